Source: an optimization exercise on an open RTL-to-GDS flow (aim: small area, a short achievable clock period and few clock cycles). Production flows keep margins and buffers that such runs may drop.
RTL that was checked went through simulation tests only; none was proved equivalent to the original.
Runs are listed by start time; runs that overlapped did not see each other's results, and the first one shown may already differ from the original design.
Not every run is shown, and edits may drop behaviour that the tests do not exercise.
Function not checked in runs 2 to 14 and 17: the RTL went through the layout flow alone.

File: flow/run.sh
#!/bin/bash
# synth_recipe.tcl (not shown) runs the flow's synth.tcl, then flattens the netlist and writes it again
# the make line also repeats each setting of config.mk as NAME=value (left out here)
make -C /OpenROAD-flow-scripts/flow DESIGN_CONFIG=/design/flow/config.mk WORK_HOME=/design/flow/orfs CLKGATE_MAP_FILE= SYNTH_SCRIPT=/design/flow/synth_recipe.tcl finish
File: flow/config.mk
export PLATFORM = sky130hd
export DESIGN_NAME = mod_mult_m_23
export DESIGN_NICKNAME = mod_mult_m_23
export VERILOG_FILES = /design/flow/design.v
export SDC_FILE = /design/flow/constraint.sdc
export NUM_CORES = 4
export LEC_CHECK = 0
export CAP_MARGIN = 20
export CORE_MARGIN = 2
export CORE_UTILIZATION = 40
export SLEW_MARGIN = 20
File: flow/constraint.sdc
create_clock -name core_clock -period 7.5 [get_ports {clk}]
set_input_delay 1.5000 -clock core_clock [delete_from_list [all_inputs] [get_ports {clk}]]
set_output_delay 1.5000 -clock core_clock [all_outputs]
set_load 0.01 [all_outputs]
File: flow/design.v
module mod_mult_m_23 (
  input  wire        clk,
  input  wire        rst,
  input  wire        in_valid,
  input  wire [22:0] input_data0,
  input  wire [22:0] input_data1,
  output wire        out_valid,
  output reg  [22:0] output_data
);
  localparam [22:0] modulus = 23'd8380417;
  reg [45:0] x_stage_00, x_stage_01, x_stage_10;
  reg [22:0] q_est;
  reg [47:0] r_partial0, r_partial1, r_partial2, r_est;
  reg [46:0] y_partial0, y_partial1, y_partial2, y_term;
  reg [24:0] diff;
  reg [22:0] q_d1, q_d2, q_d3;
  reg [23:0] h_d1, h_d2;
  reg [24:0] x_low [0:8];
  reg [12:0] valid_pipe;
  integer k;
  always @(posedge clk or negedge rst) begin
    if (!rst) begin
      x_stage_00 <= 0;
      x_stage_01 <= 0;
    end else begin
      x_stage_00 <= input_data0 * input_data1[16:0];
      x_stage_01 <= input_data0 * input_data1[22:17];
    end
  end
  always @(posedge clk or negedge rst) begin
    if (!rst)
      x_stage_10 <= 0;
    else
      x_stage_10 <= x_stage_00 + (x_stage_01 << 17);
  end
  always @(posedge clk or negedge rst) begin
    if (!rst)
      q_est <= 0;
    else
      q_est <= x_stage_10[45:23];
  end
  always @(posedge clk or negedge rst) begin
    if (!rst) begin
      for (k = 0; k < 9; k = k + 1)
        x_low[k] <= 0;
    end else begin
      x_low[0] <= x_stage_10[24:0];
      for (k = 1; k < 9; k = k + 1)
        x_low[k] <= x_low[k-1];
    end
  end
  always @(posedge clk or negedge rst) begin
    if (!rst) begin
      r_partial0 <= 0;
      r_partial1 <= 0;
      r_partial2 <= 0;
      r_est <= 0;
      q_d1 <= 0;
      q_d2 <= 0;
      q_d3 <= 0;
    end else begin
      r_partial0 <= (q_est << 23);
      r_partial1 <= r_partial0 + (q_d1 << 13);
      r_partial2 <= r_partial1 + (q_d2 << 3);
      r_est <= r_partial2 - q_d3;
      q_d1 <= q_est;
      q_d2 <= q_d1;
      q_d3 <= q_d2;
    end
  end
  always @(posedge clk or negedge rst) begin
    if (!rst) begin
      y_partial0 <= 0;
      y_partial1 <= 0;
      y_partial2 <= 0;
      y_term <= 0;
      h_d1 <= 0;
      h_d2 <= 0;
    end else begin
      y_partial0 <= (r_est[46:23] << 23);
      y_partial1 <= y_partial0 - (h_d1 << 13);
      y_partial2 <= y_partial1 + h_d2;
      y_term <= y_partial2;
      h_d1 <= r_est[46:23];
      h_d2 <= h_d1;
    end
  end
  always @(posedge clk or negedge rst) begin
    if (!rst) begin
      diff <= 0;
      output_data <= 0;
    end else begin
      diff <= x_low[8] - y_term[24:0];
      if (diff >= (modulus << 1))
        output_data <= diff - (modulus << 1);
      else if (diff >= modulus)
        output_data <= diff - modulus;
      else
        output_data <= diff;
    end
  end
  always @(posedge clk or negedge rst) begin
    if (!rst)
      valid_pipe <= 0;
    else
      valid_pipe <= {valid_pipe[11:0], in_valid};
  end
  assign out_valid = valid_pipe[12];
endmodule
==> results of run 1 <==
==> metrics by stage <==
step	cells	hold slack [ps]
after floorplan	3607	331.2
after global placement	5069	331.1
after detailed placement	5069	334.7
after CTS	5192	320.5
after global routing	5192	334.0
final	5193	327.6
==> cells in the mapped netlist (4+ instances only) <==
master	instances
sky130_fd_sc_hd__nand2_1	453
sky130_fd_sc_hd__and2_1	183
sky130_fd_sc_hd__nand4_1	24
sky130_fd_sc_hd__a21boi_0	5
sky130_fd_sc_hd__o21ai_0	61
sky130_fd_sc_hd__nor4_1	11
sky130_fd_sc_hd__o31a_1	4
sky130_fd_sc_hd__a21o_1	57
sky130_fd_sc_hd__nor3_1	38
sky130_fd_sc_hd__o21bai_1	15
sky130_fd_sc_hd__xnor2_1	158
sky130_fd_sc_hd__a211oi_1	18
sky130_fd_sc_hd__nand3b_1	7
sky130_fd_sc_hd__a21oi_1	118
sky130_fd_sc_hd__o21a_1	19
sky130_fd_sc_hd__a31oi_1	19
sky130_fd_sc_hd__or3_1	6
sky130_fd_sc_hd__nor3b_1	8
sky130_fd_sc_hd__a221oi_1	5
sky130_fd_sc_hd__o2111ai_1	6
sky130_fd_sc_hd__dfrtp_1	676
sky130_fd_sc_hd__o31ai_1	7
sky130_fd_sc_hd__o21ai_1	6
sky130_fd_sc_hd__xor2_1	58
sky130_fd_sc_hd__nor2b_1	25
sky130_fd_sc_hd__nand3_1	55
sky130_fd_sc_hd__and4_1	6
sky130_fd_sc_hd__or2_2	5
sky130_fd_sc_hd__fa_1	404
sky130_fd_sc_hd__nand2b_1	18
sky130_fd_sc_hd__inv_1	576
sky130_fd_sc_hd__and3_1	23
sky130_fd_sc_hd__ha_1	262
sky130_fd_sc_hd__nor2_1	109
sky130_fd_sc_hd__clkbuf_1	103
sky130_fd_sc_hd__o211ai_1	9
==> final cells by class <==
class,instances,area share
Clock buffer,91,0.04175
Clock inverter,32,0.009864
Tap cell,1287,0.03507
Inverter,576,0.04709
Multi-Input combinational cell,2248,0.4452
Timing Repair Buffer,282,0.05259
Sequential cell,676,0.3684
Antenna cell,1,0.00005450
==> worst max-delay path: stages <==
cell and delay [ps]:
sky130_fd_sc_hd__clkdlybuf4s50_1 570, sky130_fd_sc_hd__buf_4 240, sky130_fd_sc_hd__and2_1 150, sky130_fd_sc_hd__fa_1 490, sky130_fd_sc_hd__inv_1 50, sky130_fd_sc_hd__fa_1 550
sky130_fd_sc_hd__fa_1 440, sky130_fd_sc_hd__fa_1 490, sky130_fd_sc_hd__inv_1 60, sky130_fd_sc_hd__fa_1 530, sky130_fd_sc_hd__inv_1 60, sky130_fd_sc_hd__fa_1 520
sky130_fd_sc_hd__inv_1 40, sky130_fd_sc_hd__ha_1 190, sky130_fd_sc_hd__a21o_1 180, sky130_fd_sc_hd__a221oi_1 250, sky130_fd_sc_hd__buf_4 170, sky130_fd_sc_hd__nand3_1 90
sky130_fd_sc_hd__o211ai_1 170, sky130_fd_sc_hd__buf_4 170, sky130_fd_sc_hd__a21oi_1 70, sky130_fd_sc_hd__or4_1 500, sky130_fd_sc_hd__a21oi_1 180, sky130_fd_sc_hd__xnor2_1 130
==> logic make-up (layout without fill, tap and decap cells) <==
| kind of cell | Yosys count | after routing |
|---|---|---|
| and+or+nand+nor | 982 | 982 |
| buffers and inverters | 683 | 981 |
| DFF | 676 | 676 |
| adders and majority gates | 666 | 666 |
| AOI/OAI and AO/OA | 380 | 380 |
| xor gates and xnor gates | 216 | 216 |
| muxes | 4 | 4 |
| other | 0 | 1 |
==> registers in the layout, summed over array words and instances, names as in the netlist, 25 cells and up <==
signal,cells
y_partial2,25
x_stage_00,40
x_stage_10,46
x_stage_01,29
y_term,25
diff,25
r_partial2,34
x_low,220
==> per-layer routing <==
layer	GRT usage	vias up	wire length, µm
met5	0	-	31
met4	0.04434	6	1630
met3	0.02508	111	3232
met2	0.2709	431	37620
met1	0.2132	12280	35950
li1	-	11760	-
==> final timing paths <==
path,startpoint,endpoint,depth (start not counted)
worst min-delay path,x_low[2][15],x_low[3][15],0
worst min register to register,x_low[2][15],x_low[3][15],0
max in group asynchronous,rst,x_stage_00[25],2
worst max-delay path,input_data0[6],x_stage_00[38],24
worst max register to register,q_d2[10],r_partial2[29],11
min in group asynchronous,rst,q_d3[6],1
==> implementation parameters, run 1 <==
Parameter                              Value

Outcome
  Outcome ... finished clean

GRT
  Total congestion overflow ... 0
  Number of antenna violations at the first check in global routing ... 5
  Largest net degree at the start of global routing ... roughly 170
  Vias in the first global route ... between 20000 and 30000
  Wire length of the first global-routing pass ... 133100 µm
  Overall Global Routing Usage ... 0.1598

Routing
  Final wirelength ... between 70000 and 80000 µm
  Post-DR vias/cell ... ~4.7
  Average routed wire per standard cell ... 15.11 µm
  Final routed DRC violation total ... 0
  Pre-antenna DRT Iters ... 5
  Number of antenna-violating nets in the routed design ... 0
  DRC violation total after the first TritonRoute iteration ... about 1300
  Vias after detailed routing ... about 25000

Logic synthesis
  Share of synthesized cell area in and, or, nand and nor gates ... 0.1174
  Number of enable-type register cells in the synthesized netlist ... 0
  Net count of the mapped netlist ... 4322
  Largest cells by area after synthesis ... sky130_fd_sc_hd__dfrtp_1 42%, sky130_fd_sc_hd__fa_1 20%, sky130_fd_sc_hd__ha_1 8.2%
  Seq cells post-synth ... between 600 and 700
  Share of cell area taken by muxes after synthesis ... 0.001034
  Mapped cell area ... ~40000 µm²
  Post-synthesis async set-or-reset flop share ... 1.000
  Post-Synth Adder-Cell Area ... 0.2847
  Combinational family with the most area after synthesis ... adder cells
  Area share of the largest cell type after synthesis ... 0.4238
  Library cells used by synthesis ... 69
  Biggest area consumer among synthesized cells ... sky130_fd_sc_hd__dfrtp_1
  Average footprint of a synthesized cell ... 11.07 µm²
  Post-synthesis compound-gate area fraction ... 0.06134
  Synth Warn # ... 2
  Top_reg_cell synth ... sky130_fd_sc_hd__dfrtp_1
  Gate count after technology mapping ... 3607
  Part of the Yosys area used for sequential elements ... 0.4238
  Share of the synthesized netlist area taken by xor and xnor gates ... 0.04739

Placed design
  Placed cell area ... between 40000 and 50000 µm²
  Post-place setup slack ... -459.9 ps
  Final weighted congestion in routability-driven placement ... 0.8610
  Total of buffers placed on input and output ports ... 72
  Dpl hpwl ... just over 60000 µm

Clock tree
  Clk buf depth ... 3
  Hold buffer count at CTS ... 0
  Clk slew on worst S/H paths ... approximately 60 ps
  Post-cts gate resize count ... 0
  Num Clock Sinks ... slightly below 700
  Clk Latency, worst-skew pair ... between 600 and 700 ps
  Number of levels in the clock H-tree ... 3
  Root Buffer Master ... sky130_fd_sc_hd__clkbuf_16
  Number of buffers inserted during clock tree synthesis ... 67
  TritonCTS clock tree ... done
  Post-CTS Setup Bufs ... 0

Die
  Number of rows in the core area ... 115
  Core area ... approximately 100000 µm²
  Initial core utilization ... 0.4044
  I/O pin total ... 73
  Area enclosed by the die boundary ... 102300 µm²
  Die outline width ... 319.9 µm
  Die outline height ... roughly 320 µm

Worst setup path
  Flop2flop setup slack ... 4180 ps
  Crit path capture type ... register
  Critical path launch point type ... primary input
  Largest fanout on the critical path ... 7
  Critical path required time ... between 8000 and 9000 ps
  Worst endpoint data arrival time ... between 7000 and 8000 ps
  Crit Path Class ... primary input to register

STA
  Number of max-slew violations in the final report ... 0
  Max Clock Freq ... about 0.14 GHz
  Unrepaired setup endpoints after global routing ... no
  Setup violations, final ... 0
  Rel. slew slack ... 0.3082
  Post-route minimum period ... roughly 7300 ps
  Worst Tran Pin Value ... 1033 ps
  Max Clock Skew ... approximately 22 ps
  Post-route fraction of the period consumed by the critical path ... 0.9693
  TNS Setup ... 0 ps
  Worst Slack Setup Final ... between 200 and 250 ps
  Number of endpoints with negative hold slack in the final report ... 0

Finish
  Count of nets after finishing ... roughly 4600
  Storage cell area ... approximately 17000 µm²
  Highest-count cells in the layout ignoring fill and taps ... 676 x sky130_fd_sc_hd__dfrtp_1, 576 x sky130_fd_sc_hd__inv_1, 453 x sky130_fd_sc_hd__nand2_1, 404 x sky130_fd_sc_hd__fa_1, 262 x sky130_fd_sc_hd__ha_1
  Most common cell after layout, fill and taps aside ... sky130_fd_sc_hd__dfrtp_1
  Final Cell Area ... between 40000 and 50000 µm²
  Share of final-layout standard cells stronger than drive strength 1 ... 0.08809
  Share of the core filled with cells in the final layout ... 0.4652
  Syn-to-layout area delta ... 15.03%
  Area of combinational cells with multiple inputs ... 20440 µm²
  Number of inserted filler cells in the final layout ... slightly above 9000

Flow run
  Number of maximum-capacitance constraint violations ... 0

Worst hold path
  Worst min path class ... register to register
Testbench counts, summed over its fixed seeds: cycles 24,104.
Power of run 1 is not shown: the default activity estimate is doubtful for this run.
==> run 2, diff against run 1 <==
==> flow/design.v (replaced) <==
module mod_mult_m_23 (
  input  wire        clk,
  input  wire        rst,
  input  wire        in_valid,
  input  wire [22:0] input_data0,
  input  wire [22:0] input_data1,
  output wire        out_valid,
  output reg  [22:0] output_data
);
  localparam [22:0] modulus = 23'd8380417;
  reg [22:0] a_r, b_r;
  reg [45:0] prod;
  reg [26:0] y_r;
  reg [3:0]  valid_pipe;
  wire [12:0] pa = prod[45:33];
  wire [9:0]  pb = prod[32:23];
  wire [22:0] pl = prod[22:0];
  wire [26:0] y  = {4'd0, pl} + {1'b0, pa, 13'd0} + {4'd0, pb, 13'd0} + {4'd0, modulus}
                   - {4'd0, pa, 10'd0} - {14'd0, pa} - {17'd0, pb};
  wire [3:0]  t  = y_r[26:23];
  wire [23:0] w  = {1'b0, y_r[22:0]} + {7'd0, t, 13'd0} - {20'd0, t};
  wire [24:0] wq = {1'b0, w} - {2'd0, modulus};
  always @(posedge clk) begin
    a_r <= input_data0;
    b_r <= input_data1;
    prod <= a_r * b_r;
    y_r <= y;
    output_data <= wq[24] ? w[22:0] : wq[22:0];
  end
  always @(posedge clk or negedge rst) begin
    if (!rst)
      valid_pipe <= 0;
    else
      valid_pipe <= {valid_pipe[2:0], in_valid};
  end
  assign out_valid = valid_pipe[3];
endmodule
==> implementation parameters, run 2 <==
Parameter                              Value

Die
  Initial core utilization ... 0.4052 (+0.0008187)
  I/O pin total ... 73 (unchanged)
  Number of rows in the core area ... 91 (-21%)
  Core area ... 61830 µm² (-37%)
  Die outline height ... 254.3 µm (-21%)
  Area enclosed by the die boundary ... 64650 µm² (-37%)
  Die outline width ... 254.3 µm (-21%)

Worst hold path
  Worst min path class ... register to register

STA
  Post-route minimum period ... 7241 ps (-28.55 ps)
  TNS Setup ... 0 ps (unchanged)
  Worst Tran Pin Value ... 918.1 ps (-114.8 ps)
  Max Clock Freq ... 0.1381 GHz (+0.39%)
  Number of endpoints with negative hold slack in the final report ... 0 (unchanged)
  Unrepaired setup endpoints after global routing ... no
  Post-route fraction of the period consumed by the critical path ... 0.9655 (-0.003807)
  Max Clock Skew ... 21.77 ps (+0.2645 ps)
  Setup violations, final ... 0 (unchanged)
  Number of max-slew violations in the final report ... 0 (unchanged)
  Post-Route Hold Slack ... 354.2 ps (+26.61 ps)
  Rel. slew slack ... 0.3871 (+0.07893)

Logic synthesis
  Synth Warn # ... 1 (-1)
  Part of the Yosys area used for sequential elements ... 0.1175 (-0.3063)
  List of most frequent post-synthesis cells ... 635 x sky130_fd_sc_hd__inv_1, 473 x sky130_fd_sc_hd__fa_1, 324 x sky130_fd_sc_hd__nand2_1
  Area share of the largest cell type after synthesis ... 0.3780 (-0.04582)
  Average footprint of a synthesized cell ... 9.200 µm² (-17%)
  Biggest area consumer among synthesized cells ... sky130_fd_sc_hd__fa_1
  Largest cells by area after synthesis ... sky130_fd_sc_hd__fa_1 38%, sky130_fd_sc_hd__ha_1 14%, sky130_fd_sc_hd__dfxtp_1 11%
  Number of enable-type register cells in the synthesized netlist ... 0 (unchanged)
  Seq cells post-synth ... 146 (-78%)
  Library cells used by synthesis ... 76 (+10%)
  Mapped cell area ... 25050 µm² (-37%)
  Dominant cell by count in the synthesized netlist ... sky130_fd_sc_hd__inv_1
  Top_reg_cell synth ... sky130_fd_sc_hd__dfxtp_1
  Gate count after technology mapping ... 2723 (-25%)
  Post-synthesis async set-or-reset flop share ... 0.02740 (-0.9726)
  Net count of the mapped netlist ... 3531 (-18%)

GRT
  Fraction of met3 tracks used by global routing ... 0.02307 (-0.002010)
  Global-route track usage on met2 ... 0.3374 (+0.06649)
  Wire length of the first global-routing pass ... 97780 µm (-27%)
  Peak-usage layer in the global routing report ... met2
  Met1 capacity usage during global routing ... 0.2412 (+0.02793)
  Number of antenna violations at the first check in global routing ... 1 (-4)
  Overall Global Routing Usage ... 0.1920 (+0.03215)
  Total congestion overflow ... 0 (unchanged)
  Largest net degree at the start of global routing ... 24 (-86%)
  Vias in the first global route ... 19640 (-25%)

Worst setup path
  CP cell instances ... buf_6, and2_1, fa_1, fa_1, inv_1, fa_1, fa_1, inv_1, fa_1, fa_1, inv_1, fa_1, inv_1, ha_1, a21oi_1, or3b_1, or4_1, a21o_1, a31o_2, a221oi_4, o211ai_2, a221o_1, a21oi_2, xnor2_1
  Crit-path slowest cell ... sky130_fd_sc_hd__fa_1
  Crit path capture type ... register
  CP most frequent cell ... sky130_fd_sc_hd__fa_1
  Critical path launch point type ... register
  Worst endpoint data arrival time ... 7650 ps (-150 ps)
  Critical path required time ... 7910 ps (-120 ps)
  Flop2flop setup slack ... 260 ps (-3920 ps)
  Critical Path Max Stage Delay ... 530 ps (-40 ps)
  Largest fanout on the critical path ... 11 (+4)
  Crit Path Class ... register to register

Clock tree
  Root Buffer Master ... sky130_fd_sc_hd__clkbuf_16
  Number of buffers inserted during clock tree synthesis ... 17 (-75%)
  Hold buffer count at CTS ... 0 (unchanged)
  Number of levels in the clock H-tree ... 4 (+1)
  Num Clock Sinks ... 146 (-78%)
  Clk Latency, worst-skew pair ... 490 ps (-120 ps)
  Clk slew on worst S/H paths ... 80 ps (+20 ps)
  Clk buf depth ... 2 (-1)
  TritonCTS clock tree ... done
  Post-CTS Setup Bufs ... 0 (unchanged)

Placed design
  Final weighted congestion in routability-driven placement ... 0.8897 (+3.3%)
  Number of placed cells counting well taps ... 3629 (-28%)
  Total of buffers placed on input and output ports ... 72 (unchanged)
  Dpl hpwl ... 51120 µm (-17%)

Finish
  Most common cell after layout, fill and taps aside ... sky130_fd_sc_hd__inv_1
  Number of standard cells in the final layout excluding fillers ... 3662 (-29%)
  Number of flip-flops in the largest register ... 46 (-79%)
  Top flop regs ... prod (46), y_r (27)
  Share of final-layout standard cells stronger than drive strength 1 ... 0.06655 (-0.02154)
  Syn-to-layout area delta ... 11.64%
  Highest-count cells in the layout ignoring fill and taps ... 635 x sky130_fd_sc_hd__inv_1, 472 x sky130_fd_sc_hd__fa_1, 324 x sky130_fd_sc_hd__nand2_1, 286 x sky130_fd_sc_hd__ha_1, 252 x sky130_fd_sc_hd__and2_1
  Diodes inserted ... 0 (-1)
  Share of the core filled with cells in the final layout ... 0.4524 (-0.01281)
  Number of inserted filler cells in the final layout ... 5933 (-35%)
  Reg with most FFs ... prod
  Count of nets after finishing ... 3620 (-21%)

Outcome
  Outcome ... finished clean

Routing
  Final routed DRC violation total ... 0 (unchanged)
  DRC violation total after the first TritonRoute iteration ... 842 (-36%)
  Vias after detailed routing ... 17970 (-27%)
  Final wirelength ... 58610 µm (-25%)
  Post-DR vias/cell ... 4.907 (+3.7%)
  Pre-antenna DRT Iters ... 4 (-1)
  Number of antenna-violating nets in the routed design ... 0 (unchanged)
  Average routed wire per standard cell ... 16.01 µm (+5.9%)

Flow run
  Number of maximum-capacitance constraint violations ... 0 (unchanged)
## run 2: cell types whose count changed after synthesis, sizes merged, moves of 69 or more
cell   before  now
and2      183  253
dfrtp     676    4
dfxtp       0  142
fa        404  473
nand2     453  325
xnor2     158   60
## run 2: kinds of logic (layout without fill, tap and decap cells)
group,count (synthesis),after routing,synth area share
compound gates,262,262,0.07147
xor+xnor,96,96,0.03356
fa+ha+maj,759,759,0.5208
buf+inv,735,837,0.1107
flops,146,146,0.1175
mux,3,3,0.001199
simple gates,722,722,0.1448
## run 2: worst paths after layout
kind / start / end / cells after the start
setup reg to reg: a_r[15] / prod[43] / 24
max in group asynchronous: rst / valid_pipe[2] / 1
hold / removal: valid_pipe[2] / valid_pipe[3] / 0
hold reg to reg: valid_pipe[2] / valid_pipe[3] / 0
min in group asynchronous: rst / valid_pipe[1] / 1
setup / recovery: a_r[15] / prod[43] / 24
## run 2: routing by layer
metal  part of all wire  vias to the layer above
li1                   -                     8397
met1               0.43                     9147
met2               0.51                      334
met3              0.031                       91
met4              0.029                        0
met5                  0                        -
## run 2: area by class of cell
cell class | instances | area [µm²] | area share
clock buffer | 17 | 425.4 | 0.01521
clock inverter | 15 | 188.9 | 0.006755
inverter | 635 | 2384 | 0.08522
multi-input combinational | 1842 | 19360 | 0.6924
sequential | 146 | 2994 | 0.1071
tap | 837 | 1047 | 0.03744
timing repair buffer | 170 | 1564 | 0.05592
## run 2: critical path, delay by kind of cell (launching register included)
| family | cells | cell delay [ps] |
|---|---|---|
| compound gates | 7 | 1600 |
| xor+xnor | 1 | 110 |
| fa+ha+maj | 8 | 3760 |
| buf+inv | 5 | 370 |
| flops | 1 | 360 |
| simple gates | 3 | 940 |
## run 2: repair_timing
item	CTS	global route
resized for setup	1	43
gates cloned	0	1
pin swaps	0	1
setup endpoints to repair	2	12
endpoints found under the hold margin	0	0
## run 2: per-stage QoR
stage	worst slack, ps	cell area (µm²)
final	258.9	27970
after global routing	1.184	27970
after CTS	0.6581	27860
after detailed placement	20.36	27240
after global placement	102.0	27240
after floorplan	247.0	25050
Power of run 2 is left out: the tool's default activity adds up to more than one toggle a clock period on the data nets, which glitch-free logic cannot reach.
==> run 3, diff against run 2 <==
==> flow/design.v (replaced) <==
module mod_mult_m_23 (
  input  wire        clk,
  input  wire        rst,
  input  wire        in_valid,
  input  wire [22:0] input_data0,
  input  wire [22:0] input_data1,
  output wire        out_valid,
  output reg  [22:0] output_data
);
  reg [22:0] a_r, b_r;
  reg [3:0] valid_pipe;
  wire e1;
  wire p2;
  wire p3;
  wire p5;
  wire p7;
  wire p9;
  wire p11;
  wire p13;
  wire p15;
  wire p17;
  wire p19;
  wire p21;
  wire p23;
  wire p25;
  wire p27;
  wire p29;
  wire p31;
  wire p33;
  wire p35;
  wire p37;
  wire p39;
  wire p41;
  wire p43;
  wire p45;
  wire p47;
  wire e48;
  wire e49;
  wire p50;
  wire p51;
  wire p53;
  wire p55;
  wire p57;
  wire p59;
  wire p61;
  wire p63;
  wire p65;
  wire p67;
  wire p69;
  wire p71;
  wire p73;
  wire p75;
  wire p77;
  wire p79;
  wire p81;
  wire p83;
  wire p85;
  wire p87;
  wire p89;
  wire p91;
  wire p93;
  wire p95;
  wire e96;
  wire e97;
  wire p98;
  wire p99;
  wire p101;
  wire p103;
  wire p105;
  wire p107;
  wire p109;
  wire p111;
  wire p113;
  wire p115;
  wire p117;
  wire p119;
  wire p121;
  wire p123;
  wire p125;
  wire p127;
  wire p129;
  wire p131;
  wire p133;
  wire p135;
  wire p137;
  wire p139;
  wire p141;
  wire p143;
  wire e144;
  wire e145;
  wire p146;
  wire p147;
  wire p149;
  wire p151;
  wire p153;
  wire p155;
  wire p157;
  wire p159;
  wire p161;
  wire p163;
  wire p165;
  wire p167;
  wire p169;
  wire p171;
  wire p173;
  wire p175;
  wire p177;
  wire p179;
  wire p181;
  wire p183;
  wire p185;
  wire p187;
  wire p189;
  wire p191;
  wire e192;
  wire e193;
  wire p194;
  wire p195;
  wire p197;
  wire p199;
  wire p201;
  wire p203;
  wire p205;
  wire p207;
  wire p209;
  wire p211;
  wire p213;
  wire p215;
  wire p217;
  wire p219;
  wire p221;
  wire p223;
  wire p225;
  wire p227;
  wire p229;
  wire p231;
  wire p233;
  wire p235;
  wire p237;
  wire p239;
  wire e240;
  wire e241;
  wire p242;
  wire p243;
  wire p245;
  wire p247;
  wire p249;
  wire p251;
  wire p253;
  wire p255;
  wire p257;
  wire p259;
  wire p261;
  wire p263;
  wire p265;
  wire p267;
  wire p269;
  wire p271;
  wire p273;
  wire p275;
  wire p277;
  wire p279;
  wire p281;
  wire p283;
  wire p285;
  wire p287;
  wire e288;
  wire e289;
  wire p290;
  wire p291;
  wire p293;
  wire p295;
  wire p297;
  wire p299;
  wire p301;
  wire p303;
  wire p305;
  wire p307;
  wire p309;
  wire p311;
  wire p313;
  wire p315;
  wire p317;
  wire p319;
  wire p321;
  wire p323;
  wire p325;
  wire p327;
  wire p329;
  wire p331;
  wire p333;
  wire p335;
  wire e336;
  wire e337;
  wire p338;
  wire p339;
  wire p341;
  wire p343;
  wire p345;
  wire p347;
  wire p349;
  wire p351;
  wire p353;
  wire p355;
  wire p357;
  wire p359;
  wire p361;
  wire p363;
  wire p365;
  wire p367;
  wire p369;
  wire p371;
  wire p373;
  wire p375;
  wire p377;
  wire p379;
  wire p381;
  wire p383;
  wire e384;
  wire e385;
  wire p386;
  wire p387;
  wire p389;
  wire p391;
  wire p393;
  wire p395;
  wire p397;
  wire p399;
  wire p401;
  wire p403;
  wire p405;
  wire p407;
  wire p409;
  wire p411;
  wire p413;
  wire p415;
  wire p417;
  wire p419;
  wire p421;
  wire p423;
  wire p425;
  wire p427;
  wire p429;
  wire p431;
  wire e432;
  wire e433;
  wire p434;
  wire p435;
  wire p437;
  wire p439;
  wire p441;
  wire p443;
  wire p445;
  wire p447;
  wire p449;
  wire p451;
  wire p453;
  wire p455;
  wire p457;
  wire p459;
  wire p461;
  wire p463;
  wire p465;
  wire p467;
  wire p469;
  wire p471;
  wire p473;
  wire p475;
  wire p477;
  wire p479;
  wire e480;
  wire e481;
  wire p482;
  wire p483;
  wire p485;
  wire p487;
  wire p489;
  wire p491;
  wire p493;
  wire p495;
  wire p497;
  wire p499;
  wire p501;
  wire p503;
  wire p505;
  wire p507;
  wire p509;
  wire p511;
  wire p513;
  wire p515;
  wire p517;
  wire p519;
  wire p521;
  wire p523;
  wire p525;
  wire p527;
  wire e528;
  wire e529;
  wire p530;
  wire p531;
  wire p532;
  wire p533;
  wire p534;
  wire p535;
  wire p536;
  wire p537;
  wire p538;
  wire p539;
  wire p540;
  wire p541;
  wire p542;
  wire p543;
  wire p544;
  wire p545;
  wire p546;
  wire p547;
  wire p548;
  wire p549;
  wire p550;
  wire p551;
  wire p552;
  wire p553;
  wire s554;
  wire c555;
  wire s557;
  wire c558;
  wire s560;
  wire c561;
  wire s563;
  wire c564;
  wire s566;
  wire c567;
  wire s569;
  wire c570;
  wire s572;
  wire c573;
  wire s575;
  wire c576;
  wire s578;
  wire c579;
  wire s581;
  wire c582;
  wire s584;
  wire c585;
  wire s587;
  wire c588;
  wire s590;
  wire c591;
  wire s593;
  wire c594;
  wire s596;
  wire c597;
  wire s599;
  wire c600;
  wire s602;
  wire c603;
  wire s605;
  wire c606;
  wire s608;
  wire c609;
  wire s611;
  wire c612;
  wire s614;
  wire c615;
  wire s617;
  wire c618;
  wire s620;
  wire c621;
  wire s623;
  wire c624;
  wire s626;
  wire c627;
  wire s629;
  wire c630;
  wire s632;
  wire c633;
  wire s635;
  wire c636;
  wire s638;
  wire c639;
  wire s641;
  wire c642;
  wire s644;
  wire c645;
  wire s647;
  wire c648;
  wire s650;
  wire c651;
  wire s653;
  wire c654;
  wire s656;
  wire c657;
  wire s659;
  wire c660;
  wire s662;
  wire c663;
  wire s665;
  wire c666;
  wire s668;
  wire c669;
  wire s671;
  wire c672;
  wire s674;
  wire c675;
  wire s677;
  wire c678;
  wire s680;
  wire c681;
  wire s683;
  wire c684;
  wire s686;
  wire c687;
  wire s689;
  wire c690;
  wire s692;
  wire c693;
  wire s695;
  wire c696;
  wire s698;
  wire c699;
  wire s701;
  wire c702;
  wire s704;
  wire c705;
  wire s707;
  wire c708;
  wire s710;
  wire c711;
  wire s713;
  wire c714;
  wire s716;
  wire c717;
  wire s719;
  wire c720;
  wire s722;
  wire c723;
  wire s725;
  wire c726;
  wire s728;
  wire c729;
  wire s731;
  wire c732;
  wire s734;
  wire c735;
  wire s737;
  wire c738;
  wire s740;
  wire c741;
  wire s743;
  wire c744;
  wire s746;
  wire c747;
  wire s749;
  wire c750;
  wire s752;
  wire c753;
  wire s755;
  wire c756;
  wire s758;
  wire c759;
  wire s761;
  wire c762;
  wire s764;
  wire c765;
  wire s767;
  wire c768;
  wire s770;
  wire c771;
  wire s773;
  wire c774;
  wire s776;
  wire c777;
  wire s779;
  wire c780;
  wire s782;
  wire c783;
  wire s784;
  wire c785;
  wire s787;
  wire c788;
  wire s790;
  wire c791;
  wire s792;
  wire c793;
  wire s795;
  wire c796;
  wire s798;
  wire c799;
  wire s801;
  wire c802;
  wire s804;
  wire c805;
  wire s807;
  wire c808;
  wire s809;
  wire c810;
  wire s812;
  wire c813;
  wire s815;
  wire c816;
  wire s818;
  wire c819;
  wire s821;
  wire c822;
  wire s824;
  wire c825;
  wire s826;
  wire c827;
  wire s829;
  wire c830;
  wire s832;
  wire c833;
  wire s835;
  wire c836;
  wire s838;
  wire c839;
  wire s841;
  wire c842;
  wire s843;
  wire c844;
  wire s846;
  wire c847;
  wire s849;
  wire c850;
  wire s852;
  wire c853;
  wire s855;
  wire c856;
  wire s858;
  wire c859;
  wire s861;
  wire c862;
  wire s864;
  wire c865;
  wire s867;
  wire c868;
  wire s870;
  wire c871;
  wire s873;
  wire c874;
  wire s876;
  wire c877;
  wire s879;
  wire c880;
  wire s882;
  wire c883;
  wire s885;
  wire c886;
  wire s888;
  wire c889;
  wire s891;
  wire c892;
  wire s894;
  wire c895;
  wire s897;
  wire c898;
  wire s900;
  wire c901;
  wire s903;
  wire c904;
  wire s906;
  wire c907;
  wire s909;
  wire c910;
  wire s912;
  wire c913;
  wire s915;
  wire c916;
  wire s918;
  wire c919;
  wire s921;
  wire c922;
  wire s924;
  wire c925;
  wire s927;
  wire c928;
  wire s930;
  wire c931;
  wire s933;
  wire c934;
  wire s936;
  wire c937;
  wire s939;
  wire c940;
  wire s942;
  wire c943;
  wire s945;
  wire c946;
  wire s948;
  wire c949;
  wire s951;
  wire c952;
  wire s954;
  wire c955;
  wire s957;
  wire c958;
  wire s960;
  wire c961;
  wire s963;
  wire c964;
  wire s966;
  wire c967;
  wire s969;
  wire c970;
  wire s972;
  wire c973;
  wire s975;
  wire c976;
  wire s978;
  wire c979;
  wire s981;
  wire c982;
  wire s984;
  wire c985;
  wire s987;
  wire c988;
  wire s990;
  wire c991;
  wire s993;
  wire c994;
  wire s996;
  wire c997;
  wire s999;
  wire c1000;
  wire s1002;
  wire c1003;
  wire s1005;
  wire c1006;
  wire s1008;
  wire c1009;
  wire s1011;
  wire c1012;
  wire s1014;
  wire c1015;
  wire s1017;
  wire c1018;
  wire s1020;
  wire c1021;
  wire s1023;
  wire c1024;
  wire s1026;
  wire c1027;
  wire s1029;
  wire c1030;
  wire s1032;
  wire c1033;
  wire s1035;
  wire c1036;
  wire s1038;
  wire c1039;
  wire s1041;
  wire c1042;
  wire s1044;
  wire c1045;
  wire s1047;
  wire c1048;
  wire s1049;
  wire c1050;
  wire s1052;
  wire c1053;
  wire s1055;
  wire c1056;
  wire s1058;
  wire c1059;
  wire s1060;
  wire c1061;
  wire s1063;
  wire c1064;
  wire s1066;
  wire c1067;
  wire s1069;
  wire c1070;
  wire s1072;
  wire c1073;
  wire s1075;
  wire c1076;
  wire s1078;
  wire c1079;
  wire s1081;
  wire c1082;
  wire s1084;
  wire c1085;
  wire s1087;
  wire c1088;
  wire s1090;
  wire c1091;
  wire s1093;
  wire c1094;
  wire s1096;
  wire c1097;
  wire s1099;
  wire c1100;
  wire s1102;
  wire c1103;
  wire s1105;
  wire c1106;
  wire s1108;
  wire c1109;
  wire s1111;
  wire c1112;
  wire s1114;
  wire c1115;
  wire s1117;
  wire c1118;
  wire s1120;
  wire c1121;
  wire s1123;
  wire c1124;
  wire s1126;
  wire c1127;
  wire s1129;
  wire c1130;
  wire s1132;
  wire c1133;
  wire s1135;
  wire c1136;
  wire s1138;
  wire c1139;
  wire s1141;
  wire c1142;
  wire s1144;
  wire c1145;
  wire s1147;
  wire c1148;
  wire s1150;
  wire c1151;
  wire s1153;
  wire c1154;
  wire s1156;
  wire c1157;
  wire s1159;
  wire c1160;
  wire s1162;
  wire c1163;
  wire s1165;
  wire c1166;
  wire s1168;
  wire c1169;
  wire s1171;
  wire c1172;
  wire s1174;
  wire c1175;
  wire s1177;
  wire c1178;
  wire s1180;
  wire c1181;
  wire s1183;
  wire c1184;
  wire s1186;
  wire c1187;
  wire s1189;
  wire c1190;
  wire s1192;
  wire c1193;
  wire s1195;
  wire c1196;
  wire s1198;
  wire c1199;
  wire s1201;
  wire c1202;
  wire s1204;
  wire c1205;
  wire s1207;
  wire c1208;
  wire s1210;
  wire c1211;
  wire s1213;
  wire c1214;
  wire s1216;
  wire c1217;
  wire s1219;
  wire c1220;
  wire s1222;
  wire c1223;
  wire s1225;
  wire c1226;
  wire s1228;
  wire c1229;
  wire s1231;
  wire c1232;
  wire s1234;
  wire c1235;
  wire s1237;
  wire c1238;
  wire s1240;
  wire c1241;
  wire s1243;
  wire c1244;
  wire s1246;
  wire c1247;
  wire s1249;
  wire c1250;
  wire s1252;
  wire c1253;
  wire s1255;
  wire c1256;
  wire s1258;
  wire c1259;
  wire s1261;
  wire c1262;
  wire s1264;
  wire c1265;
  wire s1267;
  wire c1268;
  wire s1270;
  wire c1271;
  wire s1273;
  wire c1274;
  wire s1276;
  wire c1277;
  wire s1279;
  wire c1280;
  wire s1282;
  wire c1283;
  wire s1285;
  wire c1286;
  wire s1288;
  wire c1289;
  wire s1291;
  wire c1292;
  wire s1294;
  wire c1295;
  wire s1297;
  wire c1298;
  wire s1300;
  wire c1301;
  wire s1303;
  wire c1304;
  wire s1306;
  wire c1307;
  wire s1309;
  wire c1310;
  wire s1312;
  wire c1313;
  wire s1314;
  wire c1315;
  wire s1317;
  wire c1318;
  wire s1319;
  wire c1320;
  wire [45:0] sum1322;
  reg x1323;
  reg x1324;
  reg x1325;
  reg x1326;
  reg x1327;
  reg x1328;
  reg x1329;
  reg x1330;
  reg x1331;
  reg x1332;
  reg x1333;
  reg x1334;
  reg x1335;
  reg x1336;
  reg x1337;
  reg x1338;
  reg x1339;
  reg x1340;
  reg x1341;
  reg x1342;
  reg x1343;
  reg x1344;
  reg x1345;
  reg x1346;
  reg x1347;
  reg x1348;
  reg x1349;
  reg x1350;
  reg x1351;
  reg x1352;
  reg x1353;
  reg x1354;
  reg x1355;
  reg x1356;
  reg x1357;
  reg x1358;
  reg x1359;
  reg x1360;
  reg x1361;
  reg x1362;
  reg x1363;
  reg x1364;
  reg x1365;
  reg x1366;
  reg x1367;
  reg x1368;
  wire s1369;
  wire c1370;
  wire s1372;
  wire c1373;
  wire s1375;
  wire c1376;
  wire s1378;
  wire c1379;
  wire s1381;
  wire c1382;
  wire s1384;
  wire c1385;
  wire s1387;
  wire c1388;
  wire s1390;
  wire c1391;
  wire s1393;
  wire c1394;
  wire s1396;
  wire c1397;
  wire s1399;
  wire c1400;
  wire s1402;
  wire c1403;
  wire s1405;
  wire c1406;
  wire s1408;
  wire c1409;
  wire s1411;
  wire c1412;
  wire s1414;
  wire c1415;
  wire s1417;
  wire c1418;
  wire s1420;
  wire c1421;
  wire s1423;
  wire c1424;
  wire s1426;
  wire c1427;
  wire s1429;
  wire c1430;
  wire s1432;
  wire c1433;
  wire s1435;
  wire c1436;
  wire s1438;
  wire c1439;
  wire s1441;
  wire c1442;
  wire s1444;
  wire c1445;
  wire s1447;
  wire c1448;
  wire s1450;
  wire c1451;
  wire s1453;
  wire c1454;
  wire s1456;
  wire c1457;
  wire s1459;
  wire c1460;
  wire s1462;
  wire c1463;
  wire s1465;
  wire c1466;
  wire s1468;
  wire c1469;
  wire s1470;
  wire c1471;
  wire s1473;
  wire c1474;
  wire s1476;
  wire c1477;
  wire s1479;
  wire c1480;
  wire s1482;
  wire c1483;
  wire s1485;
  wire c1486;
  wire s1488;
  wire c1489;
  wire s1491;
  wire c1492;
  wire s1494;
  wire c1495;
  wire s1497;
  wire c1498;
  wire s1500;
  wire c1501;
  wire s1503;
  wire c1504;
  wire s1505;
  wire c1506;
  wire s1507;
  wire c1508;
  wire s1509;
  wire c1510;
  wire s1511;
  wire c1512;
  wire s1513;
  wire c1514;
  wire s1515;
  wire c1516;
  wire s1517;
  wire c1518;
  wire s1519;
  wire c1520;
  wire s1521;
  wire c1522;
  wire s1523;
  wire c1524;
  wire [26:0] sum1526;
  reg y1527;
  reg y1528;
  reg y1529;
  reg y1530;
  reg y1531;
  reg y1532;
  reg y1533;
  reg y1534;
  reg y1535;
  reg y1536;
  reg y1537;
  reg y1538;
  reg y1539;
  reg y1540;
  reg y1541;
  reg y1542;
  reg y1543;
  reg y1544;
  reg y1545;
  reg y1546;
  reg y1547;
  reg y1548;
  reg y1549;
  reg y1550;
  reg y1551;
  reg y1552;
  reg y1553;
  wire [23:0] w;
  wire [24:0] wq;
  assign e1 = b_r[1] & ~b_r[0];
  assign p2 = ((b_r[0] & a_r[0])) ^ b_r[1];
  mm_bpp u4 (.one(b_r[0]), .two(e1), .neg(b_r[1]), .a0(a_r[1]), .a1(a_r[0]), .p(p3));
  mm_bpp u6 (.one(b_r[0]), .two(e1), .neg(b_r[1]), .a0(a_r[2]), .a1(a_r[1]), .p(p5));
  mm_bpp u8 (.one(b_r[0]), .two(e1), .neg(b_r[1]), .a0(a_r[3]), .a1(a_r[2]), .p(p7));
  mm_bpp u10 (.one(b_r[0]), .two(e1), .neg(b_r[1]), .a0(a_r[4]), .a1(a_r[3]), .p(p9));
  mm_bpp u12 (.one(b_r[0]), .two(e1), .neg(b_r[1]), .a0(a_r[5]), .a1(a_r[4]), .p(p11));
  mm_bpp u14 (.one(b_r[0]), .two(e1), .neg(b_r[1]), .a0(a_r[6]), .a1(a_r[5]), .p(p13));
  mm_bpp u16 (.one(b_r[0]), .two(e1), .neg(b_r[1]), .a0(a_r[7]), .a1(a_r[6]), .p(p15));
  mm_bpp u18 (.one(b_r[0]), .two(e1), .neg(b_r[1]), .a0(a_r[8]), .a1(a_r[7]), .p(p17));
  mm_bpp u20 (.one(b_r[0]), .two(e1), .neg(b_r[1]), .a0(a_r[9]), .a1(a_r[8]), .p(p19));
  mm_bpp u22 (.one(b_r[0]), .two(e1), .neg(b_r[1]), .a0(a_r[10]), .a1(a_r[9]), .p(p21));
  mm_bpp u24 (.one(b_r[0]), .two(e1), .neg(b_r[1]), .a0(a_r[11]), .a1(a_r[10]), .p(p23));
  mm_bpp u26 (.one(b_r[0]), .two(e1), .neg(b_r[1]), .a0(a_r[12]), .a1(a_r[11]), .p(p25));
  mm_bpp u28 (.one(b_r[0]), .two(e1), .neg(b_r[1]), .a0(a_r[13]), .a1(a_r[12]), .p(p27));
  mm_bpp u30 (.one(b_r[0]), .two(e1), .neg(b_r[1]), .a0(a_r[14]), .a1(a_r[13]), .p(p29));
  mm_bpp u32 (.one(b_r[0]), .two(e1), .neg(b_r[1]), .a0(a_r[15]), .a1(a_r[14]), .p(p31));
  mm_bpp u34 (.one(b_r[0]), .two(e1), .neg(b_r[1]), .a0(a_r[16]), .a1(a_r[15]), .p(p33));
  mm_bpp u36 (.one(b_r[0]), .two(e1), .neg(b_r[1]), .a0(a_r[17]), .a1(a_r[16]), .p(p35));
  mm_bpp u38 (.one(b_r[0]), .two(e1), .neg(b_r[1]), .a0(a_r[18]), .a1(a_r[17]), .p(p37));
  mm_bpp u40 (.one(b_r[0]), .two(e1), .neg(b_r[1]), .a0(a_r[19]), .a1(a_r[18]), .p(p39));
  mm_bpp u42 (.one(b_r[0]), .two(e1), .neg(b_r[1]), .a0(a_r[20]), .a1(a_r[19]), .p(p41));
  mm_bpp u44 (.one(b_r[0]), .two(e1), .neg(b_r[1]), .a0(a_r[21]), .a1(a_r[20]), .p(p43));
  mm_bpp u46 (.one(b_r[0]), .two(e1), .neg(b_r[1]), .a0(a_r[22]), .a1(a_r[21]), .p(p45));
  assign p47 = ((e1 & a_r[22])) ^ b_r[1];
  assign e48 = b_r[2] ^ b_r[1];
  assign e49 = (b_r[3] & ~b_r[2] & ~b_r[1]) | (~b_r[3] & b_r[2] & b_r[1]);
  assign p50 = ((e48 & a_r[0])) ^ b_r[3];
  mm_bpp u52 (.one(e48), .two(e49), .neg(b_r[3]), .a0(a_r[1]), .a1(a_r[0]), .p(p51));
  mm_bpp u54 (.one(e48), .two(e49), .neg(b_r[3]), .a0(a_r[2]), .a1(a_r[1]), .p(p53));
  mm_bpp u56 (.one(e48), .two(e49), .neg(b_r[3]), .a0(a_r[3]), .a1(a_r[2]), .p(p55));
  mm_bpp u58 (.one(e48), .two(e49), .neg(b_r[3]), .a0(a_r[4]), .a1(a_r[3]), .p(p57));
  mm_bpp u60 (.one(e48), .two(e49), .neg(b_r[3]), .a0(a_r[5]), .a1(a_r[4]), .p(p59));
  mm_bpp u62 (.one(e48), .two(e49), .neg(b_r[3]), .a0(a_r[6]), .a1(a_r[5]), .p(p61));
  mm_bpp u64 (.one(e48), .two(e49), .neg(b_r[3]), .a0(a_r[7]), .a1(a_r[6]), .p(p63));
  mm_bpp u66 (.one(e48), .two(e49), .neg(b_r[3]), .a0(a_r[8]), .a1(a_r[7]), .p(p65));
  mm_bpp u68 (.one(e48), .two(e49), .neg(b_r[3]), .a0(a_r[9]), .a1(a_r[8]), .p(p67));
  mm_bpp u70 (.one(e48), .two(e49), .neg(b_r[3]), .a0(a_r[10]), .a1(a_r[9]), .p(p69));
  mm_bpp u72 (.one(e48), .two(e49), .neg(b_r[3]), .a0(a_r[11]), .a1(a_r[10]), .p(p71));
  mm_bpp u74 (.one(e48), .two(e49), .neg(b_r[3]), .a0(a_r[12]), .a1(a_r[11]), .p(p73));
  mm_bpp u76 (.one(e48), .two(e49), .neg(b_r[3]), .a0(a_r[13]), .a1(a_r[12]), .p(p75));
  mm_bpp u78 (.one(e48), .two(e49), .neg(b_r[3]), .a0(a_r[14]), .a1(a_r[13]), .p(p77));
  mm_bpp u80 (.one(e48), .two(e49), .neg(b_r[3]), .a0(a_r[15]), .a1(a_r[14]), .p(p79));
  mm_bpp u82 (.one(e48), .two(e49), .neg(b_r[3]), .a0(a_r[16]), .a1(a_r[15]), .p(p81));
  mm_bpp u84 (.one(e48), .two(e49), .neg(b_r[3]), .a0(a_r[17]), .a1(a_r[16]), .p(p83));
  mm_bpp u86 (.one(e48), .two(e49), .neg(b_r[3]), .a0(a_r[18]), .a1(a_r[17]), .p(p85));
  mm_bpp u88 (.one(e48), .two(e49), .neg(b_r[3]), .a0(a_r[19]), .a1(a_r[18]), .p(p87));
  mm_bpp u90 (.one(e48), .two(e49), .neg(b_r[3]), .a0(a_r[20]), .a1(a_r[19]), .p(p89));
  mm_bpp u92 (.one(e48), .two(e49), .neg(b_r[3]), .a0(a_r[21]), .a1(a_r[20]), .p(p91));
  mm_bpp u94 (.one(e48), .two(e49), .neg(b_r[3]), .a0(a_r[22]), .a1(a_r[21]), .p(p93));
  assign p95 = ((e49 & a_r[22])) ^ b_r[3];
  assign e96 = b_r[4] ^ b_r[3];
  assign e97 = (b_r[5] & ~b_r[4] & ~b_r[3]) | (~b_r[5] & b_r[4] & b_r[3]);
  assign p98 = ((e96 & a_r[0])) ^ b_r[5];
  mm_bpp u100 (.one(e96), .two(e97), .neg(b_r[5]), .a0(a_r[1]), .a1(a_r[0]), .p(p99));
  mm_bpp u102 (.one(e96), .two(e97), .neg(b_r[5]), .a0(a_r[2]), .a1(a_r[1]), .p(p101));
  mm_bpp u104 (.one(e96), .two(e97), .neg(b_r[5]), .a0(a_r[3]), .a1(a_r[2]), .p(p103));
  mm_bpp u106 (.one(e96), .two(e97), .neg(b_r[5]), .a0(a_r[4]), .a1(a_r[3]), .p(p105));
  mm_bpp u108 (.one(e96), .two(e97), .neg(b_r[5]), .a0(a_r[5]), .a1(a_r[4]), .p(p107));
  mm_bpp u110 (.one(e96), .two(e97), .neg(b_r[5]), .a0(a_r[6]), .a1(a_r[5]), .p(p109));
  mm_bpp u112 (.one(e96), .two(e97), .neg(b_r[5]), .a0(a_r[7]), .a1(a_r[6]), .p(p111));
  mm_bpp u114 (.one(e96), .two(e97), .neg(b_r[5]), .a0(a_r[8]), .a1(a_r[7]), .p(p113));
  mm_bpp u116 (.one(e96), .two(e97), .neg(b_r[5]), .a0(a_r[9]), .a1(a_r[8]), .p(p115));
  mm_bpp u118 (.one(e96), .two(e97), .neg(b_r[5]), .a0(a_r[10]), .a1(a_r[9]), .p(p117));
  mm_bpp u120 (.one(e96), .two(e97), .neg(b_r[5]), .a0(a_r[11]), .a1(a_r[10]), .p(p119));
  mm_bpp u122 (.one(e96), .two(e97), .neg(b_r[5]), .a0(a_r[12]), .a1(a_r[11]), .p(p121));
  mm_bpp u124 (.one(e96), .two(e97), .neg(b_r[5]), .a0(a_r[13]), .a1(a_r[12]), .p(p123));
  mm_bpp u126 (.one(e96), .two(e97), .neg(b_r[5]), .a0(a_r[14]), .a1(a_r[13]), .p(p125));
  mm_bpp u128 (.one(e96), .two(e97), .neg(b_r[5]), .a0(a_r[15]), .a1(a_r[14]), .p(p127));
  mm_bpp u130 (.one(e96), .two(e97), .neg(b_r[5]), .a0(a_r[16]), .a1(a_r[15]), .p(p129));
  mm_bpp u132 (.one(e96), .two(e97), .neg(b_r[5]), .a0(a_r[17]), .a1(a_r[16]), .p(p131));
  mm_bpp u134 (.one(e96), .two(e97), .neg(b_r[5]), .a0(a_r[18]), .a1(a_r[17]), .p(p133));
  mm_bpp u136 (.one(e96), .two(e97), .neg(b_r[5]), .a0(a_r[19]), .a1(a_r[18]), .p(p135));
  mm_bpp u138 (.one(e96), .two(e97), .neg(b_r[5]), .a0(a_r[20]), .a1(a_r[19]), .p(p137));
  mm_bpp u140 (.one(e96), .two(e97), .neg(b_r[5]), .a0(a_r[21]), .a1(a_r[20]), .p(p139));
  mm_bpp u142 (.one(e96), .two(e97), .neg(b_r[5]), .a0(a_r[22]), .a1(a_r[21]), .p(p141));
  assign p143 = ((e97 & a_r[22])) ^ b_r[5];
  assign e144 = b_r[6] ^ b_r[5];
  assign e145 = (b_r[7] & ~b_r[6] & ~b_r[5]) | (~b_r[7] & b_r[6] & b_r[5]);
  assign p146 = ((e144 & a_r[0])) ^ b_r[7];
  mm_bpp u148 (.one(e144), .two(e145), .neg(b_r[7]), .a0(a_r[1]), .a1(a_r[0]), .p(p147));
  mm_bpp u150 (.one(e144), .two(e145), .neg(b_r[7]), .a0(a_r[2]), .a1(a_r[1]), .p(p149));
  mm_bpp u152 (.one(e144), .two(e145), .neg(b_r[7]), .a0(a_r[3]), .a1(a_r[2]), .p(p151));
  mm_bpp u154 (.one(e144), .two(e145), .neg(b_r[7]), .a0(a_r[4]), .a1(a_r[3]), .p(p153));
  mm_bpp u156 (.one(e144), .two(e145), .neg(b_r[7]), .a0(a_r[5]), .a1(a_r[4]), .p(p155));
  mm_bpp u158 (.one(e144), .two(e145), .neg(b_r[7]), .a0(a_r[6]), .a1(a_r[5]), .p(p157));
  mm_bpp u160 (.one(e144), .two(e145), .neg(b_r[7]), .a0(a_r[7]), .a1(a_r[6]), .p(p159));
  mm_bpp u162 (.one(e144), .two(e145), .neg(b_r[7]), .a0(a_r[8]), .a1(a_r[7]), .p(p161));
  mm_bpp u164 (.one(e144), .two(e145), .neg(b_r[7]), .a0(a_r[9]), .a1(a_r[8]), .p(p163));
  mm_bpp u166 (.one(e144), .two(e145), .neg(b_r[7]), .a0(a_r[10]), .a1(a_r[9]), .p(p165));
  mm_bpp u168 (.one(e144), .two(e145), .neg(b_r[7]), .a0(a_r[11]), .a1(a_r[10]), .p(p167));
  mm_bpp u170 (.one(e144), .two(e145), .neg(b_r[7]), .a0(a_r[12]), .a1(a_r[11]), .p(p169));
  mm_bpp u172 (.one(e144), .two(e145), .neg(b_r[7]), .a0(a_r[13]), .a1(a_r[12]), .p(p171));
  mm_bpp u174 (.one(e144), .two(e145), .neg(b_r[7]), .a0(a_r[14]), .a1(a_r[13]), .p(p173));
  mm_bpp u176 (.one(e144), .two(e145), .neg(b_r[7]), .a0(a_r[15]), .a1(a_r[14]), .p(p175));
  mm_bpp u178 (.one(e144), .two(e145), .neg(b_r[7]), .a0(a_r[16]), .a1(a_r[15]), .p(p177));
  mm_bpp u180 (.one(e144), .two(e145), .neg(b_r[7]), .a0(a_r[17]), .a1(a_r[16]), .p(p179));
  mm_bpp u182 (.one(e144), .two(e145), .neg(b_r[7]), .a0(a_r[18]), .a1(a_r[17]), .p(p181));
  mm_bpp u184 (.one(e144), .two(e145), .neg(b_r[7]), .a0(a_r[19]), .a1(a_r[18]), .p(p183));
  mm_bpp u186 (.one(e144), .two(e145), .neg(b_r[7]), .a0(a_r[20]), .a1(a_r[19]), .p(p185));
  mm_bpp u188 (.one(e144), .two(e145), .neg(b_r[7]), .a0(a_r[21]), .a1(a_r[20]), .p(p187));
  mm_bpp u190 (.one(e144), .two(e145), .neg(b_r[7]), .a0(a_r[22]), .a1(a_r[21]), .p(p189));
  assign p191 = ((e145 & a_r[22])) ^ b_r[7];
  assign e192 = b_r[8] ^ b_r[7];
  assign e193 = (b_r[9] & ~b_r[8] & ~b_r[7]) | (~b_r[9] & b_r[8] & b_r[7]);
  assign p194 = ((e192 & a_r[0])) ^ b_r[9];
  mm_bpp u196 (.one(e192), .two(e193), .neg(b_r[9]), .a0(a_r[1]), .a1(a_r[0]), .p(p195));
  mm_bpp u198 (.one(e192), .two(e193), .neg(b_r[9]), .a0(a_r[2]), .a1(a_r[1]), .p(p197));
  mm_bpp u200 (.one(e192), .two(e193), .neg(b_r[9]), .a0(a_r[3]), .a1(a_r[2]), .p(p199));
  mm_bpp u202 (.one(e192), .two(e193), .neg(b_r[9]), .a0(a_r[4]), .a1(a_r[3]), .p(p201));
  mm_bpp u204 (.one(e192), .two(e193), .neg(b_r[9]), .a0(a_r[5]), .a1(a_r[4]), .p(p203));
  mm_bpp u206 (.one(e192), .two(e193), .neg(b_r[9]), .a0(a_r[6]), .a1(a_r[5]), .p(p205));
  mm_bpp u208 (.one(e192), .two(e193), .neg(b_r[9]), .a0(a_r[7]), .a1(a_r[6]), .p(p207));
  mm_bpp u210 (.one(e192), .two(e193), .neg(b_r[9]), .a0(a_r[8]), .a1(a_r[7]), .p(p209));
  mm_bpp u212 (.one(e192), .two(e193), .neg(b_r[9]), .a0(a_r[9]), .a1(a_r[8]), .p(p211));
  mm_bpp u214 (.one(e192), .two(e193), .neg(b_r[9]), .a0(a_r[10]), .a1(a_r[9]), .p(p213));
  mm_bpp u216 (.one(e192), .two(e193), .neg(b_r[9]), .a0(a_r[11]), .a1(a_r[10]), .p(p215));
  mm_bpp u218 (.one(e192), .two(e193), .neg(b_r[9]), .a0(a_r[12]), .a1(a_r[11]), .p(p217));
  mm_bpp u220 (.one(e192), .two(e193), .neg(b_r[9]), .a0(a_r[13]), .a1(a_r[12]), .p(p219));
  mm_bpp u222 (.one(e192), .two(e193), .neg(b_r[9]), .a0(a_r[14]), .a1(a_r[13]), .p(p221));
  mm_bpp u224 (.one(e192), .two(e193), .neg(b_r[9]), .a0(a_r[15]), .a1(a_r[14]), .p(p223));
  mm_bpp u226 (.one(e192), .two(e193), .neg(b_r[9]), .a0(a_r[16]), .a1(a_r[15]), .p(p225));
  mm_bpp u228 (.one(e192), .two(e193), .neg(b_r[9]), .a0(a_r[17]), .a1(a_r[16]), .p(p227));
  mm_bpp u230 (.one(e192), .two(e193), .neg(b_r[9]), .a0(a_r[18]), .a1(a_r[17]), .p(p229));
  mm_bpp u232 (.one(e192), .two(e193), .neg(b_r[9]), .a0(a_r[19]), .a1(a_r[18]), .p(p231));
  mm_bpp u234 (.one(e192), .two(e193), .neg(b_r[9]), .a0(a_r[20]), .a1(a_r[19]), .p(p233));
  mm_bpp u236 (.one(e192), .two(e193), .neg(b_r[9]), .a0(a_r[21]), .a1(a_r[20]), .p(p235));
  mm_bpp u238 (.one(e192), .two(e193), .neg(b_r[9]), .a0(a_r[22]), .a1(a_r[21]), .p(p237));
  assign p239 = ((e193 & a_r[22])) ^ b_r[9];
  assign e240 = b_r[10] ^ b_r[9];
  assign e241 = (b_r[11] & ~b_r[10] & ~b_r[9]) | (~b_r[11] & b_r[10] & b_r[9]);
  assign p242 = ((e240 & a_r[0])) ^ b_r[11];
  mm_bpp u244 (.one(e240), .two(e241), .neg(b_r[11]), .a0(a_r[1]), .a1(a_r[0]), .p(p243));
  mm_bpp u246 (.one(e240), .two(e241), .neg(b_r[11]), .a0(a_r[2]), .a1(a_r[1]), .p(p245));
  mm_bpp u248 (.one(e240), .two(e241), .neg(b_r[11]), .a0(a_r[3]), .a1(a_r[2]), .p(p247));
  mm_bpp u250 (.one(e240), .two(e241), .neg(b_r[11]), .a0(a_r[4]), .a1(a_r[3]), .p(p249));
  mm_bpp u252 (.one(e240), .two(e241), .neg(b_r[11]), .a0(a_r[5]), .a1(a_r[4]), .p(p251));
  mm_bpp u254 (.one(e240), .two(e241), .neg(b_r[11]), .a0(a_r[6]), .a1(a_r[5]), .p(p253));
  mm_bpp u256 (.one(e240), .two(e241), .neg(b_r[11]), .a0(a_r[7]), .a1(a_r[6]), .p(p255));
  mm_bpp u258 (.one(e240), .two(e241), .neg(b_r[11]), .a0(a_r[8]), .a1(a_r[7]), .p(p257));
  mm_bpp u260 (.one(e240), .two(e241), .neg(b_r[11]), .a0(a_r[9]), .a1(a_r[8]), .p(p259));
  mm_bpp u262 (.one(e240), .two(e241), .neg(b_r[11]), .a0(a_r[10]), .a1(a_r[9]), .p(p261));
  mm_bpp u264 (.one(e240), .two(e241), .neg(b_r[11]), .a0(a_r[11]), .a1(a_r[10]), .p(p263));
  mm_bpp u266 (.one(e240), .two(e241), .neg(b_r[11]), .a0(a_r[12]), .a1(a_r[11]), .p(p265));
  mm_bpp u268 (.one(e240), .two(e241), .neg(b_r[11]), .a0(a_r[13]), .a1(a_r[12]), .p(p267));
  mm_bpp u270 (.one(e240), .two(e241), .neg(b_r[11]), .a0(a_r[14]), .a1(a_r[13]), .p(p269));
  mm_bpp u272 (.one(e240), .two(e241), .neg(b_r[11]), .a0(a_r[15]), .a1(a_r[14]), .p(p271));
  mm_bpp u274 (.one(e240), .two(e241), .neg(b_r[11]), .a0(a_r[16]), .a1(a_r[15]), .p(p273));
  mm_bpp u276 (.one(e240), .two(e241), .neg(b_r[11]), .a0(a_r[17]), .a1(a_r[16]), .p(p275));
  mm_bpp u278 (.one(e240), .two(e241), .neg(b_r[11]), .a0(a_r[18]), .a1(a_r[17]), .p(p277));
  mm_bpp u280 (.one(e240), .two(e241), .neg(b_r[11]), .a0(a_r[19]), .a1(a_r[18]), .p(p279));
  mm_bpp u282 (.one(e240), .two(e241), .neg(b_r[11]), .a0(a_r[20]), .a1(a_r[19]), .p(p281));
  mm_bpp u284 (.one(e240), .two(e241), .neg(b_r[11]), .a0(a_r[21]), .a1(a_r[20]), .p(p283));
  mm_bpp u286 (.one(e240), .two(e241), .neg(b_r[11]), .a0(a_r[22]), .a1(a_r[21]), .p(p285));
  assign p287 = ((e241 & a_r[22])) ^ b_r[11];
  assign e288 = b_r[12] ^ b_r[11];
  assign e289 = (b_r[13] & ~b_r[12] & ~b_r[11]) | (~b_r[13] & b_r[12] & b_r[11]);
  assign p290 = ((e288 & a_r[0])) ^ b_r[13];
  mm_bpp u292 (.one(e288), .two(e289), .neg(b_r[13]), .a0(a_r[1]), .a1(a_r[0]), .p(p291));
  mm_bpp u294 (.one(e288), .two(e289), .neg(b_r[13]), .a0(a_r[2]), .a1(a_r[1]), .p(p293));
  mm_bpp u296 (.one(e288), .two(e289), .neg(b_r[13]), .a0(a_r[3]), .a1(a_r[2]), .p(p295));
  mm_bpp u298 (.one(e288), .two(e289), .neg(b_r[13]), .a0(a_r[4]), .a1(a_r[3]), .p(p297));
  mm_bpp u300 (.one(e288), .two(e289), .neg(b_r[13]), .a0(a_r[5]), .a1(a_r[4]), .p(p299));
  mm_bpp u302 (.one(e288), .two(e289), .neg(b_r[13]), .a0(a_r[6]), .a1(a_r[5]), .p(p301));
  mm_bpp u304 (.one(e288), .two(e289), .neg(b_r[13]), .a0(a_r[7]), .a1(a_r[6]), .p(p303));
  mm_bpp u306 (.one(e288), .two(e289), .neg(b_r[13]), .a0(a_r[8]), .a1(a_r[7]), .p(p305));
  mm_bpp u308 (.one(e288), .two(e289), .neg(b_r[13]), .a0(a_r[9]), .a1(a_r[8]), .p(p307));
  mm_bpp u310 (.one(e288), .two(e289), .neg(b_r[13]), .a0(a_r[10]), .a1(a_r[9]), .p(p309));
  mm_bpp u312 (.one(e288), .two(e289), .neg(b_r[13]), .a0(a_r[11]), .a1(a_r[10]), .p(p311));
  mm_bpp u314 (.one(e288), .two(e289), .neg(b_r[13]), .a0(a_r[12]), .a1(a_r[11]), .p(p313));
  mm_bpp u316 (.one(e288), .two(e289), .neg(b_r[13]), .a0(a_r[13]), .a1(a_r[12]), .p(p315));
  mm_bpp u318 (.one(e288), .two(e289), .neg(b_r[13]), .a0(a_r[14]), .a1(a_r[13]), .p(p317));
  mm_bpp u320 (.one(e288), .two(e289), .neg(b_r[13]), .a0(a_r[15]), .a1(a_r[14]), .p(p319));
  mm_bpp u322 (.one(e288), .two(e289), .neg(b_r[13]), .a0(a_r[16]), .a1(a_r[15]), .p(p321));
  mm_bpp u324 (.one(e288), .two(e289), .neg(b_r[13]), .a0(a_r[17]), .a1(a_r[16]), .p(p323));
  mm_bpp u326 (.one(e288), .two(e289), .neg(b_r[13]), .a0(a_r[18]), .a1(a_r[17]), .p(p325));
  mm_bpp u328 (.one(e288), .two(e289), .neg(b_r[13]), .a0(a_r[19]), .a1(a_r[18]), .p(p327));
  mm_bpp u330 (.one(e288), .two(e289), .neg(b_r[13]), .a0(a_r[20]), .a1(a_r[19]), .p(p329));
  mm_bpp u332 (.one(e288), .two(e289), .neg(b_r[13]), .a0(a_r[21]), .a1(a_r[20]), .p(p331));
  mm_bpp u334 (.one(e288), .two(e289), .neg(b_r[13]), .a0(a_r[22]), .a1(a_r[21]), .p(p333));
  assign p335 = ((e289 & a_r[22])) ^ b_r[13];
  assign e336 = b_r[14] ^ b_r[13];
  assign e337 = (b_r[15] & ~b_r[14] & ~b_r[13]) | (~b_r[15] & b_r[14] & b_r[13]);
  assign p338 = ((e336 & a_r[0])) ^ b_r[15];
  mm_bpp u340 (.one(e336), .two(e337), .neg(b_r[15]), .a0(a_r[1]), .a1(a_r[0]), .p(p339));
  mm_bpp u342 (.one(e336), .two(e337), .neg(b_r[15]), .a0(a_r[2]), .a1(a_r[1]), .p(p341));
  mm_bpp u344 (.one(e336), .two(e337), .neg(b_r[15]), .a0(a_r[3]), .a1(a_r[2]), .p(p343));
  mm_bpp u346 (.one(e336), .two(e337), .neg(b_r[15]), .a0(a_r[4]), .a1(a_r[3]), .p(p345));
  mm_bpp u348 (.one(e336), .two(e337), .neg(b_r[15]), .a0(a_r[5]), .a1(a_r[4]), .p(p347));
  mm_bpp u350 (.one(e336), .two(e337), .neg(b_r[15]), .a0(a_r[6]), .a1(a_r[5]), .p(p349));
  mm_bpp u352 (.one(e336), .two(e337), .neg(b_r[15]), .a0(a_r[7]), .a1(a_r[6]), .p(p351));
  mm_bpp u354 (.one(e336), .two(e337), .neg(b_r[15]), .a0(a_r[8]), .a1(a_r[7]), .p(p353));
  mm_bpp u356 (.one(e336), .two(e337), .neg(b_r[15]), .a0(a_r[9]), .a1(a_r[8]), .p(p355));
  mm_bpp u358 (.one(e336), .two(e337), .neg(b_r[15]), .a0(a_r[10]), .a1(a_r[9]), .p(p357));
  mm_bpp u360 (.one(e336), .two(e337), .neg(b_r[15]), .a0(a_r[11]), .a1(a_r[10]), .p(p359));
  mm_bpp u362 (.one(e336), .two(e337), .neg(b_r[15]), .a0(a_r[12]), .a1(a_r[11]), .p(p361));
  mm_bpp u364 (.one(e336), .two(e337), .neg(b_r[15]), .a0(a_r[13]), .a1(a_r[12]), .p(p363));
  mm_bpp u366 (.one(e336), .two(e337), .neg(b_r[15]), .a0(a_r[14]), .a1(a_r[13]), .p(p365));
  mm_bpp u368 (.one(e336), .two(e337), .neg(b_r[15]), .a0(a_r[15]), .a1(a_r[14]), .p(p367));
  mm_bpp u370 (.one(e336), .two(e337), .neg(b_r[15]), .a0(a_r[16]), .a1(a_r[15]), .p(p369));
  mm_bpp u372 (.one(e336), .two(e337), .neg(b_r[15]), .a0(a_r[17]), .a1(a_r[16]), .p(p371));
  mm_bpp u374 (.one(e336), .two(e337), .neg(b_r[15]), .a0(a_r[18]), .a1(a_r[17]), .p(p373));
  mm_bpp u376 (.one(e336), .two(e337), .neg(b_r[15]), .a0(a_r[19]), .a1(a_r[18]), .p(p375));
  mm_bpp u378 (.one(e336), .two(e337), .neg(b_r[15]), .a0(a_r[20]), .a1(a_r[19]), .p(p377));
  mm_bpp u380 (.one(e336), .two(e337), .neg(b_r[15]), .a0(a_r[21]), .a1(a_r[20]), .p(p379));
  mm_bpp u382 (.one(e336), .two(e337), .neg(b_r[15]), .a0(a_r[22]), .a1(a_r[21]), .p(p381));
  assign p383 = ((e337 & a_r[22])) ^ b_r[15];
  assign e384 = b_r[16] ^ b_r[15];
  assign e385 = (b_r[17] & ~b_r[16] & ~b_r[15]) | (~b_r[17] & b_r[16] & b_r[15]);
  assign p386 = ((e384 & a_r[0])) ^ b_r[17];
  mm_bpp u388 (.one(e384), .two(e385), .neg(b_r[17]), .a0(a_r[1]), .a1(a_r[0]), .p(p387));
  mm_bpp u390 (.one(e384), .two(e385), .neg(b_r[17]), .a0(a_r[2]), .a1(a_r[1]), .p(p389));
  mm_bpp u392 (.one(e384), .two(e385), .neg(b_r[17]), .a0(a_r[3]), .a1(a_r[2]), .p(p391));
  mm_bpp u394 (.one(e384), .two(e385), .neg(b_r[17]), .a0(a_r[4]), .a1(a_r[3]), .p(p393));
  mm_bpp u396 (.one(e384), .two(e385), .neg(b_r[17]), .a0(a_r[5]), .a1(a_r[4]), .p(p395));
  mm_bpp u398 (.one(e384), .two(e385), .neg(b_r[17]), .a0(a_r[6]), .a1(a_r[5]), .p(p397));
  mm_bpp u400 (.one(e384), .two(e385), .neg(b_r[17]), .a0(a_r[7]), .a1(a_r[6]), .p(p399));
  mm_bpp u402 (.one(e384), .two(e385), .neg(b_r[17]), .a0(a_r[8]), .a1(a_r[7]), .p(p401));
  mm_bpp u404 (.one(e384), .two(e385), .neg(b_r[17]), .a0(a_r[9]), .a1(a_r[8]), .p(p403));
  mm_bpp u406 (.one(e384), .two(e385), .neg(b_r[17]), .a0(a_r[10]), .a1(a_r[9]), .p(p405));
  mm_bpp u408 (.one(e384), .two(e385), .neg(b_r[17]), .a0(a_r[11]), .a1(a_r[10]), .p(p407));
  mm_bpp u410 (.one(e384), .two(e385), .neg(b_r[17]), .a0(a_r[12]), .a1(a_r[11]), .p(p409));
  mm_bpp u412 (.one(e384), .two(e385), .neg(b_r[17]), .a0(a_r[13]), .a1(a_r[12]), .p(p411));
  mm_bpp u414 (.one(e384), .two(e385), .neg(b_r[17]), .a0(a_r[14]), .a1(a_r[13]), .p(p413));
  mm_bpp u416 (.one(e384), .two(e385), .neg(b_r[17]), .a0(a_r[15]), .a1(a_r[14]), .p(p415));
  mm_bpp u418 (.one(e384), .two(e385), .neg(b_r[17]), .a0(a_r[16]), .a1(a_r[15]), .p(p417));
  mm_bpp u420 (.one(e384), .two(e385), .neg(b_r[17]), .a0(a_r[17]), .a1(a_r[16]), .p(p419));
  mm_bpp u422 (.one(e384), .two(e385), .neg(b_r[17]), .a0(a_r[18]), .a1(a_r[17]), .p(p421));
  mm_bpp u424 (.one(e384), .two(e385), .neg(b_r[17]), .a0(a_r[19]), .a1(a_r[18]), .p(p423));
  mm_bpp u426 (.one(e384), .two(e385), .neg(b_r[17]), .a0(a_r[20]), .a1(a_r[19]), .p(p425));
  mm_bpp u428 (.one(e384), .two(e385), .neg(b_r[17]), .a0(a_r[21]), .a1(a_r[20]), .p(p427));
  mm_bpp u430 (.one(e384), .two(e385), .neg(b_r[17]), .a0(a_r[22]), .a1(a_r[21]), .p(p429));
  assign p431 = ((e385 & a_r[22])) ^ b_r[17];
  assign e432 = b_r[18] ^ b_r[17];
  assign e433 = (b_r[19] & ~b_r[18] & ~b_r[17]) | (~b_r[19] & b_r[18] & b_r[17]);
  assign p434 = ((e432 & a_r[0])) ^ b_r[19];
  mm_bpp u436 (.one(e432), .two(e433), .neg(b_r[19]), .a0(a_r[1]), .a1(a_r[0]), .p(p435));
  mm_bpp u438 (.one(e432), .two(e433), .neg(b_r[19]), .a0(a_r[2]), .a1(a_r[1]), .p(p437));
  mm_bpp u440 (.one(e432), .two(e433), .neg(b_r[19]), .a0(a_r[3]), .a1(a_r[2]), .p(p439));
  mm_bpp u442 (.one(e432), .two(e433), .neg(b_r[19]), .a0(a_r[4]), .a1(a_r[3]), .p(p441));
  mm_bpp u444 (.one(e432), .two(e433), .neg(b_r[19]), .a0(a_r[5]), .a1(a_r[4]), .p(p443));
  mm_bpp u446 (.one(e432), .two(e433), .neg(b_r[19]), .a0(a_r[6]), .a1(a_r[5]), .p(p445));
  mm_bpp u448 (.one(e432), .two(e433), .neg(b_r[19]), .a0(a_r[7]), .a1(a_r[6]), .p(p447));
  mm_bpp u450 (.one(e432), .two(e433), .neg(b_r[19]), .a0(a_r[8]), .a1(a_r[7]), .p(p449));
  mm_bpp u452 (.one(e432), .two(e433), .neg(b_r[19]), .a0(a_r[9]), .a1(a_r[8]), .p(p451));
  mm_bpp u454 (.one(e432), .two(e433), .neg(b_r[19]), .a0(a_r[10]), .a1(a_r[9]), .p(p453));
  mm_bpp u456 (.one(e432), .two(e433), .neg(b_r[19]), .a0(a_r[11]), .a1(a_r[10]), .p(p455));
  mm_bpp u458 (.one(e432), .two(e433), .neg(b_r[19]), .a0(a_r[12]), .a1(a_r[11]), .p(p457));
  mm_bpp u460 (.one(e432), .two(e433), .neg(b_r[19]), .a0(a_r[13]), .a1(a_r[12]), .p(p459));
  mm_bpp u462 (.one(e432), .two(e433), .neg(b_r[19]), .a0(a_r[14]), .a1(a_r[13]), .p(p461));
  mm_bpp u464 (.one(e432), .two(e433), .neg(b_r[19]), .a0(a_r[15]), .a1(a_r[14]), .p(p463));
  mm_bpp u466 (.one(e432), .two(e433), .neg(b_r[19]), .a0(a_r[16]), .a1(a_r[15]), .p(p465));
  mm_bpp u468 (.one(e432), .two(e433), .neg(b_r[19]), .a0(a_r[17]), .a1(a_r[16]), .p(p467));
  mm_bpp u470 (.one(e432), .two(e433), .neg(b_r[19]), .a0(a_r[18]), .a1(a_r[17]), .p(p469));
  mm_bpp u472 (.one(e432), .two(e433), .neg(b_r[19]), .a0(a_r[19]), .a1(a_r[18]), .p(p471));
  mm_bpp u474 (.one(e432), .two(e433), .neg(b_r[19]), .a0(a_r[20]), .a1(a_r[19]), .p(p473));
  mm_bpp u476 (.one(e432), .two(e433), .neg(b_r[19]), .a0(a_r[21]), .a1(a_r[20]), .p(p475));
  mm_bpp u478 (.one(e432), .two(e433), .neg(b_r[19]), .a0(a_r[22]), .a1(a_r[21]), .p(p477));
  assign p479 = ((e433 & a_r[22])) ^ b_r[19];
  assign e480 = b_r[20] ^ b_r[19];
  assign e481 = (b_r[21] & ~b_r[20] & ~b_r[19]) | (~b_r[21] & b_r[20] & b_r[19]);
  assign p482 = ((e480 & a_r[0])) ^ b_r[21];
  mm_bpp u484 (.one(e480), .two(e481), .neg(b_r[21]), .a0(a_r[1]), .a1(a_r[0]), .p(p483));
  mm_bpp u486 (.one(e480), .two(e481), .neg(b_r[21]), .a0(a_r[2]), .a1(a_r[1]), .p(p485));
  mm_bpp u488 (.one(e480), .two(e481), .neg(b_r[21]), .a0(a_r[3]), .a1(a_r[2]), .p(p487));
  mm_bpp u490 (.one(e480), .two(e481), .neg(b_r[21]), .a0(a_r[4]), .a1(a_r[3]), .p(p489));
  mm_bpp u492 (.one(e480), .two(e481), .neg(b_r[21]), .a0(a_r[5]), .a1(a_r[4]), .p(p491));
  mm_bpp u494 (.one(e480), .two(e481), .neg(b_r[21]), .a0(a_r[6]), .a1(a_r[5]), .p(p493));
  mm_bpp u496 (.one(e480), .two(e481), .neg(b_r[21]), .a0(a_r[7]), .a1(a_r[6]), .p(p495));
  mm_bpp u498 (.one(e480), .two(e481), .neg(b_r[21]), .a0(a_r[8]), .a1(a_r[7]), .p(p497));
  mm_bpp u500 (.one(e480), .two(e481), .neg(b_r[21]), .a0(a_r[9]), .a1(a_r[8]), .p(p499));
  mm_bpp u502 (.one(e480), .two(e481), .neg(b_r[21]), .a0(a_r[10]), .a1(a_r[9]), .p(p501));
  mm_bpp u504 (.one(e480), .two(e481), .neg(b_r[21]), .a0(a_r[11]), .a1(a_r[10]), .p(p503));
  mm_bpp u506 (.one(e480), .two(e481), .neg(b_r[21]), .a0(a_r[12]), .a1(a_r[11]), .p(p505));
  mm_bpp u508 (.one(e480), .two(e481), .neg(b_r[21]), .a0(a_r[13]), .a1(a_r[12]), .p(p507));
  mm_bpp u510 (.one(e480), .two(e481), .neg(b_r[21]), .a0(a_r[14]), .a1(a_r[13]), .p(p509));
  mm_bpp u512 (.one(e480), .two(e481), .neg(b_r[21]), .a0(a_r[15]), .a1(a_r[14]), .p(p511));
  mm_bpp u514 (.one(e480), .two(e481), .neg(b_r[21]), .a0(a_r[16]), .a1(a_r[15]), .p(p513));
  mm_bpp u516 (.one(e480), .two(e481), .neg(b_r[21]), .a0(a_r[17]), .a1(a_r[16]), .p(p515));
  mm_bpp u518 (.one(e480), .two(e481), .neg(b_r[21]), .a0(a_r[18]), .a1(a_r[17]), .p(p517));
  mm_bpp u520 (.one(e480), .two(e481), .neg(b_r[21]), .a0(a_r[19]), .a1(a_r[18]), .p(p519));
  mm_bpp u522 (.one(e480), .two(e481), .neg(b_r[21]), .a0(a_r[20]), .a1(a_r[19]), .p(p521));
  mm_bpp u524 (.one(e480), .two(e481), .neg(b_r[21]), .a0(a_r[21]), .a1(a_r[20]), .p(p523));
  mm_bpp u526 (.one(e480), .two(e481), .neg(b_r[21]), .a0(a_r[22]), .a1(a_r[21]), .p(p525));
  assign p527 = ((e481 & a_r[22])) ^ b_r[21];
  assign e528 = b_r[22] ^ b_r[21];
  assign e529 = b_r[22] & b_r[21];
  assign p530 = (e528 & a_r[0]);
  assign p531 = (e528 & a_r[1]) | (e529 & a_r[0]);
  assign p532 = (e528 & a_r[2]) | (e529 & a_r[1]);
  assign p533 = (e528 & a_r[3]) | (e529 & a_r[2]);
  assign p534 = (e528 & a_r[4]) | (e529 & a_r[3]);
  assign p535 = (e528 & a_r[5]) | (e529 & a_r[4]);
  assign p536 = (e528 & a_r[6]) | (e529 & a_r[5]);
  assign p537 = (e528 & a_r[7]) | (e529 & a_r[6]);
  assign p538 = (e528 & a_r[8]) | (e529 & a_r[7]);
  assign p539 = (e528 & a_r[9]) | (e529 & a_r[8]);
  assign p540 = (e528 & a_r[10]) | (e529 & a_r[9]);
  assign p541 = (e528 & a_r[11]) | (e529 & a_r[10]);
  assign p542 = (e528 & a_r[12]) | (e529 & a_r[11]);
  assign p543 = (e528 & a_r[13]) | (e529 & a_r[12]);
  assign p544 = (e528 & a_r[14]) | (e529 & a_r[13]);
  assign p545 = (e528 & a_r[15]) | (e529 & a_r[14]);
  assign p546 = (e528 & a_r[16]) | (e529 & a_r[15]);
  assign p547 = (e528 & a_r[17]) | (e529 & a_r[16]);
  assign p548 = (e528 & a_r[18]) | (e529 & a_r[17]);
  assign p549 = (e528 & a_r[19]) | (e529 & a_r[18]);
  assign p550 = (e528 & a_r[20]) | (e529 & a_r[19]);
  assign p551 = (e528 & a_r[21]) | (e529 & a_r[20]);
  assign p552 = (e528 & a_r[22]) | (e529 & a_r[21]);
  assign p553 = (e529 & a_r[22]);
  mm_ha u556 (.a(p33), .b(p77), .s(s554), .co(c555));
  mm_ha u559 (.a(p35), .b(p79), .s(s557), .co(c558));
  mm_fa u562 (.a(p37), .b(p81), .ci(p125), .s(s560), .co(c561));
  mm_ha u565 (.a(p169), .b(p213), .s(s563), .co(c564));
  mm_fa u568 (.a(p39), .b(p83), .ci(p127), .s(s566), .co(c567));
  mm_ha u571 (.a(p171), .b(p215), .s(s569), .co(c570));
  mm_fa u574 (.a(p41), .b(p85), .ci(p129), .s(s572), .co(c573));
  mm_fa u577 (.a(p173), .b(p217), .ci(p261), .s(s575), .co(c576));
  mm_ha u580 (.a(p305), .b(p349), .s(s578), .co(c579));
  mm_fa u583 (.a(p43), .b(p87), .ci(p131), .s(s581), .co(c582));
  mm_fa u586 (.a(p175), .b(p219), .ci(p263), .s(s584), .co(c585));
  mm_ha u589 (.a(p307), .b(p351), .s(s587), .co(c588));
  mm_fa u592 (.a(p45), .b(p89), .ci(p133), .s(s590), .co(c591));
  mm_fa u595 (.a(p177), .b(p221), .ci(p265), .s(s593), .co(c594));
  mm_fa u598 (.a(p309), .b(p353), .ci(p397), .s(s596), .co(c597));
  mm_fa u601 (.a(p47), .b(p91), .ci(p135), .s(s599), .co(c600));
  mm_fa u604 (.a(p179), .b(p223), .ci(p267), .s(s602), .co(c603));
  mm_fa u607 (.a(p311), .b(p355), .ci(p399), .s(s605), .co(c606));
  mm_fa u610 (.a(~b_r[1]), .b(p93), .ci(p137), .s(s608), .co(c609));
  mm_fa u613 (.a(p181), .b(p225), .ci(p269), .s(s611), .co(c612));
  mm_fa u616 (.a(p313), .b(p357), .ci(p401), .s(s614), .co(c615));
  mm_ha u619 (.a(p445), .b(p489), .s(s617), .co(c618));
  mm_fa u622 (.a(p95), .b(p139), .ci(p183), .s(s620), .co(c621));
  mm_fa u625 (.a(p227), .b(p271), .ci(p315), .s(s623), .co(c624));
  mm_fa u628 (.a(p359), .b(p403), .ci(p447), .s(s626), .co(c627));
  mm_ha u631 (.a(p491), .b(p533), .s(s629), .co(c630));
  mm_fa u634 (.a(~b_r[3]), .b(p141), .ci(p185), .s(s632), .co(c633));
  mm_fa u637 (.a(p229), .b(p273), .ci(p317), .s(s635), .co(c636));
  mm_fa u640 (.a(p361), .b(p405), .ci(p449), .s(s638), .co(c639));
  mm_fa u643 (.a(p143), .b(p187), .ci(p231), .s(s641), .co(c642));
  mm_fa u646 (.a(p275), .b(p319), .ci(p363), .s(s644), .co(c645));
  mm_ha u649 (.a(p407), .b(p451), .s(s647), .co(c648));
  mm_fa u652 (.a(~b_r[5]), .b(p189), .ci(p233), .s(s650), .co(c651));
  mm_fa u655 (.a(p277), .b(p321), .ci(p365), .s(s653), .co(c654));
  mm_fa u658 (.a(p191), .b(p235), .ci(p279), .s(s656), .co(c657));
  mm_ha u661 (.a(p323), .b(p367), .s(s659), .co(c660));
  mm_fa u664 (.a(~b_r[7]), .b(p237), .ci(p281), .s(s662), .co(c663));
  mm_ha u667 (.a(p239), .b(p283), .s(s665), .co(c666));
  mm_ha u670 (.a(p21), .b(p65), .s(s668), .co(c669));
  mm_ha u673 (.a(p23), .b(p67), .s(s671), .co(c672));
  mm_fa u676 (.a(p25), .b(p69), .ci(p113), .s(s674), .co(c675));
  mm_ha u679 (.a(p157), .b(p201), .s(s677), .co(c678));
  mm_fa u682 (.a(p27), .b(p71), .ci(p115), .s(s680), .co(c681));
  mm_ha u685 (.a(p159), .b(p203), .s(s683), .co(c684));
  mm_fa u688 (.a(p29), .b(p73), .ci(p117), .s(s686), .co(c687));
  mm_fa u691 (.a(p161), .b(p205), .ci(p249), .s(s689), .co(c690));
  mm_ha u694 (.a(p293), .b(p338), .s(s692), .co(c693));
  mm_fa u697 (.a(p31), .b(p75), .ci(p119), .s(s695), .co(c696));
  mm_fa u700 (.a(p163), .b(p207), .ci(p251), .s(s698), .co(c699));
  mm_ha u703 (.a(p295), .b(p339), .s(s701), .co(c702));
  mm_fa u706 (.a(s554), .b(p121), .ci(p165), .s(s704), .co(c705));
  mm_fa u709 (.a(p209), .b(p253), .ci(p297), .s(s707), .co(c708));
  mm_fa u712 (.a(p341), .b(p386), .ci(b_r[17]), .s(s710), .co(c711));
  mm_fa u715 (.a(s557), .b(p123), .ci(p167), .s(s713), .co(c714));
  mm_fa u718 (.a(p211), .b(p255), .ci(p299), .s(s716), .co(c717));
  mm_fa u721 (.a(p343), .b(p387), .ci(c555), .s(s719), .co(c720));
  mm_fa u724 (.a(s560), .b(s563), .ci(p257), .s(s722), .co(c723));
  mm_fa u727 (.a(p301), .b(p345), .ci(p389), .s(s725), .co(c726));
  mm_fa u730 (.a(p434), .b(b_r[19]), .ci(c558), .s(s728), .co(c729));
  mm_fa u733 (.a(s566), .b(s569), .ci(p259), .s(s731), .co(c732));
  mm_fa u736 (.a(p303), .b(p347), .ci(p391), .s(s734), .co(c735));
  mm_fa u739 (.a(p435), .b(c561), .ci(c564), .s(s737), .co(c738));
  mm_fa u742 (.a(s572), .b(s575), .ci(s578), .s(s740), .co(c741));
  mm_fa u745 (.a(p393), .b(p437), .ci(p482), .s(s743), .co(c744));
  mm_fa u748 (.a(b_r[21]), .b(c567), .ci(c570), .s(s746), .co(c747));
  mm_fa u751 (.a(s581), .b(s584), .ci(s587), .s(s749), .co(c750));
  mm_fa u754 (.a(p395), .b(p439), .ci(p483), .s(s752), .co(c753));
  mm_fa u757 (.a(c573), .b(c576), .ci(c579), .s(s755), .co(c756));
  mm_fa u760 (.a(s590), .b(s593), .ci(s596), .s(s758), .co(c759));
  mm_fa u763 (.a(p441), .b(p485), .ci(p530), .s(s761), .co(c762));
  mm_fa u766 (.a(c582), .b(c585), .ci(c588), .s(s764), .co(c765));
  mm_fa u769 (.a(s599), .b(s602), .ci(s605), .s(s767), .co(c768));
  mm_fa u772 (.a(p443), .b(p487), .ci(p531), .s(s770), .co(c771));
  mm_fa u775 (.a(c591), .b(c594), .ci(c597), .s(s773), .co(c774));
  mm_fa u778 (.a(s608), .b(s611), .ci(s614), .s(s776), .co(c777));
  mm_fa u781 (.a(s617), .b(p532), .ci(c600), .s(s779), .co(c780));
  assign s782 = ~(c603 ^ c606);
  assign c783 = c603 | c606;
  mm_fa u786 (.a(s620), .b(s623), .ci(s626), .s(s784), .co(c785));
  mm_fa u789 (.a(s629), .b(c609), .ci(c612), .s(s787), .co(c788));
  assign s790 = ~(c615 ^ c618);
  assign c791 = c615 | c618;
  mm_fa u794 (.a(s632), .b(s635), .ci(s638), .s(s792), .co(c793));
  mm_fa u797 (.a(p493), .b(p534), .ci(c621), .s(s795), .co(c796));
  mm_fa u800 (.a(c624), .b(c627), .ci(c630), .s(s798), .co(c799));
  mm_fa u803 (.a(s641), .b(s644), .ci(s647), .s(s801), .co(c802));
  mm_fa u806 (.a(p495), .b(p535), .ci(c633), .s(s804), .co(c805));
  assign s807 = ~(c636 ^ c639);
  assign c808 = c636 | c639;
  mm_fa u811 (.a(s650), .b(s653), .ci(p409), .s(s809), .co(c810));
  mm_fa u814 (.a(p453), .b(p497), .ci(p536), .s(s812), .co(c813));
  mm_fa u817 (.a(c642), .b(c645), .ci(c648), .s(s815), .co(c816));
  mm_fa u820 (.a(s656), .b(s659), .ci(p411), .s(s818), .co(c819));
  mm_fa u823 (.a(p455), .b(p499), .ci(p537), .s(s821), .co(c822));
  assign s824 = ~(c651 ^ c654);
  assign c825 = c651 | c654;
  mm_fa u828 (.a(s662), .b(p325), .ci(p369), .s(s826), .co(c827));
  mm_fa u831 (.a(p413), .b(p457), .ci(p501), .s(s829), .co(c830));
  mm_fa u834 (.a(p538), .b(c657), .ci(c660), .s(s832), .co(c833));
  mm_fa u837 (.a(s665), .b(p327), .ci(p371), .s(s835), .co(c836));
  mm_fa u840 (.a(p415), .b(p459), .ci(p503), .s(s838), .co(c839));
  assign s841 = ~(p539 ^ c663);
  assign c842 = p539 | c663;
  mm_fa u845 (.a(~b_r[9]), .b(p285), .ci(p329), .s(s843), .co(c844));
  mm_fa u848 (.a(p373), .b(p417), .ci(p461), .s(s846), .co(c847));
  mm_fa u851 (.a(p505), .b(p540), .ci(c666), .s(s849), .co(c850));
  mm_fa u854 (.a(p287), .b(p331), .ci(p375), .s(s852), .co(c853));
  mm_fa u857 (.a(p419), .b(p463), .ci(p507), .s(s855), .co(c856));
  mm_fa u860 (.a(~b_r[11]), .b(p333), .ci(p377), .s(s858), .co(c859));
  mm_fa u863 (.a(p421), .b(p465), .ci(p509), .s(s861), .co(c862));
  mm_fa u866 (.a(p335), .b(p379), .ci(p423), .s(s864), .co(c865));
  mm_ha u869 (.a(p467), .b(p511), .s(s867), .co(c868));
  mm_fa u872 (.a(~b_r[13]), .b(p381), .ci(p425), .s(s870), .co(c871));
  mm_ha u875 (.a(p383), .b(p427), .s(s873), .co(c874));
  mm_ha u878 (.a(p13), .b(p57), .s(s876), .co(c877));
  mm_ha u881 (.a(p15), .b(p59), .s(s879), .co(c880));
  mm_fa u884 (.a(p17), .b(p61), .ci(p105), .s(s882), .co(c883));
  mm_ha u887 (.a(p149), .b(p194), .s(s885), .co(c886));
  mm_fa u890 (.a(p19), .b(p63), .ci(p107), .s(s888), .co(c889));
  mm_ha u893 (.a(p151), .b(p195), .s(s891), .co(c892));
  mm_fa u896 (.a(s668), .b(p109), .ci(p153), .s(s894), .co(c895));
  mm_fa u899 (.a(p197), .b(p242), .ci(b_r[11]), .s(s897), .co(c898));
  mm_fa u902 (.a(s671), .b(p111), .ci(p155), .s(s900), .co(c901));
  mm_fa u905 (.a(p199), .b(p243), .ci(c669), .s(s903), .co(c904));
  mm_fa u908 (.a(s674), .b(s677), .ci(p245), .s(s906), .co(c907));
  mm_fa u911 (.a(p290), .b(b_r[13]), .ci(c672), .s(s909), .co(c910));
  mm_fa u914 (.a(s680), .b(s683), .ci(p247), .s(s912), .co(c913));
  mm_fa u917 (.a(p291), .b(c675), .ci(c678), .s(s915), .co(c916));
  mm_fa u920 (.a(s686), .b(s689), .ci(s692), .s(s918), .co(c919));
  mm_fa u923 (.a(b_r[15]), .b(c681), .ci(c684), .s(s921), .co(c922));
  mm_fa u926 (.a(s695), .b(s698), .ci(s701), .s(s924), .co(c925));
  mm_fa u929 (.a(c687), .b(c690), .ci(c693), .s(s927), .co(c928));
  mm_fa u932 (.a(s704), .b(s707), .ci(s710), .s(s930), .co(c931));
  mm_fa u935 (.a(c696), .b(c699), .ci(c702), .s(s933), .co(c934));
  mm_fa u938 (.a(s713), .b(s716), .ci(s719), .s(s936), .co(c937));
  mm_fa u941 (.a(c705), .b(c708), .ci(c711), .s(s939), .co(c940));
  mm_fa u944 (.a(s722), .b(s725), .ci(s728), .s(s942), .co(c943));
  mm_fa u947 (.a(c714), .b(c717), .ci(c720), .s(s945), .co(c946));
  mm_fa u950 (.a(s731), .b(s734), .ci(s737), .s(s948), .co(c949));
  mm_fa u953 (.a(c723), .b(c726), .ci(c729), .s(s951), .co(c952));
  mm_fa u956 (.a(s740), .b(s743), .ci(s746), .s(s954), .co(c955));
  mm_fa u959 (.a(c732), .b(c735), .ci(c738), .s(s957), .co(c958));
  mm_fa u962 (.a(s749), .b(s752), .ci(s755), .s(s960), .co(c961));
  mm_fa u965 (.a(c741), .b(c744), .ci(c747), .s(s963), .co(c964));
  mm_fa u968 (.a(s758), .b(s761), .ci(s764), .s(s966), .co(c967));
  mm_fa u971 (.a(c750), .b(c753), .ci(c756), .s(s969), .co(c970));
  mm_fa u974 (.a(s767), .b(s770), .ci(s773), .s(s972), .co(c973));
  mm_fa u977 (.a(c759), .b(c762), .ci(c765), .s(s975), .co(c976));
  mm_fa u980 (.a(s776), .b(s779), .ci(s782), .s(s978), .co(c979));
  mm_fa u983 (.a(c768), .b(c771), .ci(c774), .s(s981), .co(c982));
  mm_fa u986 (.a(s784), .b(s787), .ci(s790), .s(s984), .co(c985));
  mm_fa u989 (.a(c777), .b(c780), .ci(c783), .s(s987), .co(c988));
  mm_fa u992 (.a(s792), .b(s795), .ci(s798), .s(s990), .co(c991));
  mm_fa u995 (.a(c785), .b(c788), .ci(c791), .s(s993), .co(c994));
  mm_fa u998 (.a(s801), .b(s804), .ci(s807), .s(s996), .co(c997));
  mm_fa u1001 (.a(c793), .b(c796), .ci(c799), .s(s999), .co(c1000));
  mm_fa u1004 (.a(s809), .b(s812), .ci(s815), .s(s1002), .co(c1003));
  mm_fa u1007 (.a(c802), .b(c805), .ci(c808), .s(s1005), .co(c1006));
  mm_fa u1010 (.a(s818), .b(s821), .ci(s824), .s(s1008), .co(c1009));
  mm_fa u1013 (.a(c810), .b(c813), .ci(c816), .s(s1011), .co(c1012));
  mm_fa u1016 (.a(s826), .b(s829), .ci(s832), .s(s1014), .co(c1015));
  mm_fa u1019 (.a(c819), .b(c822), .ci(c825), .s(s1017), .co(c1018));
  mm_fa u1022 (.a(s835), .b(s838), .ci(s841), .s(s1020), .co(c1021));
  mm_fa u1025 (.a(c827), .b(c830), .ci(c833), .s(s1023), .co(c1024));
  mm_fa u1028 (.a(s843), .b(s846), .ci(s849), .s(s1026), .co(c1027));
  mm_fa u1031 (.a(c836), .b(c839), .ci(c842), .s(s1029), .co(c1030));
  mm_fa u1034 (.a(s852), .b(s855), .ci(~p541), .s(s1032), .co(c1033));
  mm_fa u1037 (.a(c844), .b(c847), .ci(c850), .s(s1035), .co(c1036));
  mm_fa u1040 (.a(s858), .b(s861), .ci(p542), .s(s1038), .co(c1039));
  mm_fa u1043 (.a(c853), .b(c856), .ci(p541), .s(s1041), .co(c1042));
  mm_fa u1046 (.a(s864), .b(s867), .ci(p543), .s(s1044), .co(c1045));
  assign s1047 = ~(c859 ^ c862);
  assign c1048 = c859 | c862;
  mm_fa u1051 (.a(s870), .b(p469), .ci(p513), .s(s1049), .co(c1050));
  mm_fa u1054 (.a(p544), .b(c865), .ci(c868), .s(s1052), .co(c1053));
  mm_fa u1057 (.a(s873), .b(p471), .ci(p515), .s(s1055), .co(c1056));
  assign s1058 = ~(p545 ^ c871);
  assign c1059 = p545 | c871;
  mm_fa u1062 (.a(~b_r[15]), .b(p429), .ci(p473), .s(s1060), .co(c1061));
  mm_fa u1065 (.a(p517), .b(p546), .ci(c874), .s(s1063), .co(c1064));
  mm_fa u1068 (.a(p431), .b(p475), .ci(p519), .s(s1066), .co(c1067));
  mm_fa u1071 (.a(~b_r[17]), .b(p477), .ci(p521), .s(s1069), .co(c1070));
  mm_ha u1074 (.a(p479), .b(p523), .s(s1072), .co(c1073));
  mm_ha u1077 (.a(p9), .b(p53), .s(s1075), .co(c1076));
  mm_ha u1080 (.a(p11), .b(p55), .s(s1078), .co(c1079));
  mm_fa u1083 (.a(s876), .b(p101), .ci(p146), .s(s1081), .co(c1082));
  mm_fa u1086 (.a(s879), .b(p103), .ci(p147), .s(s1084), .co(c1085));
  mm_fa u1089 (.a(s882), .b(s885), .ci(b_r[9]), .s(s1087), .co(c1088));
  mm_fa u1092 (.a(s888), .b(s891), .ci(c883), .s(s1090), .co(c1091));
  mm_fa u1095 (.a(s894), .b(s897), .ci(c889), .s(s1093), .co(c1094));
  mm_fa u1098 (.a(s900), .b(s903), .ci(c895), .s(s1096), .co(c1097));
  mm_fa u1101 (.a(s906), .b(s909), .ci(c901), .s(s1099), .co(c1100));
  mm_fa u1104 (.a(s912), .b(s915), .ci(c907), .s(s1102), .co(c1103));
  mm_fa u1107 (.a(s918), .b(s921), .ci(c913), .s(s1105), .co(c1106));
  mm_fa u1110 (.a(s924), .b(s927), .ci(c919), .s(s1108), .co(c1109));
  mm_fa u1113 (.a(s930), .b(s933), .ci(c925), .s(s1111), .co(c1112));
  mm_fa u1116 (.a(s936), .b(s939), .ci(c931), .s(s1114), .co(c1115));
  mm_fa u1119 (.a(s942), .b(s945), .ci(c937), .s(s1117), .co(c1118));
  mm_fa u1122 (.a(s948), .b(s951), .ci(c943), .s(s1120), .co(c1121));
  mm_fa u1125 (.a(s954), .b(s957), .ci(c949), .s(s1123), .co(c1124));
  mm_fa u1128 (.a(s960), .b(s963), .ci(c955), .s(s1126), .co(c1127));
  mm_fa u1131 (.a(s966), .b(s969), .ci(c961), .s(s1129), .co(c1130));
  mm_fa u1134 (.a(s972), .b(s975), .ci(c967), .s(s1132), .co(c1133));
  mm_fa u1137 (.a(s978), .b(s981), .ci(c973), .s(s1135), .co(c1136));
  mm_fa u1140 (.a(s984), .b(s987), .ci(c979), .s(s1138), .co(c1139));
  mm_fa u1143 (.a(s990), .b(s993), .ci(c985), .s(s1141), .co(c1142));
  mm_fa u1146 (.a(s996), .b(s999), .ci(c991), .s(s1144), .co(c1145));
  mm_fa u1149 (.a(s1002), .b(s1005), .ci(c997), .s(s1147), .co(c1148));
  mm_fa u1152 (.a(s1008), .b(s1011), .ci(c1003), .s(s1150), .co(c1151));
  mm_fa u1155 (.a(s1014), .b(s1017), .ci(c1009), .s(s1153), .co(c1154));
  mm_fa u1158 (.a(s1020), .b(s1023), .ci(c1015), .s(s1156), .co(c1157));
  mm_fa u1161 (.a(s1026), .b(s1029), .ci(c1021), .s(s1159), .co(c1160));
  mm_fa u1164 (.a(s1032), .b(s1035), .ci(c1027), .s(s1162), .co(c1163));
  mm_fa u1167 (.a(s1038), .b(s1041), .ci(c1033), .s(s1165), .co(c1166));
  mm_fa u1170 (.a(s1044), .b(s1047), .ci(c1039), .s(s1168), .co(c1169));
  mm_fa u1173 (.a(s1049), .b(s1052), .ci(c1045), .s(s1171), .co(c1172));
  mm_fa u1176 (.a(s1055), .b(s1058), .ci(c1050), .s(s1174), .co(c1175));
  mm_fa u1179 (.a(s1060), .b(s1063), .ci(c1056), .s(s1177), .co(c1178));
  mm_fa u1182 (.a(s1066), .b(~p547), .ci(c1061), .s(s1180), .co(c1181));
  mm_fa u1185 (.a(s1069), .b(p548), .ci(c1067), .s(s1183), .co(c1184));
  mm_fa u1188 (.a(s1072), .b(p549), .ci(c1070), .s(s1186), .co(c1187));
  mm_fa u1191 (.a(~b_r[19]), .b(p525), .ci(p550), .s(s1189), .co(c1190));
  mm_ha u1194 (.a(p527), .b(p551), .s(s1192), .co(c1193));
  mm_ha u1197 (.a(p5), .b(p50), .s(s1195), .co(c1196));
  mm_ha u1200 (.a(p7), .b(p51), .s(s1198), .co(c1199));
  mm_fa u1203 (.a(s1075), .b(p98), .ci(b_r[5]), .s(s1201), .co(c1202));
  mm_fa u1206 (.a(s1078), .b(p99), .ci(c1076), .s(s1204), .co(c1205));
  mm_fa u1209 (.a(s1081), .b(b_r[7]), .ci(c1079), .s(s1207), .co(c1208));
  mm_fa u1212 (.a(s1084), .b(c877), .ci(c1082), .s(s1210), .co(c1211));
  mm_fa u1215 (.a(s1087), .b(c880), .ci(c1085), .s(s1213), .co(c1214));
  mm_fa u1218 (.a(s1090), .b(c886), .ci(c1088), .s(s1216), .co(c1217));
  mm_fa u1221 (.a(s1093), .b(c892), .ci(c1091), .s(s1219), .co(c1220));
  mm_fa u1224 (.a(s1096), .b(c898), .ci(c1094), .s(s1222), .co(c1223));
  mm_fa u1227 (.a(s1099), .b(c904), .ci(c1097), .s(s1225), .co(c1226));
  mm_fa u1230 (.a(s1102), .b(c910), .ci(c1100), .s(s1228), .co(c1229));
  mm_fa u1233 (.a(s1105), .b(c916), .ci(c1103), .s(s1231), .co(c1232));
  mm_fa u1236 (.a(s1108), .b(c922), .ci(c1106), .s(s1234), .co(c1235));
  mm_fa u1239 (.a(s1111), .b(c928), .ci(c1109), .s(s1237), .co(c1238));
  mm_fa u1242 (.a(s1114), .b(c934), .ci(c1112), .s(s1240), .co(c1241));
  mm_fa u1245 (.a(s1117), .b(c940), .ci(c1115), .s(s1243), .co(c1244));
  mm_fa u1248 (.a(s1120), .b(c946), .ci(c1118), .s(s1246), .co(c1247));
  mm_fa u1251 (.a(s1123), .b(c952), .ci(c1121), .s(s1249), .co(c1250));
  mm_fa u1254 (.a(s1126), .b(c958), .ci(c1124), .s(s1252), .co(c1253));
  mm_fa u1257 (.a(s1129), .b(c964), .ci(c1127), .s(s1255), .co(c1256));
  mm_fa u1260 (.a(s1132), .b(c970), .ci(c1130), .s(s1258), .co(c1259));
  mm_fa u1263 (.a(s1135), .b(c976), .ci(c1133), .s(s1261), .co(c1262));
  mm_fa u1266 (.a(s1138), .b(c982), .ci(c1136), .s(s1264), .co(c1265));
  mm_fa u1269 (.a(s1141), .b(c988), .ci(c1139), .s(s1267), .co(c1268));
  mm_fa u1272 (.a(s1144), .b(c994), .ci(c1142), .s(s1270), .co(c1271));
  mm_fa u1275 (.a(s1147), .b(c1000), .ci(c1145), .s(s1273), .co(c1274));
  mm_fa u1278 (.a(s1150), .b(c1006), .ci(c1148), .s(s1276), .co(c1277));
  mm_fa u1281 (.a(s1153), .b(c1012), .ci(c1151), .s(s1279), .co(c1280));
  mm_fa u1284 (.a(s1156), .b(c1018), .ci(c1154), .s(s1282), .co(c1283));
  mm_fa u1287 (.a(s1159), .b(c1024), .ci(c1157), .s(s1285), .co(c1286));
  mm_fa u1290 (.a(s1162), .b(c1030), .ci(c1160), .s(s1288), .co(c1289));
  mm_fa u1293 (.a(s1165), .b(c1036), .ci(c1163), .s(s1291), .co(c1292));
  mm_fa u1296 (.a(s1168), .b(c1042), .ci(c1166), .s(s1294), .co(c1295));
  mm_fa u1299 (.a(s1171), .b(c1048), .ci(c1169), .s(s1297), .co(c1298));
  mm_fa u1302 (.a(s1174), .b(c1053), .ci(c1172), .s(s1300), .co(c1301));
  mm_fa u1305 (.a(s1177), .b(c1059), .ci(c1175), .s(s1303), .co(c1304));
  mm_fa u1308 (.a(s1180), .b(c1064), .ci(c1178), .s(s1306), .co(c1307));
  mm_fa u1311 (.a(s1183), .b(p547), .ci(c1181), .s(s1309), .co(c1310));
  assign s1312 = ~(s1186 ^ c1184);
  assign c1313 = s1186 | c1184;
  mm_fa u1316 (.a(s1189), .b(c1073), .ci(c1187), .s(s1314), .co(c1315));
  assign s1317 = ~(s1192 ^ c1190);
  assign c1318 = s1192 | c1190;
  mm_fa u1321 (.a(~b_r[21]), .b(p552), .ci(c1193), .s(s1319), .co(c1320));
  assign sum1322 = {~p553, s1319, s1317, s1314, s1312, s1309, s1306, s1303, s1300, s1297, s1294, s1291, s1288, s1285, s1282, s1279, s1276, s1273, s1270, s1267, s1264, s1261, s1258, s1255, s1252, s1249, s1246, s1243, s1240, s1237, s1234, s1231, s1228, s1225, s1222, s1219, s1216, s1213, s1210, s1207, s1204, s1201, s1198, s1195, p3, p2} + {c1320, c1318, c1315, c1313, c1310, c1307, c1304, c1301, c1298, c1295, c1292, c1289, c1286, c1283, c1280, c1277, c1274, c1271, c1268, c1265, c1262, c1259, c1256, c1253, c1250, c1247, c1244, c1241, c1238, c1235, c1232, c1229, c1226, c1223, c1220, c1217, c1214, c1211, c1208, c1205, c1202, c1199, c1196, b_r[3], 1'b0, b_r[1]};
  mm_ha u1371 (.a(x1336), .b(x1346), .s(s1369), .co(c1370));
  mm_fa u1374 (.a(x1337), .b(x1347), .ci(x1357), .s(s1372), .co(c1373));
  mm_fa u1377 (.a(x1338), .b(x1348), .ci(x1358), .s(s1375), .co(c1376));
  mm_fa u1380 (.a(x1339), .b(x1349), .ci(x1359), .s(s1378), .co(c1379));
  mm_fa u1383 (.a(x1340), .b(x1350), .ci(x1360), .s(s1381), .co(c1382));
  mm_fa u1386 (.a(x1341), .b(x1351), .ci(x1361), .s(s1384), .co(c1385));
  mm_fa u1389 (.a(x1342), .b(x1352), .ci(x1362), .s(s1387), .co(c1388));
  mm_fa u1392 (.a(x1343), .b(x1353), .ci(x1363), .s(s1390), .co(c1391));
  mm_fa u1395 (.a(x1344), .b(x1354), .ci(x1364), .s(s1393), .co(c1394));
  mm_fa u1398 (.a(x1345), .b(x1355), .ci(x1365), .s(s1396), .co(c1397));
  mm_ha u1401 (.a(x1324), .b(~x1357), .s(s1399), .co(c1400));
  mm_ha u1404 (.a(x1325), .b(~x1358), .s(s1402), .co(c1403));
  mm_ha u1407 (.a(x1326), .b(~x1359), .s(s1405), .co(c1406));
  mm_ha u1410 (.a(x1327), .b(~x1360), .s(s1408), .co(c1409));
  mm_ha u1413 (.a(x1328), .b(~x1361), .s(s1411), .co(c1412));
  mm_ha u1416 (.a(x1329), .b(~x1362), .s(s1414), .co(c1415));
  mm_ha u1419 (.a(x1330), .b(~x1363), .s(s1417), .co(c1418));
  mm_ha u1422 (.a(x1331), .b(~x1364), .s(s1420), .co(c1421));
  mm_ha u1425 (.a(x1332), .b(~x1365), .s(s1423), .co(c1424));
  mm_ha u1428 (.a(x1333), .b(~x1366), .s(s1426), .co(c1427));
  mm_ha u1431 (.a(x1334), .b(~x1367), .s(s1429), .co(c1430));
  mm_ha u1434 (.a(x1335), .b(~x1368), .s(s1432), .co(c1433));
  mm_fa u1437 (.a(s1369), .b(x1356), .ci(~x1359), .s(s1435), .co(c1436));
  mm_fa u1440 (.a(s1372), .b(~x1360), .ci(c1370), .s(s1438), .co(c1439));
  mm_fa u1443 (.a(s1375), .b(~x1361), .ci(c1373), .s(s1441), .co(c1442));
  mm_fa u1446 (.a(s1378), .b(~x1362), .ci(c1376), .s(s1444), .co(c1445));
  mm_fa u1449 (.a(s1381), .b(~x1363), .ci(c1379), .s(s1447), .co(c1448));
  mm_fa u1452 (.a(s1384), .b(~x1364), .ci(c1382), .s(s1450), .co(c1451));
  mm_fa u1455 (.a(s1387), .b(~x1365), .ci(c1385), .s(s1453), .co(c1454));
  mm_fa u1458 (.a(s1390), .b(~x1366), .ci(c1388), .s(s1456), .co(c1457));
  mm_fa u1461 (.a(s1393), .b(~x1367), .ci(c1391), .s(s1459), .co(c1460));
  mm_fa u1464 (.a(s1396), .b(~x1368), .ci(c1394), .s(s1462), .co(c1463));
  mm_ha u1467 (.a(x1323), .b(~x1356), .s(s1465), .co(c1466));
  assign s1468 = ~(s1399 ^ ~x1347);
  assign c1469 = s1399 | ~x1347;
  mm_fa u1472 (.a(s1402), .b(~x1348), .ci(c1400), .s(s1470), .co(c1471));
  mm_fa u1475 (.a(s1405), .b(~x1349), .ci(c1403), .s(s1473), .co(c1474));
  mm_fa u1478 (.a(s1408), .b(~x1350), .ci(c1406), .s(s1476), .co(c1477));
  mm_fa u1481 (.a(s1411), .b(~x1351), .ci(c1409), .s(s1479), .co(c1480));
  mm_fa u1484 (.a(s1414), .b(~x1352), .ci(c1412), .s(s1482), .co(c1483));
  mm_fa u1487 (.a(s1417), .b(~x1353), .ci(c1415), .s(s1485), .co(c1486));
  mm_fa u1490 (.a(s1420), .b(~x1354), .ci(c1418), .s(s1488), .co(c1489));
  mm_fa u1493 (.a(s1423), .b(~x1355), .ci(c1421), .s(s1491), .co(c1492));
  mm_fa u1496 (.a(s1426), .b(~x1356), .ci(c1424), .s(s1494), .co(c1495));
  mm_fa u1499 (.a(s1429), .b(~x1357), .ci(c1427), .s(s1497), .co(c1498));
  mm_fa u1502 (.a(s1432), .b(~x1358), .ci(c1430), .s(s1500), .co(c1501));
  assign s1503 = ~(s1435 ^ c1433);
  assign c1504 = s1435 | c1433;
  assign s1505 = ~(s1438 ^ c1436);
  assign c1506 = s1438 | c1436;
  assign s1507 = ~(s1441 ^ c1439);
  assign c1508 = s1441 | c1439;
  assign s1509 = ~(s1444 ^ c1442);
  assign c1510 = s1444 | c1442;
  assign s1511 = ~(s1447 ^ c1445);
  assign c1512 = s1447 | c1445;
  assign s1513 = ~(s1450 ^ c1448);
  assign c1514 = s1450 | c1448;
  assign s1515 = ~(s1453 ^ c1451);
  assign c1516 = s1453 | c1451;
  assign s1517 = ~(s1456 ^ c1454);
  assign c1518 = s1456 | c1454;
  assign s1519 = ~(s1459 ^ c1457);
  assign c1520 = s1459 | c1457;
  assign s1521 = ~(s1462 ^ c1460);
  assign c1522 = s1462 | c1460;
  mm_fa u1525 (.a(x1366), .b(c1397), .ci(c1463), .s(s1523), .co(c1524));
  assign sum1526 = {1'b1, ~x1368, ~x1367, s1523, s1521, s1519, s1517, s1515, s1513, s1511, s1509, s1507, s1505, s1503, s1500, s1497, s1494, s1491, s1488, s1485, s1482, s1479, s1476, s1473, s1470, s1468, s1465} + {x1368, x1367, c1524, c1522, c1520, c1518, c1516, c1514, c1512, c1510, c1508, c1506, c1504, c1501, c1498, c1495, c1492, c1489, c1486, c1483, c1480, c1477, c1474, c1471, c1469, c1466, ~x1346};
  assign w = {1'b0, {y1549, y1548, y1547, y1546, y1545, y1544, y1543, y1542, y1541, y1540, y1539, y1538, y1537, y1536, y1535, y1534, y1533, y1532, y1531, y1530, y1529, y1528, y1527}} + {7'd0, {y1553, y1552, y1551, y1550}, 13'd0} - {20'd0, {y1553, y1552, y1551, y1550}};
  assign wq = {1'b0, w} - 25'd8380417;
  wire [22:0] res = wq[24] ? w[22:0] : wq[22:0];
  always @(posedge clk) begin
    a_r <= input_data0;
    b_r <= input_data1;
    x1323 <= sum1322[0];
    x1324 <= sum1322[1];
    x1325 <= sum1322[2];
    x1326 <= sum1322[3];
    x1327 <= sum1322[4];
    x1328 <= sum1322[5];
    x1329 <= sum1322[6];
    x1330 <= sum1322[7];
    x1331 <= sum1322[8];
    x1332 <= sum1322[9];
    x1333 <= sum1322[10];
    x1334 <= sum1322[11];
    x1335 <= sum1322[12];
    x1336 <= sum1322[13];
    x1337 <= sum1322[14];
    x1338 <= sum1322[15];
    x1339 <= sum1322[16];
    x1340 <= sum1322[17];
    x1341 <= sum1322[18];
    x1342 <= sum1322[19];
    x1343 <= sum1322[20];
    x1344 <= sum1322[21];
    x1345 <= sum1322[22];
    x1346 <= sum1322[23];
    x1347 <= sum1322[24];
    x1348 <= sum1322[25];
    x1349 <= sum1322[26];
    x1350 <= sum1322[27];
    x1351 <= sum1322[28];
    x1352 <= sum1322[29];
    x1353 <= sum1322[30];
    x1354 <= sum1322[31];
    x1355 <= sum1322[32];
    x1356 <= sum1322[33];
    x1357 <= sum1322[34];
    x1358 <= sum1322[35];
    x1359 <= sum1322[36];
    x1360 <= sum1322[37];
    x1361 <= sum1322[38];
    x1362 <= sum1322[39];
    x1363 <= sum1322[40];
    x1364 <= sum1322[41];
    x1365 <= sum1322[42];
    x1366 <= sum1322[43];
    x1367 <= sum1322[44];
    x1368 <= sum1322[45];
    y1527 <= sum1526[0];
    y1528 <= sum1526[1];
    y1529 <= sum1526[2];
    y1530 <= sum1526[3];
    y1531 <= sum1526[4];
    y1532 <= sum1526[5];
    y1533 <= sum1526[6];
    y1534 <= sum1526[7];
    y1535 <= sum1526[8];
    y1536 <= sum1526[9];
    y1537 <= sum1526[10];
    y1538 <= sum1526[11];
    y1539 <= sum1526[12];
    y1540 <= sum1526[13];
    y1541 <= sum1526[14];
    y1542 <= sum1526[15];
    y1543 <= sum1526[16];
    y1544 <= sum1526[17];
    y1545 <= sum1526[18];
    y1546 <= sum1526[19];
    y1547 <= sum1526[20];
    y1548 <= sum1526[21];
    y1549 <= sum1526[22];
    y1550 <= sum1526[23];
    y1551 <= sum1526[24];
    y1552 <= sum1526[25];
    y1553 <= sum1526[26];
    output_data <= res;
  end
  always @(posedge clk or negedge rst) begin
    if (!rst)
      valid_pipe <= 0;
    else
      valid_pipe <= {valid_pipe, in_valid};
  end
  assign out_valid = valid_pipe[3];
endmodule
module mm_fa (input wire a, input wire b, input wire ci, output wire s, output wire co);
  assign s = a ^ b ^ ci;
  assign co = (a & b) | (a & ci) | (b & ci);
endmodule
module mm_bpp (input wire one, input wire two, input wire neg, input wire a0, input wire a1, output wire p);
  assign p = ((one & a0) | (two & a1)) ^ neg;
endmodule
module mm_ha (input wire a, input wire b, output wire s, output wire co);
  assign s = a ^ b;
  assign co = a & b;
endmodule
--- a/flow/config.mk
+++ b/flow/config.mk
@@ -9,3 +9,5 @@
 export CORE_MARGIN = 2
 export CORE_UTILIZATION = 40
+export SETUP_SLACK_MARGIN = 4
 export SLEW_MARGIN = 20
+export SYNTH_HIERARCHICAL = 1
==> implementation parameters, run 3 <==
Parameter                              Value

Die
  Area enclosed by the die boundary ... 53450 µm² (-17%)
  Die outline width ... 231.2 µm (-9.1%)
  Core area ... 51200 µm² (-17%)
  Die outline height ... 231.2 µm (-9.1%)
  I/O pin total ... 73 (unchanged)
  Initial core utilization ... 0.4033 (-0.001933)
  Number of rows in the core area ... 83 (-8.8%)

Flow run
  Number of maximum-capacitance constraint violations ... 0 (unchanged)

Finish
  Number of standard cells in the final layout excluding fillers ... 3012 (-18%)
  Count of nets after finishing ... 2789 (-23%)
  Storage cell area ... 3043 µm² (+1.6%)
  Syn-to-layout area delta ... 36.31%
  Diodes inserted ... 0 (unchanged)
  Highest-count cells in the layout ignoring fill and taps ... 250 x sky130_fd_sc_hd__xnor2_1, 242 x sky130_fd_sc_hd__a22oi_2, 227 x sky130_fd_sc_hd__fa_1, 201 x sky130_fd_sc_hd__buf_4, 166 x sky130_fd_sc_hd__inv_1
  Area of combinational cells with multiple inputs ... 19270 µm² (-0.50%)
  Top flop regs ... a_r (23), b_r (23), output_data (23)
  Number of inserted filler cells in the final layout ... 4275 (-28%)
  Share of final-layout standard cells stronger than drive strength 1 ... 0.4207 (+0.3541)
  Most common cell after layout, fill and taps aside ... sky130_fd_sc_hd__xnor2_1

Logic synthesis
  Number of enable-type register cells in the synthesized netlist ... 0 (unchanged)
  Gate count after technology mapping ... 1954 (-28%)
  Average footprint of a synthesized cell ... 10.57 µm² (+15%)
  Area share of the largest cell type after synthesis ... 0.2463 (-0.1317)
  Dominant cell by count in the synthesized netlist ... sky130_fd_sc_hd__xnor2_1
  Library cells used by synthesis ... 83 (+9.2%)
  Post-synthesis async set-or-reset flop share ... 0.02740 (unchanged)
  Top_reg_cell synth ... sky130_fd_sc_hd__dfxtp_1
  Net count of the mapped netlist ... 2424 (-31%)
  Biggest area consumer among synthesized cells ... sky130_fd_sc_hd__fa_1
  Seq cells post-synth ... 146 (unchanged)
  Largest cells by area after synthesis ... sky130_fd_sc_hd__fa_1 25%, sky130_fd_sc_hd__a22oi_2 15%, sky130_fd_sc_hd__dfxtp_1 14%
  Part of the Yosys area used for sequential elements ... 0.1425 (+0.02506)
  Mapped cell area ... 20650 µm² (-18%)
  List of most frequent post-synthesis cells ... 317 x sky130_fd_sc_hd__xnor2_1, 254 x sky130_fd_sc_hd__fa_1, 242 x sky130_fd_sc_hd__a22oi_2
  Synth Warn # ... 7 (+6)

STA
  Post-route fraction of the period consumed by the critical path ... 0.7803 (-0.1852)
  Max Clock Freq ... 0.1709 GHz (+24%)
  Number of max-slew violations in the final report ... 0 (unchanged)
  Unrepaired setup endpoints after global routing ... yes
  Post-route minimum period ... 5852 ps (-1389 ps)
  Rel. slew slack ... 0.3643 (-0.02286)
  Max Clock Skew ... 30.76 ps (+8.993 ps)
  Worst Tran Pin Value ... 952.3 ps (+34.24 ps)
  Number of endpoints with negative hold slack in the final report ... 0 (unchanged)
  TNS Setup ... 0 ps (unchanged)
  Setup violations, final ... 0 (unchanged)

Worst hold path
  Launch point of the worst hold path ... valid_pipe[2]
  Worst min path class ... register to register
  Count of cells along the worst hold path ... 0 (unchanged)
  Terminating pin of the worst hold path ... valid_pipe[3]

Routing
  Final wirelength ... 64760 µm (+10%)
  DRC violation total after the first TritonRoute iteration ... 943 (+12%)
  Vias after detailed routing ... 16710 (-7.0%)
  Pre-antenna DRT Iters ... 5 (+1)
  Final routed DRC violation total ... 0 (unchanged)
  Post-DR vias/cell ... 5.549 (+13%)
  Number of antenna-violating nets in the routed design ... 0 (unchanged)
  Average routed wire per standard cell ... 21.50 µm (+34%)

Worst setup path
  Critical path required time ... 7860 ps (-50 ps)
  R2R Path Start ... b_r[3]
  Depth of the worst register-to-register path ... 21 (-13%)
  CP cell instances ... buf_4, xor2_4, buf_6, a22oi_2, xnor2_2, fa_1, fa_2, fa_2, fa_2, fa_2, ha_4, buf_4, nand2_4, nor2_4, o211a_1, o21ai_2, a311oi_2, and2_4, a41oi_2, buf_4, xnor2_1
  R2R Path End ... x1363
  Worst endpoint data arrival time ... 6210 ps (-1440 ps)
  Crit-path slowest cell ... sky130_fd_sc_hd__fa_2
  Crit Path Class ... register to register
  Flop2flop setup slack ... 1650 ps (+1390 ps)
  Crit path capture type ... register
  Critical path launch point type ... register
  Largest fanout on the critical path ... 6 (-5)
  Critical Path Max Stage Delay ... 600 ps (+70 ps)
  CP most frequent cell ... sky130_fd_sc_hd__fa_2

Placed design
  Final weighted congestion in routability-driven placement ... 0.9101 (+2.3%)
  Number of placed cells counting well taps ... 2740 (-24%)
  Dpl hpwl ... 45610 µm (-11%)
  Total of buffers placed on input and output ports ... 72 (unchanged)

Clock tree
  Clk Latency, worst-skew pair ... 510 ps (+20 ps)
  Num Clock Sinks ... 146 (unchanged)
  Root Buffer Master ... sky130_fd_sc_hd__clkbuf_16
  Number of buffers inserted during clock tree synthesis ... 17 (unchanged)
  Hold buffer count at CTS ... 0 (unchanged)
  Clk slew on worst S/H paths ... 60 ps (-20 ps)
  Clk buf depth ... 2 (unchanged)
  TritonCTS clock tree ... done
  Number of levels in the clock H-tree ... 4 (unchanged)

GRT
  Total congestion overflow ... 0 (unchanged)
  Overall Global Routing Usage ... 0.2429 (+0.05095)
  Number of antenna violations at the first check in global routing ... 0 (-1)
  Vias in the first global route ... 17250 (-12%)
  Largest net degree at the start of global routing ... 25 (+4.2%)
  Wire length of the first global-routing pass ... 99850 µm (+2.1%)

Outcome
  Outcome ... finished clean
[run 3: cell types whose count changed after synthesis, sizes merged, moves of 16 or more]
cell	previous run	this run
a22oi	0	244
fa	473	254
and2	253	8
nand2	325	59
nand2b	7	23
a22o	1	20
xnor2	60	317
inv	635	185
ha	286	167
clkbuf	94	28
[run 3: worst max path at each step]
stage | slack (ps) | cells after the start | endpoint | from
after floorplan | 1400 | 20 | x1367 | b_r[3]
after global placement | 910 | 19 | x1367 | b_r[5]
after detailed placement | 840 | 19 | x1367 | b_r[5]
after CTS | 1740 | 22 | x1367 | b_r[13]
after global routing | 1510 | 23 | x1359 | b_r[9]
final | 1650 | 21 | x1363 | b_r[3]
[run 3: layer usage]
layer	up-vias	track usage	part of all wire
met5	-	0	0
met4	0	0.09355	0.043
met3	156	0.04552	0.058
met2	597	0.4095	0.49
met1	8338	0.3079	0.41
li1	7622	-	-
[run 3: layout make-up]
class / count / share of cell area
clock buffers: 21 / 0.01716
repair buffers: 371 / 0.1309
flip-flops and latches: 146 / 0.1081
clock inverters: 11 / 0.003290
well taps: 680 / 0.03023
inverters: 185 / 0.02565
multi-input cells: 1598 / 0.6846
[run 3: logic make-up (layout without fill, tap and decap cells)]
kind of cell,Yosys count,count (layout),share of synthesized area
fa+ha+maj,421,421,0.3475
mux,3,3,0.001576
buf+inv,214,588,0.03927
xor+xnor,362,362,0.1536
simple gates,260,260,0.06587
flops,146,146,0.1425
compound gates,548,552,0.2497
[run 3: metrics by stage]
step           worst slack (ps)  cell area [µm²]  utilization  hold slack [ps]
4_1_cts                    1738            26990       0.5272            357.2
6_report                   1648            28140       0.5497            352.8
3_3_place_gp              905.1            23430       0.4576            337.6
5_1_grt                    1508            28140       0.5497            365.9
2_1_floorplan              1398            21670            -            331.2
3_5_place_dp              842.8            23430       0.4576            341.3
[run 3: worst max-delay path: cells and delay by family, from the launching register on]
| kind | cells | cell delay [ps] |
|---|---|---|
| simple gates | 3 | 430 |
| xor+xnor | 3 | 530 |
| buf+inv | 4 | 620 |
| flops | 1 | 400 |
| compound gates | 5 | 830 |
| fa+ha+maj | 6 | 2900 |
[run 3: modules after synthesis (local to each module, per instance)]
module | area (µm²) | copies in the design | cells
mm_bpp | 21.27 | 242 | 2
mm_fa | 20.02 | 252 | 1
mm_ha | 12.51 | 43 | 1
mod_mult_m_23 | 9917 | 1 | 1175
[run 3: repair_timing]
| item | 4_1_cts | 5_1_grt |
|---|---|---|
| setup buffers | 189 | 44 |
| cloned | 6 | 1 |
| resized for setup | 264 | 161 |
| endpoints found under the setup margin | 70 | 68 |
| pin swaps | 182 | 126 |
Power of run 3 is left out for the same reason.
==> run 4, diff against run 3 <==
--- a/flow/config.mk
+++ b/flow/config.mk
@@ -9,5 +9,4 @@
 export CORE_MARGIN = 2
 export CORE_UTILIZATION = 40
-export SETUP_SLACK_MARGIN = 4
 export SLEW_MARGIN = 20
 export SYNTH_HIERARCHICAL = 1
==> implementation parameters, run 4 <==
Parameter                              Value

Die
  Core area ... 51200 µm² (unchanged)
  Die outline height ... 231.2 µm (unchanged)
  Area enclosed by the die boundary ... 53450 µm² (unchanged)
  Number of rows in the core area ... 83 (unchanged)
  Initial core utilization ... 0.4033 (unchanged)
  Die outline width ... 231.2 µm (unchanged)
  I/O pin total ... 73 (unchanged)

STA
  Number of max-slew violations in the final report ... 0 (unchanged)
  Post-route minimum period ... 6940 ps (+1088 ps)
  Post-Route Hold Slack ... 357.1 ps (+4.319 ps)
  TNS Setup ... 0 ps (unchanged)
  Max Clock Skew ... 21.73 ps (-9.032 ps)
  Worst Tran Pin Value ... 960.4 ps (+8.047 ps)
  Setup violations, final ... 0 (unchanged)
  Number of endpoints with negative hold slack in the final report ... 0 (unchanged)
  Unrepaired setup endpoints after global routing ... no
  Max Clock Freq ... 0.1441 GHz (-16%)
  Post-route fraction of the period consumed by the critical path ... 0.9254 (+0.1451)
  Rel. slew slack ... 0.3589 (-0.005371)

Worst setup path
  Worst endpoint data arrival time ... 7290 ps (+1080 ps)
  Crit path capture type ... register
  CP most frequent cell ... sky130_fd_sc_hd__fa_1
  R2R Path End ... x1367
  Crit-path slowest cell ... sky130_fd_sc_hd__o21ai_2
  Depth of the worst register-to-register path ... 21 (unchanged)
  Critical path launch point type ... register
  CP cell instances ... nand2b_1, o21ai_2, buf_4, a22oi_2, xnor2_1, fa_1, fa_1, fa_1, fa_1, fa_1, ha_1, a21o_1, a21o_1, a21oi_1, o21ai_0, o21ai_0, a311oi_1, and2_1, a41oi_1, o21ai_0, xor2_1
  Crit Path Class ... register to register
  Critical path required time ... 7850 ps (about the same)
  R2R Path Start ... b_r[14]
  Flop2flop setup slack ... 560 ps (-1090 ps)
  Critical Path Max Stage Delay ... 720 ps (+120 ps)
  Timing startpoint of the critical path ... b_r[14]
  Largest fanout on the critical path ... 14 (+8)

Logic synthesis
  Number of enable-type register cells in the synthesized netlist ... 0 (unchanged)
  Gate count after technology mapping ... 1954 (unchanged)
  Post-synthesis async set-or-reset flop share ... 0.02740 (unchanged)
  Area share of the largest cell type after synthesis ... 0.2463 (unchanged)
  Dominant cell by count in the synthesized netlist ... sky130_fd_sc_hd__xnor2_1
  Net count of the mapped netlist ... 2424 (unchanged)
  Biggest area consumer among synthesized cells ... sky130_fd_sc_hd__fa_1
  Average footprint of a synthesized cell ... 10.57 µm² (unchanged)
  Mapped cell area ... 20650 µm² (unchanged)
  List of most frequent post-synthesis cells ... 317 x sky130_fd_sc_hd__xnor2_1, 254 x sky130_fd_sc_hd__fa_1, 242 x sky130_fd_sc_hd__a22oi_2
  Synth Warn # ... 7 (unchanged)
  Largest cells by area after synthesis ... sky130_fd_sc_hd__fa_1 25%, sky130_fd_sc_hd__a22oi_2 15%, sky130_fd_sc_hd__dfxtp_1 14%
  Top_reg_cell synth ... sky130_fd_sc_hd__dfxtp_1
  Part of the Yosys area used for sequential elements ... 0.1425 (unchanged)
  Library cells used by synthesis ... 83 (unchanged)
  Seq cells post-synth ... 146 (unchanged)

Clock tree
  Clk Latency, worst-skew pair ... 490 ps (-20 ps)
  Post-CTS Setup Bufs ... 0 (-100%)
  Number of buffers inserted during clock tree synthesis ... 17 (unchanged)
  Post-cts gate resize count ... 0 (-100%)
  Number of levels in the clock H-tree ... 4 (unchanged)
  Root Buffer Master ... sky130_fd_sc_hd__clkbuf_16
  TritonCTS clock tree ... done
  Num Clock Sinks ... 146 (unchanged)
  Clk buf depth ... 2 (unchanged)
  Clk slew on worst S/H paths ... 60 ps (about the same)
  Hold buffer count at CTS ... 0 (unchanged)

Routing
  Post-DR vias/cell ... 5.437 (-2.0%)
  Final wirelength ... 55930 µm (-14%)
  Pre-antenna DRT Iters ... 5 (unchanged)
  Vias after detailed routing ... 15150 (-9.3%)
  Number of antenna-violating nets in the routed design ... 0 (unchanged)
  Final routed DRC violation total ... 0 (unchanged)
  Average routed wire per standard cell ... 20.07 µm (-6.7%)
  DRC violation total after the first TritonRoute iteration ... 746 (-21%)

Finish
  Diodes inserted ... 0 (unchanged)
  Count of nets after finishing ... 2564 (-8.1%)
  Top flop regs ... a_r (23), b_r (23), output_data (23)
  Syn-to-layout area delta ... 13.59%
  Highest-count cells in the layout ignoring fill and taps ... 317 x sky130_fd_sc_hd__xnor2_1, 254 x sky130_fd_sc_hd__fa_1, 242 x sky130_fd_sc_hd__a22oi_2, 185 x sky130_fd_sc_hd__inv_1, 167 x sky130_fd_sc_hd__ha_1
  Share of final-layout standard cells stronger than drive strength 1 ... 0.1984 (-0.2223)
  Most common cell after layout, fill and taps aside ... sky130_fd_sc_hd__xnor2_1

GRT
  Overall Global Routing Usage ... 0.2161 (-0.02683)
  Fraction of met3 tracks used by global routing ... 0.03469 (-0.01083)
  Total congestion overflow ... 0 (unchanged)
  Global-route track usage on met2 ... 0.3812 (-0.02834)
  Largest net degree at the start of global routing ... 29 (+16%)
  Met1 capacity usage during global routing ... 0.2623 (-0.04557)
  Vias in the first global route ... 15970 (-7.4%)
  Wire length of the first global-routing pass ... 89310 µm (-11%)
  Number of antenna violations at the first check in global routing ... 0 (unchanged)
  Peak-usage layer in the global routing report ... met2

Worst hold path
  Launch point of the worst hold path ... valid_pipe[1]
  Count of cells along the worst hold path ... 0 (unchanged)
  Worst min path class ... register to register
  Terminating pin of the worst hold path ... valid_pipe[2]

Placed design
  Dpl hpwl ... 45470 µm (-0.31%)
  Final weighted congestion in routability-driven placement ... 0.9094 (about the same)
  Total of buffers placed on input and output ports ... 72 (unchanged)

Flow run
  Number of maximum-capacitance constraint violations ... 0 (unchanged)

Outcome
  Outcome ... finished clean
[run 4: cells by family (layout without fill, tap and decap cells)]
kind of cell,count (synthesis),after routing,synth area share
multiplexers,3,3,0.001576
AO/OA/AOI/OAI,548,548,0.2497
buffers and inverters,214,367,0.03927
flip-flops,146,146,0.1425
adder cells (fa/ha/maj),421,421,0.3475
XOR/XNOR,362,362,0.1536
AND/OR/NAND/NOR,260,260,0.06587
[run 4: how the worst max path moves through the flow]
stage / to / slack, ps
final: x1367 / 560
after global routing: x1367 / 210
after CTS: x1367 / 600
after detailed placement: x1367 / 600
after global placement: x1367 / 680
after floorplan: x1367 / 130
[run 4: modules after synthesis (local to each module, per instance)]
module	cells inside	cell area, µm²	flops+latches
mod_mult_m_23	1175	9917	146
mm_bpp	2	21.27	0
mm_fa	1	20.02	0
mm_ha	1	12.51	0
[run 4: routing by layer]
metal,share of wire,up-vias
met5,0,-
met4,0.031,0
met1,0.42,7542
met2,0.50,376
li1,-,7152
met3,0.046,82
[run 4: stage by stage]
step | util | cells | area [µm²] | setup WS, ps
2_1_floorplan | - | 1954 | 20760 | 128.5
3_3_place_gp | 0.4456 | 2755 | 22820 | 684.6
3_5_place_dp | 0.4456 | 2755 | 22820 | 603.4
4_1_cts | 0.4581 | 2787 | 23450 | 604.6
5_1_grt | 0.4581 | 2787 | 23450 | 208.7
6_report | 0.4581 | 2787 | 23450 | 559.5
[run 4: layout make-up]
type | count | area [µm²]
clock buffers | 20 | 467.9
clock inverters | 12 | 168.9
fillers | 4806 | 27750
inverters | 185 | 694.4
multi-input cells | 1594 | 17010
flip-flops and latches | 146 | 2955
well taps | 680 | 850.8
repair buffers | 150 | 1306
[run 4: critical path, delay by kind of cell (launching register included)]
kind                     cells  cell delay (ps)
AO/OA/AOI/OAI               10             2540
XOR/XNOR                     2              430
adder cells (fa/ha/maj)      6             2710
buffers and inverters        1              350
flip-flops                   1              360
AND/OR/NAND/NOR              2              410
Power of run 4 is left out for the same reason.
## Run 5: large edit since run 4, in outline
flow/design.v: 1777 -> 1942 lines; modules unchanged: 3
  mod_mult_m_23: edited, 1766 -> 1931 lines, shown in part
==> module mod_mult_m_23, changes in run 5, first 131 of 3357 lines <==
@@ -10,35 +10,35 @@
   reg [22:0] a_r, b_r;
   reg [3:0] valid_pipe;
-  wire e1;
-  wire p2;
-  wire p3;
+  reg be2;
+  reg be3;
+  reg be4;
   wire p5;
-  wire p7;
-  wire p9;
-  wire p11;
-  wire p13;
-  wire p15;
-  wire p17;
-  wire p19;
-  wire p21;
-  wire p23;
-  wire p25;
-  wire p27;
-  wire p29;
-  wire p31;
-  wire p33;
-  wire p35;
-  wire p37;
-  wire p39;
-  wire p41;
-  wire p43;
-  wire p45;
-  wire p47;
-  wire e48;
-  wire e49;
+  wire p6;
+  wire p8;
+  wire p10;
+  wire p12;
+  wire p14;
+  wire p16;
+  wire p18;
+  wire p20;
+  wire p22;
+  wire p24;
+  wire p26;
+  wire p28;
+  wire p30;
+  wire p32;
+  wire p34;
+  wire p36;
+  wire p38;
+  wire p40;
+  wire p42;
+  wire p44;
+  wire p46;
+  wire p48;
   wire p50;
-  wire p51;
-  wire p53;
-  wire p55;
+  reg be53;
+  reg be54;
+  reg be55;
+  wire p56;
   wire p57;
   wire p59;
@@ -61,39 +61,38 @@
   wire p93;
   wire p95;
-  wire e96;
-  wire e97;
-  wire p98;
+  wire p97;
   wire p99;
   wire p101;
-  wire p103;
-  wire p105;
+  reg be104;
+  reg be105;
+  reg be106;
   wire p107;
-  wire p109;
-  wire p111;
-  wire p113;
-  wire p115;
-  wire p117;
-  wire p119;
-  wire p121;
-  wire p123;
-  wire p125;
-  wire p127;
-  wire p129;
-  wire p131;
-  wire p133;
-  wire p135;
-  wire p137;
-  wire p139;
-  wire p141;
-  wire p143;
-  wire e144;
-  wire e145;
+  wire p108;
+  wire p110;
+  wire p112;
+  wire p114;
+  wire p116;
+  wire p118;
+  wire p120;
+  wire p122;
+  wire p124;
+  wire p126;
+  wire p128;
+  wire p130;
+  wire p132;
+  wire p134;
+  wire p136;
+  wire p138;
+  wire p140;
+  wire p142;
+  wire p144;
   wire p146;
-  wire p147;
-  wire p149;
-  wire p151;
-  wire p153;
-  wire p155;
-  wire p157;
+  wire p148;
+  wire p150;
+  wire p152;
+  reg be155;
+  reg be156;
--- a/flow/config.mk
+++ b/flow/config.mk
@@ -9,4 +9,5 @@
 export CORE_MARGIN = 2
 export CORE_UTILIZATION = 40
+export SETUP_SLACK_MARGIN = 4.2
 export SLEW_MARGIN = 20
 export SYNTH_HIERARCHICAL = 1
==> implementation parameters, run 5 <==
Parameter                              Value

STA
  Worst Tran Pin Value ... 735.1 ps (-225.2 ps)
  Post-route fraction of the period consumed by the critical path ... 0.7239 (-0.2015)
  TNS Setup ... 0 ps (unchanged)
  Number of max-slew violations in the final report ... 0 (unchanged)
  Rel. slew slack ... 0.5070 (+0.1481)
  Number of endpoints with negative hold slack in the final report ... 0 (unchanged)
  Setup violations, final ... 0 (unchanged)
  Unrepaired setup endpoints after global routing ... yes
  Post-Route Hold Slack ... 351.2 ps (-5.931 ps)
  Max Clock Freq ... 0.1842 GHz (+28%)
  Max Clock Skew ... 44.09 ps (+22.37 ps)
  Post-route minimum period ... 5429 ps (-1512 ps)

Clock tree
  Num Clock Sinks ... 229 (+57%)
  Clk slew on worst S/H paths ... 60 ps (about the same)
  Root Buffer Master ... sky130_fd_sc_hd__clkbuf_16
  Number of buffers inserted during clock tree synthesis ... 28 (+11)
  TritonCTS clock tree ... done
  Clk Latency, worst-skew pair ... 600 ps (+110 ps)
  Number of levels in the clock H-tree ... 1 (-3)
  Clk buf depth ... 3 (+1)

Logic synthesis
  Gate count after technology mapping ... 2032 (+4.0%)
  Top_reg_cell synth ... sky130_fd_sc_hd__dfxtp_1
  List of most frequent post-synthesis cells ... 336 x sky130_fd_sc_hd__xnor2_1, 254 x sky130_fd_sc_hd__fa_1, 242 x sky130_fd_sc_hd__a22oi_2
  Mapped cell area ... 22410 µm² (+8.6%)
  Largest cells by area after synthesis ... sky130_fd_sc_hd__fa_1 23%, sky130_fd_sc_hd__dfxtp_1 20%, sky130_fd_sc_hd__a22oi_2 14%
  Area share of the largest cell type after synthesis ... 0.2269 (-0.01940)
  Number of enable-type register cells in the synthesized netlist ... 0 (unchanged)
  Seq cells post-synth ... 229 (+57%)
  Average footprint of a synthesized cell ... 11.03 µm² (+4.4%)
  Net count of the mapped netlist ... 2493 (+2.8%)
  Synth Warn # ... 7 (unchanged)
  Biggest area consumer among synthesized cells ... sky130_fd_sc_hd__fa_1
  Post-synthesis async set-or-reset flop share ... 0.01747 (-0.009930)
  Part of the Yosys area used for sequential elements ... 0.2054 (+0.06291)
  Library cells used by synthesis ... 75 (-9.6%)
  Dominant cell by count in the synthesized netlist ... sky130_fd_sc_hd__xnor2_1

Routing
  DRC violation total after the first TritonRoute iteration ... 1396 (+87%)
  Pre-antenna DRT Iters ... 5 (unchanged)
  Final routed DRC violation total ... 0 (unchanged)
  Number of antenna-violating nets in the routed design ... 0 (unchanged)
  Final wirelength ... 77880 µm (+39%)
  Average routed wire per standard cell ... 24.16 µm (+20%)
  Post-DR vias/cell ... 5.649 (+3.9%)
  Vias after detailed routing ... 18210 (+20%)

Worst setup path
  Critical path launch point type ... register
  Flop2flop setup slack ... 2070 ps (+1510 ps)
  Crit path capture type ... register
  Crit Path Class ... register to register
  Worst endpoint data arrival time ... 5850 ps (-1440 ps)
  Critical path required time ... 7920 ps (+70 ps)
  Largest fanout on the critical path ... 7 (-7)

GRT
  Total congestion overflow ... 0 (unchanged)
  Number of antenna violations at the first check in global routing ... 0 (unchanged)
  Vias in the first global route ... 19130 (+20%)
  Largest net degree at the start of global routing ... 27 (-6.9%)
  Wire length of the first global-routing pass ... 114800 µm (+29%)
  Overall Global Routing Usage ... 0.2632 (+0.04710)

Placed design
  Dpl hpwl ... 43560 µm (-4.2%)
  Total of buffers placed on input and output ports ... 72 (unchanged)
  Final weighted congestion in routability-driven placement ... 0.9059 (-0.38%)

Die
  Area enclosed by the die boundary ... 57940 µm² (+8.4%)
  Die outline height ... 240.7 µm (+4.1%)
  Core area ... 55200 µm² (+7.8%)
  Initial core utilization ... 0.4060 (+0.002740)
  Number of rows in the core area ... 86 (+3.6%)
  Die outline width ... 240.7 µm (+4.1%)
  I/O pin total ... 73 (unchanged)

Flow run
  Number of maximum-capacitance constraint violations ... 0 (unchanged)

Finish
  Syn-to-layout area delta ... 38.42%
  Count of nets after finishing ... 2914 (+14%)
  Most common cell after layout, fill and taps aside ... sky130_fd_sc_hd__xnor2_1
  Highest-count cells in the layout ignoring fill and taps ... 267 x sky130_fd_sc_hd__xnor2_1, 242 x sky130_fd_sc_hd__a22oi_2, 197 x sky130_fd_sc_hd__buf_4, 157 x sky130_fd_sc_hd__fa_1, 150 x sky130_fd_sc_hd__dfxtp_1
  Diodes inserted ... 0 (unchanged)
  Top flop regs ... a_r (23), output_data (23), valid_pipe (4)
  Number of inserted filler cells in the final layout ... 4513 (-6.1%)
  Share of final-layout standard cells stronger than drive strength 1 ... 0.4279 (+0.2295)

Worst hold path
  Worst min path class ... register to register

Outcome
  Outcome ... finished clean
-- run 5: cell count changes after synthesis, moves of 8 or more --
cell / before / now
sky130_fd_sc_hd__xor2_1: 45 / 54
sky130_fd_sc_hd__o21ai_1: 3 / 11
sky130_fd_sc_hd__inv_1: 185 / 137
sky130_fd_sc_hd__a21oi_1: 85 / 71
sky130_fd_sc_hd__a211oi_1: 4 / 14
sky130_fd_sc_hd__nand2_1: 59 / 85
sky130_fd_sc_hd__ha_1: 167 / 158
sky130_fd_sc_hd__xnor2_1: 317 / 336
sky130_fd_sc_hd__clkbuf_1: 28 / 15
sky130_fd_sc_hd__nand3b_1: 3 / 12
sky130_fd_sc_hd__nand3_1: 35 / 23
sky130_fd_sc_hd__dfxtp_1: 142 / 225
sky130_fd_sc_hd__o22ai_1: 12 / 1
-- run 5: path summary, 6_finish.rpt --
check                                   to          start  depth (start not counted)
setup / recovery           output_data[10]          y1606                         24
hold / removal               valid_pipe[2]  valid_pipe[1]                          0
setup reg to reg           output_data[10]          y1606                         24
hold reg to reg              valid_pipe[2]  valid_pipe[1]                          0
max in group asynchronous    valid_pipe[1]            rst                          1
min in group asynchronous    valid_pipe[2]            rst                          1
-- run 5: critical path, cell delays in order, from the launching register on --
cell and delay, ps:
sky130_fd_sc_hd__dfxtp_2 330, sky130_fd_sc_hd__ha_4 160, sky130_fd_sc_hd__fa_2 350, sky130_fd_sc_hd__a211oi_2 180, sky130_fd_sc_hd__o21bai_1 110, sky130_fd_sc_hd__o21ai_2 220
sky130_fd_sc_hd__a21oi_4 90, sky130_fd_sc_hd__a211oi_2 280, sky130_fd_sc_hd__o31ai_2 110, sky130_fd_sc_hd__a21o_1 180, sky130_fd_sc_hd__a21oi_2 160, sky130_fd_sc_hd__xnor2_2 170
sky130_fd_sc_hd__xor2_1 180, sky130_fd_sc_hd__ha_2 310, sky130_fd_sc_hd__nor2b_4 130, sky130_fd_sc_hd__o31a_1 350, sky130_fd_sc_hd__o2111a_2 310, sky130_fd_sc_hd__o311a_4 340
sky130_fd_sc_hd__o21a_1 210, sky130_fd_sc_hd__o311ai_4 270, sky130_fd_sc_hd__o211ai_4 150, sky130_fd_sc_hd__o21bai_4 270, sky130_fd_sc_hd__buf_4 160, sky130_fd_sc_hd__nand3_1 100
sky130_fd_sc_hd__xnor2_1 160
-- run 5: area by class of cell --
| cell class | instances | area, µm² | area share |
|---|---|---|---|
| inverters | 137 | 521.8 | 0.01682 |
| clock buffers | 39 | 803.3 | 0.02589 |
| repair buffers | 410 | 4467 | 0.1440 |
| clock inverters | 13 | 96.34 | 0.003105 |
| multi-input cells | 1647 | 19370 | 0.6242 |
| flip-flops and latches | 229 | 4833 | 0.1558 |
| well taps | 748 | 935.9 | 0.03017 |
-- run 5: per-module statistics from Yosys, one instance, submodules excluded --
| module | times used | cells |
|---|---|---|
| mod_mult_m_23 | 1 | 1253 |
| mm_bpp | 242 | 2 |
| mm_fa | 252 | 1 |
| mm_ha | 43 | 1 |
-- run 5: repair_timing --
item | CTS | global route
cloned | 2 | 0
gates resized for setup | 269 | 148
hold buffers | 0 | 0
setup buffers | 258 | 74
endpoints found under the setup margin | 114 | 121
pin swaps | 178 | 155
-- run 5: kinds of logic (layout without fill, tap and decap cells) --
family	Yosys count	count (layout)	share of synthesized area
AOI/OAI and AO/OA	550	550	0.2301
muxes	8	8	0.003629
and+or+nand+nor	287	287	0.06682
xor gates and xnor gates	390	390	0.1524
DFF	229	229	0.2054
buffers and inverters	156	599	0.02657
adders and majority gates	412	412	0.3151
-- run 5: routing by layer --
layer	vias to the layer above	part of all wire	track usage
li1	8089	-	-
met2	837	0.49	0.4556
met5	-	0	0
met1	8983	0.37	0.3014
met3	299	0.072	0.04644
met4	0	0.075	0.1651
-- run 5: per-stage QoR --
stage	cells	setup WS (ps)	utilization	instance area, µm²
after detailed placement	2837	1510	0.4463	24640
after CTS	3149	2122	0.5369	29640
after global routing	3223	1768	0.5620	31020
after floorplan	2032	2282	-	23050
after global placement	2837	1698	0.4463	24640
final	3223	2071	0.5620	31020
Power of run 5 is left out for the same reason.
## Run 6: large edit since run 5, in outline
flow/design.v: 1942 -> 3306 lines; modules unchanged: 3
  mod_mult_m_23: edited, 1931 -> 3295 lines, shown in part
==> module mod_mult_m_23, changes in run 6, first 124 of 3506 lines <==
@@ -8,6 +8,6 @@
   output reg  [22:0] output_data
 );
-  reg [22:0] a_r, b_r;
-  reg [3:0] valid_pipe;
+  reg [22:0] a_r;
+  reg [4:0] valid_pipe;
   reg be2;
   reg be3;
@@ -487,22 +487,20 @@
   wire s817;
   wire c818;
-  wire s819;
-  wire c820;
-  wire s822;
-  wire c823;
-  wire s825;
-  wire c826;
-  wire s827;
-  wire c828;
-  wire s830;
-  wire c831;
-  wire s833;
-  wire c834;
-  wire s836;
-  wire c837;
-  wire s839;
-  wire c840;
-  wire s842;
-  wire c843;
+  wire s820;
+  wire c821;
+  wire s823;
+  wire c824;
+  wire s826;
+  wire c827;
+  wire s829;
+  wire c830;
+  wire s832;
+  wire c833;
+  wire s835;
+  wire c836;
+  wire s838;
+  wire c839;
+  wire s841;
+  wire c842;
   wire s844;
   wire c845;
@@ -517,154 +515,152 @@
   wire s859;
   wire c860;
-  wire s861;
-  wire c862;
-  wire s864;
-  wire c865;
-  wire s867;
-  wire c868;
-  wire s870;
-  wire c871;
-  wire s873;
-  wire c874;
-  wire s876;
-  wire c877;
-  wire s878;
-  wire c879;
-  wire s881;
-  wire c882;
-  wire s884;
-  wire c885;
-  wire s887;
-  wire c888;
-  wire s890;
-  wire c891;
-  wire s893;
-  wire c894;
-  wire s896;
-  wire c897;
-  wire s899;
-  wire c900;
-  wire s902;
-  wire c903;
-  wire s905;
-  wire c906;
-  wire s908;
-  wire c909;
-  wire s911;
-  wire c912;
-  wire s914;
-  wire c915;
-  wire s917;
-  wire c918;
-  wire s920;
-  wire c921;
-  wire s923;
-  wire c924;
-  wire s926;
-  wire c927;
-  wire s929;
-  wire c930;
-  wire s932;
-  wire c933;
-  wire s935;
-  wire c936;
-  wire s938;
-  wire c939;
-  wire s941;
-  wire c942;
-  wire s944;
-  wire c945;
-  wire s947;
-  wire c948;
-  wire s950;
-  wire c951;
-  wire s953;
-  wire c954;
-  wire s956;
-  wire c957;
-  wire s959;
-  wire c960;
-  wire s962;
-  wire c963;
-  wire s965;
-  wire c966;
-  wire s968;
==> implementation parameters, run 6 <==
Parameter                              Value

Die
  I/O pin total ... 73 (unchanged)
  Die outline height ... 237.3 µm (-1.4%)
  Initial core utilization ... 0.4047 (-0.001305)
  Core area ... 53810 µm² (-2.5%)
  Number of rows in the core area ... 85 (-1.2%)
  Area enclosed by the die boundary ... 56330 µm² (-2.8%)
  Die outline width ... 237.3 µm (-1.4%)

Finish
  Most common cell after layout, fill and taps aside ... sky130_fd_sc_hd__fa_1
  Diodes inserted ... 0 (unchanged)
  Highest-count cells in the layout ignoring fill and taps ... 300 x sky130_fd_sc_hd__fa_1, 261 x sky130_fd_sc_hd__xnor2_1, 242 x sky130_fd_sc_hd__a22oi_2, 206 x sky130_fd_sc_hd__dfxtp_1, 125 x sky130_fd_sc_hd__inv_1
  Share of the core filled with cells in the final layout ... 0.5075 (-0.05453)
  Syn-to-layout area delta ... 25.39%
  Number of inserted filler cells in the final layout ... 4628 (+2.5%)
  Share of final-layout standard cells stronger than drive strength 1 ... 0.3172 (-0.1107)
  Final Cell Area ... 27310 µm² (-12%)
  Top flop regs ... a_r (23), output_data (23)
  Count of nets after finishing ... 2466 (-15%)

Placed design
  Dpl hpwl ... 42690 µm (-2.0%)
  Total of buffers placed on input and output ports ... 72 (unchanged)
  Final weighted congestion in routability-driven placement ... 0.9231 (+1.9%)
  Placed cell area ... 23570 µm² (-4.3%)

Worst setup path
  Critical path required time ... 7930 ps (about the same)
  CP most frequent cell ... sky130_fd_sc_hd__fa_2
  Critical Path Max Stage Delay ... 590 ps (+240 ps)
  R2R Path Start ... a_r[11]
  Crit-path slowest cell ... sky130_fd_sc_hd__fa_2
  Largest fanout on the critical path ... 4 (-3)
  Flop2flop setup slack ... 3970 ps (+1900 ps)
  Crit Path Class ... register to register
  R2R Path End ... m1388
  Depth of the worst register-to-register path ... 9 (-63%)
  CP cell instances ... buf_4, buf_4, a22oi_2, xnor2_1, ha_1, fa_2, fa_2, fa_2, fa_2
  Crit path capture type ... register
  Worst endpoint data arrival time ... 3960 ps (-1890 ps)
  Critical path launch point type ... register
  Timing startpoint of the critical path ... a_r[11]

GRT
  Number of antenna violations at the first check in global routing ... 0 (unchanged)
  Largest net degree at the start of global routing ... 27 (unchanged)
  Overall Global Routing Usage ... 0.2487 (-0.01448)
  Wire length of the first global-routing pass ... 102600 µm (-11%)
  Total congestion overflow ... 0 (unchanged)
  Vias in the first global route ... 16110 (-16%)

Routing
  Final wirelength ... 69140 µm (-11%)
  Post-DR vias/cell ... 5.512 (-2.4%)
  Vias after detailed routing ... 14750 (-19%)
  DRC violation total after the first TritonRoute iteration ... 1159 (-17%)
  Final routed DRC violation total ... 0 (unchanged)
  Pre-antenna DRT Iters ... 5 (unchanged)
  Average routed wire per standard cell ... 25.84 µm (+6.9%)
  Number of antenna-violating nets in the routed design ... 0 (unchanged)

Clock tree
  Clk Latency, worst-skew pair ... 560 ps (-40 ps)
  TritonCTS clock tree ... done
  Clk slew on worst S/H paths ... 60 ps (about the same)
  Clk buf depth ... 3 (unchanged)
  Num Clock Sinks ... 267 (+17%)
  Root Buffer Master ... sky130_fd_sc_hd__clkbuf_16
  Number of levels in the clock H-tree ... 2 (+1)
  Number of buffers inserted during clock tree synthesis ... 34 (+21%)
  Hold buffer count at CTS ... 0 (unchanged)

STA
  Post-route minimum period ... 3532 ps (-1897 ps)
  Setup violations, final ... 0 (unchanged)
  Max Clock Freq ... 0.2831 GHz (+54%)
  Worst Tran Pin Value ... 688.6 ps (-46.48 ps)
  Rel. slew slack ... 0.5394 (+0.03247)
  Post-route fraction of the period consumed by the critical path ... 0.4710 (-0.2529)
  TNS Setup ... 0 ps (unchanged)
  Unrepaired setup endpoints after global routing ... yes
  Number of endpoints with negative hold slack in the final report ... 0 (unchanged)
  Max Clock Skew ... 31.98 ps (-12.11 ps)
  Number of max-slew violations in the final report ... 0 (unchanged)

Flow run
  Number of maximum-capacitance constraint violations ... 0 (unchanged)

Logic synthesis
  Top_reg_cell synth ... sky130_fd_sc_hd__dfxtp_1
  Net count of the mapped netlist ... 2197 (-12%)
  List of most frequent post-synthesis cells ... 350 x sky130_fd_sc_hd__fa_1, 290 x sky130_fd_sc_hd__xnor2_1, 262 x sky130_fd_sc_hd__dfxtp_1
  Dominant cell by count in the synthesized netlist ... sky130_fd_sc_hd__fa_1
  Number of enable-type register cells in the synthesized netlist ... 0 (unchanged)
  Biggest area consumer among synthesized cells ... sky130_fd_sc_hd__fa_1
  Area share of the largest cell type after synthesis ... 0.3217 (+0.09484)
  Library cells used by synthesis ... 61 (-19%)
  Share of the synthesized netlist area taken by xor and xnor gates ... 0.1275 (-0.02493)
  Post-synthesis async set-or-reset flop share ... 0.01873 (+0.001259)
  Seq cells post-synth ... 267 (+17%)
  Mapped cell area ... 21780 µm² (-2.8%)
  Gate count after technology mapping ... 1685 (-17%)
  Synth Warn # ... 7 (unchanged)
  Share of cell area taken by muxes after synthesis ... 0.002355 (-0.001273)
  Part of the Yosys area used for sequential elements ... 0.2466 (+0.04113)
  Post-Synth Adder-Cell Area ... 0.3866 (+0.07155)
  Largest cells by area after synthesis ... sky130_fd_sc_hd__fa_1 32%, sky130_fd_sc_hd__dfxtp_1 24%, sky130_fd_sc_hd__a22oi_2 14%
  Combinational family with the most area after synthesis ... adder cells
  Average footprint of a synthesized cell ... 12.93 µm² (+17%)
  Post-synthesis compound-gate area fraction ... 0.1804 (-0.04967)
  Share of synthesized cell area in and, or, nand and nor gates ... 0.03275 (-0.03408)

Worst hold path
  Terminating pin of the worst hold path ... valid_pipe[2]
  Count of cells along the worst hold path ... 0 (unchanged)
  Worst min path class ... register to register
  Launch point of the worst hold path ... valid_pipe[1]

Outcome
  Outcome ... finished clean
[run 6: cell types whose count changed after synthesis, sizes merged, moves of 35 or more]
cell and change:
a21o -35, a21oi -40, dfxtp +37, fa +96, ha -45, nand2 -41, xnor2 -46
[run 6: layout make-up]
cell class	instances	area, µm²	area share
clock buffer	40	873.3	0.03198
tap	696	870.8	0.03189
timing repair buffer	243	2885	0.1056
inverter	125	469.2	0.01718
multi-input combinational	1283	16310	0.5974
sequential	267	5578	0.2042
clock inverter	22	319.1	0.01168
[run 6: worst max-delay path by stage]
stage                     cells after the start  slack (ps)     end
after floorplan                               7        4130   m1392
after global placement                       14        3780  k0[15]
after detailed placement                     14        3640  k0[15]
after CTS                                     8        4040   m1378
after global routing                          8        3920   m1388
final                                         9        3970   m1388
[run 6: repair_timing]
| action | CTS | global route |
|---|---|---|
| gates resized for setup | 52 | 60 |
| buffers inserted | 148 | 20 |
| pin swaps | 38 | 59 |
| hold endpoints to repair | 0 | 0 |
| endpoints found under the setup margin | 52 | 54 |
| cloned | 0 | 1 |
[run 6: critical path, delay by kind of cell (launching register included)]
| family | cells | cell delay (ps) |
|---|---|---|
| adders and majority gates | 5 | 2330 |
| buffers and inverters | 2 | 350 |
| xor gates and xnor gates | 1 | 170 |
| DFF | 1 | 380 |
| AOI/OAI and AO/OA | 1 | 160 |
[run 6: Yosys stat by module (local to each module, per instance)]
module	copies in the design	flops+latches
mm_fa	337	0
mod_mult_m_23	1	267
mm_ha	48	0
mm_bpp	242	0
[run 6: metal layers]
metal / share of wire / track usage
met5: 0 / 0
met4: 0.063 / 0.1414
met3: 0.068 / 0.04343
met2: 0.49 / 0.4308
met1: 0.38 / 0.2915
[run 6: cell families (layout without fill, tap and decap cells)]
family                     count (synthesis)  count (layout)
DFF                                      267             267
muxes                                      5               5
adders and majority gates                463             463
AOI/OAI and AO/OA                        362             362
and+or+nand+nor                          136             136
xor gates and xnor gates                 317             317
buffers and inverters                    135             430
[run 6: per-stage QoR]
| stage | hold slack, ps | setup slack [ps] | std cells |
|---|---|---|---|
| after floorplan | 331.2 | 4129 | 1685 |
| after global placement | 334.9 | 3784 | 2445 |
| after detailed placement | 336.5 | 3643 | 2445 |
| after CTS | 349.4 | 4040 | 2655 |
| after global routing | 358.5 | 3915 | 2676 |
| final | 345.2 | 3968 | 2676 |
Power of run 6 is not shown: the default activity estimate is doubtful for this run.
==> run 7, diff against run 6 <==
--- a/flow/config.mk
+++ b/flow/config.mk
@@ -8,5 +8,5 @@
 export CAP_MARGIN = 20
 export CORE_MARGIN = 2
-export CORE_UTILIZATION = 40
+export CORE_UTILIZATION = 55
 export SETUP_SLACK_MARGIN = 4.2
 export SLEW_MARGIN = 20
==> implementation parameters, run 7 <==
Parameter                              Value

GRT
  Wire length of the first global-routing pass ... 105600 µm (+2.9%)
  Largest net degree at the start of global routing ... 27 (unchanged)
  Number of antenna violations at the first check in global routing ... 1 (+1)
  Vias in the first global route ... 16480 (+2.3%)
  Total congestion overflow ... 0 (unchanged)
  Overall Global Routing Usage ... 0.3539 (+0.1052)

Worst setup path
  Largest fanout on the critical path ... 5 (+1)
  Crit path capture type ... register
  Flop2flop setup slack ... 3920 ps (-50 ps)
  Worst endpoint data arrival time ... 4070 ps (+110 ps)
  Critical path required time ... 7980 ps (+50 ps)
  Critical path launch point type ... register
  Crit Path Class ... register to register

Routing
  DRC violation total after the first TritonRoute iteration ... 1346 (+16%)
  Final wirelength ... 73310 µm (+6.0%)
  Average routed wire per standard cell ... 29.23 µm (+13%)
  Number of antenna-violating nets in the routed design ... 0 (unchanged)
  Vias after detailed routing ... 15410 (+4.5%)
  Pre-antenna DRT Iters ... 5 (unchanged)
  Final routed DRC violation total ... 0 (unchanged)
  Post-DR vias/cell ... 6.146 (+12%)

Die
  Area enclosed by the die boundary ... 41210 µm² (-27%)
  Die outline width ... 203.0 µm (-14%)
  Number of rows in the core area ... 72 (-15%)
  Die outline height ... 203.0 µm (-14%)
  Core area ... 38830 µm² (-28%)
  I/O pin total ... 73 (unchanged)
  Initial core utilization ... 0.5609 (+0.1562)

Placed design
  Final weighted congestion in routability-driven placement ... 0.9013 (-2.4%)
  Total of buffers placed on input and output ports ... 72 (unchanged)
  Number of placed cells counting well taps ... 2268 (-7.2%)
  Dpl hpwl ... 42850 µm (+0.38%)

Finish
  Share of final-layout standard cells stronger than drive strength 1 ... 0.3372 (+0.02001)
  Highest-count cells in the layout ignoring fill and taps ... 284 x sky130_fd_sc_hd__fa_1, 257 x sky130_fd_sc_hd__xnor2_1, 242 x sky130_fd_sc_hd__a22oi_2, 204 x sky130_fd_sc_hd__dfxtp_1, 125 x sky130_fd_sc_hd__inv_1
  Number of standard cells in the final layout excluding fillers ... 2508 (-6.3%)
  Syn-to-layout area delta ... 24.49%
  Most common cell after layout, fill and taps aside ... sky130_fd_sc_hd__fa_1
  Diodes inserted ... 0 (unchanged)
  Count of nets after finishing ... 2478 (+0.49%)
  Number of inserted filler cells in the final layout ... 2703 (-42%)
  Top flop regs ... a_r (23), output_data (23)

Logic synthesis
  Largest cells by area after synthesis ... sky130_fd_sc_hd__fa_1 32%, sky130_fd_sc_hd__dfxtp_1 24%, sky130_fd_sc_hd__a22oi_2 14%
  Share of the synthesized netlist area taken by xor and xnor gates ... 0.1275 (unchanged)
  Net count of the mapped netlist ... 2197 (unchanged)
  Area share of the largest cell type after synthesis ... 0.3217 (unchanged)
  Top_reg_cell synth ... sky130_fd_sc_hd__dfxtp_1
  Dominant cell by count in the synthesized netlist ... sky130_fd_sc_hd__fa_1
  Post-synthesis async set-or-reset flop share ... 0.01873 (unchanged)
  Share of cell area taken by muxes after synthesis ... 0.002355 (unchanged)
  Combinational family with the most area after synthesis ... adder cells
  Gate count after technology mapping ... 1685 (unchanged)
  Mapped cell area ... 21780 µm² (unchanged)
  Library cells used by synthesis ... 61 (unchanged)
  Post-synthesis compound-gate area fraction ... 0.1804 (unchanged)
  Synth Warn # ... 7 (unchanged)
  Share of synthesized cell area in and, or, nand and nor gates ... 0.03275 (unchanged)
  Biggest area consumer among synthesized cells ... sky130_fd_sc_hd__fa_1
  List of most frequent post-synthesis cells ... 350 x sky130_fd_sc_hd__fa_1, 290 x sky130_fd_sc_hd__xnor2_1, 262 x sky130_fd_sc_hd__dfxtp_1
  Average footprint of a synthesized cell ... 12.93 µm² (unchanged)
  Seq cells post-synth ... 267 (unchanged)
  Post-Synth Adder-Cell Area ... 0.3866 (unchanged)
  Part of the Yosys area used for sequential elements ... 0.2466 (unchanged)
  Number of enable-type register cells in the synthesized netlist ... 0 (unchanged)

STA
  Post-route fraction of the period consumed by the critical path ... 0.4779 (+0.006936)
  Unrepaired setup endpoints after global routing ... yes
  Number of endpoints with negative hold slack in the final report ... 0 (unchanged)
  Post-route minimum period ... 3584 ps (+52.02 ps)
  Max Clock Skew ... 18.75 ps (-13.24 ps)
  Setup violations, final ... 0 (unchanged)
  Max Clock Freq ... 0.2790 GHz (-1.5%)
  Worst Tran Pin Value ... 671.0 ps (-17.64 ps)
  Rel. slew slack ... 0.5485 (+0.009109)
  TNS Setup ... 0 ps (unchanged)
  Number of max-slew violations in the final report ... 0 (unchanged)

Clock tree
  Clk Latency, worst-skew pair ... 600 ps (+40 ps)
  Number of buffers inserted during clock tree synthesis ... 30 (-12%)
  Hold buffer count at CTS ... 0 (unchanged)
  Root Buffer Master ... sky130_fd_sc_hd__clkbuf_16
  Clk slew on worst S/H paths ... 70 ps (about the same)
  Num Clock Sinks ... 267 (unchanged)
  Number of levels in the clock H-tree ... 1 (-1)
  Clk buf depth ... 3 (unchanged)
  TritonCTS clock tree ... done

Worst hold path
  Worst min path class ... register to register

Outcome
  Outcome ... finished clean

Flow run
  Number of maximum-capacitance constraint violations ... 0 (unchanged)
## run 7: routing by layer
layer / wire length (µm) / GRT usage / vias to the layer above
li1: - / - / 6372
met4: 5022 / 0.1926 / 0
met1: 25680 / 0.4021 / 7798
met2: 35860 / 0.6085 / 929
met5: 0 / 0 / -
met3: 6747 / 0.09406 / 315
## run 7: repair_timing
action	CTS	global route
setup endpoints to repair	48	58
gates resized for setup	74	86
pin swaps	50	67
buffers inserted	139	45
## run 7: metrics by stage
stage | area, µm² | hold slack, ps | util | setup slack, ps
4_1_cts | 26310 | 356.9 | 0.6775 | 4029
5_1_grt | 27110 | 374.4 | 0.6983 | 3903
6_report | 27110 | 351.6 | 0.6983 | 3916
2_1_floorplan | 22020 | 331.2 | - | 4129
3_3_place_gp | 23350 | 335.0 | 0.6014 | 3756
3_5_place_dp | 23350 | 338.0 | 0.6014 | 3647
## run 7: worst max-delay path: stages, from the launching register on
cell	delay (ps)
sky130_fd_sc_hd__dfxtp_4	420
sky130_fd_sc_hd__buf_8	170
sky130_fd_sc_hd__a22oi_2	80
sky130_fd_sc_hd__xnor2_1	280
sky130_fd_sc_hd__fa_1	500
sky130_fd_sc_hd__fa_2	590
sky130_fd_sc_hd__fa_2	450
sky130_fd_sc_hd__fa_2	540
sky130_fd_sc_hd__fa_2	420
## run 7: logic make-up after synthesis
group                      after synthesis
AOI/OAI and AO/OA                      362
xor gates and xnor gates               317
adders and majority gates              463
buffers and inverters                  135
DFF                                    267
muxes                                    5
and+or+nand+nor                        136
## run 7: Yosys stat by module (local to each module, per instance)
module         flops+latches  cell area [µm²]  cells  times used
mod_mult_m_23            267             9285    816           1
mm_ha                      0            12.51      1          48
mm_fa                      0            20.02      1         337
mm_bpp                     0            21.27      2         242
## run 7: cell type report
class	instances	area, µm²	area share
multi-input cells	1283	16420	0.6057
flip-flops and latches	267	5580	0.2058
repair buffers	259	2952	0.1089
clock buffers	40	868.3	0.03203
well taps	518	648.1	0.02390
inverters	125	469.2	0.01731
clock inverters	16	173.9	0.006414
## run 7: path summary, 6_finish.rpt
check / endpoint / depth (start not counted) / startpoint
min in group asynchronous: valid_pipe[3] / 1 / rst
hold reg to reg: valid_pipe[3] / 0 / valid_pipe[2]
setup / recovery: m1382 / 8 / a_r[12]
setup reg to reg: m1382 / 8 / a_r[12]
max in group asynchronous: valid_pipe[4] / 1 / rst
hold / removal: valid_pipe[3] / 0 / valid_pipe[2]
Power of run 7 is not shown: the default activity estimate is doubtful for this run.
==> run 8, diff against run 7 <==
--- a/flow/config.mk
+++ b/flow/config.mk
@@ -8,6 +8,6 @@
 export CAP_MARGIN = 20
 export CORE_MARGIN = 2
-export CORE_UTILIZATION = 55
-export SETUP_SLACK_MARGIN = 4.2
+export CORE_UTILIZATION = 50
+export SETUP_SLACK_MARGIN = 4.6
 export SLEW_MARGIN = 20
 export SYNTH_HIERARCHICAL = 1
==> implementation parameters, run 8 <==
Parameter                              Value

Clock tree
  Root Buffer Master ... sky130_fd_sc_hd__clkbuf_16
  Number of buffers inserted during clock tree synthesis ... 31 (+3.3%)
  TritonCTS clock tree ... done
  Clk slew on worst S/H paths ... 60 ps (about the same)
  Clk Latency, worst-skew pair ... 630 ps (+30 ps)
  Clk buf depth ... 3 (unchanged)
  Num Clock Sinks ... 267 (unchanged)
  Number of levels in the clock H-tree ... 1 (unchanged)

Routing
  Pre-antenna DRT Iters ... 5 (unchanged)
  Average routed wire per standard cell ... 29.03 µm (-0.69%)
  Vias after detailed routing ... 15490 (+0.52%)
  Post-DR vias/cell ... 5.862 (-4.6%)
  Number of antenna-violating nets in the routed design ... 0 (unchanged)
  DRC violation total after the first TritonRoute iteration ... 1379 (+2.5%)
  Final routed DRC violation total ... 0 (unchanged)
  Final wirelength ... 76720 µm (+4.7%)

STA
  TNS Setup ... 0 ps (unchanged)
  Worst Tran Pin Value ... 604.1 ps (-66.91 ps)
  Post-route minimum period ... 3595 ps (+10.30 ps)
  Post-route fraction of the period consumed by the critical path ... 0.4793 (+0.001373)
  Setup violations, final ... 0 (unchanged)
  Unrepaired setup endpoints after global routing ... yes
  Max Clock Skew ... 46.39 ps (+27.65 ps)
  Number of max-slew violations in the final report ... 0 (unchanged)
  Number of endpoints with negative hold slack in the final report ... 0 (unchanged)
  Rel. slew slack ... 0.5936 (+0.04502)
  Max Clock Freq ... 0.2782 GHz (-0.29%)

Logic synthesis
  Net count of the mapped netlist ... 2197 (unchanged)
  Share of cell area taken by muxes after synthesis ... 0.002355 (unchanged)
  Biggest area consumer among synthesized cells ... sky130_fd_sc_hd__fa_1
  Dominant cell by count in the synthesized netlist ... sky130_fd_sc_hd__fa_1
  Mapped cell area ... 21780 µm² (unchanged)
  Library cells used by synthesis ... 61 (unchanged)
  Post-Synth Adder-Cell Area ... 0.3866 (unchanged)
  Seq cells post-synth ... 267 (unchanged)
  Share of the synthesized netlist area taken by xor and xnor gates ... 0.1275 (unchanged)
  List of most frequent post-synthesis cells ... 350 x sky130_fd_sc_hd__fa_1, 290 x sky130_fd_sc_hd__xnor2_1, 262 x sky130_fd_sc_hd__dfxtp_1
  Post-synthesis async set-or-reset flop share ... 0.01873 (unchanged)
  Largest cells by area after synthesis ... sky130_fd_sc_hd__fa_1 32%, sky130_fd_sc_hd__dfxtp_1 24%, sky130_fd_sc_hd__a22oi_2 14%
  Combinational family with the most area after synthesis ... adder cells
  Top_reg_cell synth ... sky130_fd_sc_hd__dfxtp_1
  Part of the Yosys area used for sequential elements ... 0.2466 (unchanged)
  Share of synthesized cell area in and, or, nand and nor gates ... 0.03275 (unchanged)
  Average footprint of a synthesized cell ... 12.93 µm² (unchanged)
  Gate count after technology mapping ... 1685 (unchanged)
  Area share of the largest cell type after synthesis ... 0.3217 (unchanged)
  Number of enable-type register cells in the synthesized netlist ... 0 (unchanged)
  Synth Warn # ... 7 (unchanged)
  Post-synthesis compound-gate area fraction ... 0.1804 (unchanged)

Worst setup path
  CP cell instances ... buf_12, a22oi_2, xnor2_1, fa_1, fa_2, fa_2, fa_2, fa_2
  Critical path launch point type ... register
  Crit Path Class ... register to register
  Worst endpoint data arrival time ... 4090 ps (+20 ps)
  CP most frequent cell ... sky130_fd_sc_hd__fa_2
  Crit-path slowest cell ... sky130_fd_sc_hd__fa_2
  Largest fanout on the critical path ... 4 (-1)
  Critical Path Max Stage Delay ... 590 ps (about the same)
  Critical path required time ... 7990 ps (about the same)
  Crit path capture type ... register

Finish
  Most common cell after layout, fill and taps aside ... sky130_fd_sc_hd__fa_1
  Share of the core filled with cells in the final layout ... 0.6593 (-0.03905)
  Count of nets after finishing ... 2545 (+2.7%)
  Number of inserted filler cells in the final layout ... 3197 (+18%)
  Diodes inserted ... 0 (unchanged)
  Syn-to-layout area delta ... 30.39%
  Share of final-layout standard cells stronger than drive strength 1 ... 0.3892 (+0.05203)
  Top flop regs ... a_r (23), output_data (23)
  Area of combinational cells with multiple inputs ... 16710 µm² (+1.7%)
  Storage cell area ... 5597 µm² (+0.29%)
  Highest-count cells in the layout ignoring fill and taps ... 247 x sky130_fd_sc_hd__fa_1, 246 x sky130_fd_sc_hd__xnor2_1, 242 x sky130_fd_sc_hd__a22oi_2, 199 x sky130_fd_sc_hd__dfxtp_1, 124 x sky130_fd_sc_hd__inv_1

GRT
  Largest net degree at the start of global routing ... 27 (unchanged)
  Vias in the first global route ... 16990 (+3.1%)
  Overall Global Routing Usage ... 0.3395 (-0.01448)
  Number of antenna violations at the first check in global routing ... 1 (unchanged)
  Wire length of the first global-routing pass ... 109700 µm (+3.9%)
  Total congestion overflow ... 0 (unchanged)

Flow run
  Number of maximum-capacitance constraint violations ... 0 (unchanged)

Die
  Core area ... 43080 µm² (+11%)
  Area enclosed by the die boundary ... 45250 µm² (+9.8%)
  Number of rows in the core area ... 76 (+5.6%)
  I/O pin total ... 73 (unchanged)
  Die outline height ... 212.7 µm (+4.8%)
  Initial core utilization ... 0.5056 (-0.05533)
  Die outline width ... 212.7 µm (+4.8%)

Outcome
  Outcome ... finished clean

Placed design
  Dpl hpwl ... 43610 µm (+1.8%)
  Final weighted congestion in routability-driven placement ... 0.8959 (-0.60%)
  Total of buffers placed on input and output ports ... 72 (unchanged)

Worst hold path
  Worst min path class ... register to register
## run 8: cell counts after synthesis
No cell type changed its count.
## run 8: final timing paths
kind                               start       endpoint  slack, ps  depth (start not counted)
max                                be308          m1382       3910                          8
min                        valid_pipe[0]  valid_pipe[1]        350                          0
max reg2reg                        be308          m1382       3910                          8
min reg2reg                valid_pipe[0]  valid_pipe[1]        350                          0
max in group asynchronous            rst  valid_pipe[1]       6190                          1
min in group asynchronous            rst  valid_pipe[3]       1130                          1
## run 8: per-stage QoR
stage | worst slack [ps] | instances | hold WS (ps) | area [µm²]
6_report | 3905 | 2643 | 349.5 | 28400
5_1_grt | 3883 | 2643 | 356.6 | 28400
4_1_cts | 4022 | 2579 | 353.9 | 27360
3_5_place_dp | 3765 | 2335 | 339.7 | 23510
3_3_place_gp | 3790 | 2335 | 337.9 | 23510
2_1_floorplan | 4157 | 1685 | 331.2 | 22100
## run 8: cells by family (layout without fill, tap and decap cells)
| family | Yosys count | count (layout) |
|---|---|---|
| muxes | 5 | 5 |
| adders and majority gates | 463 | 463 |
| buffers and inverters | 135 | 507 |
| xor gates and xnor gates | 317 | 317 |
| and+or+nand+nor | 136 | 136 |
| DFF | 267 | 267 |
| AOI/OAI and AO/OA | 362 | 363 |
## run 8: what timing repair did
action / CTS / global route
hold buffers: 0 / 0
buffers inserted: 184 / 62
resized for setup: 169 / 105
cloned: 2 / 2
pin swaps: 104 / 104
setup endpoints to repair: 116 / 93
## run 8: critical path: cells and delay by family, from the launching register on
family | cells | cell delay [ps]
AO/OA/AOI/OAI | 1 | 220
XOR/XNOR | 1 | 180
adder cells (fa/ha/maj) | 5 | 2550
buffers and inverters | 1 | 140
flip-flops | 1 | 370
## run 8: final cells by class
type,instances,share of cell area
multi-input combinational,1284,0.5883
sequential,267,0.1971
timing repair buffer,324,0.1348
clock buffer,40,0.02956
tap,585,0.02577
inverter,125,0.01652
clock inverter,18,0.007975
## run 8: per-module statistics from Yosys (local to each module, per instance)
module         area, µm²  cells inside
mm_fa              20.02             1
mm_bpp             21.27             2
mm_ha              12.51             1
mod_mult_m_23       9285           816
## run 8: per-layer routing
| layer | track usage | vias to the layer above | wire length, µm |
|---|---|---|---|
| met1 | 0.3928 | 7883 | 27030 |
| li1 | - | 6501 | - |
| met2 | 0.5911 | 807 | 37770 |
| met5 | 0 | - | 0 |
| met4 | 0.1982 | 0 | 6281 |
| met3 | 0.06119 | 303 | 5645 |
Power of run 8 is not shown: the default activity estimate is doubtful for this run.
==> run 9, diff against run 8 <==
--- a/flow/config.mk
+++ b/flow/config.mk
@@ -9,5 +9,5 @@
 export CORE_MARGIN = 2
 export CORE_UTILIZATION = 50
-export SETUP_SLACK_MARGIN = 4.6
+export SETUP_SLACK_MARGIN = 3.8
 export SLEW_MARGIN = 20
 export SYNTH_HIERARCHICAL = 1
==> implementation parameters, run 9 <==
Parameter                              Value

STA
  Post-route fraction of the period consumed by the critical path ... 0.4869 (+0.007636)
  Max Clock Skew ... 29.99 ps (-16.40 ps)
  Number of endpoints with negative hold slack in the final report ... 0 (unchanged)
  Number of max-slew violations in the final report ... 0 (unchanged)
  Rel. slew slack ... 0.2381 (-0.3554)
  Setup violations, final ... 0 (unchanged)
  Post-route minimum period ... 3652 ps (+57.27 ps)
  Unrepaired setup endpoints after global routing ... yes
  Max Clock Freq ... 0.2738 GHz (-1.6%)
  Worst Tran Pin Value ... 1141 ps (+537.2 ps)
  TNS Setup ... 0 ps (unchanged)

GRT
  Met1 capacity usage during global routing ... 0.3739 (-0.01890)
  Number of antenna violations at the first check in global routing ... 2 (+1)
  Wire length of the first global-routing pass ... 96460 µm (-12%)
  Overall Global Routing Usage ... 0.2920 (-0.04742)
  Global-route track usage on met2 ... 0.4936 (-0.09748)
  Total congestion overflow ... 0 (unchanged)
  Largest net degree at the start of global routing ... 27 (unchanged)
  Vias in the first global route ... 15320 (-9.9%)
  Fraction of met3 tracks used by global routing ... 0.04883 (-0.01235)
  Peak-usage layer in the global routing report ... met2

Worst setup path
  Critical path required time ... 8020 ps (+30 ps)
  Critical Path Max Stage Delay ... 640 ps (+50 ps)
  Critical path launch point type ... register
  Timing startpoint of the critical path ... be208
  R2R Path Start ... be208
  Largest fanout on the critical path ... 14 (+10)
  Cell depth of the worst setup path ... 6 (-2)
  Worst endpoint data arrival time ... 4180 ps (+90 ps)
  Top cell family by delay on the critical path ... adder cells
  R2R Path End ... m1396
  CP most frequent cell ... sky130_fd_sc_hd__fa_1
  Crit Path Class ... register to register
  End point of the critical path ... m1396
  Depth of the worst register-to-register path ... 6 (-2)
  Flop2flop setup slack ... 3850 ps (-60 ps)
  Sum of buffers and inverters on the critical path ... 0 (-1)
  Crit-path slowest cell ... sky130_fd_sc_hd__fa_1
  CP cell instances ... xnor2_1, fa_1, fa_1, fa_1, fa_1, fa_1
  Crit path capture type ... register

Logic synthesis
  Mapped cell area ... 21780 µm² (unchanged)
  Library cells used by synthesis ... 61 (unchanged)
  Net count of the mapped netlist ... 2197 (unchanged)
  Post-synthesis async set-or-reset flop share ... 0.01873 (unchanged)
  Top_reg_cell synth ... sky130_fd_sc_hd__dfxtp_1
  Seq cells post-synth ... 267 (unchanged)
  Dominant cell by count in the synthesized netlist ... sky130_fd_sc_hd__fa_1
  Average footprint of a synthesized cell ... 12.93 µm² (unchanged)
  Area share of the largest cell type after synthesis ... 0.3217 (unchanged)
  Biggest area consumer among synthesized cells ... sky130_fd_sc_hd__fa_1
  Number of enable-type register cells in the synthesized netlist ... 0 (unchanged)
  Largest cells by area after synthesis ... sky130_fd_sc_hd__fa_1 32%, sky130_fd_sc_hd__dfxtp_1 24%, sky130_fd_sc_hd__a22oi_2 14%
  Synth Warn # ... 7 (unchanged)
  List of most frequent post-synthesis cells ... 350 x sky130_fd_sc_hd__fa_1, 290 x sky130_fd_sc_hd__xnor2_1, 262 x sky130_fd_sc_hd__dfxtp_1
  Part of the Yosys area used for sequential elements ... 0.2466 (unchanged)
  Gate count after technology mapping ... 1685 (unchanged)

Clock tree
  Number of buffers inserted during clock tree synthesis ... 31 (unchanged)
  Clk slew on worst S/H paths ... 60 ps (about the same)
  Root Buffer Master ... sky130_fd_sc_hd__clkbuf_16
  TritonCTS clock tree ... done
  Num Clock Sinks ... 267 (unchanged)
  Number of levels in the clock H-tree ... 1 (unchanged)
  Clk buf depth ... 3 (unchanged)
  Hold buffer count at CTS ... 0 (unchanged)
  Clk Latency, worst-skew pair ... 610 ps (-20 ps)

Finish
  Top flop regs ... a_r (23), output_data (23)
  Syn-to-layout area delta ... 18.04%
  Number of inserted filler cells in the final layout ... 3552 (+11%)
  Share of final-layout standard cells stronger than drive strength 1 ... 0.2432 (-0.1460)
  Final Cell Area ... 25710 µm² (-9.5%)
  Most common cell after layout, fill and taps aside ... sky130_fd_sc_hd__fa_1
  Count of nets after finishing ... 2403 (-5.6%)
  Highest-count cells in the layout ignoring fill and taps ... 350 x sky130_fd_sc_hd__fa_1, 289 x sky130_fd_sc_hd__xnor2_1, 242 x sky130_fd_sc_hd__a22oi_2, 217 x sky130_fd_sc_hd__dfxtp_1, 125 x sky130_fd_sc_hd__inv_1

Die
  Initial core utilization ... 0.5056 (unchanged)
  Number of rows in the core area ... 76 (unchanged)
  Die outline width ... 212.7 µm (unchanged)
  Die outline height ... 212.7 µm (unchanged)
  Core area ... 43080 µm² (unchanged)
  Area enclosed by the die boundary ... 45250 µm² (unchanged)
  I/O pin total ... 73 (unchanged)

Routing
  Final wirelength ... 66340 µm (-14%)
  Post-DR vias/cell ... 5.813 (-0.85%)
  DRC violation total after the first TritonRoute iteration ... 1013 (-27%)
  Vias after detailed routing ... 14520 (-6.3%)
  Average routed wire per standard cell ... 26.56 µm (-8.5%)
  Number of antenna-violating nets in the routed design ... 0 (unchanged)
  Final routed DRC violation total ... 0 (unchanged)
  Pre-antenna DRT Iters ... 5 (unchanged)

Flow run
  Number of maximum-capacitance constraint violations ... 0 (unchanged)

Placed design
  Placed cell area ... 23340 µm² (-0.76%)
  Final weighted congestion in routability-driven placement ... 0.9066 (+1.2%)
  Total of buffers placed on input and output ports ... 72 (unchanged)
  Dpl hpwl ... 43760 µm (+0.34%)

Outcome
  Outcome ... finished clean

Worst hold path
  Worst min path class ... register to register
  Launch point of the worst hold path ... valid_pipe[2]
[run 9: what timing repair did]
| item | in CTS | in global routing |
|---|---|---|
| setup buffers | 25 | 73 |
| gates resized for setup | 47 | 5 |
| endpoints found under the hold margin | 0 | 0 |
| setup endpoints to repair | 36 | 25 |
| pin swaps | 1 | 2 |
[run 9: modules after synthesis (local to each module, per instance)]
module	flip-flops and latches	cell area, µm²	copies in the design	cells inside
mod_mult_m_23	267	9285	1	816
mm_fa	0	20.02	337	1
mm_bpp	0	21.27	242	2
mm_ha	0	12.51	48	1
[run 9: kinds of logic (layout without fill, tap and decap cells)]
| group | after synthesis | after routing | synth area share |
|---|---|---|---|
| compound gates | 362 | 362 | 0.1804 |
| mux | 5 | 5 | 0.002355 |
| other cells | 0 | 1 | 0 |
| buf+inv | 135 | 362 | 0.02384 |
| flops | 267 | 267 | 0.2466 |
| xor+xnor | 317 | 317 | 0.1275 |
| fa+ha+maj | 463 | 463 | 0.3866 |
| simple gates | 136 | 136 | 0.03275 |
[run 9: worst register-to-register path: stages (launching register included)]
cell	delay, ps
sky130_fd_sc_hd__dfxtp_4	590
sky130_fd_sc_hd__xnor2_1	230
sky130_fd_sc_hd__fa_1	510
sky130_fd_sc_hd__fa_1	520
sky130_fd_sc_hd__fa_1	540
sky130_fd_sc_hd__fa_1	540
sky130_fd_sc_hd__fa_1	640
[run 9: worst min path at each step]
stage | end | slack (ps) | depth (start not counted)
after floorplan | valid_pipe[1] | 330 | 0
after detailed placement | valid_pipe[2] | 340 | 0
after global placement | valid_pipe[3] | 340 | 0
after CTS | valid_pipe[2] | 350 | 0
final | valid_pipe[3] | 350 | 0
after global routing | valid_pipe[4] | 350 | 0
[run 9: area by class of cell]
type / instances / area (µm²) / area share
timing repair buffer: 183 / 1964 / 0.07641
multi-input combinational: 1283 / 15930 / 0.6196
inverter: 125 / 469.2 / 0.01825
sequential: 267 / 5534 / 0.2153
clock buffer: 44 / 884.6 / 0.03441
antenna: 1 / 2.502 / 0.00009733
tap: 585 / 732.0 / 0.02847
clock inverter: 10 / 192.7 / 0.007495
[run 9: through the flow]
stage,util,instances,hold slack (ps),worst slack [ps]
final,0.5968,2498,348.8,3848
after global routing,0.5968,2497,354.8,3762
after CTS,0.5776,2424,351.9,3787
after detailed placement,0.5417,2345,338.9,3349
after global placement,0.5417,2345,335.8,3343
after floorplan,-,1685,331.2,3810
[run 9: layer usage]
| metal | part of all wire | vias to the layer above | wire length [µm] |
|---|---|---|---|
| met5 | 0.00017 | - | 11 |
| met4 | 0.050 | 2 | 3330 |
| met3 | 0.067 | 177 | 4447 |
| met2 | 0.48 | 579 | 32100 |
| met1 | 0.40 | 7558 | 26440 |
| li1 | - | 6204 | - |
Power of run 9 is not shown: the default activity estimate is doubtful for this run.
==> run 10: too many edits to list; what changed since run 9 <==
flow/design.v: 3306 -> 3378 lines; modules unchanged: 3
  mod_mult_m_23: edited, 3295 -> 3367 lines, shown in part
==> module mod_mult_m_23, changes in run 10, first 131 of 6233 lines <==
@@ -10,38 +10,42 @@
   reg [22:0] a_r;
   reg [4:0] valid_pipe;
+  reg [22:0] a_r2;
   reg be2;
-  reg be3;
+  reg bf3;
   reg be4;
-  wire p5;
-  wire p6;
+  reg bf5;
+  reg be6;
+  reg bf7;
   wire p8;
-  wire p10;
-  wire p12;
-  wire p14;
-  wire p16;
-  wire p18;
-  wire p20;
-  wire p22;
-  wire p24;
-  wire p26;
-  wire p28;
-  wire p30;
-  wire p32;
-  wire p34;
-  wire p36;
-  wire p38;
-  wire p40;
-  wire p42;
-  wire p44;
-  wire p46;
-  wire p48;
-  wire p50;
-  reg be53;
-  reg be54;
-  reg be55;
-  wire p56;
-  wire p57;
-  wire p59;
-  wire p61;
+  wire p9;
+  wire p11;
+  wire p13;
+  wire p15;
+  wire p17;
+  wire p19;
+  wire p21;
+  wire p23;
+  wire p25;
+  wire p27;
+  wire p29;
+  wire p31;
+  wire p33;
+  wire p35;
+  wire p37;
+  wire p39;
+  wire p41;
+  wire p43;
+  wire p45;
+  wire p47;
+  wire p49;
+  wire p51;
+  wire p53;
+  reg be56;
+  reg bf57;
+  reg be58;
+  reg bf59;
+  reg be60;
+  reg bf61;
+  wire p62;
   wire p63;
   wire p65;
@@ -64,41 +68,44 @@
   wire p99;
   wire p101;
-  reg be104;
-  reg be105;
-  reg be106;
+  wire p103;
+  wire p105;
   wire p107;
-  wire p108;
-  wire p110;
-  wire p112;
-  wire p114;
+  reg be110;
+  reg bf111;
+  reg be112;
+  reg bf113;
+  reg be114;
+  reg bf115;
   wire p116;
-  wire p118;
-  wire p120;
-  wire p122;
-  wire p124;
-  wire p126;
-  wire p128;
-  wire p130;
-  wire p132;
-  wire p134;
-  wire p136;
-  wire p138;
-  wire p140;
-  wire p142;
-  wire p144;
-  wire p146;
-  wire p148;
-  wire p150;
-  wire p152;
-  reg be155;
-  reg be156;
-  reg be157;
-  wire p158;
+  wire p117;
+  wire p119;
+  wire p121;
+  wire p123;
+  wire p125;
+  wire p127;
+  wire p129;
+  wire p131;
+  wire p133;
+  wire p135;
+  wire p137;
+  wire p139;
+  wire p141;
+  wire p143;
+  wire p145;
--- a/flow/config.mk
+++ b/flow/config.mk
@@ -9,5 +9,5 @@
 export CORE_MARGIN = 2
 export CORE_UTILIZATION = 50
-export SETUP_SLACK_MARGIN = 3.8
+export SETUP_SLACK_MARGIN = 4.2
 export SLEW_MARGIN = 20
 export SYNTH_HIERARCHICAL = 1
==> implementation parameters, run 10 <==
Parameter                              Value

Finish
  Share of final-layout standard cells stronger than drive strength 1 ... 0.3414 (+0.09815)
  Count of nets after finishing ... 2525 (+5.1%)
  Highest-count cells in the layout ignoring fill and taps ... 283 x sky130_fd_sc_hd__fa_1, 256 x sky130_fd_sc_hd__xnor2_1, 242 x sky130_fd_sc_hd__a22oi_2, 207 x sky130_fd_sc_hd__dfxtp_1, 130 x sky130_fd_sc_hd__buf_4
  Top flop regs ... a_r2 (23), output_data (23)
  Most common cell after layout, fill and taps aside ... sky130_fd_sc_hd__fa_1
  Number of standard cells in the final layout excluding fillers ... 2622 (+5.0%)
  Final Cell Area ... 27550 µm² (+7.2%)
  Syn-to-layout area delta ... 26.45%

Worst setup path
  Crit Path Class ... register to register
  Worst endpoint data arrival time ... 4100 ps (-80 ps)
  Timing startpoint of the critical path ... a_r2[18]
  Largest fanout on the critical path ... 7 (-7)
  Flop2flop setup slack ... 3920 ps (+70 ps)
  Critical path launch point type ... register
  Crit path capture type ... register
  R2R Path Start ... a_r2[18]
  Critical path required time ... 8020 ps (about the same)
  Depth of the worst register-to-register path ... 8 (+2)
  R2R Path End ... m1421
  End point of the critical path ... m1421

STA
  Worst Tran Pin Value ... 630.6 ps (-510.7 ps)
  Setup violations, final ... 0 (unchanged)
  Number of endpoints with negative hold slack in the final report ... 0 (unchanged)
  Number of max-slew violations in the final report ... 0 (unchanged)
  Rel. slew slack ... 0.5741 (+0.3360)
  Post-route minimum period ... 3579 ps (-73.23 ps)
  Unrepaired setup endpoints after global routing ... yes
  Max Clock Freq ... 0.2794 GHz (+2.0%)
  Post-route fraction of the period consumed by the critical path ... 0.4771 (-0.009764)
  TNS Setup ... 0 ps (unchanged)
  Max Clock Skew ... 14.33 ps (-15.66 ps)

Placed design
  Placed cell area ... 23460 µm² (+0.51%)
  Dpl hpwl ... 44300 µm (+1.2%)
  Final weighted congestion in routability-driven placement ... 0.9361 (+3.3%)
  Number of placed cells counting well taps ... 2348 (+0.13%)
  Total of buffers placed on input and output ports ... 72 (unchanged)

Logic synthesis
  Post-synthesis compound-gate area fraction ... 0.1791 (-0.001268)
  Combinational family with the most area after synthesis ... adder cells
  Gate count after technology mapping ... 1696 (+0.65%)
  Seq cells post-synth ... 267 (unchanged)
  Dominant cell by count in the synthesized netlist ... sky130_fd_sc_hd__fa_1
  Biggest area consumer among synthesized cells ... sky130_fd_sc_hd__fa_1
  Library cells used by synthesis ... 55 (-9.8%)
  Post-synthesis async set-or-reset flop share ... 0.01873 (unchanged)
  List of most frequent post-synthesis cells ... 350 x sky130_fd_sc_hd__fa_1, 290 x sky130_fd_sc_hd__xnor2_1, 262 x sky130_fd_sc_hd__dfxtp_1
  Share of synthesized cell area in and, or, nand and nor gates ... 0.03262 (-0.0001261)
  Mapped cell area ... 21790 µm² (about the same)
  Average footprint of a synthesized cell ... 12.85 µm² (-0.61%)
  Share of cell area taken by muxes after synthesis ... 0.004709 (+0.002354)
  Synth Warn # ... 7 (unchanged)
  Area share of the largest cell type after synthesis ... 0.3216 (about the same)
  Post-Synth Adder-Cell Area ... 0.3865 (about the same)
  Share of the synthesized netlist area taken by xor and xnor gates ... 0.1274 (about the same)
  Largest cells by area after synthesis ... sky130_fd_sc_hd__fa_1 32%, sky130_fd_sc_hd__dfxtp_1 24%, sky130_fd_sc_hd__a22oi_2 14%
  Number of enable-type register cells in the synthesized netlist ... 0 (unchanged)
  Top_reg_cell synth ... sky130_fd_sc_hd__dfxtp_1
  Part of the Yosys area used for sequential elements ... 0.2465 (about the same)
  Net count of the mapped netlist ... 2208 (+0.50%)

Die
  I/O pin total ... 73 (unchanged)
  Die outline height ... 212.7 µm (about the same)
  Area enclosed by the die boundary ... 45260 µm² (about the same)
  Number of rows in the core area ... 76 (unchanged)
  Core area ... 43080 µm² (unchanged)
  Initial core utilization ... 0.5058 (about the same)
  Die outline width ... 212.7 µm (about the same)

Clock tree
  Root Buffer Master ... sky130_fd_sc_hd__clkbuf_16
  Clk slew on worst S/H paths ... 70 ps (about the same)
  Clk buf depth ... 3 (unchanged)
  Num Clock Sinks ... 267 (unchanged)
  TritonCTS clock tree ... done
  Clk Latency, worst-skew pair ... 580 ps (-30 ps)
  Number of levels in the clock H-tree ... 1 (unchanged)
  Number of buffers inserted during clock tree synthesis ... 31 (unchanged)

GRT
  Wire length of the first global-routing pass ... 105300 µm (+9.1%)
  Vias in the first global route ... 16040 (+4.7%)
  Total congestion overflow ... 0 (unchanged)
  Peak-usage layer in the global routing report ... met2
  Largest net degree at the start of global routing ... 29 (+7.4%)
  Number of antenna violations at the first check in global routing ... 1 (-1)
  Met1 capacity usage during global routing ... 0.3933 (+0.01938)
  Fraction of met3 tracks used by global routing ... 0.05207 (+0.003236)
  Global-route track usage on met2 ... 0.5613 (+0.06773)
  Overall Global Routing Usage ... 0.3269 (+0.03483)

Routing
  Final routed DRC violation total ... 0 (unchanged)
  Pre-antenna DRT Iters ... 5 (unchanged)
  Final wirelength ... 73480 µm (+11%)
  Vias after detailed routing ... 15180 (+4.6%)
  Average routed wire per standard cell ... 28.03 µm (+5.5%)
  DRC violation total after the first TritonRoute iteration ... 1306 (+29%)
  Number of antenna-violating nets in the routed design ... 0 (unchanged)
  Post-DR vias/cell ... 5.790 (-0.39%)

Worst hold path
  Worst min path class ... register to register

Flow run
  Number of maximum-capacitance constraint violations ... 0 (unchanged)

Outcome
  Outcome ... finished clean
## run 10: cell count changes in the layout (fill, tap and decap cells not counted), sizes merged, moves of 3 or more
cell and change:
a21o +7, a21oi -6, and3 +3, buf +113
clkbuf -8, clkinv +4, mux2i +4, nand2b -6
nand3 -3, nor2 +5, o21a -3, o21ai +9
or2 +5
## run 10: kinds of logic (layout without fill, tap and decap cells)
logic type	Yosys count	in the layout
xor gates and xnor gates	317	317
muxes	10	10
AOI/OAI and AO/OA	368	368
buffers and inverters	131	471
other	0	1
DFF	267	267
and+or+nand+nor	140	140
adders and majority gates	463	463
## run 10: how the worst min path moves through the flow
stage,from,end,cells after the start
final,valid_pipe[3],valid_pipe[4],0
after global routing,valid_pipe[3],valid_pipe[4],0
after CTS,valid_pipe[3],valid_pipe[4],0
after detailed placement,valid_pipe[3],valid_pipe[4],0
after global placement,valid_pipe[2],valid_pipe[3],0
after floorplan,valid_pipe[0],valid_pipe[1],0
## run 10: layer usage
layer	routed length, µm	vias to the layer above	part of all wire
met4	4963	0	0.068
met5	0	-	0
met2	35950	742	0.49
met1	26930	7699	0.37
li1	-	6500	-
met3	5635	241	0.077
## run 10: worst max-delay path: stages (launching register included)
cell and delay [ps]:
sky130_fd_sc_hd__dfxtp_4 430, sky130_fd_sc_hd__buf_8 170, sky130_fd_sc_hd__a22oi_2 100, sky130_fd_sc_hd__xnor2_2 160, sky130_fd_sc_hd__fa_2 660, sky130_fd_sc_hd__fa_2 470
sky130_fd_sc_hd__fa_2 560, sky130_fd_sc_hd__fa_2 450, sky130_fd_sc_hd__fa_2 520
## run 10: area by class of cell
cell class,count,area (µm²)
clock buffers,38,842.1
well taps,585,732.0
multi-input cells,1298,16400
inverters,121,454.2
fillers,3283,15530
clock inverters,18,231.5
repair buffers,294,3309
flip-flops and latches,267,5574
diodes,1,2.502
## run 10: per-stage QoR
| step | hold slack (ps) | utilization | setup slack (ps) |
|---|---|---|---|
| final | 349.5 | 0.6395 | 3921 |
| after global routing | 354.1 | 0.6395 | 3877 |
| after CTS | 350.1 | 0.6173 | 3967 |
| after detailed placement | 336.5 | 0.5445 | 3690 |
| after global placement | 337.5 | 0.5445 | 3702 |
| after floorplan | 331.2 | - | 4129 |
## run 10: timing repair
| action | in CTS | in global routing |
|---|---|---|
| hold buffers | 0 | 0 |
| gates resized for setup | 52 | 93 |
| setup endpoints to repair | 48 | 58 |
| gates cloned | 0 | 1 |
| hold endpoints to repair | 0 | 0 |
| pin swaps | 33 | 91 |
| setup buffers | 153 | 63 |
## run 10: modules after synthesis (local to each module, per instance)
module / flops+latches / cells inside / area, µm² / times used
mm_bpp: 0 / 2 / 21.27 / 242
mm_fa: 0 / 1 / 20.02 / 337
mm_ha: 0 / 1 / 12.51 / 48
mod_mult_m_23: 267 / 827 / 9293 / 1
Power of run 10 is not shown: the default activity estimate is doubtful for this run.
==> run 11, diff against run 10 <==
==> flow/design.v: back to that of run 6 <==
==> flow/flow/run.sh (new file) <==
#!/bin/bash
# Own flow: the standard layout, with its scripts kept for inspection.
cp standard.sh standard.sh.txt 2>/dev/null
cp config.mk config.mk.txt 2>/dev/null
bash standard.sh > standard.log 2>&1
==> flow/standard.sh (new file) <==
#!/bin/bash
# synth_recipe.tcl (not shown) runs the flow's synth.tcl, then flattens the netlist and writes it again
# the make line also repeats each setting of config.mk as NAME=value (left out here)
make -C /OpenROAD-flow-scripts/flow DESIGN_CONFIG=/design/flow/config.mk WORK_HOME=/design/flow/orfs CLKGATE_MAP_FILE= SYNTH_SCRIPT=/design/flow/synth_recipe.tcl "${@:-finish}"
--- a/flow/config.mk
+++ b/flow/config.mk
@@ -9,5 +9,5 @@
 export CORE_MARGIN = 2
 export CORE_UTILIZATION = 50
-export SETUP_SLACK_MARGIN = 4.2
+export SETUP_SLACK_MARGIN = 3.8
 export SLEW_MARGIN = 20
 export SYNTH_HIERARCHICAL = 1
removed: flow/run.sh
==> implementation parameters, run 11 <==
Parameter                              Value

Outcome
  Outcome ... finished clean

Worst setup path
  Critical path required time ... 8020 ps (about the same)
  Critical path launch point type ... register
  Crit Path Class ... register to register
  Depth of the worst register-to-register path ... 6 (-2)
  Flop2flop setup slack ... 3850 ps (-70 ps)
  Crit path capture type ... register
  R2R Path End ... m1396
  R2R Path Start ... be208
  Worst endpoint data arrival time ... 4180 ps (+80 ps)
  Largest fanout on the critical path ... 14 (+7)

Logic synthesis
  Top_reg_cell synth ... sky130_fd_sc_hd__dfxtp_1
  Gate count after technology mapping ... 1685 (-0.65%)
  Average footprint of a synthesized cell ... 12.93 µm² (+0.62%)
  List of most frequent post-synthesis cells ... 350 x sky130_fd_sc_hd__fa_1, 290 x sky130_fd_sc_hd__xnor2_1, 262 x sky130_fd_sc_hd__dfxtp_1
  Library cells used by synthesis ... 61 (+11%)
  Dominant cell by count in the synthesized netlist ... sky130_fd_sc_hd__fa_1
  Net count of the mapped netlist ... 2197 (-0.50%)
  Seq cells post-synth ... 267 (unchanged)
  Mapped cell area ... 21780 µm² (about the same)
  Biggest area consumer among synthesized cells ... sky130_fd_sc_hd__fa_1
  Synth Warn # ... 7 (unchanged)
  Part of the Yosys area used for sequential elements ... 0.2466 (about the same)
  Number of enable-type register cells in the synthesized netlist ... 0 (unchanged)
  Area share of the largest cell type after synthesis ... 0.3217 (about the same)
  Post-synthesis async set-or-reset flop share ... 0.01873 (unchanged)
  Largest cells by area after synthesis ... sky130_fd_sc_hd__fa_1 32%, sky130_fd_sc_hd__dfxtp_1 24%, sky130_fd_sc_hd__a22oi_2 14%

Finish
  Top flop regs ... a_r (23), output_data (23)
  Syn-to-layout area delta ... 18.04%
  Highest-count cells in the layout ignoring fill and taps ... 350 x sky130_fd_sc_hd__fa_1, 289 x sky130_fd_sc_hd__xnor2_1, 242 x sky130_fd_sc_hd__a22oi_2, 217 x sky130_fd_sc_hd__dfxtp_1, 125 x sky130_fd_sc_hd__inv_1
  Most common cell after layout, fill and taps aside ... sky130_fd_sc_hd__fa_1
  Number of inserted filler cells in the final layout ... 3552 (+8.2%)
  Count of nets after finishing ... 2403 (-4.8%)
  Number of standard cells in the final layout excluding fillers ... 2498 (-4.7%)
  Share of final-layout standard cells stronger than drive strength 1 ... 0.2432 (-0.09815)
  Share of the core filled with cells in the final layout ... 0.5968 (-0.04270)

Routing
  Total length of routed met2 wires ... 32100 µm (-11%)
  DRC violation total after the first TritonRoute iteration ... 1013 (-22%)
  Average routed wire per standard cell ... 26.56 µm (-5.2%)
  Number of antenna-violating nets in the routed design ... 0 (unchanged)
  Highest metal layer used by the detailed router ... met5
  Post-DR vias/cell ... 5.813 (+0.39%)
  Final wirelength ... 66340 µm (-9.7%)
  Pre-antenna DRT Iters ... 5 (unchanged)
  Final routed DRC violation total ... 0 (unchanged)
  Post-Route M1 WL ... 26440 µm (-1.8%)
  Vias after detailed routing ... 14520 (-4.4%)
  Routed wl met3 ... 4447 µm (-21%)

Die
  Die outline width ... 212.7 µm (about the same)
  I/O pin total ... 73 (unchanged)
  Initial core utilization ... 0.5056 (about the same)
  Core area ... 43080 µm² (unchanged)
  Number of rows in the core area ... 76 (unchanged)
  Area enclosed by the die boundary ... 45250 µm² (about the same)
  Die outline height ... 212.7 µm (about the same)

Worst hold path
  Launch point of the worst hold path ... valid_pipe[2]
  Terminating pin of the worst hold path ... valid_pipe[3]
  Count of cells along the worst hold path ... 0 (unchanged)
  Worst min path class ... register to register

STA
  Max Clock Freq ... 0.2738 GHz (-2.0%)
  Rel. slew slack ... 0.2381 (-0.3360)
  Number of endpoints with negative hold slack in the final report ... 0 (unchanged)
  Post-route fraction of the period consumed by the critical path ... 0.4869 (+0.009764)
  Worst Tran Pin Value ... 1141 ps (+510.7 ps)
  Setup violations, final ... 0 (unchanged)
  Unrepaired setup endpoints after global routing ... yes
  Post-route minimum period ... 3652 ps (+73.23 ps)
  Number of max-slew violations in the final report ... 0 (unchanged)
  TNS Setup ... 0 ps (unchanged)
  Max Clock Skew ... 29.99 ps (+15.66 ps)

Clock tree
  Num Clock Sinks ... 267 (unchanged)
  Hold buffer count at CTS ... 0 (unchanged)
  TritonCTS clock tree ... done
  Number of buffers inserted during clock tree synthesis ... 31 (unchanged)
  Clk buf depth ... 3 (unchanged)
  Clk slew on worst S/H paths ... 60 ps (about the same)
  Number of levels in the clock H-tree ... 1 (unchanged)
  Clk Latency, worst-skew pair ... 610 ps (+30 ps)
  Root Buffer Master ... sky130_fd_sc_hd__clkbuf_16

GRT
  Largest net degree at the start of global routing ... 27 (-6.9%)
  Overall Global Routing Usage ... 0.2920 (-0.03483)
  Vias in the first global route ... 15320 (-4.5%)
  Wire length of the first global-routing pass ... 96460 µm (-8.4%)
  Total congestion overflow ... 0 (unchanged)
  Number of antenna violations at the first check in global routing ... 2 (+1)

Placed design
  Final weighted congestion in routability-driven placement ... 0.9066 (-3.2%)
  Dpl hpwl ... 43760 µm (-1.2%)
  Total of buffers placed on input and output ports ... 72 (unchanged)
  Number of placed cells counting well taps ... 2345 (-0.13%)

Flow run
  Number of maximum-capacitance constraint violations ... 0 (unchanged)
## run 11: timing repair
action / CTS / global route
endpoints found under the hold margin: 0 / 0
pin swaps: 1 / 2
setup buffers: 25 / 73
gates cloned: 0 / 0
gates resized for setup: 47 / 5
endpoints found under the setup margin: 36 / 25
## run 11: cells by family (layout without fill, tap and decap cells)
family / count (synthesis) / count (layout) / synth area share
compound gates: 362 / 362 / 0.1804
simple gates: 136 / 136 / 0.03275
mux: 5 / 5 / 0.002355
buf+inv: 135 / 362 / 0.02384
fa+ha+maj: 463 / 463 / 0.3866
flops: 267 / 267 / 0.2466
other cells: 0 / 1 / 0
xor+xnor: 317 / 317 / 0.1275
## run 11: layout make-up
cell class	count	area, µm²	area share
clock inverter	10	192.7	0.007495
timing repair buffer	183	1964	0.07641
sequential	267	5534	0.2153
inverter	125	469.2	0.01825
multi-input combinational	1283	15930	0.6196
tap	585	732.0	0.02847
clock buffer	44	884.6	0.03441
antenna	1	2.502	0.00009733
## run 11: worst max-delay path, stage by stage, from the launching register on
cell and delay (ps):
sky130_fd_sc_hd__dfxtp_4 590, sky130_fd_sc_hd__xnor2_1 210, sky130_fd_sc_hd__fa_1 510, sky130_fd_sc_hd__fa_1 520, sky130_fd_sc_hd__fa_1 540, sky130_fd_sc_hd__fa_1 530
sky130_fd_sc_hd__fa_1 640
## run 11: per-layer routing
metal,GRT usage,up-vias
li1,-,6204
met1,0.3739,7558
met2,0.4936,579
met3,0.04883,177
met4,0.1194,2
met5,0,-
## run 11: how the worst max path moves through the flow
| stage | slack [ps] | to | depth (start not counted) | start |
|---|---|---|---|---|
| after floorplan | 3810 | m1396 | 8 | a_r[22] |
| after global placement | 3340 | m1396 | 7 | be206 |
| after detailed placement | 3350 | m1396 | 7 | be156 |
| after CTS | 3790 | m1396 | 7 | be206 |
| after global routing | 3760 | k0[15] | 14 | y1861 |
| final | 3850 | m1396 | 6 | be208 |
## run 11: per-stage QoR
| stage | area, µm² | hold WS (ps) | setup slack [ps] |
|---|---|---|---|
| floorplan | 21840 | 331.2 | 3810 |
| global placement | 23340 | 335.8 | 3343 |
| detailed placement | 23340 | 338.9 | 3349 |
| CTS | 24880 | 351.9 | 3787 |
| global route | 25710 | 354.8 | 3762 |
| finish | 25710 | 348.8 | 3848 |
## run 11: Yosys stat by module, one instance, submodules excluded
module,cells,flip-flops and latches,copies in the design
mm_ha,1,0,48
mod_mult_m_23,816,267,1
mm_bpp,2,0,242
mm_fa,1,0,337
Power of run 11 is not shown: the default activity estimate is doubtful for this run.
==> run 12, diff against run 11 <==
==> flow/run.sh (new file) <==
#!/bin/bash
# synth_recipe.tcl (not shown) runs the flow's synth.tcl, then flattens the netlist and writes it again
# the make line also repeats each setting of config.mk as NAME=value (left out here)
make -C /OpenROAD-flow-scripts/flow DESIGN_CONFIG=/design/flow/config.mk WORK_HOME=/design/flow/orfs CLKGATE_MAP_FILE= SYNTH_SCRIPT=/design/flow/synth_recipe.tcl finish
--- a/flow/config.mk
+++ b/flow/config.mk
@@ -9,5 +9,5 @@
 export CORE_MARGIN = 2
 export CORE_UTILIZATION = 50
-export SETUP_SLACK_MARGIN = 3.8
+export SETUP_SLACK_MARGIN = 3.4
 export SLEW_MARGIN = 20
 export SYNTH_HIERARCHICAL = 1
removed: flow/flow/run.sh
removed: flow/standard.sh
==> implementation parameters, run 12 <==
Parameter                              Value

Finish
  Most common cell after layout, fill and taps aside ... sky130_fd_sc_hd__fa_1
  Highest-count cells in the layout ignoring fill and taps ... 350 x sky130_fd_sc_hd__fa_1, 290 x sky130_fd_sc_hd__xnor2_1, 250 x sky130_fd_sc_hd__dfxtp_1, 242 x sky130_fd_sc_hd__a22oi_2, 125 x sky130_fd_sc_hd__inv_1
  Share of final-layout standard cells stronger than drive strength 1 ... 0.2023 (-0.04095)
  Diodes inserted ... 0 (-1)
  Count of nets after finishing ... 2351 (-2.2%)
  Top flop regs ... a_r (23), output_data (23)
  Syn-to-layout area delta ... 13.41%

Worst hold path
  Count of cells along the worst hold path ... 0 (unchanged)
  Worst min path class ... register to register
  Terminating pin of the worst hold path ... valid_pipe[4]
  Launch point of the worst hold path ... valid_pipe[3]

Logic synthesis
  Combinational family with the most area after synthesis ... adder cells
  Top_reg_cell synth ... sky130_fd_sc_hd__dfxtp_1
  Share of the synthesized netlist area taken by xor and xnor gates ... 0.1275 (unchanged)
  Share of synthesized cell area in and, or, nand and nor gates ... 0.03275 (unchanged)
  Net count of the mapped netlist ... 2197 (unchanged)
  Synth Warn # ... 7 (unchanged)
  Part of the Yosys area used for sequential elements ... 0.2466 (unchanged)
  Number of enable-type register cells in the synthesized netlist ... 0 (unchanged)
  Mapped cell area ... 21780 µm² (unchanged)
  Library cells used by synthesis ... 61 (unchanged)
  Share of cell area taken by muxes after synthesis ... 0.002355 (unchanged)
  Average footprint of a synthesized cell ... 12.93 µm² (unchanged)
  Post-Synth Adder-Cell Area ... 0.3866 (unchanged)
  Post-synthesis compound-gate area fraction ... 0.1804 (unchanged)
  Post-synthesis async set-or-reset flop share ... 0.01873 (unchanged)
  Biggest area consumer among synthesized cells ... sky130_fd_sc_hd__fa_1
  Gate count after technology mapping ... 1685 (unchanged)
  Largest cells by area after synthesis ... sky130_fd_sc_hd__fa_1 32%, sky130_fd_sc_hd__dfxtp_1 24%, sky130_fd_sc_hd__a22oi_2 14%
  List of most frequent post-synthesis cells ... 350 x sky130_fd_sc_hd__fa_1, 290 x sky130_fd_sc_hd__xnor2_1, 262 x sky130_fd_sc_hd__dfxtp_1
  Area share of the largest cell type after synthesis ... 0.3217 (unchanged)
  Seq cells post-synth ... 267 (unchanged)
  Dominant cell by count in the synthesized netlist ... sky130_fd_sc_hd__fa_1

Placed design
  Dpl hpwl ... 44140 µm (+0.88%)
  Final weighted congestion in routability-driven placement ... 0.8979 (-0.96%)
  Total of buffers placed on input and output ports ... 72 (unchanged)

Clock tree
  Clk Latency, worst-skew pair ... 590 ps (-20 ps)
  Num Clock Sinks ... 267 (unchanged)
  Clk buf depth ... 3 (unchanged)
  Clk slew on worst S/H paths ... 60 ps (about the same)
  TritonCTS clock tree ... done
  Root Buffer Master ... sky130_fd_sc_hd__clkbuf_16
  Number of levels in the clock H-tree ... 1 (unchanged)
  Number of buffers inserted during clock tree synthesis ... 31 (unchanged)

STA
  Worst Tran Pin Value ... 627.2 ps (-514.0 ps)
  Post-Route Hold Slack ... 350.6 ps (+1.869 ps)
  Max Clock Skew ... 9.036 ps (-20.96 ps)
  Unrepaired setup endpoints after global routing ... no
  Post-route minimum period ... 3969 ps (+317.3 ps)
  Post-route fraction of the period consumed by the critical path ... 0.5292 (+0.04230)
  Number of max-slew violations in the final report ... 0 (unchanged)
  Number of endpoints with negative hold slack in the final report ... 0 (unchanged)
  Setup violations, final ... 0 (unchanged)
  Max Clock Freq ... 0.2519 GHz (-8.0%)
  Rel. slew slack ... 0.5818 (+0.3437)
  TNS Setup ... 0 ps (unchanged)

GRT
  Largest net degree at the start of global routing ... 27 (unchanged)
  Number of antenna violations at the first check in global routing ... 1 (-1)
  Overall Global Routing Usage ... 0.2800 (-0.01205)
  Total congestion overflow ... 0 (unchanged)
  Vias in the first global route ... 15210 (-0.70%)
  Wire length of the first global-routing pass ... 92900 µm (-3.7%)

Routing
  Final routed DRC violation total ... 0 (unchanged)
  DRC violation total after the first TritonRoute iteration ... 901 (-11%)
  Post-DR vias/cell ... 5.671 (-2.4%)
  Average routed wire per standard cell ... 24.90 µm (-6.2%)
  Vias after detailed routing ... 13890 (-4.4%)
  Number of antenna-violating nets in the routed design ... 0 (unchanged)
  Pre-antenna DRT Iters ... 5 (unchanged)
  Final wirelength ... 60990 µm (-8.1%)

Die
  Number of rows in the core area ... 76 (unchanged)
  Initial core utilization ... 0.5056 (unchanged)
  Area enclosed by the die boundary ... 45250 µm² (unchanged)
  Core area ... 43080 µm² (unchanged)
  I/O pin total ... 73 (unchanged)
  Die outline width ... 212.7 µm (unchanged)
  Die outline height ... 212.7 µm (unchanged)

Worst setup path
  Worst endpoint data arrival time ... 4420 ps (+240 ps)
  Critical path launch point type ... register
  Crit Path Class ... register to register
  Depth of the worst register-to-register path ... 8 (+2)
  R2R Path End ... m1384
  R2R Path Start ... be360
  Critical path required time ... 7950 ps (-70 ps)
  Flop2flop setup slack ... 3530 ps (-320 ps)
  Crit path capture type ... register
  Largest fanout on the critical path ... 15 (+1)

Outcome
  Outcome ... finished clean

Flow run
  Number of maximum-capacitance constraint violations ... 0 (unchanged)
==> run 12: changes by cell type in the layout (fill, tap and decap cells not counted), moves of 6 or more <==
cell                      delta
sky130_fd_sc_hd__buf_4      -12
sky130_fd_sc_hd__buf_6       -6
sky130_fd_sc_hd__dfxtp_1    +33
sky130_fd_sc_hd__dfxtp_2     +8
sky130_fd_sc_hd__dfxtp_4    -41
sky130_fd_sc_hd__buf_8      -21
==> run 12: worst max path at each step <==
| stage | cells past startpoint | from | slack (ps) | endpoint |
|---|---|---|---|---|
| 2_1_floorplan | 7 | be2 | 3520 | m1378 |
| 3_3_place_gp | 8 | be359 | 3310 | m1384 |
| 3_5_place_dp | 8 | be105 | 3250 | m1392 |
| 4_1_cts | 14 | y1861 | 3410 | k0[15] |
| 5_1_grt | 8 | be3 | 3410 | m1376 |
| 6_report | 8 | be360 | 3530 | m1384 |
==> run 12: critical path: stages, from the launching register on <==
cell,delay (ps)
sky130_fd_sc_hd__dfxtp_2,500
sky130_fd_sc_hd__buf_4,420
sky130_fd_sc_hd__a22oi_2,100
sky130_fd_sc_hd__xnor2_1,180
sky130_fd_sc_hd__fa_1,620
sky130_fd_sc_hd__fa_1,470
sky130_fd_sc_hd__fa_1,520
sky130_fd_sc_hd__fa_1,520
sky130_fd_sc_hd__fa_1,490
==> run 12: cells by family (layout without fill, tap and decap cells) <==
group / count (synthesis) / after routing
AOI/OAI and AO/OA: 362 / 362
adders and majority gates: 463 / 463
buffers and inverters: 135 / 314
muxes: 5 / 5
DFF: 267 / 267
xor gates and xnor gates: 317 / 317
and+or+nand+nor: 136 / 136
==> run 12: timing repair <==
action / CTS / global route
gates cloned: 0 / 0
gates resized for setup: 9 / 11
buffers inserted: 0 / 0
setup endpoints to repair: 25 / 25
hold buffers: 0 / 0
==> run 12: routing by layer <==
layer | share of wire | wire length (µm) | GRT usage
met2 | 0.48 | 29240 | 0.4622
met4 | 0.030 | 1838 | 0.08536
met3 | 0.075 | 4582 | 0.06545
met1 | 0.42 | 25320 | 0.3673
met5 | 0.00015 | 9 | 0
==> run 12: Yosys stat by module, one instance, submodules excluded <==
module,cells,cell area (µm²),copies in the design,flops+latches
mod_mult_m_23,816,9285,1,267
mm_bpp,2,21.27,242,0
mm_fa,1,20.02,337,0
mm_ha,1,12.51,48,0
==> run 12: final cells by class <==
cell class	count	area, µm²
clock buffers	48	909.6
clock inverters	10	120.1
fillers	3598	18380
inverters	125	469.2
multi-input cells	1283	15900
flip-flops and latches	267	5390
well taps	585	732.0
repair buffers	131	1179
==> run 12: metrics by stage <==
step | cells | setup slack [ps] | instance area [µm²] | util
after floorplan | 1685 | 3517 | 21780 | -
after global placement | 2390 | 3312 | 23620 | 0.5483
after detailed placement | 2390 | 3251 | 23620 | 0.5483
after CTS | 2448 | 3410 | 24660 | 0.5725
after global routing | 2449 | 3410 | 24700 | 0.5734
final | 2449 | 3531 | 24700 | 0.5734
Power of run 12 is not shown: the default activity estimate is doubtful for this run.
==> run 13, diff against run 12 <==
==> flow/flow/run.sh (new file) <==
#!/bin/bash
# Own flow: the standard synthesis, then every combinational cell set to its
# smallest drive strength (timing repair upsizes where the margin needs it), then
# the standard layout with port buffers of the smallest buffer cell.
set -euo pipefail
bash standard.sh synth > synth.log 2>&1
R=orfs/results/sky130hd/mod_mult_m_23/base
cp $R/1_2_yosys.v 1_2_yosys.orig.v
python3 flow/downsize.py $R/1_2_yosys.v $FLOW_HOME/platforms/sky130hd/lib/sky130_fd_sc_hd__tt_025C_1v80.lib > downsize.log 2>&1
rm -f $R/1_synth.odb $R/1_synth.sdc
bash standard.sh "BUFFER_PORTS_ARGS=-buffer_cell sky130_fd_sc_hd__buf_1" finish > layout.log 2>&1
==> flow/flow/downsize.py (new file) <==
#!/usr/bin/env python3
"""Set every combinational cell of the synthesized netlist to its smallest drive
strength (same function and pins); timing repair later upsizes where needed.
Flip-flops and other sequential cells are left as synthesis made them.
usage: downsize.py NETLIST LIBERTY"""
import re, sys
net, lib = sys.argv[1], sys.argv[2]
lt = open(lib).read()
cells = set(re.findall(r'cell\s*\(\s*"?(sky130_fd_sc_hd__\w+?)"?\s*\)', lt))
seq = set(m for m in cells if re.search(r'__(df|dl|sdf|edf|sdl|lpflow|clk|probe|conb|tap|fill|decap|diode)', m))
txt = open(net).read()
count = {}
def repl(m):
    base, drv = m.group(1), m.group(2)
    full = base + '_' + drv
    if full in seq or base + '_1' in seq:
        return m.group(0)
    for small in ('0', '1'):
        cand = base + '_' + small
        if cand in cells and cand != full and int(small) < int(drv):
            count[full + '->' + cand] = count.get(full + '->' + cand, 0) + 1
            return cand + m.group(3)
    return m.group(0)
txt2 = re.sub(r'\b(sky130_fd_sc_hd__[a-z0-9]+?)_(\d+)(\s+[\\\w])', repl, txt)
open(net, 'w').write(txt2)
for k, v in sorted(count.items()):
    print(v, k)
==> flow/standard.sh (new file) <==
#!/bin/bash
# synth_recipe.tcl (not shown) runs the flow's synth.tcl, then flattens the netlist and writes it again
# the make line also repeats each setting of config.mk as NAME=value (left out here)
make -C /OpenROAD-flow-scripts/flow DESIGN_CONFIG=/design/flow/config.mk WORK_HOME=/design/flow/orfs CLKGATE_MAP_FILE= SYNTH_SCRIPT=/design/flow/synth_recipe.tcl "${@:-finish}"
--- a/flow/config.mk
+++ b/flow/config.mk
@@ -9,5 +9,5 @@
 export CORE_MARGIN = 2
 export CORE_UTILIZATION = 50
-export SETUP_SLACK_MARGIN = 3.4
+export SETUP_SLACK_MARGIN = 3.8
 export SLEW_MARGIN = 20
 export SYNTH_HIERARCHICAL = 1
removed: flow/run.sh
==> implementation parameters, run 13 <==
Parameter                              Value

GRT
  Largest net degree at the start of global routing ... 27 (unchanged)
  Vias in the first global route ... 14990 (-1.4%)
  Overall Global Routing Usage ... 0.2815 (+0.001461)
  Number of antenna violations at the first check in global routing ... 1 (unchanged)
  Total congestion overflow ... 0 (unchanged)
  Wire length of the first global-routing pass ... 88650 µm (-4.6%)

Routing
  Final wirelength ... 60340 µm (-1.1%)
  Average routed wire per standard cell ... 25.25 µm (+1.4%)
  Pre-antenna DRT Iters ... 6 (+1)
  Vias after detailed routing ... 14170 (+2.0%)
  DRC violation total after the first TritonRoute iteration ... 1172 (+30%)
  Number of antenna-violating nets in the routed design ... 0 (unchanged)
  Post-DR vias/cell ... 5.929 (+4.5%)
  Final routed DRC violation total ... 0 (unchanged)

STA
  Post-route fraction of the period consumed by the critical path ... 0.4823 (-0.04695)
  Worst Slack Setup Final ... 3883 ps (+352.1 ps)
  Number of max-slew violations in the final report ... 0 (unchanged)
  Worst Tran Pin Value ... 1111 ps (+484.2 ps)
  Number of endpoints with negative hold slack in the final report ... 0 (unchanged)
  Max Clock Skew ... 27.67 ps (+18.63 ps)
  Post-Route Hold Slack ... 351.9 ps (+1.261 ps)
  Setup violations, final ... 0 (unchanged)
  Max Clock Freq ... 0.2765 GHz (+9.7%)
  Post-route minimum period ... 3617 ps (-352.1 ps)
  TNS Setup ... 0 ps (unchanged)
  Unrepaired setup endpoints after global routing ... yes
  Rel. slew slack ... 0.2580 (-0.3238)

Worst setup path
  Crit Path Class ... register to register
  R2R Path Start ... be3
  Flop2flop setup slack ... 3880 ps (+350 ps)
  Worst endpoint data arrival time ... 4080 ps (-340 ps)
  R2R Path End ... m1378
  Critical path required time ... 7960 ps (about the same)
  Largest fanout on the critical path ... 23 (+8)
  Critical path launch point type ... register
  Crit path capture type ... register
  Crit-path slowest cell ... sky130_fd_sc_hd__fa_1
  CP most frequent cell ... sky130_fd_sc_hd__fa_1
  Depth of the worst register-to-register path ... 8 (unchanged)
  CP cell instances ... buf_8, a22oi_1, xnor2_1, fa_1, fa_1, fa_1, fa_1, fa_1
  Critical Path Max Stage Delay ... 580 ps (-40 ps)

Worst hold path
  Terminating pin of the worst hold path ... valid_pipe[4]
  Worst min path class ... register to register
  Count of cells along the worst hold path ... 0 (unchanged)
  Launch point of the worst hold path ... valid_pipe[3]

Finish
  Syn-to-layout area delta ... 14.75%
  Number of standard cells in the final layout excluding fillers ... 2390 (-2.4%)
  Highest-count cells in the layout ignoring fill and taps ... 350 x sky130_fd_sc_hd__fa_1, 288 x sky130_fd_sc_hd__xnor2_1, 236 x sky130_fd_sc_hd__a22oi_1, 230 x sky130_fd_sc_hd__dfxtp_1, 125 x sky130_fd_sc_hd__inv_1
  Count of nets after finishing ... 2346 (-0.21%)
  Share of final-layout standard cells stronger than drive strength 1 ... 0.08288 (-0.1194)
  Area of combinational cells with multiple inputs ... 14670 µm² (-7.7%)
  Storage cell area ... 5465 µm² (+1.4%)
  Top flop regs ... a_r (23), output_data (23)
  Most common cell after layout, fill and taps aside ... sky130_fd_sc_hd__fa_1
  Diodes inserted ... 0 (unchanged)
  Number of inserted filler cells in the final layout ... 3393 (-5.7%)

Placed design
  Total of buffers placed on input and output ports ... 72 (unchanged)
  Final weighted congestion in routability-driven placement ... 0.9690 (+7.9%)
  Post-place setup slack ... 3214 ps (-36.96 ps)
  Number of placed cells counting well taps ... 2314 (-3.2%)
  Dpl hpwl ... 41160 µm (-6.8%)

Clock tree
  Clk slew on worst S/H paths ... 60 ps (about the same)
  Hold buffer count at CTS ... 0 (unchanged)
  TritonCTS clock tree ... done
  Clk Latency, worst-skew pair ... 600 ps (about the same)
  Clk buf depth ... 3 (unchanged)
  Number of buffers inserted during clock tree synthesis ... 31 (unchanged)
  Num Clock Sinks ... 267 (unchanged)
  Number of levels in the clock H-tree ... 1 (unchanged)
  Root Buffer Master ... sky130_fd_sc_hd__clkbuf_16

Die
  Die outline height ... 206.2 µm (-3.1%)
  Number of rows in the core area ... 74 (-2.6%)
  I/O pin total ... 73 (unchanged)
  Initial core utilization ... 0.5039 (-0.001718)
  Core area ... 40550 µm² (-5.9%)
  Die outline width ... 206.2 µm (-3.1%)
  Area enclosed by the die boundary ... 42500 µm² (-6.1%)

Logic synthesis
  Mapped cell area ... 20430 µm² (-6.2%)
  Gate count after technology mapping ... 1685 (unchanged)
  Average footprint of a synthesized cell ... 12.13 µm² (-6.2%)
  Net count of the mapped netlist ... 2197 (unchanged)
  Synth Warn # ... 7 (unchanged)

Flow run
  Number of maximum-capacitance constraint violations ... 0 (unchanged)

Outcome
  Outcome ... finished clean
[run 13: metrics by stage]
| stage | utilization | cell area, µm² |
|---|---|---|
| finish | 0.5782 | 23450 |
| global route | 0.5782 | 23450 |
| CTS | 0.5624 | 22810 |
| detailed placement | 0.5329 | 21610 |
| global placement | 0.5329 | 21610 |
| floorplan | - | 20450 |
[run 13: layer usage]
layer / GRT usage / share of wire
met3: 0.05125 / 0.083
met1: 0.3475 / 0.38
met2: 0.4752 / 0.50
met5: 0 / 0.00023
met4: 0.1398 / 0.043
[run 13: final cells by class]
type	instances	area share
Multi-Input combinational cell	1283	0.6257
Sequential cell	267	0.2331
Timing Repair Buffer	126	0.04898
Clock buffer	41	0.03596
Tap cell	532	0.02839
Inverter	125	0.02001
Clock inverter	16	0.007897
[run 13: how the worst max path moves through the flow]
stage	to	slack (ps)	startpoint
floorplan	m1374	3820	a_r[18]
global placement	m1380	3300	a_r[19]
detailed placement	m1376	3210	a_r[19]
CTS	m1374	3800	be3
global route	m1384	3770	a_r[9]
finish	m1378	3880	be3
[run 13: what timing repair did]
item	4_1_cts	5_1_grt
gates resized for setup	60	70
endpoints found under the setup margin	64	29
pin swaps	1	33
hold endpoints to repair	0	0
buffers inserted	0	12
cloned	0	7
[run 13: worst max-delay path: cells and delay by family (launching register included)]
kind / cells / cell delay, ps
flops: 1 / 340
compound gates: 1 / 110
xor+xnor: 1 / 290
buf+inv: 1 / 220
fa+ha+maj: 5 / 2530
Power of run 13 is not shown: the default activity estimate is doubtful for this run.
==> run 14, diff against run 13 <==
==> flow/run.sh (new file) <==
#!/bin/bash
# synth_recipe.tcl (not shown) runs the flow's synth.tcl, then flattens the netlist and writes it again
# the make line also repeats each setting of config.mk as NAME=value (left out here)
make -C /OpenROAD-flow-scripts/flow DESIGN_CONFIG=/design/flow/config.mk WORK_HOME=/design/flow/orfs CLKGATE_MAP_FILE= SYNTH_SCRIPT=/design/flow/synth_recipe.tcl finish
--- a/flow/config.mk
+++ b/flow/config.mk
@@ -9,4 +9,6 @@
 export CORE_MARGIN = 2
 export CORE_UTILIZATION = 50
+export CTS_BUF_LIST = sky130_fd_sc_hd__clkbuf_8
+export CTS_CLUSTER_SIZE = 24
 export SETUP_SLACK_MARGIN = 3.8
 export SLEW_MARGIN = 20
removed: flow/flow/run.sh
removed: flow/flow/downsize.py
removed: flow/standard.sh
==> implementation parameters, run 14 <==
Parameter                              Value

Outcome
  Outcome ... finished clean

Routing
  Vias after detailed routing ... 14550 (+2.7%)
  Final routed DRC violation total ... 0 (unchanged)
  Average routed wire per standard cell ... 25.96 µm (+2.8%)
  Post-DR vias/cell ... 5.743 (-3.1%)
  DRC violation total after the first TritonRoute iteration ... 929 (-21%)
  Pre-antenna DRT Iters ... 5 (-1)
  Number of antenna-violating nets in the routed design ... 0 (unchanged)
  Final wirelength ... 65780 µm (+9.0%)

GRT
  Number of antenna violations at the first check in global routing ... 2 (+1)
  Overall Global Routing Usage ... 0.2938 (+0.01238)
  Total congestion overflow ... 0 (unchanged)
  Wire length of the first global-routing pass ... 96480 µm (+8.8%)
  Largest net degree at the start of global routing ... 27 (unchanged)
  Vias in the first global route ... 15430 (+2.9%)

Logic synthesis
  Net count of the mapped netlist ... 2197 (unchanged)
  Post-synthesis async set-or-reset flop share ... 0.01873
  Part of the Yosys area used for sequential elements ... 0.2466
  Seq cells post-synth ... 267
  Largest cells by area after synthesis ... sky130_fd_sc_hd__fa_1 32%, sky130_fd_sc_hd__dfxtp_1 24%, sky130_fd_sc_hd__a22oi_2 14%
  Dominant cell by count in the synthesized netlist ... sky130_fd_sc_hd__fa_1
  Biggest area consumer among synthesized cells ... sky130_fd_sc_hd__fa_1
  Library cells used by synthesis ... 61
  Number of enable-type register cells in the synthesized netlist ... 0
  Mapped cell area ... 21780 µm² (+6.6%)
  Average footprint of a synthesized cell ... 12.93 µm² (+6.6%)
  Synth Warn # ... 7 (unchanged)
  Area share of the largest cell type after synthesis ... 0.3217
  Top_reg_cell synth ... sky130_fd_sc_hd__dfxtp_1
  Gate count after technology mapping ... 1685 (unchanged)
  List of most frequent post-synthesis cells ... 350 x sky130_fd_sc_hd__fa_1, 290 x sky130_fd_sc_hd__xnor2_1, 262 x sky130_fd_sc_hd__dfxtp_1

Worst setup path
  Critical path launch point type ... register
  Largest fanout on the critical path ... 11 (-52%)
  Crit path capture type ... register
  Crit Path Class ... register to register
  Worst endpoint data arrival time ... 4130 ps (+50 ps)
  Critical path required time ... 7980 ps (+20 ps)
  Flop2flop setup slack ... 3850 ps (-30 ps)

STA
  Worst Tran Pin Value ... 1097 ps (-13.98 ps)
  Rel. slew slack ... 0.2674 (+0.009332)
  Unrepaired setup endpoints after global routing ... yes
  Max Clock Freq ... 0.2741 GHz (-0.85%)
  Max Clock Skew ... 27.51 ps (-0.1632 ps)
  Number of endpoints with negative hold slack in the final report ... 0 (unchanged)
  Setup violations, final ... 0 (unchanged)
  Number of max-slew violations in the final report ... 0 (unchanged)
  TNS Setup ... 0 ps (unchanged)
  Post-route fraction of the period consumed by the critical path ... 0.4864 (+0.004112)
  Post-route minimum period ... 3648 ps (+30.84 ps)

Finish
  Area of combinational cells with multiple inputs ... 15930 µm² (+8.6%)
  Count of nets after finishing ... 2422 (+3.2%)
  Most common cell after layout, fill and taps aside ... sky130_fd_sc_hd__fa_1
  Top flop regs ... a_r (23), output_data (23)
  Highest-count cells in the layout ignoring fill and taps ... 350 x sky130_fd_sc_hd__fa_1, 289 x sky130_fd_sc_hd__xnor2_1, 242 x sky130_fd_sc_hd__a22oi_2, 217 x sky130_fd_sc_hd__dfxtp_1, 136 x sky130_fd_sc_hd__inv_1
  Number of inserted filler cells in the final layout ... 3593 (+5.9%)
  Storage cell area ... 5534 µm² (+1.3%)
  Syn-to-layout area delta ... 18.03%
  Share of final-layout standard cells stronger than drive strength 1 ... 0.2556 (+0.1728)

Placed design
  Final weighted congestion in routability-driven placement ... 0.9066 (-6.4%)
  Total of buffers placed on input and output ports ... 72 (unchanged)
  Dpl hpwl ... 43760 µm (+6.3%)

Die
  I/O pin total ... 73 (unchanged)
  Area enclosed by the die boundary ... 45250 µm² (+6.5%)
  Die outline width ... 212.7 µm (+3.2%)
  Core area ... 43080 µm² (+6.2%)
  Initial core utilization ... 0.5056 (+0.001718)
  Die outline height ... 212.7 µm (+3.2%)
  Number of rows in the core area ... 76 (+2.7%)

Worst hold path
  Worst min path class ... register to register

Clock tree
  Number of buffers inserted during clock tree synthesis ... 49 (+58%)
  Root Buffer Master ... sky130_fd_sc_hd__clkbuf_8
  Clk buf depth ... 3 (unchanged)
  TritonCTS clock tree ... done
  Hold buffer count at CTS ... 0 (unchanged)
  Clk slew on worst S/H paths ... 60 ps (about the same)
  Clk Latency, worst-skew pair ... 650 ps (+50 ps)
  Num Clock Sinks ... 267 (unchanged)
  Number of levels in the clock H-tree ... 2 (+1)

Flow run
  Number of maximum-capacitance constraint violations ... 0 (unchanged)
-- run 14: Yosys stat by module, one instance, submodules excluded --
module	cells inside	area, µm²	copies in the design	flops+latches
mm_ha	1	12.51	48	0
mm_fa	1	20.02	337	0
mm_bpp	2	21.27	242	0
mod_mult_m_23	816	9285	1	267
-- run 14: layout make-up --
class                   count  area share
diodes                      1  0.00009734
clock buffers              61     0.03266
clock inverters            28    0.008858
inverters                 125     0.01825
multi-input cells        1283      0.6195
flip-flops and latches    267      0.2153
well taps                 585     0.02847
repair buffers            184     0.07685
-- run 14: critical path, stage by stage (launching register included) --
cell and delay [ps]:
sky130_fd_sc_hd__dfxtp_4 460, sky130_fd_sc_hd__buf_4 190, sky130_fd_sc_hd__a22oi_2 70, sky130_fd_sc_hd__xnor2_1 170, sky130_fd_sc_hd__fa_1 580, sky130_fd_sc_hd__fa_1 460
sky130_fd_sc_hd__fa_1 530, sky130_fd_sc_hd__fa_1 520, sky130_fd_sc_hd__fa_1 500
-- run 14: path summary, 6_finish.rpt --
check,end,from,depth (start not counted)
setup reg to reg,m1381,be156,8
setup / recovery,m1381,be156,8
max in group asynchronous,valid_pipe[1],rst,1
min in group asynchronous,valid_pipe[4],rst,1
hold reg to reg,valid_pipe[3],valid_pipe[2],0
hold / removal,valid_pipe[3],valid_pipe[2],0
-- run 14: routing by layer --
| layer | track usage | share of wire | up-vias |
|---|---|---|---|
| li1 | - | - | 6251 |
| met1 | 0.3719 | 0.40 | 7528 |
| met2 | 0.4952 | 0.48 | 592 |
| met3 | 0.05677 | 0.070 | 180 |
| met4 | 0.1213 | 0.047 | 2 |
| met5 | 0 | 0.00020 | - |
-- run 14: what timing repair did --
| action | CTS | global route |
|---|---|---|
| endpoints found under the hold margin | 0 | 0 |
| pin swaps | 1 | 3 |
| resized for setup | 47 | 6 |
| endpoints found under the setup margin | 36 | 25 |
| setup buffers | 24 | 73 |
-- run 14: per-stage QoR --
| stage | util | setup slack (ps) | hold slack [ps] | cell area [µm²] | std cells |
|---|---|---|---|---|---|
| after floorplan | - | 3810 | 331.2 | 21840 | 1685 |
| after global placement | 0.5417 | 3343 | 335.8 | 23340 | 2345 |
| after detailed placement | 0.5417 | 3349 | 338.9 | 23340 | 2345 |
| after CTS | 0.5771 | 3770 | 350.4 | 24860 | 2458 |
| after global routing | 0.5968 | 3773 | 353.5 | 25710 | 2534 |
| final | 0.5968 | 3852 | 348.9 | 25710 | 2534 |
-- run 14: logic make-up (layout without fill, tap and decap cells) --
family / Yosys count / in the layout / share of synthesized area
compound gates: 362 / 362 / 0.1804
xor+xnor: 317 / 317 / 0.1275
fa+ha+maj: 463 / 463 / 0.3866
buf+inv: 135 / 398 / 0.02384
flops: 267 / 267 / 0.2466
mux: 5 / 5 / 0.002355
other cells: 0 / 1 / 0
simple gates: 136 / 136 / 0.03275
Power of run 14 is not shown: the default activity estimate is doubtful for this run.
==> run 15: too many edits to list; what changed since run 14 <==
flow/design.v: 3306 -> 3278 lines; modules unchanged: 3
  mod_mult_m_23: edited, 3295 -> 3267 lines, shown in part
==> module mod_mult_m_23, changes in run 15, first 96 of 2755 lines <==
@@ -926,32 +926,36 @@
   wire s1430;
   wire c1431;
-  wire s1433;
-  wire c1434;
-  wire s1436;
-  wire c1437;
-  wire s1439;
-  wire c1440;
-  wire s1442;
-  wire c1443;
-  wire s1445;
-  wire c1446;
-  wire s1448;
-  wire c1449;
-  wire s1451;
-  wire c1452;
-  wire s1454;
-  wire c1455;
-  wire s1457;
-  wire c1458;
+  wire s1432;
+  wire c1433;
+  wire s1435;
+  wire c1436;
+  wire s1438;
+  wire c1439;
+  wire s1441;
+  wire c1442;
+  wire s1444;
+  wire c1445;
+  wire s1447;
+  wire c1448;
+  wire s1450;
+  wire c1451;
+  wire s1453;
+  wire c1454;
+  wire s1455;
+  wire c1456;
+  wire s1458;
+  wire c1459;
   wire s1460;
   wire c1461;
   wire s1463;
   wire c1464;
-  wire s1466;
-  wire c1467;
-  wire s1469;
-  wire c1470;
-  wire s1472;
-  wire c1473;
+  wire s1465;
+  wire c1466;
+  wire s1468;
+  wire c1469;
+  wire s1470;
+  wire c1471;
+  wire s1473;
+  wire c1474;
   wire s1475;
   wire c1476;
@@ -994,16 +998,14 @@
   wire s1532;
   wire c1533;
-  wire s1534;
-  wire c1535;
-  wire s1537;
-  wire c1538;
-  wire s1540;
-  wire c1541;
-  wire s1542;
-  wire c1543;
-  wire s1545;
-  wire c1546;
-  wire s1548;
-  wire c1549;
+  wire s1535;
+  wire c1536;
+  wire s1538;
+  wire c1539;
+  wire s1541;
+  wire c1542;
+  wire s1544;
+  wire c1545;
+  wire s1547;
+  wire c1548;
   wire s1550;
   wire c1551;
@@ -1012,16 +1014,14 @@
   wire s1556;
   wire c1557;
-  wire s1558;
-  wire c1559;
-  wire s1561;
-  wire c1562;
-  wire s1564;
removed: flow/run.sh
==> flow/flow/run.sh (new file) <==
#!/bin/bash
# Own flow: the standard synthesis, then every combinational cell set to its
# smallest drive strength (timing repair upsizes where the margin needs it), then
# the standard layout with port buffers of the smallest buffer cell.
set -euo pipefail
bash standard.sh synth > synth.log 2>&1
R=orfs/results/sky130hd/mod_mult_m_23/base
cp $R/1_2_yosys.v 1_2_yosys.orig.v
python3 flow/downsize.py $R/1_2_yosys.v $FLOW_HOME/platforms/sky130hd/lib/sky130_fd_sc_hd__tt_025C_1v80.lib > downsize.log 2>&1
rm -f $R/1_synth.odb $R/1_synth.sdc
bash standard.sh "BUFFER_PORTS_ARGS=-buffer_cell sky130_fd_sc_hd__buf_1" finish > layout.log 2>&1
==> flow/flow/downsize.py (new file) <==
#!/usr/bin/env python3
"""Set every combinational cell of the synthesized netlist to its smallest drive
strength (same function and pins); timing repair later upsizes where needed.
Flip-flops and other sequential cells are left as synthesis made them.
usage: downsize.py NETLIST LIBERTY"""
import re, sys
net, lib = sys.argv[1], sys.argv[2]
lt = open(lib).read()
cells = set(re.findall(r'cell\s*\(\s*"?(sky130_fd_sc_hd__\w+?)"?\s*\)', lt))
seq = set(m for m in cells if re.search(r'__(df|dl|sdf|edf|sdl|lpflow|clk|probe|conb|tap|fill|decap|diode)', m))
txt = open(net).read()
count = {}
def repl(m):
    base, drv = m.group(1), m.group(2)
    full = base + '_' + drv
    if full in seq or base + '_1' in seq:
        return m.group(0)
    for small in ('0', '1'):
        cand = base + '_' + small
        if cand in cells and cand != full and int(small) < int(drv):
            count[full + '->' + cand] = count.get(full + '->' + cand, 0) + 1
            return cand + m.group(3)
    return m.group(0)
txt2 = re.sub(r'\b(sky130_fd_sc_hd__[a-z0-9]+?)_(\d+)(\s+[\\\w])', repl, txt)
open(net, 'w').write(txt2)
for k, v in sorted(count.items()):
    print(v, k)
==> flow/standard.sh (new file) <==
#!/bin/bash
# synth_recipe.tcl (not shown) runs the flow's synth.tcl, then flattens the netlist and writes it again
# the make line also repeats each setting of config.mk as NAME=value (left out here)
make -C /OpenROAD-flow-scripts/flow DESIGN_CONFIG=/design/flow/config.mk WORK_HOME=/design/flow/orfs CLKGATE_MAP_FILE= SYNTH_SCRIPT=/design/flow/synth_recipe.tcl "${@:-finish}"
--- a/flow/config.mk
+++ b/flow/config.mk
@@ -8,7 +8,5 @@
 export CAP_MARGIN = 20
 export CORE_MARGIN = 2
-export CORE_UTILIZATION = 50
-export CTS_BUF_LIST = sky130_fd_sc_hd__clkbuf_8
-export CTS_CLUSTER_SIZE = 24
+export CORE_UTILIZATION = 65
 export SETUP_SLACK_MARGIN = 3.8
 export SLEW_MARGIN = 20
==> implementation parameters, run 15 <==
Parameter                              Value

Worst setup path
  Largest fanout on the critical path ... 24 (+13)
  Worst endpoint data arrival time ... 4110 ps (-20 ps)
  Crit Path Class ... register to register
  Critical path launch point type ... register
  R2R Path Start ... a_r[20]
  Flop2flop setup slack ... 3820 ps (-30 ps)
  Depth of the worst register-to-register path ... 7 (-1)
  R2R Path End ... m1386
  Crit path capture type ... register
  Critical path required time ... 7940 ps (-40 ps)

Placed design
  Final weighted congestion in routability-driven placement ... 0.9380 (+3.5%)
  Placed cell area ... 21470 µm² (-8.0%)
  Total of buffers placed on input and output ports ... 72 (unchanged)
  Dpl hpwl ... 39980 µm (-8.6%)
  Post-place setup slack ... 3480 ps (+131.1 ps)

STA
  Post-route minimum period ... 3675 ps (+27.25 ps)
  Number of endpoints with negative hold slack in the final report ... 0 (unchanged)
  Worst Slack Setup Final ... 3825 ps (-27.25 ps)
  Setup violations, final ... 0 (unchanged)
  Number of max-slew violations in the final report ... 0 (unchanged)
  Max Clock Skew ... 15.49 ps (-12.02 ps)
  Worst Tran Pin Value ... 670.0 ps (-427.5 ps)
  Max Clock Freq ... 0.2721 GHz (-0.74%)
  TNS Setup ... 0 ps (unchanged)
  Unrepaired setup endpoints after global routing ... yes
  Rel. slew slack ... 0.5534 (+0.2860)
  Post-route fraction of the period consumed by the critical path ... 0.4900 (+0.003633)

Worst hold path
  Launch point of the worst hold path ... valid_pipe[2]
  Terminating pin of the worst hold path ... valid_pipe[3]
  Worst min path class ... register to register
  Count of cells along the worst hold path ... 0 (unchanged)

Routing
  Final routed DRC violation total ... 0 (unchanged)
  Post-Route M1 WL ... 19550 µm (-25%)
  Total length of routed met2 wires ... 28420 µm (-11%)
  Routed wl met3 ... 5508 µm (+19%)
  Pre-antenna DRT Iters ... 6 (+1)
  Average routed wire per standard cell ... 25.26 µm (-2.7%)
  Highest metal layer used by the detailed router ... met4
  Final wirelength ... 56180 µm (-15%)
  DRC violation total after the first TritonRoute iteration ... 1216 (+31%)
  Post-DR vias/cell ... 6.367 (+11%)
  Vias after detailed routing ... 14160 (-2.7%)
  Number of antenna-violating nets in the routed design ... 0 (unchanged)

Clock tree
  Num Clock Sinks ... 267 (unchanged)
  Post-CTS Setup Bufs ... 0 (-100%)
  Hold buffer count at CTS ... 0 (unchanged)
  Clk Latency, worst-skew pair ... 570 ps (-80 ps)
  Number of buffers inserted during clock tree synthesis ... 28 (-43%)
  Number of levels in the clock H-tree ... 1 (-1)
  TritonCTS clock tree ... done
  Clk buf depth ... 3 (unchanged)
  Root Buffer Master ... sky130_fd_sc_hd__clkbuf_16
  Clk slew on worst S/H paths ... 70 ps (about the same)

Flow run
  Number of maximum-capacitance constraint violations ... 0 (unchanged)

Die
  I/O pin total ... 73 (unchanged)
  Die outline height ... 181 µm (-15%)
  Core area ... 30750 µm² (-29%)
  Die outline width ... 181 µm (-15%)
  Initial core utilization ... 0.6623 (+0.1567)
  Number of rows in the core area ... 64 (-16%)
  Area enclosed by the die boundary ... 32760 µm² (-28%)

Finish
  Final Cell Area ... 22460 µm² (-13%)
  Diodes inserted ... 0 (-1)
  Share of the core filled with cells in the final layout ... 0.7304 (+0.1336)
  Count of nets after finishing ... 2313 (-4.5%)
  Top flop regs ... a_r (23), output_data (23)
  Area of combinational cells with multiple inputs ... 14560 µm² (-8.6%)
  Highest-count cells in the layout ignoring fill and taps ... 357 x sky130_fd_sc_hd__fa_1, 287 x sky130_fd_sc_hd__xnor2_1, 249 x sky130_fd_sc_hd__dfxtp_1, 242 x sky130_fd_sc_hd__a22oi_1, 116 x sky130_fd_sc_hd__inv_1
  Share of final-layout standard cells stronger than drive strength 1 ... 0.06018 (-0.1955)
  Number of inserted filler cells in the final layout ... 2173 (-40%)
  Most common cell after layout, fill and taps aside ... sky130_fd_sc_hd__fa_1
  Storage cell area ... 5391 µm² (-2.6%)
  Syn-to-layout area delta ... 10.29%

Logic synthesis
  Average footprint of a synthesized cell ... 12.22 µm² (-5.4%)
  Net count of the mapped netlist ... 2171 (-1.2%)
  Gate count after technology mapping ... 1666 (-1.1%)
  Synth Warn # ... 7 (unchanged)
  Mapped cell area ... 20360 µm² (-6.5%)

GRT
  Largest net degree at the start of global routing ... 33 (+22%)
  Total congestion overflow ... 0 (unchanged)
  Wire length of the first global-routing pass ... 86720 µm (-10%)
  Overall Global Routing Usage ... 0.3506 (+0.05674)
  Vias in the first global route ... 15230 (-1.3%)
  Number of antenna violations at the first check in global routing ... 0 (-2)

Outcome
  Outcome ... finished clean
## run 15: per-stage QoR
step	std cells	hold slack (ps)
floorplan	1666	331.2
global route	2224	362.6
global placement	2174	332.3
detailed placement	2174	343.4
finish	2224	352.4
CTS	2224	354.8
## run 15: how the worst max path moves through the flow
stage             from     end  slack (ps)
4_1_cts          be563   m1386        3840
5_1_grt          y1847  k0[15]        3760
3_5_place_dp   a_r[18]   m1386        3480
6_report       a_r[20]   m1386        3820
2_1_floorplan      be4   m1388        3810
3_3_place_gp   a_r[18]   m1386        3540
## run 15: what timing repair did
action	4_1_cts	5_1_grt
resized for setup	8	8
hold endpoints to repair	0	0
endpoints found under the setup margin	26	13
## run 15: worst max-delay path: stages, from the launching register on
cell and delay, ps:
sky130_fd_sc_hd__dfxtp_2 700, sky130_fd_sc_hd__a22oi_1 200, sky130_fd_sc_hd__xnor2_1 250, sky130_fd_sc_hd__fa_1 500
sky130_fd_sc_hd__fa_1 530, sky130_fd_sc_hd__fa_1 390, sky130_fd_sc_hd__fa_1 530, sky130_fd_sc_hd__fa_1 430
## run 15: final cells by class
cell class / instances / share of cell area
Sequential cell: 267 / 0.2400
Clock buffer: 42 / 0.03666
Clock inverter: 8 / 0.005348
Tap cell: 396 / 0.02206
Inverter: 116 / 0.01939
Multi-Input combinational cell: 1274 / 0.6481
Timing Repair Buffer: 121 / 0.02841
## run 15: routing by layer
metal	global-route usage	vias up
met3	0.07821	188
met4	0.1620	0
met1	0.4176	7073
li1	-	6010
met2	0.6089	889
met5	0	-
Testbench counts for the RTL of run 15, summed over its fixed seeds: cycles 24,040.
Power of run 15 is not shown: the default activity estimate is doubtful for this run.
==> run 16, diff against run 15 <==
--- a/flow/config.mk
+++ b/flow/config.mk
@@ -8,5 +8,5 @@
 export CAP_MARGIN = 20
 export CORE_MARGIN = 2
-export CORE_UTILIZATION = 65
+export CORE_UTILIZATION = 50
 export SETUP_SLACK_MARGIN = 3.8
 export SLEW_MARGIN = 20
==> implementation parameters, run 16 <==
Parameter                              Value

Outcome
  Outcome ... finished clean

Finish
  Share of the core filled with cells in the final layout ... 0.5705 (-0.1599)
  Count of nets after finishing ... 2313 (unchanged)
  Number of inserted filler cells in the final layout ... 3349 (+54%)
  Share of final-layout standard cells stronger than drive strength 1 ... 0.06710 (+0.006928)
  Most common cell after layout, fill and taps aside ... sky130_fd_sc_hd__fa_1
  Syn-to-layout area delta ... 12.08%
  Diodes inserted ... 0 (unchanged)
  Final Cell Area ... 22820 µm² (+1.6%)
  Top flop regs ... a_r (23), output_data (23)
  Highest-count cells in the layout ignoring fill and taps ... 357 x sky130_fd_sc_hd__fa_1, 288 x sky130_fd_sc_hd__xnor2_1, 246 x sky130_fd_sc_hd__dfxtp_1, 242 x sky130_fd_sc_hd__a22oi_1, 116 x sky130_fd_sc_hd__inv_1

Clock tree
  Num Clock Sinks ... 267 (unchanged)
  TritonCTS clock tree ... done
  Clk slew on worst S/H paths ... 70 ps (about the same)
  Root Buffer Master ... sky130_fd_sc_hd__clkbuf_16
  Clk Latency, worst-skew pair ... 600 ps (+30 ps)
  Clk buf depth ... 3 (unchanged)
  Number of buffers inserted during clock tree synthesis ... 31 (+11%)
  Number of levels in the clock H-tree ... 1 (unchanged)
  Post-CTS Setup Bufs ... 0 (unchanged)

Worst setup path
  Largest fanout on the critical path ... 23 (-4.2%)
  Crit Path Class ... register to register
  Crit path capture type ... register
  Critical path launch point type ... register
  Critical path required time ... 7970 ps (+30 ps)
  Worst endpoint data arrival time ... 4000 ps (-110 ps)

Routing
  Vias after detailed routing ... 13830 (-2.4%)
  DRC violation total after the first TritonRoute iteration ... 1195 (-1.7%)
  Pre-antenna DRT Iters ... 5 (-1)
  Final wirelength ... 58730 µm (+4.5%)
  Average routed wire per standard cell ... 24.91 µm (-1.4%)
  Post-DR vias/cell ... 5.863 (-7.9%)
  Number of antenna-violating nets in the routed design ... 0 (unchanged)
  Final routed DRC violation total ... 0 (unchanged)

STA
  Worst Tran Pin Value ... 674.4 ps (+4.449 ps)
  Number of endpoints with negative hold slack in the final report ... 0 (unchanged)
  Max Clock Freq ... 0.2830 GHz (+4.0%)
  Setup violations, final ... 0 (unchanged)
  Rel. slew slack ... 0.5473 (-0.006013)
  TNS Setup ... 0 ps (unchanged)
  Post-route minimum period ... 3534 ps (-141.5 ps)
  Post-route fraction of the period consumed by the critical path ... 0.4711 (-0.01887)
  Max Clock Skew ... 18.75 ps (+3.260 ps)
  Number of max-slew violations in the final report ... 0 (unchanged)
  Unrepaired setup endpoints after global routing ... no

Placed design
  Total of buffers placed on input and output ports ... 72 (unchanged)
  Placed cell area ... 21620 µm² (+0.66%)
  Final weighted congestion in routability-driven placement ... 0.9081 (-3.2%)
  Dpl hpwl ... 41250 µm (+3.2%)

Die
  I/O pin total ... 73 (unchanged)
  Number of rows in the core area ... 73 (+14%)
  Die outline height ... 205.8 µm (+14%)
  Die outline width ... 205.8 µm (+14%)
  Initial core utilization ... 0.5090 (-0.1532)
  Area enclosed by the die boundary ... 42360 µm² (+29%)
  Core area ... 40010 µm² (+30%)

GRT
  Vias in the first global route ... 15320 (+0.56%)
  Overall Global Routing Usage ... 0.2893 (-0.06127)
  Total congestion overflow ... 0 (unchanged)
  Largest net degree at the start of global routing ... 33 (unchanged)
  Wire length of the first global-routing pass ... 91210 µm (+5.2%)
  Number of antenna violations at the first check in global routing ... 0 (unchanged)

Flow run
  Number of maximum-capacitance constraint violations ... 0 (unchanged)

Worst hold path
  Worst min path class ... register to register

Logic synthesis
  Mapped cell area ... 20360 µm² (unchanged)
  Synth Warn # ... 7 (unchanged)
  Net count of the mapped netlist ... 2171 (unchanged)
  Gate count after technology mapping ... 1666 (unchanged)
  Average footprint of a synthesized cell ... 12.22 µm² (unchanged)
## run 16: worst max-delay path: stages, from the launching register on
cell and delay [ps]:
sky130_fd_sc_hd__dfxtp_2 750, sky130_fd_sc_hd__a22oi_1 180, sky130_fd_sc_hd__xnor2_1 210, sky130_fd_sc_hd__fa_1 460, sky130_fd_sc_hd__fa_1 480, sky130_fd_sc_hd__fa_1 390
sky130_fd_sc_hd__fa_1 520, sky130_fd_sc_hd__fa_1 420
## run 16: area by class of cell
cell class              instances  area (µm²)  share of cell area
well taps                     525       656.9             0.02878
clock inverters                23       334.1             0.01464
clock buffers                  35       810.8             0.03552
flip-flops and latches        267        5418              0.2374
multi-input cells            1274       14550              0.6377
repair buffers                118       615.6             0.02697
inverters                     116       435.4             0.01908
## run 16: per-layer routing
metal / share of wire / vias to the layer above / global-route usage
li1: - / 6010 / -
met1: 0.39 / 7090 / 0.3593
met2: 0.50 / 602 / 0.5114
met3: 0.069 / 123 / 0.04561
met4: 0.036 / 0 / 0.1015
met5: 0 / - / 0
## run 16: worst paths after layout
check	startpoint	endpoint	slack, ps	cells after the start
setup / recovery	be360	m1388	3970	7
hold / removal	valid_pipe[0]	valid_pipe[1]	350	0
setup reg to reg	be360	m1388	3970	7
hold reg to reg	valid_pipe[0]	valid_pipe[1]	350	0
max in group asynchronous	rst	valid_pipe[2]	6540	1
min in group asynchronous	rst	valid_pipe[4]	750	1
## run 16: through the flow
step                instances  worst slack [ps]  hold WS, ps
detailed placement       2300              3425        339.5
global route             2358              3835        365.0
finish                   2358              3966        348.4
global placement         2300              3385        334.7
CTS                      2358              3840        353.4
floorplan                1666              3810        331.2
## run 16: repair_timing
action | CTS | global route
hold buffers | 0 | 0
gates resized for setup | 12 | 15
endpoints found under the hold margin | 0 | 0
setup endpoints to repair | 30 | 15
Power of run 16 is not shown: the default activity estimate is doubtful for this run.
==> run 17: too many edits to list; what changed since run 16 <==
flow/design.v: 3278 -> 3921 lines; modules unchanged: 3
  mod_mult_m_23: edited, 3267 -> 3910 lines, shown in part
==> module mod_mult_m_23, changes in run 17, first 124 of 4086 lines <==
@@ -801,36 +801,52 @@
   wire s1288;
   wire c1289;
-  wire s1291;
-  wire c1292;
-  wire s1294;
-  wire c1295;
-  wire s1297;
-  wire c1298;
-  wire s1300;
-  wire c1301;
-  wire s1303;
-  wire c1304;
-  wire s1306;
-  wire c1307;
-  wire s1309;
-  wire c1310;
-  wire s1312;
-  wire c1313;
-  wire s1315;
-  wire c1316;
-  wire s1318;
-  wire c1319;
-  wire s1321;
-  wire c1322;
-  wire s1324;
-  wire c1325;
-  wire s1327;
-  wire c1328;
-  wire s1330;
-  wire c1331;
-  wire s1333;
-  wire c1334;
-  wire s1336;
-  wire c1337;
+  reg m1291;
+  reg m1292;
+  reg m1293;
+  reg m1294;
+  reg m1295;
+  reg m1296;
+  reg m1297;
+  reg m1298;
+  reg m1299;
+  reg m1300;
+  reg m1301;
+  reg m1302;
+  reg m1303;
+  reg m1304;
+  reg m1305;
+  reg m1306;
+  reg m1307;
+  reg m1308;
+  reg m1309;
+  reg m1310;
+  reg m1311;
+  reg m1312;
+  reg m1313;
+  reg m1314;
+  reg m1315;
+  reg m1316;
+  reg m1317;
+  reg m1318;
+  reg m1319;
+  reg m1320;
+  reg m1321;
+  reg m1322;
+  reg m1323;
+  reg m1324;
+  reg m1325;
+  reg m1326;
+  reg m1327;
+  reg m1328;
+  reg m1329;
+  reg m1330;
+  reg m1331;
+  reg m1332;
+  reg m1333;
+  reg m1334;
+  reg m1335;
+  reg m1336;
+  reg m1337;
+  reg m1338;
   reg m1339;
   reg m1340;
@@ -893,69 +909,60 @@
   reg m1397;
   reg m1398;
-  reg m1399;
-  reg m1400;
-  reg m1401;
-  reg m1402;
-  reg m1403;
-  reg m1404;
-  reg m1405;
-  reg m1406;
-  reg m1407;
-  reg m1408;
-  reg m1409;
-  reg m1410;
-  reg m1411;
-  reg m1412;
-  reg m1413;
-  reg m1414;
-  reg m1415;
-  reg m1416;
-  reg m1417;
-  reg m1418;
-  reg m1419;
-  reg m1420;
-  reg m1421;
-  reg m1422;
-  reg m1423;
-  reg m1424;
-  reg m1425;
-  reg m1426;
-  reg m1427;
-  reg m1428;
-  reg m1429;
-  wire s1430;
-  wire c1431;
+  wire s1399;
+  wire c1400;
+  wire s1401;
--- a/flow/config.mk
+++ b/flow/config.mk
@@ -9,5 +9,5 @@
 export CORE_MARGIN = 2
 export CORE_UTILIZATION = 50
-export SETUP_SLACK_MARGIN = 3.8
+export SETUP_SLACK_MARGIN = 4.2
 export SLEW_MARGIN = 20
 export SYNTH_HIERARCHICAL = 1
==> implementation parameters, run 17 <==
Parameter                              Value

Outcome
  Outcome ... finished clean

STA
  Unrepaired setup endpoints after global routing ... yes
  Rel. slew slack ... 0.5397 (-0.007675)
  Max Clock Freq ... 0.3003 GHz (+6.1%)
  Post-route fraction of the period consumed by the critical path ... 0.4439 (-0.02720)
  TNS Setup ... 0 ps (unchanged)
  Post-route minimum period ... 3330 ps (-204.0 ps)
  Max Clock Skew ... 29.13 ps (+10.38 ps)
  Worst Tran Pin Value ... 690.5 ps (+16.08 ps)
  Number of max-slew violations in the final report ... 0 (unchanged)
  Number of endpoints with negative hold slack in the final report ... 0 (unchanged)
  Setup violations, final ... 0 (unchanged)

Die
  I/O pin total ... 73 (unchanged)
  Die outline width ... 208.7 µm (+1.4%)
  Area enclosed by the die boundary ... 43570 µm² (+2.9%)
  Core area ... 41670 µm² (+4.1%)
  Initial core utilization ... 0.5030 (-0.006006)
  Number of rows in the core area ... 75 (+2.7%)
  Die outline height ... 208.7 µm (+1.4%)

GRT
  Overall Global Routing Usage ... 0.2800 (-0.009281)
  Vias in the first global route ... 15510 (+1.3%)
  Wire length of the first global-routing pass ... 92200 µm (+1.1%)
  Number of antenna violations at the first check in global routing ... 0 (unchanged)
  Largest net degree at the start of global routing ... 27 (-18%)
  Total congestion overflow ... 0 (unchanged)

Placed design
  Dpl hpwl ... 43310 µm (+5.0%)
  Final weighted congestion in routability-driven placement ... 0.9233 (+1.7%)
  Total of buffers placed on input and output ports ... 72 (unchanged)

Finish
  Highest-count cells in the layout ignoring fill and taps ... 375 x sky130_fd_sc_hd__fa_1, 291 x sky130_fd_sc_hd__xnor2_1, 246 x sky130_fd_sc_hd__a22oi_1, 241 x sky130_fd_sc_hd__dfxtp_1, 173 x sky130_fd_sc_hd__inv_1
  Storage cell area ... 5468 µm² (+0.92%)
  Top flop regs ... a_r (23), output_data (23), valid_pipe (5)
  Number of inserted filler cells in the final layout ... 3560 (+6.3%)
  Most common cell after layout, fill and taps aside ... sky130_fd_sc_hd__fa_1
  Syn-to-layout area delta ... 12.29%
  Diodes inserted ... 0 (unchanged)
  Area of combinational cells with multiple inputs ... 14920 µm² (+2.5%)
  Count of nets after finishing ... 2408 (+4.1%)
  Share of final-layout standard cells stronger than drive strength 1 ... 0.07826 (+0.01115)

Clock tree
  Hold buffer count at CTS ... 0 (unchanged)
  Clk Latency, worst-skew pair ... 590 ps (about the same)
  TritonCTS clock tree ... done
  Clk buf depth ... 3 (unchanged)
  Num Clock Sinks ... 270 (+1.1%)
  Number of levels in the clock H-tree ... 1 (unchanged)
  Root Buffer Master ... sky130_fd_sc_hd__clkbuf_16
  Number of buffers inserted during clock tree synthesis ... 31 (unchanged)
  Clk slew on worst S/H paths ... 60 ps (about the same)

Worst setup path
  Worst endpoint data arrival time ... 3800 ps (-200 ps)
  Critical path launch point type ... register
  Crit path capture type ... register
  Crit Path Class ... register to register
  Critical path required time ... 7970 ps (about the same)
  Largest fanout on the critical path ... 3 (-87%)

Routing
  Pre-antenna DRT Iters ... 7 (+2)
  Final routed DRC violation total ... 0 (unchanged)
  Average routed wire per standard cell ... 24.56 µm (-1.4%)
  Post-DR vias/cell ... 5.872 (+0.16%)
  Vias after detailed routing ... 14350 (+3.8%)
  Final wirelength ... 59990 µm (+2.1%)
  Number of antenna-violating nets in the routed design ... 0 (unchanged)
  DRC violation total after the first TritonRoute iteration ... 1197 (+0.17%)

Logic synthesis
  Gate count after technology mapping ... 1734 (+4.1%)
  Net count of the mapped netlist ... 2263 (+4.2%)
  Mapped cell area ... 20960 µm² (+2.9%)
  Synth Warn # ... 7 (unchanged)
  Average footprint of a synthesized cell ... 12.09 µm² (-1.1%)

Flow run
  Number of maximum-capacitance constraint violations ... 0 (unchanged)

Worst hold path
  Worst min path class ... register to register
[run 17: metal layers]
layer,up-vias,GRT usage,wire length (µm)
met4,0,0.08571,1596
li1,6171,-,-
met1,7344,0.3736,24200
met5,-,0,0
met3,110,0.04779,4821
met2,721,0.4699,29380
[run 17: area by class of cell]
type / count / share of cell area
clock buffers: 38 / 0.03578
clock inverters: 20 / 0.01276
inverters: 174 / 0.02775
multi-input cells: 1276 / 0.6339
flip-flops and latches: 270 / 0.2323
well taps: 539 / 0.02865
repair buffers: 126 / 0.02887
[run 17: metrics by stage]
stage	util	area, µm²	hold slack (ps)	setup slack [ps]	std cells
after floorplan	-	21000	331.2	4158	1734
final	0.5649	23540	352.5	4170	2443
after global placement	0.5334	22220	336.2	3997	2375
after detailed placement	0.5334	22220	341.2	3939	2375
after global routing	0.5649	23540	362.8	4063	2443
after CTS	0.5637	23490	359.4	4181	2441
[run 17: worst max-delay path, stage by stage, from the launching register on]
cell	delay, ps
sky130_fd_sc_hd__dfxtp_2	320
sky130_fd_sc_hd__fa_2	390
sky130_fd_sc_hd__fa_1	550
sky130_fd_sc_hd__ha_4	210
sky130_fd_sc_hd__o211ai_1	230
sky130_fd_sc_hd__a21oi_2	60
sky130_fd_sc_hd__or4_4	530
sky130_fd_sc_hd__a21oi_4	210
sky130_fd_sc_hd__nor2b_4	60
sky130_fd_sc_hd__a21o_1	160
sky130_fd_sc_hd__fa_2	330
sky130_fd_sc_hd__xor2_1	160
[run 17: path summary, 6_finish.rpt]
path	from	to	slack, ps	cells after the start
max in group asynchronous	rst	valid_pipe[4]	6540	1
worst max-delay path	y1919	v2458	4170	11
min in group asynchronous	rst	valid_pipe[2]	760	1
worst max register to register	y1919	v2458	4170	11
worst min-delay path	valid_pipe[1]	valid_pipe[2]	350	0
worst min register to register	valid_pipe[1]	valid_pipe[2]	350	0
[run 17: what timing repair did]
item / 4_1_cts / 5_1_grt
buffers inserted: 8 / 2
pin swaps: 7 / 1
gates resized for setup: 27 / 9
setup endpoints to repair: 53 / 20
hold endpoints to repair: 0 / 0
Power of run 17 is not shown: the default activity estimate is doubtful for this run.
==> run 18, diff against run 17 <==
--- a/flow/design.v
+++ b/flow/design.v
@@ -1512,658 +1512,373 @@
   wire s2163;
   wire s2164;
-  wire s2165;
-  wire c2166;
-  wire s2167;
-  wire c2168;
-  wire s2170;
-  wire c2171;
-  wire s2173;
-  wire c2174;
-  wire s2176;
-  wire c2177;
-  wire s2179;
-  wire c2180;
-  wire s2182;
-  wire c2183;
-  wire s2185;
-  wire c2186;
-  wire s2188;
-  wire c2189;
-  wire s2190;
-  wire c2191;
-  wire s2193;
-  wire c2194;
-  wire s2196;
-  wire c2197;
-  wire s2199;
-  wire c2200;
-  wire s2202;
-  wire c2203;
-  wire s2205;
-  wire c2206;
-  wire s2208;
-  wire c2209;
-  wire s2211;
-  wire c2212;
-  wire s2214;
-  wire c2215;
-  wire s2217;
-  wire c2218;
-  wire s2220;
-  wire c2221;
-  wire s2223;
-  wire c2224;
-  wire s2226;
-  wire c2227;
-  wire s2229;
-  wire c2230;
-  wire s2232;
-  wire c2233;
-  wire s2235;
-  wire c2236;
-  wire s2238;
-  wire c2239;
-  wire s2241;
-  wire c2242;
-  wire s2244;
-  wire c2245;
-  wire s2247;
-  wire c2248;
-  wire s2250;
-  wire c2251;
-  wire s2253;
-  wire c2254;
-  wire s2256;
-  wire c2257;
-  wire g2259;
-  wire x2260;
-  wire g2261;
-  wire x2262;
-  wire g2263;
-  wire x2264;
-  wire g2265;
-  wire x2266;
-  wire g2267;
-  wire x2268;
-  wire g2269;
-  wire x2270;
-  wire g2271;
-  wire x2272;
-  wire g2273;
-  wire x2274;
-  wire g2275;
-  wire x2276;
-  wire g2277;
-  wire x2278;
-  wire g2279;
-  wire x2280;
-  wire g2281;
-  wire x2282;
-  wire g2283;
-  wire x2284;
-  wire g2285;
-  wire x2286;
-  wire g2287;
-  wire x2288;
-  wire g2289;
-  wire x2290;
-  wire g2291;
-  wire x2292;
-  wire g2293;
-  wire x2294;
-  wire g2295;
-  wire x2296;
-  wire g2297;
-  wire x2298;
-  wire g2299;
-  wire x2300;
-  wire g2301;
-  wire x2302;
-  wire g2303;
-  wire x2304;
-  wire g2305;
-  wire x2306;
-  wire g2307;
-  wire x2308;
-  wire g2309;
-  wire q2310;
-  wire g2311;
-  wire q2312;
-  wire g2313;
-  wire q2314;
-  wire g2315;
-  wire q2316;
-  wire g2317;
-  wire q2318;
-  wire g2319;
-  wire q2320;
-  wire g2321;
-  wire q2322;
-  wire g2323;
-  wire q2324;
-  wire g2325;
-  wire q2326;
-  wire g2327;
-  wire q2328;
-  wire g2329;
-  wire q2330;
-  wire g2331;
-  wire q2332;
-  wire g2333;
-  wire q2334;
-  wire g2335;
-  wire q2336;
-  wire g2337;
-  wire q2338;
-  wire g2339;
-  wire q2340;
-  wire g2341;
-  wire q2342;
-  wire g2343;
-  wire q2344;
-  wire g2345;
-  wire q2346;
-  wire g2347;
-  wire q2348;
-  wire g2349;
-  wire q2350;
-  wire g2351;
-  wire q2352;
-  wire g2353;
-  wire q2354;
-  wire g2355;
-  wire q2356;
-  wire g2357;
-  wire q2358;
-  wire g2359;
-  wire q2360;
-  wire g2361;
-  wire q2362;
-  wire g2363;
-  wire q2364;
-  wire g2365;
-  wire q2366;
-  wire g2367;
-  wire q2368;
-  wire g2369;
-  wire q2370;
-  wire g2371;
-  wire q2372;
-  wire g2373;
-  wire q2374;
-  wire g2375;
-  wire q2376;
-  wire g2377;
-  wire q2378;
-  wire g2379;
-  wire q2380;
-  wire g2381;
-  wire q2382;
-  wire g2383;
-  wire q2384;
-  wire g2385;
-  wire q2386;
-  wire g2387;
-  wire q2388;
-  wire g2389;
-  wire q2390;
-  wire g2391;
-  wire q2392;
-  wire g2393;
-  wire q2394;
-  wire g2395;
-  wire q2396;
-  wire g2397;
-  wire q2398;
-  wire g2399;
-  wire q2400;
-  wire g2401;
-  wire q2402;
-  wire g2403;
-  wire q2404;
-  wire g2405;
-  wire q2406;
-  wire g2407;
-  wire q2408;
-  wire g2409;
-  wire q2410;
-  wire g2411;
-  wire q2412;
-  wire g2413;
-  wire q2414;
-  wire g2415;
-  wire q2416;
-  wire s2417;
-  wire s2418;
-  wire s2419;
-  wire s2420;
-  wire s2421;
-  wire s2422;
-  wire s2423;
-  wire s2424;
-  wire s2425;
-  wire s2426;
-  wire s2427;
-  wire s2428;
-  wire s2429;
-  wire s2430;
-  wire s2431;
-  wire s2432;
-  wire s2433;
-  wire s2434;
-  wire s2435;
-  wire s2436;
-  wire s2437;
-  wire s2438;
-  wire s2439;
-  wire s2440;
-  reg v2441;
-  reg v2442;
-  reg v2443;
-  reg v2444;
-  reg v2445;
-  reg v2446;
-  reg v2447;
-  reg v2448;
-  reg v2449;
-  reg v2450;
-  reg v2451;
-  reg v2452;
-  reg v2453;
-  reg v2454;
-  reg v2455;
-  reg v2456;
-  reg v2457;
-  reg v2458;
-  reg v2459;
-  reg v2460;
-  reg v2461;
-  reg v2462;
-  reg v2463;
-  reg v2464;
-  reg v2465;
+  wire [3:0] tt;
+  reg k2165;
+  reg k2166;
+  reg k2167;
+  reg k2168;
+  reg k2169;
+  reg k2170;
+  reg k2171;
+  reg k2172;
+  reg k2173;
+  reg k2174;
+  reg k2175;
+  reg k2176;
+  reg k2177;
+  reg k2178;
+  reg k2179;
+  reg k2180;
+  reg z2181;
+  reg z2182;
+  reg z2183;
+  reg z2184;
+  reg z2185;
+  reg z2186;
+  reg z2187;
+  reg z2188;
+  reg z2189;
+  reg z2190;
+  reg z2191;
+  reg z2192;
+  reg z2193;
+  reg z2194;
+  reg z2195;
+  reg z2196;
+  reg z2197;
+  reg z2198;
+  reg z2199;
+  reg z2200;
+  reg z2201;
+  reg z2202;
+  reg z2203;
+  wire g2204;
+  wire x2205;
+  wire g2206;
+  wire x2207;
+  wire g2208;
+  wire x2209;
+  wire g2210;
+  wire x2211;
+  wire g2212;
+  wire x2213;
+  wire g2214;
+  wire x2215;
+  wire g2216;
+  wire x2217;
+  wire g2218;
+  wire x2219;
+  wire g2220;
+  wire x2221;
+  wire g2222;
+  wire x2223;
+  wire g2224;
+  wire x2225;
+  wire g2226;
+  wire x2227;
+  wire g2228;
+  wire x2229;
+  wire g2230;
+  wire x2231;
+  wire g2232;
+  wire x2233;
+  wire g2234;
+  wire x2235;
+  wire g2236;
+  wire x2237;
+  wire g2238;
+  wire x2239;
+  wire g2240;
+  wire x2241;
+  wire g2242;
+  wire x2243;
+  wire g2244;
+  wire x2245;
+  wire g2246;
+  wire x2247;
+  wire g2248;
+  wire x2249;
+  wire g2250;
+  wire q2251;
+  wire g2252;
+  wire q2253;
+  wire g2254;
+  wire q2255;
+  wire g2256;
+  wire q2257;
+  wire g2258;
+  wire q2259;
+  wire g2260;
+  wire q2261;
+  wire g2262;
+  wire q2263;
+  wire g2264;
+  wire q2265;
+  wire g2266;
+  wire q2267;
+  wire g2268;
+  wire q2269;
+  wire g2270;
+  wire q2271;
+  wire g2272;
+  wire q2273;
+  wire g2274;
+  wire q2275;
+  wire g2276;
+  wire q2277;
+  wire g2278;
+  wire q2279;
+  wire g2280;
+  wire q2281;
+  wire g2282;
+  wire q2283;
+  wire g2284;
+  wire q2285;
+  wire g2286;
+  wire q2287;
+  wire g2288;
+  wire q2289;
+  wire g2290;
+  wire q2291;
+  wire g2292;
+  wire q2293;
+  wire g2294;
+  wire q2295;
+  wire g2296;
+  wire q2297;
+  wire g2298;
+  wire q2299;
+  wire g2300;
+  wire q2301;
+  wire g2302;
+  wire q2303;
+  wire g2304;
+  wire q2305;
+  wire g2306;
+  wire q2307;
+  wire g2308;
+  wire q2309;
+  wire g2310;
+  wire q2311;
+  wire g2312;
+  wire q2313;
+  wire g2314;
+  wire q2315;
+  wire g2316;
+  wire q2317;
+  wire g2318;
+  wire q2319;
+  wire g2320;
+  wire q2321;
+  wire g2322;
+  wire q2323;
+  wire g2324;
+  wire q2325;
+  wire g2326;
+  wire q2327;
+  wire g2328;
+  wire q2329;
+  wire g2330;
+  wire q2331;
+  wire g2332;
+  wire q2333;
+  wire g2334;
+  wire q2335;
+  wire g2336;
+  wire q2337;
+  wire g2338;
+  wire q2339;
+  wire g2340;
+  wire q2341;
+  wire g2342;
+  wire q2343;
+  wire g2344;
+  wire q2345;
+  wire s2346;
+  wire s2347;
+  wire s2348;
+  wire s2349;
+  wire s2350;
+  wire s2351;
+  wire s2352;
+  wire s2353;
+  wire s2354;
+  wire s2355;
+  wire s2356;
+  wire s2357;
+  wire s2358;
+  wire s2359;
+  wire s2360;
+  wire s2361;
+  wire s2362;
+  wire s2363;
+  wire s2364;
+  wire s2365;
+  wire s2366;
+  wire s2367;
+  wire g2368;
+  wire x2369;
+  wire g2370;
+  wire x2371;
+  wire g2372;
+  wire x2373;
+  wire g2374;
+  wire x2375;
+  wire g2376;
+  wire x2377;
+  wire g2378;
+  wire x2379;
+  wire g2380;
+  wire x2381;
+  wire g2382;
+  wire x2383;
+  wire g2384;
+  wire x2385;
+  wire g2386;
+  wire x2387;
+  wire g2388;
+  wire x2389;
+  wire g2390;
+  wire x2391;
+  wire g2392;
+  wire x2393;
+  wire g2394;
+  wire x2395;
+  wire g2396;
+  wire x2397;
+  wire g2398;
+  wire x2399;
+  wire g2400;
+  wire x2401;
+  wire g2402;
+  wire x2403;
+  wire g2404;
+  wire x2405;
+  wire g2406;
+  wire x2407;
+  wire g2408;
+  wire x2409;
+  wire g2410;
+  wire x2411;
+  wire g2412;
+  wire x2413;
+  wire g2414;
+  wire q2415;
+  wire g2416;
+  wire q2417;
+  wire g2418;
+  wire q2419;
+  wire g2420;
+  wire q2421;
+  wire g2422;
+  wire q2423;
+  wire g2424;
+  wire q2425;
+  wire g2426;
+  wire q2427;
+  wire g2428;
+  wire q2429;
+  wire g2430;
+  wire q2431;
+  wire g2432;
+  wire q2433;
+  wire g2434;
+  wire q2435;
+  wire g2436;
+  wire q2437;
+  wire g2438;
+  wire q2439;
+  wire g2440;
+  wire q2441;
+  wire g2442;
+  wire q2443;
+  wire g2444;
+  wire q2445;
+  wire g2446;
+  wire q2447;
+  wire g2448;
+  wire q2449;
+  wire g2450;
+  wire q2451;
+  wire g2452;
+  wire q2453;
+  wire g2454;
+  wire q2455;
+  wire g2456;
+  wire q2457;
+  wire g2458;
+  wire q2459;
+  wire g2460;
+  wire q2461;
+  wire g2462;
+  wire q2463;
+  wire g2464;
+  wire q2465;
   wire g2466;
-  wire x2467;
+  wire q2467;
   wire g2468;
-  wire x2469;
+  wire q2469;
   wire g2470;
-  wire x2471;
+  wire q2471;
   wire g2472;
-  wire x2473;
+  wire q2473;
   wire g2474;
-  wire x2475;
+  wire q2475;
   wire g2476;
-  wire x2477;
+  wire q2477;
   wire g2478;
-  wire x2479;
+  wire q2479;
   wire g2480;
-  wire x2481;
+  wire q2481;
   wire g2482;
-  wire x2483;
+  wire q2483;
   wire g2484;
-  wire x2485;
+  wire q2485;
   wire g2486;
-  wire x2487;
+  wire q2487;
   wire g2488;
-  wire x2489;
+  wire q2489;
   wire g2490;
-  wire x2491;
+  wire q2491;
   wire g2492;
-  wire x2493;
+  wire q2493;
   wire g2494;
-  wire x2495;
+  wire q2495;
   wire g2496;
-  wire x2497;
+  wire q2497;
   wire g2498;
-  wire x2499;
+  wire q2499;
   wire g2500;
-  wire x2501;
+  wire q2501;
   wire g2502;
-  wire x2503;
+  wire q2503;
   wire g2504;
-  wire x2505;
+  wire q2505;
   wire g2506;
-  wire x2507;
+  wire q2507;
   wire g2508;
-  wire x2509;
-  wire g2510;
-  wire x2511;
-  wire g2512;
-  wire x2513;
-  wire g2514;
-  wire x2515;
-  wire g2516;
-  wire x2517;
-  wire g2518;
-  wire q2519;
-  wire g2520;
-  wire q2521;
-  wire g2522;
-  wire q2523;
-  wire g2524;
-  wire q2525;
-  wire g2526;
-  wire q2527;
-  wire g2528;
-  wire q2529;
-  wire g2530;
-  wire q2531;
-  wire g2532;
-  wire q2533;
-  wire g2534;
-  wire q2535;
-  wire g2536;
-  wire q2537;
-  wire g2538;
-  wire q2539;
-  wire g2540;
-  wire q2541;
-  wire g2542;
-  wire q2543;
-  wire g2544;
-  wire q2545;
-  wire g2546;
-  wire q2547;
-  wire g2548;
-  wire q2549;
-  wire g2550;
-  wire q2551;
-  wire g2552;
-  wire q2553;
-  wire g2554;
-  wire q2555;
-  wire g2556;
-  wire q2557;
-  wire g2558;
-  wire q2559;
-  wire g2560;
-  wire q2561;
-  wire g2562;
-  wire q2563;
-  wire g2564;
-  wire q2565;
-  wire g2566;
-  wire q2567;
-  wire g2568;
-  wire q2569;
-  wire g2570;
-  wire q2571;
-  wire g2572;
-  wire q2573;
-  wire g2574;
-  wire q2575;
-  wire g2576;
-  wire q2577;
-  wire g2578;
-  wire q2579;
-  wire g2580;
-  wire q2581;
-  wire g2582;
-  wire q2583;
-  wire g2584;
-  wire q2585;
-  wire g2586;
-  wire q2587;
-  wire g2588;
-  wire q2589;
-  wire g2590;
-  wire q2591;
-  wire g2592;
-  wire q2593;
-  wire g2594;
-  wire q2595;
-  wire g2596;
-  wire q2597;
-  wire g2598;
-  wire q2599;
-  wire g2600;
-  wire q2601;
-  wire g2602;
-  wire q2603;
-  wire g2604;
-  wire q2605;
-  wire g2606;
-  wire q2607;
-  wire g2608;
-  wire q2609;
-  wire g2610;
-  wire q2611;
-  wire g2612;
-  wire q2613;
-  wire g2614;
-  wire q2615;
-  wire g2616;
-  wire q2617;
-  wire g2618;
-  wire q2619;
-  wire g2620;
-  wire q2621;
-  wire g2622;
-  wire q2623;
-  wire g2624;
-  wire q2625;
-  wire g2626;
-  wire q2627;
-  wire g2628;
-  wire q2629;
-  wire g2630;
-  wire q2631;
-  wire s2632;
-  wire s2633;
-  wire s2634;
-  wire s2635;
-  wire s2636;
-  wire s2637;
-  wire s2638;
-  wire s2639;
-  wire s2640;
-  wire s2641;
-  wire s2642;
-  wire s2643;
-  wire s2644;
-  wire s2645;
-  wire s2646;
-  wire s2647;
-  wire s2648;
-  wire s2649;
-  wire s2650;
-  wire s2651;
-  wire s2652;
-  wire s2653;
-  wire s2654;
-  wire s2655;
-  wire s2656;
-  wire g2657;
-  wire x2658;
-  wire g2659;
-  wire x2660;
-  wire g2661;
-  wire x2662;
-  wire g2663;
-  wire x2664;
-  wire g2665;
-  wire x2666;
-  wire g2667;
-  wire x2668;
-  wire g2669;
-  wire x2670;
-  wire g2671;
-  wire x2672;
-  wire g2673;
-  wire x2674;
-  wire g2675;
-  wire x2676;
-  wire g2677;
-  wire x2678;
-  wire g2679;
-  wire x2680;
-  wire g2681;
-  wire x2682;
-  wire g2683;
-  wire x2684;
-  wire g2685;
-  wire x2686;
-  wire g2687;
-  wire x2688;
-  wire g2689;
-  wire x2690;
-  wire g2691;
-  wire x2692;
-  wire g2693;
-  wire x2694;
-  wire g2695;
-  wire x2696;
-  wire g2697;
-  wire x2698;
-  wire g2699;
-  wire x2700;
-  wire g2701;
-  wire x2702;
-  wire g2703;
-  wire x2704;
-  wire g2705;
-  wire x2706;
-  wire g2707;
-  wire x2708;
-  wire g2709;
-  wire q2710;
-  wire g2711;
-  wire q2712;
-  wire g2713;
-  wire q2714;
-  wire g2715;
-  wire q2716;
-  wire g2717;
-  wire q2718;
-  wire g2719;
-  wire q2720;
-  wire g2721;
-  wire q2722;
-  wire g2723;
-  wire q2724;
-  wire g2725;
-  wire q2726;
-  wire g2727;
-  wire q2728;
-  wire g2729;
-  wire q2730;
-  wire g2731;
-  wire q2732;
-  wire g2733;
-  wire q2734;
-  wire g2735;
-  wire q2736;
-  wire g2737;
-  wire q2738;
-  wire g2739;
-  wire q2740;
-  wire g2741;
-  wire q2742;
-  wire g2743;
-  wire q2744;
-  wire g2745;
-  wire q2746;
-  wire g2747;
-  wire q2748;
-  wire g2749;
-  wire q2750;
-  wire g2751;
-  wire q2752;
-  wire g2753;
-  wire q2754;
-  wire g2755;
-  wire q2756;
-  wire g2757;
-  wire q2758;
-  wire g2759;
-  wire q2760;
-  wire g2761;
-  wire q2762;
-  wire g2763;
-  wire q2764;
-  wire g2765;
-  wire q2766;
-  wire g2767;
-  wire q2768;
-  wire g2769;
-  wire q2770;
-  wire g2771;
-  wire q2772;
-  wire g2773;
-  wire q2774;
-  wire g2775;
-  wire q2776;
-  wire g2777;
-  wire q2778;
-  wire g2779;
-  wire q2780;
-  wire g2781;
-  wire q2782;
-  wire g2783;
-  wire q2784;
-  wire g2785;
-  wire q2786;
-  wire g2787;
-  wire q2788;
-  wire g2789;
-  wire q2790;
-  wire g2791;
-  wire q2792;
-  wire g2793;
-  wire q2794;
-  wire g2795;
-  wire q2796;
-  wire g2797;
-  wire q2798;
-  wire g2799;
-  wire q2800;
-  wire g2801;
-  wire q2802;
-  wire g2803;
-  wire q2804;
-  wire g2805;
-  wire q2806;
-  wire g2807;
-  wire q2808;
-  wire g2809;
-  wire q2810;
-  wire g2811;
-  wire q2812;
-  wire g2813;
-  wire q2814;
-  wire g2815;
-  wire q2816;
-  wire g2817;
-  wire q2818;
-  wire g2819;
-  wire q2820;
-  wire g2821;
-  wire q2822;
-  wire s2823;
-  wire s2824;
-  wire s2825;
-  wire s2826;
-  wire s2827;
-  wire s2828;
-  wire s2829;
-  wire s2830;
-  wire s2831;
-  wire s2832;
-  wire s2833;
-  wire s2834;
-  wire s2835;
-  wire s2836;
-  wire s2837;
-  wire s2838;
-  wire s2839;
-  wire s2840;
-  wire s2841;
-  wire s2842;
-  wire s2843;
-  wire s2844;
-  wire s2845;
-  wire s2846;
-  wire s2847;
-  wire [22:0] r0, r1, r2;
+  wire q2509;
+  wire s2510;
+  wire s2511;
+  wire s2512;
+  wire s2513;
+  wire s2514;
+  wire s2515;
+  wire s2516;
+  wire s2517;
+  wire s2518;
+  wire s2519;
+  wire s2520;
+  wire s2521;
+  wire s2522;
+  wire s2523;
+  wire s2524;
+  wire s2525;
+  wire s2526;
+  wire s2527;
+  wire s2528;
+  wire s2529;
+  wire s2530;
+  wire s2531;
+  wire [22:0] w0, w1;
   assign p5 = ((be2 & a_r[0])) ^ be4;
   mm_bpp u7 (.one(be2), .two(be3), .neg(be4), .a0(a_r[1]), .a1(a_r[0]), .p(p6));
@@ -3077,605 +2792,335 @@
   assign s2163 = x2016 ^ g2133;
   assign s2164 = x2018 ^ g2135;
-  assign s2165 = ~(y1942 ^ y1962);
-  assign c2166 = y1942 | y1962;
-  mm_ha u2169 (.a(y1914), .b(y1915), .s(s2167), .co(c2168));
-  mm_fa u2172 (.a(y1917), .b(~y1962), .ci(~y1963), .s(s2170), .co(c2171));
-  mm_fa u2175 (.a(y1919), .b(~y1964), .ci(y1916), .s(s2173), .co(c2174));
-  mm_ha u2178 (.a(y1920), .b(y1921), .s(s2176), .co(c2177));
-  mm_fa u2181 (.a(y1960), .b(y1941), .ci(y1961), .s(s2179), .co(c2180));
-  mm_fa u2184 (.a(y1943), .b(y1963), .ci(y1940), .s(s2182), .co(c2183));
-  mm_fa u2187 (.a(y1964), .b(y1945), .ci(~y1944), .s(s2185), .co(c2186));
-  assign s2188 = ~(y1946 ^ y1947);
-  assign c2189 = y1946 | y1947;
-  mm_ha u2192 (.a(~y1960), .b(~y1961), .s(s2190), .co(c2191));
-  mm_fa u2195 (.a(c2168), .b(~y1916), .ci(s2170), .s(s2193), .co(c2194));
-  mm_fa u2198 (.a(~y1918), .b(c2171), .ci(s2173), .s(s2196), .co(c2197));
-  mm_fa u2201 (.a(y1918), .b(s2176), .ci(c2174), .s(s2199), .co(c2200));
-  mm_fa u2204 (.a(y1923), .b(c2177), .ci(~y1922), .s(s2202), .co(c2203));
-  mm_fa u2207 (.a(y1925), .b(y1922), .ci(~y1924), .s(s2205), .co(c2206));
-  mm_fa u2210 (.a(y1927), .b(y1924), .ci(~y1926), .s(s2208), .co(c2209));
-  mm_fa u2213 (.a(y1929), .b(y1926), .ci(~y1928), .s(s2211), .co(c2212));
-  mm_fa u2216 (.a(y1931), .b(y1928), .ci(~y1930), .s(s2214), .co(c2215));
-  mm_fa u2219 (.a(y1933), .b(y1930), .ci(~y1932), .s(s2217), .co(c2218));
-  mm_fa u2222 (.a(y1935), .b(y1932), .ci(~y1934), .s(s2220), .co(c2221));
-  mm_fa u2225 (.a(y1937), .b(y1934), .ci(~y1936), .s(s2223), .co(c2224));
-  mm_fa u2228 (.a(y1939), .b(y1936), .ci(~y1938), .s(s2226), .co(c2227));
-  mm_fa u2231 (.a(y1938), .b(~y1940), .ci(s2179), .s(s2229), .co(c2230));
-  mm_fa u2234 (.a(c2180), .b(s2165), .ci(s2182), .s(s2232), .co(c2233));
-  mm_fa u2237 (.a(c2166), .b(c2183), .ci(s2185), .s(s2235), .co(c2236));
-  mm_fa u2240 (.a(y1944), .b(s2188), .ci(c2186), .s(s2238), .co(c2239));
-  mm_fa u2243 (.a(y1949), .b(~y1948), .ci(c2189), .s(s2241), .co(c2242));
-  mm_fa u2246 (.a(y1951), .b(y1948), .ci(~y1950), .s(s2244), .co(c2245));
-  mm_fa u2249 (.a(y1953), .b(y1950), .ci(~y1952), .s(s2247), .co(c2248));
-  mm_fa u2252 (.a(y1955), .b(y1952), .ci(~y1954), .s(s2250), .co(c2251));
-  mm_fa u2255 (.a(y1957), .b(y1954), .ci(~y1956), .s(s2253), .co(c2254));
-  mm_fa u2258 (.a(y1959), .b(y1956), .ci(~y1958), .s(s2256), .co(c2257));
-  assign g2259 = s2190 & s2167;
-  assign x2260 = s2190 ^ s2167;
-  assign g2261 = s2193 & c2191;
-  assign x2262 = s2193 ^ c2191;
-  assign g2263 = s2196 & c2194;
-  assign x2264 = s2196 ^ c2194;
-  assign g2265 = s2199 & c2197;
-  assign x2266 = s2199 ^ c2197;
-  assign g2267 = s2202 & c2200;
-  assign x2268 = s2202 ^ c2200;
-  assign g2269 = s2205 & c2203;
-  assign x2270 = s2205 ^ c2203;
-  assign g2271 = s2208 & c2206;
-  assign x2272 = s2208 ^ c2206;
-  assign g2273 = s2211 & c2209;
-  assign x2274 = s2211 ^ c2209;
-  assign g2275 = s2214 & c2212;
-  assign x2276 = s2214 ^ c2212;
-  assign g2277 = s2217 & c2215;
-  assign x2278 = s2217 ^ c2215;
-  assign g2279 = s2220 & c2218;
-  assign x2280 = s2220 ^ c2218;
-  assign g2281 = s2223 & c2221;
-  assign x2282 = s2223 ^ c2221;
-  assign g2283 = s2226 & c2224;
-  assign x2284 = s2226 ^ c2224;
-  assign g2285 = s2229 & c2227;
-  assign x2286 = s2229 ^ c2227;
-  assign g2287 = s2232 & c2230;
-  assign x2288 = s2232 ^ c2230;
-  assign g2289 = s2235 & c2233;
-  assign x2290 = s2235 ^ c2233;
-  assign g2291 = s2238 & c2236;
-  assign x2292 = s2238 ^ c2236;
-  assign g2293 = s2241 & c2239;
-  assign x2294 = s2241 ^ c2239;
-  assign g2295 = s2244 & c2242;
-  assign x2296 = s2244 ^ c2242;
-  assign g2297 = s2247 & c2245;
-  assign x2298 = s2247 ^ c2245;
-  assign g2299 = s2250 & c2248;
-  assign x2300 = s2250 ^ c2248;
-  assign g2301 = s2253 & c2251;
-  assign x2302 = s2253 ^ c2251;
-  assign g2303 = s2256 & c2254;
-  assign x2304 = s2256 ^ c2254;
-  assign g2305 = ~y1958 & c2257;
-  assign x2306 = ~y1958 ^ c2257;
-  assign g2307 = 1'b1 & y1958;
-  assign x2308 = 1'b1 ^ y1958;
-  assign g2309 = g2261 | (x2262 & g2259);
-  assign q2310 = x2262 & x2260;
-  assign g2311 = g2265 | (x2266 & g2263);
-  assign q2312 = x2266 & x2264;
-  assign g2313 = g2269 | (x2270 & g2267);
-  assign q2314 = x2270 & x2268;
-  assign g2315 = g2273 | (x2274 & g2271);
-  assign q2316 = x2274 & x2272;
-  assign g2317 = g2277 | (x2278 & g2275);
-  assign q2318 = x2278 & x2276;
-  assign g2319 = g2281 | (x2282 & g2279);
-  assign q2320 = x2282 & x2280;
-  assign g2321 = g2285 | (x2286 & g2283);
-  assign q2322 = x2286 & x2284;
-  assign g2323 = g2289 | (x2290 & g2287);
-  assign q2324 = x2290 & x2288;
-  assign g2325 = g2293 | (x2294 & g2291);
-  assign q2326 = x2294 & x2292;
-  assign g2327 = g2297 | (x2298 & g2295);
-  assign q2328 = x2298 & x2296;
-  assign g2329 = g2301 | (x2302 & g2299);
-  assign q2330 = x2302 & x2300;
-  assign g2331 = g2305 | (x2306 & g2303);
-  assign q2332 = x2306 & x2304;
-  assign g2333 = g2263 | (x2264 & g2309);
-  assign q2334 = x2264 & q2310;
-  assign g2335 = g2311 | (q2312 & g2309);
-  assign q2336 = q2312 & q2310;
-  assign g2337 = g2271 | (x2272 & g2313);
-  assign q2338 = x2272 & q2314;
-  assign g2339 = g2315 | (q2316 & g2313);
-  assign q2340 = q2316 & q2314;
-  assign g2341 = g2279 | (x2280 & g2317);
-  assign q2342 = x2280 & q2318;
-  assign g2343 = g2319 | (q2320 & g2317);
-  assign q2344 = q2320 & q2318;
-  assign g2345 = g2287 | (x2288 & g2321);
-  assign q2346 = x2288 & q2322;
-  assign g2347 = g2323 | (q2324 & g2321);
-  assign q2348 = q2324 & q2322;
-  assign g2349 = g2295 | (x2296 & g2325);
-  assign q2350 = x2296 & q2326;
-  assign g2351 = g2327 | (q2328 & g2325);
-  assign q2352 = q2328 & q2326;
-  assign g2353 = g2303 | (x2304 & g2329);
-  assign q2354 = x2304 & q2330;
-  assign g2355 = g2331 | (q2332 & g2329);
-  assign q2356 = q2332 & q2330;
-  assign g2357 = g2267 | (x2268 & g2335);
-  assign q2358 = x2268 & q2336;
-  assign g2359 = g2313 | (q2314 & g2335);
-  assign q2360 = q2314 & q2336;
-  assign g2361 = g2337 | (q2338 & g2335);
-  assign q2362 = q2338 & q2336;
-  assign g2363 = g2339 | (q2340 & g2335);
-  assign q2364 = q2340 & q2336;
-  assign g2365 = g2283 | (x2284 & g2343);
-  assign q2366 = x2284 & q2344;
-  assign g2367 = g2321 | (q2322 & g2343);
-  assign q2368 = q2322 & q2344;
-  assign g2369 = g2345 | (q2346 & g2343);
-  assign q2370 = q2346 & q2344;
-  assign g2371 = g2347 | (q2348 & g2343);
-  assign q2372 = q2348 & q2344;
-  assign g2373 = g2299 | (x2300 & g2351);
-  assign q2374 = x2300 & q2352;
-  assign g2375 = g2329 | (q2330 & g2351);
-  assign q2376 = q2330 & q2352;
-  assign g2377 = g2353 | (q2354 & g2351);
-  assign q2378 = q2354 & q2352;
-  assign g2379 = g2355 | (q2356 & g2351);
-  assign q2380 = q2356 & q2352;
-  assign g2381 = g2275 | (x2276 & g2363);
-  assign q2382 = x2276 & q2364;
-  assign g2383 = g2317 | (q2318 & g2363);
-  assign q2384 = q2318 & q2364;
-  assign g2385 = g2341 | (q2342 & g2363);
-  assign q2386 = q2342 & q2364;
-  assign g2387 = g2343 | (q2344 & g2363);
-  assign q2388 = q2344 & q2364;
-  assign g2389 = g2365 | (q2366 & g2363);
-  assign q2390 = q2366 & q2364;
-  assign g2391 = g2367 | (q2368 & g2363);
-  assign q2392 = q2368 & q2364;
-  assign g2393 = g2369 | (q2370 & g2363);
-  assign q2394 = q2370 & q2364;
-  assign g2395 = g2371 | (q2372 & g2363);
-  assign q2396 = q2372 & q2364;
-  assign g2397 = g2307 | (x2308 & g2379);
-  assign q2398 = x2308 & q2380;
-  assign g2399 = g2291 | (x2292 & g2395);
-  assign q2400 = x2292 & q2396;
-  assign g2401 = g2325 | (q2326 & g2395);
-  assign q2402 = q2326 & q2396;
-  assign g2403 = g2349 | (q2350 & g2395);
-  assign q2404 = q2350 & q2396;
-  assign g2405 = g2351 | (q2352 & g2395);
-  assign q2406 = q2352 & q2396;
-  assign g2407 = g2373 | (q2374 & g2395);
-  assign q2408 = q2374 & q2396;
-  assign g2409 = g2375 | (q2376 & g2395);
-  assign q2410 = q2376 & q2396;
-  assign g2411 = g2377 | (q2378 & g2395);
-  assign q2412 = q2378 & q2396;
-  assign g2413 = g2379 | (q2380 & g2395);
-  assign q2414 = q2380 & q2396;
-  assign g2415 = g2397 | (q2398 & g2395);
-  assign q2416 = q2398 & q2396;
-  assign s2417 = x2262 ^ g2259;
-  assign s2418 = x2264 ^ g2309;
-  assign s2419 = x2266 ^ g2333;
-  assign s2420 = x2268 ^ g2335;
-  assign s2421 = x2270 ^ g2357;
-  assign s2422 = x2272 ^ g2359;
-  assign s2423 = x2274 ^ g2361;
-  assign s2424 = x2276 ^ g2363;
-  assign s2425 = x2278 ^ g2381;
-  assign s2426 = x2280 ^ g2383;
-  assign s2427 = x2282 ^ g2385;
-  assign s2428 = x2284 ^ g2387;
-  assign s2429 = x2286 ^ g2389;
-  assign s2430 = x2288 ^ g2391;
-  assign s2431 = x2290 ^ g2393;
-  assign s2432 = x2292 ^ g2395;
-  assign s2433 = x2294 ^ g2399;
-  assign s2434 = x2296 ^ g2401;
-  assign s2435 = x2298 ^ g2403;
-  assign s2436 = x2300 ^ g2405;
-  assign s2437 = x2302 ^ g2407;
-  assign s2438 = x2304 ^ g2409;
-  assign s2439 = x2306 ^ g2411;
-  assign s2440 = x2308 ^ g2413;
-  assign g2466 = v2441 & 1'b1;
-  assign x2467 = v2441 ^ 1'b1;
-  assign g2468 = v2442 & 1'b1;
-  assign x2469 = v2442 ^ 1'b1;
-  assign g2470 = v2443 & 1'b1;
-  assign x2471 = v2443 ^ 1'b1;
-  assign g2472 = v2444 & 1'b1;
-  assign x2473 = v2444 ^ 1'b1;
-  assign g2474 = v2445 & 1'b1;
-  assign x2475 = v2445 ^ 1'b1;
-  assign g2476 = v2446 & 1'b1;
-  assign x2477 = v2446 ^ 1'b1;
-  assign g2478 = v2447 & 1'b1;
-  assign x2479 = v2447 ^ 1'b1;
-  assign g2480 = v2448 & 1'b1;
-  assign x2481 = v2448 ^ 1'b1;
-  assign g2482 = v2449 & 1'b1;
-  assign x2483 = v2449 ^ 1'b1;
-  assign g2484 = v2450 & 1'b1;
-  assign x2485 = v2450 ^ 1'b1;
-  assign g2486 = v2451 & 1'b1;
-  assign x2487 = v2451 ^ 1'b1;
-  assign g2488 = v2452 & 1'b1;
-  assign x2489 = v2452 ^ 1'b1;
-  assign g2490 = v2453 & 1'b1;
-  assign x2491 = v2453 ^ 1'b1;
-  assign g2492 = v2454 & 1'b0;
-  assign x2493 = v2454 ^ 1'b0;
-  assign g2494 = v2455 & 1'b0;
-  assign x2495 = v2455 ^ 1'b0;
-  assign g2496 = v2456 & 1'b0;
-  assign x2497 = v2456 ^ 1'b0;
-  assign g2498 = v2457 & 1'b0;
-  assign x2499 = v2457 ^ 1'b0;
-  assign g2500 = v2458 & 1'b0;
-  assign x2501 = v2458 ^ 1'b0;
-  assign g2502 = v2459 & 1'b0;
-  assign x2503 = v2459 ^ 1'b0;
-  assign g2504 = v2460 & 1'b0;
-  assign x2505 = v2460 ^ 1'b0;
-  assign g2506 = v2461 & 1'b0;
-  assign x2507 = v2461 ^ 1'b0;
-  assign g2508 = v2462 & 1'b0;
-  assign x2509 = v2462 ^ 1'b0;
-  assign g2510 = v2463 & 1'b0;
-  assign x2511 = v2463 ^ 1'b0;
-  assign g2512 = v2464 & 1'b1;
-  assign x2513 = v2464 ^ 1'b1;
-  assign g2514 = v2465 & 1'b1;
-  assign x2515 = v2465 ^ 1'b1;
-  assign g2516 = 1'b0 & 1'b1;
-  assign x2517 = 1'b0 ^ 1'b1;
-  assign g2518 = g2468 | (x2469 & g2466);
-  assign q2519 = x2469 & x2467;
-  assign g2520 = g2472 | (x2473 & g2470);
-  assign q2521 = x2473 & x2471;
-  assign g2522 = g2476 | (x2477 & g2474);
-  assign q2523 = x2477 & x2475;
-  assign g2524 = g2480 | (x2481 & g2478);
-  assign q2525 = x2481 & x2479;
-  assign g2526 = g2484 | (x2485 & g2482);
-  assign q2527 = x2485 & x2483;
-  assign g2528 = g2488 | (x2489 & g2486);
-  assign q2529 = x2489 & x2487;
-  assign g2530 = g2492 | (x2493 & g2490);
-  assign q2531 = x2493 & x2491;
-  assign g2532 = g2496 | (x2497 & g2494);
-  assign q2533 = x2497 & x2495;
-  assign g2534 = g2500 | (x2501 & g2498);
-  assign q2535 = x2501 & x2499;
-  assign g2536 = g2504 | (x2505 & g2502);
-  assign q2537 = x2505 & x2503;
-  assign g2538 = g2508 | (x2509 & g2506);
-  assign q2539 = x2509 & x2507;
-  assign g2540 = g2512 | (x2513 & g2510);
-  assign q2541 = x2513 & x2511;
-  assign g2542 = g2516 | (x2517 & g2514);
-  assign q2543 = x2517 & x2515;
-  assign g2544 = g2470 | (x2471 & g2518);
-  assign q2545 = x2471 & q2519;
-  assign g2546 = g2520 | (q2521 & g2518);
-  assign q2547 = q2521 & q2519;
-  assign g2548 = g2478 | (x2479 & g2522);
-  assign q2549 = x2479 & q2523;
-  assign g2550 = g2524 | (q2525 & g2522);
-  assign q2551 = q2525 & q2523;
-  assign g2552 = g2486 | (x2487 & g2526);
-  assign q2553 = x2487 & q2527;
-  assign g2554 = g2528 | (q2529 & g2526);
-  assign q2555 = q2529 & q2527;
-  assign g2556 = g2494 | (x2495 & g2530);
-  assign q2557 = x2495 & q2531;
-  assign g2558 = g2532 | (q2533 & g2530);
-  assign q2559 = q2533 & q2531;
-  assign g2560 = g2502 | (x2503 & g2534);
-  assign q2561 = x2503 & q2535;
-  assign g2562 = g2536 | (q2537 & g2534);
-  assign q2563 = q2537 & q2535;
-  assign g2564 = g2510 | (x2511 & g2538);
-  assign q2565 = x2511 & q2539;
-  assign g2566 = g2540 | (q2541 & g2538);
-  assign q2567 = q2541 & q2539;
-  assign g2568 = g2474 | (x2475 & g2546);
-  assign q2569 = x2475 & q2547;
-  assign g2570 = g2522 | (q2523 & g2546);
-  assign q2571 = q2523 & q2547;
-  assign g2572 = g2548 | (q2549 & g2546);
-  assign q2573 = q2549 & q2547;
-  assign g2574 = g2550 | (q2551 & g2546);
-  assign q2575 = q2551 & q2547;
-  assign g2576 = g2490 | (x2491 & g2554);
-  assign q2577 = x2491 & q2555;
-  assign g2578 = g2530 | (q2531 & g2554);
-  assign q2579 = q2531 & q2555;
-  assign g2580 = g2556 | (q2557 & g2554);
-  assign q2581 = q2557 & q2555;
-  assign g2582 = g2558 | (q2559 & g2554);
-  assign q2583 = q2559 & q2555;
-  assign g2584 = g2506 | (x2507 & g2562);
-  assign q2585 = x2507 & q2563;
-  assign g2586 = g2538 | (q2539 & g2562);
-  assign q2587 = q2539 & q2563;
-  assign g2588 = g2564 | (q2565 & g2562);
-  assign q2589 = q2565 & q2563;
-  assign g2590 = g2566 | (q2567 & g2562);
-  assign q2591 = q2567 & q2563;
-  assign g2592 = g2482 | (x2483 & g2574);
-  assign q2593 = x2483 & q2575;
-  assign g2594 = g2526 | (q2527 & g2574);
-  assign q2595 = q2527 & q2575;
-  assign g2596 = g2552 | (q2553 & g2574);
-  assign q2597 = q2553 & q2575;
-  assign g2598 = g2554 | (q2555 & g2574);
-  assign q2599 = q2555 & q2575;
-  assign g2600 = g2576 | (q2577 & g2574);
-  assign q2601 = q2577 & q2575;
-  assign g2602 = g2578 | (q2579 & g2574);
-  assign q2603 = q2579 & q2575;
-  assign g2604 = g2580 | (q2581 & g2574);
-  assign q2605 = q2581 & q2575;
-  assign g2606 = g2582 | (q2583 & g2574);
-  assign q2607 = q2583 & q2575;
-  assign g2608 = g2514 | (x2515 & g2590);
-  assign q2609 = x2515 & q2591;
-  assign g2610 = g2542 | (q2543 & g2590);
-  assign q2611 = q2543 & q2591;
-  assign g2612 = g2498 | (x2499 & g2606);
-  assign q2613 = x2499 & q2607;
-  assign g2614 = g2534 | (q2535 & g2606);
-  assign q2615 = q2535 & q2607;
-  assign g2616 = g2560 | (q2561 & g2606);
-  assign q2617 = q2561 & q2607;
-  assign g2618 = g2562 | (q2563 & g2606);
-  assign q2619 = q2563 & q2607;
-  assign g2620 = g2584 | (q2585 & g2606);
-  assign q2621 = q2585 & q2607;
-  assign g2622 = g2586 | (q2587 & g2606);
-  assign q2623 = q2587 & q2607;
-  assign g2624 = g2588 | (q2589 & g2606);
-  assign q2625 = q2589 & q2607;
-  assign g2626 = g2590 | (q2591 & g2606);
-  assign q2627 = q2591 & q2607;
-  assign g2628 = g2608 | (q2609 & g2606);
-  assign q2629 = q2609 & q2607;
-  assign g2630 = g2610 | (q2611 & g2606);
-  assign q2631 = q2611 & q2607;
-  assign s2632 = x2469 ^ g2466;
-  assign s2633 = x2471 ^ g2518;
-  assign s2634 = x2473 ^ g2544;
-  assign s2635 = x2475 ^ g2546;
-  assign s2636 = x2477 ^ g2568;
-  assign s2637 = x2479 ^ g2570;
-  assign s2638 = x2481 ^ g2572;
-  assign s2639 = x2483 ^ g2574;
-  assign s2640 = x2485 ^ g2592;
-  assign s2641 = x2487 ^ g2594;
-  assign s2642 = x2489 ^ g2596;
-  assign s2643 = x2491 ^ g2598;
-  assign s2644 = x2493 ^ g2600;
-  assign s2645 = x2495 ^ g2602;
-  assign s2646 = x2497 ^ g2604;
-  assign s2647 = x2499 ^ g2606;
-  assign s2648 = x2501 ^ g2612;
-  assign s2649 = x2503 ^ g2614;
-  assign s2650 = x2505 ^ g2616;
-  assign s2651 = x2507 ^ g2618;
-  assign s2652 = x2509 ^ g2620;
-  assign s2653 = x2511 ^ g2622;
-  assign s2654 = x2513 ^ g2624;
-  assign s2655 = x2515 ^ g2626;
-  assign s2656 = x2517 ^ g2628;
-  assign g2657 = v2441 & 1'b0;
-  assign x2658 = v2441 ^ 1'b0;
-  assign g2659 = v2442 & 1'b1;
-  assign x2660 = v2442 ^ 1'b1;
-  assign g2661 = v2443 & 1'b1;
-  assign x2662 = v2443 ^ 1'b1;
-  assign g2663 = v2444 & 1'b1;
-  assign x2664 = v2444 ^ 1'b1;
-  assign g2665 = v2445 & 1'b1;
-  assign x2666 = v2445 ^ 1'b1;
-  assign g2667 = v2446 & 1'b1;
-  assign x2668 = v2446 ^ 1'b1;
-  assign g2669 = v2447 & 1'b1;
-  assign x2670 = v2447 ^ 1'b1;
-  assign g2671 = v2448 & 1'b1;
-  assign x2672 = v2448 ^ 1'b1;
-  assign g2673 = v2449 & 1'b1;
-  assign x2674 = v2449 ^ 1'b1;
-  assign g2675 = v2450 & 1'b1;
-  assign x2676 = v2450 ^ 1'b1;
-  assign g2677 = v2451 & 1'b1;
-  assign x2678 = v2451 ^ 1'b1;
-  assign g2679 = v2452 & 1'b1;
-  assign x2680 = v2452 ^ 1'b1;
-  assign g2681 = v2453 & 1'b1;
-  assign x2682 = v2453 ^ 1'b1;
-  assign g2683 = v2454 & 1'b1;
-  assign x2684 = v2454 ^ 1'b1;
-  assign g2685 = v2455 & 1'b0;
-  assign x2686 = v2455 ^ 1'b0;
-  assign g2687 = v2456 & 1'b0;
-  assign x2688 = v2456 ^ 1'b0;
-  assign g2689 = v2457 & 1'b0;
-  assign x2690 = v2457 ^ 1'b0;
-  assign g2691 = v2458 & 1'b0;
-  assign x2692 = v2458 ^ 1'b0;
-  assign g2693 = v2459 & 1'b0;
-  assign x2694 = v2459 ^ 1'b0;
-  assign g2695 = v2460 & 1'b0;
-  assign x2696 = v2460 ^ 1'b0;
-  assign g2697 = v2461 & 1'b0;
-  assign x2698 = v2461 ^ 1'b0;
-  assign g2699 = v2462 & 1'b0;
-  assign x2700 = v2462 ^ 1'b0;
-  assign g2701 = v2463 & 1'b0;
-  assign x2702 = v2463 ^ 1'b0;
-  assign g2703 = v2464 & 1'b0;
-  assign x2704 = v2464 ^ 1'b0;
-  assign g2705 = v2465 & 1'b1;
-  assign x2706 = v2465 ^ 1'b1;
-  assign g2707 = 1'b0 & 1'b1;
-  assign x2708 = 1'b0 ^ 1'b1;
-  assign g2709 = g2659 | (x2660 & g2657);
-  assign q2710 = x2660 & x2658;
-  assign g2711 = g2663 | (x2664 & g2661);
-  assign q2712 = x2664 & x2662;
-  assign g2713 = g2667 | (x2668 & g2665);
-  assign q2714 = x2668 & x2666;
-  assign g2715 = g2671 | (x2672 & g2669);
-  assign q2716 = x2672 & x2670;
-  assign g2717 = g2675 | (x2676 & g2673);
-  assign q2718 = x2676 & x2674;
-  assign g2719 = g2679 | (x2680 & g2677);
-  assign q2720 = x2680 & x2678;
-  assign g2721 = g2683 | (x2684 & g2681);
-  assign q2722 = x2684 & x2682;
-  assign g2723 = g2687 | (x2688 & g2685);
-  assign q2724 = x2688 & x2686;
-  assign g2725 = g2691 | (x2692 & g2689);
-  assign q2726 = x2692 & x2690;
-  assign g2727 = g2695 | (x2696 & g2693);
-  assign q2728 = x2696 & x2694;
-  assign g2729 = g2699 | (x2700 & g2697);
-  assign q2730 = x2700 & x2698;
-  assign g2731 = g2703 | (x2704 & g2701);
-  assign q2732 = x2704 & x2702;
-  assign g2733 = g2707 | (x2708 & g2705);
-  assign q2734 = x2708 & x2706;
-  assign g2735 = g2661 | (x2662 & g2709);
-  assign q2736 = x2662 & q2710;
-  assign g2737 = g2711 | (q2712 & g2709);
-  assign q2738 = q2712 & q2710;
-  assign g2739 = g2669 | (x2670 & g2713);
-  assign q2740 = x2670 & q2714;
-  assign g2741 = g2715 | (q2716 & g2713);
-  assign q2742 = q2716 & q2714;
-  assign g2743 = g2677 | (x2678 & g2717);
-  assign q2744 = x2678 & q2718;
-  assign g2745 = g2719 | (q2720 & g2717);
-  assign q2746 = q2720 & q2718;
-  assign g2747 = g2685 | (x2686 & g2721);
-  assign q2748 = x2686 & q2722;
-  assign g2749 = g2723 | (q2724 & g2721);
-  assign q2750 = q2724 & q2722;
-  assign g2751 = g2693 | (x2694 & g2725);
-  assign q2752 = x2694 & q2726;
-  assign g2753 = g2727 | (q2728 & g2725);
-  assign q2754 = q2728 & q2726;
-  assign g2755 = g2701 | (x2702 & g2729);
-  assign q2756 = x2702 & q2730;
-  assign g2757 = g2731 | (q2732 & g2729);
-  assign q2758 = q2732 & q2730;
-  assign g2759 = g2665 | (x2666 & g2737);
-  assign q2760 = x2666 & q2738;
-  assign g2761 = g2713 | (q2714 & g2737);
-  assign q2762 = q2714 & q2738;
-  assign g2763 = g2739 | (q2740 & g2737);
-  assign q2764 = q2740 & q2738;
-  assign g2765 = g2741 | (q2742 & g2737);
-  assign q2766 = q2742 & q2738;
-  assign g2767 = g2681 | (x2682 & g2745);
-  assign q2768 = x2682 & q2746;
-  assign g2769 = g2721 | (q2722 & g2745);
-  assign q2770 = q2722 & q2746;
-  assign g2771 = g2747 | (q2748 & g2745);
-  assign q2772 = q2748 & q2746;
-  assign g2773 = g2749 | (q2750 & g2745);
-  assign q2774 = q2750 & q2746;
-  assign g2775 = g2697 | (x2698 & g2753);
-  assign q2776 = x2698 & q2754;
-  assign g2777 = g2729 | (q2730 & g2753);
-  assign q2778 = q2730 & q2754;
-  assign g2779 = g2755 | (q2756 & g2753);
-  assign q2780 = q2756 & q2754;
-  assign g2781 = g2757 | (q2758 & g2753);
-  assign q2782 = q2758 & q2754;
-  assign g2783 = g2673 | (x2674 & g2765);
-  assign q2784 = x2674 & q2766;
-  assign g2785 = g2717 | (q2718 & g2765);
-  assign q2786 = q2718 & q2766;
-  assign g2787 = g2743 | (q2744 & g2765);
-  assign q2788 = q2744 & q2766;
-  assign g2789 = g2745 | (q2746 & g2765);
-  assign q2790 = q2746 & q2766;
-  assign g2791 = g2767 | (q2768 & g2765);
-  assign q2792 = q2768 & q2766;
-  assign g2793 = g2769 | (q2770 & g2765);
-  assign q2794 = q2770 & q2766;
-  assign g2795 = g2771 | (q2772 & g2765);
-  assign q2796 = q2772 & q2766;
-  assign g2797 = g2773 | (q2774 & g2765);
-  assign q2798 = q2774 & q2766;
-  assign g2799 = g2705 | (x2706 & g2781);
-  assign q2800 = x2706 & q2782;
-  assign g2801 = g2733 | (q2734 & g2781);
-  assign q2802 = q2734 & q2782;
-  assign g2803 = g2689 | (x2690 & g2797);
-  assign q2804 = x2690 & q2798;
-  assign g2805 = g2725 | (q2726 & g2797);
-  assign q2806 = q2726 & q2798;
-  assign g2807 = g2751 | (q2752 & g2797);
-  assign q2808 = q2752 & q2798;
-  assign g2809 = g2753 | (q2754 & g2797);
-  assign q2810 = q2754 & q2798;
-  assign g2811 = g2775 | (q2776 & g2797);
-  assign q2812 = q2776 & q2798;
-  assign g2813 = g2777 | (q2778 & g2797);
-  assign q2814 = q2778 & q2798;
-  assign g2815 = g2779 | (q2780 & g2797);
-  assign q2816 = q2780 & q2798;
-  assign g2817 = g2781 | (q2782 & g2797);
-  assign q2818 = q2782 & q2798;
-  assign g2819 = g2799 | (q2800 & g2797);
-  assign q2820 = q2800 & q2798;
-  assign g2821 = g2801 | (q2802 & g2797);
-  assign q2822 = q2802 & q2798;
-  assign s2823 = x2660 ^ g2657;
-  assign s2824 = x2662 ^ g2709;
-  assign s2825 = x2664 ^ g2735;
-  assign s2826 = x2666 ^ g2737;
-  assign s2827 = x2668 ^ g2759;
-  assign s2828 = x2670 ^ g2761;
-  assign s2829 = x2672 ^ g2763;
-  assign s2830 = x2674 ^ g2765;
-  assign s2831 = x2676 ^ g2783;
-  assign s2832 = x2678 ^ g2785;
-  assign s2833 = x2680 ^ g2787;
-  assign s2834 = x2682 ^ g2789;
-  assign s2835 = x2684 ^ g2791;
-  assign s2836 = x2686 ^ g2793;
-  assign s2837 = x2688 ^ g2795;
-  assign s2838 = x2690 ^ g2797;
-  assign s2839 = x2692 ^ g2803;
-  assign s2840 = x2694 ^ g2805;
-  assign s2841 = x2696 ^ g2807;
-  assign s2842 = x2698 ^ g2809;
-  assign s2843 = x2700 ^ g2811;
-  assign s2844 = x2702 ^ g2813;
-  assign s2845 = x2704 ^ g2815;
-  assign s2846 = x2706 ^ g2817;
-  assign s2847 = x2708 ^ g2819;
-  assign r0 = {v2463, v2462, v2461, v2460, v2459, v2458, v2457, v2456, v2455, v2454, v2453, v2452, v2451, v2450, v2449, v2448, v2447, v2446, v2445, v2444, v2443, v2442, v2441};
-  assign r1 = {s2653, s2652, s2651, s2650, s2649, s2648, s2647, s2646, s2645, s2644, s2643, s2642, s2641, s2640, s2639, s2638, s2637, s2636, s2635, s2634, s2633, s2632, x2467};
-  assign r2 = {s2844, s2843, s2842, s2841, s2840, s2839, s2838, s2837, s2836, s2835, s2834, s2833, s2832, s2831, s2830, s2829, s2828, s2827, s2826, s2825, s2824, s2823, x2658};
+  assign tt = {s2164, s2163, s2162, s2161};
+  assign g2204 = z2181 & k2165;
+  assign x2205 = z2181 ^ k2165;
+  assign g2206 = z2182 & k2166;
+  assign x2207 = z2182 ^ k2166;
+  assign g2208 = z2183 & k2167;
+  assign x2209 = z2183 ^ k2167;
+  assign g2210 = z2184 & k2168;
+  assign x2211 = z2184 ^ k2168;
+  assign g2212 = z2185 & k2169;
+  assign x2213 = z2185 ^ k2169;
+  assign g2214 = z2186 & k2169;
+  assign x2215 = z2186 ^ k2169;
+  assign g2216 = z2187 & k2169;
+  assign x2217 = z2187 ^ k2169;
+  assign g2218 = z2188 & k2169;
+  assign x2219 = z2188 ^ k2169;
+  assign g2220 = z2189 & k2169;
+  assign x2221 = z2189 ^ k2169;
+  assign g2222 = z2190 & k2169;
+  assign x2223 = z2190 ^ k2169;
+  assign g2224 = z2191 & k2169;
+  assign x2225 = z2191 ^ k2169;
+  assign g2226 = z2192 & k2169;
+  assign x2227 = z2192 ^ k2169;
+  assign g2228 = z2193 & k2169;
+  assign x2229 = z2193 ^ k2169;
+  assign g2230 = z2194 & k2170;
+  assign x2231 = z2194 ^ k2170;
+  assign g2232 = z2195 & k2171;
+  assign x2233 = z2195 ^ k2171;
+  assign g2234 = z2196 & k2172;
+  assign x2235 = z2196 ^ k2172;
+  assign g2236 = z2197 & k2173;
+  assign x2237 = z2197 ^ k2173;
+  assign g2238 = z2198 & 1'b0;
+  assign x2239 = z2198 ^ 1'b0;
+  assign g2240 = z2199 & 1'b0;
+  assign x2241 = z2199 ^ 1'b0;
+  assign g2242 = z2200 & 1'b0;
+  assign x2243 = z2200 ^ 1'b0;
+  assign g2244 = z2201 & 1'b0;
+  assign x2245 = z2201 ^ 1'b0;
+  assign g2246 = z2202 & 1'b0;
+  assign x2247 = z2202 ^ 1'b0;
+  assign g2248 = z2203 & 1'b0;
+  assign x2249 = z2203 ^ 1'b0;
+  assign g2250 = g2206 | (x2207 & g2204);
+  assign q2251 = x2207 & x2205;
+  assign g2252 = g2210 | (x2211 & g2208);
+  assign q2253 = x2211 & x2209;
+  assign g2254 = g2214 | (x2215 & g2212);
+  assign q2255 = x2215 & x2213;
+  assign g2256 = g2218 | (x2219 & g2216);
+  assign q2257 = x2219 & x2217;
+  assign g2258 = g2222 | (x2223 & g2220);
+  assign q2259 = x2223 & x2221;
+  assign g2260 = g2226 | (x2227 & g2224);
+  assign q2261 = x2227 & x2225;
+  assign g2262 = g2230 | (x2231 & g2228);
+  assign q2263 = x2231 & x2229;
+  assign g2264 = g2234 | (x2235 & g2232);
+  assign q2265 = x2235 & x2233;
+  assign g2266 = g2238 | (x2239 & g2236);
+  assign q2267 = x2239 & x2237;
+  assign g2268 = g2242 | (x2243 & g2240);
+  assign q2269 = x2243 & x2241;
+  assign g2270 = g2246 | (x2247 & g2244);
+  assign q2271 = x2247 & x2245;
+  assign g2272 = g2208 | (x2209 & g2250);
+  assign q2273 = x2209 & q2251;
+  assign g2274 = g2252 | (q2253 & g2250);
+  assign q2275 = q2253 & q2251;
+  assign g2276 = g2216 | (x2217 & g2254);
+  assign q2277 = x2217 & q2255;
+  assign g2278 = g2256 | (q2257 & g2254);
+  assign q2279 = q2257 & q2255;
+  assign g2280 = g2224 | (x2225 & g2258);
+  assign q2281 = x2225 & q2259;
+  assign g2282 = g2260 | (q2261 & g2258);
+  assign q2283 = q2261 & q2259;
+  assign g2284 = g2232 | (x2233 & g2262);
+  assign q2285 = x2233 & q2263;
+  assign g2286 = g2264 | (q2265 & g2262);
+  assign q2287 = q2265 & q2263;
+  assign g2288 = g2240 | (x2241 & g2266);
+  assign q2289 = x2241 & q2267;
+  assign g2290 = g2268 | (q2269 & g2266);
+  assign q2291 = q2269 & q2267;
+  assign g2292 = g2248 | (x2249 & g2270);
+  assign q2293 = x2249 & q2271;
+  assign g2294 = g2212 | (x2213 & g2274);
+  assign q2295 = x2213 & q2275;
+  assign g2296 = g2254 | (q2255 & g2274);
+  assign q2297 = q2255 & q2275;
+  assign g2298 = g2276 | (q2277 & g2274);
+  assign q2299 = q2277 & q2275;
+  assign g2300 = g2278 | (q2279 & g2274);
+  assign q2301 = q2279 & q2275;
+  assign g2302 = g2228 | (x2229 & g2282);
+  assign q2303 = x2229 & q2283;
+  assign g2304 = g2262 | (q2263 & g2282);
+  assign q2305 = q2263 & q2283;
+  assign g2306 = g2284 | (q2285 & g2282);
+  assign q2307 = q2285 & q2283;
+  assign g2308 = g2286 | (q2287 & g2282);
+  assign q2309 = q2287 & q2283;
+  assign g2310 = g2244 | (x2245 & g2290);
+  assign q2311 = x2245 & q2291;
+  assign g2312 = g2270 | (q2271 & g2290);
+  assign q2313 = q2271 & q2291;
+  assign g2314 = g2292 | (q2293 & g2290);
+  assign q2315 = q2293 & q2291;
+  assign g2316 = g2220 | (x2221 & g2300);
+  assign q2317 = x2221 & q2301;
+  assign g2318 = g2258 | (q2259 & g2300);
+  assign q2319 = q2259 & q2301;
+  assign g2320 = g2280 | (q2281 & g2300);
+  assign q2321 = q2281 & q2301;
+  assign g2322 = g2282 | (q2283 & g2300);
+  assign q2323 = q2283 & q2301;
+  assign g2324 = g2302 | (q2303 & g2300);
+  assign q2325 = q2303 & q2301;
+  assign g2326 = g2304 | (q2305 & g2300);
+  assign q2327 = q2305 & q2301;
+  assign g2328 = g2306 | (q2307 & g2300);
+  assign q2329 = q2307 & q2301;
+  assign g2330 = g2308 | (q2309 & g2300);
+  assign q2331 = q2309 & q2301;
+  assign g2332 = g2236 | (x2237 & g2330);
+  assign q2333 = x2237 & q2331;
+  assign g2334 = g2266 | (q2267 & g2330);
+  assign q2335 = q2267 & q2331;
+  assign g2336 = g2288 | (q2289 & g2330);
+  assign q2337 = q2289 & q2331;
+  assign g2338 = g2290 | (q2291 & g2330);
+  assign q2339 = q2291 & q2331;
+  assign g2340 = g2310 | (q2311 & g2330);
+  assign q2341 = q2311 & q2331;
+  assign g2342 = g2312 | (q2313 & g2330);
+  assign q2343 = q2313 & q2331;
+  assign g2344 = g2314 | (q2315 & g2330);
+  assign q2345 = q2315 & q2331;
+  assign s2346 = x2207 ^ g2204;
+  assign s2347 = x2209 ^ g2250;
+  assign s2348 = x2211 ^ g2272;
+  assign s2349 = x2213 ^ g2274;
+  assign s2350 = x2215 ^ g2294;
+  assign s2351 = x2217 ^ g2296;
+  assign s2352 = x2219 ^ g2298;
+  assign s2353 = x2221 ^ g2300;
+  assign s2354 = x2223 ^ g2316;
+  assign s2355 = x2225 ^ g2318;
+  assign s2356 = x2227 ^ g2320;
+  assign s2357 = x2229 ^ g2322;
+  assign s2358 = x2231 ^ g2324;
+  assign s2359 = x2233 ^ g2326;
+  assign s2360 = x2235 ^ g2328;
+  assign s2361 = x2237 ^ g2330;
+  assign s2362 = x2239 ^ g2332;
+  assign s2363 = x2241 ^ g2334;
+  assign s2364 = x2243 ^ g2336;
+  assign s2365 = x2245 ^ g2338;
+  assign s2366 = x2247 ^ g2340;
+  assign s2367 = x2249 ^ g2342;
+  assign g2368 = z2181 & k2174;
+  assign x2369 = z2181 ^ k2174;
+  assign g2370 = z2182 & k2175;
+  assign x2371 = z2182 ^ k2175;
+  assign g2372 = z2183 & k2176;
+  assign x2373 = z2183 ^ k2176;
+  assign g2374 = z2184 & k2177;
+  assign x2375 = z2184 ^ k2177;
+  assign g2376 = z2185 & 1'b1;
+  assign x2377 = z2185 ^ 1'b1;
+  assign g2378 = z2186 & 1'b1;
+  assign x2379 = z2186 ^ 1'b1;
+  assign g2380 = z2187 & 1'b1;
+  assign x2381 = z2187 ^ 1'b1;
+  assign g2382 = z2188 & 1'b1;
+  assign x2383 = z2188 ^ 1'b1;
+  assign g2384 = z2189 & 1'b1;
+  assign x2385 = z2189 ^ 1'b1;
+  assign g2386 = z2190 & 1'b1;
+  assign x2387 = z2190 ^ 1'b1;
+  assign g2388 = z2191 & 1'b1;
+  assign x2389 = z2191 ^ 1'b1;
+  assign g2390 = z2192 & 1'b1;
+  assign x2391 = z2192 ^ 1'b1;
+  assign g2392 = z2193 & 1'b1;
+  assign x2393 = z2193 ^ 1'b1;
+  assign g2394 = z2194 & k2165;
+  assign x2395 = z2194 ^ k2165;
+  assign g2396 = z2195 & k2178;
+  assign x2397 = z2195 ^ k2178;
+  assign g2398 = z2196 & k2179;
+  assign x2399 = z2196 ^ k2179;
+  assign g2400 = z2197 & k2180;
+  assign x2401 = z2197 ^ k2180;
+  assign g2402 = z2198 & 1'b0;
+  assign x2403 = z2198 ^ 1'b0;
+  assign g2404 = z2199 & 1'b0;
+  assign x2405 = z2199 ^ 1'b0;
+  assign g2406 = z2200 & 1'b0;
+  assign x2407 = z2200 ^ 1'b0;
+  assign g2408 = z2201 & 1'b0;
+  assign x2409 = z2201 ^ 1'b0;
+  assign g2410 = z2202 & 1'b0;
+  assign x2411 = z2202 ^ 1'b0;
+  assign g2412 = z2203 & 1'b0;
+  assign x2413 = z2203 ^ 1'b0;
+  assign g2414 = g2370 | (x2371 & g2368);
+  assign q2415 = x2371 & x2369;
+  assign g2416 = g2374 | (x2375 & g2372);
+  assign q2417 = x2375 & x2373;
+  assign g2418 = g2378 | (x2379 & g2376);
+  assign q2419 = x2379 & x2377;
+  assign g2420 = g2382 | (x2383 & g2380);
+  assign q2421 = x2383 & x2381;
+  assign g2422 = g2386 | (x2387 & g2384);
+  assign q2423 = x2387 & x2385;
+  assign g2424 = g2390 | (x2391 & g2388);
+  assign q2425 = x2391 & x2389;
+  assign g2426 = g2394 | (x2395 & g2392);
+  assign q2427 = x2395 & x2393;
+  assign g2428 = g2398 | (x2399 & g2396);
+  assign q2429 = x2399 & x2397;
+  assign g2430 = g2402 | (x2403 & g2400);
+  assign q2431 = x2403 & x2401;
+  assign g2432 = g2406 | (x2407 & g2404);
+  assign q2433 = x2407 & x2405;
+  assign g2434 = g2410 | (x2411 & g2408);
+  assign q2435 = x2411 & x2409;
+  assign g2436 = g2372 | (x2373 & g2414);
+  assign q2437 = x2373 & q2415;
+  assign g2438 = g2416 | (q2417 & g2414);
+  assign q2439 = q2417 & q2415;
+  assign g2440 = g2380 | (x2381 & g2418);
+  assign q2441 = x2381 & q2419;
+  assign g2442 = g2420 | (q2421 & g2418);
+  assign q2443 = q2421 & q2419;
+  assign g2444 = g2388 | (x2389 & g2422);
+  assign q2445 = x2389 & q2423;
+  assign g2446 = g2424 | (q2425 & g2422);
+  assign q2447 = q2425 & q2423;
+  assign g2448 = g2396 | (x2397 & g2426);
+  assign q2449 = x2397 & q2427;
+  assign g2450 = g2428 | (q2429 & g2426);
+  assign q2451 = q2429 & q2427;
+  assign g2452 = g2404 | (x2405 & g2430);
+  assign q2453 = x2405 & q2431;
+  assign g2454 = g2432 | (q2433 & g2430);
+  assign q2455 = q2433 & q2431;
+  assign g2456 = g2412 | (x2413 & g2434);
+  assign q2457 = x2413 & q2435;
+  assign g2458 = g2376 | (x2377 & g2438);
+  assign q2459 = x2377 & q2439;
+  assign g2460 = g2418 | (q2419 & g2438);
+  assign q2461 = q2419 & q2439;
+  assign g2462 = g2440 | (q2441 & g2438);
+  assign q2463 = q2441 & q2439;
+  assign g2464 = g2442 | (q2443 & g2438);
+  assign q2465 = q2443 & q2439;
+  assign g2466 = g2392 | (x2393 & g2446);
+  assign q2467 = x2393 & q2447;
+  assign g2468 = g2426 | (q2427 & g2446);
+  assign q2469 = q2427 & q2447;
+  assign g2470 = g2448 | (q2449 & g2446);
+  assign q2471 = q2449 & q2447;
+  assign g2472 = g2450 | (q2451 & g2446);
+  assign q2473 = q2451 & q2447;
+  assign g2474 = g2408 | (x2409 & g2454);
+  assign q2475 = x2409 & q2455;
+  assign g2476 = g2434 | (q2435 & g2454);
+  assign q2477 = q2435 & q2455;
+  assign g2478 = g2456 | (q2457 & g2454);
+  assign q2479 = q2457 & q2455;
+  assign g2480 = g2384 | (x2385 & g2464);
+  assign q2481 = x2385 & q2465;
+  assign g2482 = g2422 | (q2423 & g2464);
+  assign q2483 = q2423 & q2465;
+  assign g2484 = g2444 | (q2445 & g2464);
+  assign q2485 = q2445 & q2465;
+  assign g2486 = g2446 | (q2447 & g2464);
+  assign q2487 = q2447 & q2465;
+  assign g2488 = g2466 | (q2467 & g2464);
+  assign q2489 = q2467 & q2465;
+  assign g2490 = g2468 | (q2469 & g2464);
+  assign q2491 = q2469 & q2465;
+  assign g2492 = g2470 | (q2471 & g2464);
+  assign q2493 = q2471 & q2465;
+  assign g2494 = g2472 | (q2473 & g2464);
+  assign q2495 = q2473 & q2465;
+  assign g2496 = g2400 | (x2401 & g2494);
+  assign q2497 = x2401 & q2495;
+  assign g2498 = g2430 | (q2431 & g2494);
+  assign q2499 = q2431 & q2495;
+  assign g2500 = g2452 | (q2453 & g2494);
+  assign q2501 = q2453 & q2495;
+  assign g2502 = g2454 | (q2455 & g2494);
+  assign q2503 = q2455 & q2495;
+  assign g2504 = g2474 | (q2475 & g2494);
+  assign q2505 = q2475 & q2495;
+  assign g2506 = g2476 | (q2477 & g2494);
+  assign q2507 = q2477 & q2495;
+  assign g2508 = g2478 | (q2479 & g2494);
+  assign q2509 = q2479 & q2495;
+  assign s2510 = x2371 ^ g2368;
+  assign s2511 = x2373 ^ g2414;
+  assign s2512 = x2375 ^ g2436;
+  assign s2513 = x2377 ^ g2438;
+  assign s2514 = x2379 ^ g2458;
+  assign s2515 = x2381 ^ g2460;
+  assign s2516 = x2383 ^ g2462;
+  assign s2517 = x2385 ^ g2464;
+  assign s2518 = x2387 ^ g2480;
+  assign s2519 = x2389 ^ g2482;
+  assign s2520 = x2391 ^ g2484;
+  assign s2521 = x2393 ^ g2486;
+  assign s2522 = x2395 ^ g2488;
+  assign s2523 = x2397 ^ g2490;
+  assign s2524 = x2399 ^ g2492;
+  assign s2525 = x2401 ^ g2494;
+  assign s2526 = x2403 ^ g2496;
+  assign s2527 = x2405 ^ g2498;
+  assign s2528 = x2407 ^ g2500;
+  assign s2529 = x2409 ^ g2502;
+  assign s2530 = x2411 ^ g2504;
+  assign s2531 = x2413 ^ g2506;
+  assign w0 = {s2367, s2366, s2365, s2364, s2363, s2362, s2361, s2360, s2359, s2358, s2357, s2356, s2355, s2354, s2353, s2352, s2351, s2350, s2349, s2348, s2347, s2346, x2205};
+  assign w1 = {s2531, s2530, s2529, s2528, s2527, s2526, s2525, s2524, s2523, s2522, s2521, s2520, s2519, s2518, s2517, s2516, s2515, s2514, s2513, s2512, s2511, s2510, x2369};
   always @(posedge clk) begin
     a_r <= input_data0;
@@ -3874,30 +3319,44 @@
     y1963 <= c1909;
     y1964 <= c1912;
-    v2441 <= x2260;
-    v2442 <= s2417;
-    v2443 <= s2418;
-    v2444 <= s2419;
-    v2445 <= s2420;
-    v2446 <= s2421;
-    v2447 <= s2422;
-    v2448 <= s2423;
-    v2449 <= s2424;
-    v2450 <= s2425;
-    v2451 <= s2426;
-    v2452 <= s2427;
-    v2453 <= s2428;
-    v2454 <= s2429;
-    v2455 <= s2430;
-    v2456 <= s2431;
-    v2457 <= s2432;
-    v2458 <= s2433;
-    v2459 <= s2434;
-    v2460 <= s2435;
-    v2461 <= s2436;
-    v2462 <= s2437;
-    v2463 <= s2438;
-    v2464 <= s2439;
-    v2465 <= s2440;
-    output_data <= !s2847 ? r2 : (!s2656 ? r1 : r0);
+    k2165 <= (tt == 4'd1) | (tt == 4'd3) | (tt == 4'd5) | (tt == 4'd7) | (tt == 4'd9) | (tt == 4'd11) | (tt == 4'd13) | (tt == 4'd15);
+    k2166 <= (tt == 4'd1) | (tt == 4'd2) | (tt == 4'd5) | (tt == 4'd6) | (tt == 4'd9) | (tt == 4'd10) | (tt == 4'd13) | (tt == 4'd14);
+    k2167 <= (tt == 4'd1) | (tt == 4'd2) | (tt == 4'd3) | (tt == 4'd4) | (tt == 4'd9) | (tt == 4'd10) | (tt == 4'd11) | (tt == 4'd12);
+    k2168 <= (tt == 4'd1) | (tt == 4'd2) | (tt == 4'd3) | (tt == 4'd4) | (tt == 4'd5) | (tt == 4'd6) | (tt == 4'd7) | (tt == 4'd8);
+    k2169 <= (tt == 4'd1) | (tt == 4'd2) | (tt == 4'd3) | (tt == 4'd4) | (tt == 4'd5) | (tt == 4'd6) | (tt == 4'd7) | (tt == 4'd8) | (tt == 4'd9) | (tt == 4'd10) | (tt == 4'd11) | (tt == 4'd12) | (tt == 4'd13) | (tt == 4'd14) | (tt == 4'd15);
+    k2170 <= (tt == 4'd2) | (tt == 4'd4) | (tt == 4'd6) | (tt == 4'd8) | (tt == 4'd10) | (tt == 4'd12) | (tt == 4'd14);
+    k2171 <= (tt == 4'd3) | (tt == 4'd4) | (tt == 4'd7) | (tt == 4'd8) | (tt == 4'd11) | (tt == 4'd12) | (tt == 4'd15);
+    k2172 <= (tt == 4'd5) | (tt == 4'd6) | (tt == 4'd7) | (tt == 4'd8) | (tt == 4'd13) | (tt == 4'd14) | (tt == 4'd15);
+    k2173 <= (tt == 4'd9) | (tt == 4'd10) | (tt == 4'd11) | (tt == 4'd12) | (tt == 4'd13) | (tt == 4'd14) | (tt == 4'd15);
+    k2174 <= (tt == 4'd0) | (tt == 4'd2) | (tt == 4'd4) | (tt == 4'd6) | (tt == 4'd8) | (tt == 4'd10) | (tt == 4'd12) | (tt == 4'd14);
+    k2175 <= (tt == 4'd0) | (tt == 4'd1) | (tt == 4'd4) | (tt == 4'd5) | (tt == 4'd8) | (tt == 4'd9) | (tt == 4'd12) | (tt == 4'd13);
+    k2176 <= (tt == 4'd0) | (tt == 4'd1) | (tt == 4'd2) | (tt == 4'd3) | (tt == 4'd8) | (tt == 4'd9) | (tt == 4'd10) | (tt == 4'd11);
+    k2177 <= (tt == 4'd0) | (tt == 4'd1) | (tt == 4'd2) | (tt == 4'd3) | (tt == 4'd4) | (tt == 4'd5) | (tt == 4'd6) | (tt == 4'd7);
+    k2178 <= (tt == 4'd2) | (tt == 4'd3) | (tt == 4'd6) | (tt == 4'd7) | (tt == 4'd10) | (tt == 4'd11) | (tt == 4'd14) | (tt == 4'd15);
+    k2179 <= (tt == 4'd4) | (tt == 4'd5) | (tt == 4'd6) | (tt == 4'd7) | (tt == 4'd12) | (tt == 4'd13) | (tt == 4'd14) | (tt == 4'd15);
+    k2180 <= (tt == 4'd8) | (tt == 4'd9) | (tt == 4'd10) | (tt == 4'd11) | (tt == 4'd12) | (tt == 4'd13) | (tt == 4'd14) | (tt == 4'd15);
+    z2181 <= x1966;
+    z2182 <= s2139;
+    z2183 <= s2140;
+    z2184 <= s2141;
+    z2185 <= s2142;
+    z2186 <= s2143;
+    z2187 <= s2144;
+    z2188 <= s2145;
+    z2189 <= s2146;
+    z2190 <= s2147;
+    z2191 <= s2148;
+    z2192 <= s2149;
+    z2193 <= s2150;
+    z2194 <= s2151;
+    z2195 <= s2152;
+    z2196 <= s2153;
+    z2197 <= s2154;
+    z2198 <= s2155;
+    z2199 <= s2156;
+    z2200 <= s2157;
+    z2201 <= s2158;
+    z2202 <= s2159;
+    z2203 <= s2160;
+    output_data <= g2508 ? w1 : w0;
   end
   always @(posedge clk or negedge rst) begin
==> implementation parameters, run 18 <==
Parameter                              Value

Finish
  Count of nets after finishing ... 2422 (+0.58%)
  Most common cell after layout, fill and taps aside ... sky130_fd_sc_hd__fa_1
  Storage cell area ... 5748 µm² (+5.1%)
  Syn-to-layout area delta ... 12.51%
  Share of the core filled with cells in the final layout ... 0.5687 (+0.003864)
  Top flop regs ... a_r (23), output_data (23), valid_pipe (5)
  Final Cell Area ... 23800 µm² (+1.1%)
  Share of final-layout standard cells stronger than drive strength 1 ... 0.07848 (+0.0002260)
  Number of inserted filler cells in the final layout ... 3527 (-0.93%)
  Area of combinational cells with multiple inputs ... 14970 µm² (+0.36%)
  Highest-count cells in the layout ignoring fill and taps ... 359 x sky130_fd_sc_hd__fa_1, 291 x sky130_fd_sc_hd__xnor2_1, 253 x sky130_fd_sc_hd__dfxtp_1, 242 x sky130_fd_sc_hd__a22oi_1, 147 x sky130_fd_sc_hd__inv_1
  Diodes inserted ... 0 (unchanged)

STA
  Setup violations, final ... 0 (unchanged)
  Post-route minimum period ... 3207 ps (-122.8 ps)
  Post-Route Hold Slack ... 341.3 ps (-11.18 ps)
  TNS Setup ... 0 ps (unchanged)
  Max Clock Freq ... 0.3118 GHz (+3.8%)
  Rel. slew slack ... 0.5278 (-0.01186)
  Max Clock Skew ... 21.67 ps (-7.457 ps)
  Number of max-slew violations in the final report ... 0 (unchanged)
  Post-route fraction of the period consumed by the critical path ... 0.4276 (-0.01637)
  Unrepaired setup endpoints after global routing ... yes
  Number of endpoints with negative hold slack in the final report ... 0 (unchanged)
  Worst Tran Pin Value ... 708.3 ps (+17.79 ps)

Clock tree
  Clk slew on worst S/H paths ... 60 ps (about the same)
  Clk Latency, worst-skew pair ... 550 ps (-40 ps)
  Hold buffer count at CTS ... 0 (unchanged)
  Root Buffer Master ... sky130_fd_sc_hd__clkbuf_16
  Num Clock Sinks ... 284 (+5.2%)
  Clk buf depth ... 3 (unchanged)
  Number of buffers inserted during clock tree synthesis ... 35 (+13%)
  Number of levels in the clock H-tree ... 2 (+1)
  TritonCTS clock tree ... done

Worst setup path
  Crit path capture type ... register
  Largest fanout on the critical path ... 24 (+21)
  Critical path required time ... 7920 ps (-50 ps)
  Worst endpoint data arrival time ... 3630 ps (-170 ps)
  Crit Path Class ... register to register
  Flop2flop setup slack ... 4290 ps (+120 ps)
  Critical path launch point type ... register

Placed design
  Placed cell area ... 22360 µm² (+0.59%)
  Dpl hpwl ... 43570 µm (+0.62%)
  Final weighted congestion in routability-driven placement ... 0.9001 (-2.5%)
  Total of buffers placed on input and output ports ... 72 (unchanged)

Routing
  Highest metal layer used by the detailed router ... met4
  Final wirelength ... 60920 µm (+1.6%)
  Routed wl met3 ... 4707 µm (-2.4%)
  Vias after detailed routing ... 14430 (+0.59%)
  Number of antenna-violating nets in the routed design ... 0 (unchanged)
  Pre-antenna DRT Iters ... 6 (-1)
  DRC violation total after the first TritonRoute iteration ... 1228 (+2.6%)
  Post-Route M1 WL ... 23520 µm (-2.8%)
  Post-DR vias/cell ... 5.859 (-0.22%)
  Total length of routed met2 wires ... 30420 µm (+3.6%)
  Average routed wire per standard cell ... 24.73 µm (+0.73%)
  Final routed DRC violation total ... 0 (unchanged)

Outcome
  Outcome ... finished clean

GRT
  Number of antenna violations at the first check in global routing ... 0 (unchanged)
  Largest net degree at the start of global routing ... 31 (+15%)
  Vias in the first global route ... 15640 (+0.83%)
  Overall Global Routing Usage ... 0.2851 (+0.005058)
  Total congestion overflow ... 0 (unchanged)
  Wire length of the first global-routing pass ... 93580 µm (+1.5%)

Logic synthesis
  Gate count after technology mapping ... 1754 (+1.2%)
  Average footprint of a synthesized cell ... 12.06 µm² (-0.21%)
  Net count of the mapped netlist ... 2278 (+0.66%)
  Mapped cell area ... 21160 µm² (+0.94%)
  Synth Warn # ... 7 (unchanged)

Worst hold path
  Worst min path class ... register to register

Flow run
  Number of maximum-capacitance constraint violations ... 0 (unchanged)

Die
  Initial core utilization ... 0.5055 (+0.002438)
  Core area ... 41850 µm² (+0.45%)
  Die outline height ... 209.7 µm (+0.46%)
  Die outline width ... 209.7 µm (+0.46%)
  I/O pin total ... 73 (unchanged)
  Area enclosed by the die boundary ... 43970 µm² (+0.92%)
  Number of rows in the core area ... 75 (unchanged)
run 18: critical path: stages (launching register included):
cell and delay (ps):
sky130_fd_sc_hd__dfxtp_2 790, sky130_fd_sc_hd__a22oi_1 220, sky130_fd_sc_hd__xnor2_1 190, sky130_fd_sc_hd__fa_1 580, sky130_fd_sc_hd__fa_1 450, sky130_fd_sc_hd__fa_1 410
sky130_fd_sc_hd__fa_1 440
run 18: metrics by stage:
stage	std cells	setup WS, ps
finish	2463	4293
global route	2463	4188
CTS	2457	4199
detailed placement	2392	3738
global placement	2392	3936
floorplan	1754	4216
run 18: final cells by class:
cell class / count / area share
clock inverter: 22 / 0.01225
timing repair buffer: 117 / 0.02570
inverter: 148 / 0.02334
sequential: 284 / 0.2415
clock buffer: 41 / 0.03990
multi-input combinational: 1312 / 0.6290
tap: 539 / 0.02833
run 18: layer usage:
metal	up-vias	GRT usage
li1	6273	-
met3	150	0.05566
met5	-	0
met2	671	0.4932
met4	0	0.1147
met1	7337	0.3516
run 18: worst paths after layout:
path | from | to | cells past startpoint
setup / recovery | a_r[12] | m1346 | 6
hold / removal | valid_pipe[0] | valid_pipe[1] | 0
setup reg to reg | a_r[12] | m1346 | 6
hold reg to reg | valid_pipe[0] | valid_pipe[1] | 0
max in group asynchronous | rst | valid_pipe[0] | 1
min in group asynchronous | rst | valid_pipe[4] | 1
run 18: repair_timing:
action	CTS	global route
endpoints found under the setup margin	56	14
buffers inserted	2	6
gates resized for setup	32	17
pin swaps	4	11
Testbench counts for the RTL of run 18, summed over its fixed seeds: cycles 24,040.
Power of run 18 is not shown: the default activity estimate is doubtful for this run.
==> run 19, diff against run 18 <==
--- a/flow/config.mk
+++ b/flow/config.mk
@@ -9,5 +9,5 @@
 export CORE_MARGIN = 2
 export CORE_UTILIZATION = 50
-export SETUP_SLACK_MARGIN = 4.2
+export SETUP_SLACK_MARGIN = 4.4
 export SLEW_MARGIN = 20
 export SYNTH_HIERARCHICAL = 1
==> implementation parameters, run 19 <==
Parameter                              Value

Outcome
  Outcome ... finished clean

Routing
  Final wirelength ... 61190 µm (+0.44%)
  Vias after detailed routing ... 14460 (+0.17%)
  Number of antenna-violating nets in the routed design ... 0 (unchanged)
  Final routed DRC violation total ... 0 (unchanged)
  DRC violation total after the first TritonRoute iteration ... 1368 (+11%)
  Average routed wire per standard cell ... 24.98 µm (+0.98%)
  Pre-antenna DRT Iters ... 6 (unchanged)
  Post-DR vias/cell ... 5.900 (+0.70%)

Finish
  Highest-count cells in the layout ignoring fill and taps ... 359 x sky130_fd_sc_hd__fa_1, 290 x sky130_fd_sc_hd__xnor2_1, 243 x sky130_fd_sc_hd__dfxtp_1, 242 x sky130_fd_sc_hd__a22oi_1, 147 x sky130_fd_sc_hd__inv_1
  Share of final-layout standard cells stronger than drive strength 1 ... 0.08216 (+0.003674)
  Most common cell after layout, fill and taps aside ... sky130_fd_sc_hd__fa_1
  Syn-to-layout area delta ... 12.78%
  Diodes inserted ... 0 (unchanged)
  Final Cell Area ... 23860 µm² (+0.24%)
  Top flop regs ... a_r (23), output_data (23), valid_pipe (5)
  Count of nets after finishing ... 2411 (-0.45%)
  Number of inserted filler cells in the final layout ... 3535 (+0.23%)

STA
  Number of max-slew violations in the final report ... 0 (unchanged)
  Rel. slew slack ... 0.5883 (+0.06050)
  Unrepaired setup endpoints after global routing ... yes
  Worst Tran Pin Value ... 617.5 ps (-90.76 ps)
  Number of endpoints with negative hold slack in the final report ... 0 (unchanged)
  Post-route fraction of the period consumed by the critical path ... 0.4173 (-0.01029)
  Max Clock Freq ... 0.3195 GHz (+2.5%)
  Setup violations, final ... 0 (unchanged)
  TNS Setup ... 0 ps (unchanged)
  Worst Slack Setup Final ... 4370 ps (+77.21 ps)
  Post-route minimum period ... 3130 ps (-77.21 ps)
  Max Clock Skew ... 19.71 ps (-1.959 ps)

Logic synthesis
  Synth Warn # ... 7 (unchanged)
  Gate count after technology mapping ... 1754 (unchanged)
  Mapped cell area ... 21160 µm² (unchanged)
  Net count of the mapped netlist ... 2278 (unchanged)
  Average footprint of a synthesized cell ... 12.06 µm² (unchanged)

Worst setup path
  Crit-path slowest cell ... sky130_fd_sc_hd__fa_2
  Critical Path Max Stage Delay ... 350 ps (-440 ps)
  Timing startpoint of the critical path ... y1915
  R2R Path Start ... y1915
  Flop2flop setup slack ... 4370 ps (+80 ps)
  Critical path required time ... 7940 ps (+20 ps)
  CP cell instances ... ha_4, fa_2, a211oi_2, o211ai_1, a21oi_2, buf_6, o22ai_4, a211oi_2, xnor2_2, buf_4, ha_4, or2_4, nor2_4, a21oi_2, a2bb2oi_2
  Crit path capture type ... register
  Largest fanout on the critical path ... 4 (-83%)
  Worst endpoint data arrival time ... 3570 ps (-60 ps)
  R2R Path End ... k2168
  Depth of the worst register-to-register path ... 15 (+9)
  Critical path launch point type ... register
  Crit Path Class ... register to register

GRT
  Peak-usage layer in the global routing report ... met2
  Overall Global Routing Usage ... 0.2822 (-0.002851)
  Global-route track usage on met2 ... 0.4849 (-0.008248)
  Total congestion overflow ... 0 (unchanged)
  Wire length of the first global-routing pass ... 93320 µm (-0.28%)
  Largest net degree at the start of global routing ... 31 (unchanged)
  Number of antenna violations at the first check in global routing ... 1 (+1)
  Fraction of met3 tracks used by global routing ... 0.05776 (+0.002095)
  Vias in the first global route ... 15710 (+0.43%)
  Met1 capacity usage during global routing ... 0.3491 (-0.002443)

Placed design
  Dpl hpwl ... 43420 µm (-0.35%)
  Total of buffers placed on input and output ports ... 72 (unchanged)
  Placed cell area ... 22300 µm² (-0.26%)
  Post-place setup slack ... 3867 ps (+129.6 ps)
  Final weighted congestion in routability-driven placement ... 0.9379 (+4.2%)

Clock tree
  Number of levels in the clock H-tree ... 1 (-1)
  Clk Latency, worst-skew pair ... 610 ps (+60 ps)
  Num Clock Sinks ... 284 (unchanged)
  TritonCTS clock tree ... done
  Clk buf depth ... 3 (unchanged)
  Clk slew on worst S/H paths ... 60 ps (about the same)
  Root Buffer Master ... sky130_fd_sc_hd__clkbuf_16
  Number of buffers inserted during clock tree synthesis ... 31 (-11%)

Worst hold path
  Worst min path class ... register to register
  Count of cells along the worst hold path ... 0 (unchanged)
  Terminating pin of the worst hold path ... valid_pipe[1]
  Launch point of the worst hold path ... valid_pipe[0]

Die
  Area enclosed by the die boundary ... 43970 µm² (unchanged)
  I/O pin total ... 73 (unchanged)
  Die outline height ... 209.7 µm (unchanged)
  Initial core utilization ... 0.5055 (unchanged)
  Core area ... 41850 µm² (unchanged)
  Number of rows in the core area ... 75 (unchanged)
  Die outline width ... 209.7 µm (unchanged)

Flow run
  Number of maximum-capacitance constraint violations ... 0 (unchanged)
[run 19: final cells by class]
cell class                 count  area [µm²]  share of cell area
clock buffer                  40       859.6             0.03603
clock inverter                17       287.8             0.01206
inverter                     148       555.5             0.02328
multi-input combinational   1312       15050              0.6309
sequential                   284        5836              0.2446
tap                          539       674.4             0.02827
timing repair buffer         110       593.1             0.02486
[run 19: how the worst max path moves through the flow]
stage                  to  slack (ps)  cells past startpoint
global route        k2168        4240                     15
CTS                 k2167        4260                     13
finish              k2168        4370                     15
detailed placement  k2168        3870                     14
floorplan           k2167        4330                     12
global placement    k2168        3940                     14
[run 19: per-stage QoR]
step / utilization / cells / hold WS [ps]
after global routing: 0.5701 / 2450 / 362.3
after global placement: 0.5327 / 2381 / 333.8
after detailed placement: 0.5328 / 2381 / 336.3
after floorplan: - / 1754 / 331.2
after CTS: 0.5666 / 2448 / 351.5
final: 0.5701 / 2450 / 349.4
[run 19: what timing repair did]
item                                    4_1_cts  5_1_grt
endpoints found under the hold margin         0        0
pin swaps                                    14       12
resized for setup                            69       33
buffers inserted                             10        2
hold buffers                                  0        0
endpoints found under the setup margin       86       53
[run 19: critical path, delay by kind of cell (launching register included)]
kind	cells	cell delay [ps]
DFF	1	340
xor gates and xnor gates	1	110
and+or+nand+nor	2	430
buffers and inverters	2	300
adders and majority gates	3	660
AOI/OAI and AO/OA	7	1150
[run 19: layer usage]
metal / vias up / routed length, µm
met3: 157 / 5048
met2: 722 / 30330
met4: 2 / 2589
li1: 6251 / -
met1: 7323 / 23220
met5: - / 13
Power of run 19 is not shown: the default activity estimate is doubtful for this run.
==> run 20, diff against run 19 <==
--- a/flow/config.mk
+++ b/flow/config.mk
@@ -9,5 +9,5 @@
 export CORE_MARGIN = 2
 export CORE_UTILIZATION = 50
-export SETUP_SLACK_MARGIN = 4.4
+export SETUP_SLACK_MARGIN = 4.6
 export SLEW_MARGIN = 20
 export SYNTH_HIERARCHICAL = 1
==> implementation parameters, run 20 <==
Parameter                              Value

STA
  Worst Slack Setup Final ... 4360 ps (-10.64 ps)
  Post-Route Hold Slack ... 348.6 ps (-0.8830 ps)
  Setup violations, final ... 0 (unchanged)
  Number of endpoints with negative hold slack in the final report ... 0 (unchanged)
  Max Clock Skew ... 24.48 ps (+4.768 ps)
  Post-route fraction of the period consumed by the critical path ... 0.4187 (+0.001419)
  Max Clock Freq ... 0.3185 GHz (-0.34%)
  Post-route minimum period ... 3140 ps (+10.64 ps)
  Rel. slew slack ... 0.6201 (+0.03179)
  Number of max-slew violations in the final report ... 0 (unchanged)
  Worst Tran Pin Value ... 564.6 ps (-52.90 ps)
  Unrepaired setup endpoints after global routing ... yes
  TNS Setup ... 0 ps (unchanged)

Worst hold path
  Launch point of the worst hold path ... valid_pipe[1]
  Terminating pin of the worst hold path ... valid_pipe[2]
  Count of cells along the worst hold path ... 0 (unchanged)
  Worst min path class ... register to register

Clock tree
  Number of buffers inserted during clock tree synthesis ... 36 (+16%)
  TritonCTS clock tree ... done
  Number of levels in the clock H-tree ... 2 (+1)
  Root Buffer Master ... sky130_fd_sc_hd__clkbuf_16
  Hold buffer count at CTS ... 0 (unchanged)
  Clk slew on worst S/H paths ... 60 ps (about the same)
  Num Clock Sinks ... 284 (unchanged)
  Clk buf depth ... 3 (unchanged)
  Clk Latency, worst-skew pair ... 550 ps (-60 ps)

Outcome
  Outcome ... finished clean

Die
  Initial core utilization ... 0.5055 (unchanged)
  Core area ... 41850 µm² (unchanged)
  Die outline width ... 209.7 µm (unchanged)
  Area enclosed by the die boundary ... 43970 µm² (unchanged)
  Number of rows in the core area ... 75 (unchanged)
  Die outline height ... 209.7 µm (unchanged)
  I/O pin total ... 73 (unchanged)

Worst setup path
  CP most frequent cell ... sky130_fd_sc_hd__a211oi_2
  Critical Path Max Stage Delay ... 410 ps (+60 ps)
  Crit Path Class ... register to register
  Flop2flop setup slack ... 4360 ps (about the same)
  Worst endpoint data arrival time ... 3560 ps (about the same)
  Critical path launch point type ... register
  R2R Path End ... k2167
  Crit-path slowest cell ... sky130_fd_sc_hd__or3_4
  CP cell instances ... ha_4, fa_2, a211oi_2, o211ai_1, a21oi_2, o22ai_4, a211oi_2, xnor2_2, inv_2, ha_2, or3_4, mux2_4
  Timing startpoint of the critical path ... y1914
  Critical path required time ... 7920 ps (-20 ps)
  Depth of the worst register-to-register path ... 12 (-3)
  Largest fanout on the critical path ... 5 (+1)
  R2R Path Start ... y1914
  Crit path capture type ... register

Finish
  Highest-count cells in the layout ignoring fill and taps ... 335 x sky130_fd_sc_hd__fa_1, 281 x sky130_fd_sc_hd__xnor2_1, 221 x sky130_fd_sc_hd__dfxtp_1, 213 x sky130_fd_sc_hd__a22oi_1, 147 x sky130_fd_sc_hd__inv_1
  Most common cell after layout, fill and taps aside ... sky130_fd_sc_hd__fa_1
  Share of the core filled with cells in the final layout ... 0.6116 (+0.04155)
  Top flop regs ... a_r (23), output_data (23), valid_pipe (5)
  Syn-to-layout area delta ... 21.00%
  Number of inserted filler cells in the final layout ... 3373 (-4.6%)
  Count of nets after finishing ... 2502 (+3.8%)
  Share of final-layout standard cells stronger than drive strength 1 ... 0.1657 (+0.08351)

Routing
  Final routed DRC violation total ... 0 (unchanged)
  Final wirelength ... 71130 µm (+16%)
  Pre-antenna DRT Iters ... 6 (unchanged)
  Post-DR vias/cell ... 6.097 (+3.3%)
  Average routed wire per standard cell ... 27.95 µm (+12%)
  Vias after detailed routing ... 15520 (+7.3%)
  Number of antenna-violating nets in the routed design ... 0 (unchanged)
  DRC violation total after the first TritonRoute iteration ... 1852 (+35%)

GRT
  Vias in the first global route ... 16150 (+2.8%)
  Number of antenna violations at the first check in global routing ... 1 (unchanged)
  Wire length of the first global-routing pass ... 99440 µm (+6.6%)
  Total congestion overflow ... 0 (unchanged)
  Largest net degree at the start of global routing ... 30 (-3.2%)
  Overall Global Routing Usage ... 0.3071 (+0.02488)

Logic synthesis
  Synth Warn # ... 7 (unchanged)
  Average footprint of a synthesized cell ... 12.06 µm² (unchanged)
  Mapped cell area ... 21160 µm² (unchanged)
  Net count of the mapped netlist ... 2278 (unchanged)
  Gate count after technology mapping ... 1754 (unchanged)

Placed design
  Post-place setup slack ... 3971 ps (+104.1 ps)
  Final weighted congestion in routability-driven placement ... 0.9273 (-1.1%)
  Dpl hpwl ... 42980 µm (-1.0%)
  Total of buffers placed on input and output ports ... 72 (unchanged)

Flow run
  Number of maximum-capacitance constraint violations ... 0 (unchanged)
-- run 20: final cells by class --
class,instances,area [µm²],share of cell area
flip-flops and latches,284,5906,0.2307
diodes,2,5.005,0.0001955
multi-input cells,1312,15330,0.5987
inverters,148,555.5,0.02170
well taps,539,674.4,0.02635
repair buffers,196,1923,0.07513
clock buffers,51,1070,0.04179
clock inverters,13,138.9,0.005425
-- run 20: worst max path at each step --
stage / end / cells past startpoint / slack (ps)
floorplan: k2167 / 12 / 4440
CTS: k2167 / 12 / 4310
detailed placement: k2168 / 14 / 3970
global route: k2172 / 14 / 4160
finish: k2167 / 12 / 4360
global placement: k2168 / 14 / 4020
-- run 20: worst max-delay path, delay by kind of cell (launching register included) --
family	cells	cell delay [ps]
AOI/OAI and AO/OA	5	1080
adders and majority gates	3	690
and+or+nand+nor	1	410
DFF	1	320
muxes	1	270
xor gates and xnor gates	1	180
buffers and inverters	1	80
-- run 20: metrics by stage --
step	area, µm²	cells
3_3_place_gp	22270	2368
6_report	25600	2545
2_1_floorplan	21260	1754
4_1_cts	24430	2489
5_1_grt	25590	2543
3_5_place_dp	22270	2368
-- run 20: routing by layer --
metal	GRT usage	wire length [µm]
met3	0.06539	7077
met5	0	0
met2	0.5272	34180
met1	0.3721	25340
met4	0.1399	4530
-- run 20: timing repair --
action | CTS | global route
pin swaps | 8 | 64
resized for setup | 80 | 111
gates cloned | 0 | 3
endpoints found under the setup margin | 90 | 52
setup buffers | 57 | 51
Power of run 20 is not shown: the default activity estimate is doubtful for this run.
==> run 21, diff against run 20 <==
--- a/flow/design.v
+++ b/flow/design.v
@@ -1359,11 +1359,11 @@
   wire x2010;
   wire g2011;
-  wire x2012;
+  wire q2012;
   wire g2013;
-  wire x2014;
+  wire q2014;
   wire g2015;
-  wire x2016;
+  wire q2016;
   wire g2017;
-  wire x2018;
+  wire q2018;
   wire g2019;
   wire q2020;
@@ -1454,102 +1454,102 @@
   wire g2105;
   wire q2106;
-  wire g2107;
-  wire q2108;
-  wire g2109;
-  wire q2110;
-  wire g2111;
-  wire q2112;
-  wire g2113;
-  wire q2114;
-  wire g2115;
-  wire q2116;
-  wire g2117;
-  wire q2118;
-  wire g2119;
-  wire q2120;
-  wire g2121;
-  wire q2122;
-  wire g2123;
-  wire q2124;
-  wire g2125;
-  wire q2126;
-  wire g2127;
-  wire q2128;
-  wire g2129;
-  wire q2130;
-  wire g2131;
-  wire q2132;
-  wire g2133;
-  wire q2134;
-  wire g2135;
-  wire q2136;
-  wire g2137;
-  wire q2138;
-  wire s2139;
-  wire s2140;
-  wire s2141;
-  wire s2142;
-  wire s2143;
-  wire s2144;
-  wire s2145;
-  wire s2146;
-  wire s2147;
-  wire s2148;
-  wire s2149;
-  wire s2150;
-  wire s2151;
-  wire s2152;
-  wire s2153;
-  wire s2154;
-  wire s2155;
-  wire s2156;
-  wire s2157;
-  wire s2158;
-  wire s2159;
-  wire s2160;
-  wire s2161;
-  wire s2162;
-  wire s2163;
-  wire s2164;
-  wire [3:0] tt;
-  reg k2165;
-  reg k2166;
-  reg k2167;
-  reg k2168;
-  reg k2169;
-  reg k2170;
-  reg k2171;
-  reg k2172;
-  reg k2173;
-  reg k2174;
-  reg k2175;
-  reg k2176;
-  reg k2177;
-  reg k2178;
-  reg k2179;
-  reg k2180;
-  reg z2181;
-  reg z2182;
-  reg z2183;
-  reg z2184;
-  reg z2185;
-  reg z2186;
-  reg z2187;
-  reg z2188;
-  reg z2189;
-  reg z2190;
-  reg z2191;
-  reg z2192;
-  reg z2193;
-  reg z2194;
-  reg z2195;
-  reg z2196;
-  reg z2197;
-  reg z2198;
-  reg z2199;
-  reg z2200;
-  reg z2201;
-  reg z2202;
-  reg z2203;
+  wire s2107;
+  wire s2108;
+  wire s2109;
+  wire s2110;
+  wire s2111;
+  wire s2112;
+  wire s2113;
+  wire s2114;
+  wire s2115;
+  wire s2116;
+  wire s2117;
+  wire s2118;
+  wire s2119;
+  wire s2120;
+  wire s2121;
+  wire s2122;
+  wire s2123;
+  wire s2124;
+  wire s2125;
+  wire s2126;
+  wire s2127;
+  wire s2128;
+  wire [3:0] tt0, tt1;
+  reg k2129;
+  reg k2130;
+  reg k2131;
+  reg k2132;
+  reg k2133;
+  reg k2134;
+  reg k2135;
+  reg k2136;
+  reg k2137;
+  reg k2138;
+  reg k2139;
+  reg k2140;
+  reg k2141;
+  reg k2142;
+  reg k2143;
+  reg k2144;
+  reg z2145;
+  reg z2146;
+  reg z2147;
+  reg z2148;
+  reg z2149;
+  reg z2150;
+  reg z2151;
+  reg z2152;
+  reg z2153;
+  reg z2154;
+  reg z2155;
+  reg z2156;
+  reg z2157;
+  reg z2158;
+  reg z2159;
+  reg z2160;
+  reg z2161;
+  reg z2162;
+  reg z2163;
+  reg z2164;
+  reg z2165;
+  reg z2166;
+  reg z2167;
+  wire g2168;
+  wire x2169;
+  wire g2170;
+  wire x2171;
+  wire g2172;
+  wire x2173;
+  wire g2174;
+  wire x2175;
+  wire g2176;
+  wire x2177;
+  wire g2178;
+  wire x2179;
+  wire g2180;
+  wire x2181;
+  wire g2182;
+  wire x2183;
+  wire g2184;
+  wire x2185;
+  wire g2186;
+  wire x2187;
+  wire g2188;
+  wire x2189;
+  wire g2190;
+  wire x2191;
+  wire g2192;
+  wire x2193;
+  wire g2194;
+  wire x2195;
+  wire g2196;
+  wire x2197;
+  wire g2198;
+  wire x2199;
+  wire g2200;
+  wire x2201;
+  wire g2202;
+  wire x2203;
   wire g2204;
   wire x2205;
@@ -1563,39 +1563,39 @@
   wire x2213;
   wire g2214;
-  wire x2215;
+  wire q2215;
   wire g2216;
-  wire x2217;
+  wire q2217;
   wire g2218;
-  wire x2219;
+  wire q2219;
   wire g2220;
-  wire x2221;
+  wire q2221;
   wire g2222;
-  wire x2223;
+  wire q2223;
   wire g2224;
-  wire x2225;
+  wire q2225;
   wire g2226;
-  wire x2227;
+  wire q2227;
   wire g2228;
-  wire x2229;
+  wire q2229;
   wire g2230;
-  wire x2231;
+  wire q2231;
   wire g2232;
-  wire x2233;
+  wire q2233;
   wire g2234;
-  wire x2235;
+  wire q2235;
   wire g2236;
-  wire x2237;
+  wire q2237;
   wire g2238;
-  wire x2239;
+  wire q2239;
   wire g2240;
-  wire x2241;
+  wire q2241;
   wire g2242;
-  wire x2243;
+  wire q2243;
   wire g2244;
-  wire x2245;
+  wire q2245;
   wire g2246;
-  wire x2247;
+  wire q2247;
   wire g2248;
-  wire x2249;
+  wire q2249;
   wire g2250;
   wire q2251;
@@ -1658,62 +1658,62 @@
   wire g2308;
   wire q2309;
-  wire g2310;
-  wire q2311;
-  wire g2312;
-  wire q2313;
-  wire g2314;
-  wire q2315;
-  wire g2316;
-  wire q2317;
-  wire g2318;
-  wire q2319;
-  wire g2320;
-  wire q2321;
-  wire g2322;
-  wire q2323;
-  wire g2324;
-  wire q2325;
-  wire g2326;
-  wire q2327;
-  wire g2328;
-  wire q2329;
-  wire g2330;
-  wire q2331;
+  wire s2310;
+  wire s2311;
+  wire s2312;
+  wire s2313;
+  wire s2314;
+  wire s2315;
+  wire s2316;
+  wire s2317;
+  wire s2318;
+  wire s2319;
+  wire s2320;
+  wire s2321;
+  wire s2322;
+  wire s2323;
+  wire s2324;
+  wire s2325;
+  wire s2326;
+  wire s2327;
+  wire s2328;
+  wire s2329;
+  wire s2330;
+  wire s2331;
   wire g2332;
-  wire q2333;
+  wire x2333;
   wire g2334;
-  wire q2335;
+  wire x2335;
   wire g2336;
-  wire q2337;
+  wire x2337;
   wire g2338;
-  wire q2339;
+  wire x2339;
   wire g2340;
-  wire q2341;
+  wire x2341;
   wire g2342;
-  wire q2343;
+  wire x2343;
   wire g2344;
-  wire q2345;
-  wire s2346;
-  wire s2347;
-  wire s2348;
-  wire s2349;
-  wire s2350;
-  wire s2351;
-  wire s2352;
-  wire s2353;
-  wire s2354;
-  wire s2355;
-  wire s2356;
-  wire s2357;
-  wire s2358;
-  wire s2359;
-  wire s2360;
-  wire s2361;
-  wire s2362;
-  wire s2363;
-  wire s2364;
-  wire s2365;
-  wire s2366;
-  wire s2367;
+  wire x2345;
+  wire g2346;
+  wire x2347;
+  wire g2348;
+  wire x2349;
+  wire g2350;
+  wire x2351;
+  wire g2352;
+  wire x2353;
+  wire g2354;
+  wire x2355;
+  wire g2356;
+  wire x2357;
+  wire g2358;
+  wire x2359;
+  wire g2360;
+  wire x2361;
+  wire g2362;
+  wire x2363;
+  wire g2364;
+  wire x2365;
+  wire g2366;
+  wire x2367;
   wire g2368;
   wire x2369;
@@ -1727,39 +1727,39 @@
   wire x2377;
   wire g2378;
-  wire x2379;
+  wire q2379;
   wire g2380;
-  wire x2381;
+  wire q2381;
   wire g2382;
-  wire x2383;
+  wire q2383;
   wire g2384;
-  wire x2385;
+  wire q2385;
   wire g2386;
-  wire x2387;
+  wire q2387;
   wire g2388;
-  wire x2389;
+  wire q2389;
   wire g2390;
-  wire x2391;
+  wire q2391;
   wire g2392;
-  wire x2393;
+  wire q2393;
   wire g2394;
-  wire x2395;
+  wire q2395;
   wire g2396;
-  wire x2397;
+  wire q2397;
   wire g2398;
-  wire x2399;
+  wire q2399;
   wire g2400;
-  wire x2401;
+  wire q2401;
   wire g2402;
-  wire x2403;
+  wire q2403;
   wire g2404;
-  wire x2405;
+  wire q2405;
   wire g2406;
-  wire x2407;
+  wire q2407;
   wire g2408;
-  wire x2409;
+  wire q2409;
   wire g2410;
-  wire x2411;
+  wire q2411;
   wire g2412;
-  wire x2413;
+  wire q2413;
   wire g2414;
   wire q2415;
@@ -1822,62 +1822,26 @@
   wire g2472;
   wire q2473;
-  wire g2474;
-  wire q2475;
-  wire g2476;
-  wire q2477;
-  wire g2478;
-  wire q2479;
-  wire g2480;
-  wire q2481;
-  wire g2482;
-  wire q2483;
-  wire g2484;
-  wire q2485;
-  wire g2486;
-  wire q2487;
-  wire g2488;
-  wire q2489;
-  wire g2490;
-  wire q2491;
-  wire g2492;
-  wire q2493;
-  wire g2494;
-  wire q2495;
-  wire g2496;
-  wire q2497;
-  wire g2498;
-  wire q2499;
-  wire g2500;
-  wire q2501;
-  wire g2502;
-  wire q2503;
-  wire g2504;
-  wire q2505;
-  wire g2506;
-  wire q2507;
-  wire g2508;
-  wire q2509;
-  wire s2510;
-  wire s2511;
-  wire s2512;
-  wire s2513;
-  wire s2514;
-  wire s2515;
-  wire s2516;
-  wire s2517;
-  wire s2518;
-  wire s2519;
-  wire s2520;
-  wire s2521;
-  wire s2522;
-  wire s2523;
-  wire s2524;
-  wire s2525;
-  wire s2526;
-  wire s2527;
-  wire s2528;
-  wire s2529;
-  wire s2530;
-  wire s2531;
+  wire s2474;
+  wire s2475;
+  wire s2476;
+  wire s2477;
+  wire s2478;
+  wire s2479;
+  wire s2480;
+  wire s2481;
+  wire s2482;
+  wire s2483;
+  wire s2484;
+  wire s2485;
+  wire s2486;
+  wire s2487;
+  wire s2488;
+  wire s2489;
+  wire s2490;
+  wire s2491;
+  wire s2492;
+  wire s2493;
+  wire s2494;
+  wire s2495;
   wire [22:0] w0, w1;
   assign p5 = ((be2 & a_r[0])) ^ be4;
@@ -2638,489 +2602,454 @@
   assign g2009 = y1958 & y1959;
   assign x2010 = y1958 ^ y1959;
-  assign g2011 = y1960 & y1961;
-  assign x2012 = y1960 ^ y1961;
-  assign g2013 = y1962 & y1963;
-  assign x2014 = y1962 ^ y1963;
-  assign g2015 = y1964 & 1'b0;
-  assign x2016 = y1964 ^ 1'b0;
-  assign g2017 = 1'b0 & 1'b0;
-  assign x2018 = 1'b0 ^ 1'b0;
-  assign g2019 = g1967 | (x1968 & g1965);
-  assign q2020 = x1968 & x1966;
-  assign g2021 = g1971 | (x1972 & g1969);
-  assign q2022 = x1972 & x1970;
-  assign g2023 = g1975 | (x1976 & g1973);
-  assign q2024 = x1976 & x1974;
-  assign g2025 = g1979 | (x1980 & g1977);
-  assign q2026 = x1980 & x1978;
-  assign g2027 = g1983 | (x1984 & g1981);
-  assign q2028 = x1984 & x1982;
-  assign g2029 = g1987 | (x1988 & g1985);
-  assign q2030 = x1988 & x1986;
-  assign g2031 = g1991 | (x1992 & g1989);
-  assign q2032 = x1992 & x1990;
-  assign g2033 = g1995 | (x1996 & g1993);
-  assign q2034 = x1996 & x1994;
-  assign g2035 = g1999 | (x2000 & g1997);
-  assign q2036 = x2000 & x1998;
-  assign g2037 = g2003 | (x2004 & g2001);
-  assign q2038 = x2004 & x2002;
-  assign g2039 = g2007 | (x2008 & g2005);
-  assign q2040 = x2008 & x2006;
-  assign g2041 = g2011 | (x2012 & g2009);
-  assign q2042 = x2012 & x2010;
-  assign g2043 = g2015 | (x2016 & g2013);
-  assign q2044 = x2016 & x2014;
-  assign g2045 = g1969 | (x1970 & g2019);
-  assign q2046 = x1970 & q2020;
-  assign g2047 = g2021 | (q2022 & g2019);
-  assign q2048 = q2022 & q2020;
-  assign g2049 = g1977 | (x1978 & g2023);
-  assign q2050 = x1978 & q2024;
-  assign g2051 = g2025 | (q2026 & g2023);
-  assign q2052 = q2026 & q2024;
-  assign g2053 = g1985 | (x1986 & g2027);
-  assign q2054 = x1986 & q2028;
-  assign g2055 = g2029 | (q2030 & g2027);
-  assign q2056 = q2030 & q2028;
-  assign g2057 = g1993 | (x1994 & g2031);
-  assign q2058 = x1994 & q2032;
-  assign g2059 = g2033 | (q2034 & g2031);
-  assign q2060 = q2034 & q2032;
-  assign g2061 = g2001 | (x2002 & g2035);
-  assign q2062 = x2002 & q2036;
-  assign g2063 = g2037 | (q2038 & g2035);
-  assign q2064 = q2038 & q2036;
-  assign g2065 = g2009 | (x2010 & g2039);
-  assign q2066 = x2010 & q2040;
-  assign g2067 = g2041 | (q2042 & g2039);
-  assign q2068 = q2042 & q2040;
-  assign g2069 = g2017 | (x2018 & g2043);
-  assign q2070 = x2018 & q2044;
-  assign g2071 = g1973 | (x1974 & g2047);
-  assign q2072 = x1974 & q2048;
-  assign g2073 = g2023 | (q2024 & g2047);
-  assign q2074 = q2024 & q2048;
-  assign g2075 = g2049 | (q2050 & g2047);
-  assign q2076 = q2050 & q2048;
-  assign g2077 = g2051 | (q2052 & g2047);
-  assign q2078 = q2052 & q2048;
-  assign g2079 = g1989 | (x1990 & g2055);
-  assign q2080 = x1990 & q2056;
-  assign g2081 = g2031 | (q2032 & g2055);
-  assign q2082 = q2032 & q2056;
-  assign g2083 = g2057 | (q2058 & g2055);
-  assign q2084 = q2058 & q2056;
-  assign g2085 = g2059 | (q2060 & g2055);
-  assign q2086 = q2060 & q2056;
-  assign g2087 = g2005 | (x2006 & g2063);
-  assign q2088 = x2006 & q2064;
-  assign g2089 = g2039 | (q2040 & g2063);
-  assign q2090 = q2040 & q2064;
-  assign g2091 = g2065 | (q2066 & g2063);
-  assign q2092 = q2066 & q2064;
-  assign g2093 = g2067 | (q2068 & g2063);
-  assign q2094 = q2068 & q2064;
-  assign g2095 = g1981 | (x1982 & g2077);
-  assign q2096 = x1982 & q2078;
-  assign g2097 = g2027 | (q2028 & g2077);
-  assign q2098 = q2028 & q2078;
-  assign g2099 = g2053 | (q2054 & g2077);
-  assign q2100 = q2054 & q2078;
-  assign g2101 = g2055 | (q2056 & g2077);
-  assign q2102 = q2056 & q2078;
-  assign g2103 = g2079 | (q2080 & g2077);
-  assign q2104 = q2080 & q2078;
-  assign g2105 = g2081 | (q2082 & g2077);
-  assign q2106 = q2082 & q2078;
-  assign g2107 = g2083 | (q2084 & g2077);
-  assign q2108 = q2084 & q2078;
-  assign g2109 = g2085 | (q2086 & g2077);
-  assign q2110 = q2086 & q2078;
-  assign g2111 = g2013 | (x2014 & g2093);
-  assign q2112 = x2014 & q2094;
-  assign g2113 = g2043 | (q2044 & g2093);
-  assign q2114 = q2044 & q2094;
-  assign g2115 = g2069 | (q2070 & g2093);
-  assign q2116 = q2070 & q2094;
-  assign g2117 = g1997 | (x1998 & g2109);
-  assign q2118 = x1998 & q2110;
-  assign g2119 = g2035 | (q2036 & g2109);
-  assign q2120 = q2036 & q2110;
-  assign g2121 = g2061 | (q2062 & g2109);
-  assign q2122 = q2062 & q2110;
-  assign g2123 = g2063 | (q2064 & g2109);
-  assign q2124 = q2064 & q2110;
-  assign g2125 = g2087 | (q2088 & g2109);
-  assign q2126 = q2088 & q2110;
-  assign g2127 = g2089 | (q2090 & g2109);
-  assign q2128 = q2090 & q2110;
-  assign g2129 = g2091 | (q2092 & g2109);
-  assign q2130 = q2092 & q2110;
-  assign g2131 = g2093 | (q2094 & g2109);
-  assign q2132 = q2094 & q2110;
-  assign g2133 = g2111 | (q2112 & g2109);
-  assign q2134 = q2112 & q2110;
-  assign g2135 = g2113 | (q2114 & g2109);
-  assign q2136 = q2114 & q2110;
-  assign g2137 = g2115 | (q2116 & g2109);
-  assign q2138 = q2116 & q2110;
-  assign s2139 = x1968 ^ g1965;
-  assign s2140 = x1970 ^ g2019;
-  assign s2141 = x1972 ^ g2045;
-  assign s2142 = x1974 ^ g2047;
-  assign s2143 = x1976 ^ g2071;
-  assign s2144 = x1978 ^ g2073;
-  assign s2145 = x1980 ^ g2075;
-  assign s2146 = x1982 ^ g2077;
-  assign s2147 = x1984 ^ g2095;
-  assign s2148 = x1986 ^ g2097;
-  assign s2149 = x1988 ^ g2099;
-  assign s2150 = x1990 ^ g2101;
-  assign s2151 = x1992 ^ g2103;
-  assign s2152 = x1994 ^ g2105;
-  assign s2153 = x1996 ^ g2107;
-  assign s2154 = x1998 ^ g2109;
-  assign s2155 = x2000 ^ g2117;
-  assign s2156 = x2002 ^ g2119;
-  assign s2157 = x2004 ^ g2121;
-  assign s2158 = x2006 ^ g2123;
-  assign s2159 = x2008 ^ g2125;
-  assign s2160 = x2010 ^ g2127;
-  assign s2161 = x2012 ^ g2129;
-  assign s2162 = x2014 ^ g2131;
-  assign s2163 = x2016 ^ g2133;
-  assign s2164 = x2018 ^ g2135;
-  assign tt = {s2164, s2163, s2162, s2161};
-  assign g2204 = z2181 & k2165;
-  assign x2205 = z2181 ^ k2165;
-  assign g2206 = z2182 & k2166;
-  assign x2207 = z2182 ^ k2166;
-  assign g2208 = z2183 & k2167;
-  assign x2209 = z2183 ^ k2167;
-  assign g2210 = z2184 & k2168;
-  assign x2211 = z2184 ^ k2168;
-  assign g2212 = z2185 & k2169;
-  assign x2213 = z2185 ^ k2169;
-  assign g2214 = z2186 & k2169;
-  assign x2215 = z2186 ^ k2169;
-  assign g2216 = z2187 & k2169;
-  assign x2217 = z2187 ^ k2169;
-  assign g2218 = z2188 & k2169;
-  assign x2219 = z2188 ^ k2169;
-  assign g2220 = z2189 & k2169;
-  assign x2221 = z2189 ^ k2169;
-  assign g2222 = z2190 & k2169;
-  assign x2223 = z2190 ^ k2169;
-  assign g2224 = z2191 & k2169;
-  assign x2225 = z2191 ^ k2169;
-  assign g2226 = z2192 & k2169;
-  assign x2227 = z2192 ^ k2169;
-  assign g2228 = z2193 & k2169;
-  assign x2229 = z2193 ^ k2169;
-  assign g2230 = z2194 & k2170;
-  assign x2231 = z2194 ^ k2170;
-  assign g2232 = z2195 & k2171;
-  assign x2233 = z2195 ^ k2171;
-  assign g2234 = z2196 & k2172;
-  assign x2235 = z2196 ^ k2172;
-  assign g2236 = z2197 & k2173;
-  assign x2237 = z2197 ^ k2173;
-  assign g2238 = z2198 & 1'b0;
-  assign x2239 = z2198 ^ 1'b0;
-  assign g2240 = z2199 & 1'b0;
-  assign x2241 = z2199 ^ 1'b0;
-  assign g2242 = z2200 & 1'b0;
-  assign x2243 = z2200 ^ 1'b0;
-  assign g2244 = z2201 & 1'b0;
-  assign x2245 = z2201 ^ 1'b0;
-  assign g2246 = z2202 & 1'b0;
-  assign x2247 = z2202 ^ 1'b0;
-  assign g2248 = z2203 & 1'b0;
-  assign x2249 = z2203 ^ 1'b0;
-  assign g2250 = g2206 | (x2207 & g2204);
-  assign q2251 = x2207 & x2205;
-  assign g2252 = g2210 | (x2211 & g2208);
-  assign q2253 = x2211 & x2209;
-  assign g2254 = g2214 | (x2215 & g2212);
-  assign q2255 = x2215 & x2213;
-  assign g2256 = g2218 | (x2219 & g2216);
-  assign q2257 = x2219 & x2217;
-  assign g2258 = g2222 | (x2223 & g2220);
-  assign q2259 = x2223 & x2221;
-  assign g2260 = g2226 | (x2227 & g2224);
-  assign q2261 = x2227 & x2225;
-  assign g2262 = g2230 | (x2231 & g2228);
-  assign q2263 = x2231 & x2229;
-  assign g2264 = g2234 | (x2235 & g2232);
-  assign q2265 = x2235 & x2233;
-  assign g2266 = g2238 | (x2239 & g2236);
-  assign q2267 = x2239 & x2237;
-  assign g2268 = g2242 | (x2243 & g2240);
-  assign q2269 = x2243 & x2241;
-  assign g2270 = g2246 | (x2247 & g2244);
-  assign q2271 = x2247 & x2245;
-  assign g2272 = g2208 | (x2209 & g2250);
-  assign q2273 = x2209 & q2251;
-  assign g2274 = g2252 | (q2253 & g2250);
-  assign q2275 = q2253 & q2251;
-  assign g2276 = g2216 | (x2217 & g2254);
-  assign q2277 = x2217 & q2255;
+  assign g2011 = g1967 | (x1968 & g1965);
+  assign q2012 = x1968 & x1966;
+  assign g2013 = g1971 | (x1972 & g1969);
+  assign q2014 = x1972 & x1970;
+  assign g2015 = g1975 | (x1976 & g1973);
+  assign q2016 = x1976 & x1974;
+  assign g2017 = g1979 | (x1980 & g1977);
+  assign q2018 = x1980 & x1978;
+  assign g2019 = g1983 | (x1984 & g1981);
+  assign q2020 = x1984 & x1982;
+  assign g2021 = g1987 | (x1988 & g1985);
+  assign q2022 = x1988 & x1986;
+  assign g2023 = g1991 | (x1992 & g1989);
+  assign q2024 = x1992 & x1990;
+  assign g2025 = g1995 | (x1996 & g1993);
+  assign q2026 = x1996 & x1994;
+  assign g2027 = g1999 | (x2000 & g1997);
+  assign q2028 = x2000 & x1998;
+  assign g2029 = g2003 | (x2004 & g2001);
+  assign q2030 = x2004 & x2002;
+  assign g2031 = g2007 | (x2008 & g2005);
+  assign q2032 = x2008 & x2006;
+  assign g2033 = g1969 | (x1970 & g2011);
+  assign q2034 = x1970 & q2012;
+  assign g2035 = g2013 | (q2014 & g2011);
+  assign q2036 = q2014 & q2012;
+  assign g2037 = g1977 | (x1978 & g2015);
+  assign q2038 = x1978 & q2016;
+  assign g2039 = g2017 | (q2018 & g2015);
+  assign q2040 = q2018 & q2016;
+  assign g2041 = g1985 | (x1986 & g2019);
+  assign q2042 = x1986 & q2020;
+  assign g2043 = g2021 | (q2022 & g2019);
+  assign q2044 = q2022 & q2020;
+  assign g2045 = g1993 | (x1994 & g2023);
+  assign q2046 = x1994 & q2024;
+  assign g2047 = g2025 | (q2026 & g2023);
+  assign q2048 = q2026 & q2024;
+  assign g2049 = g2001 | (x2002 & g2027);
+  assign q2050 = x2002 & q2028;
+  assign g2051 = g2029 | (q2030 & g2027);
+  assign q2052 = q2030 & q2028;
+  assign g2053 = g2009 | (x2010 & g2031);
+  assign q2054 = x2010 & q2032;
+  assign g2055 = g1973 | (x1974 & g2035);
+  assign q2056 = x1974 & q2036;
+  assign g2057 = g2015 | (q2016 & g2035);
+  assign q2058 = q2016 & q2036;
+  assign g2059 = g2037 | (q2038 & g2035);
+  assign q2060 = q2038 & q2036;
+  assign g2061 = g2039 | (q2040 & g2035);
+  assign q2062 = q2040 & q2036;
+  assign g2063 = g1989 | (x1990 & g2043);
+  assign q2064 = x1990 & q2044;
+  assign g2065 = g2023 | (q2024 & g2043);
+  assign q2066 = q2024 & q2044;
+  assign g2067 = g2045 | (q2046 & g2043);
+  assign q2068 = q2046 & q2044;
+  assign g2069 = g2047 | (q2048 & g2043);
+  assign q2070 = q2048 & q2044;
+  assign g2071 = g2005 | (x2006 & g2051);
+  assign q2072 = x2006 & q2052;
+  assign g2073 = g2031 | (q2032 & g2051);
+  assign q2074 = q2032 & q2052;
+  assign g2075 = g2053 | (q2054 & g2051);
+  assign q2076 = q2054 & q2052;
+  assign g2077 = g1981 | (x1982 & g2061);
+  assign q2078 = x1982 & q2062;
+  assign g2079 = g2019 | (q2020 & g2061);
+  assign q2080 = q2020 & q2062;
+  assign g2081 = g2041 | (q2042 & g2061);
+  assign q2082 = q2042 & q2062;
+  assign g2083 = g2043 | (q2044 & g2061);
+  assign q2084 = q2044 & q2062;
+  assign g2085 = g2063 | (q2064 & g2061);
+  assign q2086 = q2064 & q2062;
+  assign g2087 = g2065 | (q2066 & g2061);
+  assign q2088 = q2066 & q2062;
+  assign g2089 = g2067 | (q2068 & g2061);
+  assign q2090 = q2068 & q2062;
+  assign g2091 = g2069 | (q2070 & g2061);
+  assign q2092 = q2070 & q2062;
+  assign g2093 = g1997 | (x1998 & g2091);
+  assign q2094 = x1998 & q2092;
+  assign g2095 = g2027 | (q2028 & g2091);
+  assign q2096 = q2028 & q2092;
+  assign g2097 = g2049 | (q2050 & g2091);
+  assign q2098 = q2050 & q2092;
+  assign g2099 = g2051 | (q2052 & g2091);
+  assign q2100 = q2052 & q2092;
+  assign g2101 = g2071 | (q2072 & g2091);
+  assign q2102 = q2072 & q2092;
+  assign g2103 = g2073 | (q2074 & g2091);
+  assign q2104 = q2074 & q2092;
+  assign g2105 = g2075 | (q2076 & g2091);
+  assign q2106 = q2076 & q2092;
+  assign s2107 = x1968 ^ g1965;
+  assign s2108 = x1970 ^ g2011;
+  assign s2109 = x1972 ^ g2033;
+  assign s2110 = x1974 ^ g2035;
+  assign s2111 = x1976 ^ g2055;
+  assign s2112 = x1978 ^ g2057;
+  assign s2113 = x1980 ^ g2059;
+  assign s2114 = x1982 ^ g2061;
+  assign s2115 = x1984 ^ g2077;
+  assign s2116 = x1986 ^ g2079;
+  assign s2117 = x1988 ^ g2081;
+  assign s2118 = x1990 ^ g2083;
+  assign s2119 = x1992 ^ g2085;
+  assign s2120 = x1994 ^ g2087;
+  assign s2121 = x1996 ^ g2089;
+  assign s2122 = x1998 ^ g2091;
+  assign s2123 = x2000 ^ g2093;
+  assign s2124 = x2002 ^ g2095;
+  assign s2125 = x2004 ^ g2097;
+  assign s2126 = x2006 ^ g2099;
+  assign s2127 = x2008 ^ g2101;
+  assign s2128 = x2010 ^ g2103;
+  assign tt0 = {1'b0, y1964, y1962, y1960} + {1'b0, 1'b0, y1963, y1961};
+  assign tt1 = tt0 + 4'd1;
+  assign g2168 = z2145 & k2129;
+  assign x2169 = z2145 ^ k2129;
+  assign g2170 = z2146 & k2130;
+  assign x2171 = z2146 ^ k2130;
+  assign g2172 = z2147 & k2131;
+  assign x2173 = z2147 ^ k2131;
+  assign g2174 = z2148 & k2132;
+  assign x2175 = z2148 ^ k2132;
+  assign g2176 = z2149 & k2133;
+  assign x2177 = z2149 ^ k2133;
+  assign g2178 = z2150 & k2133;
+  assign x2179 = z2150 ^ k2133;
+  assign g2180 = z2151 & k2133;
+  assign x2181 = z2151 ^ k2133;
+  assign g2182 = z2152 & k2133;
+  assign x2183 = z2152 ^ k2133;
+  assign g2184 = z2153 & k2133;
+  assign x2185 = z2153 ^ k2133;
+  assign g2186 = z2154 & k2133;
+  assign x2187 = z2154 ^ k2133;
+  assign g2188 = z2155 & k2133;
+  assign x2189 = z2155 ^ k2133;
+  assign g2190 = z2156 & k2133;
+  assign x2191 = z2156 ^ k2133;
+  assign g2192 = z2157 & k2133;
+  assign x2193 = z2157 ^ k2133;
+  assign g2194 = z2158 & k2134;
+  assign x2195 = z2158 ^ k2134;
+  assign g2196 = z2159 & k2135;
+  assign x2197 = z2159 ^ k2135;
+  assign g2198 = z2160 & k2136;
+  assign x2199 = z2160 ^ k2136;
+  assign g2200 = z2161 & k2137;
+  assign x2201 = z2161 ^ k2137;
+  assign g2202 = z2162 & 1'b0;
+  assign x2203 = z2162 ^ 1'b0;
+  assign g2204 = z2163 & 1'b0;
+  assign x2205 = z2163 ^ 1'b0;
+  assign g2206 = z2164 & 1'b0;
+  assign x2207 = z2164 ^ 1'b0;
+  assign g2208 = z2165 & 1'b0;
+  assign x2209 = z2165 ^ 1'b0;
+  assign g2210 = z2166 & 1'b0;
+  assign x2211 = z2166 ^ 1'b0;
+  assign g2212 = z2167 & 1'b0;
+  assign x2213 = z2167 ^ 1'b0;
+  assign g2214 = g2170 | (x2171 & g2168);
+  assign q2215 = x2171 & x2169;
+  assign g2216 = g2174 | (x2175 & g2172);
+  assign q2217 = x2175 & x2173;
+  assign g2218 = g2178 | (x2179 & g2176);
+  assign q2219 = x2179 & x2177;
+  assign g2220 = g2182 | (x2183 & g2180);
+  assign q2221 = x2183 & x2181;
+  assign g2222 = g2186 | (x2187 & g2184);
+  assign q2223 = x2187 & x2185;
+  assign g2224 = g2190 | (x2191 & g2188);
+  assign q2225 = x2191 & x2189;
+  assign g2226 = g2194 | (x2195 & g2192);
+  assign q2227 = x2195 & x2193;
+  assign g2228 = g2198 | (x2199 & g2196);
+  assign q2229 = x2199 & x2197;
+  assign g2230 = g2202 | (x2203 & g2200);
+  assign q2231 = x2203 & x2201;
+  assign g2232 = g2206 | (x2207 & g2204);
+  assign q2233 = x2207 & x2205;
+  assign g2234 = g2210 | (x2211 & g2208);
+  assign q2235 = x2211 & x2209;
+  assign g2236 = g2172 | (x2173 & g2214);
+  assign q2237 = x2173 & q2215;
+  assign g2238 = g2216 | (q2217 & g2214);
+  assign q2239 = q2217 & q2215;
+  assign g2240 = g2180 | (x2181 & g2218);
+  assign q2241 = x2181 & q2219;
+  assign g2242 = g2220 | (q2221 & g2218);
+  assign q2243 = q2221 & q2219;
+  assign g2244 = g2188 | (x2189 & g2222);
+  assign q2245 = x2189 & q2223;
+  assign g2246 = g2224 | (q2225 & g2222);
+  assign q2247 = q2225 & q2223;
+  assign g2248 = g2196 | (x2197 & g2226);
+  assign q2249 = x2197 & q2227;
+  assign g2250 = g2228 | (q2229 & g2226);
+  assign q2251 = q2229 & q2227;
+  assign g2252 = g2204 | (x2205 & g2230);
+  assign q2253 = x2205 & q2231;
+  assign g2254 = g2232 | (q2233 & g2230);
+  assign q2255 = q2233 & q2231;
+  assign g2256 = g2212 | (x2213 & g2234);
+  assign q2257 = x2213 & q2235;
+  assign g2258 = g2176 | (x2177 & g2238);
+  assign q2259 = x2177 & q2239;
+  assign g2260 = g2218 | (q2219 & g2238);
+  assign q2261 = q2219 & q2239;
+  assign g2262 = g2240 | (q2241 & g2238);
+  assign q2263 = q2241 & q2239;
+  assign g2264 = g2242 | (q2243 & g2238);
+  assign q2265 = q2243 & q2239;
+  assign g2266 = g2192 | (x2193 & g2246);
+  assign q2267 = x2193 & q2247;
+  assign g2268 = g2226 | (q2227 & g2246);
+  assign q2269 = q2227 & q2247;
+  assign g2270 = g2248 | (q2249 & g2246);
+  assign q2271 = q2249 & q2247;
+  assign g2272 = g2250 | (q2251 & g2246);
+  assign q2273 = q2251 & q2247;
+  assign g2274 = g2208 | (x2209 & g2254);
+  assign q2275 = x2209 & q2255;
+  assign g2276 = g2234 | (q2235 & g2254);
+  assign q2277 = q2235 & q2255;
   assign g2278 = g2256 | (q2257 & g2254);
   assign q2279 = q2257 & q2255;
-  assign g2280 = g2224 | (x2225 & g2258);
-  assign q2281 = x2225 & q2259;
-  assign g2282 = g2260 | (q2261 & g2258);
-  assign q2283 = q2261 & q2259;
-  assign g2284 = g2232 | (x2233 & g2262);
-  assign q2285 = x2233 & q2263;
-  assign g2286 = g2264 | (q2265 & g2262);
-  assign q2287 = q2265 & q2263;
-  assign g2288 = g2240 | (x2241 & g2266);
-  assign q2289 = x2241 & q2267;
-  assign g2290 = g2268 | (q2269 & g2266);
-  assign q2291 = q2269 & q2267;
-  assign g2292 = g2248 | (x2249 & g2270);
-  assign q2293 = x2249 & q2271;
-  assign g2294 = g2212 | (x2213 & g2274);
-  assign q2295 = x2213 & q2275;
-  assign g2296 = g2254 | (q2255 & g2274);
-  assign q2297 = q2255 & q2275;
-  assign g2298 = g2276 | (q2277 & g2274);
-  assign q2299 = q2277 & q2275;
-  assign g2300 = g2278 | (q2279 & g2274);
-  assign q2301 = q2279 & q2275;
-  assign g2302 = g2228 | (x2229 & g2282);
-  assign q2303 = x2229 & q2283;
-  assign g2304 = g2262 | (q2263 & g2282);
-  assign q2305 = q2263 & q2283;
-  assign g2306 = g2284 | (q2285 & g2282);
-  assign q2307 = q2285 & q2283;
-  assign g2308 = g2286 | (q2287 & g2282);
-  assign q2309 = q2287 & q2283;
-  assign g2310 = g2244 | (x2245 & g2290);
-  assign q2311 = x2245 & q2291;
-  assign g2312 = g2270 | (q2271 & g2290);
-  assign q2313 = q2271 & q2291;
-  assign g2314 = g2292 | (q2293 & g2290);
-  assign q2315 = q2293 & q2291;
-  assign g2316 = g2220 | (x2221 & g2300);
-  assign q2317 = x2221 & q2301;
-  assign g2318 = g2258 | (q2259 & g2300);
-  assign q2319 = q2259 & q2301;
-  assign g2320 = g2280 | (q2281 & g2300);
-  assign q2321 = q2281 & q2301;
-  assign g2322 = g2282 | (q2283 & g2300);
-  assign q2323 = q2283 & q2301;
-  assign g2324 = g2302 | (q2303 & g2300);
-  assign q2325 = q2303 & q2301;
-  assign g2326 = g2304 | (q2305 & g2300);
-  assign q2327 = q2305 & q2301;
-  assign g2328 = g2306 | (q2307 & g2300);
-  assign q2329 = q2307 & q2301;
-  assign g2330 = g2308 | (q2309 & g2300);
-  assign q2331 = q2309 & q2301;
-  assign g2332 = g2236 | (x2237 & g2330);
-  assign q2333 = x2237 & q2331;
-  assign g2334 = g2266 | (q2267 & g2330);
-  assign q2335 = q2267 & q2331;
-  assign g2336 = g2288 | (q2289 & g2330);
-  assign q2337 = q2289 & q2331;
-  assign g2338 = g2290 | (q2291 & g2330);
-  assign q2339 = q2291 & q2331;
-  assign g2340 = g2310 | (q2311 & g2330);
-  assign q2341 = q2311 & q2331;
-  assign g2342 = g2312 | (q2313 & g2330);
-  assign q2343 = q2313 & q2331;
-  assign g2344 = g2314 | (q2315 & g2330);
-  assign q2345 = q2315 & q2331;
-  assign s2346 = x2207 ^ g2204;
-  assign s2347 = x2209 ^ g2250;
-  assign s2348 = x2211 ^ g2272;
-  assign s2349 = x2213 ^ g2274;
-  assign s2350 = x2215 ^ g2294;
-  assign s2351 = x2217 ^ g2296;
-  assign s2352 = x2219 ^ g2298;
-  assign s2353 = x2221 ^ g2300;
-  assign s2354 = x2223 ^ g2316;
-  assign s2355 = x2225 ^ g2318;
-  assign s2356 = x2227 ^ g2320;
-  assign s2357 = x2229 ^ g2322;
-  assign s2358 = x2231 ^ g2324;
-  assign s2359 = x2233 ^ g2326;
-  assign s2360 = x2235 ^ g2328;
-  assign s2361 = x2237 ^ g2330;
-  assign s2362 = x2239 ^ g2332;
-  assign s2363 = x2241 ^ g2334;
-  assign s2364 = x2243 ^ g2336;
-  assign s2365 = x2245 ^ g2338;
-  assign s2366 = x2247 ^ g2340;
-  assign s2367 = x2249 ^ g2342;
-  assign g2368 = z2181 & k2174;
-  assign x2369 = z2181 ^ k2174;
-  assign g2370 = z2182 & k2175;
-  assign x2371 = z2182 ^ k2175;
-  assign g2372 = z2183 & k2176;
-  assign x2373 = z2183 ^ k2176;
-  assign g2374 = z2184 & k2177;
-  assign x2375 = z2184 ^ k2177;
-  assign g2376 = z2185 & 1'b1;
-  assign x2377 = z2185 ^ 1'b1;
-  assign g2378 = z2186 & 1'b1;
-  assign x2379 = z2186 ^ 1'b1;
-  assign g2380 = z2187 & 1'b1;
-  assign x2381 = z2187 ^ 1'b1;
-  assign g2382 = z2188 & 1'b1;
-  assign x2383 = z2188 ^ 1'b1;
-  assign g2384 = z2189 & 1'b1;
-  assign x2385 = z2189 ^ 1'b1;
-  assign g2386 = z2190 & 1'b1;
-  assign x2387 = z2190 ^ 1'b1;
-  assign g2388 = z2191 & 1'b1;
-  assign x2389 = z2191 ^ 1'b1;
-  assign g2390 = z2192 & 1'b1;
-  assign x2391 = z2192 ^ 1'b1;
-  assign g2392 = z2193 & 1'b1;
-  assign x2393 = z2193 ^ 1'b1;
-  assign g2394 = z2194 & k2165;
-  assign x2395 = z2194 ^ k2165;
-  assign g2396 = z2195 & k2178;
-  assign x2397 = z2195 ^ k2178;
-  assign g2398 = z2196 & k2179;
-  assign x2399 = z2196 ^ k2179;
-  assign g2400 = z2197 & k2180;
-  assign x2401 = z2197 ^ k2180;
-  assign g2402 = z2198 & 1'b0;
-  assign x2403 = z2198 ^ 1'b0;
-  assign g2404 = z2199 & 1'b0;
-  assign x2405 = z2199 ^ 1'b0;
-  assign g2406 = z2200 & 1'b0;
-  assign x2407 = z2200 ^ 1'b0;
-  assign g2408 = z2201 & 1'b0;
-  assign x2409 = z2201 ^ 1'b0;
-  assign g2410 = z2202 & 1'b0;
-  assign x2411 = z2202 ^ 1'b0;
-  assign g2412 = z2203 & 1'b0;
-  assign x2413 = z2203 ^ 1'b0;
-  assign g2414 = g2370 | (x2371 & g2368);
-  assign q2415 = x2371 & x2369;
-  assign g2416 = g2374 | (x2375 & g2372);
-  assign q2417 = x2375 & x2373;
-  assign g2418 = g2378 | (x2379 & g2376);
-  assign q2419 = x2379 & x2377;
-  assign g2420 = g2382 | (x2383 & g2380);
-  assign q2421 = x2383 & x2381;
-  assign g2422 = g2386 | (x2387 & g2384);
-  assign q2423 = x2387 & x2385;
-  assign g2424 = g2390 | (x2391 & g2388);
-  assign q2425 = x2391 & x2389;
-  assign g2426 = g2394 | (x2395 & g2392);
-  assign q2427 = x2395 & x2393;
-  assign g2428 = g2398 | (x2399 & g2396);
-  assign q2429 = x2399 & x2397;
-  assign g2430 = g2402 | (x2403 & g2400);
-  assign q2431 = x2403 & x2401;
-  assign g2432 = g2406 | (x2407 & g2404);
-  assign q2433 = x2407 & x2405;
-  assign g2434 = g2410 | (x2411 & g2408);
-  assign q2435 = x2411 & x2409;
-  assign g2436 = g2372 | (x2373 & g2414);
-  assign q2437 = x2373 & q2415;
-  assign g2438 = g2416 | (q2417 & g2414);
-  assign q2439 = q2417 & q2415;
-  assign g2440 = g2380 | (x2381 & g2418);
-  assign q2441 = x2381 & q2419;
+  assign g2280 = g2184 | (x2185 & g2264);
+  assign q2281 = x2185 & q2265;
+  assign g2282 = g2222 | (q2223 & g2264);
+  assign q2283 = q2223 & q2265;
+  assign g2284 = g2244 | (q2245 & g2264);
+  assign q2285 = q2245 & q2265;
+  assign g2286 = g2246 | (q2247 & g2264);
+  assign q2287 = q2247 & q2265;
+  assign g2288 = g2266 | (q2267 & g2264);
+  assign q2289 = q2267 & q2265;
+  assign g2290 = g2268 | (q2269 & g2264);
+  assign q2291 = q2269 & q2265;
+  assign g2292 = g2270 | (q2271 & g2264);
+  assign q2293 = q2271 & q2265;
+  assign g2294 = g2272 | (q2273 & g2264);
+  assign q2295 = q2273 & q2265;
+  assign g2296 = g2200 | (x2201 & g2294);
+  assign q2297 = x2201 & q2295;
+  assign g2298 = g2230 | (q2231 & g2294);
+  assign q2299 = q2231 & q2295;
+  assign g2300 = g2252 | (q2253 & g2294);
+  assign q2301 = q2253 & q2295;
+  assign g2302 = g2254 | (q2255 & g2294);
+  assign q2303 = q2255 & q2295;
+  assign g2304 = g2274 | (q2275 & g2294);
+  assign q2305 = q2275 & q2295;
+  assign g2306 = g2276 | (q2277 & g2294);
+  assign q2307 = q2277 & q2295;
+  assign g2308 = g2278 | (q2279 & g2294);
+  assign q2309 = q2279 & q2295;
+  assign s2310 = x2171 ^ g2168;
+  assign s2311 = x2173 ^ g2214;
+  assign s2312 = x2175 ^ g2236;
+  assign s2313 = x2177 ^ g2238;
+  assign s2314 = x2179 ^ g2258;
+  assign s2315 = x2181 ^ g2260;
+  assign s2316 = x2183 ^ g2262;
+  assign s2317 = x2185 ^ g2264;
+  assign s2318 = x2187 ^ g2280;
+  assign s2319 = x2189 ^ g2282;
+  assign s2320 = x2191 ^ g2284;
+  assign s2321 = x2193 ^ g2286;
+  assign s2322 = x2195 ^ g2288;
+  assign s2323 = x2197 ^ g2290;
+  assign s2324 = x2199 ^ g2292;
+  assign s2325 = x2201 ^ g2294;
+  assign s2326 = x2203 ^ g2296;
+  assign s2327 = x2205 ^ g2298;
+  assign s2328 = x2207 ^ g2300;
+  assign s2329 = x2209 ^ g2302;
+  assign s2330 = x2211 ^ g2304;
+  assign s2331 = x2213 ^ g2306;
+  assign g2332 = z2145 & k2138;
+  assign x2333 = z2145 ^ k2138;
+  assign g2334 = z2146 & k2139;
+  assign x2335 = z2146 ^ k2139;
+  assign g2336 = z2147 & k2140;
+  assign x2337 = z2147 ^ k2140;
+  assign g2338 = z2148 & k2141;
+  assign x2339 = z2148 ^ k2141;
+  assign g2340 = z2149 & 1'b1;
+  assign x2341 = z2149 ^ 1'b1;
+  assign g2342 = z2150 & 1'b1;
+  assign x2343 = z2150 ^ 1'b1;
+  assign g2344 = z2151 & 1'b1;
+  assign x2345 = z2151 ^ 1'b1;
+  assign g2346 = z2152 & 1'b1;
+  assign x2347 = z2152 ^ 1'b1;
+  assign g2348 = z2153 & 1'b1;
+  assign x2349 = z2153 ^ 1'b1;
+  assign g2350 = z2154 & 1'b1;
+  assign x2351 = z2154 ^ 1'b1;
+  assign g2352 = z2155 & 1'b1;
+  assign x2353 = z2155 ^ 1'b1;
+  assign g2354 = z2156 & 1'b1;
+  assign x2355 = z2156 ^ 1'b1;
+  assign g2356 = z2157 & 1'b1;
+  assign x2357 = z2157 ^ 1'b1;
+  assign g2358 = z2158 & k2129;
+  assign x2359 = z2158 ^ k2129;
+  assign g2360 = z2159 & k2142;
+  assign x2361 = z2159 ^ k2142;
+  assign g2362 = z2160 & k2143;
+  assign x2363 = z2160 ^ k2143;
+  assign g2364 = z2161 & k2144;
+  assign x2365 = z2161 ^ k2144;
+  assign g2366 = z2162 & 1'b0;
+  assign x2367 = z2162 ^ 1'b0;
+  assign g2368 = z2163 & 1'b0;
+  assign x2369 = z2163 ^ 1'b0;
+  assign g2370 = z2164 & 1'b0;
+  assign x2371 = z2164 ^ 1'b0;
+  assign g2372 = z2165 & 1'b0;
+  assign x2373 = z2165 ^ 1'b0;
+  assign g2374 = z2166 & 1'b0;
+  assign x2375 = z2166 ^ 1'b0;
+  assign g2376 = z2167 & 1'b0;
+  assign x2377 = z2167 ^ 1'b0;
+  assign g2378 = g2334 | (x2335 & g2332);
+  assign q2379 = x2335 & x2333;
+  assign g2380 = g2338 | (x2339 & g2336);
+  assign q2381 = x2339 & x2337;
+  assign g2382 = g2342 | (x2343 & g2340);
+  assign q2383 = x2343 & x2341;
+  assign g2384 = g2346 | (x2347 & g2344);
+  assign q2385 = x2347 & x2345;
+  assign g2386 = g2350 | (x2351 & g2348);
+  assign q2387 = x2351 & x2349;
+  assign g2388 = g2354 | (x2355 & g2352);
+  assign q2389 = x2355 & x2353;
+  assign g2390 = g2358 | (x2359 & g2356);
+  assign q2391 = x2359 & x2357;
+  assign g2392 = g2362 | (x2363 & g2360);
+  assign q2393 = x2363 & x2361;
+  assign g2394 = g2366 | (x2367 & g2364);
+  assign q2395 = x2367 & x2365;
+  assign g2396 = g2370 | (x2371 & g2368);
+  assign q2397 = x2371 & x2369;
+  assign g2398 = g2374 | (x2375 & g2372);
+  assign q2399 = x2375 & x2373;
+  assign g2400 = g2336 | (x2337 & g2378);
+  assign q2401 = x2337 & q2379;
+  assign g2402 = g2380 | (q2381 & g2378);
+  assign q2403 = q2381 & q2379;
+  assign g2404 = g2344 | (x2345 & g2382);
+  assign q2405 = x2345 & q2383;
+  assign g2406 = g2384 | (q2385 & g2382);
+  assign q2407 = q2385 & q2383;
+  assign g2408 = g2352 | (x2353 & g2386);
+  assign q2409 = x2353 & q2387;
+  assign g2410 = g2388 | (q2389 & g2386);
+  assign q2411 = q2389 & q2387;
+  assign g2412 = g2360 | (x2361 & g2390);
+  assign q2413 = x2361 & q2391;
+  assign g2414 = g2392 | (q2393 & g2390);
+  assign q2415 = q2393 & q2391;
+  assign g2416 = g2368 | (x2369 & g2394);
+  assign q2417 = x2369 & q2395;
+  assign g2418 = g2396 | (q2397 & g2394);
+  assign q2419 = q2397 & q2395;
+  assign g2420 = g2376 | (x2377 & g2398);
+  assign q2421 = x2377 & q2399;
+  assign g2422 = g2340 | (x2341 & g2402);
+  assign q2423 = x2341 & q2403;
+  assign g2424 = g2382 | (q2383 & g2402);
+  assign q2425 = q2383 & q2403;
+  assign g2426 = g2404 | (q2405 & g2402);
+  assign q2427 = q2405 & q2403;
+  assign g2428 = g2406 | (q2407 & g2402);
+  assign q2429 = q2407 & q2403;
+  assign g2430 = g2356 | (x2357 & g2410);
+  assign q2431 = x2357 & q2411;
+  assign g2432 = g2390 | (q2391 & g2410);
+  assign q2433 = q2391 & q2411;
+  assign g2434 = g2412 | (q2413 & g2410);
+  assign q2435 = q2413 & q2411;
+  assign g2436 = g2414 | (q2415 & g2410);
+  assign q2437 = q2415 & q2411;
+  assign g2438 = g2372 | (x2373 & g2418);
+  assign q2439 = x2373 & q2419;
+  assign g2440 = g2398 | (q2399 & g2418);
+  assign q2441 = q2399 & q2419;
   assign g2442 = g2420 | (q2421 & g2418);
   assign q2443 = q2421 & q2419;
-  assign g2444 = g2388 | (x2389 & g2422);
-  assign q2445 = x2389 & q2423;
-  assign g2446 = g2424 | (q2425 & g2422);
-  assign q2447 = q2425 & q2423;
-  assign g2448 = g2396 | (x2397 & g2426);
-  assign q2449 = x2397 & q2427;
-  assign g2450 = g2428 | (q2429 & g2426);
-  assign q2451 = q2429 & q2427;
-  assign g2452 = g2404 | (x2405 & g2430);
-  assign q2453 = x2405 & q2431;
-  assign g2454 = g2432 | (q2433 & g2430);
-  assign q2455 = q2433 & q2431;
-  assign g2456 = g2412 | (x2413 & g2434);
-  assign q2457 = x2413 & q2435;
-  assign g2458 = g2376 | (x2377 & g2438);
-  assign q2459 = x2377 & q2439;
-  assign g2460 = g2418 | (q2419 & g2438);
-  assign q2461 = q2419 & q2439;
-  assign g2462 = g2440 | (q2441 & g2438);
-  assign q2463 = q2441 & q2439;
-  assign g2464 = g2442 | (q2443 & g2438);
-  assign q2465 = q2443 & q2439;
-  assign g2466 = g2392 | (x2393 & g2446);
-  assign q2467 = x2393 & q2447;
-  assign g2468 = g2426 | (q2427 & g2446);
-  assign q2469 = q2427 & q2447;
-  assign g2470 = g2448 | (q2449 & g2446);
-  assign q2471 = q2449 & q2447;
-  assign g2472 = g2450 | (q2451 & g2446);
-  assign q2473 = q2451 & q2447;
-  assign g2474 = g2408 | (x2409 & g2454);
-  assign q2475 = x2409 & q2455;
-  assign g2476 = g2434 | (q2435 & g2454);
-  assign q2477 = q2435 & q2455;
-  assign g2478 = g2456 | (q2457 & g2454);
-  assign q2479 = q2457 & q2455;
-  assign g2480 = g2384 | (x2385 & g2464);
-  assign q2481 = x2385 & q2465;
-  assign g2482 = g2422 | (q2423 & g2464);
-  assign q2483 = q2423 & q2465;
-  assign g2484 = g2444 | (q2445 & g2464);
-  assign q2485 = q2445 & q2465;
-  assign g2486 = g2446 | (q2447 & g2464);
-  assign q2487 = q2447 & q2465;
-  assign g2488 = g2466 | (q2467 & g2464);
-  assign q2489 = q2467 & q2465;
-  assign g2490 = g2468 | (q2469 & g2464);
-  assign q2491 = q2469 & q2465;
-  assign g2492 = g2470 | (q2471 & g2464);
-  assign q2493 = q2471 & q2465;
-  assign g2494 = g2472 | (q2473 & g2464);
-  assign q2495 = q2473 & q2465;
-  assign g2496 = g2400 | (x2401 & g2494);
-  assign q2497 = x2401 & q2495;
-  assign g2498 = g2430 | (q2431 & g2494);
-  assign q2499 = q2431 & q2495;
-  assign g2500 = g2452 | (q2453 & g2494);
-  assign q2501 = q2453 & q2495;
-  assign g2502 = g2454 | (q2455 & g2494);
-  assign q2503 = q2455 & q2495;
-  assign g2504 = g2474 | (q2475 & g2494);
-  assign q2505 = q2475 & q2495;
-  assign g2506 = g2476 | (q2477 & g2494);
-  assign q2507 = q2477 & q2495;
-  assign g2508 = g2478 | (q2479 & g2494);
-  assign q2509 = q2479 & q2495;
-  assign s2510 = x2371 ^ g2368;
-  assign s2511 = x2373 ^ g2414;
-  assign s2512 = x2375 ^ g2436;
-  assign s2513 = x2377 ^ g2438;
-  assign s2514 = x2379 ^ g2458;
-  assign s2515 = x2381 ^ g2460;
-  assign s2516 = x2383 ^ g2462;
-  assign s2517 = x2385 ^ g2464;
-  assign s2518 = x2387 ^ g2480;
-  assign s2519 = x2389 ^ g2482;
-  assign s2520 = x2391 ^ g2484;
-  assign s2521 = x2393 ^ g2486;
-  assign s2522 = x2395 ^ g2488;
-  assign s2523 = x2397 ^ g2490;
-  assign s2524 = x2399 ^ g2492;
-  assign s2525 = x2401 ^ g2494;
-  assign s2526 = x2403 ^ g2496;
-  assign s2527 = x2405 ^ g2498;
-  assign s2528 = x2407 ^ g2500;
-  assign s2529 = x2409 ^ g2502;
-  assign s2530 = x2411 ^ g2504;
-  assign s2531 = x2413 ^ g2506;
-  assign w0 = {s2367, s2366, s2365, s2364, s2363, s2362, s2361, s2360, s2359, s2358, s2357, s2356, s2355, s2354, s2353, s2352, s2351, s2350, s2349, s2348, s2347, s2346, x2205};
-  assign w1 = {s2531, s2530, s2529, s2528, s2527, s2526, s2525, s2524, s2523, s2522, s2521, s2520, s2519, s2518, s2517, s2516, s2515, s2514, s2513, s2512, s2511, s2510, x2369};
+  assign g2444 = g2348 | (x2349 & g2428);
+  assign q2445 = x2349 & q2429;
+  assign g2446 = g2386 | (q2387 & g2428);
+  assign q2447 = q2387 & q2429;
+  assign g2448 = g2408 | (q2409 & g2428);
+  assign q2449 = q2409 & q2429;
+  assign g2450 = g2410 | (q2411 & g2428);
+  assign q2451 = q2411 & q2429;
+  assign g2452 = g2430 | (q2431 & g2428);
+  assign q2453 = q2431 & q2429;
+  assign g2454 = g2432 | (q2433 & g2428);
+  assign q2455 = q2433 & q2429;
+  assign g2456 = g2434 | (q2435 & g2428);
+  assign q2457 = q2435 & q2429;
+  assign g2458 = g2436 | (q2437 & g2428);
+  assign q2459 = q2437 & q2429;
+  assign g2460 = g2364 | (x2365 & g2458);
+  assign q2461 = x2365 & q2459;
+  assign g2462 = g2394 | (q2395 & g2458);
+  assign q2463 = q2395 & q2459;
+  assign g2464 = g2416 | (q2417 & g2458);
+  assign q2465 = q2417 & q2459;
+  assign g2466 = g2418 | (q2419 & g2458);
+  assign q2467 = q2419 & q2459;
+  assign g2468 = g2438 | (q2439 & g2458);
+  assign q2469 = q2439 & q2459;
+  assign g2470 = g2440 | (q2441 & g2458);
+  assign q2471 = q2441 & q2459;
+  assign g2472 = g2442 | (q2443 & g2458);
+  assign q2473 = q2443 & q2459;
+  assign s2474 = x2335 ^ g2332;
+  assign s2475 = x2337 ^ g2378;
+  assign s2476 = x2339 ^ g2400;
+  assign s2477 = x2341 ^ g2402;
+  assign s2478 = x2343 ^ g2422;
+  assign s2479 = x2345 ^ g2424;
+  assign s2480 = x2347 ^ g2426;
+  assign s2481 = x2349 ^ g2428;
+  assign s2482 = x2351 ^ g2444;
+  assign s2483 = x2353 ^ g2446;
+  assign s2484 = x2355 ^ g2448;
+  assign s2485 = x2357 ^ g2450;
+  assign s2486 = x2359 ^ g2452;
+  assign s2487 = x2361 ^ g2454;
+  assign s2488 = x2363 ^ g2456;
+  assign s2489 = x2365 ^ g2458;
+  assign s2490 = x2367 ^ g2460;
+  assign s2491 = x2369 ^ g2462;
+  assign s2492 = x2371 ^ g2464;
+  assign s2493 = x2373 ^ g2466;
+  assign s2494 = x2375 ^ g2468;
+  assign s2495 = x2377 ^ g2470;
+  assign w0 = {s2331, s2330, s2329, s2328, s2327, s2326, s2325, s2324, s2323, s2322, s2321, s2320, s2319, s2318, s2317, s2316, s2315, s2314, s2313, s2312, s2311, s2310, x2169};
+  assign w1 = {s2495, s2494, s2493, s2492, s2491, s2490, s2489, s2488, s2487, s2486, s2485, s2484, s2483, s2482, s2481, s2480, s2479, s2478, s2477, s2476, s2475, s2474, x2333};
   always @(posedge clk) begin
     a_r <= input_data0;
@@ -3319,44 +3248,44 @@
     y1963 <= c1909;
     y1964 <= c1912;
-    k2165 <= (tt == 4'd1) | (tt == 4'd3) | (tt == 4'd5) | (tt == 4'd7) | (tt == 4'd9) | (tt == 4'd11) | (tt == 4'd13) | (tt == 4'd15);
-    k2166 <= (tt == 4'd1) | (tt == 4'd2) | (tt == 4'd5) | (tt == 4'd6) | (tt == 4'd9) | (tt == 4'd10) | (tt == 4'd13) | (tt == 4'd14);
-    k2167 <= (tt == 4'd1) | (tt == 4'd2) | (tt == 4'd3) | (tt == 4'd4) | (tt == 4'd9) | (tt == 4'd10) | (tt == 4'd11) | (tt == 4'd12);
-    k2168 <= (tt == 4'd1) | (tt == 4'd2) | (tt == 4'd3) | (tt == 4'd4) | (tt == 4'd5) | (tt == 4'd6) | (tt == 4'd7) | (tt == 4'd8);
-    k2169 <= (tt == 4'd1) | (tt == 4'd2) | (tt == 4'd3) | (tt == 4'd4) | (tt == 4'd5) | (tt == 4'd6) | (tt == 4'd7) | (tt == 4'd8) | (tt == 4'd9) | (tt == 4'd10) | (tt == 4'd11) | (tt == 4'd12) | (tt == 4'd13) | (tt == 4'd14) | (tt == 4'd15);
-    k2170 <= (tt == 4'd2) | (tt == 4'd4) | (tt == 4'd6) | (tt == 4'd8) | (tt == 4'd10) | (tt == 4'd12) | (tt == 4'd14);
-    k2171 <= (tt == 4'd3) | (tt == 4'd4) | (tt == 4'd7) | (tt == 4'd8) | (tt == 4'd11) | (tt == 4'd12) | (tt == 4'd15);
-    k2172 <= (tt == 4'd5) | (tt == 4'd6) | (tt == 4'd7) | (tt == 4'd8) | (tt == 4'd13) | (tt == 4'd14) | (tt == 4'd15);
-    k2173 <= (tt == 4'd9) | (tt == 4'd10) | (tt == 4'd11) | (tt == 4'd12) | (tt == 4'd13) | (tt == 4'd14) | (tt == 4'd15);
-    k2174 <= (tt == 4'd0) | (tt == 4'd2) | (tt == 4'd4) | (tt == 4'd6) | (tt == 4'd8) | (tt == 4'd10) | (tt == 4'd12) | (tt == 4'd14);
-    k2175 <= (tt == 4'd0) | (tt == 4'd1) | (tt == 4'd4) | (tt == 4'd5) | (tt == 4'd8) | (tt == 4'd9) | (tt == 4'd12) | (tt == 4'd13);
-    k2176 <= (tt == 4'd0) | (tt == 4'd1) | (tt == 4'd2) | (tt == 4'd3) | (tt == 4'd8) | (tt == 4'd9) | (tt == 4'd10) | (tt == 4'd11);
-    k2177 <= (tt == 4'd0) | (tt == 4'd1) | (tt == 4'd2) | (tt == 4'd3) | (tt == 4'd4) | (tt == 4'd5) | (tt == 4'd6) | (tt == 4'd7);
-    k2178 <= (tt == 4'd2) | (tt == 4'd3) | (tt == 4'd6) | (tt == 4'd7) | (tt == 4'd10) | (tt == 4'd11) | (tt == 4'd14) | (tt == 4'd15);
-    k2179 <= (tt == 4'd4) | (tt == 4'd5) | (tt == 4'd6) | (tt == 4'd7) | (tt == 4'd12) | (tt == 4'd13) | (tt == 4'd14) | (tt == 4'd15);
-    k2180 <= (tt == 4'd8) | (tt == 4'd9) | (tt == 4'd10) | (tt == 4'd11) | (tt == 4'd12) | (tt == 4'd13) | (tt == 4'd14) | (tt == 4'd15);
-    z2181 <= x1966;
-    z2182 <= s2139;
-    z2183 <= s2140;
-    z2184 <= s2141;
-    z2185 <= s2142;
-    z2186 <= s2143;
-    z2187 <= s2144;
-    z2188 <= s2145;
-    z2189 <= s2146;
-    z2190 <= s2147;
-    z2191 <= s2148;
-    z2192 <= s2149;
-    z2193 <= s2150;
-    z2194 <= s2151;
-    z2195 <= s2152;
-    z2196 <= s2153;
-    z2197 <= s2154;
-    z2198 <= s2155;
-    z2199 <= s2156;
-    z2200 <= s2157;
-    z2201 <= s2158;
-    z2202 <= s2159;
-    z2203 <= s2160;
-    output_data <= g2508 ? w1 : w0;
+    k2129 <= g2105 ? ((tt1 == 4'd1) | (tt1 == 4'd3) | (tt1 == 4'd5) | (tt1 == 4'd7) | (tt1 == 4'd9) | (tt1 == 4'd11) | (tt1 == 4'd13) | (tt1 == 4'd15)) : ((tt0 == 4'd1) | (tt0 == 4'd3) | (tt0 == 4'd5) | (tt0 == 4'd7) | (tt0 == 4'd9) | (tt0 == 4'd11) | (tt0 == 4'd13) | (tt0 == 4'd15));
+    k2130 <= g2105 ? ((tt1 == 4'd1) | (tt1 == 4'd2) | (tt1 == 4'd5) | (tt1 == 4'd6) | (tt1 == 4'd9) | (tt1 == 4'd10) | (tt1 == 4'd13) | (tt1 == 4'd14)) : ((tt0 == 4'd1) | (tt0 == 4'd2) | (tt0 == 4'd5) | (tt0 == 4'd6) | (tt0 == 4'd9) | (tt0 == 4'd10) | (tt0 == 4'd13) | (tt0 == 4'd14));
+    k2131 <= g2105 ? ((tt1 == 4'd1) | (tt1 == 4'd2) | (tt1 == 4'd3) | (tt1 == 4'd4) | (tt1 == 4'd9) | (tt1 == 4'd10) | (tt1 == 4'd11) | (tt1 == 4'd12)) : ((tt0 == 4'd1) | (tt0 == 4'd2) | (tt0 == 4'd3) | (tt0 == 4'd4) | (tt0 == 4'd9) | (tt0 == 4'd10) | (tt0 == 4'd11) | (tt0 == 4'd12));
+    k2132 <= g2105 ? ((tt1 == 4'd1) | (tt1 == 4'd2) | (tt1 == 4'd3) | (tt1 == 4'd4) | (tt1 == 4'd5) | (tt1 == 4'd6) | (tt1 == 4'd7) | (tt1 == 4'd8)) : ((tt0 == 4'd1) | (tt0 == 4'd2) | (tt0 == 4'd3) | (tt0 == 4'd4) | (tt0 == 4'd5) | (tt0 == 4'd6) | (tt0 == 4'd7) | (tt0 == 4'd8));
+    k2133 <= g2105 ? ((tt1 == 4'd1) | (tt1 == 4'd2) | (tt1 == 4'd3) | (tt1 == 4'd4) | (tt1 == 4'd5) | (tt1 == 4'd6) | (tt1 == 4'd7) | (tt1 == 4'd8) | (tt1 == 4'd9) | (tt1 == 4'd10) | (tt1 == 4'd11) | (tt1 == 4'd12) | (tt1 == 4'd13) | (tt1 == 4'd14) | (tt1 == 4'd15)) : ((tt0 == 4'd1) | (tt0 == 4'd2) | (tt0 == 4'd3) | (tt0 == 4'd4) | (tt0 == 4'd5) | (tt0 == 4'd6) | (tt0 == 4'd7) | (tt0 == 4'd8) | (tt0 == 4'd9) | (tt0 == 4'd10) | (tt0 == 4'd11) | (tt0 == 4'd12) | (tt0 == 4'd13) | (tt0 == 4'd14) | (tt0 == 4'd15));
+    k2134 <= g2105 ? ((tt1 == 4'd2) | (tt1 == 4'd4) | (tt1 == 4'd6) | (tt1 == 4'd8) | (tt1 == 4'd10) | (tt1 == 4'd12) | (tt1 == 4'd14)) : ((tt0 == 4'd2) | (tt0 == 4'd4) | (tt0 == 4'd6) | (tt0 == 4'd8) | (tt0 == 4'd10) | (tt0 == 4'd12) | (tt0 == 4'd14));
+    k2135 <= g2105 ? ((tt1 == 4'd3) | (tt1 == 4'd4) | (tt1 == 4'd7) | (tt1 == 4'd8) | (tt1 == 4'd11) | (tt1 == 4'd12) | (tt1 == 4'd15)) : ((tt0 == 4'd3) | (tt0 == 4'd4) | (tt0 == 4'd7) | (tt0 == 4'd8) | (tt0 == 4'd11) | (tt0 == 4'd12) | (tt0 == 4'd15));
+    k2136 <= g2105 ? ((tt1 == 4'd5) | (tt1 == 4'd6) | (tt1 == 4'd7) | (tt1 == 4'd8) | (tt1 == 4'd13) | (tt1 == 4'd14) | (tt1 == 4'd15)) : ((tt0 == 4'd5) | (tt0 == 4'd6) | (tt0 == 4'd7) | (tt0 == 4'd8) | (tt0 == 4'd13) | (tt0 == 4'd14) | (tt0 == 4'd15));
+    k2137 <= g2105 ? ((tt1 == 4'd9) | (tt1 == 4'd10) | (tt1 == 4'd11) | (tt1 == 4'd12) | (tt1 == 4'd13) | (tt1 == 4'd14) | (tt1 == 4'd15)) : ((tt0 == 4'd9) | (tt0 == 4'd10) | (tt0 == 4'd11) | (tt0 == 4'd12) | (tt0 == 4'd13) | (tt0 == 4'd14) | (tt0 == 4'd15));
+    k2138 <= g2105 ? ((tt1 == 4'd0) | (tt1 == 4'd2) | (tt1 == 4'd4) | (tt1 == 4'd6) | (tt1 == 4'd8) | (tt1 == 4'd10) | (tt1 == 4'd12) | (tt1 == 4'd14)) : ((tt0 == 4'd0) | (tt0 == 4'd2) | (tt0 == 4'd4) | (tt0 == 4'd6) | (tt0 == 4'd8) | (tt0 == 4'd10) | (tt0 == 4'd12) | (tt0 == 4'd14));
+    k2139 <= g2105 ? ((tt1 == 4'd0) | (tt1 == 4'd1) | (tt1 == 4'd4) | (tt1 == 4'd5) | (tt1 == 4'd8) | (tt1 == 4'd9) | (tt1 == 4'd12) | (tt1 == 4'd13)) : ((tt0 == 4'd0) | (tt0 == 4'd1) | (tt0 == 4'd4) | (tt0 == 4'd5) | (tt0 == 4'd8) | (tt0 == 4'd9) | (tt0 == 4'd12) | (tt0 == 4'd13));
+    k2140 <= g2105 ? ((tt1 == 4'd0) | (tt1 == 4'd1) | (tt1 == 4'd2) | (tt1 == 4'd3) | (tt1 == 4'd8) | (tt1 == 4'd9) | (tt1 == 4'd10) | (tt1 == 4'd11)) : ((tt0 == 4'd0) | (tt0 == 4'd1) | (tt0 == 4'd2) | (tt0 == 4'd3) | (tt0 == 4'd8) | (tt0 == 4'd9) | (tt0 == 4'd10) | (tt0 == 4'd11));
+    k2141 <= g2105 ? ((tt1 == 4'd0) | (tt1 == 4'd1) | (tt1 == 4'd2) | (tt1 == 4'd3) | (tt1 == 4'd4) | (tt1 == 4'd5) | (tt1 == 4'd6) | (tt1 == 4'd7)) : ((tt0 == 4'd0) | (tt0 == 4'd1) | (tt0 == 4'd2) | (tt0 == 4'd3) | (tt0 == 4'd4) | (tt0 == 4'd5) | (tt0 == 4'd6) | (tt0 == 4'd7));
+    k2142 <= g2105 ? ((tt1 == 4'd2) | (tt1 == 4'd3) | (tt1 == 4'd6) | (tt1 == 4'd7) | (tt1 == 4'd10) | (tt1 == 4'd11) | (tt1 == 4'd14) | (tt1 == 4'd15)) : ((tt0 == 4'd2) | (tt0 == 4'd3) | (tt0 == 4'd6) | (tt0 == 4'd7) | (tt0 == 4'd10) | (tt0 == 4'd11) | (tt0 == 4'd14) | (tt0 == 4'd15));
+    k2143 <= g2105 ? ((tt1 == 4'd4) | (tt1 == 4'd5) | (tt1 == 4'd6) | (tt1 == 4'd7) | (tt1 == 4'd12) | (tt1 == 4'd13) | (tt1 == 4'd14) | (tt1 == 4'd15)) : ((tt0 == 4'd4) | (tt0 == 4'd5) | (tt0 == 4'd6) | (tt0 == 4'd7) | (tt0 == 4'd12) | (tt0 == 4'd13) | (tt0 == 4'd14) | (tt0 == 4'd15));
+    k2144 <= g2105 ? ((tt1 == 4'd8) | (tt1 == 4'd9) | (tt1 == 4'd10) | (tt1 == 4'd11) | (tt1 == 4'd12) | (tt1 == 4'd13) | (tt1 == 4'd14) | (tt1 == 4'd15)) : ((tt0 == 4'd8) | (tt0 == 4'd9) | (tt0 == 4'd10) | (tt0 == 4'd11) | (tt0 == 4'd12) | (tt0 == 4'd13) | (tt0 == 4'd14) | (tt0 == 4'd15));
+    z2145 <= x1966;
+    z2146 <= s2107;
+    z2147 <= s2108;
+    z2148 <= s2109;
+    z2149 <= s2110;
+    z2150 <= s2111;
+    z2151 <= s2112;
+    z2152 <= s2113;
+    z2153 <= s2114;
+    z2154 <= s2115;
+    z2155 <= s2116;
+    z2156 <= s2117;
+    z2157 <= s2118;
+    z2158 <= s2119;
+    z2159 <= s2120;
+    z2160 <= s2121;
+    z2161 <= s2122;
+    z2162 <= s2123;
+    z2163 <= s2124;
+    z2164 <= s2125;
+    z2165 <= s2126;
+    z2166 <= s2127;
+    z2167 <= s2128;
+    output_data <= g2472 ? w1 : w0;
   end
   always @(posedge clk or negedge rst) begin
==> implementation parameters, run 21 <==
Parameter                              Value

Placed design
  Total of buffers placed on input and output ports ... 72 (unchanged)
  Dpl hpwl ... 44070 µm (+2.5%)
  Final weighted congestion in routability-driven placement ... 0.9053 (-2.4%)

STA
  Post-route minimum period ... 2924 ps (-215.8 ps)
  Number of endpoints with negative hold slack in the final report ... 0 (unchanged)
  Number of max-slew violations in the final report ... 0 (unchanged)
  Setup violations, final ... 0 (unchanged)
  Rel. slew slack ... 0.6637 (+0.04356)
  Unrepaired setup endpoints after global routing ... yes
  Worst Tran Pin Value ... 504.5 ps (-60.13 ps)
  Post-route fraction of the period consumed by the critical path ... 0.3899 (-0.02878)
  Max Clock Freq ... 0.3420 GHz (+7.4%)
  Max Clock Skew ... 19.93 ps (-4.546 ps)
  TNS Setup ... 0 ps (unchanged)

Flow run
  Number of maximum-capacitance constraint violations ... 0 (unchanged)

Worst hold path
  Count of cells along the worst hold path ... 0 (unchanged)
  Terminating pin of the worst hold path ... valid_pipe[2]
  Worst min path class ... register to register
  Launch point of the worst hold path ... valid_pipe[1]

Finish
  Top flop regs ... a_r (23), output_data (23), valid_pipe (5)
  Highest-count cells in the layout ignoring fill and taps ... 337 x sky130_fd_sc_hd__fa_1, 276 x sky130_fd_sc_hd__xnor2_1, 222 x sky130_fd_sc_hd__dfxtp_1, 215 x sky130_fd_sc_hd__a22oi_1, 146 x sky130_fd_sc_hd__inv_1
  Number of inserted filler cells in the final layout ... 3354 (-0.56%)
  Share of the core filled with cells in the final layout ... 0.6111 (about the same)
  Syn-to-layout area delta ... 20.04%
  Count of nets after finishing ... 2539 (+1.5%)
  Most common cell after layout, fill and taps aside ... sky130_fd_sc_hd__fa_1
  Diodes inserted ... 0 (-2)
  Share of final-layout standard cells stronger than drive strength 1 ... 0.1552 (-0.01046)

Worst setup path
  Crit Path Class ... register to register
  Flop2flop setup slack ... 4580 ps (+220 ps)
  Critical path launch point type ... register
  Critical path required time ... 7940 ps (+20 ps)
  R2R Path End ... m1352
  Worst endpoint data arrival time ... 3360 ps (-200 ps)
  Largest fanout on the critical path ... 9 (+4)
  R2R Path Start ... a_r[16]
  Depth of the worst register-to-register path ... 7 (-5)
  Crit path capture type ... register

Routing
  Vias after detailed routing ... 15750 (+1.5%)
  Final wirelength ... 72110 µm (+1.4%)
  Average routed wire per standard cell ... 28.00 µm (+0.20%)
  Pre-antenna DRT Iters ... 8 (+2)
  Post-DR vias/cell ... 6.116 (+0.31%)
  Number of antenna-violating nets in the routed design ... 0 (unchanged)
  DRC violation total after the first TritonRoute iteration ... 1634 (-12%)
  Final routed DRC violation total ... 0 (unchanged)

Clock tree
  Number of levels in the clock H-tree ... 2 (unchanged)
  Clk slew on worst S/H paths ... 70 ps (about the same)
  Root Buffer Master ... sky130_fd_sc_hd__clkbuf_16
  TritonCTS clock tree ... done
  Clk buf depth ... 3 (unchanged)
  Num Clock Sinks ... 284 (unchanged)
  Number of buffers inserted during clock tree synthesis ... 35 (-2.8%)
  Clk Latency, worst-skew pair ... 570 ps (+20 ps)
  Hold buffer count at CTS ... 0 (unchanged)

Logic synthesis
  Net count of the mapped netlist ... 2314 (+1.6%)
  Synth Warn # ... 7 (unchanged)
  Average footprint of a synthesized cell ... 12.02 µm² (-0.37%)
  Gate count after technology mapping ... 1785 (+1.8%)
  Mapped cell area ... 21450 µm² (+1.4%)

Die
  Area enclosed by the die boundary ... 44570 µm² (+1.4%)
  Number of rows in the core area ... 75 (unchanged)
  I/O pin total ... 73 (unchanged)
  Die outline height ... 211.1 µm (+0.68%)
  Die outline width ... 211.1 µm (+0.68%)
  Initial core utilization ... 0.5091 (+0.003631)
  Core area ... 42130 µm² (+0.67%)

GRT
  Wire length of the first global-routing pass ... 101900 µm (+2.4%)
  Fraction of met3 tracks used by global routing ... 0.07553 (+0.01014)
  Vias in the first global route ... 16410 (+1.6%)
  Largest net degree at the start of global routing ... 27 (-10%)
  Peak-usage layer in the global routing report ... met2
  Total congestion overflow ... 0 (unchanged)
  Number of antenna violations at the first check in global routing ... 0 (-1)
  Overall Global Routing Usage ... 0.3118 (+0.004695)
  Global-route track usage on met2 ... 0.5096 (-0.01757)
  Met1 capacity usage during global routing ... 0.3949 (+0.02285)

Outcome
  Outcome ... finished clean
[run 21: layout make-up]
class / instances / area, µm² / area share
multi-input cells: 1344 / 15540 / 0.6035
flip-flops and latches: 284 / 5909 / 0.2295
repair buffers: 199 / 1886 / 0.07323
clock buffers: 45 / 953.4 / 0.03703
well taps: 539 / 674.4 / 0.02619
inverters: 146 / 548.0 / 0.02128
clock inverters: 18 / 237.7 / 0.009232
[run 21: per-layer routing]
metal / vias to the layer above / routed length [µm]
met4: 0 / 3523
met5: - / 0
li1: 6568 / -
met3: 242 / 7112
met1: 7930 / 27190
met2: 1008 / 34290
[run 21: how the worst max path moves through the flow]
stage	from	to	slack (ps)	cells past startpoint
3_5_place_dp	z2147	output_data[2]	3850	9
3_3_place_gp	z2147	output_data[2]	3950	9
6_report	a_r[16]	m1352	4580	7
5_1_grt	be308	m1377	4530	7
2_1_floorplan	be461	m1373	4590	6
4_1_cts	a_r[20]	m1367	4600	7
[run 21: stage by stage]
stage / setup slack (ps) / instance area, µm² / cells / hold slack [ps]
floorplan: 4588 / 21500 / 1785 / 331.2
finish: 4576 / 25750 / 2575 / 352.9
detailed placement: 3848 / 22490 / 2396 / 338.8
global route: 4530 / 25750 / 2575 / 359.4
global placement: 3946 / 22490 / 2396 / 340.2
CTS: 4600 / 24570 / 2504 / 359.1
[run 21: what timing repair did]
action,in CTS,in global routing
gates resized for setup,88,93
gates cloned,2,3
setup buffers,43,68
hold endpoints to repair,0,0
setup endpoints to repair,113,55
pin swaps,7,42
[run 21: critical path, stage by stage, from the launching register on]
cell	delay, ps
sky130_fd_sc_hd__dfxtp_4	360
sky130_fd_sc_hd__buf_12	150
sky130_fd_sc_hd__a22oi_1	220
sky130_fd_sc_hd__xnor2_1	140
sky130_fd_sc_hd__fa_1	600
sky130_fd_sc_hd__fa_2	470
sky130_fd_sc_hd__fa_1	410
sky130_fd_sc_hd__fa_1	470
Testbench counts for the RTL of run 21, summed over its fixed seeds: cycles 24,040.
Power of run 21 is not shown: the default activity estimate is doubtful for this run.
==> run 22, diff against run 21 <==
--- a/flow/config.mk
+++ b/flow/config.mk
@@ -9,5 +9,5 @@
 export CORE_MARGIN = 2
 export CORE_UTILIZATION = 50
-export SETUP_SLACK_MARGIN = 4.6
+export SETUP_SLACK_MARGIN = 4.2
 export SLEW_MARGIN = 20
 export SYNTH_HIERARCHICAL = 1
==> implementation parameters, run 22 <==
Parameter                              Value

Flow run
  Number of maximum-capacitance constraint violations ... 0 (unchanged)

Clock tree
  TritonCTS clock tree ... done
  Root Buffer Master ... sky130_fd_sc_hd__clkbuf_16
  Number of buffers inserted during clock tree synthesis ... 35 (unchanged)
  Clk buf depth ... 3 (unchanged)
  Number of levels in the clock H-tree ... 2 (unchanged)
  Hold buffer count at CTS ... 0 (unchanged)
  Num Clock Sinks ... 284 (unchanged)
  Clk slew on worst S/H paths ... 60 ps (about the same)
  Clk Latency, worst-skew pair ... 560 ps (about the same)
  Post-CTS Setup Bufs ... 0 (-100%)

Outcome
  Outcome ... finished clean

STA
  Unrepaired setup endpoints after global routing ... no
  Max Clock Freq ... 0.3178 GHz (-7.1%)
  Worst Tran Pin Value ... 676.1 ps (+171.6 ps)
  Number of max-slew violations in the final report ... 0 (unchanged)
  TNS Setup ... 0 ps (unchanged)
  Number of endpoints with negative hold slack in the final report ... 0 (unchanged)
  Setup violations, final ... 0 (unchanged)
  Rel. slew slack ... 0.5482 (-0.1155)
  Post-route minimum period ... 3146 ps (+221.9 ps)
  Max Clock Skew ... 24.91 ps (+4.977 ps)
  Post-route fraction of the period consumed by the critical path ... 0.4195 (+0.02958)

Worst setup path
  CP cell instances ... buf_4, a22oi_1, xnor2_1, fa_1, fa_1, fa_1, fa_1
  Depth of the worst register-to-register path ... 7 (unchanged)
  CP most frequent cell ... sky130_fd_sc_hd__fa_1
  Top cell family by delay on the critical path ... adder cells
  Crit path capture type ... register
  Crit-path slowest cell ... sky130_fd_sc_hd__dfxtp_2
  R2R Path End ... m1320
  Critical path launch point type ... register
  Sum of buffers and inverters on the critical path ... 1 (unchanged)
  Crit Path Class ... register to register
  Worst endpoint data arrival time ... 3570 ps (+210 ps)
  Flop2flop setup slack ... 4350 ps (-220 ps)
  Largest fanout on the critical path ... 13 (+4)
  R2R Path Start ... be156
  Critical Path Max Stage Delay ... 570 ps (-30 ps)
  Critical path required time ... 7920 ps (-20 ps)

Finish
  Diodes inserted ... 0 (unchanged)
  Top flop regs ... a_r (23), output_data (23), valid_pipe (5)
  Most common cell after layout, fill and taps aside ... sky130_fd_sc_hd__fa_1
  Share of final-layout standard cells stronger than drive strength 1 ... 0.06471 (-0.09049)
  Highest-count cells in the layout ignoring fill and taps ... 361 x sky130_fd_sc_hd__fa_1, 286 x sky130_fd_sc_hd__xnor2_1, 259 x sky130_fd_sc_hd__dfxtp_1, 244 x sky130_fd_sc_hd__a22oi_1, 146 x sky130_fd_sc_hd__inv_1
  Count of nets after finishing ... 2453 (-3.4%)
  Syn-to-layout area delta ... 11.58%

GRT
  Overall Global Routing Usage ... 0.2885 (-0.02335)
  Vias in the first global route ... 16110 (-1.8%)
  Wire length of the first global-routing pass ... 95780 µm (-6.0%)
  Number of antenna violations at the first check in global routing ... 1 (+1)
  Largest net degree at the start of global routing ... 30 (+11%)
  Total congestion overflow ... 0 (unchanged)

Routing
  Post-DR vias/cell ... 5.938 (-2.9%)
  Average routed wire per standard cell ... 25.05 µm (-11%)
  Pre-antenna DRT Iters ... 5 (-3)
  Final routed DRC violation total ... 0 (unchanged)
  Number of antenna-violating nets in the routed design ... 0 (unchanged)
  Vias after detailed routing ... 14760 (-6.3%)
  Final wirelength ... 62260 µm (-14%)
  DRC violation total after the first TritonRoute iteration ... 1103 (-32%)

Logic synthesis
  Average footprint of a synthesized cell ... 12.02 µm² (unchanged)
  Synth Warn # ... 7 (unchanged)
  Mapped cell area ... 21450 µm² (unchanged)
  Net count of the mapped netlist ... 2314 (unchanged)
  Gate count after technology mapping ... 1785 (unchanged)

Worst hold path
  Launch point of the worst hold path ... valid_pipe[3]
  Terminating pin of the worst hold path ... valid_pipe[4]
  Worst min path class ... register to register
  Count of cells along the worst hold path ... 0 (unchanged)

Die
  I/O pin total ... 73 (unchanged)
  Number of rows in the core area ... 75 (unchanged)
  Area enclosed by the die boundary ... 44570 µm² (unchanged)
  Die outline height ... 211.1 µm (unchanged)
  Initial core utilization ... 0.5091 (unchanged)
  Die outline width ... 211.1 µm (unchanged)
  Core area ... 42130 µm² (unchanged)

Placed design
  Dpl hpwl ... 44720 µm (+1.5%)
  Final weighted congestion in routability-driven placement ... 0.9137 (+0.93%)
  Total of buffers placed on input and output ports ... 72 (unchanged)
-- run 22: per-layer routing --
metal  vias to the layer above  part of all wire  track usage
met2                       679              0.49       0.4762
met1                      7563              0.41       0.3813
met3                       136             0.072      0.05798
met5                         -           0.00024            0
met4                         2             0.030      0.09665
li1                       6382                 -            -
-- run 22: how the worst max path moves through the flow --
stage,startpoint,endpoint,slack [ps],cells after the start
after global placement,z2147,output_data[2],3880,8
final,be156,m1320,4350,7
after global routing,be2,m1346,4210,6
after CTS,y1914,k2132,4220,11
after detailed placement,z2147,output_data[2],3810,8
after floorplan,be361,m1320,4260,5
-- run 22: repair_timing --
item,4_1_cts,5_1_grt
pin swaps,0,0
setup endpoints to repair,71,34
resized for setup,22,7
-- run 22: through the flow --
stage | util | worst slack (ps) | cells | hold slack (ps) | cell area (µm²)
3_3_place_gp | 0.5381 | 3876 | 2426 | 340.5 | 22670
5_1_grt | 0.5681 | 4210 | 2486 | 359.9 | 23940
6_report | 0.5681 | 4354 | 2486 | 352.2 | 23940
4_1_cts | 0.5673 | 4221 | 2486 | 356.6 | 23900
3_5_place_dp | 0.5381 | 3810 | 2426 | 337.0 | 22670
2_1_floorplan | - | 4256 | 1785 | 331.2 | 21450
-- run 22: area by class of cell --
cell class,count,area [µm²]
flip-flops and latches,284,5746
fillers,3534,18200
well taps,539,674.4
repair buffers,114,585.6
clock inverters,12,137.6
clock buffers,48,1046
multi-input cells,1343,15200
inverters,146,548.0
Power of run 22 is not shown: the default activity estimate is doubtful for this run.
==> run 23, diff against run 22 <==
--- a/flow/config.mk
+++ b/flow/config.mk
@@ -9,5 +9,6 @@
 export CORE_MARGIN = 2
 export CORE_UTILIZATION = 50
-export SETUP_SLACK_MARGIN = 4.2
+export CTS_BUF_LIST = sky130_fd_sc_hd__clkbuf_4 sky130_fd_sc_hd__clkbuf_8
+export SETUP_SLACK_MARGIN = 4.4
 export SLEW_MARGIN = 20
 export SYNTH_HIERARCHICAL = 1
==> implementation parameters, run 23 <==
Parameter                              Value

Die
  Die outline height ... 211.1 µm (unchanged)
  Core area ... 42130 µm² (unchanged)
  I/O pin total ... 73 (unchanged)
  Area enclosed by the die boundary ... 44570 µm² (unchanged)
  Initial core utilization ... 0.5091 (unchanged)
  Die outline width ... 211.1 µm (unchanged)
  Number of rows in the core area ... 75 (unchanged)

Finish
  Storage cell area ... 5827 µm² (+1.4%)
  Area of combinational cells with multiple inputs ... 15250 µm² (+0.32%)
  Highest-count cells in the layout ignoring fill and taps ... 361 x sky130_fd_sc_hd__fa_1, 286 x sky130_fd_sc_hd__xnor2_1, 246 x sky130_fd_sc_hd__dfxtp_1, 244 x sky130_fd_sc_hd__a22oi_1, 146 x sky130_fd_sc_hd__inv_1
  Most common cell after layout, fill and taps aside ... sky130_fd_sc_hd__fa_1
  Syn-to-layout area delta ... 12.40%
  Final Cell Area ... 24110 µm² (+0.73%)
  Share of final-layout standard cells stronger than drive strength 1 ... 0.09073 (+0.02601)
  Count of nets after finishing ... 2474 (+0.86%)
  Diodes inserted ... 0 (unchanged)
  Number of inserted filler cells in the final layout ... 3543 (+0.25%)
  Top flop regs ... a_r (23), output_data (23), valid_pipe (5)

Routing
  Number of antenna-violating nets in the routed design ... 0 (unchanged)
  Pre-antenna DRT Iters ... 6 (+1)
  Vias after detailed routing ... 14940 (+1.2%)
  DRC violation total after the first TritonRoute iteration ... 1261 (+14%)
  Post-DR vias/cell ... 5.922 (-0.27%)
  Final wirelength ... 63170 µm (+1.4%)
  Average routed wire per standard cell ... 25.04 µm (about the same)
  Final routed DRC violation total ... 0 (unchanged)

Clock tree
  TritonCTS clock tree ... done
  Clk slew on worst S/H paths ... 60 ps (about the same)
  Num Clock Sinks ... 284 (unchanged)
  Hold buffer count at CTS ... 0 (unchanged)
  Number of levels in the clock H-tree ... 2 (unchanged)
  Clk buf depth ... 3 (unchanged)
  Number of buffers inserted during clock tree synthesis ... 50 (+43%)
  Root Buffer Master ... sky130_fd_sc_hd__clkbuf_8
  Clk Latency, worst-skew pair ... 650 ps (+90 ps)

Worst setup path
  Largest fanout on the critical path ... 24 (+11)
  R2R Path Start ... a_r[7]
  Depth of the worst register-to-register path ... 7 (unchanged)
  Crit path capture type ... register
  CP cell instances ... buf_4, a22o_1, ha_1, fa_1, fa_1, fa_1, fa_1
  R2R Path End ... m1373
  Crit-path slowest cell ... sky130_fd_sc_hd__fa_1
  CP most frequent cell ... sky130_fd_sc_hd__fa_1
  Critical Path Max Stage Delay ... 450 ps (-120 ps)
  Critical path launch point type ... register
  Flop2flop setup slack ... 4460 ps (+110 ps)
  Worst endpoint data arrival time ... 3560 ps (about the same)
  Critical path required time ... 8030 ps (+110 ps)
  Crit Path Class ... register to register

Worst hold path
  Count of cells along the worst hold path ... 0 (unchanged)
  Worst min path class ... register to register
  Launch point of the worst hold path ... valid_pipe[0]
  Terminating pin of the worst hold path ... valid_pipe[1]

Logic synthesis
  Mapped cell area ... 21450 µm² (unchanged)
  Net count of the mapped netlist ... 2314 (unchanged)
  Average footprint of a synthesized cell ... 12.02 µm² (unchanged)
  Gate count after technology mapping ... 1785 (unchanged)
  Synth Warn # ... 7 (unchanged)

GRT
  Vias in the first global route ... 15950 (-1.0%)
  Total congestion overflow ... 0 (unchanged)
  Wire length of the first global-routing pass ... 94340 µm (-1.5%)
  Number of antenna violations at the first check in global routing ... 0 (-1)
  Overall Global Routing Usage ... 0.2866 (-0.001841)
  Largest net degree at the start of global routing ... 30 (unchanged)

STA
  Post-route fraction of the period consumed by the critical path ... 0.4048 (-0.01470)
  Post-route minimum period ... 3036 ps (-110.3 ps)
  Post-Route Hold Slack ... 352.0 ps (-0.2070 ps)
  Setup violations, final ... 0 (unchanged)
  Number of endpoints with negative hold slack in the final report ... 0 (unchanged)
  Worst Slack Setup Final ... 4464 ps (+110.3 ps)
  Unrepaired setup endpoints after global routing ... yes
  TNS Setup ... 0 ps (unchanged)
  Rel. slew slack ... 0.5378 (-0.01041)
  Max Clock Freq ... 0.3294 GHz (+3.6%)
  Number of max-slew violations in the final report ... 0 (unchanged)
  Max Clock Skew ... 29.52 ps (+4.605 ps)
  Worst Tran Pin Value ... 692.6 ps (+16.48 ps)

Outcome
  Outcome ... finished clean

Placed design
  Post-place setup slack ... 3896 ps (+86.75 ps)
  Dpl hpwl ... 44430 µm (-0.64%)
  Total of buffers placed on input and output ports ... 72 (unchanged)
  Placed cell area ... 22610 µm² (-0.29%)
  Final weighted congestion in routability-driven placement ... 0.9263 (+1.4%)

Flow run
  Number of maximum-capacitance constraint violations ... 0 (unchanged)
run 23: worst max-delay path by stage:
| stage | startpoint | end | slack, ps | cells past startpoint |
|---|---|---|---|---|
| 2_1_floorplan | a_r[22] | m1373 | 4420 | 7 |
| 3_3_place_gp | z2147 | output_data[2] | 3610 | 8 |
| 3_5_place_dp | a_r[21] | m1343 | 3900 | 6 |
| 4_1_cts | be104 | m1352 | 4400 | 6 |
| 5_1_grt | z2145 | output_data[17] | 4370 | 12 |
| 6_report | a_r[7] | m1373 | 4460 | 7 |
run 23: stage by stage:
step	utilization	cells
global placement	0.5362	2414
finish	0.5722	2523
global route	0.5722	2523
CTS	0.5664	2505
floorplan	-	1785
detailed placement	0.5365	2414
run 23: layer usage:
metal	part of all wire	up-vias	global-route usage	wire, µm
met5	0	-	0	0
met4	0.039	0	0.1224	2446
met3	0.088	168	0.06185	5543
met2	0.49	757	0.4771	30680
met1	0.39	7584	0.3619	24490
li1	-	6433	-	-
run 23: critical path: cells and delay by family (launching register included):
| family | cells | cell delay, ps |
|---|---|---|
| AO/OA/AOI/OAI | 1 | 280 |
| flip-flops | 1 | 300 |
| adder cells (fa/ha/maj) | 5 | 2100 |
| buffers and inverters | 1 | 240 |
run 23: timing repair:
item,CTS,global route
pin swaps,0,7
setup endpoints to repair,103,50
cloned,0,2
setup buffers,0,16
hold endpoints to repair,0,0
resized for setup,46,29
run 23: area by class of cell:
type                            count  share of cell area
Inverter                          146             0.02273
Multi-Input combinational cell   1345              0.6324
Tap cell                          539             0.02797
Timing Repair Buffer              118             0.02792
Sequential cell                   284              0.2417
Clock buffer                       74             0.03861
Clock inverter                     17            0.008667
Power of run 23 is not shown: the default activity estimate is doubtful for this run.
==> run 24, diff against run 23 <==
--- a/flow/config.mk
+++ b/flow/config.mk
@@ -9,5 +9,4 @@
 export CORE_MARGIN = 2
 export CORE_UTILIZATION = 50
-export CTS_BUF_LIST = sky130_fd_sc_hd__clkbuf_4 sky130_fd_sc_hd__clkbuf_8
 export SETUP_SLACK_MARGIN = 4.4
 export SLEW_MARGIN = 20
==> implementation parameters, run 24 <==
Parameter                              Value

Clock tree
  Clk buf depth ... 3 (unchanged)
  TritonCTS clock tree ... done
  Number of buffers inserted during clock tree synthesis ... 36 (-28%)
  Num Clock Sinks ... 284 (unchanged)
  Number of levels in the clock H-tree ... 2 (unchanged)
  Clk slew on worst S/H paths ... 60 ps (about the same)
  Hold buffer count at CTS ... 0 (unchanged)
  Clk Latency, worst-skew pair ... 560 ps (-90 ps)
  Root Buffer Master ... sky130_fd_sc_hd__clkbuf_16

Worst setup path
  Crit path capture type ... register
  Crit-path slowest cell ... sky130_fd_sc_hd__fa_1
  CP most frequent cell ... sky130_fd_sc_hd__fa_1
  Critical Path Max Stage Delay ... 510 ps (+60 ps)
  Critical path launch point type ... register
  Largest fanout on the critical path ... 24 (unchanged)
  CP cell instances ... buf_4, a22oi_1, xnor2_1, fa_1, fa_1, fa_1, fa_1
  Timing startpoint of the critical path ... a_r[10]
  Flop2flop setup slack ... 4450 ps (-20 ps)
  Worst endpoint data arrival time ... 3460 ps (-100 ps)
  Crit Path Class ... register to register
  R2R Path Start ... a_r[10]
  R2R Path End ... m1320
  Depth of the worst register-to-register path ... 7 (unchanged)
  Critical path required time ... 7910 ps (-120 ps)
  End point of the critical path ... m1320

GRT
  Vias in the first global route ... 15810 (-0.88%)
  Wire length of the first global-routing pass ... 94050 µm (-0.31%)
  Total congestion overflow ... 0 (unchanged)
  Number of antenna violations at the first check in global routing ... 0 (unchanged)
  Largest net degree at the start of global routing ... 30 (unchanged)
  Overall Global Routing Usage ... 0.2855 (-0.001074)

Placed design
  Dpl hpwl ... 44430 µm (unchanged)
  Final weighted congestion in routability-driven placement ... 0.9263 (unchanged)
  Total of buffers placed on input and output ports ... 72 (unchanged)
  Post-place setup slack ... 3896 ps (unchanged)

STA
  Rel. slew slack ... 0.5595 (+0.02171)
  Number of max-slew violations in the final report ... 0 (unchanged)
  Post-route minimum period ... 3054 ps (+18.54 ps)
  TNS Setup ... 0 ps (unchanged)
  Setup violations, final ... 0 (unchanged)
  Max Clock Freq ... 0.3274 GHz (-0.61%)
  Post-route fraction of the period consumed by the critical path ... 0.4073 (+0.002472)
  Worst Slack Setup Final ... 4446 ps (-18.54 ps)
  Number of endpoints with negative hold slack in the final report ... 0 (unchanged)
  Max Clock Skew ... 31.47 ps (+1.950 ps)
  Unrepaired setup endpoints after global routing ... no
  Worst Tran Pin Value ... 660.1 ps (-32.53 ps)

Finish
  Highest-count cells in the layout ignoring fill and taps ... 361 x sky130_fd_sc_hd__fa_1, 286 x sky130_fd_sc_hd__xnor2_1, 246 x sky130_fd_sc_hd__dfxtp_1, 244 x sky130_fd_sc_hd__a22oi_1, 146 x sky130_fd_sc_hd__inv_1
  Diodes inserted ... 0 (unchanged)
  Syn-to-layout area delta ... 12.41% (about the same)
  Most common cell after layout, fill and taps aside ... sky130_fd_sc_hd__fa_1
  Share of final-layout standard cells stronger than drive strength 1 ... 0.07421 (-0.01652)
  Top flop regs ... a_r (23), output_data (23), valid_pipe (5)
  Count of nets after finishing ... 2458 (-0.65%)

Die
  Area enclosed by the die boundary ... 44570 µm² (unchanged)
  Initial core utilization ... 0.5091 (unchanged)
  Die outline width ... 211.1 µm (unchanged)
  Number of rows in the core area ... 75 (unchanged)
  Die outline height ... 211.1 µm (unchanged)
  I/O pin total ... 73 (unchanged)
  Core area ... 42130 µm² (unchanged)

Routing
  Final wirelength ... 62720 µm (-0.71%)
  Pre-antenna DRT Iters ... 5 (-1)
  DRC violation total after the first TritonRoute iteration ... 1293 (+2.5%)
  Vias after detailed routing ... 14860 (-0.58%)
  Post-DR vias/cell ... 5.959 (+0.61%)
  Number of antenna-violating nets in the routed design ... 0 (unchanged)
  Average routed wire per standard cell ... 25.16 µm (+0.49%)
  Final routed DRC violation total ... 0 (unchanged)

Logic synthesis
  Gate count after technology mapping ... 1785 (unchanged)
  Net count of the mapped netlist ... 2314 (unchanged)
  Synth Warn # ... 7 (unchanged)
  Mapped cell area ... 21450 µm² (unchanged)
  Average footprint of a synthesized cell ... 12.02 µm² (unchanged)

Flow run
  Number of maximum-capacitance constraint violations ... 0 (unchanged)

Outcome
  Outcome ... finished clean

Worst hold path
  Worst min path class ... register to register
## run 24: changes by cell type in the layout (fill, tap and decap cells not counted), moves of 3 or more
cell / delta
sky130_fd_sc_hd__clkbuf_4: -14
sky130_fd_sc_hd__inv_6: +3
sky130_fd_sc_hd__clkbuf_8: -57
sky130_fd_sc_hd__clkbuf_1: +6
sky130_fd_sc_hd__clkbuf_16: +37
sky130_fd_sc_hd__buf_6: -3
## run 24: layer usage
layer / track usage / vias to the layer above / part of all wire / wire length [µm]
li1: - / 6395 / - / -
met1: 0.3625 / 7588 / 0.39 / 24520
met2: 0.4748 / 700 / 0.49 / 30480
met3: 0.06542 / 172 / 0.085 / 5353
met4: 0.1119 / 0 / 0.038 / 2364
met5: 0 / - / 0 / 0
## run 24: final cells by class
| cell class | instances | area [µm²] |
|---|---|---|
| clock buffer | 46 | 989.7 |
| clock inverter | 17 | 190.2 |
| fill | 3505 | 18020 |
| inverter | 146 | 548.0 |
| multi-input combinational | 1345 | 15240 |
| sequential | 284 | 5827 |
| tap | 539 | 674.4 |
| timing repair buffer | 116 | 641.9 |
## run 24: worst min-delay path by stage
| stage | end | cells past startpoint | slack [ps] | start |
|---|---|---|---|---|
| floorplan | valid_pipe[1] | 0 | 330 | valid_pipe[0] |
| global placement | valid_pipe[3] | 0 | 340 | valid_pipe[2] |
| detailed placement | valid_pipe[3] | 0 | 340 | valid_pipe[2] |
| CTS | valid_pipe[1] | 0 | 360 | valid_pipe[0] |
| global route | valid_pipe[3] | 0 | 360 | valid_pipe[2] |
| finish | valid_pipe[1] | 0 | 350 | valid_pipe[0] |
## run 24: worst max-delay path, delay by kind of cell (launching register included)
family / cells / cell delay [ps]
buffers and inverters: 1 / 370
XOR/XNOR: 1 / 240
adder cells (fa/ha/maj): 4 / 1810
AO/OA/AOI/OAI: 1 / 180
flip-flops: 1 / 300
## run 24: what timing repair did
| item | in CTS | in global routing |
|---|---|---|
| cloned | 0 | 2 |
| resized for setup | 46 | 26 |
| pin swaps | 0 | 7 |
| buffers inserted | 0 | 14 |
| endpoints found under the setup margin | 102 | 51 |
## run 24: stage by stage
step | std cells | utilization | hold WS (ps) | area, µm²
final | 2493 | 0.5723 | 351.3 | 24110
after global routing | 2493 | 0.5723 | 364.9 | 24110
after CTS | 2477 | 0.5671 | 356.5 | 23890
after detailed placement | 2414 | 0.5365 | 336.5 | 22610
after global placement | 2414 | 0.5362 | 340.5 | 22590
after floorplan | 1785 | - | 331.2 | 21460
Power of run 24 is not shown: the default activity estimate is doubtful for this run.
==> run 25, diff against run 24 <==
--- a/flow/config.mk
+++ b/flow/config.mk
@@ -8,5 +8,5 @@
 export CAP_MARGIN = 20
 export CORE_MARGIN = 2
-export CORE_UTILIZATION = 50
+export CORE_UTILIZATION = 55
 export SETUP_SLACK_MARGIN = 4.4
 export SLEW_MARGIN = 20
==> implementation parameters, run 25 <==
Parameter                              Value

Outcome
  Outcome ... finished clean

Finish
  Syn-to-layout area delta ... 12.25%
  Top flop regs ... a_r (23), output_data (23), valid_pipe (5)
  Highest-count cells in the layout ignoring fill and taps ... 360 x sky130_fd_sc_hd__fa_1, 286 x sky130_fd_sc_hd__xnor2_1, 244 x sky130_fd_sc_hd__a22oi_1, 244 x sky130_fd_sc_hd__dfxtp_1, 146 x sky130_fd_sc_hd__inv_1
  Count of nets after finishing ... 2451 (-0.28%)
  Share of final-layout standard cells stronger than drive strength 1 ... 0.07297 (-0.001237)
  Number of inserted filler cells in the final layout ... 3157 (-9.9%)
  Number of standard cells in the final layout excluding fillers ... 2465 (-1.1%)
  Most common cell after layout, fill and taps aside ... sky130_fd_sc_hd__fa_1

Die
  Number of rows in the core area ... 72 (-4.0%)
  Area enclosed by the die boundary ... 40600 µm² (-8.9%)
  Die outline width ... 201.5 µm (-4.6%)
  I/O pin total ... 73 (unchanged)
  Die outline height ... 201.5 µm (-4.6%)
  Initial core utilization ... 0.5563 (+0.04723)
  Core area ... 38560 µm² (-8.5%)

STA
  Setup violations, final ... 0 (unchanged)
  Worst Tran Pin Value ... 619.8 ps (-40.31 ps)
  TNS Setup ... 0 ps (unchanged)
  Max Clock Skew ... 20.36 ps (-11.11 ps)
  Max Clock Freq ... 0.3273 GHz (about the same)
  Post-route minimum period ... 3055 ps (+1.020 ps)
  Post-route fraction of the period consumed by the critical path ... 0.4074 (about the same)
  Unrepaired setup endpoints after global routing ... yes
  Rel. slew slack ... 0.5868 (+0.02735)
  Number of max-slew violations in the final report ... 0 (unchanged)
  Number of endpoints with negative hold slack in the final report ... 0 (unchanged)

GRT
  Vias in the first global route ... 15930 (+0.76%)
  Fraction of met3 tracks used by global routing ... 0.06803 (+0.002609)
  Met1 capacity usage during global routing ... 0.3920 (+0.02950)
  Total congestion overflow ... 0 (unchanged)
  Peak-usage layer in the global routing report ... met2
  Largest net degree at the start of global routing ... 30 (unchanged)
  Number of antenna violations at the first check in global routing ... 0 (unchanged)
  Global-route track usage on met2 ... 0.5264 (+0.05154)
  Overall Global Routing Usage ... 0.3136 (+0.02803)
  Wire length of the first global-routing pass ... 95120 µm (+1.1%)

Worst hold path
  Worst min path class ... register to register
  Launch point of the worst hold path ... valid_pipe[2]
  Terminating pin of the worst hold path ... valid_pipe[3]
  Count of cells along the worst hold path ... 0 (unchanged)

Placed design
  Number of placed cells counting well taps ... 2391 (-0.95%)
  Final weighted congestion in routability-driven placement ... 0.9062 (-2.2%)
  Dpl hpwl ... 44510 µm (+0.18%)
  Total of buffers placed on input and output ports ... 72 (unchanged)

Worst setup path
  Largest fanout on the critical path ... 16 (-33%)
  Depth of the worst register-to-register path ... 7 (unchanged)
  Flop2flop setup slack ... 4440 ps (about the same)
  Crit Path Class ... register to register
  Critical Path Max Stage Delay ... 530 ps (+20 ps)
  CP most frequent cell ... sky130_fd_sc_hd__fa_1
  Critical path required time ... 7910 ps (about the same)
  Critical path launch point type ... register
  Timing startpoint of the critical path ... be104
  R2R Path End ... m1343
  Crit path capture type ... register
  Crit-path slowest cell ... sky130_fd_sc_hd__fa_1
  CP cell instances ... buf_6, a22oi_1, xnor2_1, fa_1, fa_1, fa_1, fa_1
  R2R Path Start ... be104
  Worst endpoint data arrival time ... 3470 ps (about the same)

Clock tree
  Hold buffer count at CTS ... 0 (unchanged)
  Clk slew on worst S/H paths ... 60 ps (about the same)
  Clk Latency, worst-skew pair ... 550 ps (about the same)
  Root Buffer Master ... sky130_fd_sc_hd__clkbuf_16
  TritonCTS clock tree ... done
  Number of buffers inserted during clock tree synthesis ... 35 (-2.8%)
  Num Clock Sinks ... 284 (unchanged)
  Clk buf depth ... 3 (unchanged)
  Number of levels in the clock H-tree ... 2 (unchanged)

Logic synthesis
  Synth Warn # ... 7 (unchanged)
  Net count of the mapped netlist ... 2314 (unchanged)
  Gate count after technology mapping ... 1785 (unchanged)
  Mapped cell area ... 21450 µm² (unchanged)
  Average footprint of a synthesized cell ... 12.02 µm² (unchanged)

Routing
  Final routed DRC violation total ... 0 (unchanged)
  Pre-antenna DRT Iters ... 6 (+1)
  Post-DR vias/cell ... 5.945 (-0.23%)
  Vias after detailed routing ... 14660 (-1.3%)
  Number of antenna-violating nets in the routed design ... 0 (unchanged)
  Final wirelength ... 62500 µm (-0.35%)
  Average routed wire per standard cell ... 25.35 µm (+0.78%)
  DRC violation total after the first TritonRoute iteration ... 995 (-23%)

Flow run
  Number of maximum-capacitance constraint violations ... 0 (unchanged)
run 25: layout make-up:
type	instances	area [µm²]	share of cell area
sequential	284	5837	0.2424
tap	518	648.1	0.02692
antenna	1	2.502	0.0001039
clock buffer	44	1001	0.04157
inverter	146	548.0	0.02276
timing repair buffer	112	648.1	0.02692
clock inverter	17	215.2	0.008938
multi-input combinational	1343	15180	0.6304
run 25: worst max path at each step:
stage	endpoint	slack (ps)	depth (start not counted)
after global placement	m1343	3820	6
after CTS	m1343	4380	6
after detailed placement	m1343	3850	6
final	m1343	4440	7
after global routing	output_data[17]	4330	12
after floorplan	m1373	4420	7
run 25: layer usage:
layer	up-vias	wire, µm
met1	7477	24380
met4	0	2611
met3	132	4966
met5	-	0
met2	667	30550
li1	6379	-
run 25: worst max-delay path: cells and delay by family, from the launching register on:
kind	cells	cell delay, ps
adder cells (fa/ha/maj)	4	1920
buffers and inverters	1	250
flip-flops	1	430
XOR/XNOR	1	180
AO/OA/AOI/OAI	1	140
run 25: what timing repair did:
item                                    CTS  global route
gates resized for setup                  51            25
endpoints found under the setup margin   89            32
cloned                                    0             0
pin swaps                                 1             4
setup buffers                             1            11
run 25: metrics by stage:
stage	area, µm²	utilization	setup slack (ps)	hold slack [ps]
final	24080	0.6245	4445	348.8
after global routing	24080	0.6244	4327	363.2
after CTS	23900	0.6197	4381	351.2
after detailed placement	22560	0.5851	3853	335.5
after global placement	22540	0.5847	3820	334.0
after floorplan	21460	-	4422	331.2
Power of run 25 is not shown: the default activity estimate is doubtful for this run.
==> run 26, diff against run 25 <==
--- a/flow/config.mk
+++ b/flow/config.mk
@@ -8,5 +8,5 @@
 export CAP_MARGIN = 20
 export CORE_MARGIN = 2
-export CORE_UTILIZATION = 55
+export CORE_UTILIZATION = 45
 export SETUP_SLACK_MARGIN = 4.4
 export SLEW_MARGIN = 20
==> implementation parameters, run 26 <==
Parameter                              Value

Logic synthesis
  Average footprint of a synthesized cell ... 12.02 µm² (unchanged)
  Synth Warn # ... 7 (unchanged)
  Gate count after technology mapping ... 1785 (unchanged)
  Mapped cell area ... 21450 µm² (unchanged)
  Net count of the mapped netlist ... 2314 (unchanged)

Placed design
  Total of buffers placed on input and output ports ... 72 (unchanged)
  Final weighted congestion in routability-driven placement ... 0.9932 (+9.6%)
  Placed cell area ... 22670 µm² (+0.50%)
  Dpl hpwl ... 43620 µm (-2.0%)

Die
  Die outline width ... 222.3 µm (+10%)
  I/O pin total ... 73 (unchanged)
  Die outline height ... 222.3 µm (+10%)
  Core area ... 47350 µm² (+23%)
  Area enclosed by the die boundary ... 49430 µm² (+22%)
  Number of rows in the core area ... 80 (+11%)
  Initial core utilization ... 0.4531 (-0.1033)

STA
  Post-route minimum period ... 3071 ps (+16.00 ps)
  Number of endpoints with negative hold slack in the final report ... 0 (unchanged)
  Post-route fraction of the period consumed by the critical path ... 0.4095 (+0.002133)
  Setup violations, final ... 0 (unchanged)
  Worst Tran Pin Value ... 567.3 ps (-52.46 ps)
  Unrepaired setup endpoints after global routing ... yes
  Max Clock Freq ... 0.3256 GHz (-0.52%)
  Max Clock Skew ... 21.20 ps (+0.8430 ps)
  TNS Setup ... 0 ps (unchanged)
  Rel. slew slack ... 0.6218 (+0.03497)
  Number of max-slew violations in the final report ... 0 (unchanged)

GRT
  Wire length of the first global-routing pass ... 93620 µm (-1.6%)
  Total congestion overflow ... 0 (unchanged)
  Largest net degree at the start of global routing ... 30 (unchanged)
  Vias in the first global route ... 15800 (-0.78%)
  Overall Global Routing Usage ... 0.2497 (-0.06389)
  Number of antenna violations at the first check in global routing ... 1 (+1)

Finish
  Diodes inserted ... 0 (-1)
  Final Cell Area ... 24090 µm² (about the same)
  Highest-count cells in the layout ignoring fill and taps ... 361 x sky130_fd_sc_hd__fa_1, 286 x sky130_fd_sc_hd__xnor2_1, 244 x sky130_fd_sc_hd__a22oi_1, 244 x sky130_fd_sc_hd__dfxtp_1, 146 x sky130_fd_sc_hd__inv_1
  Count of nets after finishing ... 2445 (-0.24%)
  Share of final-layout standard cells stronger than drive strength 1 ... 0.06900 (-0.003969)
  Syn-to-layout area delta ... 12.31% (about the same)
  Share of the core filled with cells in the final layout ... 0.5088 (-0.1157)
  Top flop regs ... a_r (23), output_data (23), valid_pipe (5)
  Most common cell after layout, fill and taps aside ... sky130_fd_sc_hd__fa_1

Worst setup path
  Worst endpoint data arrival time ... 3500 ps (+30 ps)
  Largest fanout on the critical path ... 23 (+7)
  Crit-path slowest cell ... sky130_fd_sc_hd__fa_1
  Flop2flop setup slack ... 4430 ps (-20 ps)
  CP cell instances ... buf_4, a22oi_1, xnor2_1, fa_1, fa_1, fa_1, fa_1
  R2R Path Start ... be308
  Critical path required time ... 7930 ps (+20 ps)
  R2R Path End ... m1373
  Top cell family by delay on the critical path ... adder cells
  Crit Path Class ... register to register
  CP most frequent cell ... sky130_fd_sc_hd__fa_1
  Sum of buffers and inverters on the critical path ... 1 (unchanged)
  Critical path launch point type ... register
  Crit path capture type ... register
  Depth of the worst register-to-register path ... 7 (unchanged)
  Cell depth of the worst setup path ... 7 (unchanged)
  Critical Path Max Stage Delay ... 530 ps (about the same)

Clock tree
  Clk Latency, worst-skew pair ... 550 ps (about the same)
  Root Buffer Master ... sky130_fd_sc_hd__clkbuf_16
  TritonCTS clock tree ... done
  Num Clock Sinks ... 284 (unchanged)
  Number of levels in the clock H-tree ... 2 (unchanged)
  Clk buf depth ... 3 (unchanged)
  Clk slew on worst S/H paths ... 60 ps (about the same)
  Number of buffers inserted during clock tree synthesis ... 34 (-2.9%)
  Hold buffer count at CTS ... 0 (unchanged)

Routing
  Number of antenna-violating nets in the routed design ... 0 (unchanged)
  Average routed wire per standard cell ... 23.81 µm (-6.1%)
  Post-DR vias/cell ... 5.701 (-4.1%)
  Pre-antenna DRT Iters ... 8 (+2)
  Final wirelength ... 60880 µm (-2.6%)
  Vias after detailed routing ... 14580 (-0.53%)
  Final routed DRC violation total ... 0 (unchanged)
  DRC violation total after the first TritonRoute iteration ... 1284 (+29%)

Flow run
  Number of maximum-capacitance constraint violations ... 0 (unchanged)

Worst hold path
  Worst min path class ... register to register
  Count of cells along the worst hold path ... 0 (unchanged)
  Launch point of the worst hold path ... valid_pipe[1]
  Terminating pin of the worst hold path ... valid_pipe[2]

Outcome
  Outcome ... finished clean
## run 26: what timing repair did
item,4_1_cts,5_1_grt
buffers inserted,0,7
pin swaps,0,3
endpoints found under the hold margin,0,0
resized for setup,45,25
endpoints found under the setup margin,91,39
## run 26: layout make-up
cell class	count	area, µm²
tap	615	769.5
timing repair buffer	107	559.3
sequential	284	5834
fill	4157	23250
clock buffer	50	1042
inverter	146	548.0
multi-input combinational	1343	15200
clock inverter	12	140.1
## run 26: per-stage QoR
stage / setup slack, ps / hold WS [ps] / instances
3_5_place_dp: 3911 / 339.5 / 2488
6_report: 4429 / 348.6 / 2557
2_1_floorplan: 4422 / 331.2 / 1785
5_1_grt: 4372 / 361.5 / 2557
3_3_place_gp: 3916 / 336.7 / 2488
4_1_cts: 4406 / 352.4 / 2550
## run 26: how the worst max path moves through the flow
stage,slack [ps],end,from
2_1_floorplan,4420,m1373,a_r[22]
3_3_place_gp,3920,m1352,a_r[20]
3_5_place_dp,3910,output_data[18],k2133
4_1_cts,4410,m1352,a_r[22]
5_1_grt,4370,output_data[17],z2146
6_report,4430,m1373,be308
## run 26: per-layer routing
layer  vias to the layer above  global-route usage  share of wire
li1                       6365                   -              -
met1                      7412              0.3152           0.40
met2                       662              0.4177           0.48
met3                       137             0.05977          0.083
met4                         2             0.09223          0.036
met5                         -                   0        0.00021
Power of run 26 is not shown: the default activity estimate is doubtful for this run.
==> run 27, diff against run 26 <==
--- a/flow/config.mk
+++ b/flow/config.mk
@@ -6,8 +6,8 @@
 export NUM_CORES = 4
 export LEC_CHECK = 0
-export CAP_MARGIN = 20
+export CAP_MARGIN = 5
 export CORE_MARGIN = 2
-export CORE_UTILIZATION = 45
+export CORE_UTILIZATION = 50
 export SETUP_SLACK_MARGIN = 4.4
-export SLEW_MARGIN = 20
+export SLEW_MARGIN = 5
 export SYNTH_HIERARCHICAL = 1
==> implementation parameters, run 27 <==
Parameter                              Value

Clock tree
  Hold buffer count at CTS ... 0 (unchanged)
  TritonCTS clock tree ... done
  Number of levels in the clock H-tree ... 2 (unchanged)
  Clk buf depth ... 3 (unchanged)
  Clk slew on worst S/H paths ... 60 ps (about the same)
  Num Clock Sinks ... 284 (unchanged)
  Root Buffer Master ... sky130_fd_sc_hd__clkbuf_16
  Number of buffers inserted during clock tree synthesis ... 35 (+2.9%)
  Clk Latency, worst-skew pair ... 550 ps (about the same)

Worst setup path
  Crit path capture type ... register
  Crit Path Class ... register to register
  Largest fanout on the critical path ... 24 (+4.3%)
  Critical path required time ... 7920 ps (about the same)
  Worst endpoint data arrival time ... 3480 ps (-20 ps)
  Flop2flop setup slack ... 4440 ps (about the same)
  Critical path launch point type ... register

Die
  Core area ... 42130 µm² (-11%)
  Initial core utilization ... 0.5091 (+0.05604)
  Die outline height ... 211.1 µm (-5.0%)
  Area enclosed by the die boundary ... 44570 µm² (-9.8%)
  I/O pin total ... 73 (unchanged)
  Number of rows in the core area ... 75 (-6.3%)
  Die outline width ... 211.1 µm (-5.0%)

Logic synthesis
  Synth Warn # ... 7 (unchanged)
  Average footprint of a synthesized cell ... 12.02 µm² (unchanged)
  Net count of the mapped netlist ... 2314 (unchanged)
  Mapped cell area ... 21450 µm² (unchanged)
  Gate count after technology mapping ... 1785 (unchanged)

Finish
  Storage cell area ... 5829 µm² (about the same)
  Area of combinational cells with multiple inputs ... 15220 µm² (+0.15%)
  Syn-to-layout area delta ... 11.84%
  Number of inserted filler cells in the final layout ... 3560 (-14%)
  Diodes inserted ... 0 (unchanged)
  Share of final-layout standard cells stronger than drive strength 1 ... 0.07234 (+0.003344)
  Top flop regs ... a_r (23), output_data (23), valid_pipe (5)
  Count of nets after finishing ... 2453 (+0.33%)
  Most common cell after layout, fill and taps aside ... sky130_fd_sc_hd__fa_1
  Highest-count cells in the layout ignoring fill and taps ... 361 x sky130_fd_sc_hd__fa_1, 286 x sky130_fd_sc_hd__xnor2_1, 244 x sky130_fd_sc_hd__a22oi_1, 244 x sky130_fd_sc_hd__dfxtp_1, 146 x sky130_fd_sc_hd__inv_1
  Number of standard cells in the final layout excluding fillers ... 2488 (-2.7%)

STA
  Number of endpoints with negative hold slack in the final report ... 0 (unchanged)
  Post-route minimum period ... 3059 ps (-12.10 ps)
  Rel. slew slack ... 0.5594 (-0.06238)
  Number of max-slew violations in the final report ... 0 (unchanged)
  Unrepaired setup endpoints after global routing ... yes
  Max Clock Freq ... 0.3269 GHz (+0.40%)
  Post-route fraction of the period consumed by the critical path ... 0.4079 (-0.001613)
  Setup violations, final ... 0 (unchanged)
  TNS Setup ... 0 ps (unchanged)
  Max Clock Skew ... 22.15 ps (+0.9445 ps)
  Worst Tran Pin Value ... 660.2 ps (+92.86 ps)

Routing
  Average routed wire per standard cell ... 24.95 µm (+4.8%)
  Post-DR vias/cell ... 5.915 (+3.8%)
  Total length of routed met2 wires ... 30120 µm (+2.3%)
  Final wirelength ... 62070 µm (+2.0%)
  Highest metal layer used by the detailed router ... met4
  Vias after detailed routing ... 14720 (+0.95%)
  Final routed DRC violation total ... 0 (unchanged)
  Pre-antenna DRT Iters ... 6 (-2)
  Routed wl met3 ... 5179 µm (+2.8%)
  Number of antenna-violating nets in the routed design ... 0 (unchanged)
  Post-Route M1 WL ... 24640 µm (+1.9%)
  DRC violation total after the first TritonRoute iteration ... 1330 (+3.6%)

GRT
  Wire length of the first global-routing pass ... 94370 µm (+0.80%)
  Vias in the first global route ... 15870 (+0.42%)
  Total congestion overflow ... 0 (unchanged)
  Number of antenna violations at the first check in global routing ... 0 (-1)
  Overall Global Routing Usage ... 0.2842 (+0.03450)
  Largest net degree at the start of global routing ... 30 (unchanged)

Placed design
  Total of buffers placed on input and output ports ... 72 (unchanged)
  Final weighted congestion in routability-driven placement ... 0.9263 (-6.7%)
  Number of placed cells counting well taps ... 2414 (-3.0%)
  Dpl hpwl ... 44420 µm (+1.8%)

Worst hold path
  Worst min path class ... register to register

Flow run
  Number of maximum-capacitance constraint violations ... 0 (unchanged)

Outcome
  Outcome ... finished clean
==> run 27: cell count changes in the layout (fill, tap and decap cells not counted), sizes merged <==
cell      previous run  this run
nor2                30        31
bufinv               2         1
buf                107       113
inv                146       149
clkinv               7         9
clkbuf              50        47
clkinvlp             3         2
==> run 27: worst paths after layout <==
check / start / endpoint / depth (start not counted)
setup / recovery: a_r[7] / m1373 / 7
hold / removal: valid_pipe[0] / valid_pipe[1] / 0
hold reg to reg: valid_pipe[0] / valid_pipe[1] / 0
max in group asynchronous: rst / valid_pipe[3] / 1
min in group asynchronous: rst / valid_pipe[0] / 1
setup reg to reg: a_r[7] / m1373 / 7
==> run 27: worst max-delay path: stages, from the launching register on <==
cell and delay [ps]:
sky130_fd_sc_hd__dfxtp_1 300, sky130_fd_sc_hd__buf_4 250, sky130_fd_sc_hd__a22o_1 280, sky130_fd_sc_hd__ha_1 320
sky130_fd_sc_hd__fa_1 450, sky130_fd_sc_hd__fa_1 450, sky130_fd_sc_hd__fa_1 450, sky130_fd_sc_hd__fa_1 420
==> run 27: what timing repair did <==
item / 4_1_cts / 5_1_grt
resized for setup: 48 / 29
endpoints found under the setup margin: 103 / 50
pin swaps: 0 / 8
cloned: 0 / 1
buffers inserted: 0 / 11
==> run 27: area by class of cell <==
type | count | area share
clock buffer | 47 | 0.04047
clock inverter | 15 | 0.005320
inverter | 146 | 0.02284
multi-input combinational | 1344 | 0.6344
sequential | 284 | 0.2430
tap | 539 | 0.02811
timing repair buffer | 113 | 0.02582
==> run 27: per-layer routing <==
metal | GRT usage | vias up
met5 | 0 | -
met3 | 0.05546 | 151
met2 | 0.4732 | 711
met4 | 0.1134 | 0
li1 | - | 6374
met1 | 0.3659 | 7481
==> run 27: through the flow <==
stage | area, µm² | util | worst slack (ps) | hold WS (ps)
5_1_grt | 23990 | 0.5694 | 4368 | 363.3
4_1_cts | 23810 | 0.5651 | 4406 | 356.2
3_5_place_dp | 22590 | 0.5362 | 3686 | 336.5
2_1_floorplan | 21460 | - | 4422 | 331.2
6_report | 23990 | 0.5694 | 4441 | 351.3
3_3_place_gp | 22590 | 0.5362 | 3614 | 340.5
Power of run 27 is not shown: the default activity estimate is doubtful for this run.
==> run 28, diff against run 27 <==
--- a/flow/config.mk
+++ b/flow/config.mk
@@ -9,4 +9,5 @@
 export CORE_MARGIN = 2
 export CORE_UTILIZATION = 50
+export GPL_ROUTABILITY_DRIVEN = 0
 export SETUP_SLACK_MARGIN = 4.4
 export SLEW_MARGIN = 5
==> implementation parameters, run 28 <==
Parameter                              Value

Outcome
  Outcome ... finished clean

STA
  Unrepaired setup endpoints after global routing ... no
  Rel. slew slack ... 0.5301 (-0.02930)
  Post-route minimum period ... 3042 ps (-17.67 ps)
  Post-route fraction of the period consumed by the critical path ... 0.4056 (-0.002356)
  Max Clock Freq ... 0.3288 GHz (+0.58%)
  Max Clock Skew ... 14.79 ps (-7.360 ps)
  Setup violations, final ... 0 (unchanged)
  Number of endpoints with negative hold slack in the final report ... 0 (unchanged)
  TNS Setup ... 0 ps (unchanged)
  Worst Tran Pin Value ... 703.2 ps (+42.99 ps)
  Number of max-slew violations in the final report ... 0 (unchanged)

GRT
  Number of antenna violations at the first check in global routing ... 0 (unchanged)
  Total congestion overflow ... 0 (unchanged)
  Wire length of the first global-routing pass ... 94900 µm (+0.56%)
  Overall Global Routing Usage ... 0.2861 (+0.001934)
  Largest net degree at the start of global routing ... 30 (unchanged)
  Vias in the first global route ... 15900 (+0.16%)

Routing
  Average routed wire per standard cell ... 25.14 µm (+0.76%)
  Pre-antenna DRT Iters ... 7 (+1)
  Vias after detailed routing ... 14950 (+1.5%)
  Post-DR vias/cell ... 5.995 (+1.3%)
  Number of antenna-violating nets in the routed design ... 0 (unchanged)
  Final wirelength ... 62670 µm (+0.97%)
  DRC violation total after the first TritonRoute iteration ... 1382 (+3.9%)
  Final routed DRC violation total ... 0 (unchanged)

Placed design
  Dpl hpwl ... 44110 µm (-0.70%)
  Total of buffers placed on input and output ports ... 72 (unchanged)

Clock tree
  Hold buffer count at CTS ... 0 (unchanged)
  Clk slew on worst S/H paths ... 60 ps (about the same)
  Number of buffers inserted during clock tree synthesis ... 34 (-2.9%)
  Root Buffer Master ... sky130_fd_sc_hd__clkbuf_16
  Number of levels in the clock H-tree ... 2 (unchanged)
  Clk buf depth ... 3 (unchanged)
  TritonCTS clock tree ... done
  Clk Latency, worst-skew pair ... 550 ps (about the same)
  Num Clock Sinks ... 284 (unchanged)

Worst setup path
  Largest fanout on the critical path ... 23 (-4.2%)
  Critical path required time ... 7920 ps (about the same)
  Critical path launch point type ... register
  Crit path capture type ... register
  Critical Path Max Stage Delay ... 480 ps (+30 ps)
  Sum of buffers and inverters on the critical path ... 1 (unchanged)
  Crit Path Class ... register to register
  CP cell instances ... buf_4, a22o_1, ha_1, fa_1, fa_1, fa_1, fa_1
  Worst endpoint data arrival time ... 3460 ps (-20 ps)
  CP most frequent cell ... sky130_fd_sc_hd__fa_1
  Top cell family by delay on the critical path ... adder cells
  Crit-path slowest cell ... sky130_fd_sc_hd__fa_1

Die
  Initial core utilization ... 0.5091 (unchanged)
  Die outline height ... 211.1 µm (unchanged)
  Die outline width ... 211.1 µm (unchanged)
  Core area ... 42130 µm² (unchanged)
  I/O pin total ... 73 (unchanged)
  Area enclosed by the die boundary ... 44570 µm² (unchanged)
  Number of rows in the core area ... 75 (unchanged)

Flow run
  Number of maximum-capacitance constraint violations ... 0 (unchanged)

Finish
  Count of nets after finishing ... 2457 (+0.16%)
  Highest-count cells in the layout ignoring fill and taps ... 360 x sky130_fd_sc_hd__fa_1, 286 x sky130_fd_sc_hd__xnor2_1, 250 x sky130_fd_sc_hd__dfxtp_1, 244 x sky130_fd_sc_hd__a22oi_1, 146 x sky130_fd_sc_hd__inv_1
  Share of final-layout standard cells stronger than drive strength 1 ... 0.07168 (-0.0006602)
  Top flop regs ... a_r (23), output_data (23), valid_pipe (5)
  Most common cell after layout, fill and taps aside ... sky130_fd_sc_hd__fa_1
  Syn-to-layout area delta ... 12.49%

Logic synthesis
  Gate count after technology mapping ... 1785 (unchanged)
  Net count of the mapped netlist ... 2314 (unchanged)
  Synth Warn # ... 7 (unchanged)
  Average footprint of a synthesized cell ... 12.02 µm² (unchanged)
  Mapped cell area ... 21450 µm² (unchanged)

Worst hold path
  Worst min path class ... register to register
run 28: worst reg2reg max path, delay by kind of cell (launching register included):
| family | cells | cell delay, ps |
|---|---|---|
| AO/OA/AOI/OAI | 1 | 270 |
| adder cells (fa/ha/maj) | 5 | 2130 |
| flip-flops | 1 | 290 |
| buffers and inverters | 1 | 230 |
run 28: metrics by stage:
step	area, µm²	utilization	instances	hold slack (ps)	setup WS (ps)
finish	24130	0.5727	2493	355.0	4458
global route	24130	0.5726	2492	361.3	4390
CTS	23920	0.5677	2481	358.1	4412
detailed placement	22640	0.5373	2420	337.2	3731
global placement	22640	0.5373	2420	343.6	3725
floorplan	21460	-	1785	331.2	4422
run 28: final timing paths:
| kind | startpoint | endpoint | slack (ps) | cells past startpoint |
|---|---|---|---|---|
| max | be564 | m1373 | 4460 | 7 |
| min | valid_pipe[3] | valid_pipe[4] | 360 | 0 |
| max reg2reg | be564 | m1373 | 4460 | 7 |
| min reg2reg | valid_pipe[3] | valid_pipe[4] | 360 | 0 |
| max in group asynchronous | rst | valid_pipe[2] | 6510 | 1 |
| min in group asynchronous | rst | valid_pipe[0] | 790 | 1 |
run 28: final cells by class:
class / count / area [µm²]
Antenna cell: 1 / 2.502
Clock buffer: 46 / 967.2
Clock inverter: 15 / 211.5
Fill cell: 3589 / 18000
Inverter: 146 / 548.0
Multi-Input combinational cell: 1344 / 15230
Sequential cell: 284 / 5807
Tap cell: 539 / 674.4
Timing Repair Buffer: 118 / 691.9
run 28: what timing repair did:
action / 4_1_cts / 5_1_grt
setup buffers: 0 / 10
resized for setup: 38 / 32
endpoints found under the hold margin: 0 / 0
setup endpoints to repair: 98 / 58
cloned: 0 / 1
pin swaps: 0 / 6
run 28: per-layer routing:
layer / GRT usage / part of all wire / vias up
li1: - / - / 6396
met1: 0.3780 / 0.40 / 7671
met2: 0.4749 / 0.49 / 742
met3: 0.05040 / 0.080 / 136
met4: 0.1030 / 0.032 / 0
met5: 0 / 0 / -
Power of run 28 is not shown: the default activity estimate is doubtful for this run.
==> run 29, diff against run 28 <==
--- a/flow/config.mk
+++ b/flow/config.mk
@@ -9,5 +9,5 @@
 export CORE_MARGIN = 2
 export CORE_UTILIZATION = 50
-export GPL_ROUTABILITY_DRIVEN = 0
+export CTS_BUF_LIST = sky130_fd_sc_hd__clkbuf_4 sky130_fd_sc_hd__clkbuf_8
 export SETUP_SLACK_MARGIN = 4.4
 export SLEW_MARGIN = 5
==> implementation parameters, run 29 <==
Parameter                              Value

Die
  I/O pin total ... 73 (unchanged)
  Die outline height ... 211.1 µm (unchanged)
  Area enclosed by the die boundary ... 44570 µm² (unchanged)
  Number of rows in the core area ... 75 (unchanged)
  Initial core utilization ... 0.5091 (unchanged)
  Core area ... 42130 µm² (unchanged)
  Die outline width ... 211.1 µm (unchanged)

Placed design
  Final weighted congestion in routability-driven placement ... between 0.9 and 1
  Dpl hpwl ... 44420 µm (+0.71%)
  Total of buffers placed on input and output ports ... 72 (unchanged)

Worst hold path
  Worst min path class ... register to register
  Terminating pin of the worst hold path ... valid_pipe[3]
  Launch point of the worst hold path ... valid_pipe[2]
  Count of cells along the worst hold path ... 0 (unchanged)

Routing
  DRC violation total after the first TritonRoute iteration ... 1422 (+2.9%)
  Final wirelength ... 62810 µm (+0.23%)
  Pre-antenna DRT Iters ... 8 (+1)
  Average routed wire per standard cell ... 24.96 µm (-0.69%)
  Vias after detailed routing ... 14910 (-0.21%)
  Post-DR vias/cell ... 5.928 (-1.1%)
  Number of antenna-violating nets in the routed design ... 0 (unchanged)
  Final routed DRC violation total ... 0 (unchanged)

GRT
  Overall Global Routing Usage ... 0.2875 (+0.001413)
  Total congestion overflow ... 0 (unchanged)
  Largest net degree at the start of global routing ... 30 (unchanged)
  Wire length of the first global-routing pass ... 95350 µm (+0.48%)
  Number of antenna violations at the first check in global routing ... 0 (unchanged)
  Vias in the first global route ... 15990 (+0.60%)

Logic synthesis
  Mapped cell area ... 21450 µm² (unchanged)
  Average footprint of a synthesized cell ... 12.02 µm² (unchanged)
  Net count of the mapped netlist ... 2314 (unchanged)
  Synth Warn # ... 7 (unchanged)
  Gate count after technology mapping ... 1785 (unchanged)

Clock tree
  Clk Latency, worst-skew pair ... 650 ps (+100 ps)
  Clk slew on worst S/H paths ... 60 ps (about the same)
  Number of levels in the clock H-tree ... 2 (unchanged)
  Clk buf depth ... 3 (unchanged)
  TritonCTS clock tree ... done
  Root Buffer Master ... sky130_fd_sc_hd__clkbuf_8
  Num Clock Sinks ... 284 (unchanged)
  Number of buffers inserted during clock tree synthesis ... 50 (+47%)

STA
  Number of max-slew violations in the final report ... 0 (unchanged)
  Unrepaired setup endpoints after global routing ... no
  Rel. slew slack ... 0.5640 (+0.03391)
  Post-route minimum period ... 3063 ps (+20.87 ps)
  Post-route fraction of the period consumed by the critical path ... 0.4083 (+0.002783)
  TNS Setup ... 0 ps (unchanged)
  Max Clock Freq ... 0.3265 GHz (-0.68%)
  Worst Tran Pin Value ... 653.3 ps (-49.91 ps)
  Number of endpoints with negative hold slack in the final report ... 0 (unchanged)
  Max Clock Skew ... 36.87 ps (+22.08 ps)
  Setup violations, final ... 0 (unchanged)

Finish
  Top flop regs ... a_r (23), output_data (23), valid_pipe (5)
  Count of nets after finishing ... 2469 (+0.49%)
  Diodes inserted ... 0 (-1)
  Number of inserted filler cells in the final layout ... 3581 (-0.22%)
  Share of final-layout standard cells stronger than drive strength 1 ... 0.08751 (+0.01582)
  Area of combinational cells with multiple inputs ... 15220 µm² (about the same)
  Syn-to-layout area delta ... 12.03%
  Most common cell after layout, fill and taps aside ... sky130_fd_sc_hd__fa_1
  Storage cell area ... 5829 µm² (+0.39%)
  Highest-count cells in the layout ignoring fill and taps ... 361 x sky130_fd_sc_hd__fa_1, 286 x sky130_fd_sc_hd__xnor2_1, 246 x sky130_fd_sc_hd__dfxtp_1, 244 x sky130_fd_sc_hd__a22oi_1, 146 x sky130_fd_sc_hd__inv_1

Worst setup path
  Flop2flop setup slack ... 4440 ps (-20 ps)
  R2R Path End ... m1320
  Depth of the worst register-to-register path ... 7 (unchanged)
  R2R Path Start ... a_r[10]
  Crit Path Class ... register to register
  Critical path required time ... 7990 ps (+70 ps)
  Worst endpoint data arrival time ... 3550 ps (+90 ps)
  Largest fanout on the critical path ... 24 (+4.3%)
  Critical path launch point type ... register
  Crit path capture type ... register

Flow run
  Number of maximum-capacitance constraint violations ... 0 (unchanged)

Outcome
  Outcome ... finished clean
## run 29: through the flow
stage	area, µm²	utilization	hold slack [ps]	instances	setup slack, ps
floorplan	21460	-	331.2	1785	4422
global placement	22590	0.5362	340.5	2414	3614
detailed placement	22590	0.5362	336.5	2414	3686
CTS	23820	0.5653	349.1	2503	4401
global route	24030	0.5704	360.0	2516	4352
finish	24030	0.5704	346.2	2516	4437
## run 29: metal layers
| metal | up-vias | global-route usage | wire, µm |
|---|---|---|---|
| met5 | - | 0 | 0 |
| met1 | 7528 | 0.3698 | 24770 |
| li1 | 6411 | - | - |
| met2 | 789 | 0.4790 | 30450 |
| met4 | 0 | 0.1071 | 2302 |
| met3 | 186 | 0.06111 | 5293 |
## run 29: cell type report
class,count,area share
Sequential cell,284,0.2426
Clock buffer,75,0.03931
Inverter,146,0.02280
Clock inverter,14,0.006925
Multi-Input combinational cell,1344,0.6334
Tap cell,539,0.02806
Timing Repair Buffer,114,0.02692
## run 29: what timing repair did
| item | 4_1_cts | 5_1_grt |
|---|---|---|
| hold buffers | 0 | 0 |
| hold endpoints to repair | 0 | 0 |
| resized for setup | 46 | 33 |
| pin swaps | 0 | 7 |
| gates cloned | 0 | 1 |
| setup endpoints to repair | 103 | 51 |
| setup buffers | 0 | 12 |
## run 29: critical path: stages, from the launching register on
cell and delay [ps]:
sky130_fd_sc_hd__dfxtp_1 300, sky130_fd_sc_hd__buf_4 380, sky130_fd_sc_hd__a22oi_1 180, sky130_fd_sc_hd__xnor2_1 250, sky130_fd_sc_hd__fa_1 490, sky130_fd_sc_hd__fa_1 390, sky130_fd_sc_hd__fa_1 510, sky130_fd_sc_hd__fa_1 420
## run 29: how the worst max path moves through the flow
| stage | startpoint | endpoint | slack, ps | depth (start not counted) |
|---|---|---|---|---|
| floorplan | a_r[22] | m1373 | 4420 | 7 |
| detailed placement | z2147 | output_data[2] | 3690 | 8 |
| CTS | be104 | m1349 | 4400 | 6 |
| global route | y1914 | k2139 | 4350 | 11 |
| global placement | z2147 | output_data[2] | 3610 | 8 |
| finish | a_r[10] | m1320 | 4440 | 7 |
Power of run 29 is not shown: the default activity estimate is doubtful for this run.

-- what the ideal ports hide --
No port has a modelled driver above. Below, the same layouts with a new extraction and two added sets of constraints. Step 1 sets driving cells, clkbuf_16 on the clock port and buf_2 on the other inputs (assumed; they add their load-dependent delay and slew). Step 2, shift: input delay + t, output delay - t, t = (earliest + latest rising clock arrival at the registers) / 2. This alone moves slack from input paths to output paths. a / b / c = no drivers / after step 1 / after step 2; a / b = the first two.
run	shift t [ns]	slack for setup (ns)	worst setup path at the end	clock arrival spread, ns	pins driven straight from the clock port
run 1	0.656	0.230 / 0.269 / -0.387	input to register	0.026 / 0.026	1
run 2	0.546	0.259 / 0.259 / 0.259	register to register	0.022 / 0.022	1
run 3	0.553	1.648 / 1.648 / 1.648	register to register	0.030 / 0.031	1
run 4	0.539	0.560 / 0.560 / 0.560	register to register	0.022 / 0.022	1
run 5	0.633	2.071 / 2.071 / 2.071	register to register	0.052 / 0.052	1
run 6	0.607	3.968 / 3.968 / 3.968	register to register	0.037 / 0.037	1
run 7	0.650	3.916 / 3.916 / 3.916	register to register	0.020 / 0.020	1
run 8	0.661	3.905 / 3.905 / 3.905	register to register	0.047 / 0.047	1
run 9	0.661	3.848 / 3.848 / 3.848	register to register	0.031 / 0.031	1
run 10	0.631	3.921 / 3.921 / 3.921	register to register	0.015 / 0.014	1
run 11	0.661	3.848 / 3.848 / 3.848	register to register	0.031 / 0.031	1
run 12	0.640	3.531 / 3.531 / 3.531	register to register	0.010 / 0.010	1
run 13	0.648	3.883 / 3.883 / 3.883	register to register	0.030 / 0.030	1
run 14	0.690	3.852 / 3.852 / 3.852	register to register	0.031 / 0.031	1
run 15	0.609	3.825 / 3.825 / 3.825	register to register	0.016 / 0.017	1
run 16	0.641	3.966 / 3.966 / 3.966	register to register	0.020 / 0.020	1
run 17	0.641	4.170 / 4.170 / 4.170	register to register	0.035 / 0.035	1
run 18	0.597	4.293 / 4.293 / 4.293	register to register	0.021 / 0.021	1
run 19	0.657	4.370 / 4.370 / 4.370	register to register	0.020 / 0.020	1
run 20	0.601	4.360 / 4.360 / 4.360	register to register	0.026 / 0.027	1
run 21	0.618	4.576 / 4.576 / 4.576	register to register	0.020 / 0.020	1
run 22	0.605	4.354 / 4.354 / 4.354	register to register	0.026 / 0.027	1
run 23	0.692	4.464 / 4.464 / 4.464	register to register	0.032 / 0.032	1
run 24	0.601	4.446 / 4.446 / 4.446	register to register	0.035 / 0.036	1
run 25	0.599	4.445 / 4.445 / 4.445	register to register	0.023 / 0.023	1
run 26	0.599	4.429 / 4.429 / 4.429	register to register	0.022 / 0.023	1
run 27	0.599	4.441 / 4.441 / 4.441	register to register	0.023 / 0.023	1
run 28	0.597	4.458 / 4.458 / 4.458	register to register	0.015 / 0.015	1
run 29	0.690	4.437 / 4.437 / 4.437	register to register	0.037 / 0.038	1
Met with ideal ports but missed after step 2: setup timing in run 1. For run 1, which loses most, drivers alone change the setup slack by +0.039 ns; drivers and shift together by -0.617 ns.
